Context: an optimization exercise on an open-source flow, tuned for small area, a short achievable clock period and few clock cycles per item. The choices shown serve that exercise and are no tape-out recipe. At most, simulation tests tie the RTL to the original design; equivalence was not proved. Order is by start time. A run may have started before the one above it ended, and the first run may already hold edits. Not every run is shown, and edits may drop behaviour that the tests do not exercise. For runs 3 to 33, 39, 45, 47, 52, 59, 63 and 64, only the layout was checked, not whether the RTL still works.

### flow/design.v
module register_param #(
    parameter BIT_LENGTH = 2048
) (
    input clk, rst,
    input load,
    input [BIT_LENGTH - 1 : 0] parIn,
    output reg [BIT_LENGTH - 1 : 0] parOut
);
    always@(posedge clk, posedge rst) begin
        if (rst == 1)
            parOut <= 0;
        else begin
            if (load == 1)
                parOut <= parIn;
        end
    end
endmodule
module adder #(
    parameter BIT_LENGTH = 32
) (
    input signed [BIT_LENGTH - 1 : 0] in1, in2,
    input mode,  
    output signed [BIT_LENGTH - 1 : 0] out
);
    assign out = (mode == 1) ? (in1 + in2) : (in1 - in2);
endmodule
module upCounterRE #(
    parameter BIT_LENGTH = 16
) (
    input clk, rst,
    input init_cnt, en_cnt,
    output reg [BIT_LENGTH - 1 : 0] count
);
    always @(posedge clk, posedge rst) begin
        if (rst == 1)
            count <= 0;
        else begin
            if (init_cnt == 1)
                count <= 0;
            else if (en_cnt == 1)
                count <= count + 1;
        end
    end
endmodule
module cordic_linear_DP #(
    parameter FLOAT_SIZE = 24,
    parameter INT_SIZE = 8
) (
    input clk, rst,
    input signed [INT_SIZE + FLOAT_SIZE - 1:0] x, y, z,
    input mode,
    input loadX, loadY, loadZ,loadMode,
    input sel_input, adder_mode,
    input init_cnt, en_cnt,
    output signed [INT_SIZE + FLOAT_SIZE - 1:0] x_out, y_out, z_out,
    output co, phi
);
    wire signed [INT_SIZE + FLOAT_SIZE - 1:0] y_in, z_in;
    wire signed [INT_SIZE + FLOAT_SIZE - 1:0] out_adder_y, out_adder_z;
    assign y_in = (sel_input == 1) ? y : out_adder_y; 
    assign z_in = (sel_input == 1) ? z : out_adder_z; 
    register_param #(.BIT_LENGTH(INT_SIZE + FLOAT_SIZE)) X_Reg(
        .clk(clk),
        .rst(rst),
        .load(loadX),
        .parIn(x),
        .parOut(x_out)
    );
    register_param #(.BIT_LENGTH(INT_SIZE + FLOAT_SIZE)) Y_Reg(
        .clk(clk),
        .rst(rst),
        .load(loadY),
        .parIn(y_in),
        .parOut(y_out)
    );
    register_param #(.BIT_LENGTH(INT_SIZE + FLOAT_SIZE)) Z_Reg(
        .clk(clk),
        .rst(rst),
        .load(loadZ),
        .parIn(z_in),
        .parOut(z_out)
    );
    wire mode_val;
    register_param #(.BIT_LENGTH(1)) M_Reg(
        .clk(clk),
        .rst(rst),
        .load(loadMode),
        .parIn(mode),
        .parOut(mode_val)
    );
    wire [$clog2(FLOAT_SIZE) : 0] iter;
    upCounterRE #(.BIT_LENGTH($clog2(FLOAT_SIZE) + 1)) Iter_Count(
        .clk(clk),
        .rst(rst),
        .init_cnt(init_cnt),
        .en_cnt(en_cnt),
        .count(iter)
    );
    assign co = (iter == (FLOAT_SIZE)) ? 1'b1 : 1'b0;
    wire signed [INT_SIZE + FLOAT_SIZE - 1:0] x_shift, one, one_shift;
    assign x_shift = x >>> iter;
    assign one = { {(INT_SIZE-1){1'b0}}, 1'b1, {(FLOAT_SIZE){1'b0}} }; 
    assign one_shift = one >>> iter;
    adder #(.BIT_LENGTH(INT_SIZE + FLOAT_SIZE)) Y_Adder(
        .in1(y_out),
        .in2(x_shift),
        .mode(adder_mode),
        .out(out_adder_y)
    );
    adder #(.BIT_LENGTH(INT_SIZE + FLOAT_SIZE)) Z_Adder(
        .in1(z_out),
        .in2(one_shift),
        .mode(~adder_mode),
        .out(out_adder_z)
    );
    wire phi_rotate, phi_vector; 
    assign phi_rotate = (z_out[INT_SIZE + FLOAT_SIZE - 1] == 1) ? 1'b0 : 1'b1;
    assign phi_vector = (y_out[INT_SIZE + FLOAT_SIZE - 1] == 1) ? 1'b1 : 1'b0;
    assign phi = (mode_val == 1) ? phi_vector : phi_rotate;
endmodule
module cordic_linear_CU (
    input clk, rst,
    input start,
    input co, phi,
    output reg loadX, loadY, loadZ,loadMode,
    output reg sel_input, adder_mode,
    output reg init_cnt, en_cnt,
    output reg done
);
    parameter [1:0] IDLE = 0, INIT = 1, CALC = 2, DONE = 3;
    reg [1:0] ps, ns;
    always @(ps, start, co) begin
        case (ps)
            IDLE: ns = (start == 1) ? INIT : IDLE;
            INIT: ns = (start == 1 ) ? INIT : CALC;
            CALC: ns = (co == 1) ? DONE : CALC;
            DONE: ns = IDLE;
            default: ns = IDLE;
        endcase
    end
    always @(ps, phi) begin
        loadX = 0;
        loadY = 0;
        loadZ = 0;
        loadMode = 0;
        sel_input = 0;
        adder_mode = 0;
        init_cnt = 0;
        en_cnt = 0;
        done = 0;
        case (ps)
            IDLE: ;
            INIT: begin
                init_cnt = 1;
                loadX = 1;
                loadY = 1;
                loadZ = 1;
                loadMode = 1;
                sel_input = 1;
            end
            CALC: begin
                adder_mode = phi;
                en_cnt = 1;
                sel_input = 0;
                loadY = 1;
                loadZ = 1;
            end 
            DONE: done = 1;
            default: ;
        endcase
    end
    always @(posedge clk or posedge rst) begin
        if (rst == 1)
            ps <= IDLE;
        else 
            ps <= ns;
    end
endmodule
module cordic_linear #(
    parameter FLOAT_SIZE = 24,
    parameter INT_SIZE = 8
) (
    input clk, rst,
    input start,
    input signed [INT_SIZE + FLOAT_SIZE - 1:0] x, y, z,
    input mode,
    output signed [INT_SIZE + FLOAT_SIZE - 1:0] x_out, y_out, z_out,
    output done
);
    wire loadX, loadY, loadZ, loadMode;
    wire sel_input, adder_mode;
    wire init_cnt, en_cnt;
    wire co, phi;
    cordic_linear_DP #(.FLOAT_SIZE(FLOAT_SIZE), .INT_SIZE(INT_SIZE)) DP (
        .clk(clk),
        .rst(rst),
        .x(x),
        .y(y),
        .z(z),
        .mode(mode),
        .loadX(loadX),
        .loadY(loadY),
        .loadZ(loadZ),
        .loadMode(loadMode),
        .sel_input(sel_input),
        .adder_mode(adder_mode),
        .init_cnt(init_cnt),
        .en_cnt(en_cnt),
        .x_out(x_out),
        .y_out(y_out),
        .z_out(z_out),
        .co(co),
        .phi(phi)
    );
    cordic_linear_CU CU (
        .clk(clk),
        .rst(rst),
        .start(start),
        .co(co),
        .phi(phi),
        .loadX(loadX),
        .loadY(loadY),
        .loadZ(loadZ),
        .loadMode(loadMode),
        .sel_input(sel_input),
        .adder_mode(adder_mode),
        .init_cnt(init_cnt),
        .en_cnt(en_cnt),
        .done(done)
    );
endmodule
module reciprocal_float_DP (
    input clk, rst,
    input [31:0] x,
    input loadE, loadM, loadS,
    input selE, start_cordic,
    output [31:0] out,
    output done_cordic, zero_flag
);
    wire [7:0] E_val, E_in;
    wire [7:0] out_sub, E_reg_in;
    assign E_in = x[30:23];
    register_param #(.BIT_LENGTH(8)) E_Reg(
        .clk(clk),
        .rst(rst),
        .load(loadE),
        .parIn(E_reg_in),
        .parOut(E_val)
    );
    wire [22:0] M_val, M_in;
    assign M_in = x[22:0];
    register_param #(.BIT_LENGTH(23)) M_Reg(
        .clk(clk),
        .rst(rst),
        .load(loadM),
        .parIn(M_in),
        .parOut(M_val)
    );
    wire S_val, S_in;
    assign S_in = x[31];
    register_param #(.BIT_LENGTH(1)) S_Reg(
        .clk(clk),
        .rst(rst),
        .load(loadS),
        .parIn(S_in),
        .parOut(S_val)
    );
    assign E_reg_in = (selE == 1) ? E_in : out_sub;
    wire frac_zero;
    assign frac_zero = ~(|M_val);
    wire cin;
    assign cin = (frac_zero == 1) ? 1'b1 : 1'b0;
    assign out_sub = $unsigned(8'd253) - $unsigned(E_val) + cin;
    localparam FLOAT_SIZE = 24;
    localparam INT_SIZE = 2;
    wire signed [INT_SIZE + FLOAT_SIZE - 1:0] x_in, z, y;
    assign y = { {(INT_SIZE-1){1'b0}}, 1'b1, {(FLOAT_SIZE){1'b0}} };  
    assign z = {(INT_SIZE + FLOAT_SIZE){1'b0}};  
    assign x_in = { 2'b01, M_val, 1'b0};
    wire mode;
    assign mode = 1'b1;  
    wire signed [INT_SIZE + FLOAT_SIZE - 1:0] x_out, y_out, z_out;
    cordic_linear #(.FLOAT_SIZE(FLOAT_SIZE), .INT_SIZE(INT_SIZE)) Cordic_core(
        .clk(clk),
        .rst(rst),
        .start(start_cordic),
        .x(x_in),
        .y(y),
        .z(z),
        .mode(mode),
        .x_out(x_out),
        .y_out(y_out),
        .z_out(z_out),
        .done(done_cordic)
    );
    assign out = {S_val, E_val, z_out[22:0] };
    wire exp_zero;
    assign exp_zero = ~(|E_val);
    assign zero_flag = exp_zero && frac_zero;
endmodule
module reciprocal_float_CU (
    input clk, rst,
    input start,
    input done_cordic, zero_input,
    output reg loadE, loadM, loadS,
    output reg selE, start_cordic,
    output reg done, zero_flag
);
    parameter [2:0] IDLE = 0, INIT = 1, EXP = 2, CALC = 3, ZERO = 4;
    reg [2:0] ps, ns;
    always @(ps, start, zero_input, done_cordic) begin
        case (ps)
            IDLE: ns = (start == 1) ? INIT : IDLE;
            INIT: ns = (start == 1) ? INIT : EXP;
            EXP: ns = (zero_input == 1) ? ZERO : CALC;
            CALC: ns = (done_cordic == 1) ? IDLE : CALC;
            ZERO: ns = IDLE; 
            default: ns = IDLE;
        endcase
    end
    always @(ps, done_cordic, zero_input) begin
        loadE = 0;
        loadM = 0;
        loadS = 0;
        selE = 0;
        start_cordic = 0;
        done = 0;
        zero_flag = 0;
        case (ps)
            IDLE: ;
            INIT: begin
                selE = 1;
                loadE = 1;
                loadM = 1;
                loadS = 1;
            end 
            EXP: begin
                loadE = 1;
                start_cordic = ~zero_input;  
            end
            CALC: done = done_cordic;
            ZERO: begin
                done = 1;
                zero_flag = 1;
            end
            default: ;
        endcase
    end
    always @(posedge clk or posedge rst) begin
        if (rst == 1)
            ps <= IDLE;
        else 
            ps <= ns;
    end
endmodule
module reciprocal_float(
    input clk, rst,
    input start,
    input [31:0] x,
    output [31:0] out,
    output done, zero_flag
);
    wire loadE, loadM, loadS;
    wire selE, start_cordic;
    wire done_cordic, zero_input;
    reciprocal_float_DP DP (
        .clk(clk),
        .rst(rst),
        .x(x),
        .loadE(loadE),
        .loadM(loadM),
        .loadS(loadS),
        .selE(selE),
        .start_cordic(start_cordic),
        .out(out),
        .done_cordic(done_cordic),
        .zero_flag(zero_input)
    );
    reciprocal_float_CU CU (
        .clk(clk),
        .rst(rst),
        .start(start),
        .done_cordic(done_cordic),
        .zero_input(zero_input),
        .loadE(loadE),
        .loadM(loadM),
        .loadS(loadS),
        .selE(selE),
        .start_cordic(start_cordic),
        .done(done),
        .zero_flag(zero_flag)
    );
endmodule
### flow/run.sh
#!/bin/bash
# synth_recipe.tcl (not shown) runs the flow's synth.tcl, then flattens the netlist and writes it again
# the make line also repeats each setting of config.mk as NAME=value (left out here)
make -C /OpenROAD-flow-scripts/flow DESIGN_CONFIG=/design/flow/config.mk WORK_HOME=/design/flow/orfs CLKGATE_MAP_FILE= SYNTH_SCRIPT=/design/flow/synth_recipe.tcl finish
### flow/config.mk
export PLATFORM = sky130hd
export DESIGN_NAME = reciprocal_float
export DESIGN_NICKNAME = reciprocal_float
export VERILOG_FILES = /design/flow/design.v
export SDC_FILE = /design/flow/constraint.sdc
export NUM_CORES = 4
export LEC_CHECK = 0
export CAP_MARGIN = 20
export CORE_MARGIN = 2
export CORE_UTILIZATION = 40
export SLEW_MARGIN = 20
### flow/constraint.sdc
create_clock -name core_clock -period 11.0 [get_ports {clk}]
set_input_delay 2.2000 -clock core_clock [delete_from_list [all_inputs] [get_ports {clk}]]
set_output_delay 2.2000 -clock core_clock [all_outputs]
set_load 0.01 [all_outputs]
==> results of run 1 <==
==> logic make-up after synthesis <==
logic type	synth area share (%)
buffers and inverters	6.07
muxes	11.0
xor gates and xnor gates	5.83
DFF	25.8
adders and majority gates	9.70
AOI/OAI and AO/OA	26.1
and+or+nand+nor	15.5
==> sequential cells by signal (all words and copies together) (netlist names), named ones only <==
signal,cells
DP.E_Reg.parOut,8
CU.ps,3
DP.S_Reg.parOut,1
DP.Cordic_core.DP.M_Reg.parOut,1
DP.Cordic_core.DP.Y_Reg.parOut,26
DP.M_Reg.parOut,23
DP.Cordic_core.DP.Z_Reg.parOut,26
DP.Cordic_core.CU.ps,1
DP.Cordic_core.DP.Iter_Count.count,6
==> worst max-delay path by stage <==
stage	startpoint	to
after floorplan	DP.Cordic_core.DP.Iter_Count.count[1]$_DFFE_PP0P_	DP.Cordic_core.DP.Y_Reg.parOut[25]$_DFFE_PP0N_
after global placement	DP.Cordic_core.DP.Iter_Count.count[2]$_DFFE_PP0P_	DP.Cordic_core.DP.Y_Reg.parOut[25]$_DFFE_PP0N_
after detailed placement	DP.Cordic_core.DP.Iter_Count.count[2]$_DFFE_PP0P_	DP.Cordic_core.DP.Z_Reg.parOut[25]$_DFFE_PP0N_
after CTS	DP.Cordic_core.DP.Iter_Count.count[2]$_DFFE_PP0P_	DP.Cordic_core.DP.Z_Reg.parOut[25]$_DFFE_PP0N_
after global routing	DP.Cordic_core.DP.Iter_Count.count[2]$_DFFE_PP0P_	DP.Cordic_core.DP.Z_Reg.parOut[25]$_DFFE_PP0N_
final	DP.Cordic_core.DP.Iter_Count.count[2]$_DFFE_PP0P_	DP.Cordic_core.DP.Z_Reg.parOut[25]$_DFFE_PP0N_
==> per-stage QoR <==
| step | hold WS [ps] | area (µm²) |
|---|---|---|
| 2_1_floorplan | 455 | 9310 |
| 3_3_place_gp | 485 | 10000 |
| 3_5_place_dp | 488 | 10000 |
| 4_1_cts | 509 | 10300 |
| 5_1_grt | 537 | 10300 |
| 6_report | 503 | 10300 |
==> layer usage <==
metal  vias up  share of wire [%]  track usage, %
met5         -                  0               0
met3        26                4.7            3.13
met4         0                1.4            4.41
met1      3857                 50            29.6
li1       4001                  -               -
met2       211                 44            30.6
==> critical path, stage by stage (launching register included) <==
cell       delay [ps]
dfrtp_1          1010
inv_2             470
ha_1              440
a21oi_1           320
nand2_1           160
a21boi_0          410
a31oi_1           260
a21oi_1           340
o41ai_1           270
xnor2_1           210
ha_1              370
a21oi_1           160
o21ai_0           140
a21oi_1           310
a211oi_1          150
or3_1             420
o211ai_1          230
mux2i_1           200
o2bb2ai_1          80
==> layout by cell type, fill, tap and decap left out, drive strengths merged, types with 22 or more instances in the layout <==
cell / count
a22o: 45
dfrtp: 96
nor3: 25
nor2: 76
mux2: 35
clkdlybuf4s50: 68
xnor2: 43
o21ai: 59
nand2: 79
a31oi: 22
inv: 33
a21oi: 89
ha: 69
==> layout make-up <==
| class | instances | area (µm²) |
|---|---|---|
| Clock buffer | 10 | 229 |
| Timing Repair Buffer | 78 | 756 |
| Inverter | 32 | 123 |
| Clock inverter | 6 | 77.6 |
| Fill cell | 2204 | 12400 |
| Sequential cell | 96 | 2400 |
| Multi-Input combinational cell | 855 | 6360 |
| Tap cell | 313 | 392 |
==> results.yml, run 1 <==
run_status:
  outcome: "complete, no violations"
floorplan:
  dieArea_um2: 24500
  core.rowCount: 55
  start_util_pct: 40.9
  die_w_um: 157
  die_y_um: 157
  core_um2: 22800
  io_pins: 69
clock_network:
  clk_pin_slew_ps: 80
  clk_latency_ps: 360
  htreeDepth: 3
  clk_path_buf_depth: 2
  cts-resized-gates: 0
  cts_tree: "yes"
  cts_sinks: 96
  cts_root_buf: "clkbuf_16"
  hold_buffers: 0
  cts_buffers: 9
  cts_setup_buffers: 0
synth:
  syn-cell-area_um2: 9310
  synth_top_area_cell: "dfrtp_1"
  yosysMostFrequentCell: "dfrtp_1"
  ys.warnings.count: 7
  yosysTopAreaCellShare_pct: 25.8
  synth.avg_cell_area_um2: 8.74
  synth_seq_area_share_pct: 25.8
  synth_top_cells_by_count: "96 x dfrtp_1, 88 x a21oi_1, 79 x nand2_1"
  synth-async-reset-ratio_pct: 100
  dominantRegCellSynth: "dfrtp_1"
  synth_edf_count: 0
  synth_seq_cells: 96
  synth_area_leaders: "dfrtp_1 26%, ha_1 9.3%, a21oi_1 4.7%"
  synth_cell_types: 80
  synthCells: 1065
min_path:
  hp-class: "reg -> reg"
  worstHoldStart: "DP.Cordic_core.DP.Y_Reg.parOut[4]$_DFFE_PP0N_"
  min_to: "DP.Cordic_core.DP.Y_Reg.parOut[4]$_DFFE_PP0N_"
  hold_depth: 1
timing:
  period_share_pct: 55.3
  min_period_ps: 6080
  fin_setup_tns_ps: 0
  drv_slew: 0
  max_freq_mhz: 164
  relSlewSlack_pct: 28.6
  finalSetupViolCount: 0
  hold_viol_final: 0
  rsz0062_at_grt: "no"
  worst_pin_slew_ps: 1060
  setup_slack_ps: 4920
  clock_skew_ps: 13.5
critical_path:
  crit_fanout: 32
  worstPathRequired_ps: 11230
  critPathKind: "reg -> reg"
  critPathLaunchType: "flip-flop"
  cp-end-kind: "flip-flop"
  r2r_start: "DP.Cordic_core.DP.Iter_Count.count[2]$_DFFE_PP0P_"
  r2r_end: "DP.Cordic_core.DP.Z_Reg.parOut[25]$_DFFE_PP0N_"
  worstPathArrival_ps: 6310
  reg2reg_depth: 18
  rrSetupSlack_ps: 4920
place:
  placedCellCount: 1374
  gp_congestion: 0.938
  port_buffers: 68
  post-place-ws_ps: 5070
  hpwl_um: 17300
cells_and_area:
  utilization_pct: 45.4
  finalNonFillerCells: 1390
  drive_above_1_share_pct: 9.19
  area.growth.synth_to_final_pct: 11.0
  antennaDiodeCount: 0
  layout.nets: 1178
route:
  drt_wl_total_um: 23600
  first_iter_violations: 675
  route.detailed.drc: 0
  drt-pass1-iter-count: 5
  via_count: 8095
  via_per_inst: 5.82
  drtAntennaViolNets: 0
  wl_per_cell_um: 17.0
grt:
  grt.total_usage_pct: 20.0
  antenna_found_initial: 0
  grt_pass1_wl_um: 39600
  grt_pass1_vias: 7505
  grt-ovfl-total: 0
  grt_max_degree: 55
flow_run:
  maxCapViolCount: 0
Testbench counts, summed over its fixed seeds: cycles 48,000, items 1,600.
Power of run 1 is left out: the tool's default activity adds up to more than one toggle a clock period on the data nets, which glitch-free logic cannot reach.
==> inputs of run 2 (changes only) <==
--- a/flow/design.v
+++ b/flow/design.v
@@ -360,34 +360,55 @@
     output [31:0] out,
     output done, zero_flag
 );
-    wire loadE, loadM, loadS;
-    wire selE, start_cordic;
-    wire done_cordic, zero_input;
-    reciprocal_float_DP DP (
-        .clk(clk),
-        .rst(rst),
-        .x(x),
-        .loadE(loadE),
-        .loadM(loadM),
-        .loadS(loadS),
-        .selE(selE),
-        .start_cordic(start_cordic),
-        .out(out),
-        .done_cordic(done_cordic),
-        .zero_flag(zero_input)
-    );
-    reciprocal_float_CU CU (
-        .clk(clk),
-        .rst(rst),
-        .start(start),
-        .done_cordic(done_cordic),
-        .zero_input(zero_input),
-        .loadE(loadE),
-        .loadM(loadM),
-        .loadS(loadS),
-        .selE(selE),
-        .start_cordic(start_cordic),
-        .done(done),
-        .zero_flag(zero_flag)
-    );
+    localparam K = 2;            
+    localparam NC = 24 / K;      
+    localparam W = 30;           
+    reg busy, done_r;
+    reg [3:0] cnt;
+    reg [22:0] m_r;
+    reg [W-1:0] r;
+    reg s_r, zf_r;
+    reg [7:0] e_r;
+    wire [24:0] X = {1'b1, m_r, 1'b0};
+    wire [W-1:0] rr [0:K];
+    assign rr[0] = r;
+    genvar g, j;
+    generate
+        for (g = 0; g < K; g = g + 1) begin : st
+            wire [4:0] it = cnt * K + g;
+            wire [W-1:0] xm;
+            for (j = 0; j < W; j = j + 1) begin : msk
+                if (j < 25)
+                    assign xm[j] = X[j] & (j >= it);
+                else
+                    assign xm[j] = 1'b0;
+            end
+            wire p = ~rr[g][W-1];
+            wire [W-1:0] t = rr[g] + (xm ^ {W{p}}) + {{(W-1){1'b0}}, p};
+            assign rr[g+1] = {t[W-2:0], p};
+        end
+    endgenerate
+    always @(posedge clk or posedge rst) begin
+        if (rst) begin
+            busy <= 1'b0;
+            done_r <= 1'b0;
+        end else begin
+            done_r <= busy && (cnt == NC - 1);
+            if (!busy)
+                busy <= start;
+            else if (cnt == NC - 1)
+                busy <= 1'b0;
+        end
+    end
+    always @(posedge clk) begin
+        cnt <= busy ? cnt + 4'd1 : 4'd0;
+        r <= busy ? rr[K] : 30'h1000000;
+        m_r <= x[22:0];
+        s_r <= x[31];
+        zf_r <= ~(|x[30:0]);
+        e_r <= 8'd253 - x[30:23] + {7'd0, ~(|x[22:0])};
+    end
+    assign done = done_r;
+    assign zero_flag = zf_r;
+    assign out = {s_r, e_r, r[20:0], ~r[W-1], 1'b1};
 endmodule
==> results.yml, run 2 <==
clock_network:
  clk_pin_slew_ps: 60
  cts-resized-gates: 0
  cts_setup_buffers: 0
  cts_buffers: 9
  clk_path_buf_depth: 2
  hold_buffers: 0
  cts_sinks: 69
grt:
  grtUsageMet3_pct: 3.81
  grt_max_degree: 28
  grt_pass1_vias: 4539
  grt_util_met2_pct: 31.8
  grt.total_usage_pct: 19.8
  grt_pass1_wl_um: 22800
  antenna_found_initial: 0
  grt-ovfl-total: 0
critical_path:
  path_delay_family: "compound AO/OA/AOI/OAI gates"
  worstPathArrival_ps: 7130
  cp-end-kind: "flip-flop"
  path_cells: "inv_1, ha_1, or2_2, fa_1, a211oi_1, o211ai_1, a21oi_2, a311oi_2, and2b_4, a21oi_4, xor2_4, buf_4, xor2_1, ha_1, a21oi_1, and2b_2, nor3_1, o211ai_1, a311oi_1, nor3_1, a211oi_1, xor2_1, and2_1"
  rrSetupSlack_ps: 4110
  cpMaxStageDelayCell: "dfxtp_1"
  max_stage_delay_ps: 610
  critPathKind: "reg -> reg"
  critPathLaunchType: "flip-flop"
route:
  via_per_inst: 5.26
  dr_wl_met3_um: 697
  route.top_layer_used: "met4"
  drtAntennaViolNets: 0
  drt_wl_total_um: 14200
  drt-pass1-iter-count: 4
  wl_met2_um: 6470
synth:
  yosys.area_share.simple_pct: 18.5
  synth_seq_area_share_pct: 24.7
  yosysMostFrequentCell: "dfxtp_1"
  syn-cell-area_um2: 5620
  synth_cell_types: 60
  synth_edf_count: 0
  synth.avg_cell_area_um2: 8.56
  yosysTopAreaCellShare_pct: 23.9
  synth_compound_area_share_pct: 18.4
  synthAdderAreaFrac_pct: 14.7
  synth_area_leaders: "dfxtp_1 24%, ha_1 14%, xnor2_1 10%"
  synth_seq_cells: 69
run_status:
  outcome: "complete, no violations"
cells_and_area:
  largest_reg_flops: 30
  finalNonFillerCells: 885
  utilization_pct: 47.6
  regMostFlops: "r"
  top_regs: "r (30), m_r (23), e_r (8)"
place:
  port_buffers: 67
  hpwl_um: 11500
  post-place-ws_ps: 4220
  gp_congestion: 0.964
min_path:
  worstHoldStart: "cnt[0]$_SDFF_PN0_"
  hold_depth: 1
  min_to: "cnt[0]$_SDFF_PN0_"
floorplan:
  start_util_pct: 40.7
  die_w_um: 123
  core.rowCount: 43
  dieArea_um2: 15000
  io_pins: 69
  die_y_um: 123
timing:
  max_freq_mhz: 145
  fin_setup_tns_ps: 0
  min_period_ps: 6890
  worst_pin_slew_ps: 667
  period_share_pct: 62.7
  relSlewSlack_pct: 55.5
  finalSetupViolCount: 0
  drv_slew: 0
  setup_slack_ps: 4110
[run 2: cell count changes in the layout (fill, tap and decap cells not counted), sizes merged, moves of 21 or more]
cell	delta
nor2	-50
dfxtp	+67
o21ai	-36
a31oi	-21
dfrtp	-94
mux2	-35
a22o	-45
xor2	+24
xnor2	+22
a21oi	-40
[run 2: worst max path at each step]
stage,start,endpoint,slack [ps],cells past startpoint
2_1_floorplan,r[29]$_SDFF_PN0_,r[18]$_SDFF_PN0_,5010,25
3_3_place_gp,r[29]$_SDFF_PN0_,r[27]$_SDFF_PN0_,4480,23
3_5_place_dp,r[29]$_SDFF_PN0_,r[29]$_SDFF_PN0_,4220,23
4_1_cts,r[29]$_SDFF_PN0_,r[29]$_SDFF_PN0_,4190,23
5_1_grt,r[29]$_SDFF_PN0_,r[29]$_SDFF_PN0_,3790,23
6_report,r[29]$_SDFF_PN0_,r[29]$_SDFF_PN0_,4110,23
[run 2: area by class of cell]
cell class / count / area (µm²)
tap: 180 / 225
sequential: 69 / 1390
timing repair buffer: 70 / 693
multi-input combinational: 527 / 3890
clock inverter: 6 / 62.6
inverter: 23 / 86.3
fill: 1344 / 7240
clock buffer: 10 / 239
[run 2: stage by stage]
step | hold WS [ps] | instance area (µm²)
2_1_floorplan | 437 | 5620
3_3_place_gp | 471 | 6290
3_5_place_dp | 473 | 6290
4_1_cts | 488 | 6590
5_1_grt | 503 | 6590
6_report | 493 | 6590
[run 2: cells by family (layout without fill, tap and decap cells)]
| logic type | Yosys count | count (layout) |
|---|---|---|
| other | 1 | 1 |
| buffers and inverters | 61 | 109 |
| adder cells (fa/ha/maj) | 65 | 65 |
| flip-flops | 69 | 69 |
| AO/OA/AOI/OAI | 149 | 149 |
| AND/OR/NAND/NOR | 203 | 203 |
| XOR/XNOR | 109 | 109 |
Testbench counts for the RTL of run 2, summed over its fixed seeds: cycles 22,400, items 1,600.
Power of run 2 is left out for the same reason.
==> inputs of run 3 (changes only) <==
--- a/flow/design.v
+++ b/flow/design.v
@@ -360,11 +360,11 @@
     output [31:0] out,
     output done, zero_flag
 );
-    localparam K = 2;            
-    localparam NC = 24 / K;      
+    localparam K = 3;           
+    localparam NC = 8;        
     localparam W = 30;           
     reg busy, done_r;
-    reg [3:0] cnt;
+    reg [4:0] cnt;
     reg [22:0] m_r;
     reg [W-1:0] r;
     reg s_r, zf_r;
@@ -384,7 +384,8 @@
                     assign xm[j] = 1'b0;
             end
             wire p = ~rr[g][W-1];
-            wire [W-1:0] t = rr[g] + (xm ^ {W{p}}) + {{(W-1){1'b0}}, p};
+            wire [W:0] tt = {rr[g], 1'b1} + {xm ^ {W{p}}, p};
+            wire [W-1:0] t = tt[W:1];
             assign rr[g+1] = {t[W-2:0], p};
         end
     endgenerate
@@ -401,7 +402,7 @@
         end
     end
     always @(posedge clk) begin
-        cnt <= busy ? cnt + 4'd1 : 4'd0;
+        cnt <= busy ? cnt + 5'd1 : 5'd0;
         r <= busy ? rr[K] : 30'h1000000;
         m_r <= x[22:0];
         s_r <= x[31];
==> results.yml, run 3 <==
min_path:
  hp-class: "reg -> reg"
timing:
  drv_slew: 0
  relSlewSlack_pct: 32.7
  max_freq_mhz: 96.6
  worst_pin_slew_ps: 1000
  period_share_pct: 94.1
  hold_viol_final: 0
  whs_ps: 503
  finalSetupViolCount: 0
  rsz0062_at_grt: "no"
  clock_skew_ps: 13.3
  fin_setup_tns_ps: 0
  min_period_ps: 10350
critical_path:
  cp-end-kind: "flip-flop"
  rrSetupSlack_ps: 650
  worstPathRequired_ps: 11250
  critPathLaunchType: "flip-flop"
  max_stage_delay_ps: 540
  crit_fanout: 15
  critPathKind: "reg -> reg"
  crit_path_end: "r[27]$_SDFF_PN0_"
  r2r_end: "r[27]$_SDFF_PN0_"
  cp-startpoint: "cnt[1]$_SDFF_PN0_"
  cpMaxStageDelayCell: "fa_2"
  worstPathArrival_ps: 10600
  cpMostUsedCell: "ha_1"
  reg2reg_depth: 41
  r2r_start: "cnt[1]$_SDFF_PN0_"
route:
  dr_wl_met3_um: 2000
  drt-pass1-iter-count: 6
  route.top_layer_used: "met4"
  wl_per_cell_um: 18.9
  route.detailed.drc: 0
  wl_met2_um: 11100
  via_count: 7644
  wl_met1_um: 12000
  drt_wl_total_um: 25400
  via_per_inst: 5.69
  drtAntennaViolNets: 0
  first_iter_violations: 790
place:
  port_buffers: 67
  placedCellCount: 1328
  hpwl_um: 20700
  gp_congestion: 0.976
cells_and_area:
  regMostFlops: "r"
  area.growth.synth_to_final_pct: 14.6
  layout.nets: 1208
  drive_above_1_share_pct: 5.65
  final_cell_mix: "112 x xnor2_1, 98 x ha_1, 86 x a21oi_1"
  largest_reg_flops: 30
  fillers: 2021
  antennaDiodeCount: 0
  finalNonFillerCells: 1344
  final_common_cell: "xnor2_1"
  top_regs: "r (30), m_r (23), e_r (8)"
synth:
  synth_top_cells_by_count: "113 x xnor2_1, 98 x ha_1, 87 x a21oi_1"
  synth_area_leaders: "dfxtp_1 17%, ha_1 15%, xnor2_1 12%"
  synth_cell_types: 75
  synthCells: 1029
  synth_compound_area_share_pct: 24.7
  ys.warnings.count: 1
  synth_top_area_cell: "dfxtp_1"
  yosysMostFrequentCell: "xnor2_1"
  syn-cell-area_um2: 8040
  synth_edf_count: 0
  dominantRegCellSynth: "dfxtp_1"
  synth.avg_cell_area_um2: 7.81
  synth_seq_area_share_pct: 17.6
  yosys.area_share.simple_pct: 18.3
  synth_seq_cells: 70
  synthAdderAreaFrac_pct: 15.5
  muxShareOfSynthArea_pct: 0
  synth-async-reset-ratio_pct: 2.86
  synth_top_family_by_area: "compound AO/OA/AOI/OAI gates"
  synth-xor-area-share_pct: 18.3
  yosysTopAreaCellShare_pct: 16.9
floorplan:
  core_um2: 19600
  core.rowCount: 51
  die_w_um: 146
  dieArea_um2: 21300
  die_y_um: 146
  start_util_pct: 41.0
  io_pins: 69
grt:
  grt_max_degree: 34
  antenna_found_initial: 0
  grt_pass1_vias: 7192
  grt-ovfl-total: 0
  grt_pass1_wl_um: 39200
  grt.total_usage_pct: 23.5
run_status:
  outcome: "complete, no violations"
clock_network:
  clk_path_buf_depth: 2
  cts-resized-gates: 0
  htreeDepth: 3
  cts_buffers: 9
  clk_pin_slew_ps: 80
  cts_tree: "yes"
  cts_sinks: 70
  hold_buffers: 0
  cts_setup_buffers: 0
  cts_root_buf: "clkbuf_16"
  clk_latency_ps: 360
flow_run:
  maxCapViolCount: 0
==> run 3: layout make-up <==
type / instances / area [µm²] / share of cell area [%]
multi-input cells: 865 / 6200 / 67.4
flip-flops and latches: 70 / 1410 / 15.3
repair buffers: 84 / 798 / 8.67
well taps: 265 / 332 / 3.60
clock buffers: 9 / 225 / 2.45
inverters: 44 / 165 / 1.79
clock inverters: 7 / 73.8 / 0.802
==> run 3: stage by stage <==
stage                     utilization, %  worst slack (ps)  instance area [µm²]
after global routing                47.0              60.4                 9210
after CTS                           47.0               604                 9200
after global placement              45.4               959                 8900
after floorplan                        -               567                 8040
final                               47.0               646                 9210
after detailed placement            45.4               665                 8900
==> run 3: layer usage <==
metal / vias up / GRT usage (%)
li1: 3754 / -
met3: 22 / 4.61
met4: 0 / 4.75
met1: 3563 / 33.3
met5: - / 0
met2: 305 / 37.0
==> run 3: worst min-delay path by stage <==
stage	from	endpoint	slack [ps]	cells after the start
final	cnt[4]$_SDFF_PN0_	done_r$_DFF_PP0_	500	1
after global routing	cnt[4]$_SDFF_PN0_	done_r$_DFF_PP0_	520	1
after CTS	cnt[4]$_SDFF_PN0_	done_r$_DFF_PP0_	510	1
after detailed placement	cnt[4]$_SDFF_PN0_	done_r$_DFF_PP0_	500	1
after global placement	cnt[4]$_SDFF_PN0_	done_r$_DFF_PP0_	490	1
after floorplan	cnt[4]$_SDFF_PN0_	done_r$_DFF_PP0_	470	1
==> run 3: critical path: cells and delay by family (launching register included) <==
family	cells	cell delay, ps
AO/OA/AOI/OAI	17	3900
XOR/XNOR	5	1130
adder cells (fa/ha/maj)	6	2280
buffers and inverters	4	700
flip-flops	1	390
AND/OR/NAND/NOR	9	1820
Power of run 3 is left out for the same reason.
==> inputs of run 4 (changes only) <==
--- a/flow/design.v
+++ b/flow/design.v
@@ -360,8 +360,8 @@
     output [31:0] out,
     output done, zero_flag
 );
-    localparam K = 3;           
-    localparam NC = 8;        
+    localparam K = 1;           
+    localparam NC = 24;        
     localparam W = 30;           
     reg busy, done_r;
     reg [4:0] cnt;
==> results.yml, run 4 <==
run_status:
  outcome: "complete, no violations"
timing:
  relSlewSlack_pct: 31.3
  worst_pin_slew_ps: 1030
  max_freq_mhz: 223
  finalSetupViolCount: 0
  drv_slew: 0
  clock_skew_ps: 10.7
  rsz0062_at_grt: "no"
  period_share_pct: 40.8
  min_period_ps: 4480
  hold_viol_final: 0
  fin_setup_tns_ps: 0
  setup_slack_ps: 6520
cells_and_area:
  layout.nets: 597
  top_regs: "r (30), m_r (23), e_r (8)"
  post-route-cell-area_um2: 4970
  antennaDiodeCount: 0
  multiInputGateArea_um2: 2430
  largestClassByArea: "multi-input combinational cells"
  final_common_cell: "dfxtp_1"
  multiInputCombCellCount: 364
  largest_reg_flops: 30
  signal_buffers: 67
  drive_above_1_share_pct: 5.44
  area.growth.synth_to_final_pct: 18.9
  clkbuf_count: 9
  numSequentialCells: 70
  n_all_inverters: 16
  fillers: 1008
  seq_share_pct: 28.4
  multi_input_area_share_pct: 48.9
  seq_area_um2: 1410
  final_cell_mix: "68 x dfxtp_1, 67 x clkdlybuf4s50_1, 48 x nor2_1"
  clock_area_share_pct: 4.58
  bufAreaShareNonClock_pct: 13.5
  regMostFlops: "r"
floorplan:
  io_pins: 69
  core.rowCount: 37
  taps: 136
  core_um2: 10200
  die_y_um: 106
  die_w_um: 106
  start_util_pct: 40.9
  dieArea_um2: 11300
route:
  drtAntennaViolNets: 0
  route.detailed.drc: 0
  via_per_inst: 5.22
  wl_per_cell_um: 15.2
  first_iter_violations: 137
  drt_wl_total_um: 10200
  drt-pass1-iter-count: 4
  via_count: 3490
synth:
  synth_area_leaders: "dfxtp_1 33%, ha_1 10%, xnor2_1 8.4%"
  ys.warnings.count: 1
  synth_seq_cells: 70
  yosysTopAreaCellShare_pct: 32.5
  dominantRegCellSynth: "dfxtp_1"
  synth_seq_area_share_pct: 33.7
  synth_edf_count: 0
  synth_top_area_cell: "dfxtp_1"
  synth-async-reset-ratio_pct: 2.86
  yosysMostFrequentCell: "dfxtp_1"
  syn-cell-area_um2: 4180
  synthCells: 497
  synth_top_cells_by_count: "68 x dfxtp_1, 48 x nor2_1, 44 x nand2_1"
  synth_cell_types: 57
  synth.avg_cell_area_um2: 8.42
critical_path:
  worstPathArrival_ps: 2280
  critPathLaunchType: "flip-flop"
  worstPathRequired_ps: 8800
  cp-end-kind: "primary output"
  rrSetupSlack_ps: 7020
  path_cells: "inv_2, clkdlybuf4s50_1"
  cpMaxStageDelayCell: "dfxtp_1"
  max_stage_delay_ps: 860
  cp_num_buf_inv: 2
  critPathKind: "reg -> out"
  path_delay_family: "buffers and inverters"
  crit_fanout: 21
grt:
  grt-ovfl-total: 0
  grt_max_degree: 30
  grt_pass1_wl_um: 16400
  grt.total_usage_pct: 18.5
  antenna_found_initial: 0
  grt_pass1_vias: 3319
clock_network:
  clk_latency_ps: 360
  cts_sinks: 70
  cts_buffers: 9
  cts_setup_buffers: 0
  hold_buffers: 0
  cts-resized-gates: 0
  cts_root_buf: "clkbuf_8"
  clk_path_buf_depth: 2
  clk_pin_slew_ps: 80
  htreeDepth: 3
  cts_tree: "yes"
place:
  hpwl_um: 7670
  post-place-ws_ps: 6470
  gp_congestion: 0.870
  port_buffers: 67
  dpl_cell_area_um2: 4750
min_path:
  hp-class: "reg -> reg"
flow_run:
  maxCapViolCount: 0
-- run 4: stage by stage --
step	cells	hold slack (ps)	utilization (%)
floorplan	497	452	-
global placement	653	474	46.4
finish	669	506	48.6
detailed placement	653	484	46.4
global route	669	531	48.6
CTS	669	504	48.6
-- run 4: per-layer routing --
| layer | share of wire (%) | wire [µm] | global-route usage [%] | vias to the layer above |
|---|---|---|---|---|
| li1 | - | - | - | 1778 |
| met1 | 48 | 4920 | 24.3 | 1614 |
| met2 | 45 | 4560 | 29.5 | 83 |
| met3 | 5.4 | 546 | 5.03 | 15 |
| met4 | 1.6 | 159 | 5.55 | 0 |
| met5 | 0 | 0 | 0 | - |
-- run 4: path summary, 6_finish.rpt --
check                                  startpoint           endpoint  depth (start not counted)
worst max register to register   r[29]$_SDFF_PN0_   r[28]$_SDFF_PN0_                         10
min in group asynchronous                     rst     busy$_DFF_PP0_                          2
worst min-delay path            cnt[0]$_SDFF_PN0_  cnt[0]$_SDFF_PN0_                          1
max in group asynchronous                     rst   done_r$_DFF_PP0_                          2
worst max-delay path             r[29]$_SDFF_PN0_             out[1]                          2
worst min register to register  cnt[0]$_SDFF_PN0_  cnt[0]$_SDFF_PN0_                          1
-- run 4: logic make-up after synthesis --
kind of cell	share of synthesized area (%)
compound gates	18.3
xor+xnor	10.9
fa+ha+maj	10.2
buf+inv	8.05
flops	33.7
mux	1.32
other cells	0.0897
simple gates	17.5
-- run 4: worst reg2reg max path: stages (launching register included) --
cell and delay [ps]:
dfxtp_1 860, inv_2 470, xnor2_1 260, ha_1 370
o211ai_1 170, a21oi_1 240, nor2_1 150, o31ai_1 670
nand4_1 220, a32oi_1 300, mux2i_1 210
Power of run 4 is left out for the same reason.
==> inputs of run 5 (changes only) <==
--- a/flow/design.v
+++ b/flow/design.v
@@ -360,8 +360,8 @@
     output [31:0] out,
     output done, zero_flag
 );
-    localparam K = 1;           
-    localparam NC = 24;        
+    localparam K = 2;           
+    localparam NC = 12;        
     localparam W = 30;           
     reg busy, done_r;
     reg [4:0] cnt;
==> results.yml, run 5 <==
run_status:
  outcome: "complete, no violations"
synth:
  synth_seq_area_share_pct: 24.2
  dominantRegCellSynth: "dfxtp_1"
  synth_edf_count: 0
  ys.warnings.count: 1
  yosysMostFrequentCell: "nor2_1"
  synth.avg_cell_area_um2: 8.04
  syn-cell-area_um2: 5830
  synth_top_area_cell: "dfxtp_1"
  yosysTopAreaCellShare_pct: 23.4
  synth_top_cells_by_count: "76 x nor2_1, 75 x xnor2_1, 69 x nand2_1"
  synth-async-reset-ratio_pct: 2.86
  synth_seq_cells: 70
  synthCells: 725
  synth_cell_types: 62
  synth_area_leaders: "dfxtp_1 23%, ha_1 14%, xnor2_1 11%"
clock_network:
  cts_buffers: 9
  clk_pin_slew_ps: 60
  cts-resized-gates: 0
  cts_tree: "yes"
  clk_path_buf_depth: 2
  cts_sinks: 70
  cts_root_buf: "clkbuf_16"
  htreeDepth: 3
  cts_setup_buffers: 0
  hold_buffers: 0
  clk_latency_ps: 350
cells_and_area:
  fillers: 1401
  antennaDiodeCount: 0
  regMostFlops: "r"
  final_common_cell: "nor2_1"
  post-route-cell-area_um2: 6770
  top_regs: "r (30), m_r (23), e_r (8)"
  finalNonFillerCells: 949
  largest_reg_flops: 30
  drive_above_1_share_pct: 4.05
  multiInputGateArea_um2: 4060
  layout.nets: 858
  area.growth.synth_to_final_pct: 16.2
  final_cell_mix: "76 x nor2_1, 75 x xnor2_1, 69 x nand2_1"
  utilization_pct: 47.1
  seq_area_um2: 1410
floorplan:
  io_pins: 69
  dieArea_um2: 15600
  core.rowCount: 44
  start_util_pct: 40.6
  die_w_um: 125
  core_um2: 14400
  die_y_um: 125
flow_run:
  maxCapViolCount: 0
route:
  route.detailed.drc: 0
  wl_per_cell_um: 17.6
  first_iter_violations: 344
  via_per_inst: 5.52
  drtAntennaViolNets: 0
  drt_wl_total_um: 16700
  via_count: 5241
  drt-pass1-iter-count: 6
timing:
  period_share_pct: 57.0
  rsz0062_at_grt: "no"
  whs_ps: 469
  setup_slack_ps: 4730
  clock_skew_ps: 5.30
  min_period_ps: 6270
  worst_pin_slew_ps: 968
  max_freq_mhz: 159
  fin_setup_tns_ps: 0
  hold_viol_final: 0
  finalSetupViolCount: 0
  drv_slew: 0
  relSlewSlack_pct: 34.9
place:
  placedCellCount: 933
  gp_congestion: 1.02
  dpl_cell_area_um2: 6470
  port_buffers: 67
  hpwl_um: 13600
  post-place-ws_ps: 4840
critical_path:
  max_stage_delay_ps: 600
  crit_fanout: 24
  worstPathArrival_ps: 6510
  cpMaxStageDelayCell: "dfxtp_1"
  rrSetupSlack_ps: 4730
  path_delay_family: "compound AO/OA/AOI/OAI gates"
  cp-end-kind: "flip-flop"
  cpMostUsedCell: "a21o_1"
  path_cells: "inv_1, buf_4, xnor2_1, ha_1, a21oi_1, o21ai_0, a31oi_1, nand3_1, o2111ai_4, buf_4, xnor2_1, ha_1, a21o_1, a21o_1, a21o_1, a21o_1, a21oi_1, a211oi_1, o31ai_1, a21boi_0, nor3_1"
  critPathKind: "reg -> reg"
  critPathLaunchType: "flip-flop"
  worstPathRequired_ps: 11240
  cp_num_buf_inv: 3
grt:
  grt_pass1_wl_um: 26500
  grt.total_usage_pct: 21.5
  grt_max_degree: 32
  grt_pass1_vias: 5115
  antenna_found_initial: 0
  grt-ovfl-total: 0
min_path:
  hp-class: "reg -> reg"
[run 5: changes by cell type after synthesis, sizes merged, moves of 8 or more]
cell	previous run	this run
xnor2	40	75
nor2	49	77
o21a	7	17
xor2	12	26
a21o	11	29
nand2	44	69
nor3	8	23
a21oi	34	47
nor2b	3	11
ha	34	63
[run 5: cell type report]
cell class / count / share of cell area (%)
Clock buffer: 10 / 3.38
Clock inverter: 6 / 1.03
Inverter: 21 / 1.16
Multi-Input combinational cell: 588 / 59.9
Sequential cell: 70 / 20.8
Tap cell: 184 / 3.40
Timing Repair Buffer: 70 / 10.2
[run 5: final timing paths]
path | start | end | depth (start not counted)
min in group asynchronous | rst | busy$_DFF_PP0_ | 2
hold reg to reg | cnt[0]$_SDFF_PN0_ | cnt[0]$_SDFF_PN0_ | 1
hold / removal | cnt[0]$_SDFF_PN0_ | cnt[0]$_SDFF_PN0_ | 1
setup / recovery | r[29]$_SDFF_PN0_ | r[28]$_SDFF_PN0_ | 21
max in group asynchronous | rst | busy$_DFF_PP0_ | 2
setup reg to reg | r[29]$_SDFF_PN0_ | r[28]$_SDFF_PN0_ | 21
[run 5: routing by layer]
layer  track usage (%)  up-vias  wire length, µm
met5                 0        -                0
met2              34.6      180             7450
met3              4.34       29             1100
li1                  -     2601                -
met1              28.0     2431             7700
met4              8.66        0              472
[run 5: cell families after synthesis]
family / share of synthesized area (%)
AOI/OAI and AO/OA: 19.7
xor gates and xnor gates: 15.2
adders and majority gates: 13.5
buffers and inverters: 6.16
DFF: 24.2
muxes: 0.515
other: 0.0643
and+or+nand+nor: 20.7
Power of run 5 is left out for the same reason.
==> inputs of run 6 (changes only) <==
--- a/flow/config.mk
+++ b/flow/config.mk
@@ -5,6 +5,7 @@
 export SDC_FILE = /design/flow/constraint.sdc
 export NUM_CORES = 4
 export LEC_CHECK = 0
+export ABC_CLOCK_PERIOD_IN_PS = 3000
 export CAP_MARGIN = 20
 export CORE_MARGIN = 2
 export CORE_UTILIZATION = 40
==> results.yml, run 6 <==
run_status:
  outcome: "complete, no violations"
floorplan:
  core.rowCount: 44
  die_w_um: 125
  core_um2: 14400
  io_pins: 69
  dieArea_um2: 15600
  start_util_pct: 40.6
  die_y_um: 125
critical_path:
  path_delay_family: "compound AO/OA/AOI/OAI gates"
  worstPathRequired_ps: 11240
  cpMostUsedCell: "a21o_1"
  cp_num_buf_inv: 3
  critPathLaunchType: "flip-flop"
  crit_fanout: 24
  critPathKind: "reg -> reg"
  cp-end-kind: "flip-flop"
  worstPathArrival_ps: 6510
  path_cells: "inv_1, buf_4, xnor2_1, ha_1, a21oi_1, o21ai_0, a31oi_1, nand3_1, o2111ai_4, buf_4, xnor2_1, ha_1, a21o_1, a21o_1, a21o_1, a21o_1, a21oi_1, a211oi_1, o31ai_1, a21boi_0, nor3_1"
  cpMaxStageDelayCell: "dfxtp_1"
  max_stage_delay_ps: 600
route:
  dr_wl_met3_um: 1100
  wl_per_cell_um: 17.6
  route.top_layer_used: "met4"
  wl_met2_um: 7450
  drt_wl_total_um: 16700
  first_iter_violations: 344
  via_per_inst: 5.52
  wl_met1_um: 7700
  route.detailed.drc: 0
  drt-pass1-iter-count: 6
  drtAntennaViolNets: 0
  via_count: 5241
clock_network:
  cts_sinks: 70
  cts_setup_buffers: 0
  clk_latency_ps: 350
  cts_tree: "yes"
  clk_pin_slew_ps: 60
  clk_path_buf_depth: 2
  htreeDepth: 3
  cts_buffers: 9
  hold_buffers: 0
  cts_root_buf: "clkbuf_16"
  cts-resized-gates: 0
cells_and_area:
  largest_reg_flops: 30
  final_common_cell: "nor2_1"
  area.growth.synth_to_final_pct: 16.2
  drive_above_1_share_pct: 4.05
  top_regs: "r (30), m_r (23), e_r (8)"
  regMostFlops: "r"
  final_cell_mix: "76 x nor2_1, 75 x xnor2_1, 69 x nand2_1"
  fillers: 1401
  antennaDiodeCount: 0
  layout.nets: 858
synth:
  synthCells: 725
  synth_top_cells_by_count: "76 x nor2_1, 75 x xnor2_1, 69 x nand2_1"
  dominantRegCellSynth: "dfxtp_1"
  synth_area_leaders: "dfxtp_1 23%, ha_1 14%, xnor2_1 11%"
  synth_cell_types: 62
  yosysTopAreaCellShare_pct: 23.4
  synth_top_area_cell: "dfxtp_1"
  syn-cell-area_um2: 5830
  ys.warnings.count: 1
  synth_seq_area_share_pct: 24.2
  synth_edf_count: 0
  synth.avg_cell_area_um2: 8.04
  synth_seq_cells: 70
  synth-async-reset-ratio_pct: 2.86
  yosysMostFrequentCell: "nor2_1"
timing:
  fin_setup_tns_ps: 0
  rsz0062_at_grt: "no"
  period_share_pct: 57.0
  worst_pin_slew_ps: 968
  clock_skew_ps: 5.30
  hold_viol_final: 0
  max_freq_mhz: 159
  min_period_ps: 6270
  finalSetupViolCount: 0
  relSlewSlack_pct: 34.9
  drv_slew: 0
grt:
  grt_max_degree: 32
  grt-ovfl-total: 0
  grt_pass1_vias: 5115
  antenna_found_initial: 0
  grt_pass1_wl_um: 26500
  grt.total_usage_pct: 21.5
place:
  hpwl_um: 13600
  port_buffers: 67
  gp_congestion: 1.02
min_path:
  hp-class: "reg -> reg"
flow_run:
  maxCapViolCount: 0
==> run 6: cell counts in the layout (fill, tap and decap cells not counted) <==
No cell type changed its count.
==> run 6: metal layers <==
layer	global-route usage [%]	up-vias
li1	-	2601
met1	28.0	2431
met2	34.6	180
met3	4.34	29
met4	8.66	0
met5	0	-
==> run 6: final timing paths <==
| kind | startpoint | slack, ps | depth (start not counted) | end |
|---|---|---|---|---|
| max | r[29]$_SDFF_PN0_ | 4730 | 21 | r[28]$_SDFF_PN0_ |
| min | cnt[0]$_SDFF_PN0_ | 470 | 1 | cnt[0]$_SDFF_PN0_ |
| max reg2reg | r[29]$_SDFF_PN0_ | 4730 | 21 | r[28]$_SDFF_PN0_ |
| min reg2reg | cnt[0]$_SDFF_PN0_ | 470 | 1 | cnt[0]$_SDFF_PN0_ |
| max in group asynchronous | rst | 8890 | 2 | busy$_DFF_PP0_ |
| min in group asynchronous | rst | 2000 | 2 | busy$_DFF_PP0_ |
==> run 6: kinds of logic after synthesis <==
family,Yosys count,synth area share [%]
compound gates,165,19.7
xor+xnor,101,15.2
fa+ha+maj,63,13.5
buf+inv,67,6.16
flops,70,24.2
mux,3,0.515
other cells,1,0.0643
simple gates,255,20.7
==> run 6: metrics by stage <==
stage                     setup slack [ps]  util [%]  area [µm²]  hold slack [ps]  instances
final                                 4730      47.1        6770              469        949
after global routing                  4250      47.1        6770              499        949
after CTS                             4800      47.1        6770              474        949
after detailed placement              4840      45.0        6470              461        933
after global placement                4900      45.0        6470              446        933
after floorplan                       5330         -        5830              423        725
==> run 6: layout make-up <==
cell class	count	area, µm²	share of cell area, %
Clock buffer	10	229	3.38
Clock inverter	6	70.1	1.03
Inverter	21	78.8	1.16
Multi-Input combinational cell	588	4060	59.9
Sequential cell	70	1410	20.8
Tap cell	184	230	3.40
Timing Repair Buffer	70	693	10.2
Power of run 6 is left out for the same reason.
==> inputs of run 7 (changes only) <==
--- a/flow/design.v
+++ b/flow/design.v
@@ -24,6 +24,32 @@
 );
     assign out = (mode == 1) ? (in1 + in2) : (in1 - in2);
 endmodule
+module pfx_add #(parameter W = 30) (
+    input [W-1:0] a, b,
+    input cin,
+    output [W-1:0] s
+);
+    localparam L = $clog2(W + 1);
+    wire [W:0] g [0:L];
+    wire [W:0] p [0:L];
+    assign g[0] = {a & b, cin};
+    assign p[0] = {a ^ b, 1'b0};
+    genvar l, i;
+    generate
+        for (l = 0; l < L; l = l + 1) begin : lv
+            for (i = 0; i <= W; i = i + 1) begin : b
+                if ((i >> l) & 1) begin
+                    assign g[l+1][i] = g[l][i] | (p[l][i] & g[l][((i >> l) << l) - 1]);
+                    assign p[l+1][i] = p[l][i] & p[l][((i >> l) << l) - 1];
+                end else begin
+                    assign g[l+1][i] = g[l][i];
+                    assign p[l+1][i] = p[l][i];
+                end
+            end
+        end
+    endgenerate
+    assign s = p[0][W:1] ^ g[L][W-1:0];
+endmodule
 module upCounterRE #(
     parameter BIT_LENGTH = 16
 ) (
@@ -360,14 +386,14 @@
     output [31:0] out,
     output done, zero_flag
 );
-    localparam K = 2;           
-    localparam NC = 12;        
+    localparam K = 2;            
+    localparam NC = 11;          
     localparam W = 30;           
     reg busy, done_r;
-    reg [4:0] cnt;
+    reg [3:0] cnt;
     reg [22:0] m_r;
     reg [W-1:0] r;
-    reg s_r, zf_r;
+    reg s_r, zf_r, p24_r;
     reg [7:0] e_r;
     wire [24:0] X = {1'b1, m_r, 1'b0};
     wire [W-1:0] rr [0:K];
@@ -375,7 +401,7 @@
     genvar g, j;
     generate
         for (g = 0; g < K; g = g + 1) begin : st
-            wire [4:0] it = cnt * K + g;
+            wire [4:0] it = 5'd2 + cnt * K + g;
             wire [W-1:0] xm;
             for (j = 0; j < W; j = j + 1) begin : msk
                 if (j < 25)
@@ -384,11 +410,12 @@
                     assign xm[j] = 1'b0;
             end
             wire p = ~rr[g][W-1];
-            wire [W:0] tt = {rr[g], 1'b1} + {xm ^ {W{p}}, p};
-            wire [W-1:0] t = tt[W:1];
+            wire [W-1:0] t;
+            pfx_add #(.W(W)) ad (.a(rr[g]), .b(xm ^ {W{p}}), .cin(p), .s(t));
             assign rr[g+1] = {t[W-2:0], p};
         end
     endgenerate
+    wire [23:0] y2 = 24'h800000 - {1'b0, x[22:0]};
     always @(posedge clk or posedge rst) begin
         if (rst) begin
             busy <= 1'b0;
@@ -402,14 +429,15 @@
         end
     end
     always @(posedge clk) begin
-        cnt <= busy ? cnt + 5'd1 : 5'd0;
-        r <= busy ? rr[K] : 30'h1000000;
+        cnt <= busy ? cnt + 4'd1 : 4'd0;
+        r <= busy ? rr[K] : {{(W-26){y2[23]}}, y2, 2'b00};
+        p24_r <= ~rr[K][W-1];
         m_r <= x[22:0];
         s_r <= x[31];
         zf_r <= ~(|x[30:0]);
-        e_r <= 8'd253 - x[30:23] + {7'd0, ~(|x[22:0])};
+        e_r <= ~x[30:23] - 8'd2 + {7'd0, ~(|m_r)};
     end
     assign done = done_r;
     assign zero_flag = zf_r;
-    assign out = {s_r, e_r, r[20:0], ~r[W-1], 1'b1};
+    assign out = {s_r, e_r, r[20:0], p24_r, 1'b1};
 endmodule
--- a/flow/config.mk
+++ b/flow/config.mk
@@ -5,7 +5,6 @@
 export SDC_FILE = /design/flow/constraint.sdc
 export NUM_CORES = 4
 export LEC_CHECK = 0
-export ABC_CLOCK_PERIOD_IN_PS = 3000
 export CAP_MARGIN = 20
 export CORE_MARGIN = 2
 export CORE_UTILIZATION = 40
==> results.yml, run 7 <==
run_status:
  outcome: "complete, no violations"
synth:
  synth.avg_cell_area_um2: 8.29
  synth_area_leaders: "dfxtp_1 23%, ha_1 13%, xnor2_1 7.4%"
  syn-cell-area_um2: 6020
  synth_seq_area_share_pct: 23.5
  synth-async-reset-ratio_pct: 2.86
  synth_cell_types: 73
  dominantRegCellSynth: "dfxtp_1"
  synth_top_cells_by_count: "70 x nand2_1, 68 x dfxtp_1, 61 x ha_1"
  yosysTopAreaCellShare_pct: 22.6
  synth_top_area_cell: "dfxtp_1"
  synth_seq_cells: 70
  synth_edf_count: 0
  synthCells: 726
  ys.warnings.count: 2
  yosysMostFrequentCell: "nand2_1"
place:
  port_buffers: 67
  hpwl_um: 12600
  dpl_cell_area_um2: 6680
  gp_congestion: 0.904
  placedCellCount: 938
critical_path:
  crit_cells: 24
  path_cells: "nand3_1, xnor2_1, o21ai_0, nand2_1, xnor2_1, ha_1, a21o_1, a31o_1, a221o_1, or4_1, nor2_1, a311o_2, xor2_1, ha_1, a21o_1, a21o_1, a21oi_1, o21a_1, o22ai_1, or4_1, o21ai_4, nand4_1, and4_1, or2_1"
  r2r_start: "cnt[1]$_SDFF_PN0_"
  cpMaxStageDelayCell: "a311o_2"
  reg2reg_depth: 24
  cp-end-kind: "flip-flop"
  critPathLaunchType: "flip-flop"
  max_stage_delay_ps: 740
  path_delay_family: "compound AO/OA/AOI/OAI gates"
  cp_num_buf_inv: 0
  crit_fanout: 33
  worstPathRequired_ps: 11230
  cpMostUsedCell: "a21o_1"
  critPathKind: "reg -> reg"
  worstPathArrival_ps: 7660
  cp-startpoint: "cnt[1]$_SDFF_PN0_"
clock_network:
  htreeDepth: 3
  hold_buffers: 0
  cts-resized-gates: 0
  clk_path_buf_depth: 2
  cts_root_buf: "clkbuf_16"
  cts_tree: "yes"
  cts_setup_buffers: 0
  cts_buffers: 9
  clk_latency_ps: 340
  clk_pin_slew_ps: 60
  cts_sinks: 70
floorplan:
  die_w_um: 127
  core.rowCount: 44
  core_um2: 14600
  io_pins: 69
  dieArea_um2: 16000
  start_util_pct: 41.2
  die_y_um: 127
cells_and_area:
  final_cell_mix: "70 x nand2_1, 68 x dfxtp_1, 67 x clkdlybuf4s50_1"
  largest_reg_flops: 30
  finalNonFillerCells: 954
  antennaDiodeCount: 0
  area.growth.synth_to_final_pct: 15.5
  layout.nets: 869
  top_regs: "r (30), m_r (23), e_r (8)"
  final_common_cell: "nand2_1"
  drive_above_1_share_pct: 5.32
  regMostFlops: "r"
  fillers: 1424
  post-route-cell-area_um2: 6950
timing:
  rsz0062_at_grt: "no"
  finalSetupViolCount: 0
  min_period_ps: 7430
  drv_slew: 0
  worst_pin_slew_ps: 941
  relSlewSlack_pct: 37.2
  period_share_pct: 67.6
  fin_setup_tns_ps: 0
  max_freq_mhz: 135
  hold_viol_final: 0
  clock_skew_ps: 4.33
route:
  drtAntennaViolNets: 0
  drt_wl_total_um: 16000
  first_iter_violations: 224
  route.top_layer_used: "met4"
  dr_wl_met3_um: 723
  wl_met1_um: 7620
  route.detailed.drc: 0
  via_per_inst: 5.51
  drt-pass1-iter-count: 7
  wl_met2_um: 7280
  wl_per_cell_um: 16.7
  via_count: 5252
grt:
  grt_max_degree: 44
  grt_pass1_wl_um: 26500
  grt_util_met2_pct: 33.5
  antenna_found_initial: 0
  grtUsageMet3_pct: 4.43
  grt_use_met1_pct: 26.9
  busiest_layer: "met2"
  grt_pass1_vias: 5263
  grt.total_usage_pct: 20.6
  grt-ovfl-total: 0
min_path:
  worstHoldStart: "r[29]$_DFF_P_"
  hold_depth: 1
  hp-class: "reg -> reg"
flow_run:
  maxCapViolCount: 0
-- run 7: cell types whose count changed in the layout (fill, tap and decap cells not counted), sizes merged, moves of 5 or more --
| cell | delta |
|---|---|
| nor2 | -24 |
| xnor2 | -24 |
| xor2 | +21 |
| or3 | +15 |
| inv | +13 |
| nor4 | +13 |
| a21o | -12 |
| a21oi | -12 |
| fa | +8 |
| nor2b | -8 |
| or4 | +6 |
| nand3 | +5 |
| nand4 | -5 |
-- run 7: area by class of cell --
cell class | count | area [µm²] | share of cell area [%]
multi-input combinational | 580 | 4220 | 60.8
inverter | 36 | 135 | 1.95
clock inverter | 4 | 22.5 | 0.324
sequential | 70 | 1410 | 20.3
timing repair buffer | 68 | 678 | 9.76
tap | 184 | 230 | 3.31
clock buffer | 12 | 246 | 3.55
-- run 7: logic make-up (layout without fill, tap and decap cells) --
family	Yosys count	in the layout	share of synthesized area [%]
simple gates	254	254	21.2
mux	3	3	0.541
compound gates	154	154	18.6
fa+ha+maj	70	70	15.5
buf+inv	76	120	6.36
other cells	1	1	0.0623
flops	70	70	23.5
xor+xnor	98	98	14.3
-- run 7: per-stage QoR --
step                      hold WS [ps]  setup slack, ps  utilization (%)
after floorplan                    445             4660                -
after global placement             458             3770             45.8
after detailed placement           486             3590             45.8
after CTS                          501             3540             47.6
after global routing               523             2980             47.6
final                              489             3570             47.6
-- run 7: worst paths after layout --
path	endpoint	slack (ps)
max	p24_r$_DFF_P_	3570
min	r[1]$_SDFF_PN0_	490
max reg2reg	p24_r$_DFF_P_	3570
min reg2reg	r[1]$_SDFF_PN0_	490
max in group asynchronous	done_r$_DFF_PP0_	8880
min in group asynchronous	busy$_DFF_PP0_	2010
Power of run 7 is left out for the same reason.
==> inputs of run 8 (changes only) <==
--- a/flow/design.v
+++ b/flow/design.v
@@ -38,9 +38,9 @@
     generate
         for (l = 0; l < L; l = l + 1) begin : lv
             for (i = 0; i <= W; i = i + 1) begin : b
-                if ((i >> l) & 1) begin
-                    assign g[l+1][i] = g[l][i] | (p[l][i] & g[l][((i >> l) << l) - 1]);
-                    assign p[l+1][i] = p[l][i] & p[l][((i >> l) << l) - 1];
+                if (i >= (1 << l)) begin
+                    assign g[l+1][i] = g[l][i] | (p[l][i] & g[l][i - (1 << l)]);
+                    assign p[l+1][i] = p[l][i] & p[l][i - (1 << l)];
                 end else begin
                     assign g[l+1][i] = g[l][i];
                     assign p[l+1][i] = p[l][i];
==> results.yml, run 8 <==
synth:
  synth_compound_area_share_pct: 21.4
  synth_area_leaders: "dfxtp_1 22%, ha_1 13%, xnor2_1 12%"
  synth-async-reset-ratio_pct: 2.86
  synth_top_family_by_area: "compound AO/OA/AOI/OAI gates"
  synth_cell_types: 68
  muxShareOfSynthArea_pct: 0.520
  synth-xor-area-share_pct: 17.3
  yosysMostFrequentCell: "xnor2_1"
  synth_edf_count: 0
  yosysTopAreaCellShare_pct: 21.8
  yosys.area_share.simple_pct: 20.3
  synth_seq_area_share_pct: 22.6
  synth_top_cells_by_count: "89 x xnor2_1, 80 x nand2_1, 79 x a21oi_1"
  synth.avg_cell_area_um2: 7.97
  synth_seq_cells: 70
  dominantRegCellSynth: "dfxtp_1"
  ys.warnings.count: 2
  synth_top_area_cell: "dfxtp_1"
  synthAdderAreaFrac_pct: 13.0
  synthCells: 785
  syn-cell-area_um2: 6250
timing:
  clock_skew_ps: 5.40
  period_share_pct: 70.5
  fin_setup_tns_ps: 0
  drv_slew: 0
  min_period_ps: 7750
  worst_pin_slew_ps: 1050
  finalSetupViolCount: 0
  setup_slack_ps: 3250
  rsz0062_at_grt: "no"
  relSlewSlack_pct: 30.1
  hold_viol_final: 0
  max_freq_mhz: 129
place:
  post-place-ws_ps: 3390
  port_buffers: 67
  hpwl_um: 14400
  gp_congestion: 0.915
clock_network:
  clk_pin_slew_ps: 60
  clk_path_buf_depth: 2
  htreeDepth: 3
  cts_root_buf: "clkbuf_16"
  cts_sinks: 70
  cts_setup_buffers: 0
  clk_latency_ps: 350
  hold_buffers: 0
  cts-resized-gates: 0
  cts_buffers: 9
  cts_tree: "yes"
grt:
  grt_pass1_vias: 5680
  antenna_found_initial: 0
  grtUsageMet3_pct: 5.08
  busiest_layer: "met2"
  grt_max_degree: 52
  grt_use_met1_pct: 30.4
  grt.total_usage_pct: 22.6
  grt_pass1_wl_um: 29100
  grt-ovfl-total: 0
  grt_util_met2_pct: 36.3
floorplan:
  start_util_pct: 41.0
  die_w_um: 129
  die_y_um: 129
  dieArea_um2: 16700
  core.rowCount: 45
  core_um2: 15300
  io_pins: 69
cells_and_area:
  largest_reg_flops: 30
  drive_above_1_share_pct: 4.35
  final_common_cell: "xnor2_1"
  antennaDiodeCount: 0
  layout.nets: 922
  top_regs: "r (30), m_r (23), e_r (8)"
  regMostFlops: "r"
  final_cell_mix: "89 x xnor2_1, 80 x nand2_1, 79 x a21oi_1"
  area.growth.synth_to_final_pct: 15.8
critical_path:
  critPathKind: "reg -> reg"
  crit_path_end: "r[29]$_DFF_P_"
  worstPathArrival_ps: 8030
  cp-end-kind: "flip-flop"
  crit_fanout: 32
  reg2reg_depth: 23
  r2r_end: "r[29]$_DFF_P_"
  critPathLaunchType: "flip-flop"
  rrSetupSlack_ps: 3250
  r2r_start: "cnt[2]$_SDFF_PN0_"
  worstPathRequired_ps: 11280
  cp-startpoint: "cnt[2]$_SDFF_PN0_"
route:
  first_iter_violations: 474
  drtAntennaViolNets: 0
  drt-pass1-iter-count: 5
  via_count: 5801
  wl_per_cell_um: 17.6
  drt_wl_total_um: 18300
  route.detailed.drc: 0
  via_per_inst: 5.59
min_path:
  worstHoldStart: "cnt[0]$_SDFF_PN0_"
  hp-class: "reg -> reg"
run_status:
  outcome: "complete, no violations"
flow_run:
  maxCapViolCount: 0
==> run 8: through the flow <==
stage	area [µm²]	cells	util (%)	hold WS, ps
6_report	7240	1038	47.5	480
5_1_grt	7240	1038	47.5	505
4_1_cts	7240	1038	47.5	485
3_5_place_dp	6950	1022	45.6	471
3_3_place_gp	6950	1022	45.6	461
2_1_floorplan	6250	785	-	445
==> run 8: cell type report <==
class,instances,area [µm²]
clock buffer,10,229
sequential,70,1410
timing repair buffer,68,678
inverter,15,56.3
tap,211,264
fill,1489,8020
clock inverter,6,62.6
multi-input combinational,658,4540
==> run 8: per-layer routing <==
| metal | vias to the layer above | share of wire [%] |
|---|---|---|
| li1 | 2859 | - |
| met2 | 182 | 45 |
| met1 | 2732 | 46 |
| met4 | 0 | 1.8 |
| met3 | 28 | 6.9 |
| met5 | - | 0 |
==> run 8: worst max-delay path, cell delays in order, from the launching register on <==
cell and delay [ps]:
dfxtp_1 470, nand3_1 180, xnor2_1 280, nor2_1 580
nand3_1 250, xnor2_1 180, ha_1 400, and3_1 230
a22oi_1 320, a211oi_2 210, and4_4 240, o21ai_0 360
nand3_2 870, xnor2_1 430, ha_1 430, nand2_1 140
nor4_1 600, nor3b_1 280, a41o_1 120, a311o_1 190
o21ai_2 120, o31a_1 320, xnor3_1 360, o21ai_1 120
==> run 8: worst min path at each step <==
stage | end | cells past startpoint
6_report | cnt[0]$_SDFF_PN0_ | 1
3_3_place_gp | cnt[0]$_SDFF_PN0_ | 1
4_1_cts | cnt[0]$_SDFF_PN0_ | 1
2_1_floorplan | cnt[0]$_SDFF_PN0_ | 1
5_1_grt | cnt[0]$_SDFF_PN0_ | 1
3_5_place_dp | cnt[0]$_SDFF_PN0_ | 1
Power of run 8 is left out for the same reason.
==> inputs of run 9 (changes only) <==
--- a/flow/design.v
+++ b/flow/design.v
@@ -24,32 +24,6 @@
 );
     assign out = (mode == 1) ? (in1 + in2) : (in1 - in2);
 endmodule
-module pfx_add #(parameter W = 30) (
-    input [W-1:0] a, b,
-    input cin,
-    output [W-1:0] s
-);
-    localparam L = $clog2(W + 1);
-    wire [W:0] g [0:L];
-    wire [W:0] p [0:L];
-    assign g[0] = {a & b, cin};
-    assign p[0] = {a ^ b, 1'b0};
-    genvar l, i;
-    generate
-        for (l = 0; l < L; l = l + 1) begin : lv
-            for (i = 0; i <= W; i = i + 1) begin : b
-                if (i >= (1 << l)) begin
-                    assign g[l+1][i] = g[l][i] | (p[l][i] & g[l][i - (1 << l)]);
-                    assign p[l+1][i] = p[l][i] & p[l][i - (1 << l)];
-                end else begin
-                    assign g[l+1][i] = g[l][i];
-                    assign p[l+1][i] = p[l][i];
-                end
-            end
-        end
-    endgenerate
-    assign s = p[0][W:1] ^ g[L][W-1:0];
-endmodule
 module upCounterRE #(
     parameter BIT_LENGTH = 16
 ) (
@@ -411,7 +385,8 @@
             end
             wire p = ~rr[g][W-1];
             wire [W-1:0] t;
-            pfx_add #(.W(W)) ad (.a(rr[g]), .b(xm ^ {W{p}}), .cin(p), .s(t));
+            wire [W:0] tt = {rr[g], 1'b1} + {xm ^ {W{p}}, p};
+            assign t = tt[W:1];
             assign rr[g+1] = {t[W-2:0], p};
         end
     endgenerate
==> results.yml, run 9 <==
floorplan:
  io_pins: 69
  die_y_um: 131
  die_w_um: 131
  core.rowCount: 46
  core_um2: 15800
  dieArea_um2: 17100
  start_util_pct: 40.6
critical_path:
  critPathLaunchType: "flip-flop"
  max_stage_delay_ps: 600
  critPathKind: "reg -> reg"
  cpMaxStageDelayCell: "and2_1"
  r2r_start: "cnt[2]$_SDFF_PN0_"
  path_delay_family: "compound AO/OA/AOI/OAI gates"
  crit_fanout: 21
  cp_num_buf_inv: 1
  reg2reg_depth: 24
  cp-startpoint: "cnt[2]$_SDFF_PN0_"
  r2r_end: "r[28]$_DFF_P_"
  worstPathArrival_ps: 7400
  path_cells: "nand3_1, xnor2_1, o21ai_0, nand2_1, xnor2_1, ha_1, a21oi_1, a211oi_1, a2111oi_0, nand3_1, o21ai_2, and2_1, buf_4, xnor2_1, ha_1, o21ai_0, a22oi_1, a21oi_1, a21oi_1, o21ai_0, a31oi_1, a31oi_1, xor2_1, o21ai_0"
  cpMostUsedCell: "o21ai_0"
  worstPathRequired_ps: 11210
  rrSetupSlack_ps: 3810
cells_and_area:
  regMostFlops: "r"
  multiInputGateArea_um2: 4630
  seq_area_um2: 1410
  fillers: 1554
  final_common_cell: "xnor2_1"
  top_regs: "r (30), m_r (23), e_r (8)"
  post-route-cell-area_um2: 7450
  area.growth.synth_to_final_pct: 15.9
  antennaDiodeCount: 0
  largest_reg_flops: 30
  final_cell_mix: "88 x xnor2_1, 84 x nand2_1, 80 x a21oi_1"
  drive_above_1_share_pct: 4.16
  finalNonFillerCells: 1081
  layout.nets: 960
timing:
  max_freq_mhz: 139
  fin_setup_tns_ps: 0
  worst_pin_slew_ps: 849
  period_share_pct: 65.4
  hold_viol_final: 0
  drv_slew: 0
  relSlewSlack_pct: 43.4
  clock_skew_ps: 11.2
  min_period_ps: 7190
  finalSetupViolCount: 0
route:
  dr_wl_met3_um: 1160
  first_iter_violations: 472
  route.top_layer_used: "met4"
  drt_wl_total_um: 19500
  drt-pass1-iter-count: 4
  via_per_inst: 5.47
  via_count: 5917
  drtAntennaViolNets: 0
  wl_met1_um: 10000
  wl_per_cell_um: 18.0
synth:
  synth.avg_cell_area_um2: 7.79
  yosysMostFrequentCell: "xnor2_1"
  synthCells: 826
  synth_area_leaders: "dfxtp_1 21%, ha_1 13%, xnor2_1 12%"
  synth-async-reset-ratio_pct: 2.86
  synth_top_cells_by_count: "88 x xnor2_1, 84 x nand2_1, 80 x a21oi_1"
  synth_seq_cells: 70
  syn-cell-area_um2: 6430
  synth_top_area_cell: "dfxtp_1"
  yosysTopAreaCellShare_pct: 21.2
  dominantRegCellSynth: "dfxtp_1"
  synth_edf_count: 0
  synth_cell_types: 70
  ys.warnings.count: 1
  synth_seq_area_share_pct: 21.9
grt:
  grtUsageMet3_pct: 3.22
  grt_use_met1_pct: 35.5
  antenna_found_initial: 0
  grt-ovfl-total: 0
  grt_util_met2_pct: 34.5
  grt.total_usage_pct: 23.4
  grt_max_degree: 52
  busiest_layer: "met1"
  grt_pass1_wl_um: 30200
clock_network:
  clk_pin_slew_ps: 60
  cts_sinks: 70
  cts_tree: "yes"
  cts-resized-gates: 0
  cts_setup_buffers: 0
  clk_path_buf_depth: 2
  cts_root_buf: "clkbuf_16"
  hold_buffers: 0
  clk_latency_ps: 340
  cts_buffers: 9
min_path:
  hp-class: "reg -> reg"
  worstHoldStart: "cnt[0]$_SDFF_PN0_"
  min_to: "cnt[0]$_SDFF_PN0_"
  hold_depth: 1
place:
  hpwl_um: 15900
  gp_congestion: 0.940
  dpl_cell_area_um2: 7110
  placedCellCount: 1065
  port_buffers: 67
run_status:
  outcome: "complete, no violations"
flow_run:
  maxCapViolCount: 0
[run 9: cell types whose count changed after synthesis, moves of 4 or more]
cell | before | now
a21o_1 | 29 | 20
nand2_1 | 80 | 84
a211o_1 | 1 | 5
nor3_1 | 9 | 17
buf_2 | 3 | 7
o21bai_1 | 7 | 11
nand3_1 | 23 | 30
nor2b_1 | 4 | 8
nand2b_1 | 10 | 6
inv_1 | 14 | 29
o21ai_0 | 34 | 39
and3_1 | 3 | 7
[run 9: how the worst max path moves through the flow]
stage	endpoint	cells after the start	slack [ps]
after floorplan	r[16]$_DFF_P_	26	5240
after global placement	r[28]$_DFF_P_	25	4130
after detailed placement	r[28]$_DFF_P_	24	3930
after CTS	r[28]$_DFF_P_	24	3900
after global routing	r[28]$_DFF_P_	24	3090
final	r[28]$_DFF_P_	24	3810
[run 9: layout make-up]
type                            count  share of cell area, %
Inverter                           30                   1.51
Sequential cell                    70                   18.9
Timing Repair Buffer               69                   9.20
Clock inverter                      7                   1.63
Clock buffer                        9                   3.02
Multi-Input combinational cell    680                   62.1
Tap cell                          216                   3.63
[run 9: through the flow]
step | util (%) | hold slack [ps] | setup WS (ps)
2_1_floorplan | - | 445 | 5240
3_3_place_gp | 44.9 | 472 | 4130
3_5_place_dp | 44.9 | 479 | 3930
4_1_cts | 47.1 | 493 | 3900
5_1_grt | 47.1 | 528 | 3090
6_report | 47.1 | 494 | 3810
[run 9: cells by family after synthesis]
kind of cell	Yosys count	share of synthesized area [%]
fa+ha+maj	65	12.6
mux	1	0.175
xor+xnor	120	16.6
other cells	1	0.0583
buf+inv	76	6.11
compound gates	211	20.9
flops	70	21.9
simple gates	282	21.6
Power of run 9 is left out for the same reason.
==> inputs of run 10 (changes only) <==
--- a/flow/design.v
+++ b/flow/design.v
@@ -360,36 +360,40 @@
     output [31:0] out,
     output done, zero_flag
 );
-    localparam K = 2;            
     localparam NC = 11;          
-    localparam W = 30;           
+    localparam W = 29;           
     reg busy, done_r;
     reg [3:0] cnt;
+    reg [22:0] xm_r;             
     reg [22:0] m_r;
     reg [W-1:0] r;
     reg s_r, zf_r, p24_r;
     reg [7:0] e_r;
-    wire [24:0] X = {1'b1, m_r, 1'b0};
-    wire [W-1:0] rr [0:K];
-    assign rr[0] = r;
-    genvar g, j;
+    wire [22:0] clr_a, clr_b;    
+    genvar k;
     generate
-        for (g = 0; g < K; g = g + 1) begin : st
-            wire [4:0] it = 5'd2 + cnt * K + g;
-            wire [W-1:0] xm;
-            for (j = 0; j < W; j = j + 1) begin : msk
-                if (j < 25)
-                    assign xm[j] = X[j] & (j >= it);
-                else
-                    assign xm[j] = 1'b0;
+        for (k = 0; k < 23; k = k + 1) begin : dec
+            if (k % 2 == 1) begin
+                assign clr_a[k] = (cnt == (k - 1) / 2);
+                assign clr_b[k] = 1'b0;
+            end else begin
+                assign clr_a[k] = 1'b0;
+                assign clr_b[k] = (k >= 2) && (cnt == (k - 2) / 2);
             end
-            wire p = ~rr[g][W-1];
-            wire [W-1:0] t;
-            wire [W:0] tt = {rr[g], 1'b1} + {xm ^ {W{p}}, p};
-            assign t = tt[W:1];
-            assign rr[g+1] = {t[W-2:0], p};
         end
     endgenerate
+    wire [W-1:0] xm0 = {{(W-25){1'b0}}, 1'b1, xm_r, 1'b0};
+    wire [W-1:0] xm1 = {{(W-25){1'b0}}, 1'b1, xm_r & ~clr_a, 1'b0};
+    wire p0 = ~r[W-1];
+    wire [W-1:0] t0;
+    wire [W:0] tt0 = {r, 1'b1} + {xm0 ^ {W{p0}}, p0};
+    assign t0 = tt0[W:1];
+    wire [W-1:0] r1 = {t0[W-2:0], p0};
+    wire p1 = ~r1[W-1];
+    wire [W-1:0] t1;
+    wire [W:0] tt1 = {r1, 1'b1} + {xm1 ^ {W{p1}}, p1};
+    assign t1 = tt1[W:1];
+    wire [W-1:0] r2 = {t1[W-2:0], p1};
     wire [23:0] y2 = 24'h800000 - {1'b0, x[22:0]};
     always @(posedge clk or posedge rst) begin
         if (rst) begin
@@ -405,8 +409,9 @@
     end
     always @(posedge clk) begin
         cnt <= busy ? cnt + 4'd1 : 4'd0;
-        r <= busy ? rr[K] : {{(W-26){y2[23]}}, y2, 2'b00};
-        p24_r <= ~rr[K][W-1];
+        r <= busy ? r2 : {{(W-26){y2[23]}}, y2, 2'b00};
+        xm_r <= busy ? xm_r & ~clr_a & ~clr_b : {x[22:1], 1'b0};
+        p24_r <= ~t1[W-1];
         m_r <= x[22:0];
         s_r <= x[31];
         zf_r <= ~(|x[30:0]);
--- a/flow/config.mk
+++ b/flow/config.mk
@@ -8,4 +8,5 @@
 export CAP_MARGIN = 20
 export CORE_MARGIN = 2
 export CORE_UTILIZATION = 40
+export SETUP_SLACK_MARGIN = 5
 export SLEW_MARGIN = 20
==> results.yml, run 10 <==
synth:
  synth_compound_area_share_pct: 20.5
  synthCells: 770
  synth-async-reset-ratio_pct: 2.20
  dominantRegCellSynth: "dfxtp_1"
  yosysTopAreaCellShare_pct: 27.6
  synth_seq_cells: 91
  synth_edf_count: 0
  synth_top_family_by_area: "compound AO/OA/AOI/OAI gates"
  synth_top_cells_by_count: "89 x dfxtp_1, 81 x xnor2_1, 76 x a21oi_1"
  synth_area_leaders: "dfxtp_1 28%, ha_1 12%, xnor2_1 11%"
  syn-cell-area_um2: 6450
  yosys.area_share.simple_pct: 16.1
  synthAdderAreaFrac_pct: 12.2
  muxShareOfSynthArea_pct: 0.485
  synth-xor-area-share_pct: 16.1
  synth.avg_cell_area_um2: 8.37
  synth_seq_area_share_pct: 28.4
  synth_top_area_cell: "dfxtp_1"
  yosysMostFrequentCell: "dfxtp_1"
  synth_cell_types: 70
clock_network:
  cts_buffers: 9
  hold_buffers: 0
  clk_latency_ps: 340
  htreeDepth: 3
  clk_path_buf_depth: 2
  clk_pin_slew_ps: 60
  cts_root_buf: "clkbuf_16"
  cts_tree: "yes"
  cts_sinks: 91
run_status:
  outcome: "complete, no violations"
cells_and_area:
  numSequentialCells: 91
  largest_reg_flops: 29
  multiInputCombCellCount: 599
  finalNonFillerCells: 1032
  multi_input_area_share_pct: 56.0
  top_regs: "r (29), m_r (23), xm_r (22)"
  signal_buffers: 73
  layout.nets: 907
  largestClassByArea: "multi-input combinational cells"
  clock_area_share_pct: 4.54
  seq_area_um2: 1830
  regMostFlops: "r"
  antennaDiodeCount: 0
  n_all_inverters: 37
  bufAreaShareNonClock_pct: 9.74
  seq_share_pct: 24.3
  drive_above_1_share_pct: 5.88
  final_common_cell: "dfxtp_1"
  clkbuf_count: 11
  area.growth.synth_to_final_pct: 17.1
  fillers: 1524
  final_cell_mix: "89 x dfxtp_1, 81 x xnor2_1, 76 x a21oi_1"
  multiInputGateArea_um2: 4230
critical_path:
  path_delay_family: "compound AO/OA/AOI/OAI gates"
  cp_num_buf_inv: 3
  critPathLaunchType: "flip-flop"
  crit_fanout: 28
  cpMaxStageDelayCell: "buf_4"
  worstPathRequired_ps: 11190
  critPathKind: "reg -> reg"
  path_cells: "buf_4, xnor2_1, ha_1, a211o_1, a221o_1, o2111ai_2, nand2_2, nor2_2, xor2_4, buf_4, xor2_1, ha_1, inv_1, o21bai_1, a21oi_1, nor3b_1, o21ai_1, a32oi_1, nor2_1, a211o_1, xnor2_1, o21ai_0"
  cp-end-kind: "flip-flop"
  max_stage_delay_ps: 390
  worstPathArrival_ps: 5610
timing:
  whs_ps: 491
  min_period_ps: 5420
  fin_setup_tns_ps: 0
  relSlewSlack_pct: 43.9
  worst_pin_slew_ps: 841
  finalSetupViolCount: 0
  period_share_pct: 49.3
  drv_slew: 0
  hold_viol_final: 0
  clock_skew_ps: 4.41
route:
  route.top_layer_used: "met4"
  drt_wl_total_um: 17400
  dr_wl_met3_um: 714
  via_count: 5429
  wl_met1_um: 8430
  drtAntennaViolNets: 0
  wl_per_cell_um: 16.9
  via_per_inst: 5.26
  drt-pass1-iter-count: 5
  first_iter_violations: 273
place:
  port_buffers: 67
  placedCellCount: 1012
  hpwl_um: 14000
grt:
  grt.total_usage_pct: 21.0
  grt_max_degree: 82
  grt-ovfl-total: 0
  antenna_found_initial: 0
  grt_pass1_wl_um: 27800
floorplan:
  taps: 216
  start_util_pct: 40.7
  die_w_um: 131
  io_pins: 69
  core_um2: 15800
  die_y_um: 131
  core.rowCount: 46
  dieArea_um2: 17200
flow_run:
  maxCapViolCount: 0
min_path:
  hp-class: "reg -> reg"
[run 10: changes by cell type after synthesis, sizes merged, moves of 8 or more]
| cell | delta |
|---|---|
| o21ai | +11 |
| nor2 | -20 |
| dfxtp | +21 |
| nand2 | -25 |
| o211ai | -8 |
[run 10: through the flow]
step	setup WS (ps)	utilization [%]	instance area, µm²
floorplan	5760	-	6450
global placement	5220	45.2	7160
detailed placement	5050	45.2	7160
CTS	5030	47.4	7500
global route	5060	47.7	7550
finish	5580	47.7	7550
[run 10: routing by layer]
layer / vias to the layer above / GRT usage (%)
li1: 2771 / -
met1: 2524 / 29.2
met5: - / 0
met2: 119 / 34.1
met3: 15 / 2.61
met4: 0 / 6.76
[run 10: kinds of logic (layout without fill, tap and decap cells)]
kind of cell	after synthesis	count (layout)
buf+inv	80	126
mux	3	3
fa+ha+maj	63	63
flops	91	91
compound gates	203	203
xor+xnor	117	117
simple gates	212	212
other cells	1	1
[run 10: final timing paths]
| kind | start | endpoint | slack [ps] | depth (start not counted) |
|---|---|---|---|---|
| worst min register to register | cnt[0]$_SDFF_PN0_ | cnt[0]$_SDFF_PN0_ | 490 | 1 |
| max in group asynchronous | rst | busy$_DFF_PP0_ | 8890 | 2 |
| worst min-delay path | cnt[0]$_SDFF_PN0_ | cnt[0]$_SDFF_PN0_ | 490 | 1 |
| worst max-delay path | r[28]$_DFF_P_ | r[26]$_DFF_P_ | 5580 | 22 |
| min in group asynchronous | rst | done_r$_DFF_PP0_ | 1990 | 2 |
| worst max register to register | r[28]$_DFF_P_ | r[26]$_DFF_P_ | 5580 | 22 |
[run 10: what timing repair did]
item,4_1_cts,5_1_grt
setup buffers,0,3
endpoints found under the setup margin,0,4
gates resized for setup,0,0
Power of run 10 is left out for the same reason.
==> inputs of run 11 (changes only) <==
--- a/flow/config.mk
+++ b/flow/config.mk
@@ -8,5 +8,4 @@
 export CAP_MARGIN = 20
 export CORE_MARGIN = 2
 export CORE_UTILIZATION = 40
-export SETUP_SLACK_MARGIN = 5
 export SLEW_MARGIN = 20
==> results.yml, run 11 <==
route:
  drtAntennaViolNets: 0
  drt-pass1-iter-count: 5
  first_iter_violations: 263
  via_per_inst: 5.28
  via_count: 5435
  wl_per_cell_um: 16.9
  route.detailed.drc: 0
  drt_wl_total_um: 17400
timing:
  period_share_pct: 51.6
  finalSetupViolCount: 0
  clock_skew_ps: 4.27
  drv_slew: 0
  rsz0062_at_grt: "no"
  min_period_ps: 5680
  max_freq_mhz: 176
  hold_viol_final: 0
  fin_setup_tns_ps: 0
  relSlewSlack_pct: 42.6
  worst_pin_slew_ps: 860
critical_path:
  max_stage_delay_ps: 500
  crit_fanout: 28
  path_cells: "buf_4, xnor2_1, ha_1, a211o_1, a221o_1, o2111ai_2, nand2_2, nor2_2, xor2_4, buf_16, xnor2_1, ha_1, a21oi_1, o21bai_1, a21oi_1, nor3b_1, o21ai_1, a32oi_1, nor2_1, a211o_1, xnor2_1, o21ai_0"
  worstPathRequired_ps: 11190
  cp-end-kind: "flip-flop"
  critPathKind: "reg -> reg"
  cp_num_buf_inv: 2
  cpMostUsedCell: "xnor2_1"
  critPathLaunchType: "flip-flop"
  path_delay_family: "compound AO/OA/AOI/OAI gates"
  worstPathArrival_ps: 5860
  cpMaxStageDelayCell: "xor2_4"
synth:
  synth_seq_area_share_pct: 28.4
  yosysTopAreaCellShare_pct: 27.6
  synth_top_area_cell: "dfxtp_1"
  synth_edf_count: 0
  synth.avg_cell_area_um2: 8.37
  synth-async-reset-ratio_pct: 2.20
  yosysMostFrequentCell: "dfxtp_1"
  synth_seq_cells: 91
  synth_cell_types: 70
  synthCells: 770
  dominantRegCellSynth: "dfxtp_1"
  syn-cell-area_um2: 6450
  synth_area_leaders: "dfxtp_1 28%, ha_1 12%, xnor2_1 11%"
  ys.warnings.count: 1
  synth_top_cells_by_count: "89 x dfxtp_1, 81 x xnor2_1, 76 x a21oi_1"
floorplan:
  start_util_pct: 40.7
  die_w_um: 131
  io_pins: 69
  dieArea_um2: 17200
  die_y_um: 131
  core.rowCount: 46
  core_um2: 15800
clock_network:
  cts-resized-gates: 0
  cts_setup_buffers: 0
  clk_pin_slew_ps: 60
  cts_sinks: 91
  htreeDepth: 3
  clk_path_buf_depth: 2
  cts_root_buf: "clkbuf_16"
  cts_buffers: 9
  hold_buffers: 0
  clk_latency_ps: 340
  cts_tree: "yes"
cells_and_area:
  antennaDiodeCount: 0
  layout.nets: 904
  largest_reg_flops: 29
  regMostFlops: "r"
  final_common_cell: "dfxtp_1"
  area.growth.synth_to_final_pct: 16.8
  final_cell_mix: "89 x dfxtp_1, 81 x xnor2_1, 76 x a21oi_1"
  top_regs: "r (29), m_r (23), xm_r (22)"
  drive_above_1_share_pct: 5.54
grt:
  grt_pass1_vias: 5358
  grt_max_degree: 82
  grt.total_usage_pct: 21.0
  antenna_found_initial: 0
  grt-ovfl-total: 0
  grt_pass1_wl_um: 27800
flow_run:
  maxCapViolCount: 0
place:
  gp_congestion: 0.895
  hpwl_um: 14000
  port_buffers: 67
min_path:
  hp-class: "reg -> reg"
run_status:
  outcome: "complete, no violations"
run 11: cell counts after synthesis:
Identical to the previous run, type by type.
run 11: metrics by stage:
step	hold WS (ps)	cell area, µm²	instances	worst slack, ps	util [%]
2_1_floorplan	445	6450	770	5760	-
3_3_place_gp	463	7160	1012	5220	45.2
3_5_place_dp	478	7160	1012	5050	45.2
4_1_cts	493	7500	1028	5030	47.4
5_1_grt	525	7530	1029	4830	47.6
6_report	491	7530	1029	5320	47.6
run 11: path summary, 6_finish.rpt:
path                              startpoint                 to  slack (ps)  cells after the start
min in group asynchronous                rst   done_r$_DFF_PP0_        1990                      2
min reg2reg                cnt[0]$_SDFF_PN0_  cnt[0]$_SDFF_PN0_         490                      1
min                        cnt[0]$_SDFF_PN0_  cnt[0]$_SDFF_PN0_         490                      1
max reg2reg                    r[28]$_DFF_P_      r[26]$_DFF_P_        5320                     22
max                            r[28]$_DFF_P_      r[26]$_DFF_P_        5320                     22
max in group asynchronous                rst     busy$_DFF_PP0_        8890                      2
run 11: routing by layer:
layer | up-vias | track usage, % | part of all wire (%)
met4 | 0 | 6.76 | 1.7
met3 | 15 | 2.61 | 4.1
met1 | 2533 | 29.2 | 49
li1 | 2769 | - | -
met5 | - | 0 | 0
met2 | 118 | 34.1 | 46
run 11: layout make-up:
class,instances,area (µm²)
tap,216,270
inverter,37,139
fill,1523,8300
clock buffer,11,233
clock inverter,5,110
multi-input combinational,599,4230
sequential,91,1830
timing repair buffer,70,713
run 11: cell families after synthesis:
| kind of cell | after synthesis | share of synthesized area, % |
|---|---|---|
| simple gates | 212 | 16.1 |
| fa+ha+maj | 63 | 12.2 |
| compound gates | 203 | 20.5 |
| flops | 91 | 28.4 |
| mux | 3 | 0.485 |
| buf+inv | 80 | 6.15 |
| xor+xnor | 117 | 16.1 |
| other cells | 1 | 0.0582 |
Power of run 11 is left out for the same reason.
==> inputs of run 12 (changes only) <==
--- a/flow/design.v
+++ b/flow/design.v
@@ -24,6 +24,32 @@
 );
     assign out = (mode == 1) ? (in1 + in2) : (in1 - in2);
 endmodule
+module pfx_add #(parameter W = 30) (
+    input [W-1:0] a, b,
+    input cin,
+    output [W-1:0] s
+);
+    localparam L = $clog2(W + 1);
+    wire [W:0] g [0:L];
+    wire [W:0] p [0:L];
+    assign g[0] = {a & b, cin};
+    assign p[0] = {a ^ b, 1'b0};
+    genvar l, i;
+    generate
+        for (l = 0; l < L; l = l + 1) begin : lv
+            for (i = 0; i <= W; i = i + 1) begin : b
+                if ((i >> l) & 1) begin
+                    assign g[l+1][i] = g[l][i] | (p[l][i] & g[l][((i >> l) << l) - 1]);
+                    assign p[l+1][i] = p[l][i] & p[l][((i >> l) << l) - 1];
+                end else begin
+                    assign g[l+1][i] = g[l][i];
+                    assign p[l+1][i] = p[l][i];
+                end
+            end
+        end
+    endgenerate
+    assign s = p[0][W:1] ^ g[L][W-1:0];
+endmodule
 module upCounterRE #(
     parameter BIT_LENGTH = 16
 ) (
@@ -386,13 +412,11 @@
     wire [W-1:0] xm1 = {{(W-25){1'b0}}, 1'b1, xm_r & ~clr_a, 1'b0};
     wire p0 = ~r[W-1];
     wire [W-1:0] t0;
-    wire [W:0] tt0 = {r, 1'b1} + {xm0 ^ {W{p0}}, p0};
-    assign t0 = tt0[W:1];
+    pfx_add #(.W(W)) ad0 (.a(r), .b(xm0 ^ {W{p0}}), .cin(p0), .s(t0));
     wire [W-1:0] r1 = {t0[W-2:0], p0};
     wire p1 = ~r1[W-1];
     wire [W-1:0] t1;
-    wire [W:0] tt1 = {r1, 1'b1} + {xm1 ^ {W{p1}}, p1};
-    assign t1 = tt1[W:1];
+    pfx_add #(.W(W)) ad1 (.a(r1), .b(xm1 ^ {W{p1}}), .cin(p1), .s(t1));
     wire [W-1:0] r2 = {t1[W-2:0], p1};
     wire [23:0] y2 = 24'h800000 - {1'b0, x[22:0]};
     always @(posedge clk or posedge rst) begin
==> results.yml, run 12 <==
route:
  first_iter_violations: 243
  wl_per_cell_um: 16.4
  drtAntennaViolNets: 0
  drt_wl_total_um: 15400
  via_count: 4938
  via_per_inst: 5.24
  drt-pass1-iter-count: 4
  route.detailed.drc: 0
place:
  post-place-ws_ps: 4810
  dpl_cell_area_um2: 6840
  placedCellCount: 926
  hpwl_um: 12400
  port_buffers: 67
  gp_congestion: 0.857
critical_path:
  cp-end-kind: "flip-flop"
  max_stage_delay_ps: 670
  worstPathRequired_ps: 11250
  path_cells: "buf_4, inv_1, ha_1, nand2b_1, o21ai_4, a41oi_4, o41ai_4, a31oi_4, o21ai_4, xor2_4, buf_4, xnor2_1, ha_1, a2111oi_0, o311ai_0, and4_1, o2111ai_2, a21oi_2, o211a_1, or3_1, a31o_1"
  critPathLaunchType: "flip-flop"
  cpMaxStageDelayCell: "a2111oi_0"
  crit_fanout: 27
  critPathKind: "reg -> reg"
  worstPathArrival_ps: 6400
grt:
  grt_pass1_vias: 4891
  antenna_found_initial: 0
  grt_pass1_wl_um: 24800
  grt-ovfl-total: 0
  grt.total_usage_pct: 19.6
  grt_max_degree: 52
synth:
  synth_cell_types: 62
  synth_area_leaders: "dfxtp_1 29%, ha_1 12%, xnor2_1 12%"
  yosysTopAreaCellShare_pct: 29.0
  synth_top_family_by_area: "simple AND/OR/NAND/NOR gates"
  synth_seq_area_share_pct: 29.8
  synth-xor-area-share_pct: 15.6
  syn-cell-area_um2: 6140
  dominantRegCellSynth: "dfxtp_1"
  ys.warnings.count: 2
  synth_top_area_cell: "dfxtp_1"
  synth.avg_cell_area_um2: 8.69
  synthAdderAreaFrac_pct: 14.2
  yosysMostFrequentCell: "dfxtp_1"
  synth_edf_count: 0
  synth-async-reset-ratio_pct: 2.20
  synth_seq_cells: 91
  synthCells: 707
  muxShareOfSynthArea_pct: 0.326
  synth_top_cells_by_count: "89 x dfxtp_1, 81 x xnor2_1, 60 x ha_1"
  synth_compound_area_share_pct: 16.7
  yosys.area_share.simple_pct: 16.9
flow_run:
  maxCapViolCount: 0
timing:
  period_share_pct: 55.9
  setup_slack_ps: 4850
  drv_slew: 0
  finalSetupViolCount: 0
  relSlewSlack_pct: 36.4
  worst_pin_slew_ps: 945
  fin_setup_tns_ps: 0
  min_period_ps: 6150
  whs_ps: 503
  max_freq_mhz: 162
  clock_skew_ps: 8.11
  rsz0062_at_grt: "no"
  hold_viol_final: 0
cells_and_area:
  fillers: 1500
  utilization_pct: 47.3
  top_regs: "r (29), m_r (23), xm_r (22)"
  area.growth.synth_to_final_pct: 16.3
  largest_reg_flops: 29
  final_common_cell: "dfxtp_1"
  final_cell_mix: "89 x dfxtp_1, 81 x xnor2_1, 67 x clkdlybuf4s50_1"
  antennaDiodeCount: 0
  drive_above_1_share_pct: 4.91
  finalNonFillerCells: 942
  layout.nets: 850
  regMostFlops: "r"
  multiInputGateArea_um2: 3920
  post-route-cell-area_um2: 7140
  seq_area_um2: 1830
clock_network:
  cts_root_buf: "clkbuf_16"
  cts_buffers: 9
  cts_setup_buffers: 0
  hold_buffers: 0
  clk_path_buf_depth: 2
  clk_latency_ps: 350
  cts_tree: "yes"
  htreeDepth: 3
  clk_pin_slew_ps: 60
  cts-resized-gates: 0
  cts_sinks: 91
floorplan:
  start_util_pct: 40.7
  core.rowCount: 45
  io_pins: 69
  die_y_um: 128
  dieArea_um2: 16400
  core_um2: 15100
  die_w_um: 128
min_path:
  hp-class: "reg -> reg"
run_status:
  outcome: "complete, no violations"
==> run 12: critical path: cells and delay by family, from the launching register on <==
kind,cells,cell delay [ps]
AO/OA/AOI/OAI,11,3030
buffers and inverters,3,950
flip-flops,1,310
AND/OR/NAND/NOR,3,820
XOR/XNOR,2,340
adder cells (fa/ha/maj),2,580
==> run 12: cells by family after synthesis <==
group / after synthesis
other: 1
multiplexers: 2
flip-flops: 91
AO/OA/AOI/OAI: 147
adder cells (fa/ha/maj): 66
buffers and inverters: 80
AND/OR/NAND/NOR: 213
XOR/XNOR: 107
==> run 12: layer usage <==
layer / wire, µm / track usage (%) / vias up
met5: 0 / 0 / -
met4: 337 / 7.37 / 0
met3: 509 / 2.92 / 18
met2: 7370 / 33.4 / 88
met1: 7210 / 25.0 / 2303
li1: - / - / 2529
==> run 12: area by class of cell <==
class / count / area share (%)
Tap cell: 188 / 3.29
Sequential cell: 91 / 25.7
Clock buffer: 11 / 3.40
Clock inverter: 5 / 0.876
Inverter: 40 / 2.10
Timing Repair Buffer: 71 / 9.81
Multi-Input combinational cell: 536 / 54.8
==> run 12: final timing paths <==
check / startpoint / end / slack, ps / depth (start not counted)
setup / recovery: r[28]$_DFF_P_ / r[27]$_DFF_P_ / 4850 / 21
hold / removal: cnt[0]$_SDFF_PN0_ / cnt[0]$_SDFF_PN0_ / 500 / 1
setup reg to reg: r[28]$_DFF_P_ / r[27]$_DFF_P_ / 4850 / 21
hold reg to reg: cnt[0]$_SDFF_PN0_ / cnt[0]$_SDFF_PN0_ / 500 / 1
max in group asynchronous: rst / busy$_DFF_PP0_ / 8890 / 2
min in group asynchronous: rst / done_r$_DFF_PP0_ / 1990 / 2
Power of run 12 is left out for the same reason.
==> inputs of run 13 (changes only) <==
--- a/flow/config.mk
+++ b/flow/config.mk
@@ -8,4 +8,5 @@
 export CAP_MARGIN = 20
 export CORE_MARGIN = 2
 export CORE_UTILIZATION = 40
+export SETUP_SLACK_MARGIN = 5
 export SLEW_MARGIN = 20
==> results.yml, run 13 <==
timing:
  period_share_pct: 52.1
  drv_slew: 0
  max_freq_mhz: 175
  hold_viol_final: 0
  relSlewSlack_pct: 40.0
  worst_pin_slew_ps: 892
  fin_setup_tns_ps: 0
  rsz0062_at_grt: "no"
  finalSetupViolCount: 0
  whs_ps: 485
  min_period_ps: 5730
  clock_skew_ps: 12.6
  setup_slack_ps: 5270
cells_and_area:
  layout.nets: 856
  top_regs: "r (29), m_r (23), xm_r (22)"
  largest_reg_flops: 29
  utilization_pct: 47.9
  antennaDiodeCount: 0
  finalNonFillerCells: 948
  regMostFlops: "r"
  multiInputGateArea_um2: 3940
  post-route-cell-area_um2: 7230
  fillers: 1473
  final_common_cell: "dfxtp_1"
  seq_area_um2: 1830
  final_cell_mix: "88 x dfxtp_1, 80 x xnor2_1, 67 x clkdlybuf4s50_1"
  drive_above_1_share_pct: 6.58
  area.growth.synth_to_final_pct: 17.7
clock_network:
  cts-resized-gates: 4
  cts_setup_buffers: 0
  cts_buffers: 9
  hold_buffers: 0
  clk_path_buf_depth: 2
  clk_latency_ps: 360
  cts_sinks: 91
  cts_root_buf: "clkbuf_16"
  clk_pin_slew_ps: 60
  cts_tree: "yes"
  htreeDepth: 3
synth:
  synth.avg_cell_area_um2: 8.69
  synth_top_cells_by_count: "89 x dfxtp_1, 81 x xnor2_1, 60 x ha_1"
  yosysMostFrequentCell: "dfxtp_1"
  synth_seq_area_share_pct: 29.8
  dominantRegCellSynth: "dfxtp_1"
  synth_seq_cells: 91
  synthCells: 707
  synth_top_area_cell: "dfxtp_1"
  yosysTopAreaCellShare_pct: 29.0
  synth_cell_types: 62
  ys.warnings.count: 2
  synth_area_leaders: "dfxtp_1 29%, ha_1 12%, xnor2_1 12%"
  syn-cell-area_um2: 6140
  synth-async-reset-ratio_pct: 2.20
  synth_edf_count: 0
route:
  via_per_inst: 5.29
  route.detailed.drc: 0
  first_iter_violations: 246
  wl_per_cell_um: 16.7
  via_count: 5013
  drt-pass1-iter-count: 4
  drtAntennaViolNets: 0
  drt_wl_total_um: 15800
place:
  port_buffers: 67
  post-place-ws_ps: 4730
  gp_congestion: 0.865
  hpwl_um: 12400
  placedCellCount: 926
  dpl_cell_area_um2: 6840
critical_path:
  critPathKind: "reg -> reg"
  cpMaxStageDelayCell: "dfxtp_2"
  worstPathArrival_ps: 5960
  r2r_start: "r[28]$_DFF_P_"
  crit_fanout: 14
  cp-startpoint: "r[28]$_DFF_P_"
  worstPathRequired_ps: 11230
  cp_num_buf_inv: 3
  cp-end-kind: "flip-flop"
  cpMostUsedCell: "o21a_1"
  path_delay_family: "compound AO/OA/AOI/OAI gates"
  max_stage_delay_ps: 390
  critPathLaunchType: "flip-flop"
grt:
  grt.total_usage_pct: 19.8
  grt-ovfl-total: 0
  grt_max_degree: 53
  antenna_found_initial: 0
  grt_pass1_vias: 4976
  grt_pass1_wl_um: 25200
floorplan:
  core.rowCount: 45
  die_y_um: 128
  die_w_um: 128
  dieArea_um2: 16400
  core_um2: 15100
  start_util_pct: 40.7
  io_pins: 69
flow_run:
  maxCapViolCount: 0
min_path:
  worstHoldStart: "cnt[0]$_SDFF_PN0_"
  hp-class: "reg -> reg"
run_status:
  outcome: "complete, no violations"
==> run 13: logic make-up (layout without fill, tap and decap cells) <==
kind of cell | Yosys count | in the layout | synth area share (%)
AO/OA/AOI/OAI | 147 | 147 | 16.7
XOR/XNOR | 107 | 107 | 15.6
other | 1 | 1 | 0.0611
flip-flops | 91 | 91 | 29.8
adder cells (fa/ha/maj) | 66 | 66 | 14.2
buffers and inverters | 80 | 133 | 6.40
AND/OR/NAND/NOR | 213 | 213 | 16.9
multiplexers | 2 | 2 | 0.326
==> run 13: worst register-to-register path: cells and delay by family (launching register included) <==
| kind | cells | cell delay, ps |
|---|---|---|
| compound gates | 12 | 2710 |
| xor+xnor | 1 | 90 |
| fa+ha+maj | 2 | 390 |
| buf+inv | 3 | 460 |
| flops | 1 | 390 |
| mux | 1 | 100 |
| simple gates | 8 | 1490 |
==> run 13: final timing paths <==
| check | end | slack, ps | depth (start not counted) |
|---|---|---|---|
| worst max-delay path | r[28]$_DFF_P_ | 5270 | 27 |
| worst min-delay path | cnt[0]$_SDFF_PN0_ | 480 | 1 |
| worst max register to register | r[28]$_DFF_P_ | 5270 | 27 |
| worst min register to register | cnt[0]$_SDFF_PN0_ | 480 | 1 |
| max in group asynchronous | busy$_DFF_PP0_ | 8890 | 2 |
| min in group asynchronous | busy$_DFF_PP0_ | 2000 | 2 |
==> run 13: final cells by class <==
cell class                      count  share of cell area [%]
Clock inverter                      6                   0.675
Multi-Input combinational cell    536                    54.5
Clock buffer                       10                    3.17
Tap cell                          188                    3.25
Inverter                           40                    2.20
Timing Repair Buffer               77                    10.8
Sequential cell                    91                    25.4
==> run 13: routing by layer <==
metal  global-route usage (%)  wire, µm  up-vias
met2                     33.6      7600      111
met4                     7.82       320        0
met3                     3.59       602       22
met1                     25.0      7290     2348
li1                         -         -     2532
met5                        0         0        -
Power of run 13 is left out for the same reason.
==> inputs of run 14 (changes only) <==
--- a/flow/design.v
+++ b/flow/design.v
@@ -24,32 +24,6 @@
 );
     assign out = (mode == 1) ? (in1 + in2) : (in1 - in2);
 endmodule
-module pfx_add #(parameter W = 30) (
-    input [W-1:0] a, b,
-    input cin,
-    output [W-1:0] s
-);
-    localparam L = $clog2(W + 1);
-    wire [W:0] g [0:L];
-    wire [W:0] p [0:L];
-    assign g[0] = {a & b, cin};
-    assign p[0] = {a ^ b, 1'b0};
-    genvar l, i;
-    generate
-        for (l = 0; l < L; l = l + 1) begin : lv
-            for (i = 0; i <= W; i = i + 1) begin : b
-                if ((i >> l) & 1) begin
-                    assign g[l+1][i] = g[l][i] | (p[l][i] & g[l][((i >> l) << l) - 1]);
-                    assign p[l+1][i] = p[l][i] & p[l][((i >> l) << l) - 1];
-                end else begin
-                    assign g[l+1][i] = g[l][i];
-                    assign p[l+1][i] = p[l][i];
-                end
-            end
-        end
-    endgenerate
-    assign s = p[0][W:1] ^ g[L][W-1:0];
-endmodule
 module upCounterRE #(
     parameter BIT_LENGTH = 16
 ) (
@@ -412,11 +386,13 @@
     wire [W-1:0] xm1 = {{(W-25){1'b0}}, 1'b1, xm_r & ~clr_a, 1'b0};
     wire p0 = ~r[W-1];
     wire [W-1:0] t0;
-    pfx_add #(.W(W)) ad0 (.a(r), .b(xm0 ^ {W{p0}}), .cin(p0), .s(t0));
+    wire [W:0] tt0 = {r, 1'b1} + {xm0 ^ {W{p0}}, p0};
+    assign t0 = tt0[W:1];
     wire [W-1:0] r1 = {t0[W-2:0], p0};
     wire p1 = ~r1[W-1];
     wire [W-1:0] t1;
-    pfx_add #(.W(W)) ad1 (.a(r1), .b(xm1 ^ {W{p1}}), .cin(p1), .s(t1));
+    wire [W:0] tt1 = {r1, 1'b1} + {xm1 ^ {W{p1}}, p1};
+    assign t1 = tt1[W:1];
     wire [W-1:0] r2 = {t1[W-2:0], p1};
     wire [23:0] y2 = 24'h800000 - {1'b0, x[22:0]};
     always @(posedge clk or posedge rst) begin
==> flow/flow/run.sh (new file) <==
#!/bin/bash
# The standard layout (standard.sh, unchanged synthesis), with repair_timing
# aiming below the clock period and, where set, smaller port buffers.
set -euo pipefail
bash standard.sh SETUP_SLACK_MARGIN=7 'BUFFER_PORTS_ARGS=-buffer_cell sky130_fd_sc_hd__buf_1' finish > standard_flow.log 2>&1
==> flow/standard.sh (new file) <==
#!/bin/bash
# synth_recipe.tcl (not shown) runs the flow's synth.tcl, then flattens the netlist and writes it again
# the make line also repeats each setting of config.mk as NAME=value (left out here)
make -C /OpenROAD-flow-scripts/flow DESIGN_CONFIG=/design/flow/config.mk WORK_HOME=/design/flow/orfs CLKGATE_MAP_FILE= SYNTH_SCRIPT=/design/flow/synth_recipe.tcl "${@:-finish}"
--- a/flow/config.mk
+++ b/flow/config.mk
@@ -8,5 +8,4 @@
 export CAP_MARGIN = 20
 export CORE_MARGIN = 2
 export CORE_UTILIZATION = 40
-export SETUP_SLACK_MARGIN = 5
 export SLEW_MARGIN = 20
removed: flow/run.sh
==> results.yml, run 14 <==
run_status:
  outcome: "complete, no violations"
timing:
  hold_viol_final: 0
  setup_slack_ps: 6260
  rsz0062_at_grt: "yes"
  finalSetupViolCount: 0
  drv_slew: 0
  worst_pin_slew_ps: 882
  max_freq_mhz: 211
  clock_skew_ps: 9.78
  period_share_pct: 43.1
  min_period_ps: 4740
  relSlewSlack_pct: 41.2
  fin_setup_tns_ps: 0
route:
  wl_met1_um: 8890
  wl_per_cell_um: 17.7
  drtAntennaViolNets: 0
  route.detailed.drc: 0
  route.top_layer_used: "met4"
  drt_wl_total_um: 19700
  wl_met2_um: 9210
  dr_wl_met3_um: 909
  first_iter_violations: 364
  via_count: 6029
  drt-pass1-iter-count: 5
  via_per_inst: 5.44
place:
  placedCellCount: 1013
  hpwl_um: 13600
  post-place-ws_ps: 5200
  gp_congestion: 0.910
  port_buffers: 67
min_path:
  hold_depth: 1
  hp-class: "reg -> reg"
synth:
  yosysMostFrequentCell: "dfxtp_1"
  synth_top_area_cell: "dfxtp_1"
  synth_area_leaders: "dfxtp_1 28%, ha_1 12%, xnor2_1 11%"
  synth_edf_count: 0
  synthCells: 770
  synth_top_cells_by_count: "89 x dfxtp_1, 81 x xnor2_1, 76 x a21oi_1"
  yosys.area_share.simple_pct: 16.1
  muxShareOfSynthArea_pct: 0.485
  synth-xor-area-share_pct: 16.1
  synth_seq_area_share_pct: 28.4
  synth_compound_area_share_pct: 20.5
  synthAdderAreaFrac_pct: 12.2
  synth_cell_types: 70
  yosysTopAreaCellShare_pct: 27.6
  synth-async-reset-ratio_pct: 2.20
  ys.warnings.count: 1
  synth.avg_cell_area_um2: 8.37
  syn-cell-area_um2: 6450
  synth_top_family_by_area: "compound AO/OA/AOI/OAI gates"
  synth_seq_cells: 91
  dominantRegCellSynth: "dfxtp_1"
floorplan:
  io_pins: 69
  die_y_um: 131
  core_um2: 15800
  core.rowCount: 46
  start_util_pct: 40.7
  die_w_um: 131
  dieArea_um2: 17200
clock_network:
  clk_latency_ps: 360
  hold_buffers: 0
  clk_pin_slew_ps: 70
  cts_tree: "yes"
  cts_root_buf: "clkbuf_16"
  cts_sinks: 91
  htreeDepth: 3
  cts_buffers: 9
  clk_path_buf_depth: 2
critical_path:
  critPathKind: "reg -> reg"
  crit_fanout: 6
  reg2reg_depth: 23
  worstPathArrival_ps: 4960
  cp-end-kind: "flip-flop"
  worstPathRequired_ps: 11210
  critPathLaunchType: "flip-flop"
grt:
  grt-ovfl-total: 0
  antenna_found_initial: 0
  grt_max_degree: 82
  grt_pass1_wl_um: 29800
  grt_pass1_vias: 5804
  grt.total_usage_pct: 22.6
cells_and_area:
  layout.nets: 984
  finalNonFillerCells: 1109
  final_cell_mix: "88 x dfxtp_1, 67 x buf_1, 66 x xnor2_1"
  final_common_cell: "dfxtp_1"
  antennaDiodeCount: 0
  top_regs: "r (29), m_r (23), xm_r (22)"
  drive_above_1_share_pct: 26.1
  largest_reg_flops: 29
  regMostFlops: "r"
  area.growth.synth_to_final_pct: 31.8
flow_run:
  maxCapViolCount: 0
-- run 14: final timing paths --
path | to | start | slack, ps
max | r[28]$_DFF_P_ | r[28]$_DFF_P_ | 6260
min | cnt[0]$_SDFF_PN0_ | cnt[0]$_SDFF_PN0_ | 490
max reg2reg | r[28]$_DFF_P_ | r[28]$_DFF_P_ | 6260
min reg2reg | cnt[0]$_SDFF_PN0_ | cnt[0]$_SDFF_PN0_ | 490
max in group asynchronous | busy$_DFF_PP0_ | rst | 9230
min in group asynchronous | done_r$_DFF_PP0_ | rst | 1650
-- run 14: area by class of cell --
type	count	area, µm²
clock buffer	9	225
clock inverter	7	57.6
fill	1427	7330
inverter	37	143
multi-input combinational	599	4930
sequential	91	1840
tap	216	270
timing repair buffer	150	1030
-- run 14: what timing repair did --
item / CTS / global route
setup buffers: 60 / 18
endpoints found under the setup margin: 27 / 25
pin swaps: 83 / 64
resized for setup: 74 / 72
gates cloned: 2 / 0
-- run 14: worst max-delay path: stages, from the launching register on --
cell	delay, ps
dfxtp_4	450
buf_12	170
clkinvlp_4	180
ha_4	220
o211ai_1	300
a21oi_2	130
o211ai_1	280
a21oi_2	120
o21a_1	200
o21a_1	210
o21a_2	230
buf_4	150
a31oi_1	240
nor2_1	90
xnor2_1	180
ha_2	360
o21ai_1	110
nand2b_1	70
a21oi_1	130
o21bai_1	80
maj3_2	310
a31oi_2	150
xor2_1	160
o21ai_1	70
-- run 14: stage by stage --
step,hold slack (ps),cell area [µm²],util [%]
floorplan,445,6540,-
finish,494,8500,53.7
detailed placement,482,6790,42.9
global placement,471,6790,42.9
global route,548,8500,53.7
CTS,499,7940,50.2
-- run 14: per-layer routing --
layer / global-route usage (%) / vias to the layer above
met5: 0 / -
met4: 9.82 / 0
met3: 2.85 / 38
met2: 36.5 / 185
met1: 30.4 / 2866
li1: - / 2940
Power of run 14 is left out for the same reason.
==> inputs of run 15 (changes only) <==
==> flow/flow/run.sh (replaced) <==
#!/bin/bash
# The standard layout (standard.sh, unchanged synthesis), with repair_timing
# aiming below the clock period and, where set, smaller port buffers.
set -euo pipefail
bash standard.sh SETUP_SLACK_MARGIN=7 finish > standard_flow.log 2>&1
==> results.yml, run 15 <==
grt:
  grt-ovfl-total: 0
  grt_pass1_vias: 5611
  grt.total_usage_pct: 22.7
  grtUsageMet3_pct: 3.34
  busiest_layer: "met2"
  grt_util_met2_pct: 37.6
  grt_use_met1_pct: 30.7
  antenna_found_initial: 0
  grt_max_degree: 82
  grt_pass1_wl_um: 29600
cells_and_area:
  largest_reg_flops: 29
  finalNonFillerCells: 1090
  n_all_inverters: 37
  layout.nets: 965
  seq_share_pct: 21.6
  area.growth.synth_to_final_pct: 31.9
  fillers: 1434
  regMostFlops: "r"
  multiInputCombCellCount: 599
  final_common_cell: "dfxtp_1"
  multiInputGateArea_um2: 4640
  signal_buffers: 131
  multi_input_area_share_pct: 54.5
  post-route-cell-area_um2: 8510
  numSequentialCells: 91
  top_regs: "r (29), m_r (23), xm_r (22)"
  seq_area_um2: 1840
  clkbuf_count: 9
  utilization_pct: 53.7
  bufAreaShareNonClock_pct: 15.2
  antennaDiodeCount: 0
  clock_area_share_pct: 3.88
  largestClassByArea: "multi-input combinational cells"
  drive_above_1_share_pct: 20.9
  final_cell_mix: "88 x dfxtp_1, 69 x xnor2_1, 67 x clkdlybuf4s50_1"
route:
  wl_met2_um: 9100
  first_iter_violations: 323
  route.detailed.drc: 0
  wl_per_cell_um: 17.8
  drt_wl_total_um: 19400
  via_count: 5803
  dr_wl_met3_um: 788
  route.top_layer_used: "met4"
  drtAntennaViolNets: 0
  wl_met1_um: 9130
  via_per_inst: 5.32
  drt-pass1-iter-count: 4
place:
  dpl_cell_area_um2: 7210
  hpwl_um: 14000
  placedCellCount: 1013
  port_buffers: 67
  post-place-ws_ps: 5580
  gp_congestion: 0.892
timing:
  setup_slack_ps: 6130
  whs_ps: 485
  hold_viol_final: 0
  max_freq_mhz: 205
  finalSetupViolCount: 0
  relSlewSlack_pct: 39.9
  worst_pin_slew_ps: 901
  fin_setup_tns_ps: 0
  rsz0062_at_grt: "yes"
  drv_slew: 0
  clock_skew_ps: 12.1
  min_period_ps: 4870
  period_share_pct: 44.3
clock_network:
  cts_sinks: 91
  htreeDepth: 3
  clk_path_buf_depth: 2
  cts_root_buf: "clkbuf_16"
  cts_buffers: 9
  clk_latency_ps: 360
  clk_pin_slew_ps: 80
  cts_tree: "yes"
  hold_buffers: 0
flow_run:
  maxCapViolCount: 0
floorplan:
  taps: 216
  die_y_um: 131
  dieArea_um2: 17200
  io_pins: 69
  core_um2: 15800
  start_util_pct: 40.7
  core.rowCount: 46
  die_w_um: 131
synth:
  yosysMostFrequentCell: "dfxtp_1"
  synthCells: 770
  synth_edf_count: 0
  synth.avg_cell_area_um2: 8.37
  synth_seq_area_share_pct: 28.4
  ys.warnings.count: 1
  synth_top_area_cell: "dfxtp_1"
  synth_top_cells_by_count: "89 x dfxtp_1, 81 x xnor2_1, 76 x a21oi_1"
  dominantRegCellSynth: "dfxtp_1"
  synth_seq_cells: 91
  synth_area_leaders: "dfxtp_1 28%, ha_1 12%, xnor2_1 11%"
  yosysTopAreaCellShare_pct: 27.6
  synth-async-reset-ratio_pct: 2.20
  syn-cell-area_um2: 6450
  synth_cell_types: 70
critical_path:
  worstPathArrival_ps: 5090
  r2r_start: "r[28]$_DFF_P_"
  worstPathRequired_ps: 11220
  critPathKind: "reg -> reg"
  reg2reg_depth: 22
  crit_fanout: 7
  critPathLaunchType: "flip-flop"
  rrSetupSlack_ps: 6130
  cp-end-kind: "flip-flop"
  r2r_end: "r[28]$_DFF_P_"
run_status:
  outcome: "complete, no violations"
min_path:
  hp-class: "reg -> reg"
  hold_depth: 1
  min_to: "cnt[0]$_SDFF_PN0_"
  worstHoldStart: "cnt[0]$_SDFF_PN0_"
-- run 15: cell counts after synthesis --
No cell type changed its count.
-- run 15: how the worst max path moves through the flow --
stage	start	end	slack, ps
4_1_cts	r[28]$_DFF_P_	r[18]$_DFF_P_	6270
3_5_place_dp	r[28]$_DFF_P_	p24_r$_DFF_P_	5580
5_1_grt	r[28]$_DFF_P_	r[28]$_DFF_P_	5870
3_3_place_gp	r[28]$_DFF_P_	p24_r$_DFF_P_	5640
6_report	r[28]$_DFF_P_	r[28]$_DFF_P_	6130
2_1_floorplan	r[28]$_DFF_P_	r[25]$_DFF_P_	6470
-- run 15: worst max-delay path, stage by stage, from the launching register on --
cell and delay, ps:
dfxtp_4 380, buf_12 160, xnor2_1 160, ha_2 330
a211o_1 320, a221o_1 310, o2111ai_2 260, nand2_2 110
nor2_4 160, xor2_4 260, buf_12 180, xor2_1 150
ha_1 290, inv_2 100, o21bai_1 80, a21oi_2 220
nor3b_2 190, o21ai_1 110, a32oi_2 340, o21bai_2 130
a31oi_1 200, xor2_1 180, o21ai_1 70
-- run 15: kinds of logic after synthesis --
family / Yosys count / share of synthesized area, %
XOR/XNOR: 117 / 16.1
multiplexers: 3 / 0.485
AND/OR/NAND/NOR: 212 / 16.1
flip-flops: 91 / 28.4
adder cells (fa/ha/maj): 63 / 12.2
other: 1 / 0.0582
AO/OA/AOI/OAI: 203 / 20.5
buffers and inverters: 80 / 6.15
-- run 15: repair_timing --
| action | in CTS | in global routing |
|---|---|---|
| gates resized for setup | 49 | 42 |
| gates cloned | 3 | 1 |
| endpoints found under the hold margin | 0 | 0 |
| pin swaps | 37 | 41 |
| endpoints found under the setup margin | 28 | 26 |
| buffers inserted | 39 | 18 |
Power of run 15 is left out for the same reason.
==> inputs of run 16 (changes only) <==
--- a/flow/design.v
+++ b/flow/design.v
@@ -24,6 +24,32 @@
 );
     assign out = (mode == 1) ? (in1 + in2) : (in1 - in2);
 endmodule
+module pfx_add #(parameter W = 30) (
+    input [W-1:0] a, b,
+    input cin,
+    output [W-1:0] s
+);
+    localparam L = $clog2(W + 1);
+    wire [W:0] g [0:L];
+    wire [W:0] p [0:L];
+    assign g[0] = {a & b, cin};
+    assign p[0] = {a ^ b, 1'b0};
+    genvar l, i;
+    generate
+        for (l = 0; l < L; l = l + 1) begin : lv
+            for (i = 0; i <= W; i = i + 1) begin : b
+                if ((i >> l) & 1) begin
+                    assign g[l+1][i] = g[l][i] | (p[l][i] & g[l][((i >> l) << l) - 1]);
+                    assign p[l+1][i] = p[l][i] & p[l][((i >> l) << l) - 1];
+                end else begin
+                    assign g[l+1][i] = g[l][i];
+                    assign p[l+1][i] = p[l][i];
+                end
+            end
+        end
+    endgenerate
+    assign s = p[0][W:1] ^ g[L][W-1:0];
+endmodule
 module upCounterRE #(
     parameter BIT_LENGTH = 16
 ) (
@@ -386,13 +412,11 @@
     wire [W-1:0] xm1 = {{(W-25){1'b0}}, 1'b1, xm_r & ~clr_a, 1'b0};
     wire p0 = ~r[W-1];
     wire [W-1:0] t0;
-    wire [W:0] tt0 = {r, 1'b1} + {xm0 ^ {W{p0}}, p0};
-    assign t0 = tt0[W:1];
+    pfx_add #(.W(W)) ad0 (.a(r), .b(xm0 ^ {W{p0}}), .cin(p0), .s(t0));
     wire [W-1:0] r1 = {t0[W-2:0], p0};
     wire p1 = ~r1[W-1];
     wire [W-1:0] t1;
-    wire [W:0] tt1 = {r1, 1'b1} + {xm1 ^ {W{p1}}, p1};
-    assign t1 = tt1[W:1];
+    pfx_add #(.W(W)) ad1 (.a(r1), .b(xm1 ^ {W{p1}}), .cin(p1), .s(t1));
     wire [W-1:0] r2 = {t1[W-2:0], p1};
     wire [23:0] y2 = 24'h800000 - {1'b0, x[22:0]};
     always @(posedge clk or posedge rst) begin
==> results.yml, run 16 <==
run_status:
  outcome: "complete, no violations"
critical_path:
  critPathLaunchType: "flip-flop"
  rrSetupSlack_ps: 5670
  crit_path_end: "r[28]$_DFF_P_"
  cp-end-kind: "flip-flop"
  reg2reg_depth: 24
  crit_fanout: 7
  cp-startpoint: "r[28]$_DFF_P_"
  r2r_start: "r[28]$_DFF_P_"
  worstPathRequired_ps: 11230
clock_network:
  clk_path_buf_depth: 2
  clk_pin_slew_ps: 60
  cts_sinks: 91
  cts_tree: "yes"
  clk_latency_ps: 360
  hold_buffers: 0
  htreeDepth: 3
  cts_buffers: 9
  cts_root_buf: "clkbuf_16"
grt:
  busiest_layer: "met2"
  grt_pass1_vias: 5396
  antenna_found_initial: 1
  grt_max_degree: 50
  grtUsageMet3_pct: 3.80
  grt_use_met1_pct: 26.5
  grt.total_usage_pct: 21.8
  grt-ovfl-total: 0
cells_and_area:
  numSequentialCells: 91
  top_regs: "r (29), m_r (23), xm_r (22)"
  signal_buffers: 137
  clkbuf_count: 11
  multi_input_area_share_pct: 54.4
  area.growth.synth_to_final_pct: 35.4
  final_common_cell: "dfxtp_1"
  layout.nets: 916
  final_cell_mix: "88 x dfxtp_1, 70 x xnor2_1, 67 x clkdlybuf4s50_1"
  drive_above_1_share_pct: 22.3
  n_all_inverters: 40
  multiInputCombCellCount: 536
  fillers: 1323
  seq_share_pct: 22.1
  multiInputGateArea_um2: 4520
  clock_area_share_pct: 3.54
  antennaDiodeCount: 0
  largest_reg_flops: 29
  bufAreaShareNonClock_pct: 15.3
  largestClassByArea: "multi-input combinational cells"
synth:
  synth_cell_types: 62
  synth_seq_cells: 91
  syn-cell-area_um2: 6140
  synth_top_family_by_area: "simple AND/OR/NAND/NOR gates"
  dominantRegCellSynth: "dfxtp_1"
  synth-async-reset-ratio_pct: 2.20
  muxShareOfSynthArea_pct: 0.326
  synth_top_cells_by_count: "89 x dfxtp_1, 81 x xnor2_1, 60 x ha_1"
  yosysTopAreaCellShare_pct: 29.0
  yosys.area_share.simple_pct: 16.9
  synth_top_area_cell: "dfxtp_1"
  synth_area_leaders: "dfxtp_1 29%, ha_1 12%, xnor2_1 12%"
  synth-xor-area-share_pct: 15.6
  synth.avg_cell_area_um2: 8.69
  synth_edf_count: 0
  synth_seq_area_share_pct: 29.8
  synthCells: 707
  synthAdderAreaFrac_pct: 14.2
  synth_compound_area_share_pct: 16.7
route:
  via_count: 5426
  via_per_inst: 5.39
  wl_met2_um: 8860
  drt-pass1-iter-count: 5
  drt_wl_total_um: 17900
  first_iter_violations: 316
  wl_met1_um: 7540
  route.top_layer_used: "met5"
  route.detailed.drc: 0
  wl_per_cell_um: 17.8
  drtAntennaViolNets: 0
  dr_wl_met3_um: 907
floorplan:
  core_um2: 15100
  die_y_um: 128
  core.rowCount: 45
  start_util_pct: 40.7
  die_w_um: 128
  io_pins: 69
  taps: 188
  dieArea_um2: 16400
min_path:
  hold_depth: 1
  worstHoldStart: "cnt[0]$_SDFF_PN0_"
  hp-class: "reg -> reg"
  min_to: "cnt[0]$_SDFF_PN0_"
place:
  port_buffers: 67
  gp_congestion: 0.822
  hpwl_um: 12600
flow_run:
  maxCapViolCount: 0
timing:
  period_share_pct: 48.5
  drv_slew: 0
  min_period_ps: 5330
  rsz0062_at_grt: "yes"
  max_freq_mhz: 187
  clock_skew_ps: 6.66
  finalSetupViolCount: 0
  fin_setup_tns_ps: 0
## run 16: changes by cell type in the layout (fill, tap and decap cells not counted), sizes merged, moves of 4 or more
| cell | previous run | this run |
|---|---|---|
| o21bai | 9 | 5 |
| a21oi | 77 | 48 |
| a21o | 25 | 10 |
| buf | 63 | 70 |
| xor2 | 35 | 26 |
| o21ai | 52 | 46 |
| a31oi | 7 | 1 |
| fa | 0 | 6 |
| nand4 | 13 | 8 |
| nand3 | 28 | 34 |
## run 16: what timing repair did
item / 4_1_cts / 5_1_grt
gates resized for setup: 54 / 63
buffers inserted: 43 / 21
pin swaps: 33 / 59
endpoints found under the setup margin: 27 / 27
gates cloned: 2 / 0
## run 16: cells by family (layout without fill, tap and decap cells)
group	count (synthesis)	in the layout
buffers and inverters	80	192
multiplexers	2	2
adder cells (fa/ha/maj)	66	66
other	1	1
AO/OA/AOI/OAI	147	147
AND/OR/NAND/NOR	213	213
flip-flops	91	91
XOR/XNOR	107	107
## run 16: stage by stage
stage                     std cells  setup WS (ps)  cell area, µm²  util [%]  hold WS [ps]
after floorplan                 707           5660            6260         -           445
after global placement          926           4580            6910      45.8           465
after detailed placement        926           4370            6910      45.8           485
final                          1007           5670            8310      55.1           494
after global routing           1007           5420            8310      55.1           520
after CTS                       986           5690            7790      51.7           499
## run 16: critical path: stages (launching register included)
cell	delay (ps)
dfxtp_4	380
buf_12	160
xnor2_4	130
ha_4	310
nand2b_4	60
o21ai_4	150
a41oi_4	180
o41ai_4	420
a31oi_4	160
o21ai_4	230
xor2_4	280
inv_6	80
xnor2_1	130
ha_1	330
a21oi_4	170
nor2b_2	70
o21a_1	190
o41a_1	350
nand3_2	80
nand2_2	50
a221o_1	330
or3_1	380
o22ai_2	160
mux2i_1	100
or3_1	320
Power of run 16 is left out for the same reason.
==> inputs of run 17 (changes only) <==
--- a/flow/design.v
+++ b/flow/design.v
@@ -24,32 +24,6 @@
 );
     assign out = (mode == 1) ? (in1 + in2) : (in1 - in2);
 endmodule
-module pfx_add #(parameter W = 30) (
-    input [W-1:0] a, b,
-    input cin,
-    output [W-1:0] s
-);
-    localparam L = $clog2(W + 1);
-    wire [W:0] g [0:L];
-    wire [W:0] p [0:L];
-    assign g[0] = {a & b, cin};
-    assign p[0] = {a ^ b, 1'b0};
-    genvar l, i;
-    generate
-        for (l = 0; l < L; l = l + 1) begin : lv
-            for (i = 0; i <= W; i = i + 1) begin : b
-                if ((i >> l) & 1) begin
-                    assign g[l+1][i] = g[l][i] | (p[l][i] & g[l][((i >> l) << l) - 1]);
-                    assign p[l+1][i] = p[l][i] & p[l][((i >> l) << l) - 1];
-                end else begin
-                    assign g[l+1][i] = g[l][i];
-                    assign p[l+1][i] = p[l][i];
-                end
-            end
-        end
-    endgenerate
-    assign s = p[0][W:1] ^ g[L][W-1:0];
-endmodule
 module upCounterRE #(
     parameter BIT_LENGTH = 16
 ) (
@@ -386,38 +360,27 @@
     output [31:0] out,
     output done, zero_flag
 );
-    localparam NC = 11;          
+    localparam NC = 22;          
     localparam W = 29;           
     reg busy, done_r;
-    reg [3:0] cnt;
-    reg [22:0] xm_r;             
-    reg [22:0] m_r;
+    reg [4:0] cnt;
+    reg [21:0] xm_r;             
     reg [W-1:0] r;
-    reg s_r, zf_r, p24_r;
+    reg s_r, zf_r, mz_r, p24_r;
     reg [7:0] e_r;
-    wire [22:0] clr_a, clr_b;    
+    wire [21:0] clr;
     genvar k;
     generate
-        for (k = 0; k < 23; k = k + 1) begin : dec
-            if (k % 2 == 1) begin
-                assign clr_a[k] = (cnt == (k - 1) / 2);
-                assign clr_b[k] = 1'b0;
-            end else begin
-                assign clr_a[k] = 1'b0;
-                assign clr_b[k] = (k >= 2) && (cnt == (k - 2) / 2);
-            end
+        for (k = 0; k < 22; k = k + 1) begin : dec
+            assign clr[k] = (cnt == k);
         end
     endgenerate
-    wire [W-1:0] xm0 = {{(W-25){1'b0}}, 1'b1, xm_r, 1'b0};
-    wire [W-1:0] xm1 = {{(W-25){1'b0}}, 1'b1, xm_r & ~clr_a, 1'b0};
+    wire [W-1:0] xm0 = {{(W-25){1'b0}}, 1'b1, xm_r, 2'b00};
     wire p0 = ~r[W-1];
     wire [W-1:0] t0;
-    pfx_add #(.W(W)) ad0 (.a(r), .b(xm0 ^ {W{p0}}), .cin(p0), .s(t0));
-    wire [W-1:0] r1 = {t0[W-2:0], p0};
-    wire p1 = ~r1[W-1];
-    wire [W-1:0] t1;
-    pfx_add #(.W(W)) ad1 (.a(r1), .b(xm1 ^ {W{p1}}), .cin(p1), .s(t1));
-    wire [W-1:0] r2 = {t1[W-2:0], p1};
+    wire [W:0] tt0 = {r, 1'b1} + {xm0 ^ {W{p0}}, p0};
+    assign t0 = tt0[W:1];
+    wire [W-1:0] rn = {t0[W-2:0], p0};
     wire [23:0] y2 = 24'h800000 - {1'b0, x[22:0]};
     always @(posedge clk or posedge rst) begin
         if (rst) begin
@@ -432,14 +395,14 @@
         end
     end
     always @(posedge clk) begin
-        cnt <= busy ? cnt + 4'd1 : 4'd0;
-        r <= busy ? r2 : {{(W-26){y2[23]}}, y2, 2'b00};
-        xm_r <= busy ? xm_r & ~clr_a & ~clr_b : {x[22:1], 1'b0};
-        p24_r <= ~t1[W-1];
-        m_r <= x[22:0];
+        cnt <= busy ? cnt + 5'd1 : 5'd0;
+        r <= busy ? rn : {{(W-26){y2[23]}}, y2, 2'b00};
+        xm_r <= busy ? xm_r & ~clr : x[22:1];
+        p24_r <= ~t0[W-1];
         s_r <= x[31];
+        mz_r <= ~(|x[22:0]);
         zf_r <= ~(|x[30:0]);
-        e_r <= ~x[30:23] - 8'd2 + {7'd0, ~(|m_r)};
+        e_r <= ~x[30:23] - 8'd2 + {7'd0, mz_r};
     end
     assign done = done_r;
     assign zero_flag = zf_r;
==> flow/run.sh (new file) <==
#!/bin/bash
# synth_recipe.tcl (not shown) runs the flow's synth.tcl, then flattens the netlist and writes it again
# the make line also repeats each setting of config.mk as NAME=value (left out here)
make -C /OpenROAD-flow-scripts/flow DESIGN_CONFIG=/design/flow/config.mk WORK_HOME=/design/flow/orfs CLKGATE_MAP_FILE= SYNTH_SCRIPT=/design/flow/synth_recipe.tcl finish
removed: flow/flow/run.sh
removed: flow/standard.sh
==> results.yml, run 17 <==
synth:
  synth_seq_area_share_pct: 29.4
  yosysTopAreaCellShare_pct: 28.4
  synth-async-reset-ratio_pct: 2.86
  yosysMostFrequentCell: "dfxtp_1"
  dominantRegCellSynth: "dfxtp_1"
  syn-cell-area_um2: 4800
  synthCells: 595
  synth_cell_types: 54
  synth_seq_cells: 70
  synth_top_area_cell: "dfxtp_1"
  synth_edf_count: 0
  synth.avg_cell_area_um2: 8.06
  synth_area_leaders: "dfxtp_1 28%, ha_1 9.9%, xnor2_1 9.3%"
  synth_top_cells_by_count: "68 x dfxtp_1, 51 x xnor2_1, 41 x a21oi_1, 41 x nor2_1, 40 x inv_1"
  ys.warnings.count: 1
cells_and_area:
  area.growth.synth_to_final_pct: 18.5
  top_regs: "r (29), xm_r (22), e_r (8)"
  drive_above_1_share_pct: 4.29
  utilization_pct: 47.9
  fillers: 1121
  regMostFlops: "r"
  finalNonFillerCells: 776
  multiInputGateArea_um2: 2950
  seq_area_um2: 1410
  final_common_cell: "dfxtp_1"
  post-route-cell-area_um2: 5690
  final_cell_mix: "68 x dfxtp_1, 67 x clkdlybuf4s50_1, 51 x xnor2_1"
  largest_reg_flops: 29
  layout.nets: 697
  antennaDiodeCount: 0
grt:
  grt_use_met1_pct: 28.0
  grt_pass1_vias: 4018
  busiest_layer: "met2"
  grt_max_degree: 85
  grt.total_usage_pct: 20.3
  grt_util_met2_pct: 30.9
  grt_pass1_wl_um: 20500
  grtUsageMet3_pct: 4.57
  antenna_found_initial: 0
  grt-ovfl-total: 0
clock_network:
  cts-resized-gates: 0
  hold_buffers: 0
  clk_path_buf_depth: 2
  cts_sinks: 70
  htreeDepth: 3
  cts_root_buf: "clkbuf_16"
  clk_latency_ps: 350
  cts_setup_buffers: 0
  cts_buffers: 9
  clk_pin_slew_ps: 60
  cts_tree: "yes"
critical_path:
  critPathKind: "in -> reg"
  cpMaxStageDelayCell: "nor3_1"
  path_cells: "clkdlybuf4s50_1, nor3_1, nand2_1, nor4_1, nand3_1, nor3_1, a41oi_1, nand2_1"
  path_delay_family: "simple AND/OR/NAND/NOR gates"
  critPathLaunchType: "input pin"
  cp_num_buf_inv: 1
  worstPathArrival_ps: 4830
  worstPathRequired_ps: 11300
  crit_fanout: 5
  cp-end-kind: "flip-flop"
  max_stage_delay_ps: 600
place:
  dpl_cell_area_um2: 5380
  gp_congestion: 0.935
  placedCellCount: 760
  port_buffers: 67
  post-place-ws_ps: 6120
  hpwl_um: 9700
floorplan:
  die_y_um: 114
  core_um2: 11900
  io_pins: 69
  start_util_pct: 40.5
  dieArea_um2: 12900
  die_w_um: 114
  core.rowCount: 40
timing:
  period_share_pct: 41.2
  relSlewSlack_pct: 46.2
  fin_setup_tns_ps: 0
  drv_slew: 0
  min_period_ps: 4530
  worst_pin_slew_ps: 808
  setup_slack_ps: 6470
  rsz0062_at_grt: "no"
  clock_skew_ps: 6.00
  whs_ps: 468
  finalSetupViolCount: 0
  max_freq_mhz: 221
  hold_viol_final: 0
route:
  drtAntennaViolNets: 0
  via_count: 4184
  first_iter_violations: 234
  wl_per_cell_um: 16.2
  route.detailed.drc: 0
  drt-pass1-iter-count: 4
  drt_wl_total_um: 12500
  via_per_inst: 5.39
run_status:
  outcome: "complete, no violations"
flow_run:
  maxCapViolCount: 0
min_path:
  hp-class: "reg -> reg"
## run 17: kinds of logic after synthesis
family                   Yosys count  synth area share, %
flip-flops                        70                 29.4
buffers and inverters             91                 9.13
XOR/XNOR                          69                 12.6
AO/OA/AOI/OAI                    159                 20.9
other                              1               0.0782
AND/OR/NAND/NOR                  159                 16.3
adder cells (fa/ha/maj)           38                 9.91
multiplexers                       8                 1.67
## run 17: per-layer routing
| metal | routed length (µm) | part of all wire [%] |
|---|---|---|
| met1 | 6060 | 48 |
| met2 | 5470 | 44 |
| met3 | 652 | 5.2 |
| met4 | 363 | 2.9 |
| met5 | 0 | 0 |
## run 17: worst reg2reg max path, delay by kind of cell (launching register included)
family | cells | cell delay, ps
buffers and inverters | 2 | 680
AOI/OAI and AO/OA | 5 | 1230
and+or+nand+nor | 1 | 250
adders and majority gates | 1 | 390
DFF | 1 | 300
muxes | 1 | 230
## run 17: worst paths after layout
check / slack (ps) / end / cells after the start / start
max: 6470 / r[25]$_DFF_P_ / 8 / x[8]
min in group asynchronous: 1990 / done_r$_DFF_PP0_ / 2 / rst
min reg2reg: 470 / e_r[0]$_DFF_P_ / 1 / mz_r$_DFF_P_
min: 470 / e_r[0]$_DFF_P_ / 1 / mz_r$_DFF_P_
max reg2reg: 7760 / r[24]$_DFF_P_ / 10 / r[28]$_DFF_P_
max in group asynchronous: 8890 / busy$_DFF_PP0_ / 2 / rst
## run 17: layout make-up
class	count	share of cell area [%]
repair buffers	69	12.1
clock inverters	7	1.41
inverters	40	2.64
well taps	147	3.23
multi-input cells	434	51.9
clock buffers	9	3.96
flip-flops and latches	70	24.8
Power of run 17 is not shown: the default activity estimate is doubtful for this run.
==> inputs of run 18 (changes only) <==
--- a/flow/config.mk
+++ b/flow/config.mk
@@ -8,4 +8,5 @@
 export CAP_MARGIN = 20
 export CORE_MARGIN = 2
 export CORE_UTILIZATION = 40
+export SETUP_SLACK_MARGIN = 5
 export SLEW_MARGIN = 20
==> results.yml, run 18 <==
flow_run:
  maxCapViolCount: 0
synth:
  synth_edf_count: 0
  yosysMostFrequentCell: "dfxtp_1"
  dominantRegCellSynth: "dfxtp_1"
  synth-xor-area-share_pct: 12.6
  synth-async-reset-ratio_pct: 2.86
  ys.warnings.count: 1
  yosys.area_share.simple_pct: 16.3
  synth_cell_types: 54
  synth_top_cells_by_count: "68 x dfxtp_1, 51 x xnor2_1, 41 x a21oi_1, 41 x nor2_1, 40 x inv_1"
  synthAdderAreaFrac_pct: 9.91
  synthCells: 595
  synth_seq_cells: 70
  synth_top_area_cell: "dfxtp_1"
  syn-cell-area_um2: 4800
  synth.avg_cell_area_um2: 8.06
  synth_compound_area_share_pct: 20.9
  yosysTopAreaCellShare_pct: 28.4
  synth_area_leaders: "dfxtp_1 28%, ha_1 9.9%, xnor2_1 9.3%"
  synth_top_family_by_area: "compound AO/OA/AOI/OAI gates"
  synth_seq_area_share_pct: 29.4
  muxShareOfSynthArea_pct: 1.67
critical_path:
  max_stage_delay_ps: 600
  path_cells: "clkdlybuf4s50_1, nor3_1, nand2_1, nor4_1, nand3_1, nor3_1, a41oi_1, nand2_1"
  cpMaxStageDelayCell: "nor3_1"
  path_delay_family: "simple AND/OR/NAND/NOR gates"
  cp-end-kind: "flip-flop"
  cp_num_buf_inv: 1
  critPathLaunchType: "input pin"
  critPathKind: "in -> reg"
  crit_fanout: 5
  worstPathRequired_ps: 11300
  worstPathArrival_ps: 4830
timing:
  max_freq_mhz: 221
  period_share_pct: 41.2
  fin_setup_tns_ps: 0
  drv_slew: 0
  min_period_ps: 4530
  whs_ps: 468
  relSlewSlack_pct: 46.2
  finalSetupViolCount: 0
  rsz0062_at_grt: "no"
  clock_skew_ps: 6.00
  worst_pin_slew_ps: 808
  hold_viol_final: 0
clock_network:
  cts_root_buf: "clkbuf_16"
  cts-resized-gates: 0
  cts_buffers: 9
  hold_buffers: 0
  cts_setup_buffers: 0
  clk_latency_ps: 350
  clk_pin_slew_ps: 60
  cts_tree: "yes"
  htreeDepth: 3
  clk_path_buf_depth: 2
  cts_sinks: 70
grt:
  grt.total_usage_pct: 20.3
  grt_max_degree: 85
  antenna_found_initial: 0
  grt_pass1_wl_um: 20500
  grt_pass1_vias: 4018
  grt-ovfl-total: 0
min_path:
  hp-class: "reg -> reg"
route:
  drt_wl_total_um: 12500
  via_count: 4184
  route.detailed.drc: 0
  via_per_inst: 5.39
  wl_per_cell_um: 16.2
  drtAntennaViolNets: 0
  drt-pass1-iter-count: 4
  first_iter_violations: 234
cells_and_area:
  drive_above_1_share_pct: 4.29
  antennaDiodeCount: 0
  final_cell_mix: "68 x dfxtp_1, 67 x clkdlybuf4s50_1, 51 x xnor2_1"
  layout.nets: 697
  regMostFlops: "r"
  final_common_cell: "dfxtp_1"
  top_regs: "r (29), xm_r (22), e_r (8)"
  area.growth.synth_to_final_pct: 18.5
  largest_reg_flops: 29
floorplan:
  start_util_pct: 40.5
  dieArea_um2: 12900
  core_um2: 11900
  core.rowCount: 40
  die_y_um: 114
  die_w_um: 114
  io_pins: 69
run_status:
  outcome: "complete, no violations"
place:
  port_buffers: 67
  gp_congestion: 0.935
  hpwl_um: 9700
==> run 18: path summary, 6_finish.rpt <==
check	startpoint	to	slack, ps	depth (start not counted)
worst max-delay path	x[8]	r[25]$_DFF_P_	6470	8
worst min-delay path	mz_r$_DFF_P_	e_r[0]$_DFF_P_	470	1
worst max register to register	r[28]$_DFF_P_	r[24]$_DFF_P_	7760	10
worst min register to register	mz_r$_DFF_P_	e_r[0]$_DFF_P_	470	1
max in group asynchronous	rst	busy$_DFF_PP0_	8890	2
min in group asynchronous	rst	done_r$_DFF_PP0_	1990	2
==> run 18: cell type report <==
| type | instances | area, µm² |
|---|---|---|
| Timing Repair Buffer | 69 | 686 |
| Multi-Input combinational cell | 434 | 2950 |
| Clock inverter | 7 | 80.1 |
| Fill cell | 1121 | 6170 |
| Tap cell | 147 | 184 |
| Clock buffer | 9 | 225 |
| Inverter | 40 | 150 |
| Sequential cell | 70 | 1410 |
==> run 18: worst register-to-register path, stage by stage, from the launching register on <==
cell	delay [ps]
dfxtp_1	300
buf_4	380
inv_1	300
ha_1	390
o21ai_0	150
a22oi_1	340
nand4_1	250
a21o_1	270
a211oi_1	370
mux2i_1	230
o211ai_1	100
==> run 18: per-stage QoR <==
stage / instance area, µm² / cells / setup WS (ps) / utilization (%)
final: 5690 / 776 / 6470 / 47.9
after global placement: 5380 / 760 / 6260 / 45.4
after CTS: 5690 / 776 / 6490 / 47.9
after detailed placement: 5380 / 760 / 6120 / 45.4
after floorplan: 4800 / 595 / 7000 / -
after global routing: 5690 / 776 / 6210 / 47.9
==> run 18: metal layers <==
metal	track usage, %	wire (µm)	vias up
met5	0	0	-
met4	8.05	363	0
met3	4.57	652	25
met2	30.9	5470	113
met1	28.0	6060	1916
li1	-	-	2130
Power of run 18 is not shown: the default activity estimate is doubtful for this run.
==> inputs of run 19 (changes only) <==
--- a/flow/design.v
+++ b/flow/design.v
@@ -360,27 +360,39 @@
     output [31:0] out,
     output done, zero_flag
 );
-    localparam NC = 22;          
+    localparam NC = 11;          
     localparam W = 29;           
     reg busy, done_r;
-    reg [4:0] cnt;
+    reg [3:0] cnt;
     reg [21:0] xm_r;             
     reg [W-1:0] r;
     reg s_r, zf_r, mz_r, p24_r;
     reg [7:0] e_r;
-    wire [21:0] clr;
+    wire [21:0] clr_a, clr_b;    
     genvar k;
     generate
         for (k = 0; k < 22; k = k + 1) begin : dec
-            assign clr[k] = (cnt == k);
+            if (k % 2 == 0) begin
+                assign clr_a[k] = (cnt == k / 2);
+                assign clr_b[k] = 1'b0;
+            end else begin
+                assign clr_a[k] = 1'b0;
+                assign clr_b[k] = (cnt == k / 2);
+            end
         end
     endgenerate
     wire [W-1:0] xm0 = {{(W-25){1'b0}}, 1'b1, xm_r, 2'b00};
+    wire [W-1:0] xm1 = {{(W-25){1'b0}}, 1'b1, xm_r & ~clr_a, 2'b00};
     wire p0 = ~r[W-1];
     wire [W-1:0] t0;
     wire [W:0] tt0 = {r, 1'b1} + {xm0 ^ {W{p0}}, p0};
     assign t0 = tt0[W:1];
-    wire [W-1:0] rn = {t0[W-2:0], p0};
+    wire [W-1:0] r1 = {t0[W-2:0], p0};
+    wire p1 = ~r1[W-1];
+    wire [W-1:0] t1;
+    wire [W:0] tt1 = {r1, 1'b1} + {xm1 ^ {W{p1}}, p1};
+    assign t1 = tt1[W:1];
+    wire [W-1:0] r2 = {t1[W-2:0], p1};
     wire [23:0] y2 = 24'h800000 - {1'b0, x[22:0]};
     always @(posedge clk or posedge rst) begin
         if (rst) begin
@@ -395,12 +407,12 @@
         end
     end
     always @(posedge clk) begin
-        cnt <= busy ? cnt + 5'd1 : 5'd0;
-        r <= busy ? rn : {{(W-26){y2[23]}}, y2, 2'b00};
-        xm_r <= busy ? xm_r & ~clr : x[22:1];
-        p24_r <= ~t0[W-1];
-        s_r <= x[31];
+        cnt <= busy ? cnt + 4'd1 : 4'd0;
+        r <= busy ? r2 : {{(W-26){y2[23]}}, y2, 2'b00};
+        xm_r <= busy ? xm_r & ~clr_a & ~clr_b : x[22:1];
+        p24_r <= ~t1[W-1];
         mz_r <= ~(|x[22:0]);
+        s_r <= x[31];
         zf_r <= ~(|x[30:0]);
         e_r <= ~x[30:23] - 8'd2 + {7'd0, mz_r};
     end
==> results.yml, run 19 <==
critical_path:
  path_delay_family: "compound AO/OA/AOI/OAI gates"
  worstPathArrival_ps: 5820
  worstPathRequired_ps: 11290
  critPathLaunchType: "flip-flop"
  cpMaxStageDelayCell: "ha_1"
  max_stage_delay_ps: 380
  crit_fanout: 30
  critPathKind: "reg -> reg"
  cp-end-kind: "flip-flop"
  cp_num_buf_inv: 2
  path_cells: "clkbuf_8, xnor2_1, ha_1, a21oi_1, o21ai_0, a211oi_1, o211ai_2, xnor2_2, clkbuf_8, xor2_1, ha_1, a21o_1, a21oi_1, nor3b_1, a211o_1, nor3_1, a211oi_2, a41o_2, a211o_4, nor4b_2, a211o_1"
clock_network:
  cts_buffers: 9
  cts_sinks: 69
  clk_latency_ps: 350
  cts-resized-gates: 0
  clk_pin_slew_ps: 50
  hold_buffers: 0
  cts_root_buf: "clkbuf_16"
  cts_tree: "yes"
  cts_setup_buffers: 0
  clk_path_buf_depth: 2
  htreeDepth: 3
timing:
  whs_ps: 448
  finalSetupViolCount: 0
  period_share_pct: 50.3
  clock_skew_ps: 6.92
  worst_pin_slew_ps: 861
  max_freq_mhz: 181
  relSlewSlack_pct: 42.6
  setup_slack_ps: 5470
  rsz0062_at_grt: "no"
  drv_slew: 0
  min_period_ps: 5530
  hold_viol_final: 0
  fin_setup_tns_ps: 0
floorplan:
  dieArea_um2: 16200
  core.rowCount: 45
  io_pins: 69
  die_y_um: 127
  core_um2: 15000
  die_w_um: 127
  start_util_pct: 40.5
cells_and_area:
  seq_area_um2: 1390
  post-route-cell-area_um2: 7090
  final_cell_mix: "81 x xnor2_1, 68 x a21oi_1, 67 x dfxtp_1, 67 x clkdlybuf4s50_1"
  multiInputGateArea_um2: 4250
  layout.nets: 894
  area.growth.synth_to_final_pct: 16.4
  fillers: 1475
  drive_above_1_share_pct: 5.35
  antennaDiodeCount: 0
  regMostFlops: "r"
  largest_reg_flops: 29
  top_regs: "r (29), xm_r (22), e_r (8)"
  final_common_cell: "xnor2_1"
route:
  drt-pass1-iter-count: 5
  drtAntennaViolNets: 0
  wl_per_cell_um: 16.7
  via_per_inst: 5.45
  drt_wl_total_um: 16500
  route.detailed.drc: 0
  first_iter_violations: 316
  via_count: 5405
synth:
  yosysTopAreaCellShare_pct: 22.0
  synth_top_area_cell: "dfxtp_1"
  synth_edf_count: 0
  synth_compound_area_share_pct: 22.0
  yosys.area_share.simple_pct: 17.9
  muxShareOfSynthArea_pct: 0.760
  synth_top_cells_by_count: "82 x xnor2_1, 68 x a21oi_1, 67 x dfxtp_1"
  synth_top_family_by_area: "compound AO/OA/AOI/OAI gates"
  yosysMostFrequentCell: "xnor2_1"
  synth-xor-area-share_pct: 16.2
  ys.warnings.count: 1
  synth-async-reset-ratio_pct: 2.90
  synth_seq_area_share_pct: 22.8
  syn-cell-area_um2: 6090
  dominantRegCellSynth: "dfxtp_1"
  synth_cell_types: 71
  synth_seq_cells: 69
  synthAdderAreaFrac_pct: 12.5
  synthCells: 766
  synth_area_leaders: "dfxtp_1 22%, ha_1 13%, xnor2_1 12%"
  synth.avg_cell_area_um2: 7.95
grt:
  antenna_found_initial: 0
  grt_max_degree: 94
  grt_pass1_wl_um: 26900
  grt.total_usage_pct: 21.0
  grt_pass1_vias: 5229
  grt-ovfl-total: 0
run_status:
  outcome: "complete, no violations"
flow_run:
  maxCapViolCount: 0
min_path:
  hp-class: "reg -> reg"
place:
  hpwl_um: 13200
  post-place-ws_ps: 5250
  port_buffers: 67
  gp_congestion: 0.932
  dpl_cell_area_um2: 6730
-- run 19: cell count changes in the layout (fill, tap and decap cells not counted), sizes merged, moves of 9 or more --
| cell | before | now |
|---|---|---|
| nand3 | 20 | 40 |
| xor2 | 18 | 31 |
| a21oi | 41 | 68 |
| o211ai | 16 | 7 |
| nor2b | 2 | 11 |
| nand2 | 39 | 61 |
| ha | 38 | 61 |
| a31oi | 9 | 0 |
| xnor2 | 51 | 82 |
-- run 19: final cells by class --
type | count | area share (%)
well taps | 188 | 3.32
clock inverters | 3 | 0.918
flip-flops and latches | 69 | 19.6
repair buffers | 70 | 9.95
inverters | 43 | 2.28
clock buffers | 13 | 3.95
multi-input cells | 605 | 59.9
-- run 19: final timing paths --
| check | startpoint | to | slack [ps] | cells past startpoint |
|---|---|---|---|---|
| max | r[28]$_DFF_P_ | r[24]$_DFF_P_ | 5470 | 21 |
| min | mz_r$_DFF_P_ | e_r[0]$_DFF_P_ | 450 | 1 |
| max reg2reg | r[28]$_DFF_P_ | r[24]$_DFF_P_ | 5470 | 21 |
| min reg2reg | mz_r$_DFF_P_ | e_r[0]$_DFF_P_ | 450 | 1 |
| max in group asynchronous | rst | busy$_DFF_PP0_ | 8880 | 2 |
| min in group asynchronous | rst | done_r$_DFF_PP0_ | 2000 | 2 |
-- run 19: per-stage QoR --
step / util, % / instances
2_1_floorplan: - / 766
3_3_place_gp: 44.7 / 975
3_5_place_dp: 44.7 / 975
4_1_cts: 47.0 / 991
5_1_grt: 47.2 / 991
6_report: 47.2 / 991
-- run 19: layer usage --
metal | vias up | share of wire (%) | track usage, %
met4 | 0 | 3.5 | 8.86
met2 | 130 | 44 | 33.3
met3 | 31 | 6.1 | 5.74
met1 | 2487 | 46 | 26.8
li1 | 2757 | - | -
met5 | - | 0 | 0
Power of run 19 is left out: the tool's default activity adds up to more than one toggle a clock period on the data nets, which glitch-free logic cannot reach.
==> inputs of run 20 (changes only) <==
--- a/flow/config.mk
+++ b/flow/config.mk
@@ -8,5 +8,4 @@
 export CAP_MARGIN = 20
 export CORE_MARGIN = 2
 export CORE_UTILIZATION = 40
-export SETUP_SLACK_MARGIN = 5
 export SLEW_MARGIN = 20
==> results.yml, run 20 <==
synth:
  synth_top_family_by_area: "compound AO/OA/AOI/OAI gates"
  synth-xor-area-share_pct: 16.2
  yosysTopAreaCellShare_pct: 22.0
  syn-cell-area_um2: 6090
  synth.avg_cell_area_um2: 7.95
  synth_seq_cells: 69
  synth_cell_types: 71
  synthAdderAreaFrac_pct: 12.5
  yosys.area_share.simple_pct: 17.9
  synth_top_area_cell: "dfxtp_1"
  synth_edf_count: 0
  muxShareOfSynthArea_pct: 0.760
  synthCells: 766
  synth-async-reset-ratio_pct: 2.90
  synth_seq_area_share_pct: 22.8
  yosysMostFrequentCell: "xnor2_1"
  synth_area_leaders: "dfxtp_1 22%, ha_1 13%, xnor2_1 12%"
  dominantRegCellSynth: "dfxtp_1"
  synth_compound_area_share_pct: 22.0
  synth_top_cells_by_count: "82 x xnor2_1, 68 x a21oi_1, 67 x dfxtp_1"
  ys.warnings.count: 1
route:
  via_count: 5425
  first_iter_violations: 321
  wl_per_cell_um: 16.7
  drt-pass1-iter-count: 5
  via_per_inst: 5.47
  route.detailed.drc: 0
  drt_wl_total_um: 16500
  drtAntennaViolNets: 0
grt:
  grt-ovfl-total: 0
  antenna_found_initial: 0
  grt.total_usage_pct: 21.0
  grt_pass1_vias: 5229
  grt_max_degree: 94
  grt_pass1_wl_um: 26900
timing:
  clock_skew_ps: 6.37
  setup_slack_ps: 5220
  drv_slew: 0
  finalSetupViolCount: 0
  min_period_ps: 5780
  worst_pin_slew_ps: 854
  hold_viol_final: 0
  rsz0062_at_grt: "no"
  fin_setup_tns_ps: 0
  max_freq_mhz: 173
  relSlewSlack_pct: 43.1
  period_share_pct: 52.5
critical_path:
  critPathLaunchType: "flip-flop"
  rrSetupSlack_ps: 5220
  crit_fanout: 30
  cpMaxStageDelayCell: "buf_4"
  critPathKind: "reg -> reg"
  worstPathRequired_ps: 11290
  max_stage_delay_ps: 440
  worstPathArrival_ps: 6070
  cp-end-kind: "flip-flop"
  path_delay_family: "compound AO/OA/AOI/OAI gates"
  path_cells: "buf_4, xnor2_1, ha_1, a21oi_1, o21ai_0, a211oi_1, o211ai_2, xnor2_2, buf_4, xor2_1, ha_1, a21o_1, a21oi_1, nor3b_1, a211o_1, nor3_1, a211oi_2, a41o_2, a211o_4, nor4b_2, a211o_1"
  cp_num_buf_inv: 2
run_status:
  outcome: "complete, no violations"
cells_and_area:
  largest_reg_flops: 29
  top_regs: "r (29), xm_r (22), e_r (8)"
  drive_above_1_share_pct: 5.23
  layout.nets: 894
  fillers: 1477
  regMostFlops: "r"
  utilization_pct: 47.0
  antennaDiodeCount: 0
  final_common_cell: "xnor2_1"
  area.growth.synth_to_final_pct: 16.1
  final_cell_mix: "81 x xnor2_1, 68 x a21oi_1, 67 x dfxtp_1, 67 x clkdlybuf4s50_1"
floorplan:
  core.rowCount: 45
  core_um2: 15000
  io_pins: 69
  die_y_um: 127
  dieArea_um2: 16200
  die_w_um: 127
  start_util_pct: 40.5
clock_network:
  cts_root_buf: "clkbuf_16"
  cts_buffers: 9
  htreeDepth: 3
  cts_tree: "yes"
  cts-resized-gates: 0
  cts_setup_buffers: 0
  clk_latency_ps: 350
  hold_buffers: 0
  clk_pin_slew_ps: 50
  cts_sinks: 69
  clk_path_buf_depth: 2
place:
  port_buffers: 67
  post-place-ws_ps: 5250
  hpwl_um: 13200
  gp_congestion: 0.932
min_path:
  hp-class: "reg -> reg"
flow_run:
  maxCapViolCount: 0
run 20: metal layers:
metal | track usage, % | part of all wire [%] | vias to the layer above
met2 | 33.3 | 44 | 141
met4 | 8.86 | 3.6 | 0
met1 | 26.8 | 47 | 2485
met3 | 5.74 | 5.6 | 39
met5 | 0 | 0 | -
li1 | - | - | 2760
run 20: metrics by stage:
step                hold slack [ps]  std cells  area, µm²
floorplan                       420        766       6090
global placement                454        975       6730
detailed placement              442        975       6730
CTS                             456        991       7070
global route                    475        991       7070
finish                          448        991       7070
run 20: worst paths after layout:
check,to,startpoint,depth (start not counted)
max,r[24]$_DFF_P_,r[28]$_DFF_P_,21
min,e_r[0]$_DFF_P_,mz_r$_DFF_P_,1
max reg2reg,r[24]$_DFF_P_,r[28]$_DFF_P_,21
min reg2reg,e_r[0]$_DFF_P_,mz_r$_DFF_P_,1
max in group asynchronous,busy$_DFF_PP0_,rst,2
min in group asynchronous,done_r$_DFF_PP0_,rst,2
run 20: area by class of cell:
class	count	area (µm²)	share of cell area, %
multi-input combinational	605	4240	60.0
sequential	69	1390	19.7
timing repair buffer	70	693	9.80
clock buffer	13	280	3.96
tap	188	235	3.33
inverter	43	161	2.28
clock inverter	3	65.1	0.920
run 20: worst reg2reg max path: cells and delay by family, from the launching register on:
| family | cells | cell delay, ps |
|---|---|---|
| AO/OA/AOI/OAI | 11 | 2740 |
| XOR/XNOR | 3 | 480 |
| adder cells (fa/ha/maj) | 2 | 750 |
| buffers and inverters | 2 | 870 |
| flip-flops | 1 | 300 |
| AND/OR/NAND/NOR | 3 | 570 |
Power of run 20 is left out for the same reason.
==> inputs of run 21 (changes only) <==
--- a/flow/design.v
+++ b/flow/design.v
@@ -360,39 +360,27 @@
     output [31:0] out,
     output done, zero_flag
 );
-    localparam NC = 11;          
+    localparam NC = 22;          
     localparam W = 29;           
     reg busy, done_r;
-    reg [3:0] cnt;
+    reg [4:0] cnt;
     reg [21:0] xm_r;             
     reg [W-1:0] r;
     reg s_r, zf_r, mz_r, p24_r;
     reg [7:0] e_r;
-    wire [21:0] clr_a, clr_b;    
+    wire [21:0] clr;
     genvar k;
     generate
         for (k = 0; k < 22; k = k + 1) begin : dec
-            if (k % 2 == 0) begin
-                assign clr_a[k] = (cnt == k / 2);
-                assign clr_b[k] = 1'b0;
-            end else begin
-                assign clr_a[k] = 1'b0;
-                assign clr_b[k] = (cnt == k / 2);
-            end
+            assign clr[k] = (cnt == k);
         end
     endgenerate
     wire [W-1:0] xm0 = {{(W-25){1'b0}}, 1'b1, xm_r, 2'b00};
-    wire [W-1:0] xm1 = {{(W-25){1'b0}}, 1'b1, xm_r & ~clr_a, 2'b00};
     wire p0 = ~r[W-1];
     wire [W-1:0] t0;
     wire [W:0] tt0 = {r, 1'b1} + {xm0 ^ {W{p0}}, p0};
     assign t0 = tt0[W:1];
-    wire [W-1:0] r1 = {t0[W-2:0], p0};
-    wire p1 = ~r1[W-1];
-    wire [W-1:0] t1;
-    wire [W:0] tt1 = {r1, 1'b1} + {xm1 ^ {W{p1}}, p1};
-    assign t1 = tt1[W:1];
-    wire [W-1:0] r2 = {t1[W-2:0], p1};
+    wire [W-1:0] rn = {t0[W-2:0], p0};
     wire [23:0] y2 = 24'h800000 - {1'b0, x[22:0]};
     always @(posedge clk or posedge rst) begin
         if (rst) begin
@@ -407,12 +395,12 @@
         end
     end
     always @(posedge clk) begin
-        cnt <= busy ? cnt + 4'd1 : 4'd0;
-        r <= busy ? r2 : {{(W-26){y2[23]}}, y2, 2'b00};
-        xm_r <= busy ? xm_r & ~clr_a & ~clr_b : x[22:1];
-        p24_r <= ~t1[W-1];
-        mz_r <= ~(|x[22:0]);
+        cnt <= busy ? cnt + 5'd1 : 5'd0;
+        r <= busy ? rn : {{(W-26){y2[23]}}, y2, 2'b00};
+        xm_r <= busy ? xm_r & ~clr : x[22:1];
+        p24_r <= ~t0[W-1];
         s_r <= x[31];
+        mz_r <= ~(|x[22:0]);
         zf_r <= ~(|x[30:0]);
         e_r <= ~x[30:23] - 8'd2 + {7'd0, mz_r};
     end
==> flow/flow/run.sh (new file) <==
#!/bin/bash
# The standard layout (standard.sh, unchanged synthesis), with repair_timing
# aiming below the clock period and, where set, smaller port buffers.
set -euo pipefail
bash standard.sh SETUP_SLACK_MARGIN=7.6 'BUFFER_PORTS_ARGS=-buffer_cell sky130_fd_sc_hd__buf_1' finish > standard_flow.log 2>&1
==> flow/standard.sh (new file) <==
#!/bin/bash
# synth_recipe.tcl (not shown) runs the flow's synth.tcl, then flattens the netlist and writes it again
# the make line also repeats each setting of config.mk as NAME=value (left out here)
make -C /OpenROAD-flow-scripts/flow DESIGN_CONFIG=/design/flow/config.mk WORK_HOME=/design/flow/orfs CLKGATE_MAP_FILE= SYNTH_SCRIPT=/design/flow/synth_recipe.tcl "${@:-finish}"
removed: flow/run.sh
==> results.yml, run 21 <==
floorplan:
  die_y_um: 114
  io_pins: 69
  die_w_um: 114
  core_um2: 11900
  start_util_pct: 40.5
  core.rowCount: 40
  dieArea_um2: 12900
route:
  wl_per_cell_um: 16.1
  route.top_layer_used: "met4"
  via_count: 4270
  route.detailed.drc: 0
  drt_wl_total_um: 12700
  drtAntennaViolNets: 0
  dr_wl_met3_um: 741
  wl_met2_um: 5820
  via_per_inst: 5.44
  wl_met1_um: 5860
  drt-pass1-iter-count: 7
  first_iter_violations: 257
timing:
  clock_skew_ps: 8.18
  max_freq_mhz: 261
  fin_setup_tns_ps: 0
  drv_slew: 0
  hold_viol_final: 0
  setup_slack_ps: 7180
  period_share_pct: 34.8
  worst_pin_slew_ps: 842
  relSlewSlack_pct: 43.8
  finalSetupViolCount: 0
  rsz0062_at_grt: "yes"
  min_period_ps: 3820
synth:
  synthCells: 595
  synth_cell_types: 54
  synth_top_area_cell: "dfxtp_1"
  dominantRegCellSynth: "dfxtp_1"
  synth-xor-area-share_pct: 12.6
  muxShareOfSynthArea_pct: 1.67
  synth_top_family_by_area: "compound AO/OA/AOI/OAI gates"
  synth_compound_area_share_pct: 20.9
  synthAdderAreaFrac_pct: 9.91
  yosys.area_share.simple_pct: 16.3
  synth_edf_count: 0
  synth.avg_cell_area_um2: 8.06
  ys.warnings.count: 1
  synth_area_leaders: "dfxtp_1 28%, ha_1 9.9%, xnor2_1 9.3%"
  yosysTopAreaCellShare_pct: 28.4
  synth_top_cells_by_count: "68 x dfxtp_1, 51 x xnor2_1, 41 x a21oi_1, 41 x nor2_1, 40 x inv_1"
  synth-async-reset-ratio_pct: 2.86
  yosysMostFrequentCell: "dfxtp_1"
  synth_seq_cells: 70
  syn-cell-area_um2: 4800
  synth_seq_area_share_pct: 29.4
critical_path:
  crit_fanout: 5
  cp-end-kind: "flip-flop"
  worstPathRequired_ps: 11200
  rrSetupSlack_ps: 7790
  worstPathArrival_ps: 4020
  critPathLaunchType: "input pin"
  r2r_start: "r[28]$_DFF_P_"
  reg2reg_depth: 10
  critPathKind: "in -> reg"
  r2r_end: "r[24]$_DFF_P_"
cells_and_area:
  top_regs: "r (29), xm_r (22), e_r (8)"
  drive_above_1_share_pct: 10.7
  largest_reg_flops: 29
  final_cell_mix: "68 x dfxtp_1, 62 x buf_1, 47 x xnor2_1"
  layout.nets: 706
  antennaDiodeCount: 0
  regMostFlops: "r"
  post-route-cell-area_um2: 5560
  fillers: 1170
  finalNonFillerCells: 785
  area.growth.synth_to_final_pct: 15.8
  final_common_cell: "dfxtp_1"
flow_run:
  maxCapViolCount: 0
min_path:
  worstHoldStart: "mz_r$_DFF_P_"
  min_to: "e_r[0]$_DFF_P_"
  hold_depth: 1
  hp-class: "reg -> reg"
clock_network:
  clk_pin_slew_ps: 60
  clk_latency_ps: 350
  hold_buffers: 0
  cts_sinks: 70
  cts_tree: "yes"
  cts_buffers: 9
  cts_root_buf: "clkbuf_16"
  htreeDepth: 3
  clk_path_buf_depth: 2
place:
  dpl_cell_area_um2: 5020
  post-place-ws_ps: 6650
  gp_congestion: 0.973
  placedCellCount: 760
  port_buffers: 67
  hpwl_um: 9500
grt:
  grt-ovfl-total: 0
  grt_pass1_wl_um: 20400
  grt_pass1_vias: 4031
  antenna_found_initial: 0
  grt_max_degree: 85
  grt.total_usage_pct: 20.2
run_status:
  outcome: "complete, no violations"
-- run 21: cell count changes after synthesis, moves of 11 or more --
cell / previous run / this run
a21oi_1: 68 / 41
ha_1: 61 / 38
nand2_1: 61 / 39
nand3_1: 40 / 20
o211ai_1: 5 / 16
xnor2_1: 82 / 51
xor2_1: 31 / 18
-- run 21: stage by stage --
stage | hold slack [ps] | util, %
2_1_floorplan | 420 | -
3_3_place_gp | 454 | 42.4
3_5_place_dp | 433 | 42.4
4_1_cts | 459 | 45.7
5_1_grt | 475 | 46.9
6_report | 454 | 46.9
-- run 21: worst max-delay path, cell delays in order --
cell and delay, ps:
buf_8 100, or3_4 380, or3_1 320, or4_4 600, nor3_4 150, xor2_1 180, o211ai_1 100
-- run 21: layout make-up --
type	count	area [µm²]	share of cell area [%]
Multi-Input combinational cell	434	3130	56.3
Tap cell	147	184	3.31
Sequential cell	70	1410	25.4
Timing Repair Buffer	78	377	6.78
Clock buffer	9	225	4.05
Inverter	40	150	2.70
Clock inverter	7	80.1	1.44
-- run 21: how the worst max path moves through the flow --
stage / startpoint / to / slack (ps) / cells after the start
6_report: x[12] / r[24]$_DFF_P_ / 7180 / 7
5_1_grt: x[12] / r[24]$_DFF_P_ / 7120 / 7
3_3_place_gp: x[12] / r[24]$_DFF_P_ / 6700 / 7
4_1_cts: x[12] / r[20]$_DFF_P_ / 7200 / 8
2_1_floorplan: x[12] / r[24]$_DFF_P_ / 7000 / 7
3_5_place_dp: x[12] / r[24]$_DFF_P_ / 6650 / 7
-- run 21: per-layer routing --
layer	GRT usage, %	up-vias
met5	0	-
met2	31.8	118
li1	-	2147
met3	5.53	23
met1	27.0	1982
met4	6.75	0
-- run 21: what timing repair did --
action	4_1_cts	5_1_grt
setup endpoints to repair	14	19
setup buffers	4	5
resized for setup	16	27
pin swaps	5	6
Power of run 21 is left out for the same reason.
==> inputs of run 22 (changes only) <==
==> flow/flow/run.sh (replaced) <==
#!/bin/bash
# The standard layout (standard.sh, unchanged synthesis), with repair_timing
# aiming below the clock period and, where set, smaller port buffers.
set -euo pipefail
bash standard.sh SETUP_SLACK_MARGIN=7.0 finish > standard_flow.log 2>&1
==> results.yml, run 22 <==
flow_run:
  maxCapViolCount: 0
synth:
  synth.avg_cell_area_um2: 8.06
  synthCells: 595
  synth_edf_count: 0
  synth_area_leaders: "dfxtp_1 28%, ha_1 9.9%, xnor2_1 9.3%"
  synth-async-reset-ratio_pct: 2.86
  synth_seq_area_share_pct: 29.4
  ys.warnings.count: 1
  dominantRegCellSynth: "dfxtp_1"
  yosysTopAreaCellShare_pct: 28.4
  synth_top_area_cell: "dfxtp_1"
  synth_cell_types: 54
  synth_seq_cells: 70
  synth_top_cells_by_count: "68 x dfxtp_1, 51 x xnor2_1, 41 x a21oi_1, 41 x nor2_1, 40 x inv_1"
  syn-cell-area_um2: 4800
  yosysMostFrequentCell: "dfxtp_1"
cells_and_area:
  seq_area_um2: 1410
  area.growth.synth_to_final_pct: 20.8
  post-route-cell-area_um2: 5790
  drive_above_1_share_pct: 6.95
  fillers: 1143
  antennaDiodeCount: 0
  finalNonFillerCells: 780
  largest_reg_flops: 29
  regMostFlops: "r"
  final_common_cell: "dfxtp_1"
  layout.nets: 701
  top_regs: "r (29), xm_r (22), e_r (8)"
  final_cell_mix: "68 x dfxtp_1, 63 x clkdlybuf4s50_1, 51 x xnor2_1"
  multiInputGateArea_um2: 3020
run_status:
  outcome: "complete, no violations"
timing:
  period_share_pct: 35.9
  clock_skew_ps: 6.35
  max_freq_mhz: 253
  min_period_ps: 3950
  finalSetupViolCount: 0
  rsz0062_at_grt: "no"
  hold_viol_final: 0
  fin_setup_tns_ps: 0
  worst_pin_slew_ps: 811
  relSlewSlack_pct: 45.9
  drv_slew: 0
clock_network:
  clk_path_buf_depth: 2
  htreeDepth: 3
  cts_root_buf: "clkbuf_16"
  hold_buffers: 0
  clk_pin_slew_ps: 60
  cts_sinks: 70
  cts_buffers: 9
  clk_latency_ps: 350
  cts_tree: "yes"
critical_path:
  cp-end-kind: "flip-flop"
  crit_fanout: 5
  cpMaxStageDelayCell: "or4_4"
  worstPathArrival_ps: 4150
  worstPathRequired_ps: 11200
  crit_path_end: "r[24]$_DFF_P_"
  path_delay_family: "simple AND/OR/NAND/NOR gates"
  rrSetupSlack_ps: 7740
  cp-startpoint: "x[6]"
  r2r_end: "r[26]$_DFF_P_"
  critPathLaunchType: "input pin"
  cp_num_buf_inv: 1
  critPathKind: "in -> reg"
  path_cells: "clkdlybuf4s50_1, nor3_2, nand2_1, or4_4, nor3_4, xor2_1, o211ai_1"
  r2r_start: "r[28]$_DFF_P_"
  reg2reg_depth: 10
  crit_cells: 7
  max_stage_delay_ps: 630
grt:
  grt_max_degree: 85
  grt_pass1_wl_um: 20900
  grt_pass1_vias: 4062
  grt.total_usage_pct: 20.8
  antenna_found_initial: 0
  grt-ovfl-total: 0
route:
  via_count: 4257
  drtAntennaViolNets: 0
  first_iter_violations: 192
  drt-pass1-iter-count: 6
  drt_wl_total_um: 13000
  via_per_inst: 5.46
  route.detailed.drc: 0
  wl_per_cell_um: 16.6
place:
  dpl_cell_area_um2: 5380
  port_buffers: 67
  gp_congestion: 0.950
  placedCellCount: 760
  hpwl_um: 9810
min_path:
  hold_depth: 1
  worstHoldStart: "mz_r$_DFF_P_"
  hp-class: "reg -> reg"
  min_to: "e_r[0]$_DFF_P_"
floorplan:
  io_pins: 69
  core_um2: 11900
  core.rowCount: 40
  start_util_pct: 40.5
  die_y_um: 114
  dieArea_um2: 12900
  die_w_um: 114
## run 22: cell count changes in the layout (fill, tap and decap cells not counted), moves of 3 or more
cell and change:
buf_4 -4, clkdlybuf4s50_1 +63, buf_6 -3, nor3_2 -4
nor2_4 -3, xnor2_1 +4, buf_1 -62, nor3_1 +4
nor2_1 +4, xnor2_2 -4
## run 22: cells by family (layout without fill, tap and decap cells)
kind of cell	after synthesis	count (layout)	share of synthesized area, %
flops	70	70	29.4
compound gates	159	159	20.9
buf+inv	91	129	9.13
xor+xnor	69	69	12.6
mux	8	8	1.67
simple gates	159	159	16.3
other cells	1	1	0.0782
fa+ha+maj	38	38	9.91
## run 22: per-stage QoR
step / util [%] / hold slack (ps) / setup slack [ps]
after floorplan: - / 420 / 7000
after global placement: 45.4 / 444 / 6270
after detailed placement: 45.4 / 437 / 6150
after CTS: 48.3 / 469 / 7010
after global routing: 48.9 / 490 / 6990
final: 48.9 / 466 / 7050
## run 22: layout make-up
class | count | share of cell area (%)
tap | 147 | 3.17
clock inverter | 7 | 1.77
inverter | 40 | 2.59
multi-input combinational | 434 | 52.1
clock buffer | 9 | 3.89
sequential | 70 | 24.4
timing repair buffer | 73 | 12.1
## run 22: metal layers
layer / up-vias / share of wire (%) / global-route usage (%)
li1: 2136 / - / -
met1: 1974 / 48 / 28.8
met2: 121 / 44 / 31.3
met3: 26 / 4.4 / 4.20
met4: 0 / 2.9 / 9.27
met5: - / 0 / 0
## run 22: what timing repair did
action | 4_1_cts | 5_1_grt
gates resized for setup | 7 | 17
pin swaps | 1 | 8
endpoints found under the setup margin | 16 | 13
cloned | 0 | 0
setup buffers | 0 | 4
Power of run 22 is not shown: the default activity estimate is doubtful for this run.
==> inputs of run 23 (changes only) <==
--- a/flow/design.v
+++ b/flow/design.v
@@ -360,27 +360,39 @@
     output [31:0] out,
     output done, zero_flag
 );
-    localparam NC = 22;          
+    localparam NC = 11;          
     localparam W = 29;           
     reg busy, done_r;
-    reg [4:0] cnt;
+    reg [3:0] cnt;
     reg [21:0] xm_r;             
     reg [W-1:0] r;
     reg s_r, zf_r, mz_r, p24_r;
     reg [7:0] e_r;
-    wire [21:0] clr;
+    wire [21:0] clr_a, clr_b;    
     genvar k;
     generate
         for (k = 0; k < 22; k = k + 1) begin : dec
-            assign clr[k] = (cnt == k);
+            if (k % 2 == 0) begin
+                assign clr_a[k] = (cnt == k / 2);
+                assign clr_b[k] = 1'b0;
+            end else begin
+                assign clr_a[k] = 1'b0;
+                assign clr_b[k] = (cnt == k / 2);
+            end
         end
     endgenerate
     wire [W-1:0] xm0 = {{(W-25){1'b0}}, 1'b1, xm_r, 2'b00};
+    wire [W-1:0] xm1 = {{(W-25){1'b0}}, 1'b1, xm_r & ~clr_a, 2'b00};
     wire p0 = ~r[W-1];
     wire [W-1:0] t0;
     wire [W:0] tt0 = {r, 1'b1} + {xm0 ^ {W{p0}}, p0};
     assign t0 = tt0[W:1];
-    wire [W-1:0] rn = {t0[W-2:0], p0};
+    wire [W-1:0] r1 = {t0[W-2:0], p0};
+    wire p1 = ~r1[W-1];
+    wire [W-1:0] t1;
+    wire [W:0] tt1 = {r1, 1'b1} + {xm1 ^ {W{p1}}, p1};
+    assign t1 = tt1[W:1];
+    wire [W-1:0] r2 = {t1[W-2:0], p1};
     wire [23:0] y2 = 24'h800000 - {1'b0, x[22:0]};
     always @(posedge clk or posedge rst) begin
         if (rst) begin
@@ -395,12 +407,12 @@
         end
     end
     always @(posedge clk) begin
-        cnt <= busy ? cnt + 5'd1 : 5'd0;
-        r <= busy ? rn : {{(W-26){y2[23]}}, y2, 2'b00};
-        xm_r <= busy ? xm_r & ~clr : x[22:1];
-        p24_r <= ~t0[W-1];
-        s_r <= x[31];
+        cnt <= busy ? cnt + 4'd1 : 4'd0;
+        r <= busy ? r2 : {{(W-26){y2[23]}}, y2, 2'b00};
+        xm_r <= busy ? xm_r & ~clr_a & ~clr_b : x[22:1];
+        p24_r <= ~t1[W-1];
         mz_r <= ~(|x[22:0]);
+        s_r <= x[31];
         zf_r <= ~(|x[30:0]);
         e_r <= ~x[30:23] - 8'd2 + {7'd0, mz_r};
     end
==> flow/flow/run.sh (replaced) <==
#!/bin/bash
# The standard layout (standard.sh, unchanged synthesis), with repair_timing
# aiming below the clock period and, where set, smaller port buffers.
set -euo pipefail
bash standard.sh SETUP_SLACK_MARGIN=6.0 finish > standard_flow.log 2>&1
==> results.yml, run 23 <==
route:
  wl_per_cell_um: 17.8
  first_iter_violations: 380
  via_per_inst: 5.55
  route.detailed.drc: 0
  via_count: 5789
  drt_wl_total_um: 18600
  drt-pass1-iter-count: 5
  drtAntennaViolNets: 0
timing:
  max_freq_mhz: 202
  finalSetupViolCount: 0
  min_period_ps: 4950
  relSlewSlack_pct: 41.0
  drv_slew: 0
  hold_viol_final: 0
  worst_pin_slew_ps: 885
  clock_skew_ps: 9.25
  fin_setup_tns_ps: 0
  period_share_pct: 45.0
  rsz0062_at_grt: "yes"
grt:
  grt_pass1_wl_um: 27600
  grt_pass1_vias: 5354
  grt.total_usage_pct: 21.8
  grt_max_degree: 94
  antenna_found_initial: 0
  grt-ovfl-total: 0
synth:
  muxShareOfSynthArea_pct: 0.760
  syn-cell-area_um2: 6090
  synth_top_family_by_area: "compound AO/OA/AOI/OAI gates"
  synth.avg_cell_area_um2: 7.95
  synth-xor-area-share_pct: 16.2
  ys.warnings.count: 1
  synth-async-reset-ratio_pct: 2.90
  yosysTopAreaCellShare_pct: 22.0
  synth_top_area_cell: "dfxtp_1"
  synth_compound_area_share_pct: 22.0
  yosys.area_share.simple_pct: 17.9
  synthAdderAreaFrac_pct: 12.5
  synth_seq_area_share_pct: 22.8
  synth_seq_cells: 69
  synthCells: 766
  dominantRegCellSynth: "dfxtp_1"
  synth_cell_types: 71
  synth_top_cells_by_count: "82 x xnor2_1, 68 x a21oi_1, 67 x dfxtp_1"
  synth_edf_count: 0
  synth_area_leaders: "dfxtp_1 22%, ha_1 13%, xnor2_1 12%"
  yosysMostFrequentCell: "xnor2_1"
clock_network:
  clk_path_buf_depth: 2
  clk_latency_ps: 350
  htreeDepth: 3
  cts_sinks: 69
  cts_root_buf: "clkbuf_16"
  clk_pin_slew_ps: 60
  cts_tree: "yes"
  cts_buffers: 9
critical_path:
  crit_path_end: "p24_r$_DFF_P_"
  r2r_start: "r[28]$_DFF_P_"
  reg2reg_depth: 23
  rrSetupSlack_ps: 6050
  r2r_end: "p24_r$_DFF_P_"
  critPathKind: "reg -> reg"
  worstPathRequired_ps: 11250
  critPathLaunchType: "flip-flop"
  cp-end-kind: "flip-flop"
  worstPathArrival_ps: 5190
  cp-startpoint: "r[28]$_DFF_P_"
  crit_fanout: 11
floorplan:
  core.rowCount: 45
  die_w_um: 127
  start_util_pct: 40.5
  dieArea_um2: 16200
  io_pins: 69
  die_y_um: 127
  core_um2: 15000
cells_and_area:
  layout.nets: 947
  final_cell_mix: "74 x xnor2_1, 67 x clkdlybuf4s50_1, 66 x dfxtp_1"
  antennaDiodeCount: 0
  largest_reg_flops: 29
  seq_area_um2: 1400
  fillers: 1422
  multiInputGateArea_um2: 4720
  utilization_pct: 53.3
  regMostFlops: "r"
  final_common_cell: "xnor2_1"
  drive_above_1_share_pct: 18.0
  area.growth.synth_to_final_pct: 31.6
  top_regs: "r (29), xm_r (22), e_r (8)"
place:
  gp_congestion: 0.888
  port_buffers: 67
  hpwl_um: 13400
min_path:
  hold_depth: 1
  min_to: "e_r[0]$_DFF_P_"
  worstHoldStart: "mz_r$_DFF_P_"
  hp-class: "reg -> reg"
run_status:
  outcome: "complete, no violations"
flow_run:
  maxCapViolCount: 0
## run 23: changes by cell type in the layout (fill, tap and decap cells not counted), moves of 12 or more
cell,before,now
buf_4,6,47
xnor2_1,51,74
nand2_1,39,60
nand3_1,18,39
a21oi_1,41,55
a21oi_2,0,12
## run 23: worst max-delay path: stages, from the launching register on
cell and delay (ps):
dfxtp_4 420, buf_16 180, clkinvlp_4 160, ha_1 330, o21bai_1 180, a21oi_2 110, o21ai_2 280, o2111ai_4 220
a21oi_4 230, o2111ai_1 160, nand2b_1 140, a21o_1 130, a21oi_1 70, xnor2_1 250, ha_1 320, and3_1 200
and3_1 200, and3_1 220, nand2_1 70, nor2_1 60, a211oi_4 310, a21boi_4 120, o31a_1 310, a21o_1 160
## run 23: cell type report
class | instances | share of cell area [%]
flip-flops and latches | 69 | 17.4
clock inverters | 6 | 0.780
repair buffers | 123 | 15.0
inverters | 43 | 2.06
well taps | 188 | 2.93
multi-input cells | 605 | 58.8
clock buffers | 10 | 2.98
## run 23: routing by layer
metal / routed length [µm] / GRT usage, % / vias to the layer above
met5: 0 / 0 / -
met4: 629 / 9.89 / 0
met3: 1080 / 4.06 / 37
met2: 8670 / 35.1 / 165
met1: 8240 / 28.4 / 2724
li1: - / - / 2863
## run 23: repair_timing
item                                   4_1_cts  5_1_grt
gates resized for setup                     34       62
setup endpoints to repair                   24       13
cloned                                       2        0
hold buffers                                 0        0
pin swaps                                   27       69
endpoints found under the hold margin        0        0
setup buffers                               18       33
## run 23: metrics by stage
step	instances	area (µm²)	hold slack, ps	setup slack (ps)
floorplan	766	6120	420	6040
global placement	975	6730	446	4950
global route	1044	8020	491	5830
finish	1044	8020	458	6050
detailed placement	975	6730	454	4840
CTS	1011	7420	474	6000
Power of run 23 is not shown: default switching activity piles up to over one toggle a cycle in this logic, so the estimate is an artifact.
==> inputs of run 24 (changes only) <==
==> flow/flow/run.sh (replaced) <==
#!/bin/bash
# The standard layout (standard.sh, unchanged synthesis), with repair_timing
# aiming below the clock period and, where set, smaller port buffers.
set -euo pipefail
bash standard.sh SETUP_SLACK_MARGIN=6.5 'BUFFER_PORTS_ARGS=-buffer_cell sky130_fd_sc_hd__buf_1' finish > standard_flow.log 2>&1
==> results.yml, run 24 <==
clock_network:
  cts_buffers: 9
  clk_path_buf_depth: 2
  cts_setup_buffers: 36
  cts_sinks: 69
  cts_root_buf: "clkbuf_16"
  clk_latency_ps: 350
  cts_tree: "yes"
  cts-resized-gates: 51
  hold_buffers: 0
  clk_pin_slew_ps: 60
  htreeDepth: 3
critical_path:
  worstPathArrival_ps: 5040
  rrSetupSlack_ps: 6210
  r2r_start: "r[28]$_DFF_P_"
  critPathKind: "reg -> reg"
  worstPathRequired_ps: 11250
  cp-startpoint: "r[28]$_DFF_P_"
  reg2reg_depth: 20
  r2r_end: "r[25]$_DFF_P_"
  crit_fanout: 10
  critPathLaunchType: "flip-flop"
  cp-end-kind: "flip-flop"
timing:
  drv_slew: 0
  hold_viol_final: 0
  worst_pin_slew_ps: 884
  period_share_pct: 43.6
  min_period_ps: 4790
  whs_ps: 449
  fin_setup_tns_ps: 0
  max_freq_mhz: 209
  clock_skew_ps: 8.61
  rsz0062_at_grt: "yes"
  relSlewSlack_pct: 41.1
  finalSetupViolCount: 0
  setup_slack_ps: 6210
synth:
  ys.warnings.count: 1
  dominantRegCellSynth: "dfxtp_1"
  synth_top_area_cell: "dfxtp_1"
  synth_area_leaders: "dfxtp_1 22%, ha_1 13%, xnor2_1 12%"
  synth_seq_cells: 69
  synth_top_cells_by_count: "82 x xnor2_1, 68 x a21oi_1, 67 x dfxtp_1"
  synth_cell_types: 71
  yosysTopAreaCellShare_pct: 22.0
  synth-async-reset-ratio_pct: 2.90
  synth_seq_area_share_pct: 22.8
  yosysMostFrequentCell: "xnor2_1"
  synth.avg_cell_area_um2: 7.95
  synth_edf_count: 0
  syn-cell-area_um2: 6090
  synthCells: 766
route:
  drt-pass1-iter-count: 4
  route.detailed.drc: 0
  via_per_inst: 5.40
  wl_per_cell_um: 16.5
  first_iter_violations: 311
  drtAntennaViolNets: 0
  via_count: 5571
  drt_wl_total_um: 17000
cells_and_area:
  top_regs: "r (29), xm_r (22), e_r (8)"
  fillers: 1447
  regMostFlops: "r"
  area.growth.synth_to_final_pct: 20.1
  layout.nets: 934
  post-route-cell-area_um2: 7320
  final_cell_mix: "73 x xnor2_1, 67 x buf_1, 66 x dfxtp_1"
  largest_reg_flops: 29
  drive_above_1_share_pct: 16.3
  antennaDiodeCount: 0
  final_common_cell: "xnor2_1"
  utilization_pct: 48.7
  finalNonFillerCells: 1031
grt:
  grt_pass1_vias: 5320
  antenna_found_initial: 0
  grt_pass1_wl_um: 27200
  grt_max_degree: 94
  grt.total_usage_pct: 21.2
  grt-ovfl-total: 0
run_status:
  outcome: "complete, no violations"
floorplan:
  die_w_um: 127
  die_y_um: 127
  core_um2: 15000
  start_util_pct: 40.5
  core.rowCount: 45
  dieArea_um2: 16200
  io_pins: 69
flow_run:
  maxCapViolCount: 0
min_path:
  worstHoldStart: "mz_r$_DFF_P_"
  hp-class: "reg -> reg"
  min_to: "e_r[0]$_DFF_P_"
  hold_depth: 1
place:
  hpwl_um: 12600
  dpl_cell_area_um2: 6370
  port_buffers: 67
  placedCellCount: 974
  post-place-ws_ps: 4840
  gp_congestion: 0.835
-- run 24: cell types whose count changed in the layout (fill, tap and decap cells not counted), moves of 3 or more --
cell	delta
a21oi_2	+3
buf_1	+67
buf_4	-10
clkbuf_1	+6
clkdlybuf4s50_1	-67
clkinvlp_4	-3
-- run 24: cell families after synthesis --
kind of cell             share of synthesized area (%)
multiplexers                                     0.760
AND/OR/NAND/NOR                                   17.9
flip-flops                                        22.8
AO/OA/AOI/OAI                                     22.0
adder cells (fa/ha/maj)                           12.5
buffers and inverters                             7.64
other                                           0.0615
XOR/XNOR                                          16.2
-- run 24: worst max-delay path: stages (launching register included) --
cell	delay, ps
dfxtp_4	460
buf_12	180
ha_1	290
a21o_1	220
a21o_1	190
a221oi_2	280
o211ai_2	190
xnor2_4	260
buf_6	160
xor2_1	150
ha_1	300
a21o_1	220
a211oi_2	240
o21bai_1	90
a21o_1	190
a21oi_2	110
o221a_2	200
o21ai_2	80
a221o_1	380
a311o_1	280
a31o_1	210
-- run 24: cell type report --
cell class	count	area [µm²]	area share, %
Sequential cell	69	1400	19.1
Clock inverter	1	7.51	0.103
Multi-Input combinational cell	605	4640	63.4
Clock buffer	15	248	3.39
Tap cell	188	235	3.22
Timing Repair Buffer	110	627	8.57
Inverter	43	161	2.21
-- run 24: worst max-delay path by stage --
stage / to / depth (start not counted)
floorplan: r[24]$_DFF_P_ / 24
global placement: p24_r$_DFF_P_ / 20
detailed placement: p24_r$_DFF_P_ / 20
CTS: r[25]$_DFF_P_ / 20
global route: r[19]$_DFF_P_ / 21
finish: r[25]$_DFF_P_ / 20
-- run 24: metal layers --
metal  track usage, %  vias up  routed length (µm)
li1                 -     2821                   -
met1             28.7     2610                8130
met2             33.4      116                7650
met3             3.43       24                 727
met4             8.92        0                 499
met5                0        -                   0
Power of run 24 is left out for the same reason.
==> inputs of run 25 (changes only) <==
--- a/flow/design.v
+++ b/flow/design.v
@@ -360,40 +360,41 @@
     output [31:0] out,
     output done, zero_flag
 );
-    localparam NC = 11;          
+    localparam NC = 22;          
     localparam W = 29;           
     reg busy, done_r;
-    reg [3:0] cnt;
+    reg [4:0] cnt;
     reg [21:0] xm_r;             
     reg [W-1:0] r;
     reg s_r, zf_r, mz_r, p24_r;
     reg [7:0] e_r;
-    wire [21:0] clr_a, clr_b;    
+    wire [21:0] clr;
     genvar k;
     generate
         for (k = 0; k < 22; k = k + 1) begin : dec
-            if (k % 2 == 0) begin
-                assign clr_a[k] = (cnt == k / 2);
-                assign clr_b[k] = 1'b0;
-            end else begin
-                assign clr_a[k] = 1'b0;
-                assign clr_b[k] = (cnt == k / 2);
-            end
+            assign clr[k] = (cnt == k);
         end
     endgenerate
     wire [W-1:0] xm0 = {{(W-25){1'b0}}, 1'b1, xm_r, 2'b00};
-    wire [W-1:0] xm1 = {{(W-25){1'b0}}, 1'b1, xm_r & ~clr_a, 2'b00};
     wire p0 = ~r[W-1];
     wire [W-1:0] t0;
     wire [W:0] tt0 = {r, 1'b1} + {xm0 ^ {W{p0}}, p0};
     assign t0 = tt0[W:1];
-    wire [W-1:0] r1 = {t0[W-2:0], p0};
-    wire p1 = ~r1[W-1];
-    wire [W-1:0] t1;
-    wire [W:0] tt1 = {r1, 1'b1} + {xm1 ^ {W{p1}}, p1};
-    assign t1 = tt1[W:1];
-    wire [W-1:0] r2 = {t1[W-2:0], p1};
-    wire [23:0] y2 = 24'h800000 - {1'b0, x[22:0]};
+    wire [W-1:0] rn = {t0[W-2:0], p0};
+    wire [22:0] orp [0:5];
+    assign orp[0] = x[22:0];
+    genvar l, q;
+    generate
+        for (l = 0; l < 5; l = l + 1) begin : pre
+            for (q = 0; q < 23; q = q + 1) begin : b
+                if ((q >> l) & 1)
+                    assign orp[l+1][q] = orp[l][q] | orp[l][((q >> l) << l) - 1];
+                else
+                    assign orp[l+1][q] = orp[l][q];
+            end
+        end
+    endgenerate
+    wire [23:0] y2 = {~orp[5][22], x[22:1] ^ orp[5][21:0], x[0]};
     always @(posedge clk or posedge rst) begin
         if (rst) begin
             busy <= 1'b0;
@@ -407,12 +408,12 @@
         end
     end
     always @(posedge clk) begin
-        cnt <= busy ? cnt + 4'd1 : 4'd0;
-        r <= busy ? r2 : {{(W-26){y2[23]}}, y2, 2'b00};
-        xm_r <= busy ? xm_r & ~clr_a & ~clr_b : x[22:1];
-        p24_r <= ~t1[W-1];
-        mz_r <= ~(|x[22:0]);
+        cnt <= busy ? cnt + 5'd1 : 5'd0;
+        r <= busy ? rn : {{(W-26){y2[23]}}, y2, 2'b00};
+        xm_r <= busy ? xm_r & ~clr : x[22:1];
+        p24_r <= ~t0[W-1];
         s_r <= x[31];
+        mz_r <= ~orp[5][22];
         zf_r <= ~(|x[30:0]);
         e_r <= ~x[30:23] - 8'd2 + {7'd0, mz_r};
     end
==> flow/flow/run.sh (replaced) <==
#!/bin/bash
# The standard layout (standard.sh, unchanged synthesis), with repair_timing
# aiming below the clock period and smaller port buffers.
set -euo pipefail
bash standard.sh SETUP_SLACK_MARGIN=7.4 'BUFFER_PORTS_ARGS=-buffer_cell sky130_fd_sc_hd__buf_1' finish > standard_flow.log 2>&1
==> results.yml, run 25 <==
run_status:
  outcome: "complete, no violations"
synth:
  synthAdderAreaFrac_pct: 11.3
  muxShareOfSynthArea_pct: 1.64
  synth-async-reset-ratio_pct: 2.86
  synth_seq_area_share_pct: 30.4
  synth_edf_count: 0
  syn-cell-area_um2: 4650
  yosys.area_share.simple_pct: 16.0
  yosysTopAreaCellShare_pct: 29.3
  synth_cell_types: 58
  synth_top_area_cell: "dfxtp_1"
  synth_area_leaders: "dfxtp_1 29%, ha_1 11%, xnor2_1 9.6%"
  ys.warnings.count: 1
  synth.avg_cell_area_um2: 8.37
  dominantRegCellSynth: "dfxtp_1"
  synthCells: 555
  synth_compound_area_share_pct: 19.8
  yosysMostFrequentCell: "dfxtp_1"
  synth-xor-area-share_pct: 12.1
  synth_seq_cells: 70
  synth_top_family_by_area: "compound AO/OA/AOI/OAI gates"
  synth_top_cells_by_count: "68 x dfxtp_1, 51 x xnor2_1, 46 x o21ai_0"
cells_and_area:
  post-route-cell-area_um2: 5340
  layout.nets: 675
  seq_area_um2: 1410
  area.growth.synth_to_final_pct: 15.0
  antennaDiodeCount: 0
  final_common_cell: "dfxtp_1"
  largest_reg_flops: 29
  regMostFlops: "r"
  multiInputGateArea_um2: 2930
  top_regs: "r (29), xm_r (22), e_r (8)"
  finalNonFillerCells: 746
  drive_above_1_share_pct: 8.79
  fillers: 1137
  final_cell_mix: "68 x dfxtp_1, 65 x buf_1, 49 x xnor2_1"
place:
  gp_congestion: 0.888
  port_buffers: 67
  dpl_cell_area_um2: 4880
  hpwl_um: 8770
  placedCellCount: 724
grt:
  grt_pass1_wl_um: 18700
  grt_pass1_vias: 3855
  grt.total_usage_pct: 18.6
  grt_max_degree: 81
  antenna_found_initial: 0
  grt-ovfl-total: 0
clock_network:
  clk_path_buf_depth: 2
  cts_buffers: 9
  cts_tree: "yes"
  cts_root_buf: "clkbuf_16"
  hold_buffers: 0
  htreeDepth: 3
  clk_latency_ps: 340
  cts_sinks: 70
  clk_pin_slew_ps: 60
timing:
  worst_pin_slew_ps: 771
  fin_setup_tns_ps: 0
  relSlewSlack_pct: 48.6
  whs_ps: 444
  period_share_pct: 35.1
  drv_slew: 0
  clock_skew_ps: 10.2
  finalSetupViolCount: 0
  rsz0062_at_grt: "yes"
  max_freq_mhz: 259
  hold_viol_final: 0
  min_period_ps: 3860
route:
  drtAntennaViolNets: 0
  route.detailed.drc: 0
  drt_wl_total_um: 11600
  wl_per_cell_um: 15.5
  drt-pass1-iter-count: 4
  via_per_inst: 5.40
  first_iter_violations: 185
  via_count: 4029
critical_path:
  path_cells: "buf_8, inv_12, ha_4, nor3b_4, nand3_2, or4_4, nor4_4, nand3_1, and2_0, nor3_1, a31o_1"
  worstPathRequired_ps: 11280
  rrSetupSlack_ps: 7660
  r2r_end: "r[17]$_DFF_P_"
  r2r_start: "r[28]$_DFF_P_"
  cp_num_buf_inv: 2
  reg2reg_depth: 11
  max_stage_delay_ps: 460
  worstPathArrival_ps: 4140
  critPathLaunchType: "input pin"
  critPathKind: "in -> reg"
  crit_fanout: 3
  cpMaxStageDelayCell: "or4_4"
  cp-end-kind: "flip-flop"
  path_delay_family: "simple AND/OR/NAND/NOR gates"
floorplan:
  die_y_um: 112
  dieArea_um2: 12500
  die_w_um: 112
  core_um2: 11400
  io_pins: 69
  core.rowCount: 39
  start_util_pct: 40.9
min_path:
  hold_depth: 1
  min_to: "e_r[0]$_DFF_P_"
  worstHoldStart: "mz_r$_DFF_P_"
  hp-class: "reg -> reg"
flow_run:
  maxCapViolCount: 0
-- run 25: cell type report --
type,instances,area share (%)
multi-input cells,403,54.8
flip-flops and latches,70,26.4
repair buffers,75,6.25
clock buffers,11,4.54
well taps,143,3.35
inverters,39,3.07
clock inverters,5,1.57
-- run 25: through the flow --
stage / util, % / setup WS, ps
6_report: 47.0 / 7140
5_1_grt: 47.0 / 7030
4_1_cts: 46.5 / 7040
3_5_place_dp: 42.9 / 6440
3_3_place_gp: 42.9 / 6500
2_1_floorplan: - / 6960
-- run 25: worst max-delay path by stage --
| stage | start | endpoint | depth (start not counted) |
|---|---|---|---|
| floorplan | x[0] | r[22]$_DFF_P_ | 10 |
| global placement | x[0] | r[24]$_DFF_P_ | 11 |
| detailed placement | x[0] | r[24]$_DFF_P_ | 11 |
| CTS | x[0] | r[24]$_DFF_P_ | 11 |
| global route | x[0] | r[24]$_DFF_P_ | 11 |
| finish | x[0] | r[24]$_DFF_P_ | 11 |
-- run 25: metal layers --
layer	track usage (%)	vias to the layer above	wire [µm]
met5	0	-	0
met4	7.57	0	282
met3	3.86	20	591
met2	31.4	87	5560
met1	23.3	1896	5150
li1	-	2026	-
-- run 25: cells by family (layout without fill, tap and decap cells) --
| kind of cell | count (synthesis) | count (layout) |
|---|---|---|
| adders and majority gates | 42 | 42 |
| DFF | 70 | 70 |
| muxes | 7 | 7 |
| other | 1 | 1 |
| xor gates and xnor gates | 64 | 64 |
| buffers and inverters | 82 | 130 |
| and+or+nand+nor | 140 | 140 |
| AOI/OAI and AO/OA | 149 | 149 |
-- run 25: timing repair --
item,CTS,global route
gates resized for setup,15,10
pin swaps,7,1
buffers inserted,5,1
setup endpoints to repair,18,19
Power of run 25 is left out for the same reason.
==> inputs of run 26 (changes only) <==
--- a/flow/design.v
+++ b/flow/design.v
@@ -360,27 +360,39 @@
     output [31:0] out,
     output done, zero_flag
 );
-    localparam NC = 22;          
+    localparam NC = 11;          
     localparam W = 29;           
     reg busy, done_r;
-    reg [4:0] cnt;
+    reg [3:0] cnt;
     reg [21:0] xm_r;             
     reg [W-1:0] r;
     reg s_r, zf_r, mz_r, p24_r;
     reg [7:0] e_r;
-    wire [21:0] clr;
+    wire [21:0] clr_a, clr_b;    
     genvar k;
     generate
         for (k = 0; k < 22; k = k + 1) begin : dec
-            assign clr[k] = (cnt == k);
+            if (k % 2 == 0) begin
+                assign clr_a[k] = (cnt == k / 2);
+                assign clr_b[k] = 1'b0;
+            end else begin
+                assign clr_a[k] = 1'b0;
+                assign clr_b[k] = (cnt == k / 2);
+            end
         end
     endgenerate
     wire [W-1:0] xm0 = {{(W-25){1'b0}}, 1'b1, xm_r, 2'b00};
+    wire [W-1:0] xm1 = {{(W-25){1'b0}}, 1'b1, xm_r & ~clr_a, 2'b00};
     wire p0 = ~r[W-1];
     wire [W-1:0] t0;
     wire [W:0] tt0 = {r, 1'b1} + {xm0 ^ {W{p0}}, p0};
     assign t0 = tt0[W:1];
-    wire [W-1:0] rn = {t0[W-2:0], p0};
+    wire [W-1:0] r1 = {t0[W-2:0], p0};
+    wire p1 = ~r1[W-1];
+    wire [W-1:0] t1;
+    wire [W:0] tt1 = {r1, 1'b1} + {xm1 ^ {W{p1}}, p1};
+    assign t1 = tt1[W:1];
+    wire [W-1:0] r2 = {t1[W-2:0], p1};
     wire [22:0] orp [0:5];
     assign orp[0] = x[22:0];
     genvar l, q;
@@ -408,12 +420,12 @@
         end
     end
     always @(posedge clk) begin
-        cnt <= busy ? cnt + 5'd1 : 5'd0;
-        r <= busy ? rn : {{(W-26){y2[23]}}, y2, 2'b00};
-        xm_r <= busy ? xm_r & ~clr : x[22:1];
-        p24_r <= ~t0[W-1];
-        s_r <= x[31];
+        cnt <= busy ? cnt + 4'd1 : 4'd0;
+        r <= busy ? r2 : {{(W-26){y2[23]}}, y2, 2'b00};
+        xm_r <= busy ? xm_r & ~clr_a & ~clr_b : x[22:1];
+        p24_r <= ~t1[W-1];
         mz_r <= ~orp[5][22];
+        s_r <= x[31];
         zf_r <= ~(|x[30:0]);
         e_r <= ~x[30:23] - 8'd2 + {7'd0, mz_r};
     end
==> flow/flow/run.sh (replaced) <==
#!/bin/bash
# The standard layout (standard.sh, unchanged synthesis), with repair_timing
# aiming below the clock period and smaller port buffers.
set -euo pipefail
bash standard.sh SETUP_SLACK_MARGIN=7.0 'BUFFER_PORTS_ARGS=-buffer_cell sky130_fd_sc_hd__buf_1' finish > standard_flow.log 2>&1
==> results.yml, run 26 <==
grt:
  grt-ovfl-total: 0
  grt_pass1_wl_um: 25300
  antenna_found_initial: 0
  busiest_layer: "met2"
  grtUsageMet3_pct: 4.49
  grt_util_met2_pct: 31.2
  grt_use_met1_pct: 27.9
  grt_pass1_vias: 5147
  grt.total_usage_pct: 20.1
synth:
  yosysTopAreaCellShare_pct: 22.8
  synth_top_cells_by_count: "85 x xnor2_1, 70 x a21oi_1, 67 x dfxtp_1"
  synth-xor-area-share_pct: 16.0
  muxShareOfSynthArea_pct: 1.13
  synth_seq_cells: 69
  synth_cell_types: 64
  synth-async-reset-ratio_pct: 2.90
  syn-cell-area_um2: 5870
  yosys.area_share.simple_pct: 17.4
  synthCells: 739
  synth_edf_count: 0
  dominantRegCellSynth: "dfxtp_1"
  synth_compound_area_share_pct: 20.3
  synth_top_area_cell: "dfxtp_1"
  synth_area_leaders: "dfxtp_1 23%, ha_1 14%, xnor2_1 13%"
  synthAdderAreaFrac_pct: 13.8
  synth.avg_cell_area_um2: 7.95
  synth_seq_area_share_pct: 23.7
  ys.warnings.count: 1
  synth_top_family_by_area: "compound AO/OA/AOI/OAI gates"
clock_network:
  cts_root_buf: "clkbuf_16"
  cts_buffers: 9
  clk_latency_ps: 350
  cts_tree: "yes"
  htreeDepth: 3
  cts_sinks: 69
  clk_pin_slew_ps: 70
route:
  drt_wl_total_um: 16200
  via_per_inst: 5.23
  wl_met1_um: 7960
  route.top_layer_used: "met4"
  drtAntennaViolNets: 0
  drt-pass1-iter-count: 5
  wl_met2_um: 7230
  via_count: 5384
  route.detailed.drc: 0
  first_iter_violations: 305
  wl_per_cell_um: 15.7
  dr_wl_met3_um: 719
critical_path:
  r2r_start: "r[28]$_DFF_P_"
  max_stage_delay_ps: 420
  cp-startpoint: "r[28]$_DFF_P_"
  crit_fanout: 6
  reg2reg_depth: 23
  r2r_end: "r[28]$_DFF_P_"
  path_delay_family: "compound AO/OA/AOI/OAI gates"
  critPathKind: "reg -> reg"
  crit_path_end: "r[28]$_DFF_P_"
  cp-end-kind: "flip-flop"
  crit_cells: 23
  cp_num_buf_inv: 2
  path_cells: "buf_12, xnor2_2, ha_1, nand2_2, or3_4, a2111oi_4, a21oi_2, o211a_1, o22a_4, buf_12, xnor2_4, ha_4, a21o_1, a21o_1, a21o_1, a21o_1, a21oi_2, o21ai_2, a211oi_4, o31ai_4, a311o_1, xor2_1, a21o_1"
  cpMostUsedCell: "a21o_1"
  rrSetupSlack_ps: 6140
  worstPathRequired_ps: 11250
  critPathLaunchType: "flip-flop"
  worstPathArrival_ps: 5110
timing:
  worst_pin_slew_ps: 894
  max_freq_mhz: 206
  fin_setup_tns_ps: 0
  relSlewSlack_pct: 40.4
  clock_skew_ps: 10.9
  hold_viol_final: 0
  drv_slew: 0
  min_period_ps: 4860
  period_share_pct: 44.2
  finalSetupViolCount: 0
  rsz0062_at_grt: "yes"
cells_and_area:
  antennaDiodeCount: 0
  multiInputGateArea_um2: 4470
  largest_reg_flops: 29
  finalNonFillerCells: 1029
  final_cell_mix: "80 x xnor2_1, 66 x dfxtp_1, 65 x buf_1"
  layout.nets: 940
  drive_above_1_share_pct: 20.2
  final_common_cell: "xnor2_1"
  fillers: 1381
  top_regs: "r (29), xm_r (22), e_r (8)"
  regMostFlops: "r"
  area.growth.synth_to_final_pct: 26.5
  seq_area_um2: 1400
floorplan:
  dieArea_um2: 15700
  die_w_um: 125
  io_pins: 69
  core.rowCount: 44
  start_util_pct: 40.7
  core_um2: 14400
  die_y_um: 125
min_path:
  hp-class: "reg -> reg"
flow_run:
  maxCapViolCount: 0
run_status:
  outcome: "complete, no violations"
place:
  placedCellCount: 946
  gp_congestion: 0.902
## run 26: cell families after synthesis
family | count (synthesis)
and+or+nand+nor | 211
AOI/OAI and AO/OA | 189
xor gates and xnor gates | 107
buffers and inverters | 91
DFF | 69
adders and majority gates | 65
muxes | 6
other | 1
## run 26: repair_timing
| item | CTS | global route |
|---|---|---|
| setup endpoints to repair | 29 | 27 |
| pin swaps | 33 | 36 |
| resized for setup | 48 | 41 |
| hold buffers | 0 | 0 |
| setup buffers | 45 | 22 |
## run 26: worst min-delay path by stage
stage / to / slack, ps / from / depth (start not counted)
2_1_floorplan: e_r[0]$_DFF_P_ / 420 / mz_r$_DFF_P_ / 1
3_3_place_gp: e_r[0]$_DFF_P_ / 460 / mz_r$_DFF_P_ / 1
3_5_place_dp: e_r[0]$_DFF_P_ / 450 / mz_r$_DFF_P_ / 1
4_1_cts: e_r[0]$_DFF_P_ / 460 / mz_r$_DFF_P_ / 1
5_1_grt: e_r[0]$_DFF_P_ / 480 / mz_r$_DFF_P_ / 1
6_report: e_r[0]$_DFF_P_ / 460 / mz_r$_DFF_P_ / 1
## run 26: through the flow
step                      cell area, µm²  setup slack, ps  utilization, %  hold slack [ps]
after detailed placement            6200             5010            43.0              446
final                               7430             6140            51.5              458
after floorplan                     6040             6090               -              420
after global placement              6200             5080            43.0              463
after CTS                           7060             6180            49.0              462
after global routing                7430             5970            51.5              476
## run 26: area by class of cell
cell class              count  share of cell area, %
multi-input cells         579                   60.2
flip-flops and latches     69                   18.8
repair buffers            135                   11.4
well taps                 184                   3.10
clock buffers              10                   3.08
inverters                  46                   2.78
clock inverters             6                  0.623
Power of run 26 is left out for the same reason.
==> inputs of run 27 (changes only) <==
--- a/flow/design.v
+++ b/flow/design.v
@@ -360,39 +360,27 @@
     output [31:0] out,
     output done, zero_flag
 );
-    localparam NC = 11;          
+    localparam NC = 22;          
     localparam W = 29;           
     reg busy, done_r;
-    reg [3:0] cnt;
+    reg [4:0] cnt;
     reg [21:0] xm_r;             
     reg [W-1:0] r;
     reg s_r, zf_r, mz_r, p24_r;
     reg [7:0] e_r;
-    wire [21:0] clr_a, clr_b;    
+    wire [21:0] clr;
     genvar k;
     generate
         for (k = 0; k < 22; k = k + 1) begin : dec
-            if (k % 2 == 0) begin
-                assign clr_a[k] = (cnt == k / 2);
-                assign clr_b[k] = 1'b0;
-            end else begin
-                assign clr_a[k] = 1'b0;
-                assign clr_b[k] = (cnt == k / 2);
-            end
+            assign clr[k] = (cnt == k);
         end
     endgenerate
     wire [W-1:0] xm0 = {{(W-25){1'b0}}, 1'b1, xm_r, 2'b00};
-    wire [W-1:0] xm1 = {{(W-25){1'b0}}, 1'b1, xm_r & ~clr_a, 2'b00};
     wire p0 = ~r[W-1];
     wire [W-1:0] t0;
     wire [W:0] tt0 = {r, 1'b1} + {xm0 ^ {W{p0}}, p0};
     assign t0 = tt0[W:1];
-    wire [W-1:0] r1 = {t0[W-2:0], p0};
-    wire p1 = ~r1[W-1];
-    wire [W-1:0] t1;
-    wire [W:0] tt1 = {r1, 1'b1} + {xm1 ^ {W{p1}}, p1};
-    assign t1 = tt1[W:1];
-    wire [W-1:0] r2 = {t1[W-2:0], p1};
+    wire [W-1:0] rn = {t0[W-2:0], p0};
     wire [22:0] orp [0:5];
     assign orp[0] = x[22:0];
     genvar l, q;
@@ -420,12 +408,12 @@
         end
     end
     always @(posedge clk) begin
-        cnt <= busy ? cnt + 4'd1 : 4'd0;
-        r <= busy ? r2 : {{(W-26){y2[23]}}, y2, 2'b00};
-        xm_r <= busy ? xm_r & ~clr_a & ~clr_b : x[22:1];
-        p24_r <= ~t1[W-1];
-        mz_r <= ~orp[5][22];
+        cnt <= busy ? cnt + 5'd1 : 5'd0;
+        r <= busy ? rn : {{(W-26){y2[23]}}, y2, 2'b00};
+        xm_r <= busy ? xm_r & ~clr : x[22:1];
+        p24_r <= ~t0[W-1];
         s_r <= x[31];
+        mz_r <= ~orp[5][22];
         zf_r <= ~(|x[30:0]);
         e_r <= ~x[30:23] - 8'd2 + {7'd0, mz_r};
     end
==> flow/flow/run.sh (replaced) <==
#!/bin/bash
# The standard layout (standard.sh, unchanged synthesis), with repair_timing
# aiming below the clock period and smaller port buffers.
set -euo pipefail
bash standard.sh SETUP_SLACK_MARGIN=7.8 'BUFFER_PORTS_ARGS=-buffer_cell sky130_fd_sc_hd__buf_1' finish > standard_flow.log 2>&1
==> results.yml, run 27 <==
timing:
  clock_skew_ps: 7.91
  setup_slack_ps: 7090
  worst_pin_slew_ps: 812
  drv_slew: 0
  period_share_pct: 35.5
  finalSetupViolCount: 0
  min_period_ps: 3910
  hold_viol_final: 0
  whs_ps: 471
  fin_setup_tns_ps: 0
  max_freq_mhz: 256
  relSlewSlack_pct: 45.9
  rsz0062_at_grt: "yes"
synth:
  synth_seq_area_share_pct: 30.4
  synth.avg_cell_area_um2: 8.37
  yosysMostFrequentCell: "dfxtp_1"
  synthCells: 555
  ys.warnings.count: 1
  synth_top_cells_by_count: "68 x dfxtp_1, 51 x xnor2_1, 46 x o21ai_0"
  synth_seq_cells: 70
  synth_top_area_cell: "dfxtp_1"
  synth_edf_count: 0
  synth-async-reset-ratio_pct: 2.86
  syn-cell-area_um2: 4650
  synth_cell_types: 58
  synth_area_leaders: "dfxtp_1 29%, ha_1 11%, xnor2_1 9.6%"
  dominantRegCellSynth: "dfxtp_1"
  yosysTopAreaCellShare_pct: 29.3
grt:
  antenna_found_initial: 0
  grt.total_usage_pct: 19.0
  grt_pass1_wl_um: 19100
  grt_use_met1_pct: 24.3
  grt_util_met2_pct: 32.4
  grt-ovfl-total: 0
  grtUsageMet3_pct: 3.05
  busiest_layer: "met2"
  grt_pass1_vias: 3946
  grt_max_degree: 81
floorplan:
  core_um2: 11400
  die_y_um: 112
  die_w_um: 112
  dieArea_um2: 12500
  io_pins: 69
  start_util_pct: 40.9
  core.rowCount: 39
place:
  gp_congestion: 0.875
  placedCellCount: 724
  hpwl_um: 8710
  port_buffers: 67
  post-place-ws_ps: 6430
route:
  via_count: 4086
  route.detailed.drc: 0
  drtAntennaViolNets: 0
  via_per_inst: 5.42
  drt-pass1-iter-count: 4
  wl_per_cell_um: 15.9
  first_iter_violations: 247
  drt_wl_total_um: 12000
clock_network:
  clk_path_buf_depth: 2
  cts_tree: "yes"
  htreeDepth: 3
  cts_root_buf: "clkbuf_16"
  clk_pin_slew_ps: 60
  cts_sinks: 70
  cts_buffers: 9
  hold_buffers: 0
  clk_latency_ps: 340
cells_and_area:
  fillers: 1115
  drive_above_1_share_pct: 12.6
  largest_reg_flops: 29
  area.growth.synth_to_final_pct: 20.0
  final_cell_mix: "68 x dfxtp_1, 65 x buf_1, 46 x xnor2_1"
  seq_area_um2: 1410
  finalNonFillerCells: 754
  layout.nets: 683
  final_common_cell: "dfxtp_1"
  regMostFlops: "r"
  multiInputGateArea_um2: 3020
  antennaDiodeCount: 0
  top_regs: "r (29), xm_r (22), e_r (8)"
min_path:
  hold_depth: 2
  worstHoldStart: "xm_r[21]$_DFF_P_"
  hp-class: "reg -> reg"
  min_to: "xm_r[21]$_DFF_P_"
critical_path:
  r2r_end: "r[27]$_DFF_P_"
  r2r_start: "r[28]$_DFF_P_"
  cp-startpoint: "x[0]"
  cp-end-kind: "flip-flop"
  critPathLaunchType: "input pin"
  worstPathRequired_ps: 11200
  crit_path_end: "r[22]$_DFF_P_"
  cp_num_buf_inv: 2
  critPathKind: "in -> reg"
  path_cells: "buf_8, inv_12, ha_4, nor3b_4, nand3_2, or4_4, nor4_4, nand2_2, nor3_2, xnor2_1, mux2i_1"
  path_delay_family: "simple AND/OR/NAND/NOR gates"
  max_stage_delay_ps: 460
  crit_fanout: 3
  reg2reg_depth: 11
  worstPathArrival_ps: 4100
  cpMaxStageDelayCell: "or4_4"
  crit_cells: 11
  rrSetupSlack_ps: 7800
run_status:
  outcome: "complete, no violations"
flow_run:
  maxCapViolCount: 0
[run 27: stage by stage]
step           instance area, µm²  utilization [%]
2_1_floorplan                4690                -
3_3_place_gp                 4880             42.9
3_5_place_dp                 4880             42.9
4_1_cts                      5450             47.9
5_1_grt                      5580             49.0
6_report                     5580             49.0
[run 27: worst reg2reg max path: cells and delay by family, from the launching register on]
| kind | cells | cell delay (ps) |
|---|---|---|
| AO/OA/AOI/OAI | 3 | 1070 |
| AND/OR/NAND/NOR | 5 | 910 |
| flip-flops | 1 | 370 |
| adder cells (fa/ha/maj) | 1 | 300 |
| buffers and inverters | 1 | 230 |
| XOR/XNOR | 1 | 220 |
[run 27: area by class of cell]
cell class / instances / area share [%]
flip-flops and latches: 70 / 25.3
clock inverters: 6 / 2.38
clock buffers: 10 / 4.29
repair buffers: 83 / 7.63
well taps: 143 / 3.21
inverters: 39 / 2.94
multi-input cells: 403 / 54.2
[run 27: per-layer routing]
metal | vias to the layer above | wire (µm) | part of all wire, %
li1 | 2037 | - | -
met1 | 1922 | 5370 | 45
met2 | 110 | 5770 | 48
met3 | 17 | 567 | 4.7
met4 | 0 | 245 | 2.0
met5 | - | 0 | 0
[run 27: cell families after synthesis]
group	count (synthesis)	synth area share, %
and+or+nand+nor	140	16.0
other	1	0.0807
xor gates and xnor gates	64	12.1
AOI/OAI and AO/OA	149	19.8
buffers and inverters	82	8.64
DFF	70	30.4
muxes	7	1.64
adders and majority gates	42	11.3
[run 27: what timing repair did]
item | CTS | global route
buffers inserted | 8 | 6
resized for setup | 27 | 23
pin swaps | 11 | 16
endpoints found under the setup margin | 22 | 23
Power of run 27 is left out for the same reason.
==> inputs of run 28 (changes only) <==
--- a/flow/design.v
+++ b/flow/design.v
@@ -360,27 +360,39 @@
     output [31:0] out,
     output done, zero_flag
 );
-    localparam NC = 22;          
+    localparam NC = 11;          
     localparam W = 29;           
     reg busy, done_r;
-    reg [4:0] cnt;
+    reg [3:0] cnt;
     reg [21:0] xm_r;             
     reg [W-1:0] r;
     reg s_r, zf_r, mz_r, p24_r;
     reg [7:0] e_r;
-    wire [21:0] clr;
+    wire [21:0] clr_a, clr_b;    
     genvar k;
     generate
         for (k = 0; k < 22; k = k + 1) begin : dec
-            assign clr[k] = (cnt == k);
+            if (k % 2 == 0) begin
+                assign clr_a[k] = (cnt == k / 2);
+                assign clr_b[k] = 1'b0;
+            end else begin
+                assign clr_a[k] = 1'b0;
+                assign clr_b[k] = (cnt == k / 2);
+            end
         end
     endgenerate
     wire [W-1:0] xm0 = {{(W-25){1'b0}}, 1'b1, xm_r, 2'b00};
+    wire [W-1:0] xm1 = {{(W-25){1'b0}}, 1'b1, xm_r & ~clr_a, 2'b00};
     wire p0 = ~r[W-1];
     wire [W-1:0] t0;
     wire [W:0] tt0 = {r, 1'b1} + {xm0 ^ {W{p0}}, p0};
     assign t0 = tt0[W:1];
-    wire [W-1:0] rn = {t0[W-2:0], p0};
+    wire [W-1:0] r1 = {t0[W-2:0], p0};
+    wire p1 = ~r1[W-1];
+    wire [W-1:0] t1;
+    wire [W:0] tt1 = {r1, 1'b1} + {xm1 ^ {W{p1}}, p1};
+    assign t1 = tt1[W:1];
+    wire [W-1:0] r2 = {t1[W-2:0], p1};
     wire [22:0] orp [0:5];
     assign orp[0] = x[22:0];
     genvar l, q;
@@ -408,12 +420,12 @@
         end
     end
     always @(posedge clk) begin
-        cnt <= busy ? cnt + 5'd1 : 5'd0;
-        r <= busy ? rn : {{(W-26){y2[23]}}, y2, 2'b00};
-        xm_r <= busy ? xm_r & ~clr : x[22:1];
-        p24_r <= ~t0[W-1];
-        s_r <= x[31];
+        cnt <= busy ? cnt + 4'd1 : 4'd0;
+        r <= busy ? r2 : {{(W-26){y2[23]}}, y2, 2'b00};
+        xm_r <= busy ? xm_r & ~clr_a & ~clr_b : x[22:1];
+        p24_r <= ~t1[W-1];
         mz_r <= ~orp[5][22];
+        s_r <= x[31];
         zf_r <= ~(|x[30:0]);
         e_r <= ~x[30:23] - 8'd2 + {7'd0, mz_r};
     end
==> flow/flow/run.sh (replaced) <==
#!/bin/bash
# The standard layout (standard.sh, unchanged synthesis), with repair_timing
# aiming below the clock period and smaller port buffers.
set -euo pipefail
bash standard.sh SETUP_SLACK_MARGIN=6.5 'BUFFER_PORTS_ARGS=-buffer_cell sky130_fd_sc_hd__buf_1' finish > standard_flow.log 2>&1
==> results.yml, run 28 <==
grt:
  antenna_found_initial: 0
  grt_max_degree: 52
  grt.total_usage_pct: 19.6
  grt_pass1_wl_um: 24900
  grt_pass1_vias: 5143
  grt-ovfl-total: 0
cells_and_area:
  seq_area_um2: 1400
  n_all_inverters: 46
  multiInputCombCellCount: 579
  clock_area_share_pct: 4.37
  numSequentialCells: 69
  final_cell_mix: "76 x xnor2_1, 66 x dfxtp_1, 66 x buf_1"
  area.growth.synth_to_final_pct: 26.3
  regMostFlops: "r"
  antennaDiodeCount: 0
  multi_input_area_share_pct: 60.1
  post-route-cell-area_um2: 7420
  multiInputGateArea_um2: 4460
  bufAreaShareNonClock_pct: 11.1
  utilization_pct: 51.4
  clkbuf_count: 10
  fillers: 1434
  final_common_cell: "xnor2_1"
  top_regs: "r (29), xm_r (22), e_r (8)"
  finalNonFillerCells: 1028
  largest_reg_flops: 29
  drive_above_1_share_pct: 19.5
critical_path:
  max_stage_delay_ps: 440
  crit_fanout: 8
  cp-end-kind: "flip-flop"
  path_delay_family: "compound AO/OA/AOI/OAI gates"
  worstPathRequired_ps: 11250
  r2r_start: "r[28]$_DFF_P_"
  cpMaxStageDelayCell: "ha_1"
  rrSetupSlack_ps: 6180
  path_cells: "buf_12, buf_6, xnor2_1, ha_1, nand3_1, nor4_2, a21oi_2, o211a_1, o22a_4, buf_6, xnor2_4, ha_4, a21o_1, a21o_1, a21o_1, a21o_1, a21oi_2, o21ai_2, a211oi_4, o31ai_4, a311o_1, xor2_1, a21o_1"
  critPathKind: "reg -> reg"
  r2r_end: "r[28]$_DFF_P_"
  cp_num_buf_inv: 3
  crit_cells: 23
  worstPathArrival_ps: 5060
route:
  first_iter_violations: 263
  via_count: 5247
  drt-pass1-iter-count: 5
  wl_per_cell_um: 15.4
  via_per_inst: 5.10
  drt_wl_total_um: 15800
  drtAntennaViolNets: 0
  route.detailed.drc: 0
timing:
  rsz0062_at_grt: "yes"
  hold_viol_final: 0
  drv_slew: 0
  clock_skew_ps: 10.2
  setup_slack_ps: 6180
  whs_ps: 446
  period_share_pct: 43.8
  worst_pin_slew_ps: 811
  relSlewSlack_pct: 46.0
  finalSetupViolCount: 0
synth:
  synth_top_area_cell: "dfxtp_1"
  synth_top_cells_by_count: "85 x xnor2_1, 70 x a21oi_1, 67 x dfxtp_1"
  synth-async-reset-ratio_pct: 2.90
  synth.avg_cell_area_um2: 7.95
  synth_seq_cells: 69
  synth_edf_count: 0
  dominantRegCellSynth: "dfxtp_1"
  yosysMostFrequentCell: "xnor2_1"
  synthCells: 739
  ys.warnings.count: 1
  synth_seq_area_share_pct: 23.7
  synth_area_leaders: "dfxtp_1 23%, ha_1 14%, xnor2_1 13%"
  yosysTopAreaCellShare_pct: 22.8
  synth_cell_types: 64
clock_network:
  clk_path_buf_depth: 2
  clk_latency_ps: 350
  cts_root_buf: "clkbuf_16"
  clk_pin_slew_ps: 60
  cts_sinks: 69
  hold_buffers: 0
  htreeDepth: 3
  cts_tree: "yes"
  cts_buffers: 9
run_status:
  outcome: "complete, no violations"
floorplan:
  io_pins: 69
  taps: 184
  die_w_um: 125
  die_y_um: 125
  core_um2: 14400
  start_util_pct: 40.7
  dieArea_um2: 15700
  core.rowCount: 44
place:
  hpwl_um: 11100
  placedCellCount: 946
  dpl_cell_area_um2: 6160
  port_buffers: 67
  gp_congestion: 0.867
  post-place-ws_ps: 5000
min_path:
  hp-class: "reg -> reg"
  worstHoldStart: "mz_r$_DFF_P_"
  min_to: "e_r[0]$_DFF_P_"
  hold_depth: 1
flow_run:
  maxCapViolCount: 0
## run 28: cell types whose count changed in the layout (fill, tap and decap cells not counted), moves of 6 or more
cell,before,now
a21o_1,12,31
a21oi_1,37,55
a21oi_2,6,15
buf_4,9,61
ha_1,39,53
inv_1,37,43
nand2_1,25,51
nand3_1,19,34
nor2_1,30,54
o211ai_1,14,1
xnor2_1,46,76
xor2_1,13,21
## run 28: worst max-delay path by stage
stage	startpoint	end	slack, ps
4_1_cts	x[0]	r[26]$_DFF_P_	6200
2_1_floorplan	r[28]$_DFF_P_	r[27]$_DFF_P_	6090
5_1_grt	r[28]$_DFF_P_	r[28]$_DFF_P_	5900
3_5_place_dp	r[28]$_DFF_P_	r[27]$_DFF_P_	5000
3_3_place_gp	r[28]$_DFF_P_	r[28]$_DFF_P_	5090
6_report	r[28]$_DFF_P_	r[28]$_DFF_P_	6180
## run 28: kinds of logic (layout without fill, tap and decap cells)
logic type / count (synthesis) / count (layout) / synth area share [%]
xor gates and xnor gates: 107 / 107 / 16.0
other: 1 / 1 / 0.0638
adders and majority gates: 65 / 65 / 13.8
and+or+nand+nor: 211 / 211 / 17.4
AOI/OAI and AO/OA: 189 / 189 / 20.3
muxes: 6 / 6 / 1.13
DFF: 69 / 69 / 23.7
buffers and inverters: 91 / 196 / 7.65
## run 28: metal layers
metal / GRT usage (%) / vias to the layer above / routed length (µm)
met3: 3.51 / 17 / 511
met2: 33.9 / 73 / 7600
met5: 0 / - / 0
met1: 25.0 / 2402 / 7510
met4: 5.69 / 0 / 208
li1: - / 2755 / -
## run 28: repair_timing
action / CTS / global route
setup endpoints to repair: 29 / 19
setup buffers: 48 / 17
cloned: 0 / 1
pin swaps: 29 / 30
resized for setup: 49 / 33
Power of run 28 is left out for the same reason.
==> inputs of run 29 (changes only) <==
--- a/flow/design.v
+++ b/flow/design.v
@@ -393,20 +393,9 @@
     wire [W:0] tt1 = {r1, 1'b1} + {xm1 ^ {W{p1}}, p1};
     assign t1 = tt1[W:1];
     wire [W-1:0] r2 = {t1[W-2:0], p1};
-    wire [22:0] orp [0:5];
-    assign orp[0] = x[22:0];
-    genvar l, q;
-    generate
-        for (l = 0; l < 5; l = l + 1) begin : pre
-            for (q = 0; q < 23; q = q + 1) begin : b
-                if ((q >> l) & 1)
-                    assign orp[l+1][q] = orp[l][q] | orp[l][((q >> l) << l) - 1];
-                else
-                    assign orp[l+1][q] = orp[l][q];
-            end
-        end
-    endgenerate
-    wire [23:0] y2 = {~orp[5][22], x[22:1] ^ orp[5][21:0], x[0]};
+    wire [23:0] y2;
+    wire mz;
+    recip_y2 Y2 (.m(x[22:0]), .y2(y2), .mz(mz));
     always @(posedge clk or posedge rst) begin
         if (rst) begin
             busy <= 1'b0;
@@ -424,7 +413,7 @@
         r <= busy ? r2 : {{(W-26){y2[23]}}, y2, 2'b00};
         xm_r <= busy ? xm_r & ~clr_a & ~clr_b : x[22:1];
         p24_r <= ~t1[W-1];
-        mz_r <= ~orp[5][22];
+        mz_r <= mz;
         s_r <= x[31];
         zf_r <= ~(|x[30:0]);
         e_r <= ~x[30:23] - 8'd2 + {7'd0, mz_r};
@@ -433,3 +422,24 @@
     assign zero_flag = zf_r;
     assign out = {s_r, e_r, r[20:0], p24_r, 1'b1};
 endmodule
+module recip_y2 (
+    input [22:0] m,
+    output [23:0] y2,
+    output mz
+);
+    wire [22:0] orp [0:5];
+    assign orp[0] = m;
+    genvar l, q;
+    generate
+        for (l = 0; l < 5; l = l + 1) begin : pre
+            for (q = 0; q < 23; q = q + 1) begin : b
+                if ((q >> l) & 1)
+                    assign orp[l+1][q] = orp[l][q] | orp[l][((q >> l) << l) - 1];
+                else
+                    assign orp[l+1][q] = orp[l][q];
+            end
+        end
+    endgenerate
+    assign y2 = {~orp[5][22], m[22:1] ^ orp[5][21:0], m[0]};
+    assign mz = ~orp[5][22];
+endmodule
--- a/flow/config.mk
+++ b/flow/config.mk
@@ -9,3 +9,5 @@
 export CORE_MARGIN = 2
 export CORE_UTILIZATION = 40
 export SLEW_MARGIN = 20
+export SYNTH_HIERARCHICAL = 1
+export SYNTH_MINIMUM_KEEP_SIZE = 0
==> results.yml, run 29 <==
floorplan:
  die_y_um: 128
  core_um2: 15100
  core.rowCount: 45
  die_w_um: 128
  io_pins: 69
  start_util_pct: 40.7
  dieArea_um2: 16400
grt:
  grt-ovfl-total: 0
  grt_max_degree: 60
  antenna_found_initial: 0
  grt_pass1_vias: 5444
  grt.total_usage_pct: 22.3
  grt_pass1_wl_um: 28400
cells_and_area:
  layout.nets: 958
  seq_area_um2: 1400
  final_common_cell: "xnor2_1"
  area.growth.synth_to_final_pct: 30.3
  fillers: 1409
  antennaDiodeCount: 0
  drive_above_1_share_pct: 24.4
  multiInputGateArea_um2: 4880
  largest_reg_flops: 29
  top_regs: "r (29), xm_r (22), e_r (8)"
  post-route-cell-area_um2: 8000
  final_cell_mix: "75 x xnor2_1, 67 x buf_1, 66 x dfxtp_1, 66 x buf_4, 64 x nand2_1"
  regMostFlops: "r"
place:
  gp_congestion: 0.905
  post-place-ws_ps: 4380
  port_buffers: 67
  dpl_cell_area_um2: 6560
  hpwl_um: 12700
critical_path:
  worstPathArrival_ps: 5410
  cpMaxStageDelayCell: "or4_1"
  cp_num_buf_inv: 4
  cp-end-kind: "flip-flop"
  critPathLaunchType: "flip-flop"
  worstPathRequired_ps: 11290
  crit_fanout: 7
  critPathKind: "reg -> reg"
  path_cells: "buf_12, xnor2_2, ha_1, nand2_2, a2111oi_4, nor2_2, or2_4, a2111oi_4, a311oi_4, buf_6, buf_12, xor2_1, ha_1, buf_4, and4_4, and3_4, nand2_2, o31a_4, o211ai_4, a31oi_4, or4_1, nand4_1"
  max_stage_delay_ps: 420
  path_delay_family: "compound AO/OA/AOI/OAI gates"
timing:
  clock_skew_ps: 11.3
  finalSetupViolCount: 0
  fin_setup_tns_ps: 0
  period_share_pct: 46.5
  hold_viol_final: 0
  rsz0062_at_grt: "yes"
  relSlewSlack_pct: 29.8
  worst_pin_slew_ps: 1040
  setup_slack_ps: 5880
  min_period_ps: 5120
  max_freq_mhz: 195
  whs_ps: 459
  drv_slew: 0
synth:
  dominantRegCellSynth: "dfxtp_1"
  synth_seq_cells: 69
  synth-async-reset-ratio_pct: 2.90
  synth_area_leaders: "dfxtp_1 22%, ha_1 13%, xnor2_1 12%"
  yosysMostFrequentCell: "xnor2_1"
  ys.warnings.count: 8
  synth_top_area_cell: "dfxtp_1"
  synthCells: 738
  yosysTopAreaCellShare_pct: 21.8
  synth_seq_area_share_pct: 22.7
  syn-cell-area_um2: 6140
  synth_top_cells_by_count: "83 x xnor2_1, 67 x dfxtp_1, 67 x nand2_1"
  synth_cell_types: 73
  synth.avg_cell_area_um2: 8.32
  synth_edf_count: 0
clock_network:
  clk_path_buf_depth: 2
  clk_pin_slew_ps: 60
  htreeDepth: 3
  hold_buffers: 0
  cts_tree: "yes"
  cts-resized-gates: 30
  clk_latency_ps: 360
  cts_buffers: 9
  cts_sinks: 69
  cts_root_buf: "clkbuf_16"
  cts_setup_buffers: 45
route:
  via_count: 5820
  drtAntennaViolNets: 0
  drt-pass1-iter-count: 5
  route.detailed.drc: 0
  via_per_inst: 5.54
  drt_wl_total_um: 18400
  wl_per_cell_um: 17.6
  first_iter_violations: 481
min_path:
  hp-class: "reg -> reg"
flow_run:
  maxCapViolCount: 0
run_status:
  outcome: "complete, no violations"
-- run 29: stage by stage --
| step | cells | utilization [%] |
|---|---|---|
| floorplan | 738 | - |
| global placement | 953 | 43.5 |
| detailed placement | 953 | 43.5 |
| CTS | 1015 | 49.1 |
| global route | 1051 | 53.0 |
| finish | 1051 | 53.0 |
-- run 29: kinds of logic (layout without fill, tap and decap cells) --
kind of cell	after synthesis	after routing	share of synthesized area [%]
DFF	69	69	22.7
and+or+nand+nor	208	208	17.2
AOI/OAI and AO/OA	175	175	20.0
xor gates and xnor gates	116	116	16.5
muxes	18	18	3.28
adders and majority gates	66	66	13.4
other	1	1	0.0611
buffers and inverters	85	210	6.91
-- run 29: final timing paths --
| path | depth (start not counted) | slack [ps] | end | start |
|---|---|---|---|---|
| worst max-delay path | 22 | 5880 | r[26]$_DFF_P_ | r[28]$_DFF_P_ |
| worst min-delay path | 1 | 460 | e_r[0]$_DFF_P_ | mz_r$_DFF_P_ |
| worst max register to register | 22 | 5880 | r[26]$_DFF_P_ | r[28]$_DFF_P_ |
| worst min register to register | 1 | 460 | e_r[0]$_DFF_P_ | mz_r$_DFF_P_ |
| max in group asynchronous | 2 | 9220 | busy$_DFF_PP0_ | rst |
| min in group asynchronous | 2 | 1660 | done_r$_DFF_PP0_ | rst |
-- run 29: layer usage --
| metal | global-route usage, % | up-vias | routed length (µm) |
|---|---|---|---|
| met2 | 36.5 | 174 | 8690 |
| met5 | 0 | - | 0 |
| met4 | 7.37 | 0 | 399 |
| met1 | 28.8 | 2765 | 8260 |
| li1 | - | 2845 | - |
| met3 | 5.43 | 36 | 1100 |
-- run 29: cell type report --
cell class                 count  area share (%)
clock buffer                  10            2.99
timing repair buffer         151            12.8
tap                          188            2.94
multi-input combinational    584            60.9
clock inverter                 6           0.891
inverter                      43            2.02
sequential                    69            17.5
Power of run 29 is left out for the same reason.
==> inputs of run 30 (changes only) <==
--- a/flow/design.v
+++ b/flow/design.v
@@ -360,39 +360,27 @@
     output [31:0] out,
     output done, zero_flag
 );
-    localparam NC = 11;          
+    localparam NC = 22;          
     localparam W = 29;           
     reg busy, done_r;
-    reg [3:0] cnt;
+    reg [4:0] cnt;
     reg [21:0] xm_r;             
     reg [W-1:0] r;
     reg s_r, zf_r, mz_r, p24_r;
     reg [7:0] e_r;
-    wire [21:0] clr_a, clr_b;    
+    wire [21:0] clr;
     genvar k;
     generate
         for (k = 0; k < 22; k = k + 1) begin : dec
-            if (k % 2 == 0) begin
-                assign clr_a[k] = (cnt == k / 2);
-                assign clr_b[k] = 1'b0;
-            end else begin
-                assign clr_a[k] = 1'b0;
-                assign clr_b[k] = (cnt == k / 2);
-            end
+            assign clr[k] = (cnt == k);
         end
     endgenerate
     wire [W-1:0] xm0 = {{(W-25){1'b0}}, 1'b1, xm_r, 2'b00};
-    wire [W-1:0] xm1 = {{(W-25){1'b0}}, 1'b1, xm_r & ~clr_a, 2'b00};
     wire p0 = ~r[W-1];
     wire [W-1:0] t0;
     wire [W:0] tt0 = {r, 1'b1} + {xm0 ^ {W{p0}}, p0};
     assign t0 = tt0[W:1];
-    wire [W-1:0] r1 = {t0[W-2:0], p0};
-    wire p1 = ~r1[W-1];
-    wire [W-1:0] t1;
-    wire [W:0] tt1 = {r1, 1'b1} + {xm1 ^ {W{p1}}, p1};
-    assign t1 = tt1[W:1];
-    wire [W-1:0] r2 = {t1[W-2:0], p1};
+    wire [W-1:0] rn = {t0[W-2:0], p0};
     wire [23:0] y2;
     wire mz;
     recip_y2 Y2 (.m(x[22:0]), .y2(y2), .mz(mz));
@@ -409,12 +397,12 @@
         end
     end
     always @(posedge clk) begin
-        cnt <= busy ? cnt + 4'd1 : 4'd0;
-        r <= busy ? r2 : {{(W-26){y2[23]}}, y2, 2'b00};
-        xm_r <= busy ? xm_r & ~clr_a & ~clr_b : x[22:1];
-        p24_r <= ~t1[W-1];
-        mz_r <= mz;
+        cnt <= busy ? cnt + 5'd1 : 5'd0;
+        r <= busy ? rn : {{(W-26){y2[23]}}, y2, 2'b00};
+        xm_r <= busy ? xm_r & ~clr : x[22:1];
+        p24_r <= ~t0[W-1];
         s_r <= x[31];
+        mz_r <= mz;
         zf_r <= ~(|x[30:0]);
         e_r <= ~x[30:23] - 8'd2 + {7'd0, mz_r};
     end
==> flow/flow/run.sh (replaced) <==
#!/bin/bash
# The standard layout (standard.sh, unchanged synthesis), with repair_timing
# aiming below the clock period and smaller port buffers.
set -euo pipefail
bash standard.sh SETUP_SLACK_MARGIN=7.4 'BUFFER_PORTS_ARGS=-buffer_cell sky130_fd_sc_hd__buf_1' finish > standard_flow.log 2>&1
==> results.yml, run 30 <==
min_path:
  hp-class: "reg -> reg"
cells_and_area:
  drive_above_1_share_pct: 13.9
  antennaDiodeCount: 0
  regMostFlops: "r"
  area.growth.synth_to_final_pct: 13.0
  final_cell_mix: "68 x dfxtp_1, 60 x buf_1, 56 x xnor2_1"
  layout.nets: 698
  top_regs: "r (29), xm_r (22), e_r (8)"
  final_common_cell: "dfxtp_1"
  finalNonFillerCells: 793
  largest_reg_flops: 29
timing:
  rsz0062_at_grt: "yes"
  relSlewSlack_pct: 48.7
  drv_slew: 0
  fin_setup_tns_ps: 0
  max_freq_mhz: 279
  period_share_pct: 32.5
  hold_viol_final: 0
  min_period_ps: 3580
  setup_slack_ps: 7420
  whs_ps: 458
  worst_pin_slew_ps: 770
  finalSetupViolCount: 0
  clock_skew_ps: 7.98
floorplan:
  die_y_um: 115
  dieArea_um2: 13300
  core.rowCount: 40
  start_util_pct: 41.2
  core_um2: 12100
  die_w_um: 115
  io_pins: 69
synth:
  synth_top_area_cell: "dfxtp_1"
  synth_seq_area_share_pct: 28.4
  synth_seq_cells: 70
  synth_area_leaders: "dfxtp_1 27%, ha_1 11%, xnor2_1 9.9%"
  ys.warnings.count: 8
  muxShareOfSynthArea_pct: 4.71
  synthCells: 578
  synth_top_family_by_area: "compound AO/OA/AOI/OAI gates"
  synthAdderAreaFrac_pct: 10.6
  yosys.area_share.simple_pct: 16.1
  synth_compound_area_share_pct: 18.7
  yosysMostFrequentCell: "dfxtp_1"
  synth-xor-area-share_pct: 12.3
  synth_edf_count: 0
  syn-cell-area_um2: 4970
  yosysTopAreaCellShare_pct: 27.4
  synth_top_cells_by_count: "68 x dfxtp_1, 56 x xnor2_1, 44 x inv_1"
  synth.avg_cell_area_um2: 8.60
  synth-async-reset-ratio_pct: 2.86
  dominantRegCellSynth: "dfxtp_1"
  synth_cell_types: 70
clock_network:
  clk_pin_slew_ps: 60
  cts_setup_buffers: 4
  cts_buffers: 9
  cts_root_buf: "clkbuf_16"
  hold_buffers: 0
  cts_sinks: 70
  htreeDepth: 3
  clk_path_buf_depth: 2
  clk_latency_ps: 340
  cts_tree: "yes"
  cts-resized-gates: 17
flow_run:
  maxCapViolCount: 0
route:
  drt-pass1-iter-count: 4
  drtAntennaViolNets: 0
  first_iter_violations: 196
  route.detailed.drc: 0
  wl_per_cell_um: 15.9
  via_per_inst: 5.26
  via_count: 4173
  drt_wl_total_um: 12600
place:
  hpwl_um: 9610
  port_buffers: 67
  placedCellCount: 769
  gp_congestion: 0.882
  post-place-ws_ps: 6750
critical_path:
  crit_path_end: "r[27]$_DFF_P_"
  critPathKind: "in -> reg"
  rrSetupSlack_ps: 7830
  path_cells: "buf_8, or4_4, or2_4, nor4_4, nor3b_4, nand2_2, nand2_1, or3b_1"
  cp-end-kind: "flip-flop"
  cp-startpoint: "x[13]"
  r2r_end: "r[27]$_DFF_P_"
  worstPathRequired_ps: 11280
  critPathLaunchType: "input pin"
  cpMaxStageDelayCell: "or4_4"
  max_stage_delay_ps: 540
  worstPathArrival_ps: 3860
  crit_fanout: 4
  reg2reg_depth: 10
  r2r_start: "r[28]$_DFF_P_"
run_status:
  outcome: "complete, no violations"
grt:
  antenna_found_initial: 0
  grt-ovfl-total: 0
  grt_pass1_wl_um: 19600
  grt.total_usage_pct: 19.1
  grt_max_degree: 79
  grt_pass1_vias: 3923
## run 30: layer usage
| metal | up-vias | global-route usage [%] | routed length (µm) |
|---|---|---|---|
| li1 | 2107 | - | - |
| met1 | 1965 | 25.8 | 6060 |
| met2 | 82 | 29.6 | 5740 |
| met3 | 19 | 3.24 | 475 |
| met4 | 0 | 9.24 | 323 |
| met5 | - | 0 | 0 |
## run 30: worst min path at each step
stage	endpoint	from	slack, ps	cells past startpoint
detailed placement	e_r[0]$_DFF_P_	mz_r$_DFF_P_	430	1
global placement	e_r[0]$_DFF_P_	mz_r$_DFF_P_	450	1
global route	e_r[0]$_DFF_P_	mz_r$_DFF_P_	480	1
finish	e_r[0]$_DFF_P_	mz_r$_DFF_P_	460	1
floorplan	e_r[0]$_DFF_P_	mz_r$_DFF_P_	420	1
CTS	e_r[0]$_DFF_P_	mz_r$_DFF_P_	460	1
## run 30: final cells by class
class / instances / area (µm²)
clock buffer: 10 / 229
clock inverter: 5 / 52.6
inverter: 44 / 165
sequential: 70 / 1410
timing repair buffer: 78 / 363
fill: 1175 / 6450
tap: 168 / 210
multi-input combinational: 418 / 3180
## run 30: critical path: cells and delay by family
family,cells,cell delay [ps]
AND/OR/NAND/NOR,7,1570
buffers and inverters,1,100
## run 30: per-stage QoR
stage | utilization, % | instance area [µm²]
CTS | 46.0 | 5550
floorplan | - | 4970
finish | 46.5 | 5610
global route | 46.5 | 5610
global placement | 42.8 | 5160
detailed placement | 42.8 | 5160
## run 30: cells by family after synthesis
kind of cell	Yosys count
buffers and inverters	90
XOR/XNOR	70
flip-flops	70
adder cells (fa/ha/maj)	42
AND/OR/NAND/NOR	148
multiplexers	21
AO/OA/AOI/OAI	136
other	1
## run 30: Yosys stat by module, one instance, submodules excluded
module            cells  flops+latches
reciprocal_float    523             70
recip_y2             55              0
Power of run 30 is left out for the same reason.
==> inputs of run 31 (changes only) <==
--- a/flow/design.v
+++ b/flow/design.v
@@ -24,6 +24,32 @@
 );
     assign out = (mode == 1) ? (in1 + in2) : (in1 - in2);
 endmodule
+module pfx_add #(parameter W = 30) (
+    input [W-1:0] a, b,
+    input cin,
+    output [W-1:0] s
+);
+    localparam L = $clog2(W + 1);
+    wire [W:0] g [0:L];
+    wire [W:0] p [0:L];
+    assign g[0] = {a & b, cin};
+    assign p[0] = {a ^ b, 1'b0};
+    genvar l, i;
+    generate
+        for (l = 0; l < L; l = l + 1) begin : lv
+            for (i = 0; i <= W; i = i + 1) begin : b
+                if ((i >> l) & 1) begin
+                    assign g[l+1][i] = g[l][i] | (p[l][i] & g[l][((i >> l) << l) - 1]);
+                    assign p[l+1][i] = p[l][i] & p[l][((i >> l) << l) - 1];
+                end else begin
+                    assign g[l+1][i] = g[l][i];
+                    assign p[l+1][i] = p[l][i];
+                end
+            end
+        end
+    endgenerate
+    assign s = p[0][W:1] ^ g[L][W-1:0];
+endmodule
 module upCounterRE #(
     parameter BIT_LENGTH = 16
 ) (
@@ -360,27 +386,37 @@
     output [31:0] out,
     output done, zero_flag
 );
-    localparam NC = 22;          
+    localparam NC = 11;          
     localparam W = 29;           
     reg busy, done_r;
-    reg [4:0] cnt;
+    reg [3:0] cnt;
     reg [21:0] xm_r;             
     reg [W-1:0] r;
     reg s_r, zf_r, mz_r, p24_r;
     reg [7:0] e_r;
-    wire [21:0] clr;
+    wire [21:0] clr_a, clr_b;    
     genvar k;
     generate
         for (k = 0; k < 22; k = k + 1) begin : dec
-            assign clr[k] = (cnt == k);
+            if (k % 2 == 0) begin
+                assign clr_a[k] = (cnt == k / 2);
+                assign clr_b[k] = 1'b0;
+            end else begin
+                assign clr_a[k] = 1'b0;
+                assign clr_b[k] = (cnt == k / 2);
+            end
         end
     endgenerate
     wire [W-1:0] xm0 = {{(W-25){1'b0}}, 1'b1, xm_r, 2'b00};
+    wire [W-1:0] xm1 = {{(W-25){1'b0}}, 1'b1, xm_r & ~clr_a, 2'b00};
     wire p0 = ~r[W-1];
     wire [W-1:0] t0;
-    wire [W:0] tt0 = {r, 1'b1} + {xm0 ^ {W{p0}}, p0};
-    assign t0 = tt0[W:1];
-    wire [W-1:0] rn = {t0[W-2:0], p0};
+    pfx_add #(.W(W)) ad0 (.a(r), .b(xm0 ^ {W{p0}}), .cin(p0), .s(t0));
+    wire [W-1:0] r1 = {t0[W-2:0], p0};
+    wire p1 = ~r1[W-1];
+    wire [W-1:0] t1;
+    pfx_add #(.W(W)) ad1 (.a(r1), .b(xm1 ^ {W{p1}}), .cin(p1), .s(t1));
+    wire [W-1:0] r2 = {t1[W-2:0], p1};
     wire [23:0] y2;
     wire mz;
     recip_y2 Y2 (.m(x[22:0]), .y2(y2), .mz(mz));
@@ -397,12 +433,12 @@
         end
     end
     always @(posedge clk) begin
-        cnt <= busy ? cnt + 5'd1 : 5'd0;
-        r <= busy ? rn : {{(W-26){y2[23]}}, y2, 2'b00};
-        xm_r <= busy ? xm_r & ~clr : x[22:1];
-        p24_r <= ~t0[W-1];
-        s_r <= x[31];
+        cnt <= busy ? cnt + 4'd1 : 4'd0;
+        r <= busy ? r2 : {{(W-26){y2[23]}}, y2, 2'b00};
+        xm_r <= busy ? xm_r & ~clr_a & ~clr_b : x[22:1];
+        p24_r <= ~t1[W-1];
         mz_r <= mz;
+        s_r <= x[31];
         zf_r <= ~(|x[30:0]);
         e_r <= ~x[30:23] - 8'd2 + {7'd0, mz_r};
     end
==> flow/flow/run.sh (replaced) <==
#!/bin/bash
# The standard layout (standard.sh, unchanged synthesis), with repair_timing
# aiming below the clock period and smaller port buffers.
set -euo pipefail
bash standard.sh SETUP_SLACK_MARGIN=6.5 'BUFFER_PORTS_ARGS=-buffer_cell sky130_fd_sc_hd__buf_1' finish > standard_flow.log 2>&1
==> results.yml, run 31 <==
floorplan:
  die_y_um: 128
  core_um2: 15100
  core.rowCount: 45
  die_w_um: 128
  start_util_pct: 40.8
  io_pins: 69
  dieArea_um2: 16500
clock_network:
  hold_buffers: 0
  cts_root_buf: "clkbuf_16"
  cts_sinks: 69
  clk_latency_ps: 360
  cts_buffers: 9
  clk_path_buf_depth: 2
  htreeDepth: 3
  clk_pin_slew_ps: 70
  cts_tree: "yes"
timing:
  hold_viol_final: 0
  drv_slew: 0
  whs_ps: 466
  relSlewSlack_pct: 54.8
  worst_pin_slew_ps: 678
  max_freq_mhz: 195
  finalSetupViolCount: 0
  clock_skew_ps: 15.2
  fin_setup_tns_ps: 0
  setup_slack_ps: 5870
  min_period_ps: 5130
  rsz0062_at_grt: "yes"
  period_share_pct: 46.7
route:
  route.top_layer_used: "met4"
  via_count: 5349
  wl_met1_um: 7750
  drt-pass1-iter-count: 4
  wl_met2_um: 8780
  first_iter_violations: 316
  drt_wl_total_um: 18100
  wl_per_cell_um: 18.1
  route.detailed.drc: 0
  dr_wl_met3_um: 949
  drtAntennaViolNets: 0
  via_per_inst: 5.35
place:
  port_buffers: 67
  placedCellCount: 903
  post-place-ws_ps: 4990
  hpwl_um: 12100
  dpl_cell_area_um2: 6480
  gp_congestion: 0.888
synth:
  ys.warnings.count: 9
  syn-cell-area_um2: 6190
  synthCells: 691
  synth.avg_cell_area_um2: 8.95
critical_path:
  cp-end-kind: "flip-flop"
  crit_fanout: 5
  critPathLaunchType: "flip-flop"
  worstPathArrival_ps: 5440
  critPathKind: "reg -> reg"
  worstPathRequired_ps: 11310
cells_and_area:
  final_common_cell: "xnor2_1"
  layout.nets: 917
  final_cell_mix: "68 x xnor2_1, 67 x buf_1, 65 x dfxtp_1"
  post-route-cell-area_um2: 8030
  regMostFlops: "r"
  finalNonFillerCells: 1000
  drive_above_1_share_pct: 28.4
  antennaDiodeCount: 0
  utilization_pct: 53.0
  largest_reg_flops: 29
  top_regs: "r (29), xm_r (22), e_r (8)"
  area.growth.synth_to_final_pct: 29.7
min_path:
  hp-class: "reg -> reg"
grt:
  grt_pass1_wl_um: 27100
  antenna_found_initial: 0
  grt_pass1_vias: 5229
  grt-ovfl-total: 0
  grt.total_usage_pct: 21.3
  grt_max_degree: 42
run_status:
  outcome: "complete, no violations"
flow_run:
  maxCapViolCount: 0
run 31: critical path: stages (launching register included):
cell and delay, ps:
dfxtp_4 390, buf_12 160, buf_6 110, xnor2_1 110
ha_1 310, o211ai_1 90, buf_4 160, a211oi_4 350
o21ai_4 120, a21oi_4 160, o2111ai_2 120, nand4b_1 150
buf_6 130, xor2_4 210, buf_12 190, buf_6 110
xnor2_2 60, ha_1 350, buf_6 140, a21oi_4 150
o22ai_4 120, o21ai_4 220, a21boi_2 100, o21a_1 240
or4b_4 540, o311ai_4 100, mux2_4 190
run 31: repair_timing:
action,4_1_cts,5_1_grt
setup endpoints to repair,29,26
gates cloned,4,0
pin swaps,42,65
gates resized for setup,45,62
setup buffers,49,28
run 31: layout make-up:
class                   instances  area (µm²)
multi-input cells             515        4780
fillers                      1329        7120
flip-flops and latches         69        1400
repair buffers                149        1060
clock buffers                  10         229
clock inverters                 6        47.5
well taps                     188         235
inverters                      63         270
run 31: routing by layer:
metal	vias up	track usage (%)
met4	0	9.57
met3	37	5.11
met5	-	0
met2	143	35.1
li1	2619	-
met1	2550	26.3
run 31: worst paths after layout:
kind | from | end | slack [ps] | cells after the start
max | r[28]$_DFF_P_ | r[22]$_DFF_P_ | 5870 | 26
min | mz_r$_DFF_P_ | e_r[0]$_DFF_P_ | 470 | 1
max reg2reg | r[28]$_DFF_P_ | r[22]$_DFF_P_ | 5870 | 26
min reg2reg | mz_r$_DFF_P_ | e_r[0]$_DFF_P_ | 470 | 1
max in group asynchronous | rst | busy$_DFF_PP0_ | 9200 | 2
min in group asynchronous | rst | done_r$_DFF_PP0_ | 1680 | 2
Power of run 31 is left out for the same reason.
==> inputs of run 32 (changes only) <==
--- a/flow/design.v
+++ b/flow/design.v
@@ -386,37 +386,26 @@
     output [31:0] out,
     output done, zero_flag
 );
-    localparam NC = 11;          
+    localparam NC = 22;          
     localparam W = 29;           
     reg busy, done_r;
-    reg [3:0] cnt;
+    reg [4:0] cnt;
     reg [21:0] xm_r;             
     reg [W-1:0] r;
     reg s_r, zf_r, mz_r, p24_r;
     reg [7:0] e_r;
-    wire [21:0] clr_a, clr_b;    
+    wire [21:0] clr;
     genvar k;
     generate
         for (k = 0; k < 22; k = k + 1) begin : dec
-            if (k % 2 == 0) begin
-                assign clr_a[k] = (cnt == k / 2);
-                assign clr_b[k] = 1'b0;
-            end else begin
-                assign clr_a[k] = 1'b0;
-                assign clr_b[k] = (cnt == k / 2);
-            end
+            assign clr[k] = (cnt == k);
         end
     endgenerate
     wire [W-1:0] xm0 = {{(W-25){1'b0}}, 1'b1, xm_r, 2'b00};
-    wire [W-1:0] xm1 = {{(W-25){1'b0}}, 1'b1, xm_r & ~clr_a, 2'b00};
     wire p0 = ~r[W-1];
     wire [W-1:0] t0;
     pfx_add #(.W(W)) ad0 (.a(r), .b(xm0 ^ {W{p0}}), .cin(p0), .s(t0));
-    wire [W-1:0] r1 = {t0[W-2:0], p0};
-    wire p1 = ~r1[W-1];
-    wire [W-1:0] t1;
-    pfx_add #(.W(W)) ad1 (.a(r1), .b(xm1 ^ {W{p1}}), .cin(p1), .s(t1));
-    wire [W-1:0] r2 = {t1[W-2:0], p1};
+    wire [W-1:0] rn = {t0[W-2:0], p0};
     wire [23:0] y2;
     wire mz;
     recip_y2 Y2 (.m(x[22:0]), .y2(y2), .mz(mz));
@@ -433,12 +422,12 @@
         end
     end
     always @(posedge clk) begin
-        cnt <= busy ? cnt + 4'd1 : 4'd0;
-        r <= busy ? r2 : {{(W-26){y2[23]}}, y2, 2'b00};
-        xm_r <= busy ? xm_r & ~clr_a & ~clr_b : x[22:1];
-        p24_r <= ~t1[W-1];
-        mz_r <= mz;
+        cnt <= busy ? cnt + 5'd1 : 5'd0;
+        r <= busy ? rn : {{(W-26){y2[23]}}, y2, 2'b00};
+        xm_r <= busy ? xm_r & ~clr : x[22:1];
+        p24_r <= ~t0[W-1];
         s_r <= x[31];
+        mz_r <= mz;
         zf_r <= ~(|x[30:0]);
         e_r <= ~x[30:23] - 8'd2 + {7'd0, mz_r};
     end
==> flow/flow/run.sh (replaced) <==
#!/bin/bash
# The standard layout (standard.sh, unchanged synthesis), with repair_timing
# aiming below the clock period and smaller port buffers.
set -euo pipefail
bash standard.sh SETUP_SLACK_MARGIN=7.4 'BUFFER_PORTS_ARGS=-buffer_cell sky130_fd_sc_hd__buf_1' finish > standard_flow.log 2>&1
==> results.yml, run 32 <==
run_status:
  outcome: "complete, no violations"
timing:
  whs_ps: 482
  hold_viol_final: 0
  worst_pin_slew_ps: 629
  fin_setup_tns_ps: 0
  setup_slack_ps: 7400
  max_freq_mhz: 277
  finalSetupViolCount: 0
  drv_slew: 0
  rsz0062_at_grt: "yes"
  min_period_ps: 3600
  period_share_pct: 32.8
  clock_skew_ps: 5.42
  relSlewSlack_pct: 58.0
cells_and_area:
  top_regs: "r (29), xm_r (22), e_r (8)"
  fillers: 1123
  area.growth.synth_to_final_pct: 12.3
  seq_area_um2: 1410
  final_cell_mix: "67 x dfxtp_1, 64 x buf_1, 54 x inv_1"
  post-route-cell-area_um2: 5370
  multiInputGateArea_um2: 2900
  final_common_cell: "dfxtp_1"
  finalNonFillerCells: 713
  drive_above_1_share_pct: 14.7
  utilization_pct: 46.6
  antennaDiodeCount: 0
  largest_reg_flops: 29
  regMostFlops: "r"
  layout.nets: 645
place:
  gp_congestion: 0.880
  hpwl_um: 8300
  dpl_cell_area_um2: 4910
  placedCellCount: 690
  post-place-ws_ps: 6840
  port_buffers: 67
synth:
  synthCells: 520
  synth.avg_cell_area_um2: 9.19
  synth_seq_area_share_pct: 29.5
  synth-async-reset-ratio_pct: 2.86
  dominantRegCellSynth: "dfxtp_1"
  synth_seq_cells: 70
  synth_edf_count: 0
  synth_area_leaders: "dfxtp_1 28%, ha_1 10%, xnor2_1 9.0%"
  synth_cell_types: 61
  ys.warnings.count: 9
  syn-cell-area_um2: 4780
  yosysTopAreaCellShare_pct: 28.5
  synth_top_cells_by_count: "68 x dfxtp_1, 54 x inv_1, 49 x xnor2_1"
  synth_top_area_cell: "dfxtp_1"
  yosysMostFrequentCell: "dfxtp_1"
grt:
  grt_pass1_wl_um: 18000
  antenna_found_initial: 0
  grt-ovfl-total: 0
  grt_max_degree: 63
  grt.total_usage_pct: 17.7
  grt_pass1_vias: 3753
min_path:
  min_to: "e_r[0]$_DFF_P_"
  hp-class: "reg -> reg"
  worstHoldStart: "mz_r$_DFF_P_"
  hold_depth: 1
critical_path:
  reg2reg_depth: 11
  cp-end-kind: "flip-flop"
  crit_cells: 7
  path_cells: "buf_12, or4_4, or2_4, nor4_4, nor3b_4, nand2b_4, nand2_1"
  r2r_end: "r[22]$_DFF_P_"
  worstPathRequired_ps: 11280
  cp_num_buf_inv: 1
  r2r_start: "r[28]$_DFF_P_"
  crit_fanout: 4
  worstPathArrival_ps: 3880
  max_stage_delay_ps: 560
  rrSetupSlack_ps: 7710
  critPathKind: "in -> reg"
  critPathLaunchType: "input pin"
  path_delay_family: "simple AND/OR/NAND/NOR gates"
  cpMaxStageDelayCell: "or4_4"
clock_network:
  cts_root_buf: "clkbuf_16"
  cts-resized-gates: 8
  hold_buffers: 0
  cts_setup_buffers: 1
  clk_path_buf_depth: 2
  clk_pin_slew_ps: 60
  cts_sinks: 70
  cts_tree: "yes"
  htreeDepth: 3
  clk_latency_ps: 340
  cts_buffers: 9
route:
  via_count: 3717
  first_iter_violations: 136
  drt-pass1-iter-count: 4
  drt_wl_total_um: 10800
  route.detailed.drc: 0
  wl_per_cell_um: 15.2
  drtAntennaViolNets: 0
  via_per_inst: 5.21
flow_run:
  maxCapViolCount: 0
floorplan:
  die_y_um: 113
  die_w_um: 113
  io_pins: 69
  start_util_pct: 41.5
  core.rowCount: 39
  core_um2: 11500
  dieArea_um2: 12800
run 32: worst register-to-register path, cell delays in order, from the launching register on:
cell,delay [ps]
dfxtp_2,450
inv_1,290
inv_1,100
fa_1,440
nand2b_1,220
a211oi_2,380
o21ai_1,250
a21boi_1,270
o21a_1,240
nor2_1,100
o311ai_1,310
mux2_2,210
run 32: routing by layer:
| metal | part of all wire (%) | track usage [%] | vias to the layer above |
|---|---|---|---|
| met2 | 47 | 28.9 | 85 |
| met1 | 45 | 21.8 | 1731 |
| met5 | 0 | 0 | - |
| met3 | 4.2 | 3.86 | 29 |
| met4 | 3.7 | 9.59 | 0 |
| li1 | - | - | 1872 |
run 32: Yosys stat by module (local to each module, per instance), excerpt:
module,area [µm²],flops+latches
reciprocal_float,3040,70
recip_y2,429,0
run 32: layout make-up:
class | count | share of cell area, %
clock buffers | 9 | 4.20
clock inverters | 7 | 1.84
multi-input cells | 353 | 54.0
repair buffers | 76 | 6.41
well taps | 143 | 3.33
inverters | 55 | 3.85
flip-flops and latches | 70 | 26.4
run 32: worst max path at each step:
stage,start,endpoint,slack (ps)
after floorplan,x[14],r[25]$_DFF_P_,7310
after global placement,x[8],r[27]$_DFF_P_,6800
after detailed placement,x[8],r[25]$_DFF_P_,6840
after CTS,x[14],r[28]$_DFF_P_,7390
after global routing,x[0],r[20]$_DFF_P_,7350
final,x[12],r[28]$_DFF_P_,7400
run 32: logic make-up (layout without fill, tap and decap cells):
group / after synthesis / after routing / synth area share, %
multiplexers: 25 / 25 / 5.84
buffers and inverters: 97 / 147 / 11.0
AND/OR/NAND/NOR: 128 / 128 / 16.5
AO/OA/AOI/OAI: 90 / 90 / 12.8
other: 1 / 1 / 0.0785
adder cells (fa/ha/maj): 45 / 45 / 12.6
XOR/XNOR: 64 / 64 / 11.7
flip-flops: 70 / 70 / 29.5
Power of run 32 is not shown: the default activity estimate is doubtful for this run.
==> inputs of run 33 (changes only) <==
--- a/flow/design.v
+++ b/flow/design.v
@@ -24,32 +24,6 @@
 );
     assign out = (mode == 1) ? (in1 + in2) : (in1 - in2);
 endmodule
-module pfx_add #(parameter W = 30) (
-    input [W-1:0] a, b,
-    input cin,
-    output [W-1:0] s
-);
-    localparam L = $clog2(W + 1);
-    wire [W:0] g [0:L];
-    wire [W:0] p [0:L];
-    assign g[0] = {a & b, cin};
-    assign p[0] = {a ^ b, 1'b0};
-    genvar l, i;
-    generate
-        for (l = 0; l < L; l = l + 1) begin : lv
-            for (i = 0; i <= W; i = i + 1) begin : b
-                if ((i >> l) & 1) begin
-                    assign g[l+1][i] = g[l][i] | (p[l][i] & g[l][((i >> l) << l) - 1]);
-                    assign p[l+1][i] = p[l][i] & p[l][((i >> l) << l) - 1];
-                end else begin
-                    assign g[l+1][i] = g[l][i];
-                    assign p[l+1][i] = p[l][i];
-                end
-            end
-        end
-    endgenerate
-    assign s = p[0][W:1] ^ g[L][W-1:0];
-endmodule
 module upCounterRE #(
     parameter BIT_LENGTH = 16
 ) (
@@ -386,29 +360,30 @@
     output [31:0] out,
     output done, zero_flag
 );
-    localparam NC = 22;          
+    localparam NC = 23;          
     localparam W = 29;           
     reg busy, done_r;
     reg [4:0] cnt;
-    reg [21:0] xm_r;             
+    reg [22:0] xm_r;             
     reg [W-1:0] r;
     reg s_r, zf_r, mz_r, p24_r;
     reg [7:0] e_r;
-    wire [21:0] clr;
+    wire [22:0] clr;
     genvar k;
     generate
-        for (k = 0; k < 22; k = k + 1) begin : dec
+        for (k = 0; k < 23; k = k + 1) begin : dec
             assign clr[k] = (cnt == k);
         end
     endgenerate
-    wire [W-1:0] xm0 = {{(W-25){1'b0}}, 1'b1, xm_r, 2'b00};
+    wire first = (cnt == 5'd0);
+    wire [W-1:0] xm0 = {{(W-25){1'b0}}, 1'b1, xm_r, 1'b0};
     wire p0 = ~r[W-1];
+    wire [W-1:0] b0 = {xm0[W-1:1] ^ {(W-1){p0}}, p0 | first};
     wire [W-1:0] t0;
-    pfx_add #(.W(W)) ad0 (.a(r), .b(xm0 ^ {W{p0}}), .cin(p0), .s(t0));
+    wire [W:0] tt0 = {r, 1'b1} + {b0, p0 | first};
+    assign t0 = tt0[W:1];
     wire [W-1:0] rn = {t0[W-2:0], p0};
-    wire [23:0] y2;
-    wire mz;
-    recip_y2 Y2 (.m(x[22:0]), .y2(y2), .mz(mz));
+    wire mz = ~(|x[22:0]);
     always @(posedge clk or posedge rst) begin
         if (rst) begin
             busy <= 1'b0;
@@ -423,36 +398,15 @@
     end
     always @(posedge clk) begin
         cnt <= busy ? cnt + 5'd1 : 5'd0;
-        r <= busy ? rn : {{(W-26){y2[23]}}, y2, 2'b00};
-        xm_r <= busy ? xm_r & ~clr : x[22:1];
-        p24_r <= ~t0[W-1];
+        r <= busy ? rn : ~{{(W-25){1'b0}}, x[22:0], 2'b00};
+        xm_r <= busy ? xm_r & ~clr : x[22:0];
+        p24_r <= ~t0[W-1] & ~mz_r;
         s_r <= x[31];
         mz_r <= mz;
-        zf_r <= ~(|x[30:0]);
+        zf_r <= mz & ~(|x[30:23]);
         e_r <= ~x[30:23] - 8'd2 + {7'd0, mz_r};
     end
     assign done = done_r;
     assign zero_flag = zf_r;
-    assign out = {s_r, e_r, r[20:0], p24_r, 1'b1};
-endmodule
-module recip_y2 (
-    input [22:0] m,
-    output [23:0] y2,
-    output mz
-);
-    wire [22:0] orp [0:5];
-    assign orp[0] = m;
-    genvar l, q;
-    generate
-        for (l = 0; l < 5; l = l + 1) begin : pre
-            for (q = 0; q < 23; q = q + 1) begin : b
-                if ((q >> l) & 1)
-                    assign orp[l+1][q] = orp[l][q] | orp[l][((q >> l) << l) - 1];
-                else
-                    assign orp[l+1][q] = orp[l][q];
-            end
-        end
-    endgenerate
-    assign y2 = {~orp[5][22], m[22:1] ^ orp[5][21:0], m[0]};
-    assign mz = ~orp[5][22];
+    assign out = {s_r, e_r, r[20:0] & {21{~mz_r}}, p24_r, 1'b1};
 endmodule
==> flow/flow/run.sh (replaced) <==
#!/bin/bash
# The standard layout (standard.sh, unchanged synthesis), with repair_timing
# aiming below the clock period and smaller port buffers.
set -euo pipefail
bash standard.sh SETUP_SLACK_MARGIN=7.6 'BUFFER_PORTS_ARGS=-buffer_cell sky130_fd_sc_hd__buf_1' finish > standard_flow.log 2>&1
--- a/flow/config.mk
+++ b/flow/config.mk
@@ -9,5 +9,3 @@
 export CORE_MARGIN = 2
 export CORE_UTILIZATION = 40
 export SLEW_MARGIN = 20
-export SYNTH_HIERARCHICAL = 1
-export SYNTH_MINIMUM_KEEP_SIZE = 0
==> results.yml, run 33 <==
floorplan:
  die_w_um: 109
  start_util_pct: 41.0
  core.rowCount: 38
  die_y_um: 109
  dieArea_um2: 12000
  core_um2: 10800
  io_pins: 69
cells_and_area:
  layout.nets: 662
  largest_reg_flops: 29
  drive_above_1_share_pct: 5.20
  area.growth.synth_to_final_pct: 11.9
  top_regs: "r (29), xm_r (23), e_r (8)"
  post-route-cell-area_um2: 4980
  finalNonFillerCells: 736
  antennaDiodeCount: 0
  final_cell_mix: "67 x dfxtp_1, 67 x buf_1, 42 x nor2_1"
  utilization_pct: 45.9
  regMostFlops: "r"
critical_path:
  r2r_start: "cnt[1]$_SDFF_PN0_"
  rrSetupSlack_ps: 7760
  cp-startpoint: "mz_r$_DFF_P_"
  path_cells: "nor2b_1, buf_1"
  worstPathArrival_ps: 1140
  crit_fanout: 23
  critPathLaunchType: "flip-flop"
  crit_path_end: "out[20]"
  critPathKind: "reg -> out"
  max_stage_delay_ps: 430
  cpMaxStageDelayCell: "dfxtp_4"
  reg2reg_depth: 13
  cp-end-kind: "primary output"
  r2r_end: "r[26]$_SDFF_PN1_"
  worstPathRequired_ps: 8800
grt:
  grt-ovfl-total: 0
  grt_max_degree: 74
  grt_pass1_wl_um: 17700
  grt_pass1_vias: 3700
  antenna_found_initial: 0
  grt.total_usage_pct: 19.2
route:
  route.detailed.drc: 0
  drt-pass1-iter-count: 4
  first_iter_violations: 208
  drt_wl_total_um: 10900
  wl_per_cell_um: 14.9
  drtAntennaViolNets: 0
  via_count: 3874
  via_per_inst: 5.26
timing:
  relSlewSlack_pct: 47.1
  hold_viol_final: 0
  min_period_ps: 3340
  rsz0062_at_grt: "yes"
  period_share_pct: 30.4
  fin_setup_tns_ps: 0
  whs_ps: 454
  finalSetupViolCount: 0
  max_freq_mhz: 299
  setup_slack_ps: 7660
  clock_skew_ps: 6.57
  drv_slew: 0
  worst_pin_slew_ps: 792
clock_network:
  cts_buffers: 9
  cts_root_buf: "clkbuf_8"
  hold_buffers: 0
  htreeDepth: 3
  cts_setup_buffers: 0
  cts_tree: "yes"
  clk_path_buf_depth: 2
  clk_latency_ps: 370
  cts_sinks: 71
  clk_pin_slew_ps: 70
synth:
  yosys.area_share.simple_pct: 17.8
  synth_cell_types: 54
  synthAdderAreaFrac_pct: 10.1
  syn-cell-area_um2: 4450
  synth-async-reset-ratio_pct: 2.82
  dominantRegCellSynth: "dfxtp_1"
  synth_edf_count: 0
  synth_compound_area_share_pct: 21.0
  synth_area_leaders: "dfxtp_1 31%, ha_1 10%, xnor2_1 7.7%"
  yosysMostFrequentCell: "dfxtp_1"
  synth_seq_cells: 71
  synth-xor-area-share_pct: 10.8
  synthCells: 538
  synth_top_cells_by_count: "69 x dfxtp_1, 42 x nor2_1, 40 x nand2_1"
  ys.warnings.count: 1
  yosysTopAreaCellShare_pct: 31.0
  synth_seq_area_share_pct: 32.2
  synth_top_area_cell: "dfxtp_1"
  muxShareOfSynthArea_pct: 2.28
  synth.avg_cell_area_um2: 8.27
  synth_top_family_by_area: "compound AO/OA/AOI/OAI gates"
place:
  placedCellCount: 720
  post-place-ws_ps: 7440
  port_buffers: 67
  gp_congestion: 0.853
  hpwl_um: 8260
  dpl_cell_area_um2: 4770
flow_run:
  maxCapViolCount: 0
run_status:
  outcome: "complete, no violations"
min_path:
  hp-class: "reg -> reg"
  worstHoldStart: "cnt[0]$_SDFF_PN0_"
## run 33: layer usage
metal  global-route usage, %  routed length [µm]  vias to the layer above
met5                       0                   0                        -
met4                    6.78                 237                        0
met3                    6.11                 522                       21
met2                    30.9                5050                       75
met1                    24.0                5130                     1801
li1                        -                   -                     1977
## run 33: timing repair
action	4_1_cts	5_1_grt
endpoints found under the setup margin	23	7
pin swaps	0	3
cloned	0	0
gates resized for setup	5	6
## run 33: worst max-delay path, delay by kind of cell (launching register included)
kind          cells  cell delay, ps
flops             1             430
buf+inv           1             170
simple gates      1             180
## run 33: how the worst min path moves through the flow
stage,end,slack [ps],cells past startpoint
2_1_floorplan,cnt[0]$_SDFF_PN0_,440,1
6_report,cnt[0]$_SDFF_PN0_,450,1
3_3_place_gp,cnt[0]$_SDFF_PN0_,460,1
3_5_place_dp,cnt[0]$_SDFF_PN0_,470,1
4_1_cts,xm_r[15]$_DFF_P_,480,2
5_1_grt,cnt[0]$_SDFF_PN0_,470,1
## run 33: kinds of logic (layout without fill, tap and decap cells)
logic type               count (synthesis)  after routing
XOR/XNOR                                55             55
other                                    1              1
buffers and inverters                   62            120
multiplexers                            10             10
adder cells (fa/ha/maj)                 36             36
AO/OA/AOI/OAI                          142            142
flip-flops                              71             71
AND/OR/NAND/NOR                        161            161
## run 33: layout make-up
| type | instances | area (µm²) |
|---|---|---|
| fillers | 1105 | 5860 |
| multi-input cells | 405 | 2790 |
| clock buffers | 13 | 159 |
| inverters | 35 | 131 |
| flip-flops and latches | 71 | 1440 |
| clock inverters | 3 | 17.5 |
| well taps | 140 | 175 |
| repair buffers | 69 | 270 |
Power of run 33 is left out: the tool's default activity adds up to more than one toggle a clock period on the data nets, which glitch-free logic cannot reach.
==> inputs of run 34 (changes only) <==
--- a/flow/design.v
+++ b/flow/design.v
@@ -24,6 +24,32 @@
 );
     assign out = (mode == 1) ? (in1 + in2) : (in1 - in2);
 endmodule
+module pfx_add #(parameter W = 30) (
+    input [W-1:0] a, b,
+    input cin,
+    output [W-1:0] s
+);
+    localparam L = $clog2(W + 1);
+    wire [W:0] g [0:L];
+    wire [W:0] p [0:L];
+    assign g[0] = {a & b, cin};
+    assign p[0] = {a ^ b, 1'b0};
+    genvar l, i;
+    generate
+        for (l = 0; l < L; l = l + 1) begin : lv
+            for (i = 0; i <= W; i = i + 1) begin : b
+                if ((i >> l) & 1) begin
+                    assign g[l+1][i] = g[l][i] | (p[l][i] & g[l][((i >> l) << l) - 1]);
+                    assign p[l+1][i] = p[l][i] & p[l][((i >> l) << l) - 1];
+                end else begin
+                    assign g[l+1][i] = g[l][i];
+                    assign p[l+1][i] = p[l][i];
+                end
+            end
+        end
+    endgenerate
+    assign s = p[0][W:1] ^ g[L][W-1:0];
+endmodule
 module upCounterRE #(
     parameter BIT_LENGTH = 16
 ) (
@@ -380,8 +406,7 @@
     wire p0 = ~r[W-1];
     wire [W-1:0] b0 = {xm0[W-1:1] ^ {(W-1){p0}}, p0 | first};
     wire [W-1:0] t0;
-    wire [W:0] tt0 = {r, 1'b1} + {b0, p0 | first};
-    assign t0 = tt0[W:1];
+    pfx_add #(.W(W)) ad0 (.a(r), .b(b0), .cin(p0 | first), .s(t0));
     wire [W-1:0] rn = {t0[W-2:0], p0};
     wire mz = ~(|x[22:0]);
     always @(posedge clk or posedge rst) begin
==> flow/flow/run.sh (replaced) <==
#!/bin/bash
# The standard layout (standard.sh, unchanged synthesis), with repair_timing
# aiming below the clock period and smaller port buffers.
set -euo pipefail
bash standard.sh SETUP_SLACK_MARGIN=8.0 'BUFFER_PORTS_ARGS=-buffer_cell sky130_fd_sc_hd__buf_1' finish > standard_flow.log 2>&1
--- a/flow/config.mk
+++ b/flow/config.mk
@@ -9,3 +9,5 @@
 export CORE_MARGIN = 2
 export CORE_UTILIZATION = 40
 export SLEW_MARGIN = 20
+export SYNTH_HIERARCHICAL = 1
+export SYNTH_MINIMUM_KEEP_SIZE = 0
==> results.yml, run 34 <==
grt:
  grt.total_usage_pct: 17.8
  grtUsageMet3_pct: 2.95
  antenna_found_initial: 0
  grt_pass1_wl_um: 16100
  busiest_layer: "met2"
  grt_max_degree: 98
  grt_util_met2_pct: 28.3
  grt_pass1_vias: 3363
  grt_use_met1_pct: 22.4
timing:
  fin_setup_tns_ps: 0
  min_period_ps: 3340
  relSlewSlack_pct: 41.0
  worst_pin_slew_ps: 885
  drv_slew: 0
  max_freq_mhz: 299
  finalSetupViolCount: 0
  rsz0062_at_grt: "yes"
  clock_skew_ps: 10.8
  whs_ps: 502
  setup_slack_ps: 7660
  period_share_pct: 30.4
synth:
  synth-async-reset-ratio_pct: 2.82
  synth_seq_cells: 71
  synth_seq_area_share_pct: 32.8
  synthCells: 492
  synth_area_leaders: "dfxtp_1 32%, ha_1 10%, xnor2_1 7.6%"
  synth_top_family_by_area: "simple AND/OR/NAND/NOR gates"
  synth.avg_cell_area_um2: 8.88
  ys.warnings.count: 8
  dominantRegCellSynth: "dfxtp_1"
  synth_cell_types: 60
  synth-xor-area-share_pct: 10.0
  syn-cell-area_um2: 4370
  yosysMostFrequentCell: "dfxtp_1"
  synthAdderAreaFrac_pct: 12.3
  synth_top_area_cell: "dfxtp_1"
  yosysTopAreaCellShare_pct: 31.6
  synth_edf_count: 0
  muxShareOfSynthArea_pct: 0.229
  synth_top_cells_by_count: "69 x dfxtp_1, 49 x inv_1, 38 x xnor2_1"
cells_and_area:
  regMostFlops: "r"
  top_regs: "r (29), xm_r (23), e_r (8)"
  antennaDiodeCount: 0
  post-route-cell-area_um2: 5400
  finalNonFillerCells: 716
  drive_above_1_share_pct: 22.7
  layout.nets: 646
  largest_reg_flops: 29
  fillers: 1058
  final_cell_mix: "60 x dfxtp_1, 44 x inv_1, 36 x nand2_1, 36 x xnor2_1"
  area.growth.synth_to_final_pct: 23.7
critical_path:
  critPathKind: "reg -> out"
  critPathLaunchType: "flip-flop"
  crit_fanout: 9
  crit_cells: 3
  cp-end-kind: "primary output"
  r2r_end: "r[27]$_SDFF_PN1_"
  path_delay_family: "flip-flops"
  worstPathRequired_ps: 8800
  path_cells: "buf_12, nor2b_1, buf_2"
  r2r_start: "cnt[1]$_SDFF_PN0_"
  cp_num_buf_inv: 2
  rrSetupSlack_ps: 8040
  max_stage_delay_ps: 370
  cpMaxStageDelayCell: "dfxtp_4"
route:
  via_count: 3595
  route.detailed.drc: 0
  first_iter_violations: 160
  wl_met2_um: 4800
  drt_wl_total_um: 10400
  dr_wl_met3_um: 450
  via_per_inst: 5.02
  route.top_layer_used: "met4"
  wl_per_cell_um: 14.5
  drt-pass1-iter-count: 4
clock_network:
  cts_tree: "yes"
  clk_latency_ps: 360
  clk_path_buf_depth: 2
  hold_buffers: 0
  htreeDepth: 3
  cts_setup_buffers: 8
  cts_buffers: 9
  cts_root_buf: "clkbuf_8"
  cts_sinks: 71
floorplan:
  start_util_pct: 40.7
  die_w_um: 109
  io_pins: 69
  die_y_um: 109
  core.rowCount: 38
  core_um2: 10700
  dieArea_um2: 11800
place:
  post-place-ws_ps: 7550
  port_buffers: 67
  dpl_cell_area_um2: 4670
  gp_congestion: 0.889
  hpwl_um: 7080
  placedCellCount: 679
run_status:
  outcome: "complete, no violations"
min_path:
  worstHoldStart: "xm_r[15]$_DFF_P_"
  hold_depth: 2
  hp-class: "reg -> reg"
flow_run:
  maxCapViolCount: 0
[run 34: changes by cell type after synthesis, sizes merged, moves of 5 or more]
| cell | before | now |
|---|---|---|
| nor2 | 42 | 14 |
| a31o | 0 | 8 |
| a21oi | 28 | 21 |
| a21o | 20 | 7 |
| nand3 | 22 | 10 |
| nand2b | 3 | 14 |
| mux2i | 9 | 1 |
| inv | 35 | 49 |
| fa | 0 | 5 |
| o21ai | 44 | 37 |
| clkbuf | 14 | 4 |
| buf | 13 | 18 |
| nor3 | 2 | 9 |
[run 34: final cells by class]
type                    count  area [µm²]  area share [%]
well taps                 140         175            3.24
clock buffers              10         128            2.36
clock inverters             6         109            2.01
inverters                  49         189            3.50
flip-flops and latches     71        1450            26.9
repair buffers             90         558            10.3
multi-input cells         350        2790            51.7
[run 34: worst max path at each step]
stage / from / end
floorplan: x[23] / e_r[4]$_DFF_P_
global placement: mz_r$_DFF_P_ / out[7]
CTS: mz_r$_DFF_P_ / out[2]
finish: mz_r$_DFF_P_ / out[16]
global route: mz_r$_DFF_P_ / out[16]
detailed placement: mz_r$_DFF_P_ / out[15]
[run 34: kinds of logic (layout without fill, tap and decap cells)]
family,Yosys count,after routing
multiplexers,1,1
buffers and inverters,71,155
flip-flops,71,71
XOR/XNOR,50,50
AO/OA/AOI/OAI,113,113
adder cells (fa/ha/maj),40,40
AND/OR/NAND/NOR,145,145
other,1,1
[run 34: worst reg2reg max path: stages (launching register included)]
cell and delay [ps]:
dfxtp_4 360, inv_4 60, ha_4 150, nand2b_4 70, o31ai_4 260, inv_2 60
fa_2 360, nand2b_4 170, a211oi_4 340, o21ai_4 140, a21boi_2 200, buf_4 150
o21ai_2 60, o21a_1 210, xnor2_1 120, nand2b_1 130
Testbench counts for the RTL of run 34, summed over its fixed seeds: cycles 40,000, items 1,600.
Power of run 34 is left out for the same reason.
==> inputs of run 35 (changes only) <==
==> flow/flow/run.sh (replaced) <==
#!/bin/bash
# The standard layout (standard.sh, unchanged synthesis), with repair_timing
# aiming below the clock period and smaller port buffers.
set -euo pipefail
bash standard.sh SETUP_SLACK_MARGIN=7.6 'BUFFER_PORTS_ARGS=-buffer_cell sky130_fd_sc_hd__buf_1' finish > standard_flow.log 2>&1
==> results.yml, run 35 <==
synth:
  dominantRegCellSynth: "dfxtp_1"
  synth_seq_cells: 71
  synth_top_cells_by_count: "69 x dfxtp_1, 49 x inv_1, 38 x xnor2_1"
  synthCells: 492
  synth_area_leaders: "dfxtp_1 32%, ha_1 10%, xnor2_1 7.6%"
  synth_top_area_cell: "dfxtp_1"
  synth-async-reset-ratio_pct: 2.82
  synth_edf_count: 0
  synth_cell_types: 60
  yosysTopAreaCellShare_pct: 31.6
  synth.avg_cell_area_um2: 8.88
  yosysMostFrequentCell: "dfxtp_1"
  synth_seq_area_share_pct: 32.8
  syn-cell-area_um2: 4370
  ys.warnings.count: 8
grt:
  grt_pass1_vias: 3285
  grt-ovfl-total: 0
  antenna_found_initial: 0
  grt_max_degree: 98
  grt.total_usage_pct: 17.0
  grt_pass1_wl_um: 15700
critical_path:
  r2r_start: "cnt[0]$_SDFF_PN0_"
  max_stage_delay_ps: 440
  crit_cells: 2
  rrSetupSlack_ps: 7830
  critPathLaunchType: "flip-flop"
  cp-end-kind: "primary output"
  path_delay_family: "flip-flops"
  cpMaxStageDelayCell: "dfxtp_4"
  reg2reg_depth: 15
  worstPathRequired_ps: 8800
  worstPathArrival_ps: 1100
  path_cells: "nor2b_1, buf_1"
  crit_fanout: 23
  r2r_end: "r[15]$_DFF_P_"
  critPathKind: "reg -> out"
  cp_num_buf_inv: 1
timing:
  finalSetupViolCount: 0
  max_freq_mhz: 303
  min_period_ps: 3300
  relSlewSlack_pct: 44.0
  period_share_pct: 30.0
  clock_skew_ps: 13.6
  fin_setup_tns_ps: 0
  hold_viol_final: 0
  rsz0062_at_grt: "yes"
  drv_slew: 0
  worst_pin_slew_ps: 839
floorplan:
  core_um2: 10700
  core.rowCount: 38
  io_pins: 69
  die_y_um: 109
  dieArea_um2: 11800
  die_w_um: 109
  start_util_pct: 40.7
clock_network:
  cts_root_buf: "clkbuf_8"
  clk_latency_ps: 350
  htreeDepth: 3
  clk_path_buf_depth: 2
  cts_buffers: 9
  cts_sinks: 71
  cts_tree: "yes"
  clk_pin_slew_ps: 80
route:
  wl_met1_um: 4550
  first_iter_violations: 119
  drt_wl_total_um: 9620
  wl_met2_um: 4450
  via_count: 3492
  route.top_layer_used: "met4"
  via_per_inst: 5.02
  drtAntennaViolNets: 0
  wl_per_cell_um: 13.8
  dr_wl_met3_um: 377
  drt-pass1-iter-count: 4
  route.detailed.drc: 0
cells_and_area:
  largest_reg_flops: 29
  finalNonFillerCells: 696
  area.growth.synth_to_final_pct: 13.1
  regMostFlops: "r"
  antennaDiodeCount: 0
  final_cell_mix: "67 x dfxtp_1, 67 x buf_1, 49 x inv_1"
  top_regs: "r (29), xm_r (23), e_r (8)"
  drive_above_1_share_pct: 8.09
  layout.nets: 626
place:
  hpwl_um: 7110
  port_buffers: 67
  gp_congestion: 0.895
  placedCellCount: 679
min_path:
  hp-class: "reg -> reg"
  hold_depth: 1
  min_to: "cnt[0]$_SDFF_PN0_"
  worstHoldStart: "cnt[0]$_SDFF_PN0_"
flow_run:
  maxCapViolCount: 0
run_status:
  outcome: "complete, no violations"
==> run 35: cell families after synthesis <==
kind of cell    Yosys count  synth area share (%)
simple gates            145                  18.9
compound gates          113                  18.2
flops                    71                  32.8
buf+inv                  71                  7.50
xor+xnor                 50                  10.0
fa+ha+maj                40                  12.3
other cells               1                0.0858
mux                       1                 0.229
==> run 35: area by class of cell <==
class	count	area, µm²
inverters	49	184
fillers	1100	5800
repair buffers	70	274
flip-flops and latches	71	1440
well taps	140	175
clock buffers	12	165
clock inverters	4	52.6
multi-input cells	350	2650
==> run 35: worst max path at each step <==
stage	start	end	slack, ps
after floorplan	x[23]	e_r[7]$_DFF_P_	7970
after global placement	mz_r$_DFF_P_	out[7]	7590
after detailed placement	cnt[0]$_SDFF_PN0_	r[22]$_DFF_P_	7560
after CTS	cnt[0]$_SDFF_PN0_	r[22]$_DFF_P_	7610
after global routing	mz_r$_DFF_P_	out[20]	7600
final	mz_r$_DFF_P_	out[15]	7700
==> run 35: per-layer routing <==
| metal | track usage (%) | vias up |
|---|---|---|
| li1 | - | 1794 |
| met4 | 7.97 | 0 |
| met2 | 27.4 | 77 |
| met1 | 22.4 | 1607 |
| met5 | 0 | - |
| met3 | 2.59 | 14 |
==> run 35: through the flow <==
stage	area [µm²]	worst slack, ps	util, %	hold slack [ps]
after global placement	4670	7590	43.4	481
after floorplan	4370	7970	-	466
after CTS	4910	7610	45.7	497
after global routing	4940	7600	46.0	516
after detailed placement	4670	7560	43.4	486
final	4940	7700	46.0	492
==> run 35: repair_timing <==
action,4_1_cts,5_1_grt
hold buffers,0,0
pin swaps,2,2
endpoints found under the setup margin,26,15
resized for setup,5,5
setup buffers,1,0
Power of run 35 is left out for the same reason.
==> inputs of run 36 (changes only) <==
--- a/flow/design.v
+++ b/flow/design.v
@@ -388,7 +388,7 @@
 );
     localparam NC = 23;          
     localparam W = 29;           
-    reg busy, done_r;
+    reg busy, done_r, first_r;
     reg [4:0] cnt;
     reg [22:0] xm_r;             
     reg [W-1:0] r;
@@ -401,7 +401,7 @@
             assign clr[k] = (cnt == k);
         end
     endgenerate
-    wire first = (cnt == 5'd0);
+    wire first = first_r;
     wire [W-1:0] xm0 = {{(W-25){1'b0}}, 1'b1, xm_r, 1'b0};
     wire p0 = ~r[W-1];
     wire [W-1:0] b0 = {xm0[W-1:1] ^ {(W-1){p0}}, p0 | first};
@@ -422,10 +422,16 @@
         end
     end
     always @(posedge clk) begin
+        first_r <= ~busy;
         cnt <= busy ? cnt + 5'd1 : 5'd0;
-        r <= busy ? rn : ~{{(W-25){1'b0}}, x[22:0], 2'b00};
+        if (!busy)
+            r <= ~{{(W-25){1'b0}}, x[22:0], 2'b00};
+        else if (first && mz_r)
+            r <= {{(W-25){1'b1}}, 23'd0, 2'b11};
+        else
+            r <= rn;
         xm_r <= busy ? xm_r & ~clr : x[22:0];
-        p24_r <= ~t0[W-1] & ~mz_r;
+        p24_r <= ~t0[W-1];
         s_r <= x[31];
         mz_r <= mz;
         zf_r <= mz & ~(|x[30:23]);
@@ -433,5 +439,5 @@
     end
     assign done = done_r;
     assign zero_flag = zf_r;
-    assign out = {s_r, e_r, r[20:0] & {21{~mz_r}}, p24_r, 1'b1};
+    assign out = {s_r, e_r, r[20:0], p24_r, 1'b1};
 endmodule
--- a/flow/config.mk
+++ b/flow/config.mk
@@ -8,6 +8,7 @@
 export CAP_MARGIN = 20
 export CORE_MARGIN = 2
 export CORE_UTILIZATION = 40
+export CTS_BUF_LIST = sky130_fd_sc_hd__clkbuf_4 sky130_fd_sc_hd__clkbuf_8
 export SLEW_MARGIN = 20
 export SYNTH_HIERARCHICAL = 1
 export SYNTH_MINIMUM_KEEP_SIZE = 0
==> results.yml, run 36 <==
clock_network:
  cts-resized-gates: 0
  cts_setup_buffers: 0
  hold_buffers: 0
  clk_path_buf_depth: 2
  clk_pin_slew_ps: 80
  htreeDepth: 3
  cts_tree: "yes"
  cts_sinks: 72
  cts_root_buf: "clkbuf_8"
  clk_latency_ps: 350
  cts_buffers: 9
critical_path:
  rrSetupSlack_ps: 7910
  path_delay_family: "flip-flops"
  crit_fanout: 3
  critPathKind: "reg -> out"
  worstPathRequired_ps: 8800
  worstPathArrival_ps: 910
  max_stage_delay_ps: 400
  cp_num_buf_inv: 1
  reg2reg_depth: 13
  cpMaxStageDelayCell: "dfxtp_1"
  path_cells: "buf_1"
  critPathLaunchType: "flip-flop"
  r2r_end: "r[22]$_DFF_P_"
  r2r_start: "r[28]$_SDFF_PP1_"
  cp-end-kind: "primary output"
route:
  via_per_inst: 5.10
  drt-pass1-iter-count: 4
  route.detailed.drc: 0
  drtAntennaViolNets: 0
  drt_wl_total_um: 9710
  wl_per_cell_um: 14.5
  via_count: 3425
  first_iter_violations: 147
min_path:
  min_to: "cnt[0]$_SDFF_PN0_"
  worstHoldStart: "cnt[0]$_SDFF_PN0_"
  hp-class: "reg -> reg"
  hold_depth: 1
synth:
  ys.warnings.count: 8
  yosysTopAreaCellShare_pct: 32.5
  synth-async-reset-ratio_pct: 2.78
  synth_top_area_cell: "dfxtp_1"
  synth_area_leaders: "dfxtp_1 32%, ha_1 10%, xnor2_1 7.3%"
  synth_compound_area_share_pct: 18.4
  yosysMostFrequentCell: "dfxtp_1"
  dominantRegCellSynth: "dfxtp_1"
  synth_seq_cells: 72
  synth_seq_area_share_pct: 33.6
  muxShareOfSynthArea_pct: 0.464
  synth_top_cells_by_count: "70 x dfxtp_1, 46 x nand2_1, 42 x inv_1"
  synth_cell_types: 55
  yosys.area_share.simple_pct: 14.5
  syn-cell-area_um2: 4320
  synthCells: 492
  synth_edf_count: 0
  synth_top_family_by_area: "compound AO/OA/AOI/OAI gates"
  synth.avg_cell_area_um2: 8.77
  synthAdderAreaFrac_pct: 12.5
  synth-xor-area-share_pct: 9.94
floorplan:
  io_pins: 69
  core.rowCount: 37
  die_w_um: 108
  dieArea_um2: 11600
  core_um2: 10400
  die_y_um: 108
  start_util_pct: 41.4
cells_and_area:
  area.growth.synth_to_final_pct: 8.61
  final_common_cell: "dfxtp_1"
  antennaDiodeCount: 0
  drive_above_1_share_pct: 5.98
  final_cell_mix: "70 x dfxtp_1, 67 x buf_1, 46 x nand2_1"
  layout.nets: 605
  largest_reg_flops: 29
  top_regs: "r (29), xm_r (23), e_r (8)"
  regMostFlops: "r"
timing:
  min_period_ps: 3110
  period_share_pct: 28.3
  clock_skew_ps: 10.8
  worst_pin_slew_ps: 669
  hold_viol_final: 0
  finalSetupViolCount: 0
  relSlewSlack_pct: 55.1
  fin_setup_tns_ps: 0
  drv_slew: 0
  rsz0062_at_grt: "no"
  max_freq_mhz: 322
grt:
  grt-ovfl-total: 0
  grt_pass1_wl_um: 15900
  grt_max_degree: 66
  grt.total_usage_pct: 17.6
  grt_pass1_vias: 3282
  antenna_found_initial: 0
place:
  gp_congestion: 0.815
  port_buffers: 67
  hpwl_um: 7310
flow_run:
  maxCapViolCount: 0
run_status:
  outcome: "complete, no violations"
-- run 36: worst max path at each step --
stage	slack (ps)	from	depth (start not counted)	endpoint
3_3_place_gp	7810	x[23]	6	e_r[7]$_DFF_P_
3_5_place_dp	7710	x[23]	6	e_r[7]$_DFF_P_
2_1_floorplan	7970	x[23]	5	e_r[7]$_DFF_P_
4_1_cts	7850	r[3]$_DFF_P_	1	out[5]
5_1_grt	7710	r[28]$_SDFF_PP1_	12	r[22]$_DFF_P_
6_report	7890	r[3]$_DFF_P_	1	out[5]
-- run 36: final cells by class --
| type | instances | area (µm²) |
|---|---|---|
| well taps | 136 | 170 |
| multi-input cells | 335 | 2410 |
| clock inverters | 6 | 82.6 |
| inverters | 42 | 158 |
| flip-flops and latches | 72 | 1450 |
| clock buffers | 10 | 138 |
| fillers | 1074 | 5730 |
| repair buffers | 70 | 274 |
-- run 36: metal layers --
metal | wire [µm] | track usage, % | vias up
li1 | - | - | 1740
met1 | 4570 | 22.8 | 1608
met2 | 4590 | 29.0 | 62
met3 | 381 | 4.06 | 15
met4 | 166 | 5.68 | 0
met5 | 0 | 0 | -
-- run 36: worst reg2reg max path, delay by kind of cell, from the launching register on --
family	cells	cell delay, ps
compound gates	6	1400
fa+ha+maj	1	420
buf+inv	2	310
flops	1	300
simple gates	4	560
-- run 36: per-stage QoR --
| stage | instance area (µm²) | hold WS [ps] | setup WS, ps | instances | util (%) |
|---|---|---|---|---|---|
| floorplan | 4320 | 444 | 7970 | 492 | - |
| global placement | 4470 | 468 | 7810 | 655 | 42.9 |
| detailed placement | 4470 | 481 | 7710 | 655 | 42.9 |
| CTS | 4690 | 500 | 7850 | 671 | 45.0 |
| global route | 4690 | 518 | 7710 | 671 | 45.0 |
| finish | 4690 | 496 | 7890 | 671 | 45.0 |
Testbench counts for the RTL of run 36, summed over its fixed seeds: cycles 40,000, items 1,600.
Power of run 36 is left out for the same reason.
==> inputs of run 37 (changes only) <==
--- a/flow/config.mk
+++ b/flow/config.mk
@@ -8,7 +8,6 @@
 export CAP_MARGIN = 20
 export CORE_MARGIN = 2
 export CORE_UTILIZATION = 40
-export CTS_BUF_LIST = sky130_fd_sc_hd__clkbuf_4 sky130_fd_sc_hd__clkbuf_8
 export SLEW_MARGIN = 20
 export SYNTH_HIERARCHICAL = 1
 export SYNTH_MINIMUM_KEEP_SIZE = 0
==> results.yml, run 37 <==
cells_and_area:
  final_cell_mix: "70 x dfxtp_1, 67 x buf_1, 46 x nand2_1"
  multiInputGateArea_um2: 2410
  fillers: 1074
  finalNonFillerCells: 671
  seq_area_um2: 1450
  antennaDiodeCount: 0
  regMostFlops: "r"
  final_common_cell: "dfxtp_1"
  largest_reg_flops: 29
  drive_above_1_share_pct: 5.98
  area.growth.synth_to_final_pct: 8.61
  layout.nets: 605
  top_regs: "r (29), xm_r (23), e_r (8)"
  post-route-cell-area_um2: 4690
critical_path:
  crit_cells: 1
  critPathKind: "reg -> out"
  reg2reg_depth: 13
  crit_fanout: 3
  max_stage_delay_ps: 400
  cpMaxStageDelayCell: "dfxtp_1"
  worstPathArrival_ps: 910
  cp-end-kind: "primary output"
  critPathLaunchType: "flip-flop"
  worstPathRequired_ps: 8800
  path_cells: "buf_1"
  path_delay_family: "flip-flops"
  cp_num_buf_inv: 1
route:
  via_count: 3425
  via_per_inst: 5.10
  route.detailed.drc: 0
  drtAntennaViolNets: 0
  drt-pass1-iter-count: 4
  drt_wl_total_um: 9710
  wl_per_cell_um: 14.5
  first_iter_violations: 147
place:
  port_buffers: 67
  hpwl_um: 7310
  gp_congestion: 0.815
  dpl_cell_area_um2: 4470
  placedCellCount: 655
floorplan:
  core_um2: 10400
  start_util_pct: 41.4
  die_y_um: 108
  die_w_um: 108
  io_pins: 69
  dieArea_um2: 11600
  core.rowCount: 37
timing:
  rsz0062_at_grt: "no"
  drv_slew: 0
  max_freq_mhz: 322
  fin_setup_tns_ps: 0
  finalSetupViolCount: 0
  hold_viol_final: 0
  whs_ps: 496
  period_share_pct: 28.3
  relSlewSlack_pct: 55.1
  min_period_ps: 3110
  worst_pin_slew_ps: 669
  clock_skew_ps: 10.8
synth:
  synthCells: 492
  syn-cell-area_um2: 4320
  yosysTopAreaCellShare_pct: 32.5
  ys.warnings.count: 8
  synth.avg_cell_area_um2: 8.77
  synth_edf_count: 0
  synth_area_leaders: "dfxtp_1 32%, ha_1 10%, xnor2_1 7.3%"
  synth-async-reset-ratio_pct: 2.78
  synth_seq_cells: 72
  synth_seq_area_share_pct: 33.6
  dominantRegCellSynth: "dfxtp_1"
  synth_top_area_cell: "dfxtp_1"
  yosysMostFrequentCell: "dfxtp_1"
  synth_top_cells_by_count: "70 x dfxtp_1, 46 x nand2_1, 42 x inv_1"
  synth_cell_types: 55
run_status:
  outcome: "complete, no violations"
clock_network:
  clk_pin_slew_ps: 80
  cts_setup_buffers: 0
  cts-resized-gates: 0
  htreeDepth: 3
  clk_latency_ps: 350
  cts_sinks: 72
  hold_buffers: 0
  cts_buffers: 9
  cts_root_buf: "clkbuf_8"
  cts_tree: "yes"
  clk_path_buf_depth: 2
grt:
  grt_max_degree: 66
  grt_pass1_wl_um: 15900
  antenna_found_initial: 0
  grt.total_usage_pct: 17.6
  grt-ovfl-total: 0
  grt_pass1_vias: 3282
min_path:
  hold_depth: 1
  hp-class: "reg -> reg"
flow_run:
  maxCapViolCount: 0
[run 37: logic make-up after synthesis]
family / synth area share [%]
simple gates: 14.5
compound gates: 18.4
buf+inv: 10.5
flops: 33.6
xor+xnor: 9.94
fa+ha+maj: 12.5
mux: 0.464
other cells: 0.0869
[run 37: cell type report]
class | instances | share of cell area [%]
clock inverter | 6 | 1.76
clock buffer | 10 | 2.94
inverter | 42 | 3.36
sequential | 72 | 31.0
multi-input combinational | 335 | 51.5
tap | 136 | 3.63
timing repair buffer | 70 | 5.85
[run 37: per-layer routing]
metal	wire length, µm	part of all wire, %	track usage, %
met3	381	3.9	4.06
met1	4570	47	22.8
met2	4590	47	29.0
met5	0	0	0
met4	166	1.7	5.68
[run 37: path summary, 6_finish.rpt]
check,startpoint,end,slack (ps)
max,r[3]$_DFF_P_,out[5],7890
min,cnt[0]$_SDFF_PN0_,cnt[0]$_SDFF_PN0_,500
max reg2reg,r[28]$_SDFF_PP1_,r[22]$_DFF_P_,7910
min reg2reg,cnt[0]$_SDFF_PN0_,cnt[0]$_SDFF_PN0_,500
max in group asynchronous,rst,busy$_DFF_PP0_,9190
min in group asynchronous,rst,busy$_DFF_PP0_,1690
[run 37: through the flow]
step / utilization (%) / setup slack, ps
final: 45.0 / 7890
after global routing: 45.0 / 7710
after CTS: 45.0 / 7850
after detailed placement: 42.9 / 7710
after global placement: 42.9 / 7810
after floorplan: - / 7970
Power of run 37 is left out for the same reason.
==> inputs of run 38 (changes only) <==
==> flow/flow/run.sh (replaced) <==
#!/bin/bash
# The standard layout (standard.sh, unchanged synthesis), with repair_timing
# aiming below the clock period and smaller port buffers.
set -euo pipefail
bash standard.sh SETUP_SLACK_MARGIN=7.8 'BUFFER_PORTS_ARGS=-buffer_cell sky130_fd_sc_hd__buf_1' finish > standard_flow.log 2>&1
==> results.yml, run 38 <==
run_status:
  outcome: "complete, no violations"
timing:
  clock_skew_ps: 10.8
  fin_setup_tns_ps: 0
  min_period_ps: 3110
  max_freq_mhz: 322
  whs_ps: 496
  hold_viol_final: 0
  finalSetupViolCount: 0
  relSlewSlack_pct: 55.1
  worst_pin_slew_ps: 669
  drv_slew: 0
  rsz0062_at_grt: "no"
  period_share_pct: 28.3
synth:
  yosysTopAreaCellShare_pct: 32.5
  synth_cell_types: 55
  synth-async-reset-ratio_pct: 2.78
  synth_seq_cells: 72
  synth_top_cells_by_count: "70 x dfxtp_1, 46 x nand2_1, 42 x inv_1"
  yosysMostFrequentCell: "dfxtp_1"
  synth_seq_area_share_pct: 33.6
  synth_top_area_cell: "dfxtp_1"
  synth.avg_cell_area_um2: 8.77
  dominantRegCellSynth: "dfxtp_1"
  synth_area_leaders: "dfxtp_1 32%, ha_1 10%, xnor2_1 7.3%"
  ys.warnings.count: 8
  synthCells: 492
  syn-cell-area_um2: 4320
  synth_edf_count: 0
grt:
  busiest_layer: "met2"
  grtUsageMet3_pct: 4.06
  grt_use_met1_pct: 22.8
  antenna_found_initial: 0
  grt.total_usage_pct: 17.6
  grt_pass1_vias: 3282
  grt_util_met2_pct: 29.0
  grt_max_degree: 66
  grt-ovfl-total: 0
  grt_pass1_wl_um: 15900
route:
  drtAntennaViolNets: 0
  via_count: 3425
  wl_per_cell_um: 14.5
  route.top_layer_used: "met4"
  wl_met2_um: 4590
  via_per_inst: 5.10
  drt_wl_total_um: 9710
  route.detailed.drc: 0
  dr_wl_met3_um: 381
  first_iter_violations: 147
  wl_met1_um: 4570
  drt-pass1-iter-count: 4
cells_and_area:
  finalNonFillerCells: 671
  layout.nets: 605
  final_common_cell: "dfxtp_1"
  fillers: 1074
  drive_above_1_share_pct: 5.98
  regMostFlops: "r"
  final_cell_mix: "70 x dfxtp_1, 67 x buf_1, 46 x nand2_1"
  top_regs: "r (29), xm_r (23), e_r (8)"
  area.growth.synth_to_final_pct: 8.70
  largest_reg_flops: 29
  antennaDiodeCount: 0
critical_path:
  cp_num_buf_inv: 1
  cpMaxStageDelayCell: "dfxtp_1"
  path_delay_family: "flip-flops"
  path_cells: "buf_1"
  worstPathArrival_ps: 910
  max_stage_delay_ps: 400
  cp-end-kind: "primary output"
  crit_fanout: 3
  critPathKind: "reg -> out"
  worstPathRequired_ps: 8800
  critPathLaunchType: "flip-flop"
clock_network:
  cts_setup_buffers: 0
  htreeDepth: 3
  cts_tree: "yes"
  clk_pin_slew_ps: 80
  cts_root_buf: "clkbuf_8"
  clk_latency_ps: 350
  cts_buffers: 9
  cts_sinks: 72
  clk_path_buf_depth: 2
floorplan:
  core.rowCount: 37
  dieArea_um2: 11600
  core_um2: 10400
  io_pins: 69
  die_w_um: 108
  die_y_um: 108
  start_util_pct: 41.4
place:
  placedCellCount: 655
  port_buffers: 67
  gp_congestion: 0.815
  hpwl_um: 7310
flow_run:
  maxCapViolCount: 0
min_path:
  hp-class: "reg -> reg"
-- run 38: cell counts after synthesis --
Identical to the previous run, type by type.
-- run 38: metrics by stage --
| step | setup slack, ps | cell area, µm² | utilization (%) |
|---|---|---|---|
| global placement | 7810 | 4470 | 42.9 |
| detailed placement | 7710 | 4470 | 42.9 |
| CTS | 7850 | 4690 | 45.0 |
| global route | 7810 | 4690 | 45.0 |
| floorplan | 7970 | 4320 | - |
| finish | 7890 | 4690 | 45.0 |
-- run 38: final timing paths --
path                                    from                 to  slack (ps)  depth (start not counted)
max                             r[3]$_DFF_P_             out[5]        7890                          1
min                        cnt[0]$_SDFF_PN0_  cnt[0]$_SDFF_PN0_         500                          1
max reg2reg                 r[28]$_SDFF_PP1_      r[22]$_DFF_P_        7980                         13
min reg2reg                cnt[0]$_SDFF_PN0_  cnt[0]$_SDFF_PN0_         500                          1
max in group asynchronous                rst     busy$_DFF_PP0_        9190                          2
min in group asynchronous                rst     busy$_DFF_PP0_        1690                          2
-- run 38: repair_timing --
action                     4_1_cts  5_1_grt
gates resized for setup          0        1
setup endpoints to repair        0        2
hold buffers                     0        0
-- run 38: cell type report --
| type | count | area [µm²] | area share [%] |
|---|---|---|---|
| clock inverter | 6 | 82.6 | 1.76 |
| timing repair buffer | 70 | 278 | 5.92 |
| multi-input combinational | 335 | 2410 | 51.4 |
| clock buffer | 10 | 138 | 2.93 |
| tap | 136 | 170 | 3.63 |
| sequential | 72 | 1450 | 31.0 |
| inverter | 42 | 158 | 3.36 |
-- run 38: logic make-up after synthesis --
family | synth area share, %
buffers and inverters | 10.5
DFF | 33.6
muxes | 0.464
AOI/OAI and AO/OA | 18.4
adders and majority gates | 12.5
and+or+nand+nor | 14.5
other | 0.0869
xor gates and xnor gates | 9.94
Power of run 38 is left out for the same reason.
==> inputs of run 39 (changes only) <==
--- a/flow/design.v
+++ b/flow/design.v
@@ -29,26 +29,46 @@
     input cin,
     output [W-1:0] s
 );
-    localparam L = $clog2(W + 1);
-    wire [W:0] g [0:L];
-    wire [W:0] p [0:L];
-    assign g[0] = {a & b, cin};
-    assign p[0] = {a ^ b, 1'b0};
+    localparam N = W + 1;                
+    localparam L = $clog2(N);
+    wire [N-1:0] g0 = {a & b, cin};
+    wire [N-1:0] p0 = {a ^ b, 1'b0};
+    wire [N-1:0] gu [0:L];
+    wire [N-1:0] pu [0:L];
+    assign gu[0] = g0;
+    assign pu[0] = p0;
     genvar l, i;
     generate
-        for (l = 0; l < L; l = l + 1) begin : lv
-            for (i = 0; i <= W; i = i + 1) begin : b
-                if ((i >> l) & 1) begin
-                    assign g[l+1][i] = g[l][i] | (p[l][i] & g[l][((i >> l) << l) - 1]);
-                    assign p[l+1][i] = p[l][i] & p[l][((i >> l) << l) - 1];
+        for (l = 0; l < L; l = l + 1) begin : up
+            for (i = 0; i < N; i = i + 1) begin : b
+                if ((((i + 1) % (1 << (l + 1))) == 0) && (i >= (1 << l))) begin
+                    assign gu[l+1][i] = gu[l][i] | (pu[l][i] & gu[l][i - (1 << l)]);
+                    assign pu[l+1][i] = pu[l][i] & pu[l][i - (1 << l)];
                 end else begin
-                    assign g[l+1][i] = g[l][i];
-                    assign p[l+1][i] = p[l][i];
+                    assign gu[l+1][i] = gu[l][i];
+                    assign pu[l+1][i] = pu[l][i];
                 end
             end
         end
     endgenerate
-    assign s = p[0][W:1] ^ g[L][W-1:0];
+    wire [N-1:0] gd [0:L];
+    wire [N-1:0] pd [0:L];
+    assign gd[L] = gu[L];
+    assign pd[L] = pu[L];
+    generate
+        for (l = L - 1; l >= 1; l = l - 1) begin : dn
+            for (i = 0; i < N; i = i + 1) begin : b
+                if ((((i + 1) % (1 << l)) == (1 << (l - 1))) && (i + 1 > (1 << l))) begin
+                    assign gd[l][i] = gd[l+1][i] | (pd[l+1][i] & gd[l+1][i - (1 << (l - 1))]);
+                    assign pd[l][i] = pd[l+1][i] & pd[l+1][i - (1 << (l - 1))];
+                end else begin
+                    assign gd[l][i] = gd[l+1][i];
+                    assign pd[l][i] = pd[l+1][i];
+                end
+            end
+        end
+    endgenerate
+    assign s = p0[N-1:1] ^ gd[1][N-2:0];
 endmodule
 module upCounterRE #(
     parameter BIT_LENGTH = 16
==> results.yml, run 39 <==
critical_path:
  reg2reg_depth: 13
  crit_fanout: 6
  cp-startpoint: "r[28]$_SDFF_PP1_"
  worstPathRequired_ps: 11250
  crit_path_end: "r[28]$_SDFF_PP1_"
  cpMaxStageDelayCell: "fa_1"
  r2r_start: "r[28]$_SDFF_PP1_"
  cp-end-kind: "flip-flop"
  r2r_end: "r[28]$_SDFF_PP1_"
  rrSetupSlack_ps: 7880
  cp_num_buf_inv: 3
  path_cells: "buf_12, xnor2_1, ha_1, o211ai_1, a21oi_4, o2111ai_4, nor4_2, a211oi_2, buf_4, buf_6, o41ai_4, fa_1, nand2b_4"
  critPathLaunchType: "flip-flop"
  worstPathArrival_ps: 3370
  critPathKind: "reg -> reg"
  path_delay_family: "compound AO/OA/AOI/OAI gates"
  max_stage_delay_ps: 440
  crit_cells: 13
grt:
  grt_pass1_vias: 3177
  grt-ovfl-total: 0
  grt_max_degree: 66
  grt.total_usage_pct: 17.1
  grt_pass1_wl_um: 15300
  antenna_found_initial: 0
synth:
  ys.warnings.count: 8
  synth.avg_cell_area_um2: 8.95
  synth-async-reset-ratio_pct: 2.78
  synth_cell_types: 43
  synth_edf_count: 0
  yosysTopAreaCellShare_pct: 33.2
  syn-cell-area_um2: 4220
  synth_seq_cells: 72
  synth_top_area_cell: "dfxtp_1"
  yosysMostFrequentCell: "dfxtp_1"
  synth_area_leaders: "dfxtp_1 33%, ha_1 10%, xnor2_1 7.9%"
  synth_top_cells_by_count: "70 x dfxtp_1, 58 x inv_1, 45 x nand2_1"
  synthCells: 472
  synth_seq_area_share_pct: 34.4
  dominantRegCellSynth: "dfxtp_1"
floorplan:
  core.rowCount: 37
  start_util_pct: 41.1
  core_um2: 10300
  dieArea_um2: 11400
  die_w_um: 107
  die_y_um: 107
  io_pins: 69
cells_and_area:
  drive_above_1_share_pct: 9.51
  seq_area_um2: 1460
  largest_reg_flops: 29
  multiInputGateArea_um2: 2380
  final_cell_mix: "69 x dfxtp_1, 67 x buf_1, 58 x inv_1"
  top_regs: "r (29), xm_r (23), e_r (8)"
  final_common_cell: "dfxtp_1"
  regMostFlops: "r"
  layout.nets: 605
  fillers: 1033
  antennaDiodeCount: 0
  area.growth.synth_to_final_pct: 15.1
route:
  via_per_inst: 4.85
  drt-pass1-iter-count: 4
  route.detailed.drc: 0
  first_iter_violations: 125
  drt_wl_total_um: 9500
  drtAntennaViolNets: 0
  wl_per_cell_um: 14.4
  via_count: 3211
min_path:
  min_to: "cnt[0]$_SDFF_PN0_"
  hold_depth: 1
  worstHoldStart: "cnt[0]$_SDFF_PN0_"
  hp-class: "reg -> reg"
timing:
  min_period_ps: 3120
  finalSetupViolCount: 0
  fin_setup_tns_ps: 0
  relSlewSlack_pct: 60.5
  rsz0062_at_grt: "yes"
  worst_pin_slew_ps: 589
  period_share_pct: 28.3
  clock_skew_ps: 16.3
  max_freq_mhz: 321
  drv_slew: 0
  hold_viol_final: 0
place:
  hpwl_um: 6830
  port_buffers: 67
  gp_congestion: 0.813
flow_run:
  maxCapViolCount: 0
clock_network:
  cts_buffers: 9
  hold_buffers: 0
  cts_sinks: 72
  clk_pin_slew_ps: 80
  clk_latency_ps: 360
  htreeDepth: 3
  clk_path_buf_depth: 2
  cts_root_buf: "clkbuf_8"
  cts_tree: "yes"
run_status:
  outcome: "complete, no violations"
==> run 39: cell count changes in the layout (fill, tap and decap cells not counted), moves of 3 or more <==
cell / delta
a21oi_1: -6
and4_1: -3
buf_4: +6
clkinv_2: -3
fa_1: +9
inv_1: +16
nand2b_1: -4
nand2b_4: +3
nor3_1: -4
xor2_1: -5
==> run 39: per-stage QoR <==
step	cell area, µm²	setup WS [ps]	utilization, %	instances	hold slack (ps)
global route	4860	7730	47.3	662	524
global placement	4400	7640	42.8	637	473
floorplan	4220	7890	-	472	444
detailed placement	4400	7510	42.8	637	478
finish	4860	7880	47.3	662	497
CTS	4670	7800	45.4	655	495
==> run 39: per-layer routing <==
layer	global-route usage, %	vias up	routed length [µm]
met2	28.8	64	4710
met4	3.99	0	58
met3	5.47	6	487
li1	-	1636	-
met5	0	-	0
met1	21.3	1505	4250
==> run 39: kinds of logic after synthesis <==
family | Yosys count | share of synthesized area (%)
flip-flops | 72 | 34.4
multiplexers | 1 | 0.237
AO/OA/AOI/OAI | 100 | 15.4
AND/OR/NAND/NOR | 103 | 11.5
XOR/XNOR | 46 | 9.54
adder cells (fa/ha/maj) | 49 | 17.2
buffers and inverters | 100 | 11.7
other | 1 | 0.0888
==> run 39: area by class of cell <==
| cell class | count | share of cell area [%] |
|---|---|---|
| Multi-Input combinational cell | 300 | 49.0 |
| Clock inverter | 4 | 1.55 |
| Inverter | 59 | 4.56 |
| Sequential cell | 72 | 30.0 |
| Tap cell | 136 | 3.50 |
| Timing Repair Buffer | 79 | 8.09 |
| Clock buffer | 12 | 3.40 |
==> run 39: timing repair <==
item	in CTS	in global routing
gates cloned	0	2
setup endpoints to repair	16	16
resized for setup	4	18
setup buffers	2	5
pin swaps	2	9
Power of run 39 is left out for the same reason.
==> inputs of run 40 (changes only) <==
--- a/flow/design.v
+++ b/flow/design.v
@@ -29,46 +29,26 @@
     input cin,
     output [W-1:0] s
 );
-    localparam N = W + 1;                
-    localparam L = $clog2(N);
-    wire [N-1:0] g0 = {a & b, cin};
-    wire [N-1:0] p0 = {a ^ b, 1'b0};
-    wire [N-1:0] gu [0:L];
-    wire [N-1:0] pu [0:L];
-    assign gu[0] = g0;
-    assign pu[0] = p0;
+    localparam L = $clog2(W + 1);
+    wire [W:0] g [0:L];
+    wire [W:0] p [0:L];
+    assign g[0] = {a & b, cin};
+    assign p[0] = {a ^ b, 1'b0};
     genvar l, i;
     generate
-        for (l = 0; l < L; l = l + 1) begin : up
-            for (i = 0; i < N; i = i + 1) begin : b
-                if ((((i + 1) % (1 << (l + 1))) == 0) && (i >= (1 << l))) begin
-                    assign gu[l+1][i] = gu[l][i] | (pu[l][i] & gu[l][i - (1 << l)]);
-                    assign pu[l+1][i] = pu[l][i] & pu[l][i - (1 << l)];
+        for (l = 0; l < L; l = l + 1) begin : lv
+            for (i = 0; i <= W; i = i + 1) begin : b
+                if ((i >> l) & 1) begin
+                    assign g[l+1][i] = g[l][i] | (p[l][i] & g[l][((i >> l) << l) - 1]);
+                    assign p[l+1][i] = p[l][i] & p[l][((i >> l) << l) - 1];
                 end else begin
-                    assign gu[l+1][i] = gu[l][i];
-                    assign pu[l+1][i] = pu[l][i];
+                    assign g[l+1][i] = g[l][i];
+                    assign p[l+1][i] = p[l][i];
                 end
             end
         end
     endgenerate
-    wire [N-1:0] gd [0:L];
-    wire [N-1:0] pd [0:L];
-    assign gd[L] = gu[L];
-    assign pd[L] = pu[L];
-    generate
-        for (l = L - 1; l >= 1; l = l - 1) begin : dn
-            for (i = 0; i < N; i = i + 1) begin : b
-                if ((((i + 1) % (1 << l)) == (1 << (l - 1))) && (i + 1 > (1 << l))) begin
-                    assign gd[l][i] = gd[l+1][i] | (pd[l+1][i] & gd[l+1][i - (1 << (l - 1))]);
-                    assign pd[l][i] = pd[l+1][i] & pd[l+1][i - (1 << (l - 1))];
-                end else begin
-                    assign gd[l][i] = gd[l+1][i];
-                    assign pd[l][i] = pd[l+1][i];
-                end
-            end
-        end
-    endgenerate
-    assign s = p0[N-1:1] ^ gd[1][N-2:0];
+    assign s = p[0][W:1] ^ g[L][W-1:0];
 endmodule
 module upCounterRE #(
     parameter BIT_LENGTH = 16
--- a/flow/config.mk
+++ b/flow/config.mk
@@ -7,7 +7,7 @@
 export LEC_CHECK = 0
 export CAP_MARGIN = 20
 export CORE_MARGIN = 2
-export CORE_UTILIZATION = 40
+export CORE_UTILIZATION = 60
 export SLEW_MARGIN = 20
 export SYNTH_HIERARCHICAL = 1
 export SYNTH_MINIMUM_KEEP_SIZE = 0
==> results.yml, run 40 <==
run_status:
  outcome: "complete, no violations"
synth:
  synth.avg_cell_area_um2: 8.77
  synth_compound_area_share_pct: 18.4
  synth_cell_types: 55
  synth_edf_count: 0
  syn-cell-area_um2: 4320
  synth_seq_area_share_pct: 33.6
  synth_seq_cells: 72
  synth_top_area_cell: "dfxtp_1"
  synth-async-reset-ratio_pct: 2.78
  dominantRegCellSynth: "dfxtp_1"
  synth_top_family_by_area: "compound AO/OA/AOI/OAI gates"
  synth-xor-area-share_pct: 9.94
  synth_area_leaders: "dfxtp_1 32%, ha_1 10%, xnor2_1 7.3%"
  synth_top_cells_by_count: "70 x dfxtp_1, 46 x nand2_1, 42 x inv_1"
  synthCells: 492
  yosysTopAreaCellShare_pct: 32.5
  muxShareOfSynthArea_pct: 0.464
  yosys.area_share.simple_pct: 14.5
  ys.warnings.count: 8
  synthAdderAreaFrac_pct: 12.5
  yosysMostFrequentCell: "dfxtp_1"
timing:
  finalSetupViolCount: 0
  rsz0062_at_grt: "no"
  worst_pin_slew_ps: 776
  relSlewSlack_pct: 47.9
  period_share_pct: 28.2
  fin_setup_tns_ps: 0
  hold_viol_final: 0
  clock_skew_ps: 9.71
  drv_slew: 0
  min_period_ps: 3110
  max_freq_mhz: 322
critical_path:
  path_cells: "buf_1"
  worstPathArrival_ps: 910
  worstPathRequired_ps: 8800
  crit_fanout: 3
  cp_num_buf_inv: 1
  max_stage_delay_ps: 390
  path_delay_family: "flip-flops"
  cpMaxStageDelayCell: "dfxtp_1"
  critPathLaunchType: "flip-flop"
  cp-end-kind: "primary output"
  critPathKind: "reg -> out"
clock_network:
  cts_buffers: 9
  clk_path_buf_depth: 2
  clk_pin_slew_ps: 80
  cts-resized-gates: 1
  hold_buffers: 0
  cts_tree: "yes"
  cts_setup_buffers: 0
  cts_root_buf: "clkbuf_8"
  cts_sinks: 72
  htreeDepth: 3
  clk_latency_ps: 350
place:
  port_buffers: 67
  hpwl_um: 6800
  gp_congestion: 0.875
  dpl_cell_area_um2: 4420
cells_and_area:
  largest_reg_flops: 29
  antennaDiodeCount: 0
  drive_above_1_share_pct: 5.98
  top_regs: "r (29), xm_r (23), e_r (8)"
  layout.nets: 605
  area.growth.synth_to_final_pct: 8.09
  final_cell_mix: "69 x dfxtp_1, 67 x buf_1, 46 x nand2_1"
  post-route-cell-area_um2: 4660
  utilization_pct: 67.9
  final_common_cell: "dfxtp_1"
  regMostFlops: "r"
floorplan:
  start_util_pct: 62.8
  core_um2: 6870
  dieArea_um2: 7890
  core.rowCount: 30
  die_w_um: 88.8
  die_y_um: 88.8
  io_pins: 69
route:
  drtAntennaViolNets: 0
  via_count: 3424
  first_iter_violations: 164
  via_per_inst: 5.43
  drt-pass1-iter-count: 4
  drt_wl_total_um: 9160
  wl_per_cell_um: 14.5
  route.detailed.drc: 0
grt:
  grt-ovfl-total: 0
  grt_pass1_wl_um: 15100
  grt_max_degree: 65
  grt.total_usage_pct: 25.1
  grt_pass1_vias: 3128
  antenna_found_initial: 0
flow_run:
  maxCapViolCount: 0
min_path:
  hp-class: "reg -> reg"
## run 40: path summary, 6_finish.rpt
check | from | end | slack, ps | cells after the start
setup / recovery | r[7]$_DFF_P_ | out[9] | 7890 | 1
hold / removal | xm_r[15]$_DFF_P_ | xm_r[15]$_DFF_P_ | 490 | 2
setup reg to reg | r[28]$_SDFF_PP1_ | r[22]$_DFF_P_ | 8010 | 12
hold reg to reg | xm_r[15]$_DFF_P_ | xm_r[15]$_DFF_P_ | 490 | 2
max in group asynchronous | rst | done_r$_DFF_PP0_ | 9230 | 2
min in group asynchronous | rst | busy$_DFF_PP0_ | 1660 | 2
## run 40: metal layers
layer	track usage, %	up-vias	share of wire (%)
li1	-	1743	-
met1	34.9	1594	48
met2	38.9	73	46
met3	4.29	14	4.6
met4	9.64	0	1.5
met5	0	-	0
## run 40: layout make-up
| type | count | area (µm²) |
|---|---|---|
| repair buffers | 70 | 282 |
| well taps | 96 | 120 |
| clock buffers | 11 | 151 |
| inverters | 42 | 158 |
| fillers | 611 | 2200 |
| flip-flops and latches | 72 | 1460 |
| clock inverters | 5 | 78.8 |
| multi-input cells | 335 | 2420 |
## run 40: metrics by stage
step / cells / setup WS [ps] / hold slack (ps)
2_1_floorplan: 492 / 7970 / 444
3_3_place_gp: 615 / 7720 / 474
3_5_place_dp: 615 / 7690 / 480
4_1_cts: 631 / 7860 / 491
5_1_grt: 631 / 7800 / 522
6_report: 631 / 7890 / 488
## run 40: cells by family (layout without fill, tap and decap cells)
logic type | Yosys count | count (layout)
other | 1 | 1
adder cells (fa/ha/maj) | 40 | 40
AND/OR/NAND/NOR | 124 | 124
XOR/XNOR | 49 | 49
flip-flops | 72 | 72
buffers and inverters | 85 | 128
multiplexers | 2 | 2
AO/OA/AOI/OAI | 119 | 119
Testbench counts for the RTL of run 40, summed over its fixed seeds: cycles 40,000, items 1,600.
Power of run 40 is left out for the same reason.
==> inputs of run 41 (changes only) <==
--- a/flow/config.mk
+++ b/flow/config.mk
@@ -7,7 +7,9 @@
 export LEC_CHECK = 0
 export CAP_MARGIN = 20
 export CORE_MARGIN = 2
-export CORE_UTILIZATION = 60
+export CORE_UTILIZATION = 40
+export CTS_CLUSTER_DIAMETER = 100
+export CTS_CLUSTER_SIZE = 50
 export SLEW_MARGIN = 20
 export SYNTH_HIERARCHICAL = 1
 export SYNTH_MINIMUM_KEEP_SIZE = 0
==> results.yml, run 41 <==
route:
  via_per_inst: 5.10
  route.detailed.drc: 0
  drt_wl_total_um: 9710
  wl_per_cell_um: 14.5
  via_count: 3425
  first_iter_violations: 147
  drtAntennaViolNets: 0
  drt-pass1-iter-count: 4
timing:
  fin_setup_tns_ps: 0
  hold_viol_final: 0
  rsz0062_at_grt: "no"
  clock_skew_ps: 10.8
  relSlewSlack_pct: 55.1
  min_period_ps: 3110
  drv_slew: 0
  finalSetupViolCount: 0
  max_freq_mhz: 322
  worst_pin_slew_ps: 669
  whs_ps: 496
  period_share_pct: 28.3
synth:
  yosysTopAreaCellShare_pct: 32.5
  synthCells: 492
  synth.avg_cell_area_um2: 8.77
  synth_area_leaders: "dfxtp_1 32%, ha_1 10%, xnor2_1 7.3%"
  synth_seq_area_share_pct: 33.6
  synth_cell_types: 55
  synth-async-reset-ratio_pct: 2.78
  ys.warnings.count: 8
  synth_top_cells_by_count: "70 x dfxtp_1, 46 x nand2_1, 42 x inv_1"
  dominantRegCellSynth: "dfxtp_1"
  synth_seq_cells: 72
  syn-cell-area_um2: 4320
  synth_top_area_cell: "dfxtp_1"
  yosysMostFrequentCell: "dfxtp_1"
  synth_edf_count: 0
grt:
  grtUsageMet3_pct: 4.06
  grt-ovfl-total: 0
  grt_pass1_wl_um: 15900
  grt_util_met2_pct: 29.0
  grt_pass1_vias: 3282
  grt_use_met1_pct: 22.8
  busiest_layer: "met2"
  grt.total_usage_pct: 17.6
  antenna_found_initial: 0
  grt_max_degree: 66
cells_and_area:
  regMostFlops: "r"
  largest_reg_flops: 29
  antennaDiodeCount: 0
  final_cell_mix: "70 x dfxtp_1, 67 x buf_1, 46 x nand2_1"
  layout.nets: 605
  top_regs: "r (29), xm_r (23), e_r (8)"
  final_common_cell: "dfxtp_1"
  drive_above_1_share_pct: 5.98
  fillers: 1074
  area.growth.synth_to_final_pct: 8.70
floorplan:
  start_util_pct: 41.4
  die_w_um: 108
  die_y_um: 108
  io_pins: 69
  core.rowCount: 37
  dieArea_um2: 11600
  core_um2: 10400
clock_network:
  clk_path_buf_depth: 2
  cts_root_buf: "clkbuf_8"
  clk_pin_slew_ps: 80
  clk_latency_ps: 350
  cts_sinks: 72
  htreeDepth: 3
  hold_buffers: 0
  cts_buffers: 9
  cts_tree: "yes"
min_path:
  hp-class: "reg -> reg"
  worstHoldStart: "cnt[0]$_SDFF_PN0_"
  min_to: "cnt[0]$_SDFF_PN0_"
  hold_depth: 1
critical_path:
  r2r_start: "r[28]$_SDFF_PP1_"
  r2r_end: "r[22]$_DFF_P_"
  path_delay_family: "flip-flops"
  critPathLaunchType: "flip-flop"
  path_cells: "buf_1"
  critPathKind: "reg -> out"
  crit_fanout: 3
  cpMaxStageDelayCell: "dfxtp_1"
  reg2reg_depth: 13
  cp_num_buf_inv: 1
  cp-end-kind: "primary output"
  worstPathRequired_ps: 8800
  max_stage_delay_ps: 400
  rrSetupSlack_ps: 7980
  worstPathArrival_ps: 910
  cp-startpoint: "r[3]$_DFF_P_"
flow_run:
  maxCapViolCount: 0
place:
  port_buffers: 67
  hpwl_um: 7310
  gp_congestion: 0.815
run_status:
  outcome: "complete, no violations"
run 41: cell counts after synthesis:
No cell type changed its count.
run 41: cell type report:
cell class                 count  area, µm²  share of cell area (%)
clock buffer                  10        138                    2.93
clock inverter                 6       82.6                    1.76
inverter                      42        158                    3.36
multi-input combinational    335       2410                    51.4
sequential                    72       1450                    31.0
tap                          136        170                    3.63
timing repair buffer          70        278                    5.92
run 41: routing by layer:
layer / wire length [µm] / part of all wire (%)
met2: 4590 / 47
met4: 166 / 1.7
met1: 4570 / 47
met5: 0 / 0
met3: 381 / 3.9
run 41: worst max-delay path by stage:
stage                           to  slack [ps]  cells after the start
detailed placement  e_r[7]$_DFF_P_        7710                      6
floorplan           e_r[7]$_DFF_P_        7970                      5
global placement    e_r[7]$_DFF_P_        7810                      6
finish                      out[5]        7890                      1
global route         r[22]$_DFF_P_        7810                     12
CTS                         out[5]        7850                      1
run 41: per-stage QoR:
stage	setup WS (ps)	std cells	instance area, µm²	util (%)
5_1_grt	7810	671	4690	45.0
3_3_place_gp	7810	655	4470	42.9
3_5_place_dp	7710	655	4470	42.9
6_report	7890	671	4690	45.0
2_1_floorplan	7970	492	4320	-
4_1_cts	7850	671	4690	45.0
run 41: logic make-up after synthesis:
| logic type | Yosys count | share of synthesized area (%) |
|---|---|---|
| other | 1 | 0.0869 |
| AO/OA/AOI/OAI | 119 | 18.4 |
| multiplexers | 2 | 0.464 |
| AND/OR/NAND/NOR | 124 | 14.5 |
| buffers and inverters | 85 | 10.5 |
| XOR/XNOR | 49 | 9.94 |
| adder cells (fa/ha/maj) | 40 | 12.5 |
| flip-flops | 72 | 33.6 |
run 41: timing repair:
item / in CTS / in global routing
hold endpoints to repair: 0 / 0
gates resized for setup: 0 / 1
buffers inserted: 0 / 0
setup endpoints to repair: 0 / 2
Power of run 41 is left out for the same reason.
==> inputs of run 42 (changes only) <==
==> flow/flow/run.sh (replaced) <==
#!/bin/bash
# The standard layout (standard.sh, unchanged synthesis), with repair_timing
# aiming below the clock period and smaller port buffers.
set -euo pipefail
bash standard.sh SETUP_SLACK_MARGIN=7.6 'BUFFER_PORTS_ARGS=-buffer_cell sky130_fd_sc_hd__buf_1' finish > standard_flow.log 2>&1
--- a/flow/config.mk
+++ b/flow/config.mk
@@ -5,11 +5,10 @@
 export SDC_FILE = /design/flow/constraint.sdc
 export NUM_CORES = 4
 export LEC_CHECK = 0
+export ABC_AREA = 1
 export CAP_MARGIN = 20
 export CORE_MARGIN = 2
 export CORE_UTILIZATION = 40
-export CTS_CLUSTER_DIAMETER = 100
-export CTS_CLUSTER_SIZE = 50
 export SLEW_MARGIN = 20
 export SYNTH_HIERARCHICAL = 1
 export SYNTH_MINIMUM_KEEP_SIZE = 0
==> results.yml, run 42 <==
run_status:
  outcome: "complete, no violations"
synth:
  yosysTopAreaCellShare_pct: 30.7
  synth_area_leaders: "dfxtp_1 31%, nand2_1 14%, ha_1 9.6%"
  synth_edf_count: 0
  synth_top_area_cell: "dfxtp_1"
  synthCells: 632
  yosysMostFrequentCell: "nand2_1"
  synth-async-reset-ratio_pct: 2.78
  synth_seq_cells: 72
  synth.avg_cell_area_um2: 7.21
  ys.warnings.count: 8
  synth_seq_area_share_pct: 31.8
  synth_cell_types: 35
  synth_top_cells_by_count: "176 x nand2_1, 70 x dfxtp_1, 69 x inv_1"
  dominantRegCellSynth: "dfxtp_1"
  syn-cell-area_um2: 4560
route:
  route.detailed.drc: 0
  first_iter_violations: 109
  via_count: 3841
  drt_wl_total_um: 9960
  drt-pass1-iter-count: 4
  via_per_inst: 4.70
  wl_per_cell_um: 12.2
  drtAntennaViolNets: 0
grt:
  grt.total_usage_pct: 17.0
  grt_pass1_wl_um: 17200
  grt-ovfl-total: 0
  grt_max_degree: 44
  antenna_found_initial: 0
  grt_pass1_vias: 3789
floorplan:
  die_w_um: 111
  core_um2: 11000
  start_util_pct: 41.5
  die_y_um: 111
  core.rowCount: 38
  dieArea_um2: 12300
  io_pins: 69
timing:
  relSlewSlack_pct: 63.2
  hold_viol_final: 0
  finalSetupViolCount: 0
  max_freq_mhz: 322
  setup_slack_ps: 7890
  clock_skew_ps: 8.42
  worst_pin_slew_ps: 551
  rsz0062_at_grt: "no"
  drv_slew: 0
  fin_setup_tns_ps: 0
  min_period_ps: 3110
  period_share_pct: 28.3
min_path:
  worstHoldStart: "xm_r[0]$_DFF_P_"
  min_to: "xm_r[0]$_DFF_P_"
  hp-class: "reg -> reg"
  hold_depth: 2
critical_path:
  cp-end-kind: "primary output"
  rrSetupSlack_ps: 7960
  path_delay_family: "flip-flops"
  cpMaxStageDelayCell: "dfxtp_1"
  critPathKind: "reg -> out"
  crit_cells: 1
  path_cells: "buf_1"
  crit_path_end: "out[5]"
  max_stage_delay_ps: 400
  crit_fanout: 3
  cp-startpoint: "r[3]$_DFF_P_"
  worstPathArrival_ps: 910
  reg2reg_depth: 17
  r2r_end: "r[17]$_DFF_P_"
  critPathLaunchType: "flip-flop"
  r2r_start: "r[28]$_SDFF_PP1_"
  worstPathRequired_ps: 8800
  cp_num_buf_inv: 1
cells_and_area:
  final_cell_mix: "176 x nand2_1, 70 x dfxtp_1, 69 x inv_1"
  regMostFlops: "r"
  antennaDiodeCount: 0
  layout.nets: 747
  area.growth.synth_to_final_pct: 10.1
  drive_above_1_share_pct: 6.94
  largest_reg_flops: 29
  top_regs: "r (29), xm_r (23), e_r (8)"
  final_common_cell: "nand2_1"
clock_network:
  clk_pin_slew_ps: 60
  cts_root_buf: "clkbuf_16"
  cts_buffers: 9
  hold_buffers: 0
  htreeDepth: 3
  cts_setup_buffers: 0
  cts-resized-gates: 0
  clk_latency_ps: 330
  cts_sinks: 72
  clk_path_buf_depth: 2
  cts_tree: "yes"
place:
  gp_congestion: 0.844
  port_buffers: 67
  post-place-ws_ps: 7810
  hpwl_um: 7530
flow_run:
  maxCapViolCount: 0
-- run 42: cell types whose count changed after synthesis, moves of 8 or more --
cell      change
a21oi_1      +10
nand2_1     +130
nor2_1       +29
o211ai_1     -13
nand3_1      +37
nand2b_1     -16
a21o_1       -12
or2_2         +8
nor3_1        -8
inv_1        +27
-- run 42: final cells by class --
| cell class | instances | area (µm²) |
|---|---|---|
| multi-input cells | 446 | 2530 |
| inverters | 74 | 278 |
| clock inverters | 2 | 35.0 |
| clock buffers | 14 | 284 |
| fillers | 1149 | 5970 |
| flip-flops and latches | 72 | 1450 |
| repair buffers | 69 | 267 |
| well taps | 140 | 175 |
-- run 42: cell families (layout without fill, tap and decap cells) --
family,count (synthesis),in the layout,synth area share [%]
AND/OR/NAND/NOR,295,295,27.8
buffers and inverters,114,159,12.7
flip-flops,72,72,31.8
AO/OA/AOI/OAI,69,69,7.91
XOR/XNOR,41,41,7.88
adder cells (fa/ha/maj),40,40,11.8
other,1,1,0.0823
-- run 42: per-stage QoR --
| stage | hold WS (ps) | utilization, % | std cells | area [µm²] |
|---|---|---|---|---|
| 2_1_floorplan | 443 | - | 632 | 4560 |
| 3_3_place_gp | 466 | 42.8 | 801 | 4700 |
| 3_5_place_dp | 472 | 42.8 | 801 | 4700 |
| 4_1_cts | 481 | 45.7 | 817 | 5020 |
| 5_1_grt | 503 | 45.7 | 817 | 5020 |
| 6_report | 482 | 45.7 | 817 | 5020 |
-- run 42: routing by layer --
| layer | routed length (µm) | vias up | global-route usage [%] | share of wire (%) |
|---|---|---|---|---|
| met3 | 386 | 7 | 4.54 | 3.9 |
| met5 | 0 | - | 0 | 0 |
| met2 | 4780 | 56 | 29.6 | 48 |
| li1 | - | 2041 | - | - |
| met4 | 89 | 0 | 4.25 | 0.89 |
| met1 | 4700 | 1737 | 20.8 | 47 |
Power of run 42 is left out for the same reason.
==> inputs of run 43 (changes only) <==
==> flow/flow/run.sh (replaced) <==
#!/bin/bash
# The standard layout (standard.sh, unchanged synthesis), with repair_timing
# aiming below the clock period and smaller port buffers.
set -euo pipefail
bash standard.sh SETUP_SLACK_MARGIN=7.8 'BUFFER_PORTS_ARGS=-buffer_cell sky130_fd_sc_hd__buf_1' finish > standard_flow.log 2>&1
==> results.yml, run 43 <==
synth:
  synth_cell_types: 35
  yosysMostFrequentCell: "nand2_1"
  synth-xor-area-share_pct: 7.88
  synth_compound_area_share_pct: 7.91
  synthCells: 632
  yosys.area_share.simple_pct: 27.8
  synth_top_cells_by_count: "176 x nand2_1, 70 x dfxtp_1, 69 x inv_1"
  syn-cell-area_um2: 4560
  synth_top_area_cell: "dfxtp_1"
  synth-async-reset-ratio_pct: 2.78
  synth_top_family_by_area: "simple AND/OR/NAND/NOR gates"
  dominantRegCellSynth: "dfxtp_1"
  synthAdderAreaFrac_pct: 11.8
  yosysTopAreaCellShare_pct: 30.7
  synth.avg_cell_area_um2: 7.21
  muxShareOfSynthArea_pct: 0
  synth_seq_cells: 72
  synth_area_leaders: "dfxtp_1 31%, nand2_1 14%, ha_1 9.6%"
  ys.warnings.count: 8
  synth_edf_count: 0
  synth_seq_area_share_pct: 31.8
cells_and_area:
  top_regs: "r (29), xm_r (23), e_r (8)"
  utilization_pct: 45.7
  largest_reg_flops: 29
  regMostFlops: "r"
  finalNonFillerCells: 817
  layout.nets: 747
  final_cell_mix: "176 x nand2_1, 70 x dfxtp_1, 69 x inv_1"
  drive_above_1_share_pct: 6.94
  antennaDiodeCount: 0
  area.growth.synth_to_final_pct: 10.2
  final_common_cell: "nand2_1"
  fillers: 1148
route:
  wl_per_cell_um: 12.2
  via_per_inst: 4.70
  drt_wl_total_um: 9960
  route.detailed.drc: 0
  via_count: 3841
  first_iter_violations: 109
  drtAntennaViolNets: 0
  drt-pass1-iter-count: 4
timing:
  period_share_pct: 28.3
  whs_ps: 482
  fin_setup_tns_ps: 0
  max_freq_mhz: 322
  relSlewSlack_pct: 63.2
  clock_skew_ps: 8.42
  rsz0062_at_grt: "no"
  drv_slew: 0
  hold_viol_final: 0
  worst_pin_slew_ps: 551
  finalSetupViolCount: 0
  min_period_ps: 3110
clock_network:
  clk_latency_ps: 330
  hold_buffers: 0
  cts_tree: "yes"
  cts_root_buf: "clkbuf_16"
  htreeDepth: 3
  cts_buffers: 9
  clk_pin_slew_ps: 60
  cts_setup_buffers: 0
  clk_path_buf_depth: 2
  cts_sinks: 72
critical_path:
  worstPathArrival_ps: 910
  critPathKind: "reg -> out"
  critPathLaunchType: "flip-flop"
  cpMaxStageDelayCell: "dfxtp_1"
  cp_num_buf_inv: 1
  crit_fanout: 3
  worstPathRequired_ps: 8800
  max_stage_delay_ps: 400
  path_cells: "buf_1"
  path_delay_family: "flip-flops"
  cp-end-kind: "primary output"
floorplan:
  die_w_um: 111
  core.rowCount: 38
  start_util_pct: 41.5
  die_y_um: 111
  dieArea_um2: 12300
  io_pins: 69
  core_um2: 11000
grt:
  grt_max_degree: 44
  grt-ovfl-total: 0
  grt.total_usage_pct: 17.0
  grt_pass1_vias: 3789
  grt_pass1_wl_um: 17200
  antenna_found_initial: 0
place:
  gp_congestion: 0.844
  hpwl_um: 7530
  port_buffers: 67
  placedCellCount: 801
min_path:
  hp-class: "reg -> reg"
run_status:
  outcome: "complete, no violations"
flow_run:
  maxCapViolCount: 0
==> run 43: cell counts after synthesis <==
Identical to the previous run, type by type.
==> run 43: worst paths after layout <==
kind                                  start               end  slack (ps)  cells after the start
min in group asynchronous               rst  done_r$_DFF_PP0_        1680                      2
max                            r[3]$_DFF_P_            out[5]        7890                      1
max reg2reg                r[28]$_SDFF_PP1_     r[17]$_DFF_P_        8040                     17
min reg2reg                 xm_r[0]$_DFF_P_   xm_r[0]$_DFF_P_         480                      2
min                         xm_r[0]$_DFF_P_   xm_r[0]$_DFF_P_         480                      2
max in group asynchronous               rst    busy$_DFF_PP0_        9200                      2
==> run 43: timing repair <==
| item | 4_1_cts | 5_1_grt |
|---|---|---|
| endpoints found under the hold margin | 0 | 0 |
| gates resized for setup | 0 | 1 |
| endpoints found under the setup margin | 0 | 2 |
==> run 43: through the flow <==
stage	setup WS, ps	instance area [µm²]
floorplan	8000	4560
global placement	7850	4700
detailed placement	7810	4700
CTS	7860	5020
global route	7830	5020
finish	7890	5020
==> run 43: logic make-up after synthesis <==
group,count (synthesis)
simple gates,295
buf+inv,114
flops,72
compound gates,69
xor+xnor,41
fa+ha+maj,40
other cells,1
==> run 43: layer usage <==
layer / vias up / share of wire, % / track usage, %
met5: - / 0 / 0
met4: 0 / 0.89 / 4.25
met3: 7 / 3.9 / 4.54
met2: 56 / 48 / 29.6
met1: 1737 / 47 / 20.8
li1: 2041 / - / -
==> run 43: area by class of cell <==
class,count,area [µm²],share of cell area [%]
Clock buffer,14,284,5.66
Clock inverter,2,35.0,0.698
Inverter,74,278,5.53
Multi-Input combinational cell,446,2530,50.3
Sequential cell,72,1450,28.9
Tap cell,140,175,3.49
Timing Repair Buffer,69,270,5.38
Power of run 43 is left out for the same reason.
==> inputs of run 44 (changes only) <==
--- a/flow/design.v
+++ b/flow/design.v
@@ -393,7 +393,6 @@
     reg [22:0] xm_r;             
     reg [W-1:0] r;
     reg s_r, zf_r, mz_r, p24_r;
-    reg [7:0] e_r;
     wire [22:0] clr;
     genvar k;
     generate
@@ -404,20 +403,22 @@
     wire first = first_r;
     wire [W-1:0] xm0 = {{(W-25){1'b0}}, 1'b1, xm_r, 1'b0};
     wire p0 = ~r[W-1];
-    wire [W-1:0] b0 = {xm0[W-1:1] ^ {(W-1){p0}}, p0 | first};
-    wire [W-1:0] t0;
-    pfx_add #(.W(W)) ad0 (.a(r), .b(b0), .cin(p0 | first), .s(t0));
-    wire [W-1:0] rn = {t0[W-2:0], p0};
+    wire [W-1:1] b0 = xm0[W-1:1] ^ {(W-1){p0}};
+    wire [W-1:1] t0;
+    pfx_add #(.W(W-1)) ad0 (.a(r[W-1:1]), .b(b0), .cin(p0 | first), .s(t0));
+    wire [W-1:0] rn = {t0[W-2:1], r[0], p0};
     wire mz = ~(|x[22:0]);
+    wire last = (cnt == NC - 1);
+    wire [7:0] ex = ~x[30:23] - 8'd2 + {7'd0, mz_r};
     always @(posedge clk or posedge rst) begin
         if (rst) begin
             busy <= 1'b0;
             done_r <= 1'b0;
         end else begin
-            done_r <= busy && (cnt == NC - 1);
+            done_r <= busy && last;
             if (!busy)
                 busy <= start;
-            else if (cnt == NC - 1)
+            else if (last)
                 busy <= 1'b0;
         end
     end
@@ -428,6 +429,8 @@
             r <= ~{{(W-25){1'b0}}, x[22:0], 2'b00};
         else if (first && mz_r)
             r <= {{(W-25){1'b1}}, 23'd0, 2'b11};
+        else if (last)
+            r <= {ex, rn[20:0]};
         else
             r <= rn;
         xm_r <= busy ? xm_r & ~clr : x[22:0];
@@ -435,9 +438,8 @@
         s_r <= x[31];
         mz_r <= mz;
         zf_r <= mz & ~(|x[30:23]);
-        e_r <= ~x[30:23] - 8'd2 + {7'd0, mz_r};
     end
     assign done = done_r;
     assign zero_flag = zf_r;
-    assign out = {s_r, e_r, r[20:0], p24_r, 1'b1};
+    assign out = {s_r, r[28:21], r[20:0], p24_r, 1'b1};
 endmodule
--- a/flow/config.mk
+++ b/flow/config.mk
@@ -5,7 +5,6 @@
 export SDC_FILE = /design/flow/constraint.sdc
 export NUM_CORES = 4
 export LEC_CHECK = 0
-export ABC_AREA = 1
 export CAP_MARGIN = 20
 export CORE_MARGIN = 2
 export CORE_UTILIZATION = 40
==> results.yml, run 44 <==
synth:
  synth-async-reset-ratio_pct: 3.13
  syn-cell-area_um2: 3840
  synth_seq_area_share_pct: 33.6
  synth_top_cells_by_count: "62 x dfxtp_1, 49 x o21ai_0, 39 x inv_1"
  synth_seq_cells: 64
  synth_cell_types: 49
  synth.avg_cell_area_um2: 8.58
  synthCells: 448
  dominantRegCellSynth: "dfxtp_1"
  yosysTopAreaCellShare_pct: 32.3
  ys.warnings.count: 8
  yosysMostFrequentCell: "dfxtp_1"
  synth_edf_count: 0
  synth_area_leaders: "dfxtp_1 32%, ha_1 11%, xnor2_1 8.7%"
  synth_top_area_cell: "dfxtp_1"
critical_path:
  cpMaxStageDelayCell: "dfxtp_4"
  worstPathRequired_ps: 8800
  crit_path_end: "out[30]"
  path_delay_family: "flip-flops"
  crit_cells: 2
  reg2reg_depth: 13
  worstPathArrival_ps: 970
  r2r_end: "r[24]$_DFF_P_"
  critPathLaunchType: "flip-flop"
  cp-startpoint: "r[28]$_SDFF_PP1_"
  crit_fanout: 5
  path_cells: "buf_12, buf_2"
  critPathKind: "reg -> out"
  cp-end-kind: "primary output"
  rrSetupSlack_ps: 7990
  r2r_start: "r[28]$_SDFF_PP1_"
  cp_num_buf_inv: 2
  max_stage_delay_ps: 360
timing:
  rsz0062_at_grt: "no"
  hold_viol_final: 0
  fin_setup_tns_ps: 0
  setup_slack_ps: 7830
  drv_slew: 0
  worst_pin_slew_ps: 639
  period_share_pct: 28.8
  finalSetupViolCount: 0
  min_period_ps: 3170
  whs_ps: 454
  clock_skew_ps: 8.58
  max_freq_mhz: 316
  relSlewSlack_pct: 57.4
clock_network:
  hold_buffers: 0
  clk_path_buf_depth: 2
  htreeDepth: 3
  clk_pin_slew_ps: 70
  clk_latency_ps: 340
  cts_root_buf: "clkbuf_8"
  cts_tree: "yes"
  cts_sinks: 64
  cts_buffers: 9
cells_and_area:
  area.growth.synth_to_final_pct: 15.4
  bufAreaShareNonClock_pct: 6.57
  antennaDiodeCount: 0
  final_cell_mix: "66 x buf_1, 61 x dfxtp_1, 49 x o21ai_0"
  largestClassByArea: "multi-input combinational cells"
  regMostFlops: "r"
  multiInputGateArea_um2: 2310
  clock_area_share_pct: 4.96
  drive_above_1_share_pct: 6.63
  numSequentialCells: 64
  largest_reg_flops: 29
  n_all_inverters: 41
  final_common_cell: "buf_1"
  signal_buffers: 70
  multi_input_area_share_pct: 52.1
  fillers: 972
  seq_share_pct: 29.3
  top_regs: "r (29), xm_r (23), cnt (5)"
  seq_area_um2: 1300
  clkbuf_count: 9
  multiInputCombCellCount: 322
  finalNonFillerCells: 642
  layout.nets: 581
floorplan:
  io_pins: 69
  start_util_pct: 41.4
  core.rowCount: 35
  taps: 129
  core_um2: 9280
  dieArea_um2: 10400
  die_w_um: 102
  die_y_um: 102
place:
  hpwl_um: 6980
  post-place-ws_ps: 7440
  placedCellCount: 624
  port_buffers: 67
  gp_congestion: 0.829
min_path:
  hp-class: "reg -> reg"
  hold_depth: 1
route:
  first_iter_violations: 114
  drtAntennaViolNets: 0
  via_count: 3235
  drt_wl_total_um: 9190
  wl_per_cell_um: 14.3
  via_per_inst: 5.04
  drt-pass1-iter-count: 7
  route.detailed.drc: 0
grt:
  grt_pass1_wl_um: 15000
  grt_pass1_vias: 3118
  grt.total_usage_pct: 18.7
  antenna_found_initial: 0
  grt-ovfl-total: 0
  grt_max_degree: 73
run_status:
  outcome: "complete, no violations"
flow_run:
  maxCapViolCount: 0
## run 44: cell count changes in the layout (fill, tap and decap cells not counted), moves of 14 or more
cell	previous run	this run
nand2_1	176	37
o21ai_0	35	49
inv_1	69	39
nand3_1	43	19
o211ai_1	0	14
nor2_1	47	17
## run 44: logic make-up (layout without fill, tap and decap cells)
logic type,Yosys count,after routing,share of synthesized area (%)
buffers and inverters,62,127,6.97
AOI/OAI and AO/OA,114,114,18.2
and+or+nand+nor,112,112,14.7
DFF,64,64,33.6
adders and majority gates,38,38,13.3
xor gates and xnor gates,55,55,12.5
muxes,2,2,0.521
other,1,1,0.0976
## run 44: timing repair
item	4_1_cts	5_1_grt
resized for setup	6	4
setup buffers	2	0
endpoints found under the setup margin	12	3
hold endpoints to repair	0	0
cloned	0	0
## run 44: how the worst min path moves through the flow
stage,from,end
2_1_floorplan,cnt[0]$_SDFF_PN0_,cnt[0]$_SDFF_PN0_
3_3_place_gp,r[0]$_SDFF_PP1_,r[1]$_SDFF_PP1_
5_1_grt,r[0]$_SDFF_PP1_,r[1]$_SDFF_PP1_
3_5_place_dp,r[0]$_SDFF_PP1_,r[1]$_SDFF_PP1_
6_report,r[0]$_SDFF_PP1_,r[1]$_SDFF_PP1_
4_1_cts,r[0]$_SDFF_PP1_,r[1]$_SDFF_PP1_
## run 44: metrics by stage
step / utilization [%] / area (µm²)
finish: 47.8 / 4440
global route: 47.8 / 4440
CTS: 47.4 / 4400
detailed placement: 44.7 / 4150
global placement: 44.7 / 4150
floorplan: - / 3840
## run 44: layer usage
layer | vias to the layer above | GRT usage, % | part of all wire (%)
met1 | 1490 | 24.6 | 48
li1 | 1664 | - | -
met5 | - | 0 | 0
met4 | 0 | 7.79 | 2.1
met3 | 13 | 3.97 | 4.0
met2 | 68 | 29.9 | 46
Testbench counts for the RTL of run 44, summed over its fixed seeds: cycles 40,000, items 1,600.
Power of run 44 is left out for the same reason.
==> inputs of run 45 (changes only) <==
--- a/flow/design.v
+++ b/flow/design.v
@@ -392,7 +392,7 @@
     reg [4:0] cnt;
     reg [22:0] xm_r;             
     reg [W-1:0] r;
-    reg s_r, zf_r, mz_r, p24_r;
+    reg s_r, zf_r, mz_r, p24_r, e7_r;
     wire [22:0] clr;
     genvar k;
     generate
@@ -430,16 +430,17 @@
         else if (first && mz_r)
             r <= {{(W-25){1'b1}}, 23'd0, 2'b11};
         else if (last)
-            r <= {ex, rn[20:0]};
+            r <= {rn[28], ex[6:0], rn[20:0]};
         else
             r <= rn;
         xm_r <= busy ? xm_r & ~clr : x[22:0];
         p24_r <= ~t0[W-1];
+        e7_r <= ex[7];
         s_r <= x[31];
         mz_r <= mz;
         zf_r <= mz & ~(|x[30:23]);
     end
     assign done = done_r;
     assign zero_flag = zf_r;
-    assign out = {s_r, r[28:21], r[20:0], p24_r, 1'b1};
+    assign out = {s_r, e7_r, r[27:21], r[20:0], p24_r, 1'b1};
 endmodule
==> results.yml, run 45 <==
place:
  dpl_cell_area_um2: 4180
  placedCellCount: 622
  gp_congestion: 0.851
  hpwl_um: 7120
  port_buffers: 67
  post-place-ws_ps: 7530
synth:
  ys.warnings.count: 8
  synth_top_cells_by_count: "63 x dfxtp_1, 43 x o21ai_0, 39 x inv_1"
  synth.avg_cell_area_um2: 8.66
  synth_top_area_cell: "dfxtp_1"
  synthCells: 446
  synth_seq_cells: 65
  synth_cell_types: 49
  synth_edf_count: 0
  synth_area_leaders: "dfxtp_1 33%, ha_1 11%, xnor2_1 8.6%"
  synth-async-reset-ratio_pct: 3.08
  synth_seq_area_share_pct: 33.9
  syn-cell-area_um2: 3860
  dominantRegCellSynth: "dfxtp_1"
  yosysMostFrequentCell: "dfxtp_1"
  yosysTopAreaCellShare_pct: 32.7
clock_network:
  cts_sinks: 65
  cts_tree: "yes"
  cts_buffers: 9
  clk_path_buf_depth: 2
  clk_latency_ps: 350
  clk_pin_slew_ps: 70
  htreeDepth: 3
  cts_root_buf: "clkbuf_8"
critical_path:
  max_stage_delay_ps: 400
  path_delay_family: "flip-flops"
  critPathLaunchType: "flip-flop"
  worstPathArrival_ps: 930
  crit_fanout: 3
  cp_num_buf_inv: 1
  cpMaxStageDelayCell: "dfxtp_1"
  r2r_end: "r[24]$_DFF_P_"
  path_cells: "buf_1"
  cp-end-kind: "primary output"
  worstPathRequired_ps: 8800
  cp-startpoint: "r[4]$_DFF_P_"
  r2r_start: "r[28]$_SDFF_PP1_"
  critPathKind: "reg -> out"
  reg2reg_depth: 14
  rrSetupSlack_ps: 8010
flow_run:
  maxCapViolCount: 0
cells_and_area:
  layout.nets: 582
  regMostFlops: "r"
  post-route-cell-area_um2: 4490
  finalNonFillerCells: 643
  final_common_cell: "buf_1"
  largest_reg_flops: 29
  final_cell_mix: "67 x buf_1, 62 x dfxtp_1, 43 x o21ai_0"
  area.growth.synth_to_final_pct: 16.3
  drive_above_1_share_pct: 7.59
  antennaDiodeCount: 0
  utilization_pct: 48.4
  top_regs: "r (29), xm_r (23), cnt (5)"
timing:
  period_share_pct: 28.5
  max_freq_mhz: 319
  setup_slack_ps: 7870
  clock_skew_ps: 11.6
  fin_setup_tns_ps: 0
  hold_viol_final: 0
  min_period_ps: 3130
  worst_pin_slew_ps: 688
  rsz0062_at_grt: "no"
  whs_ps: 436
  drv_slew: 0
  finalSetupViolCount: 0
  relSlewSlack_pct: 54.0
grt:
  grt.total_usage_pct: 18.9
  antenna_found_initial: 0
  grt-ovfl-total: 0
  grt_util_met2_pct: 29.4
  grt_use_met1_pct: 26.3
  grt_pass1_vias: 3021
  grtUsageMet3_pct: 4.10
  grt_max_degree: 73
  busiest_layer: "met2"
  grt_pass1_wl_um: 15200
route:
  via_per_inst: 5.08
  first_iter_violations: 196
  wl_per_cell_um: 14.9
  drt-pass1-iter-count: 4
  drt_wl_total_um: 9580
  drtAntennaViolNets: 0
  route.detailed.drc: 0
  via_count: 3269
floorplan:
  die_y_um: 102
  start_util_pct: 41.6
  die_w_um: 102
  io_pins: 69
  core.rowCount: 35
  dieArea_um2: 10500
  core_um2: 9280
min_path:
  min_to: "r[1]$_SDFF_PP1_"
  hold_depth: 1
  worstHoldStart: "r[0]$_SDFF_PP1_"
  hp-class: "reg -> reg"
run_status:
  outcome: "complete, no violations"
==> run 45: cell type report <==
| cell class | instances | area (µm²) |
|---|---|---|
| repair buffers | 73 | 339 |
| clock buffers | 10 | 128 |
| multi-input cells | 319 | 2310 |
| fillers | 943 | 4790 |
| flip-flops and latches | 65 | 1320 |
| inverters | 41 | 154 |
| well taps | 129 | 161 |
| clock inverters | 6 | 82.6 |
==> run 45: kinds of logic (layout without fill, tap and decap cells) <==
family	count (synthesis)	in the layout	synth area share (%)
other	1	1	0.0971
flip-flops	65	65	33.9
XOR/XNOR	55	55	12.5
adder cells (fa/ha/maj)	38	38	13.3
AO/OA/AOI/OAI	112	112	17.8
buffers and inverters	62	130	7.03
multiplexers	2	2	0.518
AND/OR/NAND/NOR	111	111	14.8
==> run 45: timing repair <==
action,in CTS,in global routing
resized for setup,5,2
cloned,0,1
hold buffers,0,0
pin swaps,0,4
buffers inserted,0,4
endpoints found under the setup margin,7,3
==> run 45: how the worst max path moves through the flow <==
stage / to / slack, ps / depth (start not counted)
after floorplan: r[27]$_SDFF_PP1_ / 7810 / 8
after global placement: r[24]$_DFF_P_ / 7590 / 13
after detailed placement: r[24]$_DFF_P_ / 7530 / 13
after CTS: r[24]$_DFF_P_ / 7840 / 13
after global routing: out[6] / 7810 / 1
final: out[6] / 7870 / 1
==> run 45: worst register-to-register path: stages, from the launching register on <==
cell and delay [ps]:
dfxtp_4 360, buf_12 130, clkbuf_16 180, nand2b_1 80
inv_1 50, fa_2 350, nand2b_1 170, a21o_1 230
a211o_1 370, a21boi_2 210, a311o_1 220, a21oi_1 90
xnor2_1 130, mux2i_1 180, o22ai_1 100
==> run 45: layer usage <==
metal	vias up	part of all wire, %	wire [µm]
li1	1654	-	-
met2	59	47	4480
met3	14	4.2	403
met5	-	0	0
met1	1542	47	4550
met4	0	1.6	157
Power of run 45 is left out for the same reason.
==> inputs of run 46 (changes only) <==
--- a/flow/design.v
+++ b/flow/design.v
@@ -392,12 +392,12 @@
     reg [4:0] cnt;
     reg [22:0] xm_r;             
     reg [W-1:0] r;
-    reg s_r, zf_r, mz_r, p24_r, e7_r;
-    wire [22:0] clr;
+    reg s_r, zf_r, mz_r, p24_r;
+    wire [22:0] keep;
     genvar k;
     generate
         for (k = 0; k < 23; k = k + 1) begin : dec
-            assign clr[k] = (cnt == k);
+            assign keep[k] = ~busy | (cnt < k);
         end
     endgenerate
     wire first = first_r;
@@ -430,17 +430,16 @@
         else if (first && mz_r)
             r <= {{(W-25){1'b1}}, 23'd0, 2'b11};
         else if (last)
-            r <= {rn[28], ex[6:0], rn[20:0]};
+            r <= {ex, rn[20:0]};
         else
             r <= rn;
-        xm_r <= busy ? xm_r & ~clr : x[22:0];
+        xm_r <= x[22:0] & keep;
         p24_r <= ~t0[W-1];
-        e7_r <= ex[7];
         s_r <= x[31];
         mz_r <= mz;
         zf_r <= mz & ~(|x[30:23]);
     end
     assign done = done_r;
     assign zero_flag = zf_r;
-    assign out = {s_r, e7_r, r[27:21], r[20:0], p24_r, 1'b1};
+    assign out = {s_r, r[28:21], r[20:0], p24_r, 1'b1};
 endmodule
==> results.yml, run 46 <==
synth:
  ys.warnings.count: 8
  yosysTopAreaCellShare_pct: 34.0
  synth.avg_cell_area_um2: 8.89
  yosys.area_share.simple_pct: 14.7
  syn-cell-area_um2: 3650
  yosysMostFrequentCell: "dfxtp_1"
  synthCells: 411
  synth_seq_area_share_pct: 35.3
  synth_top_cells_by_count: "62 x dfxtp_1, 38 x xnor2_1, 35 x nand2_1"
  synth_top_family_by_area: "compound AO/OA/AOI/OAI gates"
  muxShareOfSynthArea_pct: 0.822
  synth-xor-area-share_pct: 13.2
  synth_top_area_cell: "dfxtp_1"
  synth_compound_area_share_pct: 18.3
  synth_seq_cells: 64
  dominantRegCellSynth: "dfxtp_1"
  synth_cell_types: 53
  synthAdderAreaFrac_pct: 12.7
  synth-async-reset-ratio_pct: 3.13
  synth_edf_count: 0
  synth_area_leaders: "dfxtp_1 34%, ha_1 9.9%, xnor2_1 9.1%"
timing:
  relSlewSlack_pct: 28.0
  min_period_ps: 3140
  drv_slew: 0
  worst_pin_slew_ps: 1080
  fin_setup_tns_ps: 0
  rsz0062_at_grt: "no"
  hold_viol_final: 0
  max_freq_mhz: 318
  period_share_pct: 28.6
  clock_skew_ps: 9.44
  whs_ps: 429
  finalSetupViolCount: 0
place:
  port_buffers: 67
  placedCellCount: 568
  hpwl_um: 6460
  gp_congestion: 0.798
clock_network:
  clk_pin_slew_ps: 70
  cts_tree: "yes"
  cts_sinks: 64
  hold_buffers: 0
  clk_latency_ps: 340
  cts_buffers: 9
  cts_root_buf: "clkbuf_8"
  clk_path_buf_depth: 2
  htreeDepth: 3
cells_and_area:
  largest_reg_flops: 29
  final_common_cell: "buf_1"
  final_cell_mix: "66 x buf_1, 61 x dfxtp_1, 38 x xnor2_1"
  seq_area_um2: 1290
  area.growth.synth_to_final_pct: 16.5
  layout.nets: 543
  top_regs: "r (29), xm_r (23), cnt (5)"
  fillers: 880
  regMostFlops: "r"
  drive_above_1_share_pct: 6.89
  multiInputGateArea_um2: 2210
  finalNonFillerCells: 587
  antennaDiodeCount: 0
floorplan:
  io_pins: 69
  core.rowCount: 34
  die_y_um: 99.6
  die_w_um: 99.6
  dieArea_um2: 9910
  start_util_pct: 41.5
  core_um2: 8810
grt:
  grt.total_usage_pct: 18.7
  grt_max_degree: 34
  grt_pass1_vias: 3081
  grt_pass1_wl_um: 14600
  grt-ovfl-total: 0
  antenna_found_initial: 0
critical_path:
  max_stage_delay_ps: 360
  cp-end-kind: "primary output"
  worstPathArrival_ps: 940
  cp-startpoint: "r[28]$_SDFF_PP1_"
  crit_fanout: 2
  r2r_start: "r[28]$_SDFF_PP1_"
  path_cells: "buf_12, buf_2"
  cpMaxStageDelayCell: "dfxtp_4"
  cp_num_buf_inv: 2
  critPathKind: "reg -> out"
  worstPathRequired_ps: 8800
  critPathLaunchType: "flip-flop"
  path_delay_family: "flip-flops"
route:
  wl_per_cell_um: 14.9
  route.detailed.drc: 0
  first_iter_violations: 86
  via_count: 3068
  via_per_inst: 5.23
  drt-pass1-iter-count: 4
  drt_wl_total_um: 8740
  drtAntennaViolNets: 0
min_path:
  worstHoldStart: "r[0]$_SDFF_PP1_"
  hp-class: "reg -> reg"
flow_run:
  maxCapViolCount: 0
run_status:
  outcome: "complete, no violations"
-- run 46: cell types whose count changed in the layout (fill, tap and decap cells not counted), sizes merged, moves of 5 or more --
| cell | previous run | this run |
|---|---|---|
| nor3 | 4 | 12 |
| o21ai | 51 | 33 |
| inv | 41 | 17 |
| o211ai | 14 | 2 |
| nand3 | 18 | 6 |
| o21a | 5 | 18 |
| a21oi | 22 | 27 |
| nor2b | 2 | 7 |
-- run 46: repair_timing --
item / in CTS / in global routing
setup buffers: 3 / 0
pin swaps: 0 / 1
hold endpoints to repair: 0 / 0
setup endpoints to repair: 14 / 9
resized for setup: 7 / 4
-- run 46: final timing paths --
check / endpoint / depth (start not counted) / slack, ps
max: out[30] / 2 / 7860
min: r[1]$_SDFF_PP1_ / 1 / 430
max reg2reg: r[24]$_DFF_P_ / 13 / 8000
min reg2reg: r[1]$_SDFF_PP1_ / 1 / 430
max in group asynchronous: busy$_DFF_PP0_ / 2 / 9230
min in group asynchronous: done_r$_DFF_PP0_ / 2 / 1670
-- run 46: layout make-up --
type | instances | area share [%]
multi-input combinational | 308 | 52.0
sequential | 64 | 30.4
timing repair buffer | 73 | 7.29
clock buffer | 15 | 4.85
tap | 108 | 3.17
inverter | 18 | 1.59
clock inverter | 1 | 0.705
-- run 46: layer usage --
layer	GRT usage [%]	vias to the layer above	wire, µm
met2	30.0	63	3980
met3	2.95	11	345
met1	24.8	1450	4270
met5	0	-	0
met4	8.43	0	143
li1	-	1544	-
-- run 46: stage by stage --
step	worst slack, ps	instance area (µm²)	utilization (%)
final	7860	4260	48.4
after global routing	7810	4260	48.4
after CTS	7800	4230	48.1
after detailed placement	7460	3950	44.9
after global placement	7510	3950	44.9
after floorplan	7830	3650	-
Testbench counts for the RTL of run 46, summed over its fixed seeds: cycles 40,000, items 1,600.
Power of run 46 is left out for the same reason.
==> inputs of run 47 (changes only) <==
--- a/flow/design.v
+++ b/flow/design.v
@@ -403,7 +403,8 @@
     wire first = first_r;
     wire [W-1:0] xm0 = {{(W-25){1'b0}}, 1'b1, xm_r, 1'b0};
     wire p0 = ~r[W-1];
-    wire [W-1:1] b0 = xm0[W-1:1] ^ {(W-1){p0}};
+    wire fm = first & mz_r;
+    wire [W-1:1] b0 = (xm0[W-1:1] ^ {(W-1){p0}}) | {{(W-25){fm}}, {24{1'b0}}};
     wire [W-1:1] t0;
     pfx_add #(.W(W-1)) ad0 (.a(r[W-1:1]), .b(b0), .cin(p0 | first), .s(t0));
     wire [W-1:0] rn = {t0[W-2:1], r[0], p0};
@@ -427,8 +428,6 @@
         cnt <= busy ? cnt + 5'd1 : 5'd0;
         if (!busy)
             r <= ~{{(W-25){1'b0}}, x[22:0], 2'b00};
-        else if (first && mz_r)
-            r <= {{(W-25){1'b1}}, 23'd0, 2'b11};
         else if (last)
             r <= {ex, rn[20:0]};
         else
==> results.yml, run 47 <==
run_status:
  outcome: "complete, no violations"
timing:
  finalSetupViolCount: 0
  whs_ps: 446
  rsz0062_at_grt: "no"
  relSlewSlack_pct: 46.3
  max_freq_mhz: 315
  clock_skew_ps: 9.49
  fin_setup_tns_ps: 0
  setup_slack_ps: 7830
  period_share_pct: 28.8
  min_period_ps: 3170
  hold_viol_final: 0
  drv_slew: 0
  worst_pin_slew_ps: 804
route:
  drt-pass1-iter-count: 4
  route.detailed.drc: 0
  via_per_inst: 5.20
  drt_wl_total_um: 8780
  via_count: 3111
  first_iter_violations: 86
  wl_per_cell_um: 14.7
  drtAntennaViolNets: 0
cells_and_area:
  largest_reg_flops: 29
  seq_area_um2: 1290
  layout.nets: 551
  regMostFlops: "r"
  top_regs: "r (29), xm_r (23), cnt (5)"
  final_common_cell: "buf_1"
  final_cell_mix: "66 x buf_1, 61 x dfxtp_1, 40 x xnor2_1"
  utilization_pct: 47.6
  finalNonFillerCells: 598
  area.growth.synth_to_final_pct: 15.9
  post-route-cell-area_um2: 4380
  fillers: 899
  multiInputGateArea_um2: 2310
  drive_above_1_share_pct: 8.21
  antennaDiodeCount: 0
synth:
  synth_top_cells_by_count: "62 x dfxtp_1, 40 x xnor2_1, 34 x nand2_1"
  synth_top_area_cell: "dfxtp_1"
  ys.warnings.count: 8
  dominantRegCellSynth: "dfxtp_1"
  synth_edf_count: 0
  yosysMostFrequentCell: "dfxtp_1"
  synth_area_leaders: "dfxtp_1 33%, ha_1 9.6%, xnor2_1 9.3%"
  synth.avg_cell_area_um2: 8.95
  synthCells: 422
  yosysTopAreaCellShare_pct: 32.8
  synth_seq_area_share_pct: 34.2
  synth_cell_types: 52
  synth_seq_cells: 64
  synth-async-reset-ratio_pct: 3.13
  syn-cell-area_um2: 3780
place:
  dpl_cell_area_um2: 4050
  gp_congestion: 0.872
  hpwl_um: 6520
  port_buffers: 67
  placedCellCount: 578
  post-place-ws_ps: 7580
critical_path:
  rrSetupSlack_ps: 7990
  reg2reg_depth: 14
  r2r_start: "r[28]$_SDFF_PN1_"
  critPathKind: "reg -> out"
  r2r_end: "r[27]$_SDFF_PN1_"
  crit_fanout: 4
  worstPathArrival_ps: 970
  critPathLaunchType: "flip-flop"
  worstPathRequired_ps: 8800
  cp-end-kind: "primary output"
clock_network:
  cts_tree: "yes"
  clk_path_buf_depth: 2
  cts_sinks: 64
  cts_root_buf: "clkbuf_8"
  cts_buffers: 9
  clk_latency_ps: 340
  htreeDepth: 3
  clk_pin_slew_ps: 70
floorplan:
  die_w_um: 101
  dieArea_um2: 10200
  die_y_um: 101
  core_um2: 9200
  start_util_pct: 41.1
  core.rowCount: 35
  io_pins: 69
grt:
  grt_max_degree: 56
  grt_pass1_vias: 2967
  grt_pass1_wl_um: 14200
  grt.total_usage_pct: 17.8
  grt-ovfl-total: 0
  antenna_found_initial: 0
min_path:
  hold_depth: 1
  worstHoldStart: "r[0]$_SDFF_PN1_"
  min_to: "r[1]$_SDFF_PN1_"
  hp-class: "reg -> reg"
flow_run:
  maxCapViolCount: 0
==> run 47: cell type report <==
type	instances	area share, %
inverter	19	1.63
multi-input combinational	315	52.8
clock inverter	2	0.800
sequential	64	29.5
tap	111	3.17
clock buffer	14	4.17
timing repair buffer	73	7.95
==> run 47: worst max-delay path by stage <==
stage,end,slack [ps],from,cells past startpoint
3_3_place_gp,r[27]$_SDFF_PN1_,7630,x[23],8
5_1_grt,r[27]$_SDFF_PN1_,7800,r[28]$_SDFF_PN1_,14
6_report,out[30],7830,r[28]$_SDFF_PN1_,2
2_1_floorplan,r[27]$_SDFF_PN1_,7800,x[23],7
3_5_place_dp,r[27]$_SDFF_PN1_,7580,x[23],8
4_1_cts,r[24]$_DFF_P_,7820,r[28]$_SDFF_PN1_,13
==> run 47: logic make-up (layout without fill, tap and decap cells) <==
kind of cell    count (synthesis)  after routing  share of synthesized area (%)
compound gates                110            110                           19.4
other cells                     1              1                         0.0992
flops                          64             64                           34.2
xor+xnor                       52             52                           12.1
simple gates                  118            118                           16.4
buf+inv                        43            108                           5.56
fa+ha+maj                      34             34                           12.3
==> run 47: timing repair <==
action / CTS / global route
resized for setup: 5 / 6
endpoints found under the setup margin: 7 / 7
hold buffers: 0 / 0
buffers inserted: 1 / 2
cloned: 1 / 0
pin swaps: 0 / 1
==> run 47: per-layer routing <==
layer | track usage [%] | up-vias | wire length (µm)
met5 | 0 | - | 0
met4 | 6.76 | 0 | 124
met3 | 2.90 | 11 | 287
met2 | 29.3 | 51 | 4080
met1 | 23.3 | 1460 | 4290
li1 | - | 1589 | -
==> run 47: critical path: stages, from the launching register on <==
cell and delay [ps]:
dfxtp_2 380, buf_12 130, buf_2 120
Power of run 47 is left out for the same reason.
==> inputs of run 48 (changes only) <==
--- a/flow/design.v
+++ b/flow/design.v
@@ -403,8 +403,7 @@
     wire first = first_r;
     wire [W-1:0] xm0 = {{(W-25){1'b0}}, 1'b1, xm_r, 1'b0};
     wire p0 = ~r[W-1];
-    wire fm = first & mz_r;
-    wire [W-1:1] b0 = (xm0[W-1:1] ^ {(W-1){p0}}) | {{(W-25){fm}}, {24{1'b0}}};
+    wire [W-1:1] b0 = xm0[W-1:1] ^ {(W-1){p0}};
     wire [W-1:1] t0;
     pfx_add #(.W(W-1)) ad0 (.a(r[W-1:1]), .b(b0), .cin(p0 | first), .s(t0));
     wire [W-1:0] rn = {t0[W-2:1], r[0], p0};
@@ -428,6 +427,8 @@
         cnt <= busy ? cnt + 5'd1 : 5'd0;
         if (!busy)
             r <= ~{{(W-25){1'b0}}, x[22:0], 2'b00};
+        else if (first && mz_r)
+            r <= {{(W-25){1'b1}}, 23'd0, 2'b11};
         else if (last)
             r <= {ex, rn[20:0]};
         else
--- a/flow/config.mk
+++ b/flow/config.mk
@@ -7,7 +7,7 @@
 export LEC_CHECK = 0
 export CAP_MARGIN = 20
 export CORE_MARGIN = 2
-export CORE_UTILIZATION = 40
+export CORE_UTILIZATION = 55
 export SLEW_MARGIN = 20
 export SYNTH_HIERARCHICAL = 1
 export SYNTH_MINIMUM_KEEP_SIZE = 0
==> results.yml, run 48 <==
critical_path:
  r2r_end: "r[24]$_DFF_P_"
  cp-end-kind: "primary output"
  reg2reg_depth: 13
  crit_fanout: 4
  worstPathArrival_ps: 930
  worstPathRequired_ps: 8800
  rrSetupSlack_ps: 7940
  r2r_start: "r[28]$_SDFF_PP1_"
  critPathKind: "reg -> out"
  critPathLaunchType: "flip-flop"
clock_network:
  hold_buffers: 0
  htreeDepth: 3
  cts_root_buf: "clkbuf_8"
  cts_tree: "yes"
  cts_sinks: 64
  clk_path_buf_depth: 2
  cts-resized-gates: 5
  clk_pin_slew_ps: 70
  clk_latency_ps: 340
  cts_setup_buffers: 2
  cts_buffers: 9
floorplan:
  io_pins: 69
  core.rowCount: 29
  die_w_um: 85.5
  dieArea_um2: 7310
  start_util_pct: 57.2
  core_um2: 6390
  die_y_um: 85.5
synth:
  synth_seq_cells: 64
  synth_top_cells_by_count: "62 x dfxtp_1, 38 x xnor2_1, 35 x nand2_1"
  synth_seq_area_share_pct: 35.3
  synth_edf_count: 0
  yosys.area_share.simple_pct: 14.7
  ys.warnings.count: 8
  synth_area_leaders: "dfxtp_1 34%, ha_1 9.9%, xnor2_1 9.1%"
  synth-async-reset-ratio_pct: 3.13
  synth_compound_area_share_pct: 18.3
  synth-xor-area-share_pct: 13.2
  yosysMostFrequentCell: "dfxtp_1"
  synth_cell_types: 53
  yosysTopAreaCellShare_pct: 34.0
  synth_top_area_cell: "dfxtp_1"
  synth_top_family_by_area: "compound AO/OA/AOI/OAI gates"
  synthCells: 411
  synthAdderAreaFrac_pct: 12.7
  synth.avg_cell_area_um2: 8.89
  syn-cell-area_um2: 3650
  dominantRegCellSynth: "dfxtp_1"
  muxShareOfSynthArea_pct: 0.822
timing:
  max_freq_mhz: 320
  min_period_ps: 3130
  hold_viol_final: 0
  drv_slew: 0
  worst_pin_slew_ps: 599
  fin_setup_tns_ps: 0
  rsz0062_at_grt: "yes"
  finalSetupViolCount: 0
  clock_skew_ps: 8.27
  relSlewSlack_pct: 60.0
  period_share_pct: 28.4
grt:
  grt_pass1_wl_um: 14400
  antenna_found_initial: 0
  grt_pass1_vias: 3021
  grt-ovfl-total: 0
  grt.total_usage_pct: 24.7
  grt_max_degree: 34
route:
  drt_wl_total_um: 8450
  first_iter_violations: 92
  drtAntennaViolNets: 0
  drt-pass1-iter-count: 5
  wl_met2_um: 3930
  route.detailed.drc: 0
  via_per_inst: 5.55
  via_count: 3084
  wl_met1_um: 4070
  route.top_layer_used: "met4"
  dr_wl_met3_um: 345
  wl_per_cell_um: 15.2
cells_and_area:
  utilization_pct: 65.6
  drive_above_1_share_pct: 6.05
  final_cell_mix: "66 x buf_1, 61 x dfxtp_1, 38 x xnor2_1"
  finalNonFillerCells: 556
  regMostFlops: "r"
  layout.nets: 543
  largest_reg_flops: 29
  seq_area_um2: 1290
  antennaDiodeCount: 0
  area.growth.synth_to_final_pct: 14.6
  top_regs: "r (29), xm_r (23), cnt (5)"
  multiInputGateArea_um2: 2200
  fillers: 573
  final_common_cell: "buf_1"
flow_run:
  maxCapViolCount: 0
run_status:
  outcome: "complete, no violations"
place:
  hpwl_um: 6060
  port_buffers: 67
  gp_congestion: 0.861
  placedCellCount: 537
min_path:
  min_to: "r[1]$_SDFF_PP1_"
  worstHoldStart: "r[0]$_SDFF_PP1_"
  hp-class: "reg -> reg"
  hold_depth: 1
[run 48: worst max path at each step]
stage / start / slack, ps / to / cells past startpoint
2_1_floorplan: x[23] / 7830 / r[28]$_SDFF_PP1_ / 6
3_3_place_gp: x[23] / 7670 / r[28]$_SDFF_PP1_ / 7
3_5_place_dp: x[23] / 7570 / r[28]$_SDFF_PP1_ / 7
4_1_cts: r[28]$_SDFF_PP1_ / 7860 / out[30] / 2
5_1_grt: r[28]$_SDFF_PP1_ / 7770 / r[24]$_DFF_P_ / 13
6_report: r[28]$_SDFF_PP1_ / 7870 / out[30] / 2
[run 48: metrics by stage]
stage | area, µm² | worst slack, ps | hold WS, ps
2_1_floorplan | 3650 | 7830 | 476
5_1_grt | 4190 | 7770 | 496
4_1_cts | 4180 | 7860 | 437
3_3_place_gp | 3910 | 7670 | 417
6_report | 4190 | 7870 | 434
3_5_place_dp | 3910 | 7570 | 420
[run 48: cells by family (layout without fill, tap and decap cells)]
family | Yosys count | count (layout)
multiplexers | 3 | 3
AND/OR/NAND/NOR | 110 | 110
AO/OA/AOI/OAI | 105 | 105
flip-flops | 64 | 64
buffers and inverters | 39 | 107
other | 1 | 1
XOR/XNOR | 55 | 55
adder cells (fa/ha/maj) | 34 | 34
[run 48: final cells by class]
| class | instances | share of cell area, % |
|---|---|---|
| multi-input cells | 308 | 52.5 |
| repair buffers | 73 | 8.01 |
| clock buffers | 13 | 3.80 |
| inverters | 18 | 1.61 |
| flip-flops and latches | 64 | 30.9 |
| well taps | 77 | 2.30 |
| clock inverters | 3 | 0.956 |
[run 48: metal layers]
layer	GRT usage (%)	vias up
li1	-	1551
met1	32.7	1444
met2	40.8	79
met3	3.95	10
met4	8.80	0
met5	0	-
[run 48: worst max-delay path, stage by stage, from the launching register on]
cell and delay [ps]:
dfxtp_2 340, buf_12 120, buf_2 130
Testbench counts for the RTL of run 48, summed over its fixed seeds: cycles 40,000, items 1,600.
Power of run 48 is left out for the same reason.
==> inputs of run 49 (changes only) <==
--- a/flow/config.mk
+++ b/flow/config.mk
@@ -7,7 +7,8 @@
 export LEC_CHECK = 0
 export CAP_MARGIN = 20
 export CORE_MARGIN = 2
-export CORE_UTILIZATION = 55
+export CORE_UTILIZATION = 40
+export PLACE_DENSITY = 0.75
 export SLEW_MARGIN = 20
 export SYNTH_HIERARCHICAL = 1
 export SYNTH_MINIMUM_KEEP_SIZE = 0
==> results.yml, run 49 <==
run_status:
  outcome: "complete, no violations"
grt:
  antenna_found_initial: 0
  grt_pass1_vias: 3039
  grt.total_usage_pct: 17.7
  grt-ovfl-total: 0
  grt_max_degree: 34
  grt_pass1_wl_um: 13900
route:
  drt-pass1-iter-count: 4
  wl_per_cell_um: 14.4
  route.detailed.drc: 0
  via_per_inst: 5.33
  via_count: 3131
  first_iter_violations: 119
  drtAntennaViolNets: 0
  drt_wl_total_um: 8470
cells_and_area:
  bufAreaShareNonClock_pct: 8.32
  multiInputGateArea_um2: 2210
  numSequentialCells: 64
  top_regs: "r (29), xm_r (23), cnt (5)"
  final_cell_mix: "66 x buf_1, 61 x dfxtp_1, 38 x xnor2_1"
  drive_above_1_share_pct: 7.10
  layout.nets: 544
  final_common_cell: "buf_1"
  clock_area_share_pct: 4.81
  regMostFlops: "r"
  largest_reg_flops: 29
  fillers: 837
  signal_buffers: 74
  area.growth.synth_to_final_pct: 16.9
  seq_share_pct: 30.3
  multiInputCombCellCount: 308
  n_all_inverters: 18
  antennaDiodeCount: 0
  multi_input_area_share_pct: 51.9
  largestClassByArea: "multi-input combinational cells"
  clkbuf_count: 12
  seq_area_um2: 1290
timing:
  clock_skew_ps: 9.66
  period_share_pct: 28.5
  finalSetupViolCount: 0
  fin_setup_tns_ps: 0
  rsz0062_at_grt: "no"
  worst_pin_slew_ps: 961
  hold_viol_final: 0
  drv_slew: 0
  relSlewSlack_pct: 35.9
  max_freq_mhz: 318
  min_period_ps: 3140
synth:
  synth_cell_types: 53
  synth_seq_cells: 64
  dominantRegCellSynth: "dfxtp_1"
  synth_top_cells_by_count: "62 x dfxtp_1, 38 x xnor2_1, 35 x nand2_1"
  yosysTopAreaCellShare_pct: 34.0
  yosysMostFrequentCell: "dfxtp_1"
  synth_edf_count: 0
  synth.avg_cell_area_um2: 8.89
  synth_top_area_cell: "dfxtp_1"
  syn-cell-area_um2: 3650
  synth-async-reset-ratio_pct: 3.13
  synth_area_leaders: "dfxtp_1 34%, ha_1 9.9%, xnor2_1 9.1%"
  ys.warnings.count: 8
  synth_seq_area_share_pct: 35.3
  synthCells: 411
floorplan:
  taps: 108
  die_y_um: 99.6
  dieArea_um2: 9910
  io_pins: 69
  die_w_um: 99.6
  start_util_pct: 41.5
  core_um2: 8810
  core.rowCount: 34
clock_network:
  htreeDepth: 3
  cts_buffers: 9
  clk_path_buf_depth: 2
  clk_pin_slew_ps: 70
  cts_root_buf: "clkbuf_8"
  cts_tree: "yes"
  hold_buffers: 0
  cts_sinks: 64
  clk_latency_ps: 340
critical_path:
  worstPathArrival_ps: 940
  crit_fanout: 3
  reg2reg_depth: 14
  rrSetupSlack_ps: 7930
  r2r_start: "r[28]$_SDFF_PP1_"
  critPathLaunchType: "flip-flop"
  worstPathRequired_ps: 8800
  cp-end-kind: "primary output"
  r2r_end: "r[24]$_DFF_P_"
  critPathKind: "reg -> out"
min_path:
  hold_depth: 1
  min_to: "r[1]$_SDFF_PP1_"
  worstHoldStart: "r[0]$_SDFF_PP1_"
  hp-class: "reg -> reg"
flow_run:
  maxCapViolCount: 0
place:
  port_buffers: 67
  gp_congestion: 0.846
  hpwl_um: 6320
## run 49: repair_timing
| item | 4_1_cts | 5_1_grt |
|---|---|---|
| endpoints found under the setup margin | 7 | 9 |
| gates cloned | 1 | 0 |
| resized for setup | 5 | 5 |
| pin swaps | 0 | 1 |
| setup buffers | 1 | 2 |
## run 49: critical path: stages (launching register included)
cell and delay (ps):
dfxtp_2 340, buf_12 130, buf_2 130
## run 49: worst max path at each step
stage / from / end / slack, ps
final: r[28]$_SDFF_PP1_ / out[30] / 7860
after global routing: r[28]$_SDFF_PP1_ / r[24]$_DFF_P_ / 7770
after detailed placement: x[23] / r[28]$_SDFF_PP1_ / 7580
after floorplan: x[23] / r[28]$_SDFF_PP1_ / 7830
after global placement: x[23] / r[28]$_SDFF_PP1_ / 7670
after CTS: r[28]$_SDFF_PP1_ / r[24]$_DFF_P_ / 7820
## run 49: stage by stage
step                      cells  hold slack, ps  worst slack, ps  util, %  area [µm²]
after global placement      568             424             7670     44.9        3950
final                       587             438             7860     48.5        4270
after global routing        587             464             7770     48.5        4270
after detailed placement    568             426             7580     44.9        3950
after floorplan             411             476             7830        -        3650
after CTS                   585             442             7820     48.0        4230
## run 49: logic make-up (layout without fill, tap and decap cells)
logic type / Yosys count / in the layout / synth area share [%]
other cells: 1 / 1 / 0.103
fa+ha+maj: 34 / 34 / 12.7
mux: 3 / 3 / 0.822
flops: 64 / 64 / 35.3
compound gates: 105 / 105 / 18.3
xor+xnor: 55 / 55 / 13.2
simple gates: 110 / 110 / 14.7
buf+inv: 39 / 107 / 4.86
## run 49: per-layer routing
layer	GRT usage [%]	wire length [µm]	up-vias	part of all wire, %
li1	-	-	1559	-
met1	21.8	3900	1456	46
met2	28.8	3910	91	46
met3	3.30	349	25	4.1
met4	10.6	306	0	3.6
met5	0	0	-	0
Power of run 49 is left out for the same reason.
==> inputs of run 50 (changes only) <==
==> flow/flow/run.sh (replaced) <==
#!/bin/bash
# The standard layout (standard.sh, unchanged synthesis), with repair_timing
# aiming below the clock period and smaller port buffers.
set -euo pipefail
bash standard.sh SETUP_SLACK_MARGIN=7.7 'BUFFER_PORTS_ARGS=-buffer_cell sky130_fd_sc_hd__buf_1' finish > standard_flow.log 2>&1
--- a/flow/config.mk
+++ b/flow/config.mk
@@ -8,7 +8,6 @@
 export CAP_MARGIN = 20
 export CORE_MARGIN = 2
 export CORE_UTILIZATION = 40
-export PLACE_DENSITY = 0.75
 export SLEW_MARGIN = 20
 export SYNTH_HIERARCHICAL = 1
 export SYNTH_MINIMUM_KEEP_SIZE = 0
==> results.yml, run 50 <==
route:
  wl_per_cell_um: 14.8
  first_iter_violations: 84
  via_per_inst: 5.23
  drtAntennaViolNets: 0
  drt_wl_total_um: 8680
  via_count: 3062
  route.detailed.drc: 0
  drt-pass1-iter-count: 5
synth:
  dominantRegCellSynth: "dfxtp_1"
  syn-cell-area_um2: 3650
  ys.warnings.count: 8
  synthCells: 411
  synth_edf_count: 0
  yosysMostFrequentCell: "dfxtp_1"
  synth.avg_cell_area_um2: 8.89
  synth_cell_types: 53
  synth_top_cells_by_count: "62 x dfxtp_1, 38 x xnor2_1, 35 x nand2_1"
  synth_top_area_cell: "dfxtp_1"
  synth_area_leaders: "dfxtp_1 34%, ha_1 9.9%, xnor2_1 9.1%"
  yosysTopAreaCellShare_pct: 34.0
  synth_seq_area_share_pct: 35.3
  synth_seq_cells: 64
  synth-async-reset-ratio_pct: 3.13
grt:
  grt-ovfl-total: 0
  grt_pass1_wl_um: 14400
  antenna_found_initial: 0
  grt_max_degree: 34
  grt.total_usage_pct: 18.4
  grt_pass1_vias: 3052
clock_network:
  cts_root_buf: "clkbuf_8"
  clk_pin_slew_ps: 70
  clk_path_buf_depth: 2
  clk_latency_ps: 340
  hold_buffers: 0
  cts_tree: "yes"
  cts_buffers: 9
  cts_sinks: 64
  htreeDepth: 3
floorplan:
  io_pins: 69
  dieArea_um2: 9910
  core_um2: 8810
  core.rowCount: 34
  start_util_pct: 41.5
  die_w_um: 99.6
  die_y_um: 99.6
critical_path:
  r2r_end: "r[24]$_DFF_P_"
  reg2reg_depth: 13
  max_stage_delay_ps: 360
  r2r_start: "r[28]$_SDFF_PP1_"
  cp-startpoint: "r[28]$_SDFF_PP1_"
  path_cells: "buf_8, clkbuf_2"
  critPathLaunchType: "flip-flop"
  crit_fanout: 17
  worstPathRequired_ps: 8800
  crit_path_end: "out[30]"
  worstPathArrival_ps: 1050
  cp-end-kind: "primary output"
  rrSetupSlack_ps: 7920
  cpMaxStageDelayCell: "dfxtp_4"
  critPathKind: "reg -> out"
cells_and_area:
  antennaDiodeCount: 0
  final_cell_mix: "66 x buf_1, 61 x dfxtp_1, 38 x xnor2_1"
  drive_above_1_share_pct: 6.29
  largest_reg_flops: 29
  final_common_cell: "buf_1"
  area.growth.synth_to_final_pct: 15.7
  utilization_pct: 48.0
  top_regs: "r (29), xm_r (23), cnt (5)"
  regMostFlops: "r"
  layout.nets: 541
timing:
  relSlewSlack_pct: 28.6
  finalSetupViolCount: 0
  min_period_ps: 3250
  period_share_pct: 29.5
  setup_slack_ps: 7750
  rsz0062_at_grt: "yes"
  hold_viol_final: 0
  fin_setup_tns_ps: 0
  worst_pin_slew_ps: 1070
  max_freq_mhz: 308
  clock_skew_ps: 9.48
  drv_slew: 0
place:
  gp_congestion: 0.798
  hpwl_um: 6460
  post-place-ws_ps: 7460
  port_buffers: 67
min_path:
  min_to: "r[1]$_SDFF_PP1_"
  hp-class: "reg -> reg"
  worstHoldStart: "r[0]$_SDFF_PP1_"
  hold_depth: 1
run_status:
  outcome: "complete, no violations"
flow_run:
  maxCapViolCount: 0
==> run 50: cell counts after synthesis <==
Identical to the previous run, type by type.
==> run 50: metrics by stage <==
stage / cell area [µm²] / hold slack [ps] / std cells
after floorplan: 3650 / 476 / 411
after CTS: 4210 / 440 / 585
after global routing: 4230 / 470 / 585
final: 4230 / 430 / 585
after detailed placement: 3950 / 421 / 568
after global placement: 3950 / 417 / 568
==> run 50: metal layers <==
layer | track usage (%) | vias up | share of wire, %
met3 | 2.95 | 13 | 4.3
met4 | 8.43 | 0 | 1.9
met2 | 29.6 | 63 | 45
li1 | - | 1539 | -
met1 | 24.3 | 1447 | 48
met5 | 0 | - | 0
==> run 50: cell families after synthesis <==
| family | Yosys count | share of synthesized area, % |
|---|---|---|
| buffers and inverters | 39 | 4.86 |
| multiplexers | 3 | 0.822 |
| XOR/XNOR | 55 | 13.2 |
| other | 1 | 0.103 |
| flip-flops | 64 | 35.3 |
| AO/OA/AOI/OAI | 105 | 18.3 |
| adder cells (fa/ha/maj) | 34 | 12.7 |
| AND/OR/NAND/NOR | 110 | 14.7 |
==> run 50: worst max-delay path, delay by kind of cell, from the launching register on <==
family | cells | cell delay, ps
buf+inv | 2 | 340
flops | 1 | 360
==> run 50: area by class of cell <==
type / instances / area, µm²
Fill cell: 885 / 4580
Multi-Input combinational cell: 308 / 2200
Sequential cell: 64 / 1290
Timing Repair Buffer: 71 / 290
Clock buffer: 15 / 206
Tap cell: 108 / 135
Inverter: 18 / 67.6
Clock inverter: 1 / 30.0
==> run 50: timing repair <==
action,in CTS,in global routing
resized for setup,4,4
setup endpoints to repair,13,5
setup buffers,1,0
Power of run 50 is left out for the same reason.
==> inputs of run 51 (changes only) <==
==> flow/flow/run.sh (replaced) <==
#!/bin/bash
# The standard layout (standard.sh, unchanged synthesis), with repair_timing
# aiming below the clock period and smaller port buffers.
set -euo pipefail
bash standard.sh SETUP_SLACK_MARGIN=7.9 'BUFFER_PORTS_ARGS=-buffer_cell sky130_fd_sc_hd__buf_1' finish > standard_flow.log 2>&1
==> results.yml, run 51 <==
run_status:
  outcome: "complete, no violations"
clock_network:
  clk_path_buf_depth: 2
  cts_tree: "yes"
  hold_buffers: 0
  clk_pin_slew_ps: 70
  clk_latency_ps: 330
  cts_root_buf: "clkbuf_8"
  htreeDepth: 3
  cts_buffers: 9
  cts_sinks: 64
synth:
  synth_cell_types: 53
  muxShareOfSynthArea_pct: 0.822
  ys.warnings.count: 8
  synth_edf_count: 0
  yosysMostFrequentCell: "dfxtp_1"
  synth-xor-area-share_pct: 13.2
  synth_seq_area_share_pct: 35.3
  syn-cell-area_um2: 3650
  synth_seq_cells: 64
  synth_top_area_cell: "dfxtp_1"
  synthCells: 411
  yosys.area_share.simple_pct: 14.7
  synth_top_family_by_area: "compound AO/OA/AOI/OAI gates"
  synth_area_leaders: "dfxtp_1 34%, ha_1 9.9%, xnor2_1 9.1%"
  yosysTopAreaCellShare_pct: 34.0
  synth-async-reset-ratio_pct: 3.13
  synth.avg_cell_area_um2: 8.89
  dominantRegCellSynth: "dfxtp_1"
  synthAdderAreaFrac_pct: 12.7
  synth_compound_area_share_pct: 18.3
  synth_top_cells_by_count: "62 x dfxtp_1, 38 x xnor2_1, 35 x nand2_1"
cells_and_area:
  largest_reg_flops: 29
  drive_above_1_share_pct: 10.2
  regMostFlops: "r"
  final_common_cell: "dfxtp_1"
  final_cell_mix: "59 x dfxtp_1, 53 x buf_1, 38 x xnor2_1"
  area.growth.synth_to_final_pct: 16.7
  antennaDiodeCount: 0
  layout.nets: 545
  top_regs: "r (29), xm_r (23), cnt (5)"
critical_path:
  worstPathArrival_ps: 940
  crit_fanout: 2
  crit_cells: 2
  cp-startpoint: "r[28]$_SDFF_PP1_"
  r2r_end: "r[25]$_SDFF_PP1_"
  critPathLaunchType: "flip-flop"
  cp_num_buf_inv: 2
  crit_path_end: "out[30]"
  cp-end-kind: "primary output"
  r2r_start: "r[28]$_SDFF_PP1_"
  path_cells: "buf_12, buf_6"
  cpMaxStageDelayCell: "dfxtp_4"
  critPathKind: "reg -> out"
  reg2reg_depth: 13
  worstPathRequired_ps: 8800
  max_stage_delay_ps: 370
  rrSetupSlack_ps: 8090
  path_delay_family: "flip-flops"
route:
  via_per_inst: 5.25
  wl_per_cell_um: 15.1
  drt-pass1-iter-count: 4
  drtAntennaViolNets: 0
  via_count: 3090
  route.detailed.drc: 0
  first_iter_violations: 145
  drt_wl_total_um: 8900
timing:
  min_period_ps: 3140
  finalSetupViolCount: 0
  worst_pin_slew_ps: 604
  drv_slew: 0
  hold_viol_final: 0
  max_freq_mhz: 318
  fin_setup_tns_ps: 0
  period_share_pct: 28.6
  rsz0062_at_grt: "yes"
  relSlewSlack_pct: 59.7
  clock_skew_ps: 7.30
grt:
  grt_max_degree: 34
  grt_pass1_wl_um: 14700
  grt_pass1_vias: 3018
  antenna_found_initial: 0
  grt-ovfl-total: 0
  grt.total_usage_pct: 18.7
floorplan:
  die_y_um: 99.6
  core_um2: 8810
  die_w_um: 99.6
  core.rowCount: 34
  dieArea_um2: 9910
  start_util_pct: 41.5
  io_pins: 69
min_path:
  hp-class: "reg -> reg"
  worstHoldStart: "r[0]$_SDFF_PP1_"
place:
  gp_congestion: 0.927
  port_buffers: 67
  hpwl_um: 6530
flow_run:
  maxCapViolCount: 0
## run 51: cell counts after synthesis
No cell type changed its count.
## run 51: per-layer routing
layer	wire [µm]	share of wire (%)	GRT usage [%]	up-vias
met4	70	0.79	5.06	0
met3	400	4.5	4.99	6
met5	0	0	0	-
li1	-	-	-	1560
met1	4250	48	25.0	1443
met2	4180	47	30.1	81
## run 51: timing repair
item | in CTS | in global routing
setup buffers | 2 | 3
pin swaps | 0 | 6
cloned | 0 | 0
endpoints found under the setup margin | 17 | 23
gates resized for setup | 13 | 22
## run 51: worst min-delay path by stage
stage	end	slack, ps	cells past startpoint
4_1_cts	r[1]$_SDFF_PP1_	450	1
5_1_grt	r[1]$_SDFF_PP1_	490	1
3_5_place_dp	r[1]$_SDFF_PP1_	430	1
3_3_place_gp	r[1]$_SDFF_PP1_	420	1
2_1_floorplan	cnt[0]$_SDFF_PN0_	480	1
6_report	r[1]$_SDFF_PP1_	440	1
## run 51: final cells by class
cell class / instances / area [µm²]
clock buffers: 15 / 146
well taps: 108 / 135
repair buffers: 75 / 368
fillers: 900 / 4540
clock inverters: 1 / 5.00
inverters: 18 / 67.6
multi-input cells: 308 / 2250
flip-flops and latches: 64 / 1300
## run 51: metrics by stage
step           setup slack [ps]  utilization, %  hold slack, ps  cell area (µm²)  instances
5_1_grt                    7820            48.4             494             4270        589
3_3_place_gp               7450            44.9             425             3960        568
4_1_cts                    7850            47.4             450             4170        586
6_report                   7860            48.4             445             4270        589
2_1_floorplan              7900               -             476             3660        411
3_5_place_dp               7450            44.9             429             3960        568
Power of run 51 is left out for the same reason.
==> inputs of run 52 (changes only) <==
--- a/flow/design.v
+++ b/flow/design.v
@@ -38,9 +38,9 @@
     generate
         for (l = 0; l < L; l = l + 1) begin : lv
             for (i = 0; i <= W; i = i + 1) begin : b
-                if ((i >> l) & 1) begin
-                    assign g[l+1][i] = g[l][i] | (p[l][i] & g[l][((i >> l) << l) - 1]);
-                    assign p[l+1][i] = p[l][i] & p[l][((i >> l) << l) - 1];
+                if (i >= (1 << l)) begin
+                    assign g[l+1][i] = g[l][i] | (p[l][i] & g[l][i - (1 << l)]);
+                    assign p[l+1][i] = p[l][i] & p[l][i - (1 << l)];
                 end else begin
                     assign g[l+1][i] = g[l][i];
                     assign p[l+1][i] = p[l][i];
==> flow/flow/run.sh (replaced) <==
#!/bin/bash
# The standard layout (standard.sh, unchanged synthesis), with repair_timing
# aiming below the clock period and smaller port buffers.
set -euo pipefail
bash standard.sh SETUP_SLACK_MARGIN=7.8 'BUFFER_PORTS_ARGS=-buffer_cell sky130_fd_sc_hd__buf_1' finish > standard_flow.log 2>&1
==> results.yml, run 52 <==
run_status:
  outcome: "complete, no violations"
timing:
  drv_slew: 0
  min_period_ps: 3160
  max_freq_mhz: 316
  setup_slack_ps: 7840
  period_share_pct: 28.7
  fin_setup_tns_ps: 0
  finalSetupViolCount: 0
  whs_ps: 470
  clock_skew_ps: 8.00
  hold_viol_final: 0
  relSlewSlack_pct: 35.7
  worst_pin_slew_ps: 964
  rsz0062_at_grt: "yes"
clock_network:
  htreeDepth: 3
  cts_sinks: 64
  cts_tree: "yes"
  clk_pin_slew_ps: 80
  clk_path_buf_depth: 2
  cts_buffers: 9
  clk_latency_ps: 350
  cts_root_buf: "clkbuf_8"
route:
  wl_per_cell_um: 15.8
  first_iter_violations: 170
  drt-pass1-iter-count: 5
  wl_met2_um: 4860
  route.top_layer_used: "met4"
  route.detailed.drc: 0
  via_count: 3545
  dr_wl_met3_um: 493
  wl_met1_um: 5150
  via_per_inst: 5.28
  drt_wl_total_um: 10600
  drtAntennaViolNets: 0
synth:
  synth_area_leaders: "dfxtp_1 31%, ha_1 9.5%, xnor2_1 9.3%"
  synth.avg_cell_area_um2: 8.51
  synth_edf_count: 0
  synth_top_cells_by_count: "62 x dfxtp_1, 52 x nand2_1, 42 x xnor2_1"
  yosysTopAreaCellShare_pct: 31.4
  synth-async-reset-ratio_pct: 3.13
  synthCells: 465
  synth_seq_area_share_pct: 32.6
  synth_cell_types: 55
  synth_seq_cells: 64
  dominantRegCellSynth: "dfxtp_1"
  yosysMostFrequentCell: "dfxtp_1"
  syn-cell-area_um2: 3960
  ys.warnings.count: 8
  synth_top_area_cell: "dfxtp_1"
critical_path:
  cp_num_buf_inv: 2
  r2r_start: "r[28]$_SDFF_PP1_"
  cpMaxStageDelayCell: "dfxtp_4"
  critPathKind: "reg -> out"
  worstPathRequired_ps: 8800
  critPathLaunchType: "flip-flop"
  crit_fanout: 2
  cp-end-kind: "primary output"
  path_cells: "buf_12, buf_2"
  cp-startpoint: "r[28]$_SDFF_PP1_"
  rrSetupSlack_ps: 7960
  worstPathArrival_ps: 960
  path_delay_family: "flip-flops"
  max_stage_delay_ps: 360
cells_and_area:
  final_common_cell: "buf_1"
  top_regs: "r (29), xm_r (23), cnt (5)"
  largest_reg_flops: 29
  post-route-cell-area_um2: 4660
  final_cell_mix: "66 x buf_1, 61 x dfxtp_1, 52 x nand2_1"
  layout.nets: 600
  regMostFlops: "r"
  antennaDiodeCount: 0
  utilization_pct: 48.1
  area.growth.synth_to_final_pct: 17.7
  drive_above_1_share_pct: 10.0
  finalNonFillerCells: 672
floorplan:
  start_util_pct: 40.8
  core.rowCount: 36
  die_w_um: 103
  die_y_um: 103
  core_um2: 9680
  dieArea_um2: 10700
  io_pins: 69
grt:
  grtUsageMet3_pct: 3.63
  grt-ovfl-total: 0
  grt_pass1_vias: 3347
  grt.total_usage_pct: 20.2
  grt_use_met1_pct: 28.4
  grt_pass1_wl_um: 16500
  grt_util_met2_pct: 30.8
  busiest_layer: "met2"
  antenna_found_initial: 0
  grt_max_degree: 33
place:
  placedCellCount: 646
  port_buffers: 67
  post-place-ws_ps: 7460
  gp_congestion: 0.906
  hpwl_um: 7670
  dpl_cell_area_um2: 4280
min_path:
  worstHoldStart: "r[0]$_SDFF_PP1_"
  hp-class: "reg -> reg"
flow_run:
  maxCapViolCount: 0
run 52: cell types whose count changed after synthesis, sizes merged, moves of 3 or more:
cell and delta:
nand2 +17, a21o +11, a21oi +11, nor2 +11, nor3 -5, a31oi +4
and3 +4, fa -4, inv -4, nand3 +4, xnor2 +4, nand2b -3
o21ai +3
run 52: logic make-up after synthesis:
family	synth area share [%]
buffers and inverters	4.24
XOR/XNOR	12.8
AND/OR/NAND/NOR	16.6
flip-flops	32.6
AO/OA/AOI/OAI	22.8
multiplexers	0.759
adder cells (fa/ha/maj)	10.0
other	0.0948
run 52: timing repair:
| item | CTS | global route |
|---|---|---|
| hold endpoints to repair | 0 | 0 |
| pin swaps | 1 | 12 |
| setup buffers | 4 | 6 |
| setup endpoints to repair | 9 | 6 |
| hold buffers | 0 | 0 |
| gates resized for setup | 8 | 16 |
run 52: path summary, 6_finish.rpt:
| path | cells past startpoint | end |
|---|---|---|
| max in group asynchronous | 2 | busy$_DFF_PP0_ |
| setup reg to reg | 14 | r[27]$_SDFF_PP1_ |
| min in group asynchronous | 2 | done_r$_DFF_PP0_ |
| setup / recovery | 2 | out[30] |
| hold / removal | 1 | r[1]$_SDFF_PP1_ |
| hold reg to reg | 1 | r[1]$_SDFF_PP1_ |
run 52: worst reg2reg max path: stages (launching register included):
cell	delay (ps)
dfxtp_4	360
buf_4	150
buf_6	160
xnor2_1	140
ha_1	350
nor2b_4	210
o2111ai_4	150
a31oi_4	260
o211ai_2	150
a31oi_4	300
a41oi_4	200
a21oi_2	190
o311ai_2	90
a21oi_1	120
o21ai_0	90
run 52: layout make-up:
cell class	instances	area [µm²]
Tap cell	133	166
Clock inverter	6	35.0
Sequential cell	64	1290
Inverter	14	52.6
Fill cell	972	5030
Multi-Input combinational cell	365	2590
Clock buffer	10	138
Timing Repair Buffer	80	379
Power of run 52 is left out for the same reason.
==> inputs of run 53 (changes only) <==
--- a/flow/design.v
+++ b/flow/design.v
@@ -24,31 +24,32 @@
 );
     assign out = (mode == 1) ? (in1 + in2) : (in1 - in2);
 endmodule
-module pfx_add #(parameter W = 30) (
+module pfx_addx #(parameter W = 30) (
     input [W-1:0] a, b,
-    input cin,
+    input p, cin,
     output [W-1:0] s
 );
     localparam L = $clog2(W + 1);
+    wire [W-1:0] bx = b ^ {W{p}};
     wire [W:0] g [0:L];
-    wire [W:0] p [0:L];
-    assign g[0] = {a & b, cin};
-    assign p[0] = {a ^ b, 1'b0};
+    wire [W:0] pp [0:L];
+    assign g[0] = {a & bx, cin};
+    assign pp[0] = {a ^ bx, 1'b0};
     genvar l, i;
     generate
         for (l = 0; l < L; l = l + 1) begin : lv
             for (i = 0; i <= W; i = i + 1) begin : b
-                if (i >= (1 << l)) begin
-                    assign g[l+1][i] = g[l][i] | (p[l][i] & g[l][i - (1 << l)]);
-                    assign p[l+1][i] = p[l][i] & p[l][i - (1 << l)];
+                if ((i >> l) & 1) begin
+                    assign g[l+1][i] = g[l][i] | (pp[l][i] & g[l][((i >> l) << l) - 1]);
+                    assign pp[l+1][i] = pp[l][i] & pp[l][((i >> l) << l) - 1];
                 end else begin
                     assign g[l+1][i] = g[l][i];
-                    assign p[l+1][i] = p[l][i];
+                    assign pp[l+1][i] = pp[l][i];
                 end
             end
         end
     endgenerate
-    assign s = p[0][W:1] ^ g[L][W-1:0];
+    assign s = pp[0][W:1] ^ g[L][W-1:0];
 endmodule
 module upCounterRE #(
     parameter BIT_LENGTH = 16
@@ -403,9 +404,8 @@
     wire first = first_r;
     wire [W-1:0] xm0 = {{(W-25){1'b0}}, 1'b1, xm_r, 1'b0};
     wire p0 = ~r[W-1];
-    wire [W-1:1] b0 = xm0[W-1:1] ^ {(W-1){p0}};
     wire [W-1:1] t0;
-    pfx_add #(.W(W-1)) ad0 (.a(r[W-1:1]), .b(b0), .cin(p0 | first), .s(t0));
+    pfx_addx #(.W(W-1)) ad0 (.a(r[W-1:1]), .b(xm0[W-1:1]), .p(p0), .cin(p0 | first), .s(t0));
     wire [W-1:0] rn = {t0[W-2:1], r[0], p0};
     wire mz = ~(|x[22:0]);
     wire last = (cnt == NC - 1);
==> results.yml, run 53 <==
run_status:
  outcome: "complete, no violations"
timing:
  fin_setup_tns_ps: 0
  worst_pin_slew_ps: 717
  drv_slew: 0
  relSlewSlack_pct: 52.2
  period_share_pct: 28.5
  max_freq_mhz: 319
  rsz0062_at_grt: "no"
  hold_viol_final: 0
  clock_skew_ps: 12.3
  finalSetupViolCount: 0
  min_period_ps: 3130
grt:
  grt_pass1_vias: 3047
  grt-ovfl-total: 0
  busiest_layer: "met2"
  grtUsageMet3_pct: 3.09
  grt.total_usage_pct: 18.8
  grt_max_degree: 33
  grt_pass1_wl_um: 14600
  antenna_found_initial: 0
  grt_util_met2_pct: 31.1
  grt_use_met1_pct: 24.6
cells_and_area:
  antennaDiodeCount: 0
  largest_reg_flops: 29
  area.growth.synth_to_final_pct: 18.0
  layout.nets: 549
  drive_above_1_share_pct: 8.87
  top_regs: "r (29), xm_r (23), cnt (5)"
  final_cell_mix: "67 x buf_1, 61 x dfxtp_1, 40 x xor2_1"
  fillers: 878
  final_common_cell: "buf_1"
  regMostFlops: "r"
synth:
  synth_seq_area_share_pct: 35.4
  synth_cell_types: 51
  synthCells: 410
  synth_area_leaders: "dfxtp_1 34%, ha_1 9.9%, xor2_1 9.8%"
  synth_top_cells_by_count: "62 x dfxtp_1, 41 x xor2_1, 36 x nand2_1"
  yosysTopAreaCellShare_pct: 34.0
  yosysMostFrequentCell: "dfxtp_1"
  syn-cell-area_um2: 3650
  synth_seq_cells: 64
  synth.avg_cell_area_um2: 8.90
  ys.warnings.count: 8
  dominantRegCellSynth: "dfxtp_1"
  synth-async-reset-ratio_pct: 3.13
  synth_edf_count: 0
  synth_top_area_cell: "dfxtp_1"
route:
  via_per_inst: 5.20
  route.detailed.drc: 0
  dr_wl_met3_um: 344
  first_iter_violations: 139
  drtAntennaViolNets: 0
  drt-pass1-iter-count: 4
  via_count: 3084
  route.top_layer_used: "met4"
  wl_met2_um: 4210
  drt_wl_total_um: 8830
  wl_per_cell_um: 14.9
  wl_met1_um: 4120
min_path:
  hold_depth: 1
  hp-class: "reg -> reg"
critical_path:
  crit_cells: 1
  path_delay_family: "flip-flops"
  cpMaxStageDelayCell: "dfxtp_1"
  path_cells: "buf_1"
  crit_fanout: 3
  max_stage_delay_ps: 420
  critPathKind: "reg -> out"
  rrSetupSlack_ps: 8030
  cp-end-kind: "primary output"
  reg2reg_depth: 14
  worstPathRequired_ps: 8800
  worstPathArrival_ps: 930
  cp_num_buf_inv: 1
  critPathLaunchType: "flip-flop"
floorplan:
  core.rowCount: 34
  start_util_pct: 41.6
  dieArea_um2: 9900
  core_um2: 8760
  die_y_um: 99.5
  die_w_um: 99.5
  io_pins: 69
clock_network:
  htreeDepth: 3
  cts_buffers: 9
  cts_tree: "yes"
  clk_path_buf_depth: 2
  cts_root_buf: "clkbuf_8"
  clk_latency_ps: 350
  cts_sinks: 64
  hold_buffers: 0
  clk_pin_slew_ps: 70
place:
  gp_congestion: 0.843
  hpwl_um: 6650
  port_buffers: 67
flow_run:
  maxCapViolCount: 0
## run 53: cell types whose count changed after synthesis, sizes merged, moves of 4 or more
cell and change:
xnor2 -28, xor2 +25, nand2 -15, a21oi -11, a21o -8, nor2 -7
a31oi -4, fa +4, nand3 -4, o21ai -4
## run 53: cells by family after synthesis
family,Yosys count,synth area share [%]
and+or+nand+nor,112,15.1
AOI/OAI and AO/OA,105,18.3
DFF,64,35.4
xor gates and xnor gates,55,13.2
buffers and inverters,35,4.32
adders and majority gates,34,12.7
muxes,3,0.823
other,2,0.206
## run 53: final timing paths
path | startpoint | to
setup / recovery | r[16]$_DFF_P_ | out[18]
hold / removal | r[28]$_SDFF_PP1_ | r[0]$_SDFF_PP1_
setup reg to reg | r[28]$_SDFF_PP1_ | r[28]$_SDFF_PP1_
hold reg to reg | r[28]$_SDFF_PP1_ | r[0]$_SDFF_PP1_
max in group asynchronous | rst | done_r$_DFF_PP0_
min in group asynchronous | rst | busy$_DFF_PP0_
## run 53: timing repair
item | 4_1_cts | 5_1_grt
cloned | 0 | 0
buffers inserted | 3 | 2
pin swaps | 0 | 6
gates resized for setup | 2 | 13
setup endpoints to repair | 12 | 15
## run 53: through the flow
stage	worst slack [ps]	instances	hold slack, ps	instance area, µm²	utilization, %
after floorplan	7830	414	447	3660	-
after global placement	7440	572	417	3970	45.3
after detailed placement	7460	572	433	3970	45.3
after CTS	7790	591	476	4230	48.2
after global routing	7810	593	465	4300	49.1
final	7870	593	449	4300	49.1
## run 53: final cells by class
cell class,instances,area [µm²],area share [%]
Inverter,15,60.1,1.40
Sequential cell,64,1290,30.1
Clock inverter,3,40.0,0.931
Clock buffer,13,159,3.69
Multi-Input combinational cell,315,2280,52.9
Timing Repair Buffer,75,337,7.82
Tap cell,108,135,3.14
Testbench counts for the RTL of run 53, summed over its fixed seeds: cycles 40,000, items 1,600.
Power of run 53 is left out for the same reason.
==> inputs of run 54 (changes only) <==
--- a/flow/design.v
+++ b/flow/design.v
@@ -24,32 +24,31 @@
 );
     assign out = (mode == 1) ? (in1 + in2) : (in1 - in2);
 endmodule
-module pfx_addx #(parameter W = 30) (
+module pfx_add #(parameter W = 30) (
     input [W-1:0] a, b,
-    input p, cin,
+    input cin,
     output [W-1:0] s
 );
     localparam L = $clog2(W + 1);
-    wire [W-1:0] bx = b ^ {W{p}};
     wire [W:0] g [0:L];
-    wire [W:0] pp [0:L];
-    assign g[0] = {a & bx, cin};
-    assign pp[0] = {a ^ bx, 1'b0};
+    wire [W:0] p [0:L];
+    assign g[0] = {a & b, cin};
+    assign p[0] = {a ^ b, 1'b0};
     genvar l, i;
     generate
         for (l = 0; l < L; l = l + 1) begin : lv
             for (i = 0; i <= W; i = i + 1) begin : b
                 if ((i >> l) & 1) begin
-                    assign g[l+1][i] = g[l][i] | (pp[l][i] & g[l][((i >> l) << l) - 1]);
-                    assign pp[l+1][i] = pp[l][i] & pp[l][((i >> l) << l) - 1];
+                    assign g[l+1][i] = g[l][i] | (p[l][i] & g[l][((i >> l) << l) - 1]);
+                    assign p[l+1][i] = p[l][i] & p[l][((i >> l) << l) - 1];
                 end else begin
                     assign g[l+1][i] = g[l][i];
-                    assign pp[l+1][i] = pp[l][i];
+                    assign p[l+1][i] = p[l][i];
                 end
             end
         end
     endgenerate
-    assign s = pp[0][W:1] ^ g[L][W-1:0];
+    assign s = p[0][W:1] ^ g[L][W-1:0];
 endmodule
 module upCounterRE #(
     parameter BIT_LENGTH = 16
@@ -404,8 +403,9 @@
     wire first = first_r;
     wire [W-1:0] xm0 = {{(W-25){1'b0}}, 1'b1, xm_r, 1'b0};
     wire p0 = ~r[W-1];
+    wire [W-1:1] b0 = xm0[W-1:1] ^ {(W-1){p0}};
     wire [W-1:1] t0;
-    pfx_addx #(.W(W-1)) ad0 (.a(r[W-1:1]), .b(xm0[W-1:1]), .p(p0), .cin(p0 | first), .s(t0));
+    pfx_add #(.W(W-1)) ad0 (.a(r[W-1:1]), .b(b0), .cin(p0 | first), .s(t0));
     wire [W-1:0] rn = {t0[W-2:1], r[0], p0};
     wire mz = ~(|x[22:0]);
     wire last = (cnt == NC - 1);
--- a/flow/config.mk
+++ b/flow/config.mk
@@ -9,5 +9,3 @@
 export CORE_MARGIN = 2
 export CORE_UTILIZATION = 40
 export SLEW_MARGIN = 20
-export SYNTH_HIERARCHICAL = 1
-export SYNTH_MINIMUM_KEEP_SIZE = 0
==> results.yml, run 54 <==
route:
  first_iter_violations: 91
  route.detailed.drc: 0
  wl_per_cell_um: 15.4
  drt_wl_total_um: 8620
  drt-pass1-iter-count: 4
  via_count: 2955
  drtAntennaViolNets: 0
  via_per_inst: 5.27
timing:
  fin_setup_tns_ps: 0
  relSlewSlack_pct: 42.2
  clock_skew_ps: 15.2
  worst_pin_slew_ps: 865
  hold_viol_final: 0
  rsz0062_at_grt: "no"
  min_period_ps: 3210
  period_share_pct: 29.1
  finalSetupViolCount: 0
  drv_slew: 0
  max_freq_mhz: 312
cells_and_area:
  area.growth.synth_to_final_pct: 18.0
  final_common_cell: "buf_1"
  regMostFlops: "r"
  top_regs: "r (29), xm_r (23), cnt (5)"
  final_cell_mix: "66 x buf_1, 61 x dfxtp_1, 40 x xnor2_1"
  antennaDiodeCount: 0
  fillers: 877
  layout.nets: 517
  drive_above_1_share_pct: 8.17
  utilization_pct: 48.3
  largest_reg_flops: 29
critical_path:
  worstPathRequired_ps: 11220
  max_stage_delay_ps: 180
  cp-end-kind: "flip-flop"
  reg2reg_depth: 11
  path_cells: "buf_2, inv_8, ha_4, nor2b_1, nand4_1, buf_4, xor2_1, a21oi_1, o31ai_1"
  critPathKind: "in -> reg"
  r2r_end: "r[28]$_SDFF_PP1_"
  cp_num_buf_inv: 3
  cpMaxStageDelayCell: "nor2b_1"
  cp-startpoint: "x[23]"
  rrSetupSlack_ps: 7970
  crit_fanout: 2
  worstPathArrival_ps: 3430
  crit_cells: 9
  crit_path_end: "r[26]$_SDFF_PP1_"
  r2r_start: "r[28]$_SDFF_PP1_"
  critPathLaunchType: "input pin"
  path_delay_family: "buffers and inverters"
place:
  port_buffers: 67
  hpwl_um: 6370
  gp_congestion: 0.853
clock_network:
  cts_buffers: 9
  cts_setup_buffers: 0
  hold_buffers: 0
  cts-resized-gates: 5
  htreeDepth: 3
  clk_pin_slew_ps: 80
  cts_sinks: 64
  cts_tree: "yes"
  cts_root_buf: "clkbuf_8"
  clk_latency_ps: 340
  clk_path_buf_depth: 2
floorplan:
  start_util_pct: 41.0
  dieArea_um2: 9610
  core.rowCount: 34
  die_w_um: 98.1
  io_pins: 69
  core_um2: 8640
  die_y_um: 98.1
synth:
  synth_area_leaders: "dfxtp_1 35%, ha_1 10%, xnor2_1 9.9%"
  dominantRegCellSynth: "dfxtp_1"
  synth-async-reset-ratio_pct: 3.13
  synthCells: 385
  yosysMostFrequentCell: "dfxtp_1"
  yosysTopAreaCellShare_pct: 35.1
  synth_edf_count: 0
  ys.warnings.count: 2
  synth_top_cells_by_count: "62 x dfxtp_1, 40 x xnor2_1, 29 x ha_1, 29 x nand2_1, 23 x a21oi_1"
  synth_seq_area_share_pct: 36.5
  synth_cell_types: 53
  synth.avg_cell_area_um2: 9.19
  synth_seq_cells: 64
  synth_top_area_cell: "dfxtp_1"
  syn-cell-area_um2: 3540
grt:
  grt_pass1_vias: 2917
  grt.total_usage_pct: 18.6
  grt_max_degree: 35
  antenna_found_initial: 0
  grt_pass1_wl_um: 14300
  grt-ovfl-total: 0
run_status:
  outcome: "complete, no violations"
min_path:
  min_to: "r[1]$_SDFF_PP1_"
  worstHoldStart: "r[0]$_SDFF_PP1_"
  hold_depth: 1
  hp-class: "reg -> reg"
flow_run:
  maxCapViolCount: 0
[run 54: cell types whose count changed in the layout (fill, tap and decap cells not counted), moves of 3 or more]
cell / change
o21ai_1: -4
inv_1: -3
nand2_1: -7
buf_4: -3
o21ai_0: -13
o221ai_1: +3
xnor2_1: +26
a21o_1: -3
conb_1: -5
o22ai_1: +10
a21oi_2: -3
nor2_1: -3
xor2_1: -30
[run 54: per-layer routing]
layer | track usage, % | wire, µm | vias to the layer above
met4 | 6.73 | 165 | 0
li1 | - | - | 1493
met5 | 0 | 0 | -
met1 | 25.0 | 4080 | 1380
met2 | 29.5 | 4010 | 69
met3 | 4.15 | 369 | 13
[run 54: cell type report]
type / count / area [µm²] / share of cell area [%]
multi-input cells: 289 / 2170 / 52.0
inverters: 13 / 56.3 / 1.35
clock buffers: 13 / 159 / 3.81
well taps: 108 / 135 / 3.24
repair buffers: 71 / 295 / 7.07
clock inverters: 3 / 65.1 / 1.56
flip-flops and latches: 64 / 1290 / 31.0
[run 54: per-stage QoR]
step                      instances  worst slack (ps)  area, µm²  hold slack [ps]
after detailed placement        544              7410       3910              442
after floorplan                 385              7800       3580              470
after global placement          544              7460       3910              427
after global routing            561              7680       4170              476
final                           561              7790       4170              454
after CTS                       560              7800       4150              463
[run 54: cell families (layout without fill, tap and decap cells)]
| family | count (synthesis) | count (layout) | synth area share [%] |
|---|---|---|---|
| fa+ha+maj | 34 | 34 | 13.1 |
| compound gates | 100 | 100 | 19.4 |
| flops | 64 | 64 | 36.5 |
| xor+xnor | 50 | 50 | 12.4 |
| buf+inv | 32 | 100 | 3.71 |
| simple gates | 103 | 103 | 14.5 |
| other cells | 1 | 1 | 0.106 |
| mux | 1 | 1 | 0.283 |
Testbench counts for the RTL of run 54, summed over its fixed seeds: cycles 40,000, items 1,600.
Power of run 54 is not shown: the default activity estimate is doubtful for this run.
==> inputs of run 55 (changes only) <==
--- a/flow/design.v
+++ b/flow/design.v
@@ -24,31 +24,32 @@
 );
     assign out = (mode == 1) ? (in1 + in2) : (in1 - in2);
 endmodule
-module pfx_add #(parameter W = 30) (
+module pfx_addx #(parameter W = 30) (
     input [W-1:0] a, b,
-    input cin,
+    input p, cin,
     output [W-1:0] s
 );
     localparam L = $clog2(W + 1);
+    wire [W-1:0] bx = b ^ {W{p}};
     wire [W:0] g [0:L];
-    wire [W:0] p [0:L];
-    assign g[0] = {a & b, cin};
-    assign p[0] = {a ^ b, 1'b0};
+    wire [W:0] pp [0:L];
+    assign g[0] = {a & bx, cin};
+    assign pp[0] = {a ^ bx, 1'b0};
     genvar l, i;
     generate
         for (l = 0; l < L; l = l + 1) begin : lv
             for (i = 0; i <= W; i = i + 1) begin : b
                 if ((i >> l) & 1) begin
-                    assign g[l+1][i] = g[l][i] | (p[l][i] & g[l][((i >> l) << l) - 1]);
-                    assign p[l+1][i] = p[l][i] & p[l][((i >> l) << l) - 1];
+                    assign g[l+1][i] = g[l][i] | (pp[l][i] & g[l][((i >> l) << l) - 1]);
+                    assign pp[l+1][i] = pp[l][i] & pp[l][((i >> l) << l) - 1];
                 end else begin
                     assign g[l+1][i] = g[l][i];
-                    assign p[l+1][i] = p[l][i];
+                    assign pp[l+1][i] = pp[l][i];
                 end
             end
         end
     endgenerate
-    assign s = p[0][W:1] ^ g[L][W-1:0];
+    assign s = pp[0][W:1] ^ g[L][W-1:0];
 endmodule
 module upCounterRE #(
     parameter BIT_LENGTH = 16
@@ -403,9 +404,8 @@
     wire first = first_r;
     wire [W-1:0] xm0 = {{(W-25){1'b0}}, 1'b1, xm_r, 1'b0};
     wire p0 = ~r[W-1];
-    wire [W-1:1] b0 = xm0[W-1:1] ^ {(W-1){p0}};
     wire [W-1:1] t0;
-    pfx_add #(.W(W-1)) ad0 (.a(r[W-1:1]), .b(b0), .cin(p0 | first), .s(t0));
+    pfx_addx #(.W(W-1)) ad0 (.a(r[W-1:1]), .b(xm0[W-1:1]), .p(p0), .cin(p0 | first), .s(t0));
     wire [W-1:0] rn = {t0[W-2:1], r[0], p0};
     wire mz = ~(|x[22:0]);
     wire last = (cnt == NC - 1);
==> results.yml, run 55 <==
run_status:
  outcome: "complete, no violations"
critical_path:
  path_cells: "buf_1"
  cp-end-kind: "primary output"
  crit_cells: 1
  rrSetupSlack_ps: 7980
  path_delay_family: "flip-flops"
  worstPathRequired_ps: 8800
  critPathKind: "reg -> out"
  crit_path_end: "out[4]"
  crit_fanout: 3
  critPathLaunchType: "flip-flop"
  max_stage_delay_ps: 400
  r2r_end: "r[15]$_DFF_P_"
  cp-startpoint: "r[2]$_DFF_P_"
  worstPathArrival_ps: 930
  reg2reg_depth: 11
  cp_num_buf_inv: 1
  r2r_start: "r[28]$_SDFF_PP1_"
  cpMaxStageDelayCell: "dfxtp_1"
clock_network:
  cts_tree: "yes"
  clk_path_buf_depth: 2
  cts_root_buf: "clkbuf_8"
  htreeDepth: 3
  hold_buffers: 0
  cts_buffers: 9
  clk_pin_slew_ps: 70
  cts_sinks: 64
  cts_setup_buffers: 0
  clk_latency_ps: 350
route:
  dr_wl_met3_um: 397
  drt_wl_total_um: 8900
  wl_met2_um: 4150
  drt-pass1-iter-count: 4
  via_per_inst: 5.31
  drtAntennaViolNets: 0
  via_count: 2981
  wl_per_cell_um: 15.9
  route.detailed.drc: 0
  wl_met1_um: 4190
  first_iter_violations: 104
  route.top_layer_used: "met4"
place:
  post-place-ws_ps: 7410
  port_buffers: 67
  hpwl_um: 6380
  gp_congestion: 0.853
  dpl_cell_area_um2: 3910
  placedCellCount: 544
synth:
  synth_seq_cells: 64
  synth_top_area_cell: "dfxtp_1"
  synth_seq_area_share_pct: 36.5
  ys.warnings.count: 2
  yosysTopAreaCellShare_pct: 35.1
  synth-async-reset-ratio_pct: 3.13
  dominantRegCellSynth: "dfxtp_1"
  synth_area_leaders: "dfxtp_1 35%, ha_1 10%, xnor2_1 9.9%"
  synth_edf_count: 0
  synth_top_cells_by_count: "62 x dfxtp_1, 40 x xnor2_1, 29 x ha_1, 29 x nand2_1, 23 x a21oi_1"
  synth.avg_cell_area_um2: 9.19
  synth_cell_types: 53
  synthCells: 385
  yosysMostFrequentCell: "dfxtp_1"
  syn-cell-area_um2: 3540
cells_and_area:
  final_common_cell: "buf_1"
  largest_reg_flops: 29
  drive_above_1_share_pct: 8.39
  finalNonFillerCells: 561
  antennaDiodeCount: 0
  post-route-cell-area_um2: 4200
  layout.nets: 517
  top_regs: "r (29), xm_r (23), cnt (5)"
  regMostFlops: "r"
  area.growth.synth_to_final_pct: 18.6
  final_cell_mix: "66 x buf_1, 61 x dfxtp_1, 40 x xnor2_1"
grt:
  grt-ovfl-total: 0
  grt.total_usage_pct: 18.8
  antenna_found_initial: 0
  grt_pass1_vias: 2937
  grt_pass1_wl_um: 14300
  grt_max_degree: 35
timing:
  rsz0062_at_grt: "no"
  hold_viol_final: 0
  min_period_ps: 3130
  relSlewSlack_pct: 43.3
  fin_setup_tns_ps: 0
  period_share_pct: 28.4
  finalSetupViolCount: 0
  max_freq_mhz: 320
  worst_pin_slew_ps: 849
  drv_slew: 0
  clock_skew_ps: 7.55
  setup_slack_ps: 7870
floorplan:
  dieArea_um2: 9610
  core_um2: 8640
  core.rowCount: 34
  die_w_um: 98.1
  die_y_um: 98.1
  start_util_pct: 41.0
  io_pins: 69
min_path:
  hp-class: "reg -> reg"
  worstHoldStart: "r[0]$_SDFF_PP1_"
flow_run:
  maxCapViolCount: 0
==> run 55: cell counts after synthesis <==
No cell type changed its count.
==> run 55: metal layers <==
| metal | up-vias | GRT usage (%) |
|---|---|---|
| met5 | - | 0 |
| met3 | 14 | 5.01 |
| met4 | 0 | 5.98 |
| li1 | 1490 | - |
| met1 | 1418 | 24.6 |
| met2 | 59 | 30.2 |
==> run 55: logic make-up after synthesis <==
| kind of cell | share of synthesized area, % |
|---|---|
| adder cells (fa/ha/maj) | 13.1 |
| flip-flops | 36.5 |
| AND/OR/NAND/NOR | 14.5 |
| multiplexers | 0.283 |
| other | 0.106 |
| XOR/XNOR | 12.4 |
| AO/OA/AOI/OAI | 19.4 |
| buffers and inverters | 3.71 |
==> run 55: cell type report <==
class / count / area (µm²)
clock buffer: 13 / 159
clock inverter: 3 / 65.1
fill: 871 / 4440
inverter: 13 / 56.3
multi-input combinational: 289 / 2170
sequential: 64 / 1290
tap: 108 / 135
timing repair buffer: 71 / 313
==> run 55: timing repair <==
item / CTS / global route
setup endpoints to repair: 9 / 9
gates cloned: 0 / 1
resized for setup: 5 / 6
pin swaps: 0 / 2
==> run 55: worst min path at each step <==
stage	to	cells after the start
floorplan	cnt[0]$_SDFF_PN0_	1
global placement	r[1]$_SDFF_PP1_	1
detailed placement	r[1]$_SDFF_PP1_	1
CTS	r[1]$_SDFF_PP1_	1
global route	r[1]$_SDFF_PP1_	1
finish	r[1]$_SDFF_PP1_	1
==> run 55: stage by stage <==
stage                     util [%]  hold slack [ps]
after global routing          48.6              480
after CTS                     48.1              460
final                         48.6              448
after global placement        45.2              427
after floorplan                  -              470
after detailed placement      45.2              440
Testbench counts for the RTL of run 55, summed over its fixed seeds: cycles 40,000, items 1,600.
Power of run 55 is not shown: the default activity estimate is doubtful for this run.
==> inputs of run 56 (changes only) <==
--- a/flow/config.mk
+++ b/flow/config.mk
@@ -7,5 +7,5 @@
 export LEC_CHECK = 0
 export CAP_MARGIN = 20
 export CORE_MARGIN = 2
-export CORE_UTILIZATION = 40
+export CORE_UTILIZATION = 50
 export SLEW_MARGIN = 20
==> results.yml, run 56 <==
run_status:
  outcome: "complete, no violations"
critical_path:
  reg2reg_depth: 12
  r2r_start: "r[28]$_SDFF_PP1_"
  worstPathRequired_ps: 8800
  critPathKind: "reg -> out"
  critPathLaunchType: "flip-flop"
  path_cells: "buf_12, buf_2"
  crit_fanout: 5
  rrSetupSlack_ps: 7940
  r2r_end: "r[28]$_SDFF_PP1_"
  worstPathArrival_ps: 970
  cp-end-kind: "primary output"
  cpMaxStageDelayCell: "dfxtp_4"
  max_stage_delay_ps: 370
synth:
  yosysTopAreaCellShare_pct: 35.1
  synth_area_leaders: "dfxtp_1 35%, ha_1 10%, xnor2_1 9.9%"
  synth_top_area_cell: "dfxtp_1"
  synthCells: 385
  syn-cell-area_um2: 3540
  ys.warnings.count: 2
  synth.avg_cell_area_um2: 9.19
  synth-async-reset-ratio_pct: 3.13
  synth_cell_types: 53
  synth_seq_area_share_pct: 36.5
  synth_edf_count: 0
  yosysMostFrequentCell: "dfxtp_1"
  synth_top_cells_by_count: "62 x dfxtp_1, 40 x xnor2_1, 29 x ha_1, 29 x nand2_1, 23 x a21oi_1"
  dominantRegCellSynth: "dfxtp_1"
  synth_seq_cells: 64
min_path:
  hp-class: "reg -> reg"
  hold_depth: 1
  min_to: "r[1]$_SDFF_PP1_"
  worstHoldStart: "r[0]$_SDFF_PP1_"
clock_network:
  cts_root_buf: "clkbuf_8"
  cts_sinks: 64
  clk_pin_slew_ps: 80
  clk_latency_ps: 330
  cts_tree: "yes"
  htreeDepth: 3
  cts_buffers: 9
  clk_path_buf_depth: 2
timing:
  period_share_pct: 28.8
  clock_skew_ps: 7.01
  setup_slack_ps: 7830
  fin_setup_tns_ps: 0
  whs_ps: 444
  hold_viol_final: 0
  relSlewSlack_pct: 43.9
  worst_pin_slew_ps: 840
  max_freq_mhz: 316
  min_period_ps: 3170
  finalSetupViolCount: 0
  rsz0062_at_grt: "no"
  drv_slew: 0
cells_and_area:
  layout.nets: 520
  utilization_pct: 62.4
  top_regs: "r (29), xm_r (23), cnt (5)"
  area.growth.synth_to_final_pct: 20.4
  largest_reg_flops: 29
  regMostFlops: "r"
  drive_above_1_share_pct: 9.21
  final_cell_mix: "65 x buf_1, 61 x dfxtp_1, 40 x xnor2_1"
  post-route-cell-area_um2: 4260
  final_common_cell: "buf_1"
  finalNonFillerCells: 552
  antennaDiodeCount: 0
place:
  port_buffers: 67
  dpl_cell_area_um2: 3890
  post-place-ws_ps: 7450
  hpwl_um: 6050
  gp_congestion: 0.809
  placedCellCount: 532
route:
  via_per_inst: 5.40
  wl_per_cell_um: 15.5
  drt-pass1-iter-count: 4
  first_iter_violations: 116
  drtAntennaViolNets: 0
  via_count: 2981
  drt_wl_total_um: 8540
  route.detailed.drc: 0
floorplan:
  die_y_um: 88.1
  core_um2: 6830
  start_util_pct: 51.8
  core.rowCount: 30
  io_pins: 69
  dieArea_um2: 7770
  die_w_um: 88.1
grt:
  grt-ovfl-total: 0
  grt_max_degree: 35
  grt_pass1_vias: 2796
  grt.total_usage_pct: 23.3
  grt_pass1_wl_um: 13800
  antenna_found_initial: 0
flow_run:
  maxCapViolCount: 0
[run 56: cell counts after synthesis]
No cell type changed its count.
[run 56: how the worst max path moves through the flow]
stage	from	to	slack, ps	cells past startpoint
after global routing	r[28]$_SDFF_PP1_	out[30]	7800	2
after detailed placement	x[23]	r[28]$_SDFF_PP1_	7450	9
after CTS	r[28]$_SDFF_PP1_	r[28]$_SDFF_PP1_	7800	12
after global placement	x[23]	r[28]$_SDFF_PP1_	7480	9
after floorplan	x[23]	r[28]$_SDFF_PP1_	7800	8
final	r[28]$_SDFF_PP1_	out[30]	7830	2
[run 56: area by class of cell]
cell class / instances / area (µm²)
Tap cell: 96 / 120
Clock buffer: 9 / 124
Timing Repair Buffer: 74 / 357
Clock inverter: 7 / 144
Fill cell: 637 / 2570
Multi-Input combinational cell: 289 / 2170
Sequential cell: 64 / 1290
Inverter: 13 / 56.3
[run 56: metal layers]
metal  wire length (µm)  up-vias  track usage [%]  share of wire, %
met2               3920       56             37.3                46
met1               4180     1416             32.0                49
met3                344        8             5.37               4.0
met5                  0        -                0                 0
li1                   -     1501                -                 -
met4                 97        0             6.06               1.1
[run 56: cells by family (layout without fill, tap and decap cells)]
family	after synthesis	after routing	synth area share, %
AND/OR/NAND/NOR	103	103	14.5
AO/OA/AOI/OAI	100	100	19.4
flip-flops	64	64	36.5
XOR/XNOR	50	50	12.4
adder cells (fa/ha/maj)	34	34	13.1
buffers and inverters	32	103	3.71
other	1	1	0.106
multiplexers	1	1	0.283
[run 56: worst max-delay path, delay by kind of cell, from the launching register on]
kind | cells | cell delay, ps
DFF | 1 | 370
buffers and inverters | 2 | 260
[run 56: timing repair]
action,in CTS,in global routing
setup endpoints to repair,5,9
buffers inserted,3,0
pin swaps,0,2
gates cloned,1,0
hold buffers,0,0
resized for setup,5,5
Power of run 56 is not shown: the default activity estimate is doubtful for this run.
==> inputs of run 57 (changes only) <==
==> flow/flow/run.sh (replaced) <==
#!/bin/bash
# The standard layout (standard.sh, unchanged synthesis), with repair_timing
# aiming below the clock period and smaller port buffers.
set -euo pipefail
bash standard.sh SETUP_SLACK_MARGIN=7.95 'BUFFER_PORTS_ARGS=-buffer_cell sky130_fd_sc_hd__buf_1' finish > standard_flow.log 2>&1
--- a/flow/config.mk
+++ b/flow/config.mk
@@ -7,5 +7,5 @@
 export LEC_CHECK = 0
 export CAP_MARGIN = 20
 export CORE_MARGIN = 2
-export CORE_UTILIZATION = 50
+export CORE_UTILIZATION = 40
 export SLEW_MARGIN = 20
==> results.yml, run 57 <==
clock_network:
  hold_buffers: 0
  cts_buffers: 9
  clk_path_buf_depth: 2
  cts_sinks: 64
  cts_root_buf: "clkbuf_8"
  htreeDepth: 3
  cts_tree: "yes"
  clk_latency_ps: 340
  clk_pin_slew_ps: 70
synth:
  yosysTopAreaCellShare_pct: 35.1
  synth_area_leaders: "dfxtp_1 35%, ha_1 10%, xnor2_1 9.9%"
  synth_top_area_cell: "dfxtp_1"
  synth.avg_cell_area_um2: 9.19
  synth_seq_cells: 64
  synth_edf_count: 0
  yosysMostFrequentCell: "dfxtp_1"
  syn-cell-area_um2: 3540
  dominantRegCellSynth: "dfxtp_1"
  synth_top_cells_by_count: "62 x dfxtp_1, 40 x xnor2_1, 29 x ha_1, 29 x nand2_1, 23 x a21oi_1"
  synthCells: 385
  synth-async-reset-ratio_pct: 3.13
  ys.warnings.count: 2
  synth_cell_types: 53
  synth_seq_area_share_pct: 36.5
cells_and_area:
  drive_above_1_share_pct: 21.7
  utilization_pct: 51.3
  post-route-cell-area_um2: 4430
  final_cell_mix: "48 x dfxtp_1, 38 x xnor2_1, 36 x buf_1"
  final_common_cell: "dfxtp_1"
  antennaDiodeCount: 0
  layout.nets: 535
  multiInputGateArea_um2: 2210
  fillers: 862
  largest_reg_flops: 29
  seq_area_um2: 1310
  area.growth.synth_to_final_pct: 25.3
  top_regs: "r (29), xm_r (23), cnt (5)"
  regMostFlops: "r"
  finalNonFillerCells: 579
floorplan:
  die_w_um: 98.1
  core_um2: 8640
  die_y_um: 98.1
  core.rowCount: 34
  dieArea_um2: 9610
  io_pins: 69
  start_util_pct: 41.0
critical_path:
  reg2reg_depth: 13
  crit_fanout: 6
  r2r_end: "r[28]$_SDFF_PP1_"
  worstPathRequired_ps: 8800
  worstPathArrival_ps: 940
  critPathKind: "reg -> out"
  rrSetupSlack_ps: 7970
  cp-end-kind: "primary output"
  critPathLaunchType: "flip-flop"
  r2r_start: "r[28]$_SDFF_PP1_"
timing:
  hold_viol_final: 0
  fin_setup_tns_ps: 0
  clock_skew_ps: 5.99
  rsz0062_at_grt: "yes"
  period_share_pct: 28.5
  finalSetupViolCount: 0
  worst_pin_slew_ps: 838
  drv_slew: 0
  setup_slack_ps: 7860
  max_freq_mhz: 318
  min_period_ps: 3140
  relSlewSlack_pct: 44.0
  whs_ps: 462
min_path:
  min_to: "r[1]$_SDFF_PP1_"
  worstHoldStart: "r[0]$_SDFF_PP1_"
  hold_depth: 1
  hp-class: "reg -> reg"
place:
  post-place-ws_ps: 7440
  port_buffers: 67
  hpwl_um: 6240
  placedCellCount: 544
  dpl_cell_area_um2: 3910
  gp_congestion: 0.820
grt:
  grt.total_usage_pct: 19.4
  antenna_found_initial: 0
  grt_pass1_vias: 3039
  grt_max_degree: 35
  grt-ovfl-total: 0
  grt_pass1_wl_um: 15000
route:
  route.detailed.drc: 0
  first_iter_violations: 134
  drtAntennaViolNets: 0
  via_count: 3079
  drt_wl_total_um: 9010
  wl_per_cell_um: 15.6
  via_per_inst: 5.32
  drt-pass1-iter-count: 4
run_status:
  outcome: "complete, no violations"
flow_run:
  maxCapViolCount: 0
==> run 57: critical path, stage by stage (launching register included) <==
cell and delay (ps):
dfxtp_4 350, buf_12 130, buf_6 110
==> run 57: cell type report <==
cell class                      instances  share of cell area, %
Sequential cell                        64                   29.6
Clock buffer                           13                   3.58
Clock inverter                          3                  0.903
Timing Repair Buffer                   89                   11.8
Inverter                               13                   1.27
Multi-Input combinational cell        289                   49.8
Tap cell                              108                   3.05
==> run 57: repair_timing <==
action	in CTS	in global routing
resized for setup	46	20
endpoints found under the setup margin	34	22
setup buffers	13	5
cloned	1	0
pin swaps	8	12
==> run 57: how the worst max path moves through the flow <==
stage	endpoint	depth (start not counted)	start
floorplan	r[28]$_SDFF_PP1_	8	x[23]
global placement	r[28]$_SDFF_PP1_	9	x[23]
detailed placement	r[28]$_SDFF_PP1_	9	x[23]
CTS	out[30]	2	r[28]$_SDFF_PP1_
global route	out[30]	2	r[28]$_SDFF_PP1_
finish	out[30]	2	r[28]$_SDFF_PP1_
==> run 57: kinds of logic (layout without fill, tap and decap cells) <==
| group | Yosys count | after routing | share of synthesized area, % |
|---|---|---|---|
| AO/OA/AOI/OAI | 100 | 100 | 19.4 |
| XOR/XNOR | 50 | 50 | 12.4 |
| adder cells (fa/ha/maj) | 34 | 34 | 13.1 |
| buffers and inverters | 32 | 118 | 3.71 |
| flip-flops | 64 | 64 | 36.5 |
| multiplexers | 1 | 1 | 0.283 |
| other | 1 | 1 | 0.106 |
| AND/OR/NAND/NOR | 103 | 103 | 14.5 |
==> run 57: metal layers <==
metal / GRT usage, % / up-vias / share of wire (%)
li1: - / 1526 / -
met1: 25.8 / 1465 / 47
met2: 31.9 / 77 / 47
met3: 3.22 / 11 / 4.3
met4: 6.41 / 0 / 1.4
met5: 0 / - / 0
Power of run 57 is not shown: the default activity estimate is doubtful for this run.
==> inputs of run 58 (changes only) <==
==> flow/flow/run.sh (replaced) <==
#!/bin/bash
# The standard layout (standard.sh, unchanged synthesis), with repair_timing
# aiming below the clock period and smaller port buffers.
set -euo pipefail
bash standard.sh SETUP_SLACK_MARGIN=7.8 'BUFFER_PORTS_ARGS=-buffer_cell sky130_fd_sc_hd__buf_1' finish > standard_flow.log 2>&1
--- a/flow/config.mk
+++ b/flow/config.mk
@@ -8,4 +8,5 @@
 export CAP_MARGIN = 20
 export CORE_MARGIN = 2
 export CORE_UTILIZATION = 40
+export GPL_TIMING_DRIVEN = 1
 export SLEW_MARGIN = 20
==> results.yml, run 58 <==
critical_path:
  path_cells: "buf_1"
  cp-end-kind: "primary output"
  r2r_end: "r[15]$_DFF_P_"
  crit_cells: 1
  critPathKind: "reg -> out"
  critPathLaunchType: "flip-flop"
  worstPathArrival_ps: 930
  path_delay_family: "flip-flops"
  r2r_start: "r[28]$_SDFF_PP1_"
  crit_fanout: 3
  reg2reg_depth: 11
  cp_num_buf_inv: 1
  cp-startpoint: "r[2]$_DFF_P_"
  max_stage_delay_ps: 400
  cpMaxStageDelayCell: "dfxtp_1"
  crit_path_end: "out[4]"
  worstPathRequired_ps: 8800
  rrSetupSlack_ps: 7980
synth:
  dominantRegCellSynth: "dfxtp_1"
  ys.warnings.count: 2
  synth_seq_cells: 64
  synth_edf_count: 0
  synth_cell_types: 53
  synth_top_cells_by_count: "62 x dfxtp_1, 40 x xnor2_1, 29 x ha_1, 29 x nand2_1, 23 x a21oi_1"
  syn-cell-area_um2: 3540
  yosysMostFrequentCell: "dfxtp_1"
  synthCells: 385
  synth_seq_area_share_pct: 36.5
  synth_area_leaders: "dfxtp_1 35%, ha_1 10%, xnor2_1 9.9%"
  synth_top_area_cell: "dfxtp_1"
  yosysTopAreaCellShare_pct: 35.1
  synth.avg_cell_area_um2: 9.19
  synth-async-reset-ratio_pct: 3.13
place:
  dpl_cell_area_um2: 3910
  placedCellCount: 544
  gp_congestion: 0.853
  hpwl_um: 6380
  port_buffers: 67
  post-place-ws_ps: 7410
route:
  route.detailed.drc: 0
  wl_per_cell_um: 15.9
  via_count: 2981
  first_iter_violations: 104
  drt-pass1-iter-count: 4
  drtAntennaViolNets: 0
  drt_wl_total_um: 8900
  via_per_inst: 5.31
timing:
  period_share_pct: 28.4
  max_freq_mhz: 320
  finalSetupViolCount: 0
  setup_slack_ps: 7870
  rsz0062_at_grt: "no"
  min_period_ps: 3130
  drv_slew: 0
  hold_viol_final: 0
  whs_ps: 448
  fin_setup_tns_ps: 0
  relSlewSlack_pct: 43.3
  worst_pin_slew_ps: 849
  clock_skew_ps: 7.55
cells_and_area:
  post-route-cell-area_um2: 4200
  top_regs: "r (29), xm_r (23), cnt (5)"
  regMostFlops: "r"
  final_common_cell: "buf_1"
  drive_above_1_share_pct: 8.39
  largest_reg_flops: 29
  antennaDiodeCount: 0
  fillers: 871
  utilization_pct: 48.6
  final_cell_mix: "66 x buf_1, 61 x dfxtp_1, 40 x xnor2_1"
  finalNonFillerCells: 561
  layout.nets: 517
  area.growth.synth_to_final_pct: 18.6
clock_network:
  cts_root_buf: "clkbuf_8"
  hold_buffers: 0
  cts_buffers: 9
  clk_path_buf_depth: 2
  cts_sinks: 64
  clk_latency_ps: 350
  clk_pin_slew_ps: 70
  cts_tree: "yes"
  htreeDepth: 3
grt:
  grt.total_usage_pct: 18.8
  grt_max_degree: 35
  grtUsageMet3_pct: 5.01
  grt_util_met2_pct: 30.2
  busiest_layer: "met2"
  antenna_found_initial: 0
  grt_pass1_vias: 2937
  grt-ovfl-total: 0
  grt_use_met1_pct: 24.6
  grt_pass1_wl_um: 14300
floorplan:
  die_y_um: 98.1
  dieArea_um2: 9610
  io_pins: 69
  die_w_um: 98.1
  start_util_pct: 41.0
  core_um2: 8640
  core.rowCount: 34
flow_run:
  maxCapViolCount: 0
min_path:
  hp-class: "reg -> reg"
run_status:
  outcome: "complete, no violations"
[run 58: worst min-delay path by stage]
stage	depth (start not counted)	to	start	slack, ps
after floorplan	1	cnt[0]$_SDFF_PN0_	cnt[0]$_SDFF_PN0_	470
after global placement	1	r[1]$_SDFF_PP1_	r[0]$_SDFF_PP1_	430
after detailed placement	1	r[1]$_SDFF_PP1_	r[0]$_SDFF_PP1_	440
after CTS	1	r[1]$_SDFF_PP1_	r[0]$_SDFF_PP1_	460
after global routing	1	r[1]$_SDFF_PP1_	r[0]$_SDFF_PP1_	480
final	1	r[1]$_SDFF_PP1_	r[0]$_SDFF_PP1_	450
[run 58: cells by family (layout without fill, tap and decap cells)]
kind of cell / after synthesis / after routing / share of synthesized area [%]
and+or+nand+nor: 103 / 103 / 14.5
AOI/OAI and AO/OA: 100 / 100 / 19.4
DFF: 64 / 64 / 36.5
xor gates and xnor gates: 50 / 50 / 12.4
adders and majority gates: 34 / 34 / 13.1
buffers and inverters: 32 / 100 / 3.71
other: 1 / 1 / 0.106
muxes: 1 / 1 / 0.283
[run 58: layout make-up]
type	count	area, µm²	share of cell area [%]
Clock buffer	13	159	3.79
Multi-Input combinational cell	289	2170	51.8
Sequential cell	64	1290	30.9
Inverter	13	56.3	1.34
Tap cell	108	135	3.22
Timing Repair Buffer	71	313	7.45
Clock inverter	3	65.1	1.55
[run 58: what timing repair did]
item	in CTS	in global routing
gates cloned	0	1
pin swaps	0	2
resized for setup	5	6
setup endpoints to repair	9	9
setup buffers	0	0
[run 58: layer usage]
layer / vias to the layer above / wire [µm]
li1: 1490 / -
met2: 59 / 4150
met3: 14 / 397
met5: - / 0
met1: 1418 / 4190
met4: 0 / 162
Power of run 58 is not shown: the default activity estimate is doubtful for this run.
==> inputs of run 59 (changes only) <==
--- a/flow/design.v
+++ b/flow/design.v
@@ -404,8 +404,9 @@
     wire first = first_r;
     wire [W-1:0] xm0 = {{(W-25){1'b0}}, 1'b1, xm_r, 1'b0};
     wire p0 = ~r[W-1];
+    wire fm = first & mz_r;
     wire [W-1:1] t0;
-    pfx_addx #(.W(W-1)) ad0 (.a(r[W-1:1]), .b(xm0[W-1:1]), .p(p0), .cin(p0 | first), .s(t0));
+    pfx_addx #(.W(W-1)) ad0 (.a(r[W-1:1]), .b(xm0[W-1:1] | {{(W-25){fm}}, {24{1'b0}}}), .p(p0), .cin(p0 | first), .s(t0));
     wire [W-1:0] rn = {t0[W-2:1], r[0], p0};
     wire mz = ~(|x[22:0]);
     wire last = (cnt == NC - 1);
@@ -427,8 +428,6 @@
         cnt <= busy ? cnt + 5'd1 : 5'd0;
         if (!busy)
             r <= ~{{(W-25){1'b0}}, x[22:0], 2'b00};
-        else if (first && mz_r)
-            r <= {{(W-25){1'b1}}, 23'd0, 2'b11};
         else if (last)
             r <= {ex, rn[20:0]};
         else
--- a/flow/config.mk
+++ b/flow/config.mk
@@ -8,5 +8,4 @@
 export CAP_MARGIN = 20
 export CORE_MARGIN = 2
 export CORE_UTILIZATION = 40
-export GPL_TIMING_DRIVEN = 1
 export SLEW_MARGIN = 20
==> results.yml, run 59 <==
min_path:
  hp-class: "reg -> reg"
  hold_depth: 1
  min_to: "r[1]$_SDFF_PN1_"
  worstHoldStart: "r[0]$_SDFF_PN1_"
critical_path:
  critPathLaunchType: "flip-flop"
  worstPathRequired_ps: 8800
  cp-end-kind: "primary output"
  r2r_start: "r[28]$_SDFF_PN1_"
  cp_num_buf_inv: 2
  path_cells: "buf_12, clkbuf_2"
  worstPathArrival_ps: 950
  cpMaxStageDelayCell: "dfxtp_4"
  r2r_end: "r[18]$_DFF_P_"
  crit_fanout: 8
  reg2reg_depth: 13
  max_stage_delay_ps: 370
  crit_cells: 2
  path_delay_family: "flip-flops"
  rrSetupSlack_ps: 7950
  critPathKind: "reg -> out"
synth:
  synth_edf_count: 0
  synth_cell_types: 53
  synth-async-reset-ratio_pct: 3.13
  ys.warnings.count: 2
  synth.avg_cell_area_um2: 8.97
  yosysTopAreaCellShare_pct: 33.4
  synth_area_leaders: "dfxtp_1 33%, ha_1 9.8%, xnor2_1 8.0%"
  dominantRegCellSynth: "dfxtp_1"
  synth_seq_area_share_pct: 34.8
  synth_seq_cells: 64
  synth_top_cells_by_count: "62 x dfxtp_1, 34 x xnor2_1, 29 x ha_1"
  syn-cell-area_um2: 3710
  synthCells: 414
  synth_top_area_cell: "dfxtp_1"
  yosysMostFrequentCell: "dfxtp_1"
grt:
  grt_use_met1_pct: 25.2
  grt_pass1_vias: 3144
  antenna_found_initial: 0
  grt_util_met2_pct: 32.1
  grtUsageMet3_pct: 3.90
  busiest_layer: "met2"
  grt_max_degree: 40
  grt_pass1_wl_um: 15200
  grt-ovfl-total: 0
  grt.total_usage_pct: 19.4
cells_and_area:
  largest_reg_flops: 29
  final_common_cell: "buf_1"
  final_cell_mix: "65 x buf_1, 61 x dfxtp_1, 34 x xnor2_1"
  area.growth.synth_to_final_pct: 17.2
  layout.nets: 548
  drive_above_1_share_pct: 10.1
  regMostFlops: "r"
  antennaDiodeCount: 0
  top_regs: "r (29), xm_r (23), cnt (5)"
  fillers: 953
clock_network:
  cts_sinks: 64
  hold_buffers: 0
  cts_tree: "yes"
  cts_setup_buffers: 0
  htreeDepth: 3
  cts-resized-gates: 5
  cts_root_buf: "clkbuf_8"
  clk_latency_ps: 340
  clk_pin_slew_ps: 70
  clk_path_buf_depth: 2
  cts_buffers: 9
timing:
  min_period_ps: 3150
  hold_viol_final: 0
  relSlewSlack_pct: 59.8
  rsz0062_at_grt: "no"
  finalSetupViolCount: 0
  fin_setup_tns_ps: 0
  clock_skew_ps: 9.40
  max_freq_mhz: 317
  drv_slew: 0
  period_share_pct: 28.7
  worst_pin_slew_ps: 602
floorplan:
  die_w_um: 100
  core.rowCount: 35
  die_y_um: 100
  io_pins: 69
  start_util_pct: 40.8
  core_um2: 9110
  dieArea_um2: 10100
route:
  first_iter_violations: 76
  wl_met1_um: 4340
  via_per_inst: 5.24
  dr_wl_met3_um: 303
  route.top_layer_used: "met4"
  drtAntennaViolNets: 0
  route.detailed.drc: 0
  via_count: 3118
  wl_met2_um: 4340
  drt_wl_total_um: 9170
  wl_per_cell_um: 15.4
  drt-pass1-iter-count: 4
flow_run:
  maxCapViolCount: 0
place:
  hpwl_um: 6770
  port_buffers: 67
  gp_congestion: 0.909
run_status:
  outcome: "complete, no violations"
-- run 59: cell count changes after synthesis, sizes merged, moves of 4 or more --
cell   before  now
o21ai      14   23
inv        12   16
o22ai      13    0
xnor2      40   34
and3        4    8
o21a       13   17
or3         3    7
mux2i       1    7
nor2       21   29
nand2      29   25
-- run 59: per-stage QoR --
step	setup WS, ps	area (µm²)	util (%)	hold slack, ps	std cells
after floorplan	7710	3740	-	482	414
after global placement	7380	4070	44.6	416	574
after global routing	7780	4350	47.8	466	595
after CTS	7730	4300	47.2	454	591
final	7850	4350	47.8	450	595
after detailed placement	7370	4070	44.6	435	574
-- run 59: logic make-up (layout without fill, tap and decap cells) --
kind of cell | after synthesis | count (layout) | share of synthesized area, %
mux | 7 | 7 | 1.89
fa+ha+maj | 34 | 34 | 12.5
flops | 64 | 64 | 34.8
compound gates | 105 | 105 | 19.2
xor+xnor | 47 | 47 | 11.1
buf+inv | 37 | 107 | 4.04
other cells | 1 | 1 | 0.101
simple gates | 119 | 119 | 16.4
-- run 59: how the worst max path moves through the flow --
stage,start,end,slack [ps]
3_3_place_gp,x[23],r[28]$_SDFF_PN1_,7380
2_1_floorplan,x[23],r[28]$_SDFF_PN1_,7710
4_1_cts,r[28]$_SDFF_PN1_,out[30],7730
5_1_grt,r[28]$_SDFF_PN1_,r[18]$_DFF_P_,7780
6_report,r[28]$_SDFF_PN1_,out[30],7850
3_5_place_dp,x[23],r[28]$_SDFF_PN1_,7370
-- run 59: cell type report --
cell class | count | area (µm²) | area share [%]
Inverter | 16 | 67.6 | 1.55
Clock buffer | 12 | 145 | 3.34
Sequential cell | 64 | 1290 | 29.8
Clock inverter | 4 | 45.0 | 1.04
Timing Repair Buffer | 75 | 354 | 8.14
Tap cell | 111 | 139 | 3.19
Multi-Input combinational cell | 313 | 2300 | 53.0
Power of run 59 is not shown: the default activity estimate is doubtful for this run.
==> inputs of run 60 (changes only) <==
--- a/flow/design.v
+++ b/flow/design.v
@@ -404,9 +404,8 @@
     wire first = first_r;
     wire [W-1:0] xm0 = {{(W-25){1'b0}}, 1'b1, xm_r, 1'b0};
     wire p0 = ~r[W-1];
-    wire fm = first & mz_r;
     wire [W-1:1] t0;
-    pfx_addx #(.W(W-1)) ad0 (.a(r[W-1:1]), .b(xm0[W-1:1] | {{(W-25){fm}}, {24{1'b0}}}), .p(p0), .cin(p0 | first), .s(t0));
+    pfx_addx #(.W(W-1)) ad0 (.a(r[W-1:1]), .b(xm0[W-1:1]), .p(p0), .cin(p0 | first), .s(t0));
     wire [W-1:0] rn = {t0[W-2:1], r[0], p0};
     wire mz = ~(|x[22:0]);
     wire last = (cnt == NC - 1);
@@ -428,6 +427,8 @@
         cnt <= busy ? cnt + 5'd1 : 5'd0;
         if (!busy)
             r <= ~{{(W-25){1'b0}}, x[22:0], 2'b00};
+        else if (first && mz_r)
+            r <= {{(W-25){1'b1}}, 23'd0, 2'b11};
         else if (last)
             r <= {ex, rn[20:0]};
         else
--- a/flow/config.mk
+++ b/flow/config.mk
@@ -8,4 +8,6 @@
 export CAP_MARGIN = 20
 export CORE_MARGIN = 2
 export CORE_UTILIZATION = 40
+export CTS_BUF_LIST = sky130_fd_sc_hd__clkbuf_4
+export CTS_CLUSTER_SIZE = 10
 export SLEW_MARGIN = 20
==> results.yml, run 60 <==
cells_and_area:
  post-route-cell-area_um2: 4110
  area.growth.synth_to_final_pct: 16.2
  finalNonFillerCells: 560
  seq_area_um2: 1300
  multiInputGateArea_um2: 2170
  utilization_pct: 47.6
  top_regs: "r (29), xm_r (23), cnt (5)"
  regMostFlops: "r"
  drive_above_1_share_pct: 11.1
  layout.nets: 516
  largest_reg_flops: 29
  final_cell_mix: "56 x dfxtp_1, 56 x buf_1, 40 x xnor2_1"
  antennaDiodeCount: 0
  fillers: 883
critical_path:
  path_delay_family: "flip-flops"
  reg2reg_depth: 11
  max_stage_delay_ps: 370
  cp_num_buf_inv: 1
  worstPathRequired_ps: 8800
  crit_fanout: 2
  path_cells: "buf_1"
  cpMaxStageDelayCell: "dfxtp_1"
  cp-end-kind: "primary output"
  critPathKind: "reg -> out"
  crit_cells: 1
  worstPathArrival_ps: 940
  critPathLaunchType: "flip-flop"
grt:
  grt_pass1_vias: 2890
  grt.total_usage_pct: 18.5
  antenna_found_initial: 0
  grt_max_degree: 35
  grt-ovfl-total: 0
  grt_pass1_wl_um: 14100
synth:
  synth_top_cells_by_count: "62 x dfxtp_1, 40 x xnor2_1, 29 x ha_1, 29 x nand2_1, 23 x a21oi_1"
  synth_top_area_cell: "dfxtp_1"
  synth_area_leaders: "dfxtp_1 35%, ha_1 10%, xnor2_1 9.9%"
  synth_seq_area_share_pct: 36.5
  synth_edf_count: 0
  ys.warnings.count: 2
  syn-cell-area_um2: 3540
  synth_seq_cells: 64
  synth-async-reset-ratio_pct: 3.13
  yosysMostFrequentCell: "dfxtp_1"
  yosysTopAreaCellShare_pct: 35.1
  synthCells: 385
  synth.avg_cell_area_um2: 9.19
  synth_cell_types: 53
  dominantRegCellSynth: "dfxtp_1"
route:
  wl_per_cell_um: 15.4
  via_count: 2993
  route.detailed.drc: 0
  first_iter_violations: 112
  drtAntennaViolNets: 0
  via_per_inst: 5.34
  drt-pass1-iter-count: 4
  drt_wl_total_um: 8600
flow_run:
  maxCapViolCount: 0
clock_network:
  cts_setup_buffers: 0
  hold_buffers: 0
  clk_pin_slew_ps: 120
  cts_buffers: 9
  cts_root_buf: "clkbuf_4"
  cts_tree: "yes"
  clk_latency_ps: 420
  htreeDepth: 3
  clk_path_buf_depth: 2
  cts_sinks: 64
floorplan:
  die_w_um: 98.1
  dieArea_um2: 9610
  core.rowCount: 34
  start_util_pct: 41.0
  die_y_um: 98.1
  core_um2: 8640
  io_pins: 69
timing:
  rsz0062_at_grt: "yes"
  period_share_pct: 28.5
  min_period_ps: 3140
  relSlewSlack_pct: 45.1
  drv_slew: 0
  clock_skew_ps: 17.7
  max_freq_mhz: 319
  finalSetupViolCount: 0
  whs_ps: 461
  fin_setup_tns_ps: 0
  setup_slack_ps: 7860
  worst_pin_slew_ps: 822
  hold_viol_final: 0
min_path:
  hp-class: "reg -> reg"
  hold_depth: 1
place:
  post-place-ws_ps: 7410
  placedCellCount: 544
  hpwl_um: 6380
  port_buffers: 67
  gp_congestion: 0.853
  dpl_cell_area_um2: 3910
run_status:
  outcome: "complete, no violations"
[run 60: cell type report]
class / count / area share (%)
Clock buffer: 11 / 2.01
Clock inverter: 5 / 1.77
Inverter: 13 / 1.37
Multi-Input combinational cell: 289 / 52.7
Sequential cell: 64 / 31.7
Tap cell: 108 / 3.29
Timing Repair Buffer: 70 / 7.18
[run 60: worst paths after layout]
| check | start | to | slack (ps) |
|---|---|---|---|
| max in group asynchronous | rst | done_r$_DFF_PP0_ | 9320 |
| worst max-delay path | r[7]$_DFF_P_ | out[9] | 7860 |
| min in group asynchronous | rst | busy$_DFF_PP0_ | 1580 |
| worst min-delay path | r[0]$_SDFF_PP1_ | r[1]$_SDFF_PP1_ | 460 |
| worst min register to register | r[0]$_SDFF_PP1_ | r[1]$_SDFF_PP1_ | 460 |
| worst max register to register | r[28]$_SDFF_PP1_ | r[15]$_DFF_P_ | 7930 |
[run 60: cell families after synthesis]
logic type / Yosys count / share of synthesized area (%)
and+or+nand+nor: 103 / 14.5
AOI/OAI and AO/OA: 100 / 19.4
DFF: 64 / 36.5
xor gates and xnor gates: 50 / 12.4
adders and majority gates: 34 / 13.1
buffers and inverters: 32 / 3.71
other: 1 / 0.106
muxes: 1 / 0.283
[run 60: per-layer routing]
| metal | vias to the layer above | global-route usage (%) | share of wire (%) |
|---|---|---|---|
| met3 | 15 | 5.23 | 4.6 |
| met1 | 1414 | 24.4 | 47 |
| met2 | 70 | 29.6 | 47 |
| met4 | 0 | 5.34 | 1.8 |
| li1 | 1494 | - | - |
| met5 | - | 0 | 0 |
[run 60: repair_timing]
action | in CTS | in global routing
cloned | 0 | 0
pin swaps | 0 | 1
hold endpoints to repair | 0 | 0
endpoints found under the setup margin | 12 | 20
gates resized for setup | 7 | 17
Testbench counts for the RTL of run 60, summed over its fixed seeds: cycles 40,000, items 1,600.
Power of run 60 is not shown: the default activity estimate is doubtful for this run.
==> inputs of run 61 (changes only) <==
--- a/flow/config.mk
+++ b/flow/config.mk
@@ -9,5 +9,5 @@
 export CORE_MARGIN = 2
 export CORE_UTILIZATION = 40
 export CTS_BUF_LIST = sky130_fd_sc_hd__clkbuf_4
-export CTS_CLUSTER_SIZE = 10
+export CTS_CLUSTER_DIAMETER = 40
 export SLEW_MARGIN = 20
==> results.yml, run 61 <==
grt:
  grt.total_usage_pct: 18.5
  grt-ovfl-total: 0
  grt_max_degree: 35
  grt_pass1_vias: 2890
  antenna_found_initial: 0
  grt_pass1_wl_um: 14100
cells_and_area:
  antennaDiodeCount: 0
  top_regs: "r (29), xm_r (23), cnt (5)"
  largest_reg_flops: 29
  fillers: 883
  seq_area_um2: 1300
  multiInputGateArea_um2: 2170
  regMostFlops: "r"
  area.growth.synth_to_final_pct: 16.2
  finalNonFillerCells: 560
  final_cell_mix: "56 x dfxtp_1, 56 x buf_1, 40 x xnor2_1"
  drive_above_1_share_pct: 11.1
  layout.nets: 516
synth:
  dominantRegCellSynth: "dfxtp_1"
  yosys.area_share.simple_pct: 14.5
  synth-xor-area-share_pct: 12.4
  ys.warnings.count: 2
  synthAdderAreaFrac_pct: 13.1
  synth_top_cells_by_count: "62 x dfxtp_1, 40 x xnor2_1, 29 x ha_1, 29 x nand2_1, 23 x a21oi_1"
  synth.avg_cell_area_um2: 9.19
  synth_area_leaders: "dfxtp_1 35%, ha_1 10%, xnor2_1 9.9%"
  synth-async-reset-ratio_pct: 3.13
  synth_top_area_cell: "dfxtp_1"
  muxShareOfSynthArea_pct: 0.283
  synth_seq_cells: 64
  yosysMostFrequentCell: "dfxtp_1"
  synth_edf_count: 0
  synthCells: 385
  yosysTopAreaCellShare_pct: 35.1
  synth_compound_area_share_pct: 19.4
  synth_cell_types: 53
  synth_top_family_by_area: "compound AO/OA/AOI/OAI gates"
  synth_seq_area_share_pct: 36.5
  syn-cell-area_um2: 3540
critical_path:
  cpMaxStageDelayCell: "dfxtp_1"
  reg2reg_depth: 11
  r2r_start: "r[28]$_SDFF_PP1_"
  cp_num_buf_inv: 1
  path_cells: "buf_1"
  path_delay_family: "flip-flops"
  max_stage_delay_ps: 370
  r2r_end: "r[15]$_DFF_P_"
  rrSetupSlack_ps: 7930
  worstPathArrival_ps: 940
  cp-end-kind: "primary output"
  critPathLaunchType: "flip-flop"
  crit_fanout: 2
  crit_cells: 1
  critPathKind: "reg -> out"
  cp-startpoint: "r[7]$_DFF_P_"
  worstPathRequired_ps: 8800
floorplan:
  die_w_um: 98.1
  io_pins: 69
  core_um2: 8640
  die_y_um: 98.1
  start_util_pct: 41.0
  core.rowCount: 34
  dieArea_um2: 9610
timing:
  drv_slew: 0
  fin_setup_tns_ps: 0
  period_share_pct: 28.5
  finalSetupViolCount: 0
  max_freq_mhz: 319
  min_period_ps: 3140
  hold_viol_final: 0
  clock_skew_ps: 17.7
  worst_pin_slew_ps: 822
  relSlewSlack_pct: 45.1
  rsz0062_at_grt: "yes"
clock_network:
  clk_latency_ps: 420
  cts_setup_buffers: 0
  cts_buffers: 9
  htreeDepth: 3
  cts_root_buf: "clkbuf_4"
  hold_buffers: 0
  cts_tree: "yes"
  clk_pin_slew_ps: 120
  clk_path_buf_depth: 2
  cts_sinks: 64
route:
  drtAntennaViolNets: 0
  drt-pass1-iter-count: 4
  route.detailed.drc: 0
  via_per_inst: 5.34
  drt_wl_total_um: 8600
  wl_per_cell_um: 15.4
  via_count: 2993
  first_iter_violations: 112
min_path:
  min_to: "r[1]$_SDFF_PP1_"
  hp-class: "reg -> reg"
  hold_depth: 1
  worstHoldStart: "r[0]$_SDFF_PP1_"
flow_run:
  maxCapViolCount: 0
place:
  placedCellCount: 544
  port_buffers: 67
  gp_congestion: 0.853
  hpwl_um: 6380
run_status:
  outcome: "complete, no violations"
## run 61: how the worst max path moves through the flow
stage	end	slack, ps
finish	out[9]	7860
global route	r[28]$_SDFF_PP1_	7750
CTS	out[6]	7800
detailed placement	r[28]$_SDFF_PP1_	7410
global placement	r[28]$_SDFF_PP1_	7460
floorplan	r[28]$_SDFF_PP1_	7800
## run 61: through the flow
step           hold slack (ps)  instance area (µm²)  util (%)  setup slack, ps
6_report                   461                 4110      47.6             7860
4_1_cts                    473                 4080      47.2             7800
3_3_place_gp               427                 3910      45.2             7460
2_1_floorplan              470                 3580         -             7800
3_5_place_dp               440                 3910      45.2             7410
5_1_grt                    501                 4110      47.6             7750
## run 61: repair_timing
action | 4_1_cts | 5_1_grt
endpoints found under the setup margin | 12 | 20
pin swaps | 0 | 1
gates resized for setup | 7 | 17
gates cloned | 0 | 0
## run 61: layout make-up
| class | instances | share of cell area, % |
|---|---|---|
| clock buffer | 11 | 2.01 |
| clock inverter | 5 | 1.77 |
| inverter | 13 | 1.37 |
| multi-input combinational | 289 | 52.7 |
| sequential | 64 | 31.7 |
| tap | 108 | 3.29 |
| timing repair buffer | 70 | 7.18 |
## run 61: kinds of logic after synthesis
family	count (synthesis)
AO/OA/AOI/OAI	100
XOR/XNOR	50
adder cells (fa/ha/maj)	34
buffers and inverters	32
flip-flops	64
multiplexers	1
other	1
AND/OR/NAND/NOR	103
## run 61: layer usage
layer / vias up / routed length (µm) / GRT usage (%)
met1: 1414 / 4030 / 24.4
met5: - / 0 / 0
li1: 1494 / - / -
met4: 0 / 152 / 5.34
met2: 70 / 4020 / 29.6
met3: 15 / 397 / 5.23
Power of run 61 is not shown: the default activity estimate is doubtful for this run.
==> inputs of run 62 (changes only) <==
--- a/flow/config.mk
+++ b/flow/config.mk
@@ -8,6 +8,5 @@
 export CAP_MARGIN = 20
 export CORE_MARGIN = 2
 export CORE_UTILIZATION = 40
-export CTS_BUF_LIST = sky130_fd_sc_hd__clkbuf_4
-export CTS_CLUSTER_DIAMETER = 40
+export CTS_BUF_LIST = sky130_fd_sc_hd__clkbuf_2 sky130_fd_sc_hd__clkbuf_4
 export SLEW_MARGIN = 20
==> results.yml, run 62 <==
timing:
  hold_viol_final: 0
  rsz0062_at_grt: "yes"
  whs_ps: 461
  clock_skew_ps: 17.7
  worst_pin_slew_ps: 822
  fin_setup_tns_ps: 0
  finalSetupViolCount: 0
  max_freq_mhz: 319
  min_period_ps: 3140
  relSlewSlack_pct: 45.1
  period_share_pct: 28.5
  drv_slew: 0
critical_path:
  rrSetupSlack_ps: 7930
  cp-end-kind: "primary output"
  path_cells: "buf_1"
  worstPathArrival_ps: 940
  worstPathRequired_ps: 8800
  r2r_start: "r[28]$_SDFF_PP1_"
  path_delay_family: "flip-flops"
  r2r_end: "r[15]$_DFF_P_"
  max_stage_delay_ps: 370
  reg2reg_depth: 11
  critPathLaunchType: "flip-flop"
  cpMaxStageDelayCell: "dfxtp_1"
  crit_fanout: 2
  cp_num_buf_inv: 1
  critPathKind: "reg -> out"
cells_and_area:
  final_cell_mix: "56 x dfxtp_1, 56 x buf_1, 40 x xnor2_1"
  largest_reg_flops: 29
  fillers: 883
  top_regs: "r (29), xm_r (23), cnt (5)"
  seq_area_um2: 1300
  multiInputGateArea_um2: 2170
  antennaDiodeCount: 0
  regMostFlops: "r"
  area.growth.synth_to_final_pct: 16.2
  layout.nets: 516
  drive_above_1_share_pct: 11.1
  post-route-cell-area_um2: 4110
synth:
  yosysMostFrequentCell: "dfxtp_1"
  synth_edf_count: 0
  synth_top_cells_by_count: "62 x dfxtp_1, 40 x xnor2_1, 29 x ha_1, 29 x nand2_1, 23 x a21oi_1"
  synth_cell_types: 53
  ys.warnings.count: 2
  synth_area_leaders: "dfxtp_1 35%, ha_1 10%, xnor2_1 9.9%"
  synth.avg_cell_area_um2: 9.19
  yosysTopAreaCellShare_pct: 35.1
  syn-cell-area_um2: 3540
  synth_top_area_cell: "dfxtp_1"
  synth_seq_area_share_pct: 36.5
  synthCells: 385
  synth_seq_cells: 64
  synth-async-reset-ratio_pct: 3.13
  dominantRegCellSynth: "dfxtp_1"
min_path:
  worstHoldStart: "r[0]$_SDFF_PP1_"
  hp-class: "reg -> reg"
  min_to: "r[1]$_SDFF_PP1_"
  hold_depth: 1
grt:
  grt_pass1_vias: 2890
  grt_pass1_wl_um: 14100
  grt_max_degree: 35
  grt.total_usage_pct: 18.5
  grt-ovfl-total: 0
  antenna_found_initial: 0
route:
  wl_per_cell_um: 15.4
  route.detailed.drc: 0
  drt_wl_total_um: 8600
  first_iter_violations: 112
  drt-pass1-iter-count: 4
  via_per_inst: 5.34
  via_count: 2993
  drtAntennaViolNets: 0
place:
  hpwl_um: 6380
  gp_congestion: 0.853
  dpl_cell_area_um2: 3910
  port_buffers: 67
floorplan:
  core_um2: 8640
  dieArea_um2: 9610
  die_y_um: 98.1
  die_w_um: 98.1
  start_util_pct: 41.0
  io_pins: 69
  core.rowCount: 34
clock_network:
  cts_sinks: 64
  cts_buffers: 9
  htreeDepth: 3
  cts_tree: "yes"
  clk_latency_ps: 420
  clk_path_buf_depth: 2
  cts_root_buf: "clkbuf_4"
  cts_setup_buffers: 0
  hold_buffers: 0
  clk_pin_slew_ps: 120
run_status:
  outcome: "complete, no violations"
flow_run:
  maxCapViolCount: 0
run 62: metrics by stage:
stage | setup slack [ps] | instances | util [%]
global placement | 7460 | 544 | 45.2
global route | 7750 | 560 | 47.6
finish | 7860 | 560 | 47.6
detailed placement | 7410 | 544 | 45.2
CTS | 7800 | 560 | 47.2
floorplan | 7800 | 385 | -
run 62: worst max-delay path by stage:
stage                 startpoint                to  slack (ps)  cells past startpoint
finish              r[7]$_DFF_P_            out[9]        7860                      1
global route               x[23]  r[28]$_SDFF_PP1_        7750                      9
CTS                 r[4]$_DFF_P_            out[6]        7800                      1
detailed placement         x[23]  r[28]$_SDFF_PP1_        7410                      9
global placement           x[23]  r[28]$_SDFF_PP1_        7460                      9
floorplan                  x[23]  r[28]$_SDFF_PP1_        7800                      8
run 62: kinds of logic after synthesis:
logic type	count (synthesis)	synth area share (%)
flops	64	36.5
other cells	1	0.106
xor+xnor	50	12.4
fa+ha+maj	34	13.1
buf+inv	32	3.71
simple gates	103	14.5
mux	1	0.283
compound gates	100	19.4
run 62: metal layers:
metal	track usage (%)	part of all wire [%]	up-vias
li1	-	-	1494
met1	24.4	47	1414
met2	29.6	47	70
met3	5.23	4.6	15
met4	5.34	1.8	0
met5	0	0	-
run 62: area by class of cell:
class                      count  share of cell area, %
sequential                    64                   31.7
clock buffer                  11                   2.01
timing repair buffer          70                   7.18
inverter                      13                   1.37
tap                          108                   3.29
clock inverter                 5                   1.77
multi-input combinational    289                   52.7
run 62: repair_timing:
action                                  4_1_cts  5_1_grt
endpoints found under the setup margin       12       20
pin swaps                                     0        1
gates resized for setup                       7       17
Power of run 62 is not shown: the default activity estimate is doubtful for this run.
==> inputs of run 63 (changes only) <==
--- a/flow/design.v
+++ b/flow/design.v
@@ -29,27 +29,47 @@
     input p, cin,
     output [W-1:0] s
 );
-    localparam L = $clog2(W + 1);
+    localparam N = W + 1;                
+    localparam L = $clog2(N);
     wire [W-1:0] bx = b ^ {W{p}};
-    wire [W:0] g [0:L];
-    wire [W:0] pp [0:L];
-    assign g[0] = {a & bx, cin};
-    assign pp[0] = {a ^ bx, 1'b0};
+    wire [N-1:0] g0 = {a & bx, cin};
+    wire [N-1:0] p0 = {a ^ bx, 1'b0};
+    wire [N-1:0] gu [0:L];
+    wire [N-1:0] pu [0:L];
+    assign gu[0] = g0;
+    assign pu[0] = p0;
     genvar l, i;
     generate
-        for (l = 0; l < L; l = l + 1) begin : lv
-            for (i = 0; i <= W; i = i + 1) begin : b
-                if ((i >> l) & 1) begin
-                    assign g[l+1][i] = g[l][i] | (pp[l][i] & g[l][((i >> l) << l) - 1]);
-                    assign pp[l+1][i] = pp[l][i] & pp[l][((i >> l) << l) - 1];
+        for (l = 0; l < L; l = l + 1) begin : up
+            for (i = 0; i < N; i = i + 1) begin : b
+                if ((((i + 1) % (1 << (l + 1))) == 0) && (i >= (1 << l))) begin
+                    assign gu[l+1][i] = gu[l][i] | (pu[l][i] & gu[l][i - (1 << l)]);
+                    assign pu[l+1][i] = pu[l][i] & pu[l][i - (1 << l)];
                 end else begin
-                    assign g[l+1][i] = g[l][i];
-                    assign pp[l+1][i] = pp[l][i];
+                    assign gu[l+1][i] = gu[l][i];
+                    assign pu[l+1][i] = pu[l][i];
                 end
             end
         end
     endgenerate
-    assign s = pp[0][W:1] ^ g[L][W-1:0];
+    wire [N-1:0] gd [0:L];
+    wire [N-1:0] pd [0:L];
+    assign gd[L] = gu[L];
+    assign pd[L] = pu[L];
+    generate
+        for (l = L - 1; l >= 1; l = l - 1) begin : dn
+            for (i = 0; i < N; i = i + 1) begin : b
+                if ((((i + 1) % (1 << l)) == (1 << (l - 1))) && (i + 1 > (1 << l))) begin
+                    assign gd[l][i] = gd[l+1][i] | (pd[l+1][i] & gd[l+1][i - (1 << (l - 1))]);
+                    assign pd[l][i] = pd[l+1][i] & pd[l+1][i - (1 << (l - 1))];
+                end else begin
+                    assign gd[l][i] = gd[l+1][i];
+                    assign pd[l][i] = pd[l+1][i];
+                end
+            end
+        end
+    endgenerate
+    assign s = p0[N-1:1] ^ gd[1][N-2:0];
 endmodule
 module upCounterRE #(
     parameter BIT_LENGTH = 16
--- a/flow/config.mk
+++ b/flow/config.mk
@@ -8,5 +8,4 @@
 export CAP_MARGIN = 20
 export CORE_MARGIN = 2
 export CORE_UTILIZATION = 40
-export CTS_BUF_LIST = sky130_fd_sc_hd__clkbuf_2 sky130_fd_sc_hd__clkbuf_4
 export SLEW_MARGIN = 20
==> results.yml, run 63 <==
timing:
  clock_skew_ps: 3.15
  rsz0062_at_grt: "yes"
  whs_ps: 475
  max_freq_mhz: 318
  fin_setup_tns_ps: 0
  min_period_ps: 3140
  finalSetupViolCount: 0
  period_share_pct: 28.6
  setup_slack_ps: 7860
  relSlewSlack_pct: 50.6
  hold_viol_final: 0
  drv_slew: 0
  worst_pin_slew_ps: 740
place:
  dpl_cell_area_um2: 4060
  gp_congestion: 0.814
  port_buffers: 67
  hpwl_um: 6690
  placedCellCount: 550
  post-place-ws_ps: 7280
synth:
  synth_compound_area_share_pct: 18.0
  synth_top_area_cell: "dfxtp_1"
  synth_cell_types: 57
  ys.warnings.count: 2
  synth_area_leaders: "dfxtp_1 33%, ha_1 9.8%, xnor2_1 8.5%"
  yosys.area_share.simple_pct: 13.9
  synthCells: 390
  synth-xor-area-share_pct: 10.6
  synth_top_family_by_area: "compound AO/OA/AOI/OAI gates"
  dominantRegCellSynth: "dfxtp_1"
  syn-cell-area_um2: 3720
  synth_edf_count: 0
  yosysTopAreaCellShare_pct: 33.4
  synthAdderAreaFrac_pct: 17.3
  muxShareOfSynthArea_pct: 0.673
  synth.avg_cell_area_um2: 9.54
  yosysMostFrequentCell: "dfxtp_1"
  synth_seq_cells: 64
  synth_seq_area_share_pct: 34.7
  synth_top_cells_by_count: "62 x dfxtp_1, 36 x xnor2_1, 31 x nand2_1"
  synth-async-reset-ratio_pct: 3.13
min_path:
  hp-class: "reg -> reg"
route:
  via_count: 2954
  route.detailed.drc: 0
  drtAntennaViolNets: 0
  drt-pass1-iter-count: 4
  wl_per_cell_um: 15.5
  drt_wl_total_um: 8820
  first_iter_violations: 120
  via_per_inst: 5.20
cells_and_area:
  layout.nets: 530
  finalNonFillerCells: 568
  largest_reg_flops: 29
  antennaDiodeCount: 0
  utilization_pct: 47.9
  top_regs: "r (29), xm_r (23), cnt (5)"
  area.growth.synth_to_final_pct: 17.3
  final_cell_mix: "67 x buf_1, 61 x dfxtp_1, 34 x xnor2_1"
  regMostFlops: "r"
  drive_above_1_share_pct: 10.5
  post-route-cell-area_um2: 4360
  final_common_cell: "buf_1"
critical_path:
  reg2reg_depth: 12
  cp-end-kind: "primary output"
  worstPathArrival_ps: 940
  cp-startpoint: "r[10]$_DFF_P_"
  crit_fanout: 3
  worstPathRequired_ps: 8800
  critPathLaunchType: "flip-flop"
  r2r_end: "r[24]$_DFF_P_"
  path_cells: "buf_1"
  path_delay_family: "flip-flops"
  max_stage_delay_ps: 420
  crit_cells: 1
  cpMaxStageDelayCell: "dfxtp_1"
  critPathKind: "reg -> out"
  cp_num_buf_inv: 1
  crit_path_end: "out[12]"
  rrSetupSlack_ps: 7980
  r2r_start: "r[28]$_SDFF_PP1_"
grt:
  grt_pass1_vias: 2947
  grt.total_usage_pct: 18.4
  grt-ovfl-total: 0
  grt_max_degree: 34
  grt_pass1_wl_um: 14500
  antenna_found_initial: 0
floorplan:
  dieArea_um2: 10100
  die_w_um: 100
  core.rowCount: 35
  die_y_um: 100
  io_pins: 69
  core_um2: 9110
  start_util_pct: 40.8
clock_network:
  clk_path_buf_depth: 2
  cts_root_buf: "clkbuf_8"
  htreeDepth: 3
  clk_pin_slew_ps: 70
  cts-resized-gates: 5
  cts_buffers: 9
  cts_tree: "yes"
  cts_setup_buffers: 2
  hold_buffers: 0
  clk_latency_ps: 340
  cts_sinks: 64
flow_run:
  maxCapViolCount: 0
run_status:
  outcome: "complete, no violations"
[run 63: changes by cell type after synthesis, sizes merged, moves of 4 or more]
cell / previous run / this run
clkbuf: 13 / 8
inv: 12 / 18
buf: 6 / 12
fa: 5 / 14
xnor2: 40 / 36
[run 63: kinds of logic (layout without fill, tap and decap cells)]
family,Yosys count,in the layout
AO/OA/AOI/OAI,94,94
XOR/XNOR,45,45
other,1,1
multiplexers,2,2
buffers and inverters,39,106
adder cells (fa/ha/maj),43,43
AND/OR/NAND/NOR,102,102
flip-flops,64,64
[run 63: worst min path at each step]
stage,slack [ps],start,to,cells past startpoint
global placement,440,r[0]$_SDFF_PP1_,r[1]$_SDFF_PP1_,1
CTS,480,r[0]$_SDFF_PP1_,r[1]$_SDFF_PP1_,1
finish,470,r[0]$_SDFF_PP1_,r[1]$_SDFF_PP1_,1
global route,490,r[0]$_SDFF_PP1_,r[1]$_SDFF_PP1_,1
detailed placement,460,r[0]$_SDFF_PP1_,r[1]$_SDFF_PP1_,1
floorplan,480,r[0]$_SDFF_PP1_,r[1]$_SDFF_PP1_,1
[run 63: cell type report]
type	instances	area, µm²
Clock buffer	9	124
Clock inverter	7	110
Fill cell	902	4750
Inverter	19	71.3
Multi-Input combinational cell	287	2330
Sequential cell	64	1290
Tap cell	111	139
Timing Repair Buffer	71	294
[run 63: metal layers]
| metal | global-route usage, % | vias up | wire length, µm |
|---|---|---|---|
| met1 | 25.6 | 1412 | 4300 |
| met4 | 5.90 | 0 | 123 |
| met3 | 3.48 | 12 | 333 |
| met2 | 28.9 | 51 | 4060 |
| li1 | - | 1479 | - |
| met5 | 0 | - | 0 |
Power of run 63 is not shown: the default activity estimate is doubtful for this run.
==> inputs of run 64 (changes only) <==
--- a/flow/design.v
+++ b/flow/design.v
@@ -29,47 +29,27 @@
     input p, cin,
     output [W-1:0] s
 );
-    localparam N = W + 1;                
-    localparam L = $clog2(N);
+    localparam L = $clog2(W + 1);
     wire [W-1:0] bx = b ^ {W{p}};
-    wire [N-1:0] g0 = {a & bx, cin};
-    wire [N-1:0] p0 = {a ^ bx, 1'b0};
-    wire [N-1:0] gu [0:L];
-    wire [N-1:0] pu [0:L];
-    assign gu[0] = g0;
-    assign pu[0] = p0;
+    wire [W:0] g [0:L];
+    wire [W:0] pp [0:L];
+    assign g[0] = {a & bx, cin};
+    assign pp[0] = {a ^ bx, 1'b0};
     genvar l, i;
     generate
-        for (l = 0; l < L; l = l + 1) begin : up
-            for (i = 0; i < N; i = i + 1) begin : b
-                if ((((i + 1) % (1 << (l + 1))) == 0) && (i >= (1 << l))) begin
-                    assign gu[l+1][i] = gu[l][i] | (pu[l][i] & gu[l][i - (1 << l)]);
-                    assign pu[l+1][i] = pu[l][i] & pu[l][i - (1 << l)];
+        for (l = 0; l < L; l = l + 1) begin : lv
+            for (i = 0; i <= W; i = i + 1) begin : b
+                if ((i >> l) & 1) begin
+                    assign g[l+1][i] = g[l][i] | (pp[l][i] & g[l][((i >> l) << l) - 1]);
+                    assign pp[l+1][i] = pp[l][i] & pp[l][((i >> l) << l) - 1];
                 end else begin
-                    assign gu[l+1][i] = gu[l][i];
-                    assign pu[l+1][i] = pu[l][i];
+                    assign g[l+1][i] = g[l][i];
+                    assign pp[l+1][i] = pp[l][i];
                 end
             end
         end
     endgenerate
-    wire [N-1:0] gd [0:L];
-    wire [N-1:0] pd [0:L];
-    assign gd[L] = gu[L];
-    assign pd[L] = pu[L];
-    generate
-        for (l = L - 1; l >= 1; l = l - 1) begin : dn
-            for (i = 0; i < N; i = i + 1) begin : b
-                if ((((i + 1) % (1 << l)) == (1 << (l - 1))) && (i + 1 > (1 << l))) begin
-                    assign gd[l][i] = gd[l+1][i] | (pd[l+1][i] & gd[l+1][i - (1 << (l - 1))]);
-                    assign pd[l][i] = pd[l+1][i] & pd[l+1][i - (1 << (l - 1))];
-                end else begin
-                    assign gd[l][i] = gd[l+1][i];
-                    assign pd[l][i] = pd[l+1][i];
-                end
-            end
-        end
-    endgenerate
-    assign s = p0[N-1:1] ^ gd[1][N-2:0];
+    assign s = pp[0][W:1] ^ g[L][W-1:0];
 endmodule
 module upCounterRE #(
     parameter BIT_LENGTH = 16
@@ -414,6 +394,7 @@
     reg [22:0] xm_r;             
     reg [W-1:0] r;
     reg s_r, zf_r, mz_r, p24_r;
+    reg sg_r;                    
     wire [22:0] keep;
     genvar k;
     generate
@@ -423,7 +404,7 @@
     endgenerate
     wire first = first_r;
     wire [W-1:0] xm0 = {{(W-25){1'b0}}, 1'b1, xm_r, 1'b0};
-    wire p0 = ~r[W-1];
+    wire p0 = ~sg_r;
     wire [W-1:1] t0;
     pfx_addx #(.W(W-1)) ad0 (.a(r[W-1:1]), .b(xm0[W-1:1]), .p(p0), .cin(p0 | first), .s(t0));
     wire [W-1:0] rn = {t0[W-2:1], r[0], p0};
@@ -453,6 +434,7 @@
             r <= {ex, rn[20:0]};
         else
             r <= rn;
+        sg_r <= ~busy | (first && mz_r) | rn[W-1];
         xm_r <= x[22:0] & keep;
         p24_r <= ~t0[W-1];
         s_r <= x[31];
==> results.yml, run 64 <==
clock_network:
  clk_pin_slew_ps: 70
  clk_path_buf_depth: 2
  clk_latency_ps: 350
  hold_buffers: 0
  cts_buffers: 9
  cts_root_buf: "clkbuf_8"
  cts_sinks: 65
  cts_tree: "yes"
  htreeDepth: 3
synth:
  yosys.area_share.simple_pct: 15.9
  synth_seq_area_share_pct: 35.1
  yosysMostFrequentCell: "dfxtp_1"
  synth_compound_area_share_pct: 21.1
  synthCells: 408
  yosysTopAreaCellShare_pct: 33.7
  synth-async-reset-ratio_pct: 3.08
  ys.warnings.count: 2
  synth-xor-area-share_pct: 12.2
  synth_cell_types: 58
  dominantRegCellSynth: "dfxtp_1"
  synth_edf_count: 0
  synth_seq_cells: 65
  syn-cell-area_um2: 3740
  synth_area_leaders: "dfxtp_1 34%, ha_1 9.7%, xnor2_1 8.4%"
  synth_top_cells_by_count: "63 x dfxtp_1, 36 x xnor2_1, 30 x nor2_1"
  muxShareOfSynthArea_pct: 0
  synth.avg_cell_area_um2: 9.16
  synth_top_family_by_area: "compound AO/OA/AOI/OAI gates"
  synthAdderAreaFrac_pct: 12.4
  synth_top_area_cell: "dfxtp_1"
grt:
  grt.total_usage_pct: 19.7
  antenna_found_initial: 0
  grt_pass1_vias: 3224
  grt_max_degree: 37
  grt_pass1_wl_um: 15700
  grt-ovfl-total: 0
timing:
  fin_setup_tns_ps: 0
  drv_slew: 0
  whs_ps: 439
  hold_viol_final: 0
  worst_pin_slew_ps: 1110
  max_freq_mhz: 316
  finalSetupViolCount: 0
  setup_slack_ps: 7840
  min_period_ps: 3160
  rsz0062_at_grt: "yes"
  period_share_pct: 28.7
  clock_skew_ps: 8.70
  relSlewSlack_pct: 26.1
cells_and_area:
  largest_reg_flops: 29
  antennaDiodeCount: 0
  drive_above_1_share_pct: 9.68
  finalNonFillerCells: 586
  utilization_pct: 47.4
  layout.nets: 540
  final_common_cell: "buf_1"
  top_regs: "r (29), xm_r (23), cnt (5)"
  post-route-cell-area_um2: 4340
  regMostFlops: "r"
  area.growth.synth_to_final_pct: 16.1
  final_cell_mix: "66 x buf_1, 62 x dfxtp_1, 36 x xnor2_1"
critical_path:
  critPathLaunchType: "input pin"
  cpMaxStageDelayCell: "a311oi_1"
  cp-startpoint: "x[23]"
  critPathKind: "in -> reg"
  max_stage_delay_ps: 240
  path_delay_family: "simple AND/OR/NAND/NOR gates"
  cp-end-kind: "flip-flop"
  worstPathRequired_ps: 11230
  r2r_start: "sg_r$_DFF_P_"
  cp_num_buf_inv: 2
  worstPathArrival_ps: 3390
  crit_fanout: 2
  path_cells: "buf_8, inv_8, ha_4, nor2b_4, nand4_1, nor2_2, xor2_1, nor2_1, a311oi_1, o21ai_1"
place:
  post-place-ws_ps: 7310
  placedCellCount: 567
  hpwl_um: 6900
  port_buffers: 67
  dpl_cell_area_um2: 4090
  gp_congestion: 0.883
floorplan:
  core_um2: 9150
  start_util_pct: 40.8
  core.rowCount: 35
  io_pins: 69
  die_y_um: 101
  die_w_um: 101
  dieArea_um2: 10100
run_status:
  outcome: "complete, no violations"
route:
  drt_wl_total_um: 9370
  via_per_inst: 5.47
  route.detailed.drc: 0
  drt-pass1-iter-count: 4
  first_iter_violations: 107
  drtAntennaViolNets: 0
  via_count: 3207
  wl_per_cell_um: 16.0
flow_run:
  maxCapViolCount: 0
min_path:
  worstHoldStart: "r[0]$_SDFF_PP1_"
  hp-class: "reg -> reg"
[run 64: changes by cell type in the layout (fill, tap and decap cells not counted), sizes merged, moves of 5 or more]
cell	previous run	this run
nor2	21	30
a21o	4	9
nand2	32	23
inv	18	9
fa	14	5
xor2	9	16
[run 64: cell families after synthesis]
logic type      after synthesis
flops                        65
fa+ha+maj                    34
xor+xnor                     52
simple gates                114
buf+inv                      30
other cells                   1
compound gates              112
[run 64: repair_timing]
action	CTS	global route
setup buffers	1	3
endpoints found under the hold margin	0	0
cloned	0	0
resized for setup	3	8
pin swaps	0	3
setup endpoints to repair	18	12
[run 64: layer usage]
layer	wire length, µm	vias up	global-route usage [%]
met2	4460	96	32.8
li1	-	1583	-
met5	0	-	0
met3	482	17	3.40
met4	210	0	9.17
met1	4220	1511	24.9
[run 64: worst paths after layout]
| kind | endpoint | slack, ps | depth (start not counted) |
|---|---|---|---|
| max reg2reg | sg_r$_DFF_P_ | 8000 | 10 |
| max | r[28]$_SDFF_PP1_ | 7840 | 10 |
| max in group asynchronous | done_r$_DFF_PP0_ | 9240 | 2 |
| min reg2reg | r[1]$_SDFF_PP1_ | 440 | 1 |
| min | r[1]$_SDFF_PP1_ | 440 | 1 |
| min in group asynchronous | busy$_DFF_PP0_ | 1650 | 2 |
[run 64: cell type report]
type,count,area [µm²]
multi-input cells,313,2340
repair buffers,73,312
flip-flops and latches,65,1320
clock buffers,12,155
fillers,909,4810
well taps,111,139
clock inverters,3,40.0
inverters,9,41.3
Power of run 64 is not shown: the default activity estimate is doubtful for this run.
==> inputs of run 65 (changes only) <==
--- a/flow/design.v
+++ b/flow/design.v
@@ -394,7 +394,6 @@
     reg [22:0] xm_r;             
     reg [W-1:0] r;
     reg s_r, zf_r, mz_r, p24_r;
-    reg sg_r;                    
     wire [22:0] keep;
     genvar k;
     generate
@@ -404,7 +403,7 @@
     endgenerate
     wire first = first_r;
     wire [W-1:0] xm0 = {{(W-25){1'b0}}, 1'b1, xm_r, 1'b0};
-    wire p0 = ~sg_r;
+    wire p0 = ~r[W-1];
     wire [W-1:1] t0;
     pfx_addx #(.W(W-1)) ad0 (.a(r[W-1:1]), .b(xm0[W-1:1]), .p(p0), .cin(p0 | first), .s(t0));
     wire [W-1:0] rn = {t0[W-2:1], r[0], p0};
@@ -434,7 +433,6 @@
             r <= {ex, rn[20:0]};
         else
             r <= rn;
-        sg_r <= ~busy | (first && mz_r) | rn[W-1];
         xm_r <= x[22:0] & keep;
         p24_r <= ~t0[W-1];
         s_r <= x[31];
--- a/flow/config.mk
+++ b/flow/config.mk
@@ -5,6 +5,7 @@
 export SDC_FILE = /design/flow/constraint.sdc
 export NUM_CORES = 4
 export LEC_CHECK = 0
+export ABC_CLOCK_PERIOD_IN_PS = 1500
 export CAP_MARGIN = 20
 export CORE_MARGIN = 2
 export CORE_UTILIZATION = 40
==> results.yml, run 65 <==
clock_network:
  clk_pin_slew_ps: 70
  cts_tree: "yes"
  hold_buffers: 0
  cts_buffers: 9
  cts_root_buf: "clkbuf_8"
  htreeDepth: 3
  clk_path_buf_depth: 2
  clk_latency_ps: 350
  cts_sinks: 64
synth:
  yosysTopAreaCellShare_pct: 35.1
  synth_seq_area_share_pct: 36.5
  yosys.area_share.simple_pct: 14.5
  synth-async-reset-ratio_pct: 3.13
  dominantRegCellSynth: "dfxtp_1"
  synth_compound_area_share_pct: 19.4
  syn-cell-area_um2: 3540
  synth_top_cells_by_count: "62 x dfxtp_1, 40 x xnor2_1, 29 x ha_1, 29 x nand2_1, 23 x a21oi_1"
  yosysMostFrequentCell: "dfxtp_1"
  synth_top_family_by_area: "compound AO/OA/AOI/OAI gates"
  synth_seq_cells: 64
  synth_cell_types: 53
  synth_edf_count: 0
  synth_top_area_cell: "dfxtp_1"
  synth.avg_cell_area_um2: 9.19
  synth_area_leaders: "dfxtp_1 35%, ha_1 10%, xnor2_1 9.9%"
  synthAdderAreaFrac_pct: 13.1
  muxShareOfSynthArea_pct: 0.283
  ys.warnings.count: 2
  synth-xor-area-share_pct: 12.4
  synthCells: 385
timing:
  clock_skew_ps: 7.55
  relSlewSlack_pct: 43.3
  finalSetupViolCount: 0
  max_freq_mhz: 320
  worst_pin_slew_ps: 849
  fin_setup_tns_ps: 0
  rsz0062_at_grt: "no"
  period_share_pct: 28.4
  hold_viol_final: 0
  drv_slew: 0
  min_period_ps: 3130
floorplan:
  die_w_um: 98.1
  core.rowCount: 34
  die_y_um: 98.1
  io_pins: 69
  dieArea_um2: 9610
  core_um2: 8640
  start_util_pct: 41.0
grt:
  antenna_found_initial: 0
  grt_pass1_vias: 2937
  grt_max_degree: 35
  grt-ovfl-total: 0
  grt.total_usage_pct: 18.8
  grt_pass1_wl_um: 14300
route:
  via_per_inst: 5.31
  drtAntennaViolNets: 0
  drt_wl_total_um: 8900
  route.detailed.drc: 0
  drt-pass1-iter-count: 4
  wl_per_cell_um: 15.9
  first_iter_violations: 104
  via_count: 2981
cells_and_area:
  layout.nets: 517
  regMostFlops: "r"
  final_cell_mix: "66 x buf_1, 61 x dfxtp_1, 40 x xnor2_1"
  utilization_pct: 48.6
  area.growth.synth_to_final_pct: 18.6
  antennaDiodeCount: 0
  final_common_cell: "buf_1"
  top_regs: "r (29), xm_r (23), cnt (5)"
  largest_reg_flops: 29
  drive_above_1_share_pct: 8.39
critical_path:
  max_stage_delay_ps: 400
  critPathKind: "reg -> out"
  worstPathRequired_ps: 8800
  path_cells: "buf_1"
  cpMaxStageDelayCell: "dfxtp_1"
  crit_fanout: 3
  critPathLaunchType: "flip-flop"
  path_delay_family: "flip-flops"
  cp-end-kind: "primary output"
  worstPathArrival_ps: 930
  cp_num_buf_inv: 1
place:
  gp_congestion: 0.853
  port_buffers: 67
  hpwl_um: 6380
run_status:
  outcome: "complete, no violations"
flow_run:
  maxCapViolCount: 0
min_path:
  hp-class: "reg -> reg"
## run 65: cell type report
| cell class | instances | area [µm²] |
|---|---|---|
| fill | 871 | 4440 |
| clock buffer | 13 | 159 |
| timing repair buffer | 71 | 313 |
| clock inverter | 3 | 65.1 |
| multi-input combinational | 289 | 2170 |
| inverter | 13 | 56.3 |
| sequential | 64 | 1290 |
| tap | 108 | 135 |
## run 65: worst paths after layout
kind / startpoint / to / slack, ps / depth (start not counted)
min in group asynchronous: rst / busy$_DFF_PP0_ / 1650 / 2
hold reg to reg: r[0]$_SDFF_PP1_ / r[1]$_SDFF_PP1_ / 450 / 1
max in group asynchronous: rst / done_r$_DFF_PP0_ / 9240 / 2
setup / recovery: r[2]$_DFF_P_ / out[4] / 7870 / 1
setup reg to reg: r[28]$_SDFF_PP1_ / r[15]$_DFF_P_ / 7980 / 11
hold / removal: r[0]$_SDFF_PP1_ / r[1]$_SDFF_PP1_ / 450 / 1
## run 65: repair_timing
action | in CTS | in global routing
gates resized for setup | 5 | 6
endpoints found under the setup margin | 9 | 9
pin swaps | 0 | 2
hold endpoints to repair | 0 | 0
gates cloned | 0 | 1
setup buffers | 0 | 0
## run 65: through the flow
stage / setup slack (ps) / std cells / area (µm²) / hold slack [ps]
2_1_floorplan: 7800 / 385 / 3580 / 470
3_3_place_gp: 7460 / 544 / 3910 / 427
3_5_place_dp: 7410 / 544 / 3910 / 440
4_1_cts: 7800 / 560 / 4150 / 460
5_1_grt: 7810 / 561 / 4200 / 480
6_report: 7870 / 561 / 4200 / 448
## run 65: routing by layer
layer / global-route usage (%) / part of all wire [%] / vias up
met3: 5.01 / 4.5 / 14
met4: 5.98 / 1.8 / 0
li1: - / - / 1490
met5: 0 / 0 / -
met1: 24.6 / 47 / 1418
met2: 30.2 / 47 / 59
Testbench counts for the RTL of run 65, summed over its fixed seeds: cycles 40,000, items 1,600.
Power of run 65 is not shown: the default activity estimate is doubtful for this run.
==> inputs of run 66 (changes only) <==
--- a/flow/config.mk
+++ b/flow/config.mk
@@ -5,7 +5,7 @@
 export SDC_FILE = /design/flow/constraint.sdc
 export NUM_CORES = 4
 export LEC_CHECK = 0
-export ABC_CLOCK_PERIOD_IN_PS = 1500
+export ABC_CLOCK_PERIOD_IN_PS = 2500
 export CAP_MARGIN = 20
 export CORE_MARGIN = 2
 export CORE_UTILIZATION = 40
==> results.yml, run 66 <==
clock_network:
  cts_setup_buffers: 0
  clk_path_buf_depth: 2
  cts_root_buf: "clkbuf_8"
  htreeDepth: 3
  clk_latency_ps: 350
  cts_tree: "yes"
  cts_buffers: 9
  hold_buffers: 0
  clk_pin_slew_ps: 70
  cts_sinks: 64
place:
  dpl_cell_area_um2: 3910
  port_buffers: 67
  gp_congestion: 0.853
  placedCellCount: 544
  hpwl_um: 6380
  post-place-ws_ps: 7410
critical_path:
  worstPathArrival_ps: 930
  cpMaxStageDelayCell: "dfxtp_1"
  reg2reg_depth: 11
  rrSetupSlack_ps: 7980
  cp_num_buf_inv: 1
  cp-end-kind: "primary output"
  r2r_start: "r[28]$_SDFF_PP1_"
  path_delay_family: "flip-flops"
  max_stage_delay_ps: 400
  crit_cells: 1
  crit_fanout: 3
  critPathLaunchType: "flip-flop"
  path_cells: "buf_1"
  worstPathRequired_ps: 8800
  r2r_end: "r[15]$_DFF_P_"
  critPathKind: "reg -> out"
grt:
  grt_max_degree: 35
  grt.total_usage_pct: 18.8
  grt_pass1_vias: 2937
  grt-ovfl-total: 0
  grt_pass1_wl_um: 14300
  antenna_found_initial: 0
floorplan:
  core_um2: 8640
  start_util_pct: 41.0
  die_w_um: 98.1
  die_y_um: 98.1
  dieArea_um2: 9610
  io_pins: 69
  core.rowCount: 34
synth:
  synth.avg_cell_area_um2: 9.19
  synth_top_cells_by_count: "62 x dfxtp_1, 40 x xnor2_1, 29 x ha_1, 29 x nand2_1, 23 x a21oi_1"
  synth-xor-area-share_pct: 12.4
  dominantRegCellSynth: "dfxtp_1"
  synthCells: 385
  synth_compound_area_share_pct: 19.4
  synth_cell_types: 53
  yosysTopAreaCellShare_pct: 35.1
  synth_edf_count: 0
  syn-cell-area_um2: 3540
  synth_seq_cells: 64
  synthAdderAreaFrac_pct: 13.1
  synth_seq_area_share_pct: 36.5
  ys.warnings.count: 2
  yosysMostFrequentCell: "dfxtp_1"
  synth_area_leaders: "dfxtp_1 35%, ha_1 10%, xnor2_1 9.9%"
  synth_top_family_by_area: "compound AO/OA/AOI/OAI gates"
  synth-async-reset-ratio_pct: 3.13
  yosys.area_share.simple_pct: 14.5
  muxShareOfSynthArea_pct: 0.283
  synth_top_area_cell: "dfxtp_1"
cells_and_area:
  top_regs: "r (29), xm_r (23), cnt (5)"
  post-route-cell-area_um2: 4200
  drive_above_1_share_pct: 8.39
  final_cell_mix: "66 x buf_1, 61 x dfxtp_1, 40 x xnor2_1"
  regMostFlops: "r"
  finalNonFillerCells: 561
  largest_reg_flops: 29
  antennaDiodeCount: 0
  utilization_pct: 48.6
  final_common_cell: "buf_1"
  layout.nets: 517
  area.growth.synth_to_final_pct: 18.6
route:
  drt_wl_total_um: 8900
  first_iter_violations: 104
  wl_per_cell_um: 15.9
  drtAntennaViolNets: 0
  via_per_inst: 5.31
  route.detailed.drc: 0
  drt-pass1-iter-count: 4
  via_count: 2981
timing:
  hold_viol_final: 0
  clock_skew_ps: 7.55
  setup_slack_ps: 7870
  fin_setup_tns_ps: 0
  worst_pin_slew_ps: 849
  finalSetupViolCount: 0
  min_period_ps: 3130
  drv_slew: 0
  whs_ps: 448
  relSlewSlack_pct: 43.3
  max_freq_mhz: 320
  rsz0062_at_grt: "no"
  period_share_pct: 28.4
min_path:
  hp-class: "reg -> reg"
  min_to: "r[1]$_SDFF_PP1_"
  worstHoldStart: "r[0]$_SDFF_PP1_"
  hold_depth: 1
run_status:
  outcome: "complete, no violations"
flow_run:
  maxCapViolCount: 0
run 66: cell counts after synthesis:
Identical to the previous run, type by type.
run 66: repair_timing:
item / CTS / global route
endpoints found under the setup margin: 9 / 9
pin swaps: 0 / 2
cloned: 0 / 1
resized for setup: 5 / 6
run 66: worst max-delay path by stage:
stage / from / to / slack [ps]
final: r[2]$_DFF_P_ / out[4] / 7870
after global routing: r[2]$_DFF_P_ / out[4] / 7810
after CTS: r[28]$_SDFF_PP1_ / r[28]$_SDFF_PP1_ / 7800
after detailed placement: x[23] / r[28]$_SDFF_PP1_ / 7410
after global placement: x[23] / r[28]$_SDFF_PP1_ / 7460
after floorplan: x[23] / r[28]$_SDFF_PP1_ / 7800
run 66: cell type report:
type / instances / area, µm²
repair buffers: 71 / 313
clock inverters: 3 / 65.1
fillers: 871 / 4440
clock buffers: 13 / 159
well taps: 108 / 135
inverters: 13 / 56.3
multi-input cells: 289 / 2170
flip-flops and latches: 64 / 1290
run 66: cells by family after synthesis:
kind of cell | Yosys count
compound gates | 100
other cells | 1
xor+xnor | 50
fa+ha+maj | 34
flops | 64
buf+inv | 32
mux | 1
simple gates | 103
run 66: worst reg2reg max path, stage by stage, from the launching register on:
cell	delay, ps
dfxtp_4	380
buf_12	160
xnor2_1	160
fa_1	480
a211oi_2	270
o211ai_1	170
a31oi_1	200
nor2b_1	80
o211a_1	260
o21a_1	200
or3_1	310
a31o_2	240
run 66: metal layers:
metal / part of all wire, % / global-route usage, %
met3: 4.5 / 5.01
met4: 1.8 / 5.98
met5: 0 / 0
met1: 47 / 24.6
met2: 47 / 30.2
Power of run 66 is not shown: the default activity estimate is doubtful for this run.

## separate check: timing with driven ports
Ports are ideal in the flow. The routed layouts listed here were re-timed in OpenROAD. Step 1: set_driving_cell puts a clkbuf_16 on clk and a buf_2 on each other input, an assumption about the parent block. Step 2 moves the port delays by t, midway between the first and last clock arrival at a register: inputs arrive t later, outputs are due t later. That takes back most of the time a late clock gives input paths. a / b / c = ideal / step 1 / step 2; a / b = the first two.
run | t, ns | slack for setup (ns) | worst setup path at the end | worst register clock-pin slew, ns | pins driven straight from the clock port
run 1 | 0.401 | 4.918 / 4.918 / 4.918 | register to register | 0.08 / 0.08 | 1
run 2 | 0.380 | 4.107 / 4.107 / 4.107 | register to register | 0.06 / 0.06 | 1
run 3 | 0.399 | 0.646 / 0.646 / 0.646 | register to register | 0.08 / 0.08 | 1
run 4 | 0.388 | 6.516 / 6.482 / 6.527 | input to register | 0.09 / 0.09 | 1
run 5 | 0.385 | 4.725 / 4.725 / 4.725 | register to register | 0.06 / 0.06 | 1
run 6 | 0.385 | 4.725 / 4.725 / 4.725 | register to register | 0.06 / 0.06 | 1
run 7 | 0.381 | 3.569 / 3.569 / 3.569 | register to register | 0.06 / 0.06 | 1
run 8 | 0.387 | 3.247 / 3.247 / 3.247 | register to register | 0.06 / 0.06 | 1
run 9 | 0.380 | 3.811 / 3.811 / 3.811 | register to register | 0.07 / 0.07 | 1
run 10 | 0.383 | 5.578 / 5.578 / 5.578 | register to register | 0.07 / 0.07 | 1
run 11 | 0.383 | 5.324 / 5.324 / 5.324 | register to register | 0.06 / 0.06 | 1
run 12 | 0.389 | 4.846 / 4.846 / 4.846 | register to register | 0.07 / 0.07 | 1
run 13 | 0.394 | 5.274 / 5.274 / 5.274 | register to register | 0.07 / 0.07 | 1
run 14 | 0.395 | 6.257 / 6.257 / 6.257 | register to register | 0.07 / 0.07 | 1
run 15 | 0.396 | 6.129 / 6.129 / 6.129 | register to register | 0.08 / 0.08 | 1
run 16 | 0.395 | 5.665 / 5.665 / 5.665 | register to register | 0.06 / 0.06 | 1
run 17 | 0.390 | 6.468 / 6.477 / 6.087 | input to register | 0.06 / 0.06 | 1
run 18 | 0.390 | 6.468 / 6.477 / 6.087 | input to register | 0.06 / 0.06 | 1
run 19 | 0.387 | 5.471 / 5.471 / 5.368 | input to register | 0.06 / 0.06 | 1
run 20 | 0.386 | 5.221 / 5.221 / 5.221 | register to register | 0.06 / 0.06 | 1
run 21 | 0.383 | 7.175 / 7.166 / 6.783 | input to register | 0.06 / 0.06 | 1
run 22 | 0.386 | 7.048 / 7.054 / 6.668 | input to register | 0.06 / 0.06 | 1
run 23 | 0.388 | 6.054 / 6.054 / 5.756 | input to register | 0.06 / 0.06 | 1
run 24 | 0.386 | 6.207 / 6.207 / 5.986 | input to register | 0.06 / 0.06 | 1
run 25 | 0.372 | 7.140 / 7.135 / 6.763 | input to register | 0.06 / 0.06 | 1
run 26 | 0.392 | 6.138 / 6.138 / 6.007 | input to register | 0.07 / 0.07 | 1
run 27 | 0.371 | 7.094 / 7.090 / 6.719 | input to register | 0.06 / 0.06 | 1
run 28 | 0.387 | 6.184 / 6.184 / 6.109 | input to register | 0.06 / 0.06 | 1
run 29 | 0.391 | 5.884 / 5.884 / 5.884 | register to register | 0.07 / 0.07 | 1
run 30 | 0.372 | 7.420 / 7.412 / 7.040 | input to register | 0.06 / 0.06 | 1
run 31 | 0.390 | 5.867 / 5.867 / 5.867 | register to register | 0.07 / 0.07 | 1
run 32 | 0.374 | 7.396 / 7.386 / 7.012 | input to register | 0.06 / 0.06 | 1
run 33 | 0.396 | 7.656 / 7.623 / 7.470 | input to register | 0.08 / 0.08 | 1
run 34 | 0.384 | 7.658 / 7.626 / 7.759 | input to register | 0.08 / 0.08 | 1
run 35 | 0.375 | 7.696 / 7.666 / 7.527 | input to register | 0.09 / 0.09 | 1
run 36 | 0.376 | 7.892 / 7.859 / 7.739 | input to register | 0.08 / 0.08 | 1
run 37 | 0.376 | 7.892 / 7.859 / 7.739 | input to register | 0.08 / 0.08 | 1
run 38 | 0.376 | 7.892 / 7.859 / 7.739 | input to register | 0.08 / 0.08 | 1
run 39 | 0.377 | 7.882 / 7.854 / 7.741 | input to register | 0.08 / 0.08 | 1
run 40 | 0.375 | 7.895 / 7.863 / 7.777 | input to register | 0.08 / 0.08 | 1
run 41 | 0.376 | 7.892 / 7.859 / 7.739 | input to register | 0.08 / 0.08 | 1
run 42 | 0.368 | 7.892 / 7.853 / 7.806 | input to register | 0.06 / 0.06 | 1
run 43 | 0.368 | 7.892 / 7.853 / 7.806 | input to register | 0.06 / 0.06 | 1
run 44 | 0.372 | 7.833 / 7.800 / 7.590 | input to register | 0.08 / 0.08 | 1
run 45 | 0.374 | 7.867 / 7.836 / 7.599 | input to register | 0.08 / 0.08 | 1
run 46 | 0.369 | 7.855 / 7.824 / 7.619 | input to register | 0.07 / 0.07 | 1
run 47 | 0.368 | 7.828 / 7.796 / 7.579 | input to register | 0.07 / 0.07 | 1
run 48 | 0.361 | 7.873 / 7.843 / 7.513 | input to register | 0.07 / 0.07 | 1
run 49 | 0.371 | 7.860 / 7.827 / 7.571 | input to register | 0.07 / 0.07 | 1
run 50 | 0.370 | 7.750 / 7.720 / 7.518 | input to register | 0.07 / 0.07 | 1
run 51 | 0.362 | 7.859 / 7.827 / 7.639 | input to register | 0.07 / 0.07 | 1
run 52 | 0.380 | 7.840 / 7.808 / 7.526 | input to register | 0.08 / 0.08 | 1
run 53 | 0.377 | 7.868 / 7.835 / 7.572 | input to register | 0.08 / 0.08 | 1
run 54 | 0.365 | 7.795 / 7.807 / 7.441 | input to register | 0.08 / 0.08 | 1
run 55 | 0.379 | 7.872 / 7.842 / 7.546 | input to register | 0.07 / 0.07 | 1
run 56 | 0.363 | 7.833 / 7.801 / 7.544 | input to register | 0.08 / 0.08 | 1
run 57 | 0.370 | 7.860 / 7.830 / 7.580 | input to register | 0.07 / 0.07 | 1
run 58 | 0.379 | 7.872 / 7.842 / 7.546 | input to register | 0.07 / 0.07 | 1
run 59 | 0.368 | 7.848 / 7.815 / 7.496 | input to register | 0.07 / 0.07 | 1
run 60 | 0.436 | 7.860 / 7.832 / 7.437 | input to register | 0.12 / 0.12 | 1
run 61 | 0.436 | 7.860 / 7.832 / 7.437 | input to register | 0.12 / 0.12 | 1
run 62 | 0.436 | 7.860 / 7.832 / 7.437 | input to register | 0.12 / 0.12 | 1
run 63 | 0.378 | 7.857 / 7.821 / 7.557 | input to register | 0.07 / 0.07 | 1
run 64 | 0.382 | 7.839 / 7.819 / 7.437 | input to register | 0.08 / 0.08 | 1
run 65 | 0.379 | 7.872 / 7.842 / 7.546 | input to register | 0.07 / 0.07 | 1
run 66 | 0.379 | 7.872 / 7.842 / 7.546 | input to register | 0.07 / 0.07 | 1
After both steps every run listed still meets setup and hold.
